What follows belongs to an exercise in optimizing a design on an open flow for small area; a production flow would make more cautious choices. RTL that was checked went through simulation tests only; none was proved equivalent to the original. Runs are listed by start time; runs that overlapped did not see each other's results, and the first one shown may already differ from the original design. Some runs may be left out. An edit can pass the tests and still lose a function that they never use. Only the layout flow was run in run 5; the RTL was not checked for function there. No driver is modelled on the clock port, so clocking that relies on it looks cheaper here than on a real chip. Power and IR drop assume default switching activity.

$ cat flow/run.sh
#!/bin/bash
# synth_recipe.tcl (not shown) runs the flow's synth.tcl, then flattens the netlist and writes it again
# the make line also repeats each setting of config.mk as NAME=value (left out here)
make -C /OpenROAD-flow-scripts/flow DESIGN_CONFIG=/design/flow/config.mk WORK_HOME=/design/flow/orfs CLKGATE_MAP_FILE= SYNTH_SCRIPT=/design/flow/synth_recipe.tcl finish
$ cat flow/constraint.sdc
create_clock -name core_clock -period 10.0 [get_ports {clk}]
set_input_delay 2.0000 -clock core_clock [delete_from_list [all_inputs] [get_ports {clk}]]
set_output_delay 2.0000 -clock core_clock [all_outputs]
set_load 0.01 [all_outputs]
$ cat flow/config.mk
export PLATFORM = sky130hd
export DESIGN_NAME = IDCT_all
export DESIGN_NICKNAME = IDCT_all
export VERILOG_FILES = /design/flow/design.v
export SDC_FILE = /design/flow/constraint.sdc
export NUM_CORES = 8
export LEC_CHECK = 0
export CAP_MARGIN = 20
export CORE_MARGIN = 2
export CORE_UTILIZATION = 45
export SLEW_MARGIN = 20
$ cat flow/design.v
module ff25(data_in, data_out, clk, reset);
    input clk;
    input reset;
    input [24:0] data_in;
    output reg signed [24:0] data_out;
    always @ ( posedge clk ) begin
        if(reset) begin
        	data_out <= 0;
        end
        else begin
        	data_out <= data_in;
    	end
    end
endmodule
module delay2(data_in, data_out, clk, reset);
	input clk;
	input reset;
	input signed [24:0] data_in;
	output reg signed [24:0] data_out;
	reg signed [24:0] data_temp1;
	always @ ( posedge clk ) begin
		if(reset) data_temp1 <= 0;
		else data_temp1 <= data_in;
	end
	always @ ( posedge clk ) begin
		if(reset) data_out <= 0;
		else data_out <= data_temp1;
	end
endmodule
module delay3(data_in, data_out, clk, reset);
	input clk;
	input reset;
	input signed [24:0] data_in;
	output reg signed [24:0] data_out;
	reg signed [24:0] data_temp1;
	reg signed [24:0] data_temp2;
	always @ ( posedge clk ) begin
		if(reset) data_temp1 <= 0;
		else data_temp1 <= data_in;
	end
	always @ ( posedge clk ) begin
		if(reset) data_temp2 <= 0;
		else data_temp2 <= data_temp1;
	end
	always @ ( posedge clk ) begin
		if(reset) data_out <= 0;
		else data_out <= data_temp2;
	end
endmodule
module delay4(data_in, data_out, clk, reset);
	input clk;
	input reset;
	input signed [24:0] data_in;
	output reg signed [24:0] data_out;
	reg signed [24:0] data_temp1;
	reg signed [24:0] data_temp2;
	reg signed [24:0] data_temp3;
	always @ ( posedge clk ) begin
		if(reset) data_temp1 <= 0;
		else data_temp1 <= data_in;
	end
	always @ ( posedge clk ) begin
		if(reset) data_temp2 <= 0;
		else data_temp2 <= data_temp1;
	end
	always @ ( posedge clk ) begin
		if(reset) data_temp3 <= 0;
		else data_temp3 <= data_temp2;
	end
	always @ ( posedge clk ) begin
		if(reset) data_out <= 0;
		else data_out <= data_temp3;
	end
endmodule
module delay5(data_in, data_out, clk, reset);
	input clk;
	input reset;
	input signed [24:0] data_in;
	output reg signed [24:0] data_out;
	reg signed [24:0] data_temp1;
	reg signed [24:0] data_temp2;
	reg signed [24:0] data_temp3;
	reg signed [24:0] data_temp4;
	always @ ( posedge clk ) begin
		if(reset) data_temp1 <= 0;
		else data_temp1 <= data_in;
	end
	always @ ( posedge clk ) begin
		if(reset) data_temp2 <= 0;
		else data_temp2 <= data_temp1;
	end
	always @ ( posedge clk ) begin
		if(reset) data_temp3 <= 0;
		else data_temp3 <= data_temp2;
	end
	always @ ( posedge clk ) begin
		if(reset) data_temp4 <= 0;
		else data_temp4 <= data_temp3;
	end
	always @ ( posedge clk ) begin
		if(reset) data_out <= 0;
		else data_out <= data_temp4;
	end
endmodule
module delay6(data_in, data_out, clk, reset);
	input clk;
	input reset;
	input signed [24:0] data_in;
	output reg signed [24:0] data_out;
	reg signed [24:0] data_temp1;
	reg signed [24:0] data_temp2;
	reg signed [24:0] data_temp3;
	reg signed [24:0] data_temp4;
	reg signed [24:0] data_temp5;
	always @ ( posedge clk ) begin
		if(reset) data_temp1 <= 0;
		else data_temp1 <= data_in;
	end
	always @ ( posedge clk ) begin
		if(reset) data_temp2 <= 0;
		else data_temp2 <= data_temp1;
	end
	always @ ( posedge clk ) begin
		if(reset) data_temp3 <= 0;
		else data_temp3 <= data_temp2;
	end
	always @ ( posedge clk ) begin
		if(reset) data_temp4 <= 0;
		else data_temp4 <= data_temp3;
	end
	always @ ( posedge clk ) begin
		if(reset) data_temp5 <= 0;
		else data_temp5 <= data_temp4;
	end
	always @ ( posedge clk ) begin
		if(reset) data_out <= 0;
		else data_out <= data_temp5;
	end
endmodule
module delay7(data_in, data_out, clk, reset);
	input clk;
	input reset;
	input signed [24:0] data_in;
	output reg signed [24:0] data_out;
	reg signed [24:0] data_temp1;
	reg signed [24:0] data_temp2;
	reg signed [24:0] data_temp3;
	reg signed [24:0] data_temp4;
	reg signed [24:0] data_temp5;
	reg signed [24:0] data_temp6;
	always @ ( posedge clk ) begin
		if(reset) data_temp1 <= 0;
		else data_temp1 <= data_in;
	end
	always @ ( posedge clk ) begin
		if(reset) data_temp2 <= 0;
		else data_temp2 <= data_temp1;
	end
	always @ ( posedge clk ) begin
		if(reset) data_temp3 <= 0;
		else data_temp3 <= data_temp2;
	end
	always @ ( posedge clk ) begin
		if(reset) data_temp4 <= 0;
		else data_temp4 <= data_temp3;
	end
	always @ ( posedge clk ) begin
		if(reset) data_temp5 <= 0;
		else data_temp5 <= data_temp4;
	end
	always @ ( posedge clk ) begin
		if(reset) data_temp6 <= 0;
		else data_temp6 <= data_temp5;
	end
	always @ ( posedge clk ) begin
		if(reset) data_out <= 0;
		else data_out <= data_temp6;
	end
endmodule
module IDCT_test1 ( d_in_1, d_in_2, d_in_3, d_in_4,
                    reset, clk,
                    d_out, d_out_1, d_out_2, d_out_3, d_out_4);
      input reset;
      input clk;
      input signed [24:0] d_in_1;
      input signed [24:0] d_in_2;
      input signed [24:0] d_in_3;
      input signed [24:0] d_in_4;
      parameter unsigned shift = 7;
      parameter signed add = 64;
      output reg signed [24:0] d_out;
      wire signed [24:0] d_out_temp;
      output signed [24:0] d_out_1;
      output signed [24:0] d_out_2;
      output signed [24:0] d_out_3;
      output signed [24:0] d_out_4;
      wire signed [24:0] multi_out_1;
      wire signed [24:0] multi_out_2;
      wire signed [24:0] multi_out_3;
      wire signed [24:0] multi_out_4;
      wire signed [24:0] ff_out_1;
      wire signed [24:0] ff_out_2;
      wire signed [24:0] ff_out_3;
      wire signed [24:0] adder_out_1;
      wire signed [24:0] adder_out_2;
      ff25 ff4(d_in_1, d_out_1, clk,reset);
      ff25 ff6(d_in_2, d_out_2, clk, reset);
      ff25 ff9(d_in_3, d_out_3, clk, reset);
      ff25 ff13(d_in_4, d_out_4, clk, reset);
      assign multi_out_1 = d_in_1 * 64;
      assign multi_out_2 = d_in_2 * 83;
      assign multi_out_3 = d_in_3 * 64;
      assign multi_out_4 = d_in_4 * 36;
      ff25 ff1(multi_out_1, ff_out_1, clk, reset);
      ff25 ff2(adder_out_1, ff_out_2, clk, reset);
      ff25 ff3(adder_out_2, ff_out_3, clk, reset);
      assign adder_out_1 = multi_out_2 + ff_out_1; 
      assign adder_out_2 = multi_out_3 + ff_out_2; 
      assign d_out_temp = multi_out_4 + ff_out_3; 
      always @ ( posedge clk ) begin
          if(reset) d_out <= 25'd0;
          else begin
              d_out <= (d_out_temp + add ) >>> shift;
          end
      end
endmodule
module IDCT_test2 ( d_in_1, d_in_2, d_in_3, d_in_4,
                    reset, clk,
                    d_out, d_out_1, d_out_2, d_out_3, d_out_4);
      input reset;
      input clk;
      input signed [24:0] d_in_1;
      input signed [24:0] d_in_2;
      input signed [24:0] d_in_3;
      input signed [24:0] d_in_4;
      parameter unsigned shift = 7;
      parameter signed add = 64;
      output reg signed [24:0] d_out;
      output signed [24:0] d_out_1;
      output signed [24:0] d_out_2;
      output signed [24:0] d_out_3;
      output signed [24:0] d_out_4;
      wire signed [24:0] d_out_temp;
      wire signed [24:0] multi_out_1;
      wire signed [24:0] multi_out_2;
      wire signed [24:0] multi_out_3;
      wire signed [24:0] multi_out_4;
      wire signed [24:0] ff_out_1;
      wire signed [24:0] ff_out_2;
      wire signed [24:0] ff_out_3;
      wire signed [24:0] adder_out_1;
      wire signed [24:0] adder_out_2;
      ff25 ff4(d_in_1, d_out_1, clk,reset);
      ff25 ff6(d_in_2, d_out_2, clk, reset);
      ff25 ff9(d_in_3, d_out_3, clk, reset);
      ff25 ff13(d_in_4, d_out_4, clk, reset);
      assign multi_out_1 = d_in_1 * 64;
      assign multi_out_2 = d_in_2 * 36;
      assign multi_out_3 = d_in_3 * -64;
      assign multi_out_4 = d_in_4 * -83;
      ff25 ff1(multi_out_1, ff_out_1, clk, reset);
      ff25 ff2(adder_out_1, ff_out_2, clk, reset);
      ff25 ff3(adder_out_2, ff_out_3, clk, reset);
      assign adder_out_1 = multi_out_2 + ff_out_1; 
      assign adder_out_2 = multi_out_3 + ff_out_2; 
      assign d_out_temp = multi_out_4 + ff_out_3; 
      always @ ( posedge clk ) begin
          if(reset) d_out <= 25'd0;
          else d_out <= (d_out_temp + add ) >>> shift;
      end
endmodule
module IDCT_test3 ( d_in_1, d_in_2, d_in_3, d_in_4,
                    reset, clk,
                    d_out, d_out_1, d_out_2, d_out_3, d_out_4);
      input reset;
      input clk;
      input signed [24:0] d_in_1;
      input signed [24:0] d_in_2;
      input signed [24:0] d_in_3;
      input signed [24:0] d_in_4;
      parameter unsigned shift = 7;
      parameter signed add = 64;
      output reg signed [24:0] d_out;
      output signed [24:0] d_out_1;
      output signed [24:0] d_out_2;
      output signed [24:0] d_out_3;
      output signed [24:0] d_out_4;
      wire signed [24:0] d_out_temp;
      wire signed [24:0] multi_out_1;
      wire signed [24:0] multi_out_2;
      wire signed [24:0] multi_out_3;
      wire signed [24:0] multi_out_4;
      wire signed [24:0] ff_out_1;
      wire signed [24:0] ff_out_2;
      wire signed [24:0] ff_out_3;
      wire signed [24:0] adder_out_1;
      wire signed [24:0] adder_out_2;
     ff25 ff4(d_in_1, d_out_1, clk,reset);
      ff25 ff6(d_in_2, d_out_2, clk, reset);
      ff25 ff9(d_in_3, d_out_3, clk, reset);
      ff25 ff13(d_in_4, d_out_4, clk, reset);
      assign multi_out_1 = d_in_1 * 64;
      assign multi_out_2 = d_in_2 * -36;
      assign multi_out_3 = d_in_3 * -64;
      assign multi_out_4 = d_in_4 * 83;
      ff25 ff1(multi_out_1, ff_out_1, clk, reset);
      ff25 ff2(adder_out_1, ff_out_2, clk, reset);
      ff25 ff3(adder_out_2, ff_out_3, clk, reset);
      assign adder_out_1 = multi_out_2 + ff_out_1; 
      assign adder_out_2 = multi_out_3 + ff_out_2; 
      assign d_out_temp = multi_out_4 + ff_out_3; 
      always @ ( posedge clk ) begin
          if(reset) d_out <= 25'd0;
          else d_out <= (d_out_temp + add ) >>> shift;
      end
endmodule
module IDCT_test4 ( d_in_1, d_in_2, d_in_3, d_in_4,
                    reset, clk,
                    d_out);
      input reset;
      input clk;
      input signed [24:0] d_in_1;
      input signed [24:0] d_in_2;
      input signed [24:0] d_in_3;
      input signed [24:0] d_in_4;
      parameter unsigned shift = 7;
      parameter signed add = 64;
      output reg signed [24:0] d_out;
      wire signed [24:0] d_out_temp;
      wire signed [24:0] multi_out_1;
      wire signed [24:0] multi_out_2;
      wire signed [24:0] multi_out_3;
      wire signed [24:0] multi_out_4;
      wire signed [24:0] ff_out_1;
      wire signed [24:0] ff_out_2;
      wire signed [24:0] ff_out_3;
      wire signed [24:0] adder_out_1;
      wire signed [24:0] adder_out_2;
      assign multi_out_1 = d_in_1 * 64;
      assign multi_out_2 = d_in_2 * -83;
      assign multi_out_3 = d_in_3 * 64;
      assign multi_out_4 = d_in_4 * -36;
      ff25 ff1(multi_out_1, ff_out_1, clk, reset);
      ff25 ff2(adder_out_1, ff_out_2, clk, reset);
      ff25 ff3(adder_out_2, ff_out_3, clk, reset);
      assign adder_out_1 = multi_out_2 + ff_out_1; 
      assign adder_out_2 = multi_out_3 + ff_out_2; 
      assign d_out_temp = multi_out_4 + ff_out_3; 
      always @ ( posedge clk ) begin
          if(reset) d_out <= 25'd0;
          else d_out <= (d_out_temp + add ) >>> shift;
      end
endmodule
module IDCT_test5 ( d_in_1, d_in_2, d_in_3, d_in_4,
                    reset, clk,
                    d_out, d_out_1, d_out_2, d_out_3, d_out_4);
      input reset;
      input clk;
      input signed [24:0] d_in_1;
      input signed [24:0] d_in_2;
      input signed [24:0] d_in_3;
      input signed [24:0] d_in_4;
      parameter unsigned shift = 12;
      parameter signed add = 2048;
      output reg signed [24:0] d_out;
      wire signed [24:0] d_out_temp;
      output signed [24:0] d_out_1;
      output signed [24:0] d_out_2;
      output signed [24:0] d_out_3;
      output signed [24:0] d_out_4;
      wire signed [24:0] multi_out_1;
      wire signed [24:0] multi_out_2;
      wire signed [24:0] multi_out_3;
      wire signed [24:0] multi_out_4;
      wire signed [24:0] ff_out_1;
      wire signed [24:0] ff_out_2;
      wire signed [24:0] ff_out_3;
      wire signed [24:0] adder_out_1;
      wire signed [24:0] adder_out_2;
      ff25 ff4(d_in_1, d_out_1, clk,reset);
      ff25 ff6(d_in_2, d_out_2, clk, reset);
      ff25 ff9(d_in_3, d_out_3, clk, reset);
      ff25 ff13(d_in_4, d_out_4, clk, reset);
      assign multi_out_1 = d_in_1 * 64;
      assign multi_out_2 = d_in_2 * 83;
      assign multi_out_3 = d_in_3 * 64;
      assign multi_out_4 = d_in_4 * 36;
      ff25 ff1(multi_out_1, ff_out_1, clk, reset);
      ff25 ff2(adder_out_1, ff_out_2, clk, reset);
      ff25 ff3(adder_out_2, ff_out_3, clk, reset);
      assign adder_out_1 = multi_out_2 + ff_out_1; 
      assign adder_out_2 = multi_out_3 + ff_out_2; 
      assign d_out_temp = multi_out_4 + ff_out_3; 
      always @ ( posedge clk ) begin
          if(reset) d_out <= 25'd0;
          else begin
              d_out <= (d_out_temp + add ) >>> shift;
          end
      end
endmodule
module IDCT_test6 ( d_in_1, d_in_2, d_in_3, d_in_4,
                    reset, clk,
                    d_out, d_out_1, d_out_2, d_out_3, d_out_4);
      input reset;
      input clk;
      input signed [24:0] d_in_1;
      input signed [24:0] d_in_2;
      input signed [24:0] d_in_3;
      input signed [24:0] d_in_4;
      parameter unsigned shift = 12;
      parameter signed add = 2048;
      output reg signed [24:0] d_out;
      output signed [24:0] d_out_1;
      output signed [24:0] d_out_2;
      output signed [24:0] d_out_3;
      output signed [24:0] d_out_4;
      wire signed [24:0] d_out_temp;
      wire signed [24:0] multi_out_1;
      wire signed [24:0] multi_out_2;
      wire signed [24:0] multi_out_3;
      wire signed [24:0] multi_out_4;
      wire signed [24:0] ff_out_1;
      wire signed [24:0] ff_out_2;
      wire signed [24:0] ff_out_3;
      wire signed [24:0] adder_out_1;
      wire signed [24:0] adder_out_2;
      ff25 ff4(d_in_1, d_out_1, clk,reset);
      ff25 ff6(d_in_2, d_out_2, clk, reset);
      ff25 ff9(d_in_3, d_out_3, clk, reset);
      ff25 ff13(d_in_4, d_out_4, clk, reset);
      assign multi_out_1 = d_in_1 * 64;
      assign multi_out_2 = d_in_2 * 36;
      assign multi_out_3 = d_in_3 * -64;
      assign multi_out_4 = d_in_4 * -83;
      ff25 ff1(multi_out_1, ff_out_1, clk, reset);
      ff25 ff2(adder_out_1, ff_out_2, clk, reset);
      ff25 ff3(adder_out_2, ff_out_3, clk, reset);
      assign adder_out_1 = multi_out_2 + ff_out_1; 
      assign adder_out_2 = multi_out_3 + ff_out_2; 
      assign d_out_temp = multi_out_4 + ff_out_3; 
      always @ ( posedge clk ) begin
          if(reset) d_out <= 25'd0;
          else d_out <= (d_out_temp + add ) >>> shift;
      end
endmodule
module IDCT_test7 ( d_in_1, d_in_2, d_in_3, d_in_4,
                    reset, clk,
                    d_out, d_out_1, d_out_2, d_out_3, d_out_4);
      input reset;
      input clk;
      input signed [24:0] d_in_1;
      input signed [24:0] d_in_2;
      input signed [24:0] d_in_3;
      input signed [24:0] d_in_4;
      parameter unsigned shift = 12;
      parameter signed add = 2048;
      output reg signed [24:0] d_out;
      output signed [24:0] d_out_1;
      output signed [24:0] d_out_2;
      output signed [24:0] d_out_3;
      output signed [24:0] d_out_4;
      wire signed [24:0] d_out_temp;
      wire signed [24:0] multi_out_1;
      wire signed [24:0] multi_out_2;
      wire signed [24:0] multi_out_3;
      wire signed [24:0] multi_out_4;
      wire signed [24:0] ff_out_1;
      wire signed [24:0] ff_out_2;
      wire signed [24:0] ff_out_3;
      wire signed [24:0] adder_out_1;
      wire signed [24:0] adder_out_2;
     ff25 ff4(d_in_1, d_out_1, clk,reset);
      ff25 ff6(d_in_2, d_out_2, clk, reset);
      ff25 ff9(d_in_3, d_out_3, clk, reset);
      ff25 ff13(d_in_4, d_out_4, clk, reset);
      assign multi_out_1 = d_in_1 * 64;
      assign multi_out_2 = d_in_2 * -36;
      assign multi_out_3 = d_in_3 * -64;
      assign multi_out_4 = d_in_4 * 83;
      ff25 ff1(multi_out_1, ff_out_1, clk, reset);
      ff25 ff2(adder_out_1, ff_out_2, clk, reset);
      ff25 ff3(adder_out_2, ff_out_3, clk, reset);
      assign adder_out_1 = multi_out_2 + ff_out_1; 
      assign adder_out_2 = multi_out_3 + ff_out_2; 
      assign d_out_temp = multi_out_4 + ff_out_3; 
      always @ ( posedge clk ) begin
          if(reset) d_out <= 25'd0;
          else d_out <= (d_out_temp + add ) >>> shift;
      end
endmodule
module IDCT_test8 ( d_in_1, d_in_2, d_in_3, d_in_4,
                    reset, clk,
                    d_out);
      input reset;
      input clk;
      input signed [24:0] d_in_1;
      input signed [24:0] d_in_2;
      input signed [24:0] d_in_3;
      input signed [24:0] d_in_4;
      parameter unsigned shift = 12;
      parameter signed add = 2048;
      output reg signed [24:0] d_out;
      wire signed [24:0] d_out_temp;
      wire signed [24:0] multi_out_1;
      wire signed [24:0] multi_out_2;
      wire signed [24:0] multi_out_3;
      wire signed [24:0] multi_out_4;
      wire signed [24:0] ff_out_1;
      wire signed [24:0] ff_out_2;
      wire signed [24:0] ff_out_3;
      wire signed [24:0] adder_out_1;
      wire signed [24:0] adder_out_2;
      assign multi_out_1 = d_in_1 * 64;
      assign multi_out_2 = d_in_2 * -83;
      assign multi_out_3 = d_in_3 * 64;
      assign multi_out_4 = d_in_4 * -36;
      ff25 ff1(multi_out_1, ff_out_1, clk, reset);
      ff25 ff2(adder_out_1, ff_out_2, clk, reset);
      ff25 ff3(adder_out_2, ff_out_3, clk, reset);
      assign adder_out_1 = multi_out_2 + ff_out_1; 
      assign adder_out_2 = multi_out_3 + ff_out_2; 
      assign d_out_temp = multi_out_4 + ff_out_3; 
      always @ ( posedge clk ) begin
          if(reset) d_out <= 25'd0;
          else d_out <= (d_out_temp + add ) >>> shift;
      end
endmodule
module IDCT_whole ( d_in_1_ori, d_in_2_ori, d_in_3_ori, d_in_4_ori,
                    reset, clk,
                    d_out_5_fin, d_out_6_fin, d_out_7_fin, d_out_8_fin);
      input reset;
      input clk;
      input signed [24:0] d_in_1_ori;
      input signed [24:0] d_in_2_ori;
      input signed [24:0] d_in_3_ori;
      input signed [24:0] d_in_4_ori;
      output wire signed [24:0] d_out_5_fin;
      output wire signed [24:0] d_out_6_fin;
      output wire signed [24:0] d_out_7_fin;
      output wire signed [24:0] d_out_8_fin;
      wire signed [24:0] d_in_1;
      wire signed [24:0] d_in_2;
      wire signed [24:0] d_in_3;
      wire signed [24:0] d_in_4;
      wire signed [24:0] d_out_1;
      wire signed [24:0] d_out_2;
      wire signed [24:0] d_out_3;
      wire signed [24:0] d_out_4;
      wire signed [24:0] d_in_5;
      wire signed [24:0] d_in_6;
      wire signed [24:0] d_in_7;
      wire signed [24:0] d_in_8;
      wire signed [24:0] d_out_5;
      wire signed [24:0] d_out_6;
      wire signed [24:0] d_out_7;
      wire signed [24:0] d_out_8;
      wire signed [24:0] int1_2_1;
      wire signed [24:0] int1_2_2;
      wire signed [24:0] int1_2_3;
      wire signed [24:0] int1_2_4;
      wire signed [24:0] int2_3_1;
      wire signed [24:0] int2_3_2;
      wire signed [24:0] int2_3_3;
      wire signed [24:0] int2_3_4;
      wire signed [24:0] int3_4_1;
      wire signed [24:0] int3_4_2;
      wire signed [24:0] int3_4_3;
      wire signed [24:0] int3_4_4;
      wire signed [24:0] int5_6_1;
      wire signed [24:0] int5_6_2;
      wire signed [24:0] int5_6_3;
      wire signed [24:0] int5_6_4;
      wire signed [24:0] int6_7_1;
      wire signed [24:0] int6_7_2;
      wire signed [24:0] int6_7_3;
      wire signed [24:0] int6_7_4;
      wire signed [24:0] int7_8_1;
      wire signed [24:0] int7_8_2;
      wire signed [24:0] int7_8_3;
      wire signed [24:0] int7_8_4;
      reg unsigned [1:0] counter;
      assign d_in_1 = d_in_1_ori;
      ff25 module9(.data_in(d_in_2_ori), .data_out(d_in_2), .clk(clk), .reset(reset));
      delay2 module10(.data_in(d_in_3_ori), .data_out(d_in_3), .clk(clk), .reset(reset));
      delay3 module11(.data_in(d_in_4_ori), .data_out(d_in_4), .clk(clk), .reset(reset));
      assign d_out_8_fin = d_out_8;
      ff25 module12(.data_in(d_out_7), .data_out(d_out_7_fin), .clk(clk), .reset(reset));
      delay2 module13(.data_in(d_out_6), .data_out(d_out_6_fin), .clk(clk), .reset(reset));
      delay3 module14(.data_in(d_out_5), .data_out(d_out_5_fin), .clk(clk), .reset(reset));
      always @ ( posedge clk ) begin
          if(reset) counter <= 0;
          else if(counter == 4'd3) begin
              counter <= 4'd0;
          end
          else begin
              counter <= counter + 1;
          end
      end
      assign d_in_5 = (counter == 1) ? d_out_1:
                      (counter == 2) ? d_out_2:
                      (counter == 3) ? d_out_3:d_out_4;
      assign d_in_6 = (counter == 2) ? d_out_1:
                      (counter == 3) ? d_out_2:
                      (counter == 0) ? d_out_3:d_out_4;
      assign d_in_7 = (counter == 3) ? d_out_1:
                      (counter == 0) ? d_out_2:
                      (counter == 1) ? d_out_3:d_out_4;
      assign d_in_8 = (counter == 0) ? d_out_1:
                      (counter == 1) ? d_out_2:
                      (counter == 2) ? d_out_3:d_out_4;
      IDCT_test1 module1( .d_in_1(d_in_1), .d_in_2(d_in_2), .d_in_3(d_in_3), .d_in_4(d_in_4),
                    .reset(reset), .clk(clk),
                    .d_out(d_out_1), .d_out_1(int1_2_1), .d_out_2(int1_2_2), .d_out_3(int1_2_3), .d_out_4(int1_2_4));
      IDCT_test2 module2( .d_in_1(int1_2_1), .d_in_2(int1_2_2), .d_in_3(int1_2_3), .d_in_4(int1_2_4),
                    .reset(reset), .clk(clk),
                    .d_out(d_out_2), .d_out_1(int2_3_1), .d_out_2(int2_3_2), .d_out_3(int2_3_3), .d_out_4(int2_3_4));
      IDCT_test3 module3( .d_in_1(int2_3_1), .d_in_2(int2_3_2), .d_in_3(int2_3_3), .d_in_4(int2_3_4),
                    .reset(reset), .clk(clk),
                    .d_out(d_out_3), .d_out_1(int3_4_1), .d_out_2(int3_4_2), .d_out_3(int3_4_3), .d_out_4(int3_4_4));
      IDCT_test4 module4( .d_in_1(int3_4_1), .d_in_2(int3_4_2), .d_in_3(int3_4_3), .d_in_4(int3_4_4),
                    .reset(reset), .clk(clk),
                    .d_out(d_out_4));
      IDCT_test5 module5( .d_in_1(d_in_5), .d_in_2(d_in_6), .d_in_3(d_in_7), .d_in_4(d_in_8),
                    .reset(reset), .clk(clk),
                    .d_out(d_out_5), .d_out_1(int5_6_1), .d_out_2(int5_6_2), .d_out_3(int5_6_3), .d_out_4(int5_6_4));
      IDCT_test6 module6( .d_in_1(int5_6_1), .d_in_2(int5_6_2), .d_in_3(int5_6_3), .d_in_4(int5_6_4),
                    .reset(reset), .clk(clk),
                    .d_out(d_out_6), .d_out_1(int6_7_1), .d_out_2(int6_7_2), .d_out_3(int6_7_3), .d_out_4(int6_7_4));
      IDCT_test7 module7( .d_in_1(int6_7_1), .d_in_2(int6_7_2), .d_in_3(int6_7_3), .d_in_4(int6_7_4),
                    .reset(reset), .clk(clk),
                    .d_out(d_out_7), .d_out_1(int7_8_1), .d_out_2(int7_8_2), .d_out_3(int7_8_3), .d_out_4(int7_8_4));
      IDCT_test8 module8( .d_in_1(int7_8_1), .d_in_2(int7_8_2), .d_in_3(int7_8_3), .d_in_4(int7_8_4),
                    .reset(reset), .clk(clk),
                    .d_out(d_out_8));
endmodule
module IDCT_test8_1( d_in_1, d_in_2, d_in_3, d_in_4,
                     d_in_5, d_in_6, d_in_7, d_in_8,
                     reset, clk,
                     d_out,
                     d_prop_1, d_prop_2, d_prop_3, d_prop_4,
                     d_prop_5, d_prop_6, d_prop_7, d_prop_8,
                     shift, add);
    input reset;
    input clk;
    input signed [24:0] d_in_1;
    input signed [24:0] d_in_2;
    input signed [24:0] d_in_3;
    input signed [24:0] d_in_4;
    input signed [24:0] d_in_5;
    input signed [24:0] d_in_6;
    input signed [24:0] d_in_7;
    input signed [24:0] d_in_8;
    input signed [24:0] add;
    input signed [3:0] shift;
    output reg signed [24:0] d_out;
    output reg signed [24:0] d_prop_1;
    output reg signed [24:0] d_prop_2;
    output reg signed [24:0] d_prop_3;
    output reg signed [24:0] d_prop_4;
    output reg signed [24:0] d_prop_5;
    output reg signed [24:0] d_prop_6;
    output reg signed [24:0] d_prop_7;
    output reg signed [24:0] d_prop_8;
	reg signed [24:0] adder1_in;
	reg signed [24:0] adder2_in;
	reg signed [24:0] adder3_in;
	reg signed [24:0] adder4_in;
	reg signed [24:0] adder5_in;
	reg signed [24:0] adder6_in;
	reg signed [24:0] adder7_in;
    always @ ( posedge clk ) begin
        if(reset) adder1_in <= 0;
		else adder1_in <= d_in_1 * 64;
    end
	always @ ( posedge clk ) begin
		if(reset) adder2_in <= 0;
		else adder2_in <= adder1_in + d_in_2 * 89;
	end
	always @ ( posedge clk ) begin
		if(reset) adder3_in <= 0;
		else adder3_in <= adder2_in + d_in_3 * 83;
	end
	always @ ( posedge clk ) begin
		if(reset) adder4_in <= 0;
		else adder4_in <= adder3_in + d_in_4 * 75;
	end
	always @ ( posedge clk ) begin
		if(reset) adder5_in <= 0;
		else adder5_in <= adder4_in + d_in_5 * 64;
	end
	always @ ( posedge clk ) begin
		if(reset) adder6_in <= 0;
		else adder6_in <= adder5_in + d_in_6 * 50;
	end
	always @ ( posedge clk ) begin
		if(reset) adder7_in <= 0;
		else adder7_in <= adder6_in + d_in_7 * 36;
	end
	always @ ( posedge clk ) begin
		if(reset) d_out <= 0;
		else d_out <= (adder7_in + d_in_8 * 18 + add) >>> shift;
	end
	always @ ( posedge clk ) begin
		if(reset) d_prop_1 <= 0;
		else d_prop_1 <= d_in_1;
	end
	always @ ( posedge clk ) begin
		if(reset) d_prop_2 <= 0;
		else d_prop_2 <= d_in_2;
	end
	always @ ( posedge clk ) begin
		if(reset) d_prop_3 <= 0;
		else d_prop_3 <= d_in_3;
	end
	always @ ( posedge clk ) begin
		if(reset) d_prop_4 <= 0;
		else d_prop_4 <= d_in_4;
	end
	always @ ( posedge clk ) begin
		if(reset) d_prop_5 <= 0;
		else d_prop_5 <= d_in_5;
	end
	always @ ( posedge clk ) begin
		if(reset) d_prop_6 <= 0;
		else d_prop_6 <= d_in_6;
	end
	always @ ( posedge clk ) begin
		if(reset) d_prop_7 <= 0;
		else d_prop_7 <= d_in_7;
	end
	always @ ( posedge clk ) begin
		if(reset) d_prop_8 <= 0;
		else d_prop_8 <= d_in_8;
	end
endmodule
module IDCT_test8_2( d_in_1, d_in_2, d_in_3, d_in_4,
                     d_in_5, d_in_6, d_in_7, d_in_8,
                     reset, clk,
                     d_out,
                     d_prop_1, d_prop_2, d_prop_3, d_prop_4,
                     d_prop_5, d_prop_6, d_prop_7, d_prop_8,
                     shift, add);
    input reset;
    input clk;
    input signed [24:0] d_in_1;
    input signed [24:0] d_in_2;
    input signed [24:0] d_in_3;
    input signed [24:0] d_in_4;
    input signed [24:0] d_in_5;
    input signed [24:0] d_in_6;
    input signed [24:0] d_in_7;
    input signed [24:0] d_in_8;
    input signed [24:0] add;
    input signed [3:0] shift;
    output reg signed [24:0] d_out;
    output reg signed [24:0] d_prop_1;
    output reg signed [24:0] d_prop_2;
    output reg signed [24:0] d_prop_3;
    output reg signed [24:0] d_prop_4;
    output reg signed [24:0] d_prop_5;
    output reg signed [24:0] d_prop_6;
    output reg signed [24:0] d_prop_7;
    output reg signed [24:0] d_prop_8;
	reg signed [24:0] adder1_in;
	reg signed [24:0] adder2_in;
	reg signed [24:0] adder3_in;
	reg signed [24:0] adder4_in;
	reg signed [24:0] adder5_in;
	reg signed [24:0] adder6_in;
	reg signed [24:0] adder7_in;
    always @ ( posedge clk ) begin
        if(reset) adder1_in <= 0;
		else adder1_in <= d_in_1 * 64;
    end
	always @ ( posedge clk ) begin
		if(reset) adder2_in <= 0;
		else adder2_in <= adder1_in + d_in_2 * 75;
	end
	always @ ( posedge clk ) begin
		if(reset) adder3_in <= 0;
		else adder3_in <= adder2_in + d_in_3 * 36;
	end
	always @ ( posedge clk ) begin
		if(reset) adder4_in <= 0;
		else adder4_in <= adder3_in + d_in_4 * -18;
	end
	always @ ( posedge clk ) begin
		if(reset) adder5_in <= 0;
		else adder5_in <= adder4_in + d_in_5 * -64;
	end
	always @ ( posedge clk ) begin
		if(reset) adder6_in <= 0;
		else adder6_in <= adder5_in + d_in_6 * -89;
	end
	always @ ( posedge clk ) begin
		if(reset) adder7_in <= 0;
		else adder7_in <= adder6_in + d_in_7 * -83;
	end
	always @ ( posedge clk ) begin
		if(reset) d_out <= 0;
		else d_out <= (adder7_in + d_in_8 * -50 + add) >>> shift;
	end
	always @ ( posedge clk ) begin
		if(reset) d_prop_1 <= 0;
		else d_prop_1 <= d_in_1;
	end
	always @ ( posedge clk ) begin
		if(reset) d_prop_2 <= 0;
		else d_prop_2 <= d_in_2;
	end
	always @ ( posedge clk ) begin
		if(reset) d_prop_3 <= 0;
		else d_prop_3 <= d_in_3;
	end
	always @ ( posedge clk ) begin
		if(reset) d_prop_4 <= 0;
		else d_prop_4 <= d_in_4;
	end
	always @ ( posedge clk ) begin
		if(reset) d_prop_5 <= 0;
		else d_prop_5 <= d_in_5;
	end
	always @ ( posedge clk ) begin
		if(reset) d_prop_6 <= 0;
		else d_prop_6 <= d_in_6;
	end
	always @ ( posedge clk ) begin
		if(reset) d_prop_7 <= 0;
		else d_prop_7 <= d_in_7;
	end
	always @ ( posedge clk ) begin
		if(reset) d_prop_8 <= 0;
		else d_prop_8 <= d_in_8;
	end
endmodule
module IDCT_test8_3( d_in_1, d_in_2, d_in_3, d_in_4,
                     d_in_5, d_in_6, d_in_7, d_in_8,
                     reset, clk,
                     d_out,
                     d_prop_1, d_prop_2, d_prop_3, d_prop_4,
                     d_prop_5, d_prop_6, d_prop_7, d_prop_8,
                     shift, add);
    input reset;
    input clk;
    input signed [24:0] d_in_1;
    input signed [24:0] d_in_2;
    input signed [24:0] d_in_3;
    input signed [24:0] d_in_4;
    input signed [24:0] d_in_5;
    input signed [24:0] d_in_6;
    input signed [24:0] d_in_7;
    input signed [24:0] d_in_8;
    input signed [24:0] add;
    input signed [3:0] shift;
    output reg signed [24:0] d_out;
    output reg signed [24:0] d_prop_1;
    output reg signed [24:0] d_prop_2;
    output reg signed [24:0] d_prop_3;
    output reg signed [24:0] d_prop_4;
    output reg signed [24:0] d_prop_5;
    output reg signed [24:0] d_prop_6;
    output reg signed [24:0] d_prop_7;
    output reg signed [24:0] d_prop_8;
	reg signed [24:0] adder1_in;
	reg signed [24:0] adder2_in;
	reg signed [24:0] adder3_in;
	reg signed [24:0] adder4_in;
	reg signed [24:0] adder5_in;
	reg signed [24:0] adder6_in;
	reg signed [24:0] adder7_in;
    always @ ( posedge clk ) begin
        if(reset) adder1_in <= 0;
		else adder1_in <= d_in_1 * 64;
    end
	always @ ( posedge clk ) begin
		if(reset) adder2_in <= 0;
		else adder2_in <= adder1_in + d_in_2 * 50;
	end
	always @ ( posedge clk ) begin
		if(reset) adder3_in <= 0;
		else adder3_in <= adder2_in + d_in_3 * -36;
	end
	always @ ( posedge clk ) begin
		if(reset) adder4_in <= 0;
		else adder4_in <= adder3_in + d_in_4 * -89;
	end
	always @ ( posedge clk ) begin
		if(reset) adder5_in <= 0;
		else adder5_in <= adder4_in + d_in_5 * -64;
	end
	always @ ( posedge clk ) begin
		if(reset) adder6_in <= 0;
		else adder6_in <= adder5_in + d_in_6 * 18;
	end
	always @ ( posedge clk ) begin
		if(reset) adder7_in <= 0;
		else adder7_in <= adder6_in + d_in_7 * 83;
	end
	always @ ( posedge clk ) begin
		if(reset) d_out <= 0;
		else d_out <= (adder7_in + d_in_8 * 75 + add) >>> shift;
	end
	always @ ( posedge clk ) begin
		if(reset) d_prop_1 <= 0;
		else d_prop_1 <= d_in_1;
	end
	always @ ( posedge clk ) begin
		if(reset) d_prop_2 <= 0;
		else d_prop_2 <= d_in_2;
	end
	always @ ( posedge clk ) begin
		if(reset) d_prop_3 <= 0;
		else d_prop_3 <= d_in_3;
	end
	always @ ( posedge clk ) begin
		if(reset) d_prop_4 <= 0;
		else d_prop_4 <= d_in_4;
	end
	always @ ( posedge clk ) begin
		if(reset) d_prop_5 <= 0;
		else d_prop_5 <= d_in_5;
	end
	always @ ( posedge clk ) begin
		if(reset) d_prop_6 <= 0;
		else d_prop_6 <= d_in_6;
	end
	always @ ( posedge clk ) begin
		if(reset) d_prop_7 <= 0;
		else d_prop_7 <= d_in_7;
	end
	always @ ( posedge clk ) begin
		if(reset) d_prop_8 <= 0;
		else d_prop_8 <= d_in_8;
	end
endmodule
module IDCT_test8_4( d_in_1, d_in_2, d_in_3, d_in_4,
                     d_in_5, d_in_6, d_in_7, d_in_8,
                     reset, clk,
                     d_out,
                     d_prop_1, d_prop_2, d_prop_3, d_prop_4,
                     d_prop_5, d_prop_6, d_prop_7, d_prop_8,
                     shift, add);
    input reset;
    input clk;
    input signed [24:0] d_in_1;
    input signed [24:0] d_in_2;
    input signed [24:0] d_in_3;
    input signed [24:0] d_in_4;
    input signed [24:0] d_in_5;
    input signed [24:0] d_in_6;
    input signed [24:0] d_in_7;
    input signed [24:0] d_in_8;
    input signed [24:0] add;
    input signed [3:0] shift;
    output reg signed [24:0] d_out;
    output reg signed [24:0] d_prop_1;
    output reg signed [24:0] d_prop_2;
    output reg signed [24:0] d_prop_3;
    output reg signed [24:0] d_prop_4;
    output reg signed [24:0] d_prop_5;
    output reg signed [24:0] d_prop_6;
    output reg signed [24:0] d_prop_7;
    output reg signed [24:0] d_prop_8;
	reg signed [24:0] adder1_in;
	reg signed [24:0] adder2_in;
	reg signed [24:0] adder3_in;
	reg signed [24:0] adder4_in;
	reg signed [24:0] adder5_in;
	reg signed [24:0] adder6_in;
	reg signed [24:0] adder7_in;
    always @ ( posedge clk ) begin
        if(reset) adder1_in <= 0;
		else adder1_in <= d_in_1 * 64;
    end
	always @ ( posedge clk ) begin
		if(reset) adder2_in <= 0;
		else adder2_in <= adder1_in + d_in_2 * 18;
	end
	always @ ( posedge clk ) begin
		if(reset) adder3_in <= 0;
		else adder3_in <= adder2_in + d_in_3 * -83;
	end
	always @ ( posedge clk ) begin
		if(reset) adder4_in <= 0;
		else adder4_in <= adder3_in + d_in_4 * -50;
	end
	always @ ( posedge clk ) begin
		if(reset) adder5_in <= 0;
		else adder5_in <= adder4_in + d_in_5 * 64;
	end
	always @ ( posedge clk ) begin
		if(reset) adder6_in <= 0;
		else adder6_in <= adder5_in + d_in_6 * 75;
	end
	always @ ( posedge clk ) begin
		if(reset) adder7_in <= 0;
		else adder7_in <= adder6_in + d_in_7 * -36;
	end
	always @ ( posedge clk ) begin
		if(reset) d_out <= 0;
		else d_out <= (adder7_in + d_in_8 * -89 + add) >>> shift;
	end
	always @ ( posedge clk ) begin
		if(reset) d_prop_1 <= 0;
		else d_prop_1 <= d_in_1;
	end
	always @ ( posedge clk ) begin
		if(reset) d_prop_2 <= 0;
		else d_prop_2 <= d_in_2;
	end
	always @ ( posedge clk ) begin
		if(reset) d_prop_3 <= 0;
		else d_prop_3 <= d_in_3;
	end
	always @ ( posedge clk ) begin
		if(reset) d_prop_4 <= 0;
		else d_prop_4 <= d_in_4;
	end
	always @ ( posedge clk ) begin
		if(reset) d_prop_5 <= 0;
		else d_prop_5 <= d_in_5;
	end
	always @ ( posedge clk ) begin
		if(reset) d_prop_6 <= 0;
		else d_prop_6 <= d_in_6;
	end
	always @ ( posedge clk ) begin
		if(reset) d_prop_7 <= 0;
		else d_prop_7 <= d_in_7;
	end
	always @ ( posedge clk ) begin
		if(reset) d_prop_8 <= 0;
		else d_prop_8 <= d_in_8;
	end
endmodule
module IDCT_test8_5( d_in_1, d_in_2, d_in_3, d_in_4,
                     d_in_5, d_in_6, d_in_7, d_in_8,
                     reset, clk,
                     d_out,
                     d_prop_1, d_prop_2, d_prop_3, d_prop_4,
                     d_prop_5, d_prop_6, d_prop_7, d_prop_8,
                     shift, add);
    input reset;
    input clk;
    input signed [24:0] d_in_1;
    input signed [24:0] d_in_2;
    input signed [24:0] d_in_3;
    input signed [24:0] d_in_4;
    input signed [24:0] d_in_5;
    input signed [24:0] d_in_6;
    input signed [24:0] d_in_7;
    input signed [24:0] d_in_8;
    input signed [24:0] add;
    input signed [3:0] shift;
    output reg signed [24:0] d_out;
    output reg signed [24:0] d_prop_1;
    output reg signed [24:0] d_prop_2;
    output reg signed [24:0] d_prop_3;
    output reg signed [24:0] d_prop_4;
    output reg signed [24:0] d_prop_5;
    output reg signed [24:0] d_prop_6;
    output reg signed [24:0] d_prop_7;
    output reg signed [24:0] d_prop_8;
	reg signed [24:0] adder1_in;
	reg signed [24:0] adder2_in;
	reg signed [24:0] adder3_in;
	reg signed [24:0] adder4_in;
	reg signed [24:0] adder5_in;
	reg signed [24:0] adder6_in;
	reg signed [24:0] adder7_in;
    always @ ( posedge clk ) begin
        if(reset) adder1_in <= 0;
		else adder1_in <= d_in_1 * 64;
    end
	always @ ( posedge clk ) begin
		if(reset) adder2_in <= 0;
		else adder2_in <= adder1_in + d_in_2 * -18;
	end
	always @ ( posedge clk ) begin
		if(reset) adder3_in <= 0;
		else adder3_in <= adder2_in + d_in_3 * -83;
	end
	always @ ( posedge clk ) begin
		if(reset) adder4_in <= 0;
		else adder4_in <= adder3_in + d_in_4 * 50;
	end
	always @ ( posedge clk ) begin
		if(reset) adder5_in <= 0;
		else adder5_in <= adder4_in + d_in_5 * 64;
	end
	always @ ( posedge clk ) begin
		if(reset) adder6_in <= 0;
		else adder6_in <= adder5_in + d_in_6 * -75;
	end
	always @ ( posedge clk ) begin
		if(reset) adder7_in <= 0;
		else adder7_in <= adder6_in + d_in_7 * -36;
	end
	always @ ( posedge clk ) begin
		if(reset) d_out <= 0;
		else d_out <= (adder7_in + d_in_8 * 89 + add) >>> shift;
	end
	always @ ( posedge clk ) begin
		if(reset) d_prop_1 <= 0;
		else d_prop_1 <= d_in_1;
	end
	always @ ( posedge clk ) begin
		if(reset) d_prop_2 <= 0;
		else d_prop_2 <= d_in_2;
	end
	always @ ( posedge clk ) begin
		if(reset) d_prop_3 <= 0;
		else d_prop_3 <= d_in_3;
	end
	always @ ( posedge clk ) begin
		if(reset) d_prop_4 <= 0;
		else d_prop_4 <= d_in_4;
	end
	always @ ( posedge clk ) begin
		if(reset) d_prop_5 <= 0;
		else d_prop_5 <= d_in_5;
	end
	always @ ( posedge clk ) begin
		if(reset) d_prop_6 <= 0;
		else d_prop_6 <= d_in_6;
	end
	always @ ( posedge clk ) begin
		if(reset) d_prop_7 <= 0;
		else d_prop_7 <= d_in_7;
	end
	always @ ( posedge clk ) begin
		if(reset) d_prop_8 <= 0;
		else d_prop_8 <= d_in_8;
	end
endmodule
module IDCT_test8_6( d_in_1, d_in_2, d_in_3, d_in_4,
                     d_in_5, d_in_6, d_in_7, d_in_8,
                     reset, clk,
                     d_out,
                     d_prop_1, d_prop_2, d_prop_3, d_prop_4,
                     d_prop_5, d_prop_6, d_prop_7, d_prop_8,
                     shift, add);
    input reset;
    input clk;
    input signed [24:0] d_in_1;
    input signed [24:0] d_in_2;
    input signed [24:0] d_in_3;
    input signed [24:0] d_in_4;
    input signed [24:0] d_in_5;
    input signed [24:0] d_in_6;
    input signed [24:0] d_in_7;
    input signed [24:0] d_in_8;
    input signed [24:0] add;
    input signed [3:0] shift;
    output reg signed [24:0] d_out;
    output reg signed [24:0] d_prop_1;
    output reg signed [24:0] d_prop_2;
    output reg signed [24:0] d_prop_3;
    output reg signed [24:0] d_prop_4;
    output reg signed [24:0] d_prop_5;
    output reg signed [24:0] d_prop_6;
    output reg signed [24:0] d_prop_7;
    output reg signed [24:0] d_prop_8;
	reg signed [24:0] adder1_in;
	reg signed [24:0] adder2_in;
	reg signed [24:0] adder3_in;
	reg signed [24:0] adder4_in;
	reg signed [24:0] adder5_in;
	reg signed [24:0] adder6_in;
	reg signed [24:0] adder7_in;
    always @ ( posedge clk ) begin
        if(reset) adder1_in <= 0;
		else adder1_in <= d_in_1 * 64;
    end
	always @ ( posedge clk ) begin
		if(reset) adder2_in <= 0;
		else adder2_in <= adder1_in + d_in_2 * -50;
	end
	always @ ( posedge clk ) begin
		if(reset) adder3_in <= 0;
		else adder3_in <= adder2_in + d_in_3 * -36;
	end
	always @ ( posedge clk ) begin
		if(reset) adder4_in <= 0;
		else adder4_in <= adder3_in + d_in_4 * 89;
	end
	always @ ( posedge clk ) begin
		if(reset) adder5_in <= 0;
		else adder5_in <= adder4_in + d_in_5 * -64;
	end
	always @ ( posedge clk ) begin
		if(reset) adder6_in <= 0;
		else adder6_in <= adder5_in + d_in_6 * -18;
	end
	always @ ( posedge clk ) begin
		if(reset) adder7_in <= 0;
		else adder7_in <= adder6_in + d_in_7 * 83;
	end
	always @ ( posedge clk ) begin
		if(reset) d_out <= 0;
		else d_out <= (adder7_in + d_in_8 * -75 +add) >>> shift;
	end
	always @ ( posedge clk ) begin
		if(reset) d_prop_1 <= 0;
		else d_prop_1 <= d_in_1;
	end
	always @ ( posedge clk ) begin
		if(reset) d_prop_2 <= 0;
		else d_prop_2 <= d_in_2;
	end
	always @ ( posedge clk ) begin
		if(reset) d_prop_3 <= 0;
		else d_prop_3 <= d_in_3;
	end
	always @ ( posedge clk ) begin
		if(reset) d_prop_4 <= 0;
		else d_prop_4 <= d_in_4;
	end
	always @ ( posedge clk ) begin
		if(reset) d_prop_5 <= 0;
		else d_prop_5 <= d_in_5;
	end
	always @ ( posedge clk ) begin
		if(reset) d_prop_6 <= 0;
		else d_prop_6 <= d_in_6;
	end
	always @ ( posedge clk ) begin
		if(reset) d_prop_7 <= 0;
		else d_prop_7 <= d_in_7;
	end
	always @ ( posedge clk ) begin
		if(reset) d_prop_8 <= 0;
		else d_prop_8 <= d_in_8;
	end
endmodule
module IDCT_test8_7( d_in_1, d_in_2, d_in_3, d_in_4,
                     d_in_5, d_in_6, d_in_7, d_in_8,
                     reset, clk,
                     d_out,
                     d_prop_1, d_prop_2, d_prop_3, d_prop_4,
                     d_prop_5, d_prop_6, d_prop_7, d_prop_8,
                     shift, add);
    input reset;
    input clk;
    input signed [24:0] d_in_1;
    input signed [24:0] d_in_2;
    input signed [24:0] d_in_3;
    input signed [24:0] d_in_4;
    input signed [24:0] d_in_5;
    input signed [24:0] d_in_6;
    input signed [24:0] d_in_7;
    input signed [24:0] d_in_8;
    input signed [24:0] add;
    input signed [3:0] shift;
    output reg signed [24:0] d_out;
    output reg signed [24:0] d_prop_1;
    output reg signed [24:0] d_prop_2;
    output reg signed [24:0] d_prop_3;
    output reg signed [24:0] d_prop_4;
    output reg signed [24:0] d_prop_5;
    output reg signed [24:0] d_prop_6;
    output reg signed [24:0] d_prop_7;
    output reg signed [24:0] d_prop_8;
	reg signed [24:0] adder1_in;
	reg signed [24:0] adder2_in;
	reg signed [24:0] adder3_in;
	reg signed [24:0] adder4_in;
	reg signed [24:0] adder5_in;
	reg signed [24:0] adder6_in;
	reg signed [24:0] adder7_in;
    always @ ( posedge clk ) begin
        if(reset) adder1_in <= 0;
		else adder1_in <= d_in_1 * 64;
    end
	always @ ( posedge clk ) begin
		if(reset) adder2_in <= 0;
		else adder2_in <= adder1_in + d_in_2 * -75;
	end
	always @ ( posedge clk ) begin
		if(reset) adder3_in <= 0;
		else adder3_in <= adder2_in + d_in_3 * 36;
	end
	always @ ( posedge clk ) begin
		if(reset) adder4_in <= 0;
		else adder4_in <= adder3_in + d_in_4 * 18;
	end
	always @ ( posedge clk ) begin
		if(reset) adder5_in <= 0;
		else adder5_in <= adder4_in + d_in_5 * -64;
	end
	always @ ( posedge clk ) begin
		if(reset) adder6_in <= 0;
		else adder6_in <= adder5_in + d_in_6 * 89;
	end
	always @ ( posedge clk ) begin
		if(reset) adder7_in <= 0;
		else adder7_in <= adder6_in + d_in_7 * -83;
	end
	always @ ( posedge clk ) begin
		if(reset) d_out <= 0;
		else d_out <= (adder7_in + d_in_8 * 50 + add) >>> shift;
	end
	always @ ( posedge clk ) begin
		if(reset) d_prop_1 <= 0;
		else d_prop_1 <= d_in_1;
	end
	always @ ( posedge clk ) begin
		if(reset) d_prop_2 <= 0;
		else d_prop_2 <= d_in_2;
	end
	always @ ( posedge clk ) begin
		if(reset) d_prop_3 <= 0;
		else d_prop_3 <= d_in_3;
	end
	always @ ( posedge clk ) begin
		if(reset) d_prop_4 <= 0;
		else d_prop_4 <= d_in_4;
	end
	always @ ( posedge clk ) begin
		if(reset) d_prop_5 <= 0;
		else d_prop_5 <= d_in_5;
	end
	always @ ( posedge clk ) begin
		if(reset) d_prop_6 <= 0;
		else d_prop_6 <= d_in_6;
	end
	always @ ( posedge clk ) begin
		if(reset) d_prop_7 <= 0;
		else d_prop_7 <= d_in_7;
	end
	always @ ( posedge clk ) begin
		if(reset) d_prop_8 <= 0;
		else d_prop_8 <= d_in_8;
	end
endmodule
module IDCT_test8_8( d_in_1, d_in_2, d_in_3, d_in_4,
                     d_in_5, d_in_6, d_in_7, d_in_8,
                     reset, clk,
                     d_out,
                     shift, add);
    input reset;
    input clk;
    input signed [24:0] d_in_1;
    input signed [24:0] d_in_2;
    input signed [24:0] d_in_3;
    input signed [24:0] d_in_4;
    input signed [24:0] d_in_5;
    input signed [24:0] d_in_6;
    input signed [24:0] d_in_7;
    input signed [24:0] d_in_8;
    input signed [24:0] add;
    input signed [3:0] shift;
    output reg signed [24:0] d_out;
	reg signed [24:0] adder1_in;
	reg signed [24:0] adder2_in;
	reg signed [24:0] adder3_in;
	reg signed [24:0] adder4_in;
	reg signed [24:0] adder5_in;
	reg signed [24:0] adder6_in;
	reg signed [24:0] adder7_in;
    always @ ( posedge clk ) begin
        if(reset) adder1_in <= 0;
		else adder1_in <= d_in_1 * 64;
    end
	always @ ( posedge clk ) begin
		if(reset) adder2_in <= 0;
		else adder2_in <= adder1_in + d_in_2 * -89;
	end
	always @ ( posedge clk ) begin
		if(reset) adder3_in <= 0;
		else adder3_in <= adder2_in + d_in_3 * 83;
	end
	always @ ( posedge clk ) begin
		if(reset) adder4_in <= 0;
		else adder4_in <= adder3_in + d_in_4 * -75;
	end
	always @ ( posedge clk ) begin
		if(reset) adder5_in <= 0;
		else adder5_in <= adder4_in + d_in_5 * 64;
	end
	always @ ( posedge clk ) begin
		if(reset) adder6_in <= 0;
		else adder6_in <= adder5_in + d_in_6 * -50;
	end
	always @ ( posedge clk ) begin
		if(reset) adder7_in <= 0;
		else adder7_in <= adder6_in + d_in_7 * 36;
	end
	always @ ( posedge clk ) begin
		if(reset) d_out <= 0;
		else d_out <= (adder7_in + d_in_8 * -18 + add) >>> shift;
	end
endmodule
module IDCT8_whole( data_in_1_ori, data_in_2_ori, data_in_3_ori, data_in_4_ori,
                    data_in_5_ori, data_in_6_ori, data_in_7_ori, data_in_8_ori,
                    reset, clk,
                    data_out_1_fin, data_out_2_fin, data_out_3_fin, data_out_4_fin,
					          data_out_5_fin, data_out_6_fin, data_out_7_fin, data_out_8_fin);
        input reset;
        input clk;
        input signed [24:0] data_in_1_ori;
        input signed [24:0] data_in_2_ori;
        input signed [24:0] data_in_3_ori;
        input signed [24:0] data_in_4_ori;
        input signed [24:0] data_in_5_ori;
        input signed [24:0] data_in_6_ori;
        input signed [24:0] data_in_7_ori;
        input signed [24:0] data_in_8_ori;
        output wire signed [24:0] data_out_1_fin;
        output wire signed [24:0] data_out_2_fin;
        output wire signed [24:0] data_out_3_fin;
        output wire signed [24:0] data_out_4_fin;
        output wire signed [24:0] data_out_5_fin;
        output wire signed [24:0] data_out_6_fin;
        output wire signed [24:0] data_out_7_fin;
        output wire signed [24:0] data_out_8_fin;
        wire signed [24:0] data_in_1;
        wire signed [24:0] data_in_2;
        wire signed [24:0] data_in_3;
        wire signed [24:0] data_in_4;
        wire signed [24:0] data_in_5;
        wire signed [24:0] data_in_6;
        wire signed [24:0] data_in_7;
        wire signed [24:0] data_in_8;
       wire signed [24:0] data_out_1;
       wire signed [24:0] data_out_2;
       wire signed [24:0] data_out_3;
       wire signed [24:0] data_out_4;
       wire signed [24:0] data_out_5;
       wire signed [24:0] data_out_6;
       wire signed [24:0] data_out_7;
       wire signed [24:0] data_out_8;
    wire unsigned [3:0]  shift_col;
		wire signed   [24:0] add_col;
		wire unsigned [3:0]  shift_row;
		wire signed   [24:0] add_row;
        wire signed [24:0] prop_11_2 [8:1];
        wire signed [24:0] prop_12_3 [8:1];
        wire signed [24:0] prop_13_4 [8:1];
        wire signed [24:0] prop_14_5 [8:1];
        wire signed [24:0] prop_15_6 [8:1];
        wire signed [24:0] prop_16_7 [8:1];
        wire signed [24:0] prop_17_8 [8:1];
		wire signed [24:0] prop_21_2 [8:1];
        wire signed [24:0] prop_22_3 [8:1];
        wire signed [24:0] prop_23_4 [8:1];
        wire signed [24:0] prop_24_5 [8:1];
        wire signed [24:0] prop_25_6 [8:1];
        wire signed [24:0] prop_26_7 [8:1];
        wire signed [24:0] prop_27_8 [8:1];
        reg unsigned [4:0] counter;
		    wire signed [24:0] data_out_temp1;
        wire signed [24:0] data_out_temp2;
        wire signed [24:0] data_out_temp3;
        wire signed [24:0] data_out_temp4;
        wire signed [24:0] data_out_temp5;
        wire signed [24:0] data_out_temp6;
        wire signed [24:0] data_out_temp7;
        wire signed [24:0] data_out_temp8;
        wire signed [24:0] data_in_temp1;
        wire signed [24:0] data_in_temp2;
        wire signed [24:0] data_in_temp3;
        wire signed [24:0] data_in_temp4;
        wire signed [24:0] data_in_temp5;
        wire signed [24:0] data_in_temp6;
        wire signed [24:0] data_in_temp7;
        wire signed [24:0] data_in_temp8;
      assign data_in_1 = data_in_1_ori;
      ff25 module29(.data_in(data_in_2_ori), .data_out(data_in_2), .clk(clk), .reset(reset));
      delay2 module30(.data_in(data_in_3_ori), .data_out(data_in_3), .clk(clk), .reset(reset));
      delay3 module31(.data_in(data_in_4_ori), .data_out(data_in_4), .clk(clk), .reset(reset));
      delay4 module32(.data_in(data_in_5_ori), .data_out(data_in_5), .clk(clk), .reset(reset));
      delay5 module33(.data_in(data_in_6_ori), .data_out(data_in_6), .clk(clk), .reset(reset));
      delay6 module34(.data_in(data_in_7_ori), .data_out(data_in_7), .clk(clk), .reset(reset));
      delay7 module35(.data_in(data_in_8_ori), .data_out(data_in_8), .clk(clk), .reset(reset));
      assign data_out_8_fin = data_out_8;
      ff25 module36(.data_in(data_out_7), .data_out(data_out_7_fin), .clk(clk), .reset(reset));
      delay2 module37(.data_in(data_out_6), .data_out(data_out_6_fin), .clk(clk), .reset(reset));
      delay3 module38(.data_in(data_out_5), .data_out(data_out_5_fin), .clk(clk), .reset(reset));
      delay4 module39(.data_in(data_out_4), .data_out(data_out_4_fin), .clk(clk), .reset(reset));
      delay5 module40(.data_in(data_out_3), .data_out(data_out_3_fin), .clk(clk), .reset(reset));
      delay6 module41(.data_in(data_out_2), .data_out(data_out_2_fin), .clk(clk), .reset(reset));
      delay7 module42(.data_in(data_out_1), .data_out(data_out_1_fin), .clk(clk), .reset(reset));
		assign data_in_temp1 = (counter==1) ? data_out_temp1 :
							   (counter==2) ? data_out_temp2 :
							   (counter==3) ? data_out_temp3 : 
							   (counter==4) ? data_out_temp4 :
							   (counter==5) ? data_out_temp5 :
							   (counter==6) ? data_out_temp6 :
							   (counter==7) ? data_out_temp7 : data_out_temp8;
		assign data_in_temp2 = (counter==2) ? data_out_temp1 :
							   (counter==3) ? data_out_temp2 :
							   (counter==4) ? data_out_temp3 :
							   (counter==5) ? data_out_temp4 :
							   (counter==6) ? data_out_temp5 :
							   (counter==7) ? data_out_temp6 :
							   (counter==8) ? data_out_temp7 : data_out_temp8;
		assign data_in_temp3 = (counter==3) ? data_out_temp1 :
							   (counter==4) ? data_out_temp2 :
							   (counter==5) ? data_out_temp3 :
							   (counter==6) ? data_out_temp4 :
							   (counter==7) ? data_out_temp5 :
							   (counter==8) ? data_out_temp6 :
							   (counter==1) ? data_out_temp7 : data_out_temp8;
		assign data_in_temp4 = (counter==4) ? data_out_temp1 :
							   (counter==5) ? data_out_temp2 :
							   (counter==6) ? data_out_temp3 :
							   (counter==7) ? data_out_temp4 :
							   (counter==8) ? data_out_temp5 :
							   (counter==1) ? data_out_temp6 :
							   (counter==2) ? data_out_temp7 : data_out_temp8;					   
		assign data_in_temp5 = (counter==5) ? data_out_temp1 :
							   (counter==6) ? data_out_temp2 :
							   (counter==7) ? data_out_temp3 :
							   (counter==8) ? data_out_temp4 :
							   (counter==1) ? data_out_temp5 :
							   (counter==2) ? data_out_temp6 :
							   (counter==3) ? data_out_temp7 : data_out_temp8;
		assign data_in_temp6 = (counter==6) ? data_out_temp1 :
							   (counter==7) ? data_out_temp2 :
							   (counter==8) ? data_out_temp3 :
							   (counter==1) ? data_out_temp4 :
							   (counter==2) ? data_out_temp5 :
							   (counter==3) ? data_out_temp6 :
							   (counter==4) ? data_out_temp7 : data_out_temp8;
		assign data_in_temp7 = (counter==7) ? data_out_temp1 :
							   (counter==8) ? data_out_temp2 :
							   (counter==1) ? data_out_temp3 :
							   (counter==2) ? data_out_temp4 :
							   (counter==3) ? data_out_temp5 :
							   (counter==4) ? data_out_temp6 :
							   (counter==5) ? data_out_temp7 : data_out_temp8;
		assign data_in_temp8 = (counter==8) ? data_out_temp1 :
							   (counter==1) ? data_out_temp2 :
							   (counter==2) ? data_out_temp3 :
							   (counter==3) ? data_out_temp4 :
							   (counter==4) ? data_out_temp5 :
							   (counter==5) ? data_out_temp6 :
							   (counter==6) ? data_out_temp7 : data_out_temp8;
		assign shift_col = 4'd7;
		assign add_col = 25'd64;
		assign shift_row = 4'd12;
		assign add_row = 25'd2048;
        always @ ( posedge clk ) begin
            if(reset) counter <= 0;
            else if(counter == 8) counter <= 1;
            else begin
              counter <= counter + 1;
            end
        end
        IDCT_test8_1  module11( .d_in_1( data_in_1 ), .d_in_2( data_in_2 ), .d_in_3( data_in_3 ), .d_in_4( data_in_4 ),
							                 .d_in_5( data_in_5 ), .d_in_6( data_in_6 ), .d_in_7( data_in_7 ), .d_in_8( data_in_8 ),
							                 .reset(reset), .clk(clk),
							                 .d_out(data_out_temp1),
							                 .d_prop_1( prop_11_2[1] ), .d_prop_2( prop_11_2[2] ), .d_prop_3( prop_11_2[3] ), .d_prop_4( prop_11_2[4] ),
							                 .d_prop_5( prop_11_2[5] ), .d_prop_6( prop_11_2[6] ), .d_prop_7( prop_11_2[7] ), .d_prop_8( prop_11_2[8] ),
							                 .shift( shift_col ), .add( add_col )
							               );
        IDCT_test8_2  module12( .d_in_1( prop_11_2[1] ), .d_in_2( prop_11_2[2] ), .d_in_3( prop_11_2[3] ), .d_in_4( prop_11_2[4] ),
                     				   .d_in_5( prop_11_2[5] ), .d_in_6( prop_11_2[6] ), .d_in_7( prop_11_2[7] ), .d_in_8( prop_11_2[8] ),
                     					 .reset(reset), .clk(clk),
                     					 .d_out(data_out_temp2),
                     					 .d_prop_1( prop_12_3[1] ), .d_prop_2( prop_12_3[2] ), .d_prop_3( prop_12_3[3] ), .d_prop_4( prop_12_3[4] ),
                     					 .d_prop_5( prop_12_3[5] ), .d_prop_6( prop_12_3[6] ), .d_prop_7( prop_12_3[7] ), .d_prop_8( prop_12_3[8] ),
                     					 .shift( shift_col ), .add( add_col )
                     				 );
        IDCT_test8_3  module13( .d_in_1( prop_12_3[1] ), .d_in_2( prop_12_3[2] ), .d_in_3( prop_12_3[3] ), .d_in_4( prop_12_3[4] ),
                               .d_in_5( prop_12_3[5] ), .d_in_6( prop_12_3[6] ), .d_in_7( prop_12_3[7] ), .d_in_8( prop_12_3[8] ),
                               .reset(reset), .clk(clk),
                               .d_out(data_out_temp3),
                               .d_prop_1( prop_13_4[1] ), .d_prop_2( prop_13_4[2] ), .d_prop_3( prop_13_4[3] ), .d_prop_4( prop_13_4[4] ),
                               .d_prop_5( prop_13_4[5] ), .d_prop_6( prop_13_4[6] ), .d_prop_7( prop_13_4[7] ), .d_prop_8( prop_13_4[8] ),
                               .shift( shift_col ), .add( add_col )
                              );
        IDCT_test8_4  module14( .d_in_1( prop_13_4[1] ), .d_in_2( prop_13_4[2] ), .d_in_3( prop_13_4[3] ), .d_in_4( prop_13_4[4] ),
                               .d_in_5( prop_13_4[5] ), .d_in_6( prop_13_4[6] ), .d_in_7( prop_13_4[7] ), .d_in_8( prop_13_4[8] ),
                               .reset(reset), .clk(clk),
                               .d_out(data_out_temp4),
                               .d_prop_1( prop_14_5[1] ), .d_prop_2( prop_14_5[2] ), .d_prop_3( prop_14_5[3] ), .d_prop_4( prop_14_5[4] ),
                               .d_prop_5( prop_14_5[5] ), .d_prop_6( prop_14_5[6] ), .d_prop_7( prop_14_5[7] ), .d_prop_8( prop_14_5[8] ),
                               .shift( shift_col ), .add( add_col )
                            );
        IDCT_test8_5  module15( .d_in_1( prop_14_5[1] ), .d_in_2( prop_14_5[2] ), .d_in_3( prop_14_5[3] ), .d_in_4( prop_14_5[4] ),
  						                 .d_in_5( prop_14_5[5] ), .d_in_6( prop_14_5[6] ), .d_in_7( prop_14_5[7] ), .d_in_8( prop_14_5[8] ),
  						                 .reset(reset), .clk(clk),
  						                 .d_out(data_out_temp5),
  						                 .d_prop_1( prop_15_6[1] ), .d_prop_2( prop_15_6[2] ), .d_prop_3( prop_15_6[3] ), .d_prop_4( prop_15_6[4] ),
  						                 .d_prop_5( prop_15_6[5] ), .d_prop_6( prop_15_6[6] ), .d_prop_7( prop_15_6[7] ), .d_prop_8( prop_15_6[8] ),
  						                 .shift( shift_col ), .add( add_col )
  						               );
        IDCT_test8_6  module16( .d_in_1( prop_15_6[1] ), .d_in_2( prop_15_6[2] ), .d_in_3( prop_15_6[3] ), .d_in_4( prop_15_6[4] ),
                     				   .d_in_5( prop_15_6[5] ), .d_in_6( prop_15_6[6] ), .d_in_7( prop_15_6[7] ), .d_in_8( prop_15_6[8] ),
                     					 .reset(reset), .clk(clk),
                     					 .d_out(data_out_temp6),
                     					 .d_prop_1( prop_16_7[1] ), .d_prop_2( prop_16_7[2] ), .d_prop_3( prop_16_7[3] ), .d_prop_4( prop_16_7[4] ),
                     					 .d_prop_5( prop_16_7[5] ), .d_prop_6( prop_16_7[6] ), .d_prop_7( prop_16_7[7] ), .d_prop_8( prop_16_7[8] ),
                     					 .shift( shift_col ), .add( add_col )
                     				 );
        IDCT_test8_7  module17( .d_in_1( prop_16_7[1] ), .d_in_2( prop_16_7[2] ), .d_in_3( prop_16_7[3] ), .d_in_4( prop_16_7[4] ),
                               .d_in_5( prop_16_7[5] ), .d_in_6( prop_16_7[6] ), .d_in_7( prop_16_7[7] ), .d_in_8( prop_16_7[8] ),
                               .reset(reset), .clk(clk),
                               .d_out(data_out_temp7),
                               .d_prop_1( prop_17_8[1] ), .d_prop_2( prop_17_8[2] ), .d_prop_3( prop_17_8[3] ), .d_prop_4( prop_17_8[4] ),
                               .d_prop_5( prop_17_8[5] ), .d_prop_6( prop_17_8[6] ), .d_prop_7( prop_17_8[7] ), .d_prop_8( prop_17_8[8] ),
                               .shift( shift_col ), .add( add_col )
                              );
        IDCT_test8_8  module18( .d_in_1( prop_17_8[1] ), .d_in_2( prop_17_8[2] ), .d_in_3( prop_17_8[3] ), .d_in_4( prop_17_8[4] ),
                               .d_in_5( prop_17_8[5] ), .d_in_6( prop_17_8[6] ), .d_in_7( prop_17_8[7] ), .d_in_8( prop_17_8[8] ),
                               .reset(reset), .clk(clk),
                               .d_out(data_out_temp8),
                               .shift( shift_col ), .add( add_col )
                            );
        IDCT_test8_1  module21( .d_in_1( data_in_temp1 ), .d_in_2( data_in_temp2 ), .d_in_3( data_in_temp3 ), .d_in_4( data_in_temp4 ),
							                 .d_in_5( data_in_temp5 ), .d_in_6( data_in_temp6 ), .d_in_7( data_in_temp7 ), .d_in_8( data_in_temp8 ),
							                 .reset(reset), .clk(clk),
							                 .d_out(data_out_1),
							                 .d_prop_1( prop_21_2[1] ), .d_prop_2( prop_21_2[2] ), .d_prop_3( prop_21_2[3] ), .d_prop_4( prop_21_2[4] ),
							                 .d_prop_5( prop_21_2[5] ), .d_prop_6( prop_21_2[6] ), .d_prop_7( prop_21_2[7] ), .d_prop_8( prop_21_2[8] ),
							                 .shift( shift_row ), .add( add_row )
							               );
        IDCT_test8_2  module22( .d_in_1( prop_21_2[1] ), .d_in_2( prop_21_2[2] ), .d_in_3( prop_21_2[3] ), .d_in_4( prop_21_2[4] ),
                     				   .d_in_5( prop_21_2[5] ), .d_in_6( prop_21_2[6] ), .d_in_7( prop_21_2[7] ), .d_in_8( prop_21_2[8] ),
                     					 .reset(reset), .clk(clk),
                     					 .d_out(data_out_2),
                     					 .d_prop_1( prop_22_3[1] ), .d_prop_2( prop_22_3[2] ), .d_prop_3( prop_22_3[3] ), .d_prop_4( prop_22_3[4] ),
                     					 .d_prop_5( prop_22_3[5] ), .d_prop_6( prop_22_3[6] ), .d_prop_7( prop_22_3[7] ), .d_prop_8( prop_22_3[8] ),
                     					 .shift( shift_row ), .add( add_row )
                     				 );
        IDCT_test8_3  module23( .d_in_1( prop_22_3[1] ), .d_in_2( prop_22_3[2] ), .d_in_3( prop_22_3[3] ), .d_in_4( prop_22_3[4] ),
                               .d_in_5( prop_22_3[5] ), .d_in_6( prop_22_3[6] ), .d_in_7( prop_22_3[7] ), .d_in_8( prop_22_3[8] ),
                               .reset(reset), .clk(clk),
                               .d_out(data_out_3),
                               .d_prop_1( prop_23_4[1] ), .d_prop_2( prop_23_4[2] ), .d_prop_3( prop_23_4[3] ), .d_prop_4( prop_23_4[4] ),
                               .d_prop_5( prop_23_4[5] ), .d_prop_6( prop_23_4[6] ), .d_prop_7( prop_23_4[7] ), .d_prop_8( prop_23_4[8] ),
                               .shift( shift_row ), .add( add_row )
                              );
        IDCT_test8_4  module24( .d_in_1( prop_23_4[1] ), .d_in_2( prop_23_4[2] ), .d_in_3( prop_23_4[3] ), .d_in_4( prop_23_4[4] ),
                               .d_in_5( prop_23_4[5] ), .d_in_6( prop_23_4[6] ), .d_in_7( prop_23_4[7] ), .d_in_8( prop_23_4[8] ),
                               .reset(reset), .clk(clk),
                               .d_out(data_out_4),
                               .d_prop_1( prop_24_5[1] ), .d_prop_2( prop_24_5[2] ), .d_prop_3( prop_24_5[3] ), .d_prop_4( prop_24_5[4] ),
                               .d_prop_5( prop_24_5[5] ), .d_prop_6( prop_24_5[6] ), .d_prop_7( prop_24_5[7] ), .d_prop_8( prop_24_5[8] ),
                               .shift( shift_row ), .add( add_row )
                            );
        IDCT_test8_5  module25( .d_in_1( prop_24_5[1] ), .d_in_2( prop_24_5[2] ), .d_in_3( prop_24_5[3] ), .d_in_4( prop_24_5[4] ),
  						                 .d_in_5( prop_24_5[5] ), .d_in_6( prop_24_5[6] ), .d_in_7( prop_24_5[7] ), .d_in_8( prop_24_5[8] ),
  						                 .reset(reset), .clk(clk),
  						                 .d_out(data_out_5),
  						                 .d_prop_1( prop_25_6[1] ), .d_prop_2( prop_25_6[2] ), .d_prop_3( prop_25_6[3] ), .d_prop_4( prop_25_6[4] ),
  						                 .d_prop_5( prop_25_6[5] ), .d_prop_6( prop_25_6[6] ), .d_prop_7( prop_25_6[7] ), .d_prop_8( prop_25_6[8] ),
  						                 .shift( shift_row ), .add( add_row )
  						               );
        IDCT_test8_6  module26( .d_in_1( prop_25_6[1] ), .d_in_2( prop_25_6[2] ), .d_in_3( prop_25_6[3] ), .d_in_4( prop_25_6[4] ),
                     				   .d_in_5( prop_25_6[5] ), .d_in_6( prop_25_6[6] ), .d_in_7( prop_25_6[7] ), .d_in_8( prop_25_6[8] ),
                     					 .reset(reset), .clk(clk),
                     					 .d_out(data_out_6),
                     					 .d_prop_1( prop_26_7[1] ), .d_prop_2( prop_26_7[2] ), .d_prop_3( prop_26_7[3] ), .d_prop_4( prop_26_7[4] ),
                     					 .d_prop_5( prop_26_7[5] ), .d_prop_6( prop_26_7[6] ), .d_prop_7( prop_26_7[7] ), .d_prop_8( prop_26_7[8] ),
                     					 .shift( shift_row ), .add( add_row )
                     				 );
        IDCT_test8_7  module27( .d_in_1( prop_26_7[1] ), .d_in_2( prop_26_7[2] ), .d_in_3( prop_26_7[3] ), .d_in_4( prop_26_7[4] ),
                               .d_in_5( prop_26_7[5] ), .d_in_6( prop_26_7[6] ), .d_in_7( prop_26_7[7] ), .d_in_8( prop_26_7[8] ),
                               .reset(reset), .clk(clk),
                               .d_out(data_out_7),
                               .d_prop_1( prop_27_8[1] ), .d_prop_2( prop_27_8[2] ), .d_prop_3( prop_27_8[3] ), .d_prop_4( prop_27_8[4] ),
                               .d_prop_5( prop_27_8[5] ), .d_prop_6( prop_27_8[6] ), .d_prop_7( prop_27_8[7] ), .d_prop_8( prop_27_8[8] ),
                               .shift( shift_row ), .add( add_row )
                              );
        IDCT_test8_8  module28( .d_in_1( prop_27_8[1] ), .d_in_2( prop_27_8[2] ), .d_in_3( prop_27_8[3] ), .d_in_4( prop_27_8[4] ),
                               .d_in_5( prop_27_8[5] ), .d_in_6( prop_27_8[6] ), .d_in_7( prop_27_8[7] ), .d_in_8( prop_27_8[8] ),
                               .reset(reset), .clk(clk),
                               .d_out(data_out_8),
                               .shift( shift_row ), .add( add_row )
                            );
endmodule
module IDCT_all( seq_in, mode, clk, reset,
                    seq_out_4,seq_out_8);
input signed [24:0] seq_in;
input mode;
input clk;
input reset;
output signed  [24:0] seq_out_4;
output signed  [24:0] seq_out_8;
wire rst4;
wire rst8;
wire r4;
wire r8;
reg signed [24:0] buffer_in_8 [63:0];
reg signed [24:0] buffer_out_8 [63:0];
reg signed [24:0] buffer_in_4 [15:0];
reg signed [24:0] buffer_out_4 [15:0];
reg signed [24:0] out_tmp_4;
reg signed [24:0] out_tmp_8;
reg signed [9:0]  count_in_4_sql;
reg signed [9:0]  count_in_8_sql;
reg signed [9:0]  count_in_4_pal;
reg signed [9:0]  count_in_8_pal;
reg signed [1:0] count_in;
reg signed [9:0] count_out_4_sql;
reg signed [9:0] count_out_8_sql;
reg signed [9:0] count_out_8_pal;
reg signed [9:0] count_out_4_pal;
wire signed [24:0] out8[7:0];
wire signed [24:0] out4[3:0];
always @ ( posedge clk ) begin
	if(!reset) begin
		if( count_in_8_sql >= 0 && count_in_8_sql < 64 ) begin
			buffer_in_8[ count_in_8_sql ] <= seq_in;
		end
	end
end
always @ ( posedge clk ) begin
	if(!reset) begin
		if( count_in_4_sql >= 0 && count_in_4_sql < 16 ) begin
			buffer_in_4[ count_in_4_sql ] <= seq_in;
		end
	end
end
always @ ( posedge clk ) begin
	if(!reset) begin
		if(count_out_8_pal >= 0 && count_out_8_pal < 8) begin
			buffer_out_8[count_out_8_pal*8+0] <= out8[0];
			buffer_out_8[count_out_8_pal*8+1] <= out8[1];
			buffer_out_8[count_out_8_pal*8+2] <= out8[2];
			buffer_out_8[count_out_8_pal*8+3] <= out8[3];
			buffer_out_8[count_out_8_pal*8+4] <= out8[4];
			buffer_out_8[count_out_8_pal*8+5] <= out8[5];
			buffer_out_8[count_out_8_pal*8+6] <= out8[6];
			buffer_out_8[count_out_8_pal*8+7] <= out8[7];
		end
	end
end
always @ ( posedge clk ) begin
	if(!reset) begin
		if(count_out_4_pal >=0 && count_out_4_pal < 4) begin
			buffer_out_4[count_out_4_pal*4+0] <= out4[0];
			buffer_out_4[count_out_4_pal*4+1] <= out4[1];
			buffer_out_4[count_out_4_pal*4+2] <= out4[2];
			buffer_out_4[count_out_4_pal*4+3] <= out4[3];
		end
	end
end
always @ ( posedge clk ) begin
	if(reset) begin
        count_in_4_pal  <= -1;
	end
	else if(count_in_4_sql == 15) begin
		count_in_4_pal <= 0;
	end
	else if(count_in_4_pal == 3) begin
		count_in_4_pal <= -1;
	end
	else if(count_in_4_pal == -1) begin
		count_in_4_pal <= count_in_4_pal + 0;
	end
	else begin
		count_in_4_pal <= count_in_4_pal + 1;
	end
end
always @ ( posedge clk ) begin
	if(reset) begin
        count_in_8_pal  <= -1;
	end
	else if(count_in_8_sql == 63) begin
		count_in_8_pal <= 0;
	end
	else if(count_in_8_pal == 7) begin
		count_in_8_pal <= -1;
	end
	else if(count_in_8_pal == -1) begin 
		count_in_8_pal <= count_in_8_pal + 0;
	end
	else begin
		count_in_8_pal <= count_in_8_pal + 1;
	end
end
always @ ( posedge clk ) begin
	if(reset) begin
        count_in_8_sql  <= -1;
	end
	else if(count_in == 0 && mode == 1) begin
		count_in_8_sql <= 0;
	end
	else if(count_in_8_sql == 63) begin
		count_in_8_sql <= -1;
	end
	else if(count_in_8_sql == -1) begin 
		count_in_8_sql <= count_in_8_sql + 0;
	end
	else begin
		count_in_8_sql <= count_in_8_sql + 1;
	end
end
always @ ( posedge clk ) begin
	if(reset) begin
		count_in_4_sql  <= -1;
	end
	else if(count_in == 2'b00 && mode==0 ) begin
		count_in_4_sql <= 10'd0;
	end
	else if(count_in_4_sql == 15) begin
		count_in_4_sql <= -1;
	end
	else if(count_in_4_sql == -1) begin
		count_in_4_sql <= count_in_4_sql + 0;
	end
	else begin
		count_in_4_sql <= count_in_4_sql + 1;
	end
end
always @ ( posedge clk ) begin
	if(reset) begin
        count_out_8_sql <= -1;
	end
	else if(count_out_8_sql == 63) begin
		count_out_8_sql <= -1;
	end
	else if(count_out_8_pal == 0) begin
		count_out_8_sql <= 0;
	end
	else if(count_out_8_sql == -1) begin
		count_out_8_sql <= count_out_8_sql + 0;
	end
	else begin
		count_out_8_sql <= count_out_8_sql + 1;
	end
end
always @ ( posedge clk ) begin
	if(reset) begin
        count_out_4_sql <= -1;
	end
	else if(count_out_4_sql == 15) begin
		count_out_4_sql <= -1;
	end
	else if(count_out_4_pal == 0) begin
		count_out_4_sql <= 0;
	end
	else if(count_out_4_sql == -1) begin
		count_out_4_sql <= count_out_4_sql + 0;
	end	
	else begin
		count_out_4_sql <= count_out_4_sql + 1;
	end
end
always @ ( posedge clk ) begin
	if(reset) begin
        count_out_8_pal <= -24;
	end
	else if(count_out_8_pal == 7) begin
		count_out_8_pal <= -24;
	end
	else if(count_in_8_sql == 63) begin
		count_out_8_pal <= -23;
	end
	else if(count_out_8_pal == -24) begin
		count_out_8_pal <= count_out_8_pal + 0;
	end
	else begin
		count_out_8_pal <= count_out_8_pal + 1;
	end
end
always @ ( posedge clk ) begin
	if(reset) begin
        count_out_4_pal <= -12;
	end
	else if(count_out_4_pal == 3) begin
		count_out_4_pal <= -12;
	end
	else if(count_in_4_sql == 15) begin
		count_out_4_pal <= -11;
	end
	else if(count_out_4_pal == -12) begin
		count_out_4_pal <= count_out_4_pal + 0;
	end
	else begin
		count_out_4_pal <= count_out_4_pal + 1;
	end
end
always @ ( posedge clk ) begin
	if(reset) begin
        count_in <= 2'b00;
	end
	else if(count_in==2'b00) begin
		count_in <= 2'b01;
	end
	else if(count_in == 2'b11) begin
		count_in <= 2'b00;
	end
	else if(count_in_8_sql==62 || count_in_4_sql==14) begin
		count_in <= 2'b11;
	end
	else if(count_in == 2'b01) begin
		count_in <= count_in + 0;
	end
end
always @ ( posedge clk ) begin
	if(count_out_8_sql >= 0 && count_out_8_sql < 64) begin
		out_tmp_8 <= buffer_out_8[count_out_8_sql] ;
	end
end
always @ ( posedge clk ) begin
	if(count_out_4_sql >= 0 && count_out_4_sql < 16) begin
		out_tmp_4 <= buffer_out_4[count_out_4_sql] ;
	end
end
assign  r8 = (reset || (count_in_8_sql==62))?1:0;
assign rst8 = r8 | reset;
assign r4 = (reset || (count_in_4_sql==14))?1:0;
assign rst4 = r4 | reset;
assign seq_out_8 = out_tmp_8;
assign seq_out_4 = out_tmp_4;
	IDCT8_whole module1(.data_in_1_ori(buffer_in_8[count_in_8_pal*8+0]),
       .data_in_2_ori(buffer_in_8[count_in_8_pal*8+1]),
       .data_in_3_ori(buffer_in_8[count_in_8_pal*8+2]),
       .data_in_4_ori(buffer_in_8[count_in_8_pal*8+3]),
       .data_in_5_ori(buffer_in_8[count_in_8_pal*8+4]),
       .data_in_6_ori(buffer_in_8[count_in_8_pal*8+5]),
       .data_in_7_ori(buffer_in_8[count_in_8_pal*8+6]),
       .data_in_8_ori(buffer_in_8[count_in_8_pal*8+7]),
       .reset(rst8),
       .clk(clk),
       .data_out_1_fin(out8[0]),
       .data_out_2_fin(out8[1]),
       .data_out_3_fin(out8[2]),
       .data_out_4_fin(out8[3]),
       .data_out_5_fin(out8[4]),
       .data_out_6_fin(out8[5]),
       .data_out_7_fin(out8[6]),
       .data_out_8_fin(out8[7]));
	IDCT_whole module2(.d_in_1_ori(buffer_in_4[count_in_4_pal*4]),
       .d_in_2_ori(buffer_in_4[count_in_4_pal*4+1]),
       .d_in_3_ori(buffer_in_4[count_in_4_pal*4+2]),
       .d_in_4_ori(buffer_in_4[count_in_4_pal*4+3]),
       .reset(rst4),
       .clk(clk),
       .d_out_5_fin(out4[0]),
       .d_out_6_fin(out4[1]),
       .d_out_7_fin(out4[2]),
       .d_out_8_fin(out4[3]));
endmodule
==> summary.md, run 1 <==
| Metric | Value |
|---|---|
| Clk slew on worst S/H paths | approximately 70 ps |
| Hold EP | module1.module41.data_temp4[10] |
| Die W | 1271 um |
| CP Launch Type | register |
| Starting Density | between 40% and 50% |
| Core ar. | between 1.5 and 2 mm2 |
| DRT antenna net count | 0 |
| # IOs | slightly below 80 |
| R2r setup slk | between 1000 and 1500 ps |
| RSZ-0062 raised after global routing | false |
| Post-synth design cell area | roughly 0.72 mm2 |
| Clock Skew | ~140 ps |
| Post-CTS setup buffers | 0 |
| Outcome | complete, no violations |
| Cell mode on critical path | buf_4 |
| DRC viols | 0 |
| Initial antenna violation count | around 110 |
| Maximum vdd drop | 0.3210 mV |
| DR WL/cell | just over 20 um |
| Post-CTS sizing | 0 |
| Vias in the first global route | between 400k and 500k |
| Most frequent cells in the layout | 10180 x ha_1, 7877 x dfxtp_1, 7365 x inv_1 |
| Nets | between 80000 and 90000 |
| Largest fanout on the critical path | 72 |
| Minimum clock period | 8689 ps |
| Final Hold Fails | 0 |
| First-pass GRT wire length | between 2000000 and 3000000 um |
| Yosys reg bits | between 10000 and 15000 |
| CP max stage cell | and2_4 |
| Vias per cell | 5.150 |
| CP Capture Type | register |
| Die area | between 1.5 and 2 mm2 |
| WHS Path Cells | 1 |
| Number of core rows | approximately 470 |
| Depth of the worst register-to-register path | 29 |
| Root Buffer | clkbuf_16 |
| Latest clock arrival within the worst-skew pair | 1370 ps |
| Router iterations before antenna repair | 6 |
| Placed Cells | 86100 |
| Post-DP HPWL | approximately 1400000 um |
| Clock sink total | roughly 11000 |
| Via count | 456400 |
| Layout cell share with drive strength beyond 1 | approximately 6% |
| Unique masters post-synth | slightly above 100 |
| Final period utilization | 86.89% |
| Crit path kind | reg -> reg |
| Largest net degree at the start of global routing | 270 |
| Overall routing resource usage | approximately 22% |
| Syn Nets | between 80000 and 90000 |
| Max Slew Vio Count | 0 |
| Actual slew at the worst max-slew pin | roughly 1400 ps |
| Ys flop type | dfxtp_1 |
| Die Y | 1271 um |
| Pleak | around 0.37 uW |
| Peak Freq | ~120 MHz |
| Routability Congestion | 0.9245 |
| Post-Layout Cell Count | between 80000 and 90000 |
| Slew headroom | between 8 and 9% |
| Seq/Total Area, Yosys | a little over a third |
| Pwr per Cell Area | 226.2 mW/mm2 |
| Asr flop ratio synth | 0% |
| Post-synth EDFFs | ~3400 |
| Required @ worst endpoint | ~11000 ps |
| Drt initial violations | 25030 |
| CTS tree | yes |
| Post-Syn Area per Cell | between 10 and 15 um2 |
| CTS Buf Count | roughly 1300 |
| Post-synthesis cell count | approximately 66000 |
| Area growth from synthesis to layout | 9.699% |
| Worst R2R End | module1.module21.d_out[17] |
| Max-cap viol count | 0 |
| Final Setup Violations | 0 |
| RR Startpoint | module1.counter[2] |
| Htree depth | 7 |
| CTS Buffer Depth | 6 |
| Gr ovfl total | 0 |
| Hold_sp | module1.module41.data_temp3[10] |
| Synth Warn # | 26 |
| Setup tns final | 0 ps |
| Data arrival time of the critical path | around 9800 ps |
| Worst Hold Class | reg -> reg |
| IO buf count | 77 |
| Final wirelength | between 1500000 and 2000000 um |
| Crit-path max cell delay | around 800 ps |
| Hold Buf Count CTS | 0 |
| Most common cell after layout, fill and taps aside | ha_1 |
## per-stage QoR
stage                     util [%]  setup slack (ps)  cell area, um2  hold WS [ps]  power (uW)
after CTS                    49.41              1337          791500         307.5      181000
after floorplan                  -             27.20          722100         405.7      112600
final                        49.45              1311          792100         320.1      179200
after detailed placement     46.71              1430          748100         409.7      131600
after global placement       46.70              1240          748100         407.5      131300
after global routing         49.45             817.2          792000         334.2      192600
## critical path, delay by kind of cell (launching register included)
family,cells,cell delay [ps]
AO/OA/AOI/OAI,12,3370
XOR/XNOR,1,110
adder cells (fa/ha/maj),4,1010
buffers and inverters,5,1170
flip-flops,1,590
multiplexers,1,100
AND/OR/NAND/NOR,6,2090
## cells by family after synthesis
group                    count (synthesis)  synth area share, %
buffers and inverters                 9015                4.707
multiplexers                          1353                3.530
XOR/XNOR                              4178                5.072
AND/OR/NAND/NOR                      16670                11.35
flip-flops                           11290                35.99
adder cells (fa/ha/maj)              15450                32.25
AO/OA/AOI/OAI                         7993                7.097
## area by class of cell
cell class	instances	area, um2
repair buffers	551	5179
clock buffers	1719	36750
fillers	145000	809600
diodes	219	548.0
inverters	7365	27650
well taps	21250	26590
flip-flops and latches	11290	259900
clock inverters	579	6618
multi-input cells	45650	428900
## synth_stat cells (all sizes together) (819+ instances only)
cell type  instances  share of area, %
nor3            1356              0.94
and2            3890               3.4
mux4             954               3.0
ha             10190                18
nand2           2106               1.1
inv             7365               3.8
o21ai           1524               1.1
nand3           1033              0.72
xor2            1326               1.6
a21o             819              0.85
clkbuf          1411              0.74
edfxtp          3394                14
xnor2           2850               3.5
dfxtp           7891                22
nor2            5814               3.0
a21oi           2508               1.7
fa              5264                15
## metal layers
| layer | part of all wire, % | vias up | wire length, um | global-route usage (%) |
|---|---|---|---|---|
| li1 | - | 223800 | - | - |
| met1 | 43 | 222300 | 784900 | 28.36 |
| met2 | 49 | 7484 | 895500 | 38.99 |
| met3 | 3.4 | 2728 | 62480 | 2.171 |
| met4 | 4.4 | 26 | 79450 | 8.386 |
| met5 | 0.0094 | - | 172 | 0 |
## state kept, by name, summed over array words and instances, names as in the netlist, 224 cells and up
signal,count
buffer_out_8,1280
buffer_out_4,224
buffer_in_8,1504
buffer_in_4,352
## power breakdown
group          total [uW]  internal [uW]  switching, uW
combinational       74400          32800          41600
clock               48500          29000          19500
sequential          56300          51800           4410
## worst max-delay path by stage
| stage | slack, ps | from | endpoint | depth (start not counted) |
|---|---|---|---|---|
| after floorplan | 30 | reset | buffer_out_8[40][0] | 5 |
| after global placement | 1240 | module1.counter[2] | module1.module21.d_out[18] | 31 |
| after detailed placement | 1430 | module1.counter[2] | module1.module21.d_out[18] | 31 |
| after CTS | 1340 | module1.counter[2] | module1.module21.d_out[18] | 31 |
| after global routing | 820 | module1.counter[2] | module1.module21.adder2_in[23] | 29 |
| final | 1310 | module1.counter[2] | module1.module21.d_out[17] | 29 |
==> inputs of run 2 (changes only) <==
==> flow/design.v (replaced) <==
module IDCT_all(seq_in, mode, clk, reset, seq_out_4, seq_out_8);
input  signed [24:0] seq_in;
input                mode;
input                clk;
input                reset;
output signed [24:0] seq_out_4;
output signed [24:0] seq_out_8;
reg       act;         
reg       m8;          
reg [5:0] cnt;         
always @(posedge clk) begin
    if (reset)
        act <= 1'b0;
    else if (!act)
        act <= 1'b1;
    else if (cnt == (m8 ? 6'd63 : 6'd15))
        act <= 1'b0;
    if (!act) begin
        m8  <= mode;
        cnt <= 6'd0;
    end else
        cnt <= cnt + 6'd1;
end
reg signed [15:0] xr;
reg               xv;
reg               xm;
reg [5:0]         xi;
always @(posedge clk) begin
    xr <= seq_in[15:0];
    xi <= cnt;
    xm <= m8;
    xv <= act & ~reset;
end
wire [2:0] c1     = xm ? xi[2:0] : {xi[1:0], 1'b0};
wire       first1 = xm ? (xi[2:0] == 3'd0) : (xi[1:0] == 2'd0);
wire [8*23-1:0] acc1;
idct_mac #(.AW(23), .N(8), .RND(64)) pass1 (
    .clk(clk), .x(xr), .c(c1), .first(first1), .acc(acc1));
wire [15:0] y0 = acc1[0*23+7 +: 16];
wire [15:0] y1 = acc1[1*23+7 +: 16];
wire [15:0] y2 = acc1[2*23+7 +: 16];
wire [15:0] y3 = acc1[3*23+7 +: 16];
wire [15:0] y4 = acc1[4*23+7 +: 16];
wire [15:0] y5 = acc1[5*23+7 +: 16];
wire [15:0] y6 = acc1[6*23+7 +: 16];
wire [15:0] y7 = acc1[7*23+7 +: 16];
reg rd;      
reg rdm;     
always @(posedge clk) begin
    rd  <= xv & (xm ? (xi[2:0] == 3'd7) : (xi[1:0] == 2'd3));
    rdm <= xm;
end
reg [15:0] ys1, ys2, ys3, ys4, ys5, ys6, ys7;
wire ld8 = rd &  rdm;
wire ld4 = rd & ~rdm;
always @(posedge clk) begin
    ys1 <= ld8 ? y1 : ys2;
    ys2 <= ld8 ? y2 : ys3;
    ys3 <= ld8 ? y3 : ld4 ? y0 : ys4;
    ys4 <= ld8 ? y4 : ld4 ? y1 : ys5;
    ys5 <= ld8 ? y5 : ld4 ? y2 : ys6;
    ys6 <= ld8 ? y6 : ld4 ? y3 : ys7;
    ys7 <= y7;
end
wire [15:0] ystr = ld8 ? y0 : ys1;
reg       s8v;
reg [5:0] s8p;
reg       s4v;
reg [3:0] s4p;
always @(posedge clk) begin
    if (reset)
        s8v <= 1'b0;
    else if (xv & xm & (xi == 6'd7))
        s8v <= 1'b1;
    else if (s8p == 6'd63)
        s8v <= 1'b0;
    if (xv & xm & (xi == 6'd7))
        s8p <= 6'd0;
    else
        s8p <= s8p + 6'd1;
    if (reset)
        s4v <= 1'b0;
    else if (xv & ~xm & (xi == 6'd6))
        s4v <= 1'b1;
    else if (s4p == 4'd15)
        s4v <= 1'b0;
    if (xv & ~xm & (xi == 6'd6))
        s4p <= 4'd0;
    else
        s4p <= s4p + 4'd1;
end
wire [15:0] ta, tb, tc;
wire        pav, pbv, pcv;
wire [5:0]  pa, pb, pc;
idct_swap #(.W(16), .PW(6), .D(7),  .I(0), .J(3)) sw8a (
    .clk(clk), .reset(reset), .din(ystr), .piv(s8v), .pin(s8p), .dout(ta), .pov(pav), .pout(pa));
idct_swap #(.W(16), .PW(6), .D(14), .I(1), .J(4)) sw8b (
    .clk(clk), .reset(reset), .din(ta), .piv(pav), .pin(pa), .dout(tb), .pov(pbv), .pout(pb));
idct_swap #(.W(16), .PW(6), .D(28), .I(2), .J(5)) sw8c (
    .clk(clk), .reset(reset), .din(tb), .piv(pbv), .pin(pb), .dout(tc), .pov(pcv), .pout(pc));
wire [8*25-1:0] acc2;
idct_mac #(.AW(25), .N(8), .RND(2048)) pass2 (
    .clk(clk), .x(tc), .c(pc[2:0]), .first(pc[2:0] == 3'd0), .acc(acc2));
reg cd8;
always @(posedge clk) cd8 <= pcv & (pc[2:0] == 3'd7);
reg [12:0] z8 [0:29];
integer n8;
always @(posedge clk) begin
    for (n8 = 0; n8 < 22; n8 = n8 + 1)
        z8[n8] <= z8[n8+1];
    for (n8 = 22; n8 < 29; n8 = n8 + 1)
        z8[n8] <= cd8 ? acc2[(n8-22)*25+12 +: 13] : z8[n8+1];
    z8[29] <= acc2[7*25+12 +: 13];
end
assign seq_out_8 = {{12{z8[0][12]}}, z8[0]};
wire [15:0] ua, ub;
wire        qav, qbv;
wire [3:0]  qa, qb;
idct_swap #(.W(16), .PW(4), .D(3), .I(0), .J(2)) sw4a (
    .clk(clk), .reset(reset), .din(ys1), .piv(s4v), .pin(s4p), .dout(ua), .pov(qav), .pout(qa));
idct_swap #(.W(16), .PW(4), .D(6), .I(1), .J(3)) sw4b (
    .clk(clk), .reset(reset), .din(ua), .piv(qav), .pin(qa), .dout(ub), .pov(qbv), .pout(qb));
wire [4*24-1:0] acc4;
idct_mac #(.AW(24), .N(4), .RND(2048)) pass4 (
    .clk(clk), .x(ub), .c({qb[1:0], 1'b0}), .first(qb[1:0] == 2'd0), .acc(acc4));
reg cd4;
always @(posedge clk) cd4 <= qbv & (qb[1:0] == 2'd3);
reg [11:0] z4 [0:10];
integer n4;
always @(posedge clk) begin
    for (n4 = 0; n4 < 7; n4 = n4 + 1)
        z4[n4] <= z4[n4+1];
    for (n4 = 7; n4 < 10; n4 = n4 + 1)
        z4[n4] <= cd4 ? acc4[(n4-7)*24+12 +: 12] : z4[n4+1];
    z4[10] <= acc4[3*24+12 +: 12];
end
assign seq_out_4 = {{13{z4[0][11]}}, z4[0]};
endmodule
module idct_mac #(parameter AW = 23, parameter N = 8, parameter RND = 64) (
    input                  clk,
    input  signed [15:0]   x,
    input         [2:0]    c,
    input                  first,
    output     [N*AW-1:0]  acc);
wire signed [AW-1:0] X   = x;
wire signed [AW-1:0] m64 = X <<< 6;
wire signed [AW-1:0] m9  = (X <<< 3) + X;
wire signed [AW-1:0] m5  = (X <<< 2) + X;
wire signed [AW-1:0] m89 = (m5 <<< 4) + m9;
wire signed [AW-1:0] m75 = (m5 <<< 4) - m5;
wire signed [AW-1:0] m25 = (X <<< 4) + m9;
wire signed [AW-1:0] m50 = m25 <<< 1;
wire signed [AW-1:0] m83 = m75 + (X <<< 3);
wire signed [AW-1:0] m36 = m9 <<< 2;
wire signed [AW-1:0] m18 = m9 <<< 1;
reg  [AW-1:0] mag [0:3];
reg  [3:0]    neg;
always @* begin
    case (c)
    3'd0: begin mag[0] = m64; mag[1] = m64; mag[2] = m64; mag[3] = m64; neg = 4'b0000; end
    3'd1: begin mag[0] = m89; mag[1] = m75; mag[2] = m50; mag[3] = m18; neg = 4'b0000; end
    3'd2: begin mag[0] = m83; mag[1] = m36; mag[2] = m36; mag[3] = m83; neg = 4'b1100; end
    3'd3: begin mag[0] = m75; mag[1] = m18; mag[2] = m89; mag[3] = m50; neg = 4'b1110; end
    3'd4: begin mag[0] = m64; mag[1] = m64; mag[2] = m64; mag[3] = m64; neg = 4'b0110; end
    3'd5: begin mag[0] = m50; mag[1] = m89; mag[2] = m18; mag[3] = m75; neg = 4'b0010; end
    3'd6: begin mag[0] = m36; mag[1] = m83; mag[2] = m83; mag[3] = m36; neg = 4'b1010; end
    default: begin mag[0] = m18; mag[1] = m50; mag[2] = m75; mag[3] = m89; neg = 4'b1010; end
    endcase
end
reg [AW-1:0] a [0:N-1];
genvar k;
generate
    for (k = 0; k < 4; k = k + 1) begin : lo
        wire [AW-1:0] base = first ? RND[AW-1:0] : a[k];
        always @(posedge clk)
            a[k] <= base + (mag[k] ^ {AW{neg[k]}}) + {{(AW-1){1'b0}}, neg[k]};
        assign acc[k*AW +: AW] = a[k];
    end
    if (N == 8) begin : hi
        for (k = 0; k < 4; k = k + 1) begin : h
            wire          ng   = neg[k] ^ c[0];
            wire [AW-1:0] base = first ? RND[AW-1:0] : a[7-k];
            always @(posedge clk)
                a[7-k] <= base + (mag[k] ^ {AW{ng}}) + {{(AW-1){1'b0}}, ng};
            assign acc[(7-k)*AW +: AW] = a[7-k];
        end
    end
endgenerate
endmodule
module idct_swap #(parameter W = 16, parameter PW = 6, parameter D = 7,
                   parameter I = 0, parameter J = 3) (
    input               clk,
    input               reset,
    input  [W-1:0]      din,
    input               piv,
    input  [PW-1:0]     pin,
    output [W-1:0]      dout,
    output reg          pov,
    output reg [PW-1:0] pout);
reg  [W-1:0] line [0:D-1];
wire         sel = piv & ~pin[I] & pin[J];
integer n;
always @(posedge clk) begin
    line[0] <= sel ? line[D-1] : din;
    for (n = 1; n < D; n = n + 1)
        line[n] <= line[n-1];
end
assign dout = sel ? din : line[D-1];
always @(posedge clk) begin
    if (reset)
        pov <= 1'b0;
    else if (piv & (pin == D - 1))
        pov <= 1'b1;
    else if (pout == {PW{1'b1}})
        pov <= 1'b0;
    if (piv & (pin == D - 1))
        pout <= {PW{1'b0}};
    else
        pout <= pout + 1'b1;
end
endmodule
==> run 2 against run 1 <==
  * Still clean on timing, DRC and antenna
  * Sequential cell count shrank 9164
  * Routed wire length decreased by 86%
  * Die area is 86% lower
  * Largest cell class unchanged
  * Highest routed layer is now met4
==> summary.md, run 2 <==
| Metric | Value |
|---|---|
| Final Setup Violations | 0 |
| Synth Warn # | 22 |
| Placed Cells | 12930 |
| Area growth from synthesis to layout | 13.28% |
| Asr flop ratio synth | 0% |
| Critical path buffers and inverters | 3 |
| Post-synth design cell area | between 0.09 and 0.1 mm2 |
| DR WL/cell | ~18 um |
| Post-Layout Cell Count | roughly 13000 |
| Htree depth | 4 |
| Minimum clock period | around 9500 ps |
| Gr ovfl total | 0 |
| Peak Freq | approximately 110 MHz |
| Initial antenna violation count | 4 |
| Largest Register | sw8c.line |
| CTS Buf Count | 211 |
| IO buf count | 68 |
| Hold EP | sw8c.line[27][1] |
| Vias in the first global route | approximately 70000 |
| # IOs | around 80 |
| Router iterations before antenna repair | 6 |
| Crit path kind | reg -> reg |
| Nets | roughly 11000 |
| Layout cell share with drive strength beyond 1 | 9.951% |
| Slew headroom | between 20% and 30% |
| Outcome | complete, no violations |
| Unique masters post-synth | ~120 |
| Clk slew on worst S/H paths | 70 ps |
| Number of core rows | 170 |
| Hold WS | between 200 and 300 ps |
| Final period utilization | between 90% and 100% |
| DRC viols | 0 |
| Cell mode on critical path | ha_1 |
| CTS tree | yes |
| Die W | roughly 470 um |
| Number of flip-flops in the largest register | 448 |
| Biggest regs | sw8c.line x448, z8 x390, sw8b.line x224 |
| CTS Buffer Depth | 3 |
| Drt initial violations | 5429 |
| Crit. path cell count | 39 |
| Ys flop type | dfxtp_1 |
| Largest fanout on the critical path | 12 |
| Post-DP HPWL | 184400 um |
| Vias per cell | 5.417 |
| Required @ worst endpoint | approximately 11000 ps |
| Top cell type's share of synthesized area | about 44% |
| CP Capture Type | register |
| Final Hold Fails | 0 |
| CP top delay family | compound AO/OA/AOI/OAI gates |
| Root Buffer | clkbuf_16 |
| Top-count cell post-synth | dfxtp_1 |
| Top cells by count, synth | 2120 x dfxtp_1, 817 x xnor2_1, 783 x nor2_1 |
| R2r setup slk | ~500 ps |
| Post-Syn Area per Cell | ~9.6 um2 |
| Clock Skew | about 80 ps |
| Most common cell after layout, fill and taps aside | dfxtp_1 |
| Largest net degree at the start of global routing | just over 90 |
| Max-cap viol count | 0 |
| Leading area contributor after synthesis | dfxtp_1 |
| CP max stage cell | a21oi_1 |
| CP Launch Type | register |
| Most frequent cells in the layout | 2112 x dfxtp_1, 811 x xnor2_1, 776 x nor2_1 |
| Latest clock arrival within the worst-skew pair | 880 ps |
| Worst Hold Class | reg -> reg |
| Post-synthesis cell count | between 10000 and 15000 |
| First-pass GRT wire length | approximately 390000 um |
| Data arrival time of the critical path | slightly above 10000 ps |
| Crit-path max cell delay | a little under 600 ps |
| Routability Congestion | approximately 0.93 |
| Hold Buf Count CTS | 0 |
| Max Slew Vio Count | 0 |
| Yosys reg bits | between 2000 and 2500 |
| Clock sink total | approximately 2100 |
| Post-synth EDFFs | 1 |
| Actual slew at the worst max-slew pin | 1149 ps |
| Hold_sp | sw8c.line[26][1] |
| Die area | between 0.2 and 0.25 mm2 |
| DRT antenna net count | 0 |
| Overall routing resource usage | between 20 and 25% |
| Seq/Total Area, Yosys | between 40% and 50% |
| Worst R2R End | pass2.a[0][24] |
| WHS Path Cells | 0 |
| Final wirelength | roughly 250000 um |
| Via count | around 72000 |
| Syn Nets | between 10000 and 15000 |
| Die Y | 468.7 um |
| Core ar. | between 0.2 and 0.25 mm2 |
| Dominant cells by area after synthesis | dfxtp_1 44%, ha_1 9.7%, xnor2_1 7.4%, a21oi_1 3.9%, nor2_1 3.0% |
| Starting Density | a little under half |
| Depth of the worst register-to-register path | 39 |
| RR Startpoint | s8p[3] |
==> run 2: logic make-up (layout without fill, tap and decap cells) <==
group,after synthesis,after routing,synth area share [%]
compound gates,2438,2438,16.45
xor+xnor,1094,1094,9.890
fa+ha+maj,789,789,10.39
buf+inv,715,1091,2.920
flops,2121,2121,43.70
mux,298,298,3.328
other cells,0,2,0
simple gates,2670,2670,13.32
==> run 2: routing by layer <==
| layer | vias to the layer above | part of all wire (%) | global-route usage [%] |
|---|---|---|---|
| met5 | - | 0 | 0 |
| met4 | 0 | 2.5 | 6.143 |
| met3 | 353 | 5.6 | 3.340 |
| met2 | 1866 | 43 | 34.34 |
| met1 | 34230 | 49 | 31.50 |
| li1 | 35820 | - | - |
==> run 2: worst max path at each step <==
stage	startpoint	end	slack, ps
6_report	s8p[3]	pass2.a[0][24]	510
5_1_grt	s8p[3]	pass2.a[6][24]	-80
4_1_cts	sw8a.pout[4]	pass2.a[3][24]	130
3_5_place_dp	rdm	pass2.a[3][24]	110
3_3_place_gp	rdm	pass2.a[3][24]	100
2_1_floorplan	sw8b.pout[2]	pass2.a[3][24]	630
==> run 2: final cells by class <==
class                   instances  area, um2
multi-input cells            7289      52210
well taps                    2838       3551
fillers                     19210     104500
inverters                     342       1286
clock buffers                 286       6033
repair buffers                353       2848
flip-flops and latches       2121      42490
clock inverters               110       1654
diodes                          2      5.005
==> run 2: repair_timing <==
action                     in CTS  in global routing
gates resized for setup         0                 41
setup buffers                   0                 11
setup endpoints to repair       0                 38
==> run 2: metrics by stage <==
| step | area, um2 | setup WS (ps) | TNS (ps) | utilization [%] |
|---|---|---|---|---|
| final | 110100 | 507.8 | 0 | 51.29 |
| after global routing | 110100 | -80.78 | -197.8 | 51.29 |
| after CTS | 109800 | 135.0 | 0 | 51.15 |
| after detailed placement | 102100 | 110.3 | 0 | 47.56 |
| after global placement | 102100 | 98.59 | 0 | 47.56 |
| after floorplan | 97180 | 626.9 | 0 | - |
==> run 2: worst reg2reg max path, delay by kind of cell, from the launching register on <==
kind | cells | cell delay (ps)
AND/OR/NAND/NOR | 5 | 790
AO/OA/AOI/OAI | 22 | 5200
adder cells (fa/ha/maj) | 6 | 2030
flip-flops | 1 | 410
XOR/XNOR | 3 | 530
buffers and inverters | 3 | 430
Power of run 2 is left out: the tool's default activity adds up to more than one toggle a clock period on the data nets, which glitch-free logic cannot reach.
==> run 3: too many edits to list; what changed since run 2 <==
flow/design.v: 221 -> 2847 lines; modules unchanged: 1
  idct_mac1: new, 1020 lines, not shown
  idct_mac2: new, 1052 lines, shown in part
  idct_mac4: new, 564 lines, not shown
  IDCT_all: edited, 138 -> 179 lines
  removed: idct_mac
==> module idct_mac2 as of run 3, first 47 of 1052 lines <==
module idct_mac2 (
    input              clk,
    input       [15:0] x,
    input       [2:0] c,
    input              first,
    output      [103:0] acca,
    output      [95:0] accb);
reg [15:7] xd;
reg [2:0] cd;
reg firstd;
always @(posedge clk) begin
    xd <= x[15:7];
    cd <= c;
    firstd <= first;
end
wire [12:0] m3_1;
wire [13:0] m3_c1;
assign m3_c1[0] = 1'b0;
assign m3_1[0] = 1'b0 ^ x[0] ^ m3_c1[0];
assign m3_c1[1] = (1'b0 & x[0]) | (m3_c1[0] & (1'b0 ^ x[0]));
assign m3_1[1] = x[0] ^ x[1] ^ m3_c1[1];
assign m3_c1[2] = (x[0] & x[1]) | (m3_c1[1] & (x[0] ^ x[1]));
assign m3_1[2] = x[1] ^ x[2] ^ m3_c1[2];
assign m3_c1[3] = (x[1] & x[2]) | (m3_c1[2] & (x[1] ^ x[2]));
assign m3_1[3] = x[2] ^ x[3] ^ m3_c1[3];
assign m3_c1[4] = (x[2] & x[3]) | (m3_c1[3] & (x[2] ^ x[3]));
assign m3_1[4] = x[3] ^ x[4] ^ m3_c1[4];
assign m3_c1[5] = (x[3] & x[4]) | (m3_c1[4] & (x[3] ^ x[4]));
assign m3_1[5] = x[4] ^ x[5] ^ m3_c1[5];
assign m3_c1[6] = (x[4] & x[5]) | (m3_c1[5] & (x[4] ^ x[5]));
assign m3_1[6] = x[5] ^ x[6] ^ m3_c1[6];
assign m3_c1[7] = (x[5] & x[6]) | (m3_c1[6] & (x[5] ^ x[6]));
assign m3_1[7] = x[6] ^ x[7] ^ m3_c1[7];
assign m3_c1[8] = (x[6] & x[7]) | (m3_c1[7] & (x[6] ^ x[7]));
assign m3_1[8] = x[7] ^ x[8] ^ m3_c1[8];
assign m3_c1[9] = (x[7] & x[8]) | (m3_c1[8] & (x[7] ^ x[8]));
assign m3_1[9] = x[8] ^ x[9] ^ m3_c1[9];
assign m3_c1[10] = (x[8] & x[9]) | (m3_c1[9] & (x[8] ^ x[9]));
assign m3_1[10] = x[9] ^ x[10] ^ m3_c1[10];
assign m3_c1[11] = (x[9] & x[10]) | (m3_c1[10] & (x[9] ^ x[10]));
assign m3_1[11] = x[10] ^ x[11] ^ m3_c1[11];
assign m3_c1[12] = (x[10] & x[11]) | (m3_c1[11] & (x[10] ^ x[11]));
assign m3_1[12] = x[11] ^ x[12] ^ m3_c1[12];
assign m3_c1[13] = (x[11] & x[12]) | (m3_c1[12] & (x[11] ^ x[12]));
wire [17:13] m3_2;
wire [18:13] m3_c2;
reg m3_cr;
==> module IDCT_all as of run 3 <==
module IDCT_all(seq_in, mode, clk, reset, seq_out_4, seq_out_8);
input  signed [24:0] seq_in;
input                mode;
input                clk;
input                reset;
output signed [24:0] seq_out_4;
output signed [24:0] seq_out_8;
reg       act;         
reg       m8;          
reg [5:0] cnt;         
always @(posedge clk) begin
    if (reset)
        act <= 1'b0;
    else if (!act)
        act <= 1'b1;
    else if (cnt == (m8 ? 6'd63 : 6'd15))
        act <= 1'b0;
    if (!act) begin
        m8  <= mode;
        cnt <= 6'd0;
    end else
        cnt <= cnt + 6'd1;
end
reg [15:0] xr;
reg        xv;
reg        xm;
reg [5:0]  xi;
always @(posedge clk) begin
    xr <= seq_in[15:0];
    xi <= cnt;
    xm <= m8;
    xv <= act & ~reset;
end
wire [2:0]  c1     = xm ? xi[2:0] : {xi[1:0], 1'b0};
wire        first1 = xm ? (xi[2:0] == 3'd0) : (xi[1:0] == 2'd0);
localparam S1 = 13;              
localparam YA = S1 - 7;          
localparam YB = 23 - S1;         
wire [8*S1-1:0] a1;              
wire [8*YB-1:0] b1;              
idct_mac1 pass1 (.clk(clk), .x(xr), .c(c1), .first(first1), .acca(a1), .accb(b1));
reg rd, rdm;         
reg rd2, rdm2;       
always @(posedge clk) begin
    rd   <= xv & (xm ? (xi[2:0] == 3'd7) : (xi[1:0] == 2'd3));
    rdm  <= xm;
    rd2  <= rd;
    rdm2 <= rdm;
end
wire [YA-1:0] ya0 = a1[0*S1+7 +: YA];
wire [YA-1:0] ya1 = a1[1*S1+7 +: YA];
wire [YA-1:0] ya2 = a1[2*S1+7 +: YA];
wire [YA-1:0] ya3 = a1[3*S1+7 +: YA];
wire [YA-1:0] ya4 = a1[4*S1+7 +: YA];
wire [YA-1:0] ya5 = a1[5*S1+7 +: YA];
wire [YA-1:0] ya6 = a1[6*S1+7 +: YA];
wire [YA-1:0] ya7 = a1[7*S1+7 +: YA];
wire [YB-1:0] yb0 = b1[0*YB +: YB];
wire [YB-1:0] yb1 = b1[1*YB +: YB];
wire [YB-1:0] yb2 = b1[2*YB +: YB];
wire [YB-1:0] yb3 = b1[3*YB +: YB];
wire [YB-1:0] yb4 = b1[4*YB +: YB];
wire [YB-1:0] yb5 = b1[5*YB +: YB];
wire [YB-1:0] yb6 = b1[6*YB +: YB];
wire [YB-1:0] yb7 = b1[7*YB +: YB];
reg [YA-1:0] sa1, sa2, sa3, sa4, sa5, sa6, sa7, sa8;
reg [YB-1:0] sb1, sb2, sb3, sb4, sb5, sb6, sb7;
wire ld8a = rd  &  rdm;
wire ld4a = rd  & ~rdm;
wire ld8b = rd2 &  rdm2;
wire ld4b = rd2 & ~rdm2;
always @(posedge clk) begin
    sa1 <= ld8a ? ya0 : sa2;
    sa2 <= ld8a ? ya1 : sa3;
    sa3 <= ld8a ? ya2 : sa4;
    sa4 <= ld8a ? ya3 : ld4a ? ya0 : sa5;
    sa5 <= ld8a ? ya4 : ld4a ? ya1 : sa6;
    sa6 <= ld8a ? ya5 : ld4a ? ya2 : sa7;
    sa7 <= ld8a ? ya6 : ld4a ? ya3 : sa8;
    sa8 <= ya7;
    sb1 <= ld8b ? yb1 : sb2;
    sb2 <= ld8b ? yb2 : sb3;
    sb3 <= ld8b ? yb3 : ld4b ? yb0 : sb4;
    sb4 <= ld8b ? yb4 : ld4b ? yb1 : sb5;
    sb5 <= ld8b ? yb5 : ld4b ? yb2 : sb6;
    sb6 <= ld8b ? yb6 : ld4b ? yb3 : sb7;
    sb7 <= yb7;
end
wire [15:0] ystr = {ld8b ? yb0 : sb1, sa1};    
wire [15:0] ys1  = {sb1, sa1};                 
reg       s8v;
reg [5:0] s8p;
reg       s4v;
reg [3:0] s4p;
always @(posedge clk) begin
    if (reset)
        s8v <= 1'b0;
    else if (xv & xm & (xi == 6'd8))
        s8v <= 1'b1;
    else if (s8p == 6'd63)
        s8v <= 1'b0;
    if (xv & xm & (xi == 6'd8))
        s8p <= 6'd0;
    else
        s8p <= s8p + 6'd1;
    if (reset)
        s4v <= 1'b0;
    else if (xv & ~xm & (xi == 6'd7))
        s4v <= 1'b1;
    else if (s4p == 4'd15)
        s4v <= 1'b0;
    if (xv & ~xm & (xi == 6'd7))
        s4p <= 4'd0;
    else
        s4p <= s4p + 4'd1;
end
wire [15:0] ta, tb, tc;
wire        pav, pbv, pcv;
wire [5:0]  pa, pb, pc;
idct_swap #(.W(16), .PW(6), .D(7),  .I(0), .J(3)) sw8a (
    .clk(clk), .reset(reset), .din(ystr), .piv(s8v), .pin(s8p), .dout(ta), .pov(pav), .pout(pa));
idct_swap #(.W(16), .PW(6), .D(14), .I(1), .J(4)) sw8b (
    .clk(clk), .reset(reset), .din(ta), .piv(pav), .pin(pa), .dout(tb), .pov(pbv), .pout(pb));
idct_swap #(.W(16), .PW(6), .D(28), .I(2), .J(5)) sw8c (
    .clk(clk), .reset(reset), .din(tb), .piv(pbv), .pin(pb), .dout(tc), .pov(pcv), .pout(pc));
localparam S2 = 13;              
localparam ZA = S2 - 12;         
localparam ZB = 25 - S2;         
wire [8*S2-1:0] a2;
wire [8*ZB-1:0] b2;
idct_mac2 pass2 (.clk(clk), .x(tc), .c(pc[2:0]), .first(pc[2:0] == 3'd0), .acca(a2), .accb(b2));
reg cd8a, cd8;       
always @(posedge clk) begin
    cd8a <= pcv & (pc[2:0] == 3'd7);
    cd8  <= cd8a;
end
reg [ZB-1:0] z8b [0:27];
reg [ZA-1:0] z8a [0:28];
integer n8;
always @(posedge clk) begin
    for (n8 = 0; n8 < 20; n8 = n8 + 1)
        z8b[n8] <= z8b[n8+1];
    for (n8 = 20; n8 < 27; n8 = n8 + 1)
        z8b[n8] <= cd8 ? b2[(n8-20)*ZB +: ZB] : z8b[n8+1];
    z8b[27] <= b2[7*ZB +: ZB];
    for (n8 = 0; n8 < 21; n8 = n8 + 1)
        z8a[n8] <= z8a[n8+1];
    for (n8 = 21; n8 < 28; n8 = n8 + 1)
        z8a[n8] <= cd8a ? a2[(n8-21)*S2+12 +: ZA] : z8a[n8+1];
    z8a[28] <= a2[7*S2+12 +: ZA];
end
wire [12:0] z8o = {z8b[0], z8a[0]};
assign seq_out_8 = {{12{z8o[12]}}, z8o};
wire [15:0] ua, ub;
wire        qav, qbv;
wire [3:0]  qa, qb;
idct_swap #(.W(16), .PW(4), .D(3), .I(0), .J(2)) sw4a (
    .clk(clk), .reset(reset), .din(ys1), .piv(s4v), .pin(s4p), .dout(ua), .pov(qav), .pout(qa));
idct_swap #(.W(16), .PW(4), .D(6), .I(1), .J(3)) sw4b (
    .clk(clk), .reset(reset), .din(ua), .piv(qav), .pin(qa), .dout(ub), .pov(qbv), .pout(qb));
wire [47:0] a4;      
wire [47:0] b4;      
idct_mac4 pass4 (.clk(clk), .x(ub), .c(qb[1:0]), .first(qb[1:0] == 2'd0), .acca(a4), .accb(b4));
reg cd4a, cd4;
always @(posedge clk) begin
    cd4a <= qbv & (qb[1:0] == 2'd3);
    cd4  <= cd4a;
end
reg [11:0] z4 [0:8];
integer n4;
always @(posedge clk) begin
    for (n4 = 0; n4 < 5; n4 = n4 + 1)
        z4[n4] <= z4[n4+1];
    for (n4 = 5; n4 < 8; n4 = n4 + 1)
        z4[n4] <= cd4 ? b4[(n4-5)*12 +: 12] : z4[n4+1];
    z4[8] <= b4[3*12 +: 12];
end
assign seq_out_4 = {{13{z4[0][11]}}, z4[0]};
endmodule
==> run 3 against run 2 <==
  * Non-clock buffer count down 196
  * Worst hold slack better by 15 ps
  * Maximum frequency up 7.4%
  * Clock skew down 22 ps
  * Highest routed layer unchanged
  * Register-to-register slack better by 650 ps
==> summary.md, run 3 <==
| Metric | Value |
|---|---|
| Outcome | complete, no violations |
| Router iterations before antenna repair | 6 |
| Minimum clock period | between 8000 and 9000 ps |
| Largest fanout on the critical path | 12 |
| Die area | around 0.19 mm2 |
| Drt initial violations | about 3400 |
| Largest net degree at the start of global routing | 97 |
| DRT antenna net count | 0 |
| CTS Buffer Depth | 3 |
| Data arrival time of the critical path | roughly 9600 ps |
| Latest clock arrival within the worst-skew pair | 840 ps |
| DR WL/cell | ~16 um |
| Biggest regs | sw8c.line x448, z8b x336, sw8b.line x224 |
| Yosys reg bits | 2179 |
| Pwr per Cell Area | between 300 and 400 mW/mm2 |
| Leading area contributor after synthesis | dfxtp_1 |
| Top cells by count, synth | 2178 x dfxtp_1, 713 x fa_1, 710 x inv_1 |
| Clk slew on worst S/H paths | 60 ps |
| Crit path kind | reg -> reg |
| CP Launch Type | register |
| Core ar. | about 0.19 mm2 |
| Nets | about 8200 |
| First-pass GRT wire length | roughly 270000 um |
| DRC viols | 0 |
| CTS Buf Count | between 200 and 250 |
| Vias per cell | 4.869 |
| CP max stage cell | fa_1 |
| Post-CTS sizing | 0 |
| Starting Density | between 40% and 50% |
| Final Setup Violations | 0 |
| Utilization after layout | about 51% |
| Required @ worst endpoint | between 10000 and 15000 ps |
| Gr ovfl total | 0 |
| CP top delay family | adder cells |
| Layout cell share with drive strength beyond 1 | 9.849% |
| Max-cap viol count | 0 |
| Overall routing resource usage | 17.21% |
| Final period utilization | between 80% and 90% |
| Top cell type's share of synthesized area | between 50 and 60% |
| Asr flop ratio synth | 0% |
| Worst Hold Class | reg -> reg |
| Maximum vdd drop | about 0.33 mV |
| Peak Freq | about 110 MHz |
| Cell mode on critical path | fa_1 |
| Die W | roughly 440 um |
| Vias in the first global route | approximately 49000 |
| Top-count cell post-synth | dfxtp_1 |
| Via count | 48860 |
| Synth Warn # | 17 |
| Area growth from synthesis to layout | 12.44% |
| Multi-input logic area | 0.03617 mm2 |
| Htree depth | 4 |
| Most frequent cells in the layout | 2164 x dfxtp_1, 713 x fa_1, 710 x inv_1 |
| Clock sink total | between 2000 and 2500 |
| Total Power | between 20000 and 30000 uW |
| Fill count | around 16000 |
| Dominant cells by area after synthesis | dfxtp_1 52%, fa_1 17%, inv_1 3.2%, mux2_2 2.8%, xnor2_1 2.5% |
| Reg area | 0.04366 mm2 |
| Max Slew Vio Count | 0 |
| Crit-path max cell delay | approximately 540 ps |
| Final wirelength | ~160000 um |
| Post-CTS setup buffers | 0 |
| Post-synth EDFFs | 1 |
| Largest Register | sw8c.line |
| Ys flop type | dfxtp_1 |
| Final Hold Fails | 0 |
| Setup tns final | 0 ps |
| Actual slew at the worst max-slew pin | roughly 1100 ps |
| Post-synth design cell area | ~0.084 mm2 |
| Post-synthesis cell count | ~7400 |
| Critical path buffers and inverters | 1 |
| CTS tree | yes |
| Root Buffer | clkbuf_16 |
| Pleak | around 0.04 uW |
| Post-Syn Area per Cell | between 10 and 15 um2 |
| Routability Congestion | ~0.86 |
| Syn Nets | 8163 |
| Cell area after layout | about 0.095 mm2 |
| Hold Buf Count CTS | 0 |
| CP Capture Type | register |
| Most common cell after layout, fill and taps aside | dfxtp_1 |
| Post-DP HPWL | between 100000 and 150000 um |
| Unique masters post-synth | between 90 and 100 |
| Number of flip-flops in the largest register | about 450 |
| Clock Skew | 57.34 ps |
| Initial antenna violation count | 2 |
| Slew headroom | approximately a quarter |
| RSZ-0062 raised after global routing | false |
| Die Y | around 440 um |
| IO buf count | a little under 70 |
| Number of core rows | around 160 |
| Seq/Total Area, Yosys | roughly half |
| Placement Cell Area | 0.08698 mm2 |
| # IOs | 78 |
[run 3: cell count changes after synthesis, sizes merged, moves of 122 or more]
cell    before  now
xor2       275  109
and2       386   38
nor2       785  367
inv        335  714
nor3       183   26
a21oi      750  344
a21o       156   31
xnor2      818  244
o21ai      507  313
ha         752   46
o21bai     132   10
nand2b      93  252
fa          31  713
[run 3: cell type report]
| type | instances | area share (%) |
|---|---|---|
| clock inverters | 110 | 1.674 |
| repair buffers | 157 | 1.425 |
| inverters | 721 | 2.864 |
| diodes | 1 | 0.002646 |
| flip-flops and latches | 2179 | 46.16 |
| multi-input cells | 4102 | 38.24 |
| well taps | 2480 | 3.281 |
| clock buffers | 285 | 6.345 |
[run 3: final timing paths]
check / slack, ps / cells after the start / end / from
setup / recovery: 1160 / 25 / pass2.a1[12] / s8p[0]
hold / removal: 280 / 0 / sw8b.line[4][14] / sw8b.line[3][14]
setup reg to reg: 1160 / 25 / pass2.a1[12] / s8p[0]
hold reg to reg: 280 / 0 / sw8b.line[4][14] / sw8b.line[3][14]
[run 3: routing by layer]
metal / global-route usage [%] / vias up / share of wire, %
li1: - / 23650 / -
met4: 4.950 / 0 / 2.4
met2: 26.30 / 1216 / 44
met1: 25.04 / 23700 / 48
met5: 0 / - / 0
met3: 2.959 / 297 / 5.1
[run 3: logic make-up after synthesis]
group / share of synthesized area, %
compound gates: 8.502
xor+xnor: 3.676
fa+ha+maj: 17.66
buf+inv: 5.167
flops: 51.88
mux: 4.976
simple gates: 8.148
[run 3: power breakdown]
| group | switching (uW) | internal (uW) | total, uW |
|---|---|---|---|
| combinational | 4230 | 3430 | 7650 |
| clock | 3420 | 4960 | 8380 |
| sequential | 1000 | 11700 | 12700 |
[run 3: metrics by stage]
stage               setup slack [ps]  instances  hold WS, ps
floorplan                       1907       7376        309.6
global placement                1259       9638        309.8
detailed placement              1128       9639        312.1
CTS                             1136      10030        268.4
global route                   728.2      10040        284.3
finish                          1159      10040        279.4
==> inputs of run 4 (changes only) <==
--- a/flow/config.mk
+++ b/flow/config.mk
@@ -8,4 +8,5 @@
 export CAP_MARGIN = 20
 export CORE_MARGIN = 2
 export CORE_UTILIZATION = 45
+export CTS_BUF_LIST = sky130_fd_sc_hd__clkbuf_2 sky130_fd_sc_hd__clkbuf_4 sky130_fd_sc_hd__clkbuf_8
 export SLEW_MARGIN = 20
==> run 4 against run 3 <==
  * Worst hold slack lost 10 ps
  * Synthesized cell count is the same
  * Sequential cell count is the same
  * Critical path depth is the same
  * Power shrank 1.4%
  * Core utilization is essentially flat
  * Critical path type unchanged
  * Critical endpoint unchanged
  * Largest power group unchanged
==> summary.md, run 4 <==
| Metric | Value |
|---|---|
| Worst R2R End | pass2.a1[12] |
| Gr ovfl total | 0 |
| Final Hold Fails | 0 |
| Hold EP | sw8c.line[17][3] |
| WHS Path Cells | 0 |
| CP Launch Type | register |
| CP max stage cell | fa_1 |
| IO buf count | ~70 |
| Dominant cells by area after synthesis | dfxtp_1 52%, fa_1 17%, inv_1 3.2%, mux2_2 2.8%, xnor2_1 2.5% |
| R2r setup slk | 1180 ps |
| DRC viols | 0 |
| Top-count cell post-synth | dfxtp_1 |
| Critical path buffers and inverters | 1 |
| Reg area | 0.04366 mm2 |
| Top cells by count, synth | 2178 x dfxtp_1, 713 x fa_1, 710 x inv_1 |
| Maximum vdd drop | roughly 0.33 mV |
| Routability Congestion | around 0.86 |
| Cell area after layout | 0.09456 mm2 |
| First-pass GRT wire length | between 200000 and 300000 um |
| Slew headroom | between 20% and 30% |
| Unique masters post-synth | 91 |
| Number of core rows | 158 |
| Multi-input logic area | about 0.036 mm2 |
| Largest net degree at the start of global routing | 97 |
| Drt initial violations | between 3000 and 4000 |
| DRT antenna net count | 0 |
| Asr flop ratio synth | 0% |
| Hold Buf Count CTS | 0 |
| Router iterations before antenna repair | 8 |
| Pleak | ~0.040 uW |
| Biggest regs | sw8c.line x448, z8b x336, sw8b.line x224 |
| Final Setup Violations | 0 |
| Data arrival time of the critical path | 9700 ps |
| Most frequent cells in the layout | 2164 x dfxtp_1, 713 x fa_1, 710 x inv_1 |
| Area growth from synthesis to layout | 12.43% |
| Required @ worst endpoint | roughly 11000 ps |
| Via count | between 40000 and 50000 |
| Post-DP HPWL | approximately 110000 um |
| Vias per cell | 4.837 |
| Die Y | roughly 440 um |
| Starting Density | 45.31% |
| Post-CTS setup buffers | 0 |
| Most common cell after layout, fill and taps aside | dfxtp_1 |
| Hold_sp | sw8c.line[16][3] |
| CTS tree | yes |
| Ys flop type | dfxtp_1 |
| Actual slew at the worst max-slew pin | ~1100 ps |
| Die area | between 0.15 and 0.2 mm2 |
| Clock Skew | 80.20 ps |
| Synth Warn # | 17 |
| Internal Power | between 15000 and 20000 uW |
| Post-CTS sizing | 0 |
| Pwr per Cell Area | between 200 and 300 mW/mm2 |
| Depth of the worst register-to-register path | 25 |
| Cell mode on critical path | fa_1 |
| Vias in the first global route | 50390 |
| CTS Buf Count | roughly 350 |
| Worst Hold Class | reg -> reg |
| Max Slew Vio Count | 0 |
| Setup tns final | 0 ps |
| RSZ-0062 raised after global routing | false |
| Final period utilization | 88.22% |
| CP top delay family | adder cells |
| Syn Nets | between 8000 and 9000 |
| Post-Syn Area per Cell | between 10 and 15 um2 |
| Combinational power share | 27.0% |
| Final wirelength | ~160000 um |
| Htree depth | 5 |
| CTS Buffer Depth | 4 |
| Leading area contributor after synthesis | dfxtp_1 |
| Number of flip-flops in the largest register | between 400 and 500 |
| Top cell type's share of synthesized area | roughly half |
| Minimum clock period | 8822 ps |
| # IOs | 78 |
| Outcome | complete, no violations |
| Crit path kind | reg -> reg |
| Total Power | about 28000 uW |
| Max-cap viol count | 0 |
| Initial antenna violation count | 3 |
| RR Startpoint | s8p[0] |
| P_sw | 8571 uW |
| Clk slew on worst S/H paths | 60 ps |
| Crit-path max cell delay | approximately 540 ps |
| Die W | 436.3 um |
| Clock sink total | 2179 |
| DR WL/cell | about 16 um |
| Seq/Total Area, Yosys | between 50% and 60% |
| Yosys reg bits | between 2000 and 2500 |
| Overall routing resource usage | ~17% |
| Clk network pwr share | around 28% |
| Post-synth design cell area | 0.08411 mm2 |
| CP Capture Type | register |
| Placement Cell Area | 0.08698 mm2 |
| Utilization after layout | between 50% and 60% |
| Largest Register | sw8c.line |
| Nets | between 8000 and 9000 |
| Root Buffer | clkbuf_8 |
| Layout cell share with drive strength beyond 1 | between 10% and 20% |
| Fill count | between 15000 and 20000 |
| Core ar. | between 0.15 and 0.2 mm2 |
| Sw Ratio | a little under a third |
| Latest clock arrival within the worst-skew pair | between 1000 and 1500 ps |
| Largest fanout on the critical path | 12 |
| Post-synth EDFFs | 1 |
| Sequential share of power | between 40% and 50% |
| Post-synthesis cell count | 7376 |
| Peak Freq | approximately 110 MHz |
==> run 4: cell counts after synthesis <==
No cell type changed its count.
==> run 4: final cells by class <==
class | instances | area share (%)
Tap cell | 2480 | 3.282
Antenna cell | 7 | 0.01852
Timing Repair Buffer | 157 | 1.425
Multi-Input combinational cell | 4102 | 38.25
Clock buffer | 540 | 7.264
Inverter | 721 | 2.865
Sequential cell | 2179 | 46.17
Clock inverter | 71 | 0.7238
==> run 4: worst max path at each step <==
stage | from | slack (ps) | to | depth (start not counted)
2_1_floorplan | s8p[0] | 1910 | pass2.a6[12] | 26
3_3_place_gp | s8p[0] | 1260 | pass2.a1[12] | 25
3_5_place_dp | s8p[0] | 1130 | pass2.a1[12] | 25
4_1_cts | s8p[0] | 1170 | pass2.a1[12] | 25
5_1_grt | s8p[0] | 780 | pass2.a1[12] | 25
6_report | s8p[0] | 1180 | pass2.a1[12] | 25
==> run 4: power by group through the flow <==
stage	registers [uW]	logic, uW	clock network (uW)
2_1_floorplan	12500	5840	0
3_3_place_gp	12800	7360	0
3_5_place_dp	12900	7680	0
4_1_cts	12700	7730	8270
5_1_grt	13000	8940	8680
6_report	12700	7650	7980
==> run 4: per-stage QoR <==
stage,instances,setup WS (ps),hold slack [ps]
floorplan,7376,1907,309.6
finish,10260,1178,269.2
global placement,9638,1259,309.8
global route,10260,777.2,272.7
CTS,10250,1170,256.9
detailed placement,9639,1128,312.1
==> run 4: cells by family after synthesis <==
| group | share of synthesized area (%) |
|---|---|
| muxes | 4.976 |
| DFF | 51.88 |
| AOI/OAI and AO/OA | 8.502 |
| adders and majority gates | 17.66 |
| buffers and inverters | 5.167 |
| xor gates and xnor gates | 3.676 |
| and+or+nand+nor | 8.148 |
==> run 4: per-layer routing <==
metal | routed length (um) | share of wire, % | GRT usage [%]
met5 | 0 | 0 | 0
met4 | 4261 | 2.6 | 6.033
met3 | 8318 | 5.1 | 3.256
met2 | 72820 | 45 | 26.43
met1 | 78150 | 48 | 24.89
--- run 5: outline of the changes from run 4 ---
flow/design.v: 2847 -> 2693 lines; modules unchanged: 1
  idct_mac1: edited, 1020 -> 928 lines, shown in part
  idct_mac2: edited, 1052 -> 960 lines, not shown
  idct_mac4: edited, 564 -> 578 lines, not shown
  IDCT_all: edited, 179 -> 195 lines
==> module idct_mac1, changes in run 5, first 40 of 404 lines <==
@@ -13,98 +13,6 @@
     cd <= c;
     firstd <= first;
 end
-wire [12:0] m3_1;
-wire [13:0] m3_c1;
-assign m3_c1[0] = 1'b0;
-assign m3_1[0] = 1'b0 ^ x[0] ^ m3_c1[0];
-assign m3_c1[1] = (1'b0 & x[0]) | (m3_c1[0] & (1'b0 ^ x[0]));
-assign m3_1[1] = x[0] ^ x[1] ^ m3_c1[1];
-assign m3_c1[2] = (x[0] & x[1]) | (m3_c1[1] & (x[0] ^ x[1]));
-assign m3_1[2] = x[1] ^ x[2] ^ m3_c1[2];
-assign m3_c1[3] = (x[1] & x[2]) | (m3_c1[2] & (x[1] ^ x[2]));
-assign m3_1[3] = x[2] ^ x[3] ^ m3_c1[3];
-assign m3_c1[4] = (x[2] & x[3]) | (m3_c1[3] & (x[2] ^ x[3]));
-assign m3_1[4] = x[3] ^ x[4] ^ m3_c1[4];
-assign m3_c1[5] = (x[3] & x[4]) | (m3_c1[4] & (x[3] ^ x[4]));
-assign m3_1[5] = x[4] ^ x[5] ^ m3_c1[5];
-assign m3_c1[6] = (x[4] & x[5]) | (m3_c1[5] & (x[4] ^ x[5]));
-assign m3_1[6] = x[5] ^ x[6] ^ m3_c1[6];
-assign m3_c1[7] = (x[5] & x[6]) | (m3_c1[6] & (x[5] ^ x[6]));
-assign m3_1[7] = x[6] ^ x[7] ^ m3_c1[7];
-assign m3_c1[8] = (x[6] & x[7]) | (m3_c1[7] & (x[6] ^ x[7]));
-assign m3_1[8] = x[7] ^ x[8] ^ m3_c1[8];
-assign m3_c1[9] = (x[7] & x[8]) | (m3_c1[8] & (x[7] ^ x[8]));
-assign m3_1[9] = x[8] ^ x[9] ^ m3_c1[9];
-assign m3_c1[10] = (x[8] & x[9]) | (m3_c1[9] & (x[8] ^ x[9]));
-assign m3_1[10] = x[9] ^ x[10] ^ m3_c1[10];
-assign m3_c1[11] = (x[9] & x[10]) | (m3_c1[10] & (x[9] ^ x[10]));
-assign m3_1[11] = x[10] ^ x[11] ^ m3_c1[11];
-assign m3_c1[12] = (x[10] & x[11]) | (m3_c1[11] & (x[10] ^ x[11]));
-assign m3_1[12] = x[11] ^ x[12] ^ m3_c1[12];
-assign m3_c1[13] = (x[11] & x[12]) | (m3_c1[12] & (x[11] ^ x[12]));
-wire [17:13] m3_2;
-wire [18:13] m3_c2;
-reg m3_cr;
-always @(posedge clk) m3_cr <= m3_c1[13];
-assign m3_c2[13] = m3_cr;
-assign m3_2[13] = xd[12] ^ xd[13] ^ m3_c2[13];
-assign m3_c2[14] = (xd[12] & xd[13]) | (m3_c2[13] & (xd[12] ^ xd[13]));
==> module IDCT_all, changes in run 5 <==
@@ -128,26 +128,34 @@
 localparam ZB = 25 - S2;         
 wire [8*S2-1:0] a2;
 wire [8*ZB-1:0] b2;
-idct_mac2 pass2 (.clk(clk), .x(tc), .c(pc[2:0]), .first(pc[2:0] == 3'd0), .acca(a2), .accb(b2));
+reg [15:0] tr;
+reg [2:0]  pr;
+reg        prv;
+always @(posedge clk) begin
+    tr  <= tc;
+    pr  <= pc[2:0];
+    prv <= pcv;
+end
+idct_mac2 pass2 (.clk(clk), .x(tr), .c(pr), .first(pr == 3'd0), .acca(a2), .accb(b2));
 reg cd8a, cd8;       
 always @(posedge clk) begin
-    cd8a <= pcv & (pc[2:0] == 3'd7);
+    cd8a <= prv & (pr == 3'd7);
     cd8  <= cd8a;
 end
-reg [ZB-1:0] z8b [0:27];
-reg [ZA-1:0] z8a [0:28];
+reg [ZB-1:0] z8b [0:26];
+reg [ZA-1:0] z8a [0:27];
 integer n8;
 always @(posedge clk) begin
+    for (n8 = 0; n8 < 19; n8 = n8 + 1)
+        z8b[n8] <= z8b[n8+1];
+    for (n8 = 19; n8 < 26; n8 = n8 + 1)
+        z8b[n8] <= cd8 ? b2[(n8-19)*ZB +: ZB] : z8b[n8+1];
+    z8b[26] <= b2[7*ZB +: ZB];
     for (n8 = 0; n8 < 20; n8 = n8 + 1)
-        z8b[n8] <= z8b[n8+1];
+        z8a[n8] <= z8a[n8+1];
     for (n8 = 20; n8 < 27; n8 = n8 + 1)
-        z8b[n8] <= cd8 ? b2[(n8-20)*ZB +: ZB] : z8b[n8+1];
-    z8b[27] <= b2[7*ZB +: ZB];
-    for (n8 = 0; n8 < 21; n8 = n8 + 1)
-        z8a[n8] <= z8a[n8+1];
-    for (n8 = 21; n8 < 28; n8 = n8 + 1)
-        z8a[n8] <= cd8a ? a2[(n8-21)*S2+12 +: ZA] : z8a[n8+1];
-    z8a[28] <= a2[7*S2+12 +: ZA];
+        z8a[n8] <= cd8a ? a2[(n8-20)*S2+12 +: ZA] : z8a[n8+1];
+    z8a[27] <= a2[7*S2+12 +: ZA];
 end
 wire [12:0] z8o = {z8b[0], z8a[0]};
 assign seq_out_8 = {{12{z8o[12]}}, z8o};
@@ -158,22 +166,30 @@
     .clk(clk), .reset(reset), .din(ys1), .piv(s4v), .pin(s4p), .dout(ua), .pov(qav), .pout(qa));
 idct_swap #(.W(16), .PW(4), .D(6), .I(1), .J(3)) sw4b (
     .clk(clk), .reset(reset), .din(ua), .piv(qav), .pin(qa), .dout(ub), .pov(qbv), .pout(qb));
+reg [15:0] ur;
+reg [1:0]  qr;
+reg        qrv;
+always @(posedge clk) begin
+    ur  <= ub;
+    qr  <= qb[1:0];
+    qrv <= qbv;
+end
 wire [47:0] a4;      
 wire [47:0] b4;      
-idct_mac4 pass4 (.clk(clk), .x(ub), .c(qb[1:0]), .first(qb[1:0] == 2'd0), .acca(a4), .accb(b4));
+idct_mac4 pass4 (.clk(clk), .x(ur), .c(qr), .first(qr == 2'd0), .acca(a4), .accb(b4));
 reg cd4a, cd4;
 always @(posedge clk) begin
-    cd4a <= qbv & (qb[1:0] == 2'd3);
+    cd4a <= qrv & (qr == 2'd3);
     cd4  <= cd4a;
 end
-reg [11:0] z4 [0:8];
+reg [11:0] z4 [0:7];
 integer n4;
 always @(posedge clk) begin
-    for (n4 = 0; n4 < 5; n4 = n4 + 1)
+    for (n4 = 0; n4 < 4; n4 = n4 + 1)
         z4[n4] <= z4[n4+1];
-    for (n4 = 5; n4 < 8; n4 = n4 + 1)
-        z4[n4] <= cd4 ? b4[(n4-5)*12 +: 12] : z4[n4+1];
-    z4[8] <= b4[3*12 +: 12];
+    for (n4 = 4; n4 < 7; n4 = n4 + 1)
+        z4[n4] <= cd4 ? b4[(n4-4)*12 +: 12] : z4[n4+1];
+    z4[7] <= b4[3*12 +: 12];
 end
 assign seq_out_4 = {{13{z4[0][11]}}, z4[0]};
 endmodule
removed: flow/run.sh
==> flow/flow/run.sh (new file) <==
#!/bin/bash
set -uo pipefail

RES=orfs/results/${FLOW_PLATFORM}/IDCT_all/base
LOGS=orfs/logs/${FLOW_PLATFORM}/IDCT_all/base

flops() {
    grep -oE 'sky130_fd_sc_hd__[a-z0-9_]+ +[^ (]+ *\(' "$1" \
        | grep -E 'sky130_fd_sc_hd__(s?e?df|dl)' | sed 's/ *($//' | sort
}

# 1. reference: the standard synthesis
bash standard.sh synth > synth_standard.log 2>&1 || exit 1
cp "$RES/1_2_yosys.v" synth_standard.v
cp "$LOGS/1_2_yosys.log" synth_standard_yosys.log 2>/dev/null

# 2. synthesis without the generic abc pass
rm -f "$RES/1_2_yosys.v" "$RES/1_2_yosys.sdc" "$RES/1_synth.odb" "$RES/1_synth.sdc"
if SYNTH_OPERATIONS_ARGS=-noabc bash standard.sh synth > synth_noabc.log 2>&1 \
    && [[ -s "$RES/1_2_yosys.v" ]] \
    && flops synth_standard.v > flops_standard.txt \
    && flops "$RES/1_2_yosys.v" > flops_noabc.txt \
    && [[ -s flops_standard.txt ]] \
    && cmp -s flops_standard.txt flops_noabc.txt; then
    echo "using the -noabc synthesis" > synth_choice.txt
else
    echo "registers differ or synthesis failed: using the standard synthesis" > synth_choice.txt
    rm -f "$RES/1_2_yosys.v" "$RES/1_2_yosys.sdc" "$RES/1_synth.odb" "$RES/1_synth.sdc"
    cp synth_standard.v "$RES/1_2_yosys.v"
    cp "$FLOW_SDC" "$RES/1_2_yosys.sdc"
    bash standard.sh synth > synth_restore.log 2>&1 || exit 1
fi

# 3. the rest of the standard flow, with the clock tree settings
CTS_ARGS="-sink_clustering_enable -repair_clock_nets -dont_use_dummy_load -sink_clustering_size 16 -sink_clustering_max_diameter 60 -buf_list sky130_fd_sc_hd__clkbuf_8" \
    bash standard.sh finish > finish.log 2>&1 || exit 1

[[ -s out/final.def ]]
==> flow/standard.sh (new file) <==
#!/bin/bash
# synth_recipe.tcl (not shown) runs the flow's synth.tcl, then flattens the netlist and writes it again
# the make line also repeats each setting of config.mk as NAME=value (left out here)
make -C /OpenROAD-flow-scripts/flow DESIGN_CONFIG=/design/flow/config.mk WORK_HOME=/design/flow/orfs CLKGATE_MAP_FILE= SYNTH_SCRIPT=/design/flow/synth_recipe.tcl "${@:-finish}"
--- a/flow/config.mk
+++ b/flow/config.mk
@@ -8,5 +8,4 @@
 export CAP_MARGIN = 20
 export CORE_MARGIN = 2
 export CORE_UTILIZATION = 45
-export CTS_BUF_LIST = sky130_fd_sc_hd__clkbuf_2 sky130_fd_sc_hd__clkbuf_4 sky130_fd_sc_hd__clkbuf_8
 export SLEW_MARGIN = 20
==> run 5 against run 4 <==
  * Register-to-register slack got worse by 720 ps
  * First-iteration DRC count fell by 4.7%
  * Worst hold slack got worse by 20 ps
  * Critical path type unchanged
  * Routed wire length fell by 6.1%
  * Sequential cell count fell by 1
  * Clock-buffer cell count fell by 366
  * Synthesized cell count fell by 9.7%
  * Clock skew rose by 13 ps
==> summary.md, run 5 <==
| Metric | Value |
|---|---|
| Die Y | about 430 um |
| Top-count cell post-synth | dfxtp_1 |
| Vias in the first global route | about 46000 |
| Die area | ~0.19 mm2 |
| Crit path kind | reg -> reg |
| Max-cap viol count | 0 |
| Hold Buf Count CTS | 0 |
| Nets | approximately 7400 |
| Post-synthesis cell count | 6661 |
| Syn Nets | ~7400 |
| Core ar. | about 0.18 mm2 |
| Gr ovfl total | 0 |
| Peak Freq | about 100 MHz |
| RSZ-0062 raised after global routing | false |
| Initial antenna violation count | 4 |
| Critical path buffers and inverters | 0 |
| Top cells by count, synth | 2177 x dfxtp_1, 680 x fa_1, 505 x nor2b_1 |
| Biggest regs | sw8c.line x448, z8b x324, sw8b.line x224 |
| Post-synth EDFFs | 1 |
| Minimum clock period | 9545 ps |
| Final period utilization | between 90% and 100% |
| # IOs | 78 |
| Router iterations before antenna repair | 5 |
| Htree depth | 4 |
| Final Setup Violations | 0 |
| Latest clock arrival within the worst-skew pair | between 900 and 1000 ps |
| Number of core rows | between 150 and 200 |
| Asr flop ratio synth | 0% |
| CP Launch Type | register |
| CTS tree | yes |
| Clock Skew | between 90 and 100 ps |
| Clock sink total | between 2000 and 2500 |
| Via count | 45050 |
| Die W | around 430 um |
| CP Capture Type | register |
| Starting Density | between 40% and 50% |
| Setup tns final | 0 ps |
| Leading area contributor after synthesis | dfxtp_1 |
| Number of flip-flops in the largest register | between 400 and 500 |
| Synth Warn # | 17 |
| R2r setup slk | 460 ps |
| CTS Buf Count | 174 |
| Unique masters post-synth | a little over 100 |
| Ys flop type | dfxtp_1 |
| Slew headroom | approximately a quarter |
| DR WL/cell | about 17 um |
| IO buf count | 68 |
| Top cell type's share of synthesized area | 53.11% |
| Largest fanout on the critical path | 6 |
| Area growth from synthesis to layout | 6.223% |
| Root Buffer | clkbuf_8 |
| Max Slew Vio Count | 0 |
| DRC viols | 0 |
| Data arrival time of the critical path | 10310 ps |
| Most frequent cells in the layout | 2158 x dfxtp_1, 679 x fa_1, 504 x nor2b_1 |
| Largest net degree at the start of global routing | 88 |
| First-pass GRT wire length | ~250000 um |
| Required @ worst endpoint | 10770 ps |
| Vias per cell | 5.010 |
| Final wirelength | 153500 um |
| Largest Register | sw8c.line |
| Post-Syn Area per Cell | 12.32 um2 |
| Seq/Total Area, Yosys | a little over half |
| CP top delay family | adder cells |
| Outcome | complete, no violations |
| CTS Buffer Depth | 3 |
| Layout cell share with drive strength beyond 1 | a little under a tenth |
| Yosys reg bits | between 2000 and 2500 |
| Routability Congestion | slightly below 0.9 |
| CP max stage cell | fa_1 |
| Post-DP HPWL | around 110000 um |
| Drt initial violations | 3269 |
| Final Hold Fails | 0 |
| Clk slew on worst S/H paths | approximately 100 ps |
| Actual slew at the worst max-slew pin | roughly 1100 ps |
| Crit-path max cell delay | ~660 ps |
| Cell mode on critical path | fa_1 |
| Worst-path cell chain | fa_2 > fa_1 > fa_1 > fa_1 > o211a_1 > a211o_1 > a311oi_4 > o21ai_0 > and3_1 > fa_1 > fa_1 > fa_1 > fa_1 > fa_1 > fa_1 > fa_1 > fa_1 > fa_1 > fa_1 > fa_1 > xnor2_1 > xnor2_1 |
| DRT antenna net count | 0 |
| Post-synth design cell area | around 0.08 mm2 |
| Most common cell after layout, fill and taps aside | dfxtp_1 |
| Worst Hold Class | reg -> reg |
| Overall routing resource usage | approximately 17% |
| Dominant cells by area after synthesis | dfxtp_1 53%, fa_1 17%, nor2b_1 3.9%, mux2i_1 3.0%, mux2_2 3.0% |
==> run 5: changes by cell type in the layout (fill, tap and decap cells not counted), sizes merged, moves of 68 or more <==
cell and change:
o2bb2ai +69, mux2i +68, nand2 -229, nor2b +402
inv -665, nand2b -200, clkbuf -366
==> run 5: layer usage <==
layer	part of all wire [%]	track usage, %
met5	0	0
met4	2.3	4.768
met3	4.7	2.847
met2	43	25.23
met1	49	24.90
==> run 5: final timing paths <==
| check | startpoint | end | cells past startpoint |
|---|---|---|---|
| hold / removal | sw8c.line[11][8] | sw8c.line[12][8] | 0 |
| setup / recovery | pass2.xd[10] | pass2.b6[11] | 22 |
| hold reg to reg | sw8c.line[11][8] | sw8c.line[12][8] | 0 |
| setup reg to reg | pass2.xd[10] | pass2.b6[11] | 22 |
==> run 5: layout make-up <==
class	instances	area [um2]
multi-input cells	4038	36460
well taps	2370	2965
inverters	60	225.2
clock buffers	174	2395
repair buffers	168	1456
diodes	5	12.51
flip-flops and latches	2178	43650
fillers	15940	93780
==> run 5: repair_timing <==
action                                  4_1_cts  5_1_grt
endpoints found under the setup margin        0        3
setup buffers                                 0        0
gates resized for setup                       0        3
==> run 5: cells by family after synthesis <==
logic type / count (synthesis) / synth area share (%)
muxes: 476 / 6.191
xor gates and xnor gates: 298 / 3.181
DFF: 2178 / 53.15
AOI/OAI and AO/OA: 1025 / 8.095
buffers and inverters: 445 / 2.508
adders and majority gates: 738 / 17.47
and+or+nand+nor: 1501 / 9.402
==> run 5: per-stage QoR <==
stage                     worst slack [ps]  instances  utilization, %  hold slack [ps]  instance area, um2
after floorplan                      721.3       6661               -            309.6               82060
after global routing                 43.85       8992           48.17            243.6               87160
after detailed placement             220.3       8814           46.83            312.1               84730
final                                455.2       8993           48.17            249.6               87160
after global placement               309.6       8814           46.82            309.8               84720
after CTS                            179.0       8988           48.15            241.1               87120
Power of run 5 is left out: the tool's default activity adds up to more than one toggle a clock period on the data nets, which glitch-free logic cannot reach.
--- run 6: outline of the changes from run 5 ---
flow/design.v: 2693 -> 2505 lines; modules unchanged: 1
  idct_mac1: edited, 928 -> 860 lines
  idct_mac2: edited, 960 -> 892 lines, shown in part
  idct_mac4: edited, 578 -> 526 lines, not shown
  IDCT_all: edited, 195 -> 195 lines
==> module idct_mac1, changes in run 6 <==
@@ -277,110 +277,42 @@
 assign m83_c2[22] = (m75_2[21] & xd[15]) | (m83_c2[21] & (m75_2[21] ^ xd[15]));
 assign m83_2[22] = m75_2[22] ^ xd[15] ^ m83_c2[22];
 assign m83_c2[23] = (m75_2[22] & xd[15]) | (m83_c2[22] & (m75_2[22] ^ xd[15]));
-reg [12:0] p1_0;
-always @* begin
-    case (c)
-    3'd0: p1_0 = {x[6], x[5], x[4], x[3], x[2], x[1], x[0], 1'b0, 1'b0, 1'b0, 1'b0, 1'b0, 1'b0};
-    3'd1: p1_0 = {m89_1[12], m89_1[11], m89_1[10], m89_1[9], m89_1[8], m89_1[7], m89_1[6], m89_1[5], m89_1[4], m89_1[3], m89_1[2], m89_1[1], m89_1[0]};
-    3'd2: p1_0 = {m83_1[12], m83_1[11], m83_1[10], m83_1[9], m83_1[8], m83_1[7], m83_1[6], m83_1[5], m83_1[4], m83_1[3], m83_1[2], m83_1[1], m83_1[0]};
-    3'd3: p1_0 = {m75_1[12], m75_1[11], m75_1[10], m75_1[9], m75_1[8], m75_1[7], m75_1[6], m75_1[5], m75_1[4], m75_1[3], m75_1[2], m75_1[1], m75_1[0]};
-    3'd4: p1_0 = {x[6], x[5], x[4], x[3], x[2], x[1], x[0], 1'b0, 1'b0, 1'b0, 1'b0, 1'b0, 1'b0};
-    3'd5: p1_0 = {m25_1[11], m25_1[10], m25_1[9], m25_1[8], m25_1[7], m25_1[6], m25_1[5], m25_1[4], m25_1[3], m25_1[2], m25_1[1], m25_1[0], 1'b0};
-    3'd6: p1_0 = {m9_1[10], m9_1[9], m9_1[8], m9_1[7], m9_1[6], m9_1[5], m9_1[4], m9_1[3], m9_1[2], m9_1[1], m9_1[0], 1'b0, 1'b0};
-    default: p1_0 = {m9_1[11], m9_1[10], m9_1[9], m9_1[8], m9_1[7], m9_1[6], m9_1[5], m9_1[4], m9_1[3], m9_1[2], m9_1[1], m9_1[0], 1'b0};
-    endcase
-end
-reg [12:0] p1_1;
-always @* begin
-    case (c)
-    3'd0: p1_1 = {x[6], x[5], x[4], x[3], x[2], x[1], x[0], 1'b0, 1'b0, 1'b0, 1'b0, 1'b0, 1'b0};
-    3'd1: p1_1 = {m75_1[12], m75_1[11], m75_1[10], m75_1[9], m75_1[8], m75_1[7], m75_1[6], m75_1[5], m75_1[4], m75_1[3], m75_1[2], m75_1[1], m75_1[0]};
-    3'd2: p1_1 = {m9_1[10], m9_1[9], m9_1[8], m9_1[7], m9_1[6], m9_1[5], m9_1[4], m9_1[3], m9_1[2], m9_1[1], m9_1[0], 1'b0, 1'b0};
-    3'd3: p1_1 = {m9_1[11], m9_1[10], m9_1[9], m9_1[8], m9_1[7], m9_1[6], m9_1[5], m9_1[4], m9_1[3], m9_1[2], m9_1[1], m9_1[0], 1'b0};
-    3'd4: p1_1 = {x[6], x[5], x[4], x[3], x[2], x[1], x[0], 1'b0, 1'b0, 1'b0, 1'b0, 1'b0, 1'b0};
-    3'd5: p1_1 = {m89_1[12], m89_1[11], m89_1[10], m89_1[9], m89_1[8], m89_1[7], m89_1[6], m89_1[5], m89_1[4], m89_1[3], m89_1[2], m89_1[1], m89_1[0]};
-    3'd6: p1_1 = {m83_1[12], m83_1[11], m83_1[10], m83_1[9], m83_1[8], m83_1[7], m83_1[6], m83_1[5], m83_1[4], m83_1[3], m83_1[2], m83_1[1], m83_1[0]};
-    default: p1_1 = {m25_1[11], m25_1[10], m25_1[9], m25_1[8], m25_1[7], m25_1[6], m25_1[5], m25_1[4], m25_1[3], m25_1[2], m25_1[1], m25_1[0], 1'b0};
-    endcase
-end
-reg [12:0] p1_2;
-always @* begin
-    case (c)
-    3'd0: p1_2 = {x[6], x[5], x[4], x[3], x[2], x[1], x[0], 1'b0, 1'b0, 1'b0, 1'b0, 1'b0, 1'b0};
-    3'd1: p1_2 = {m25_1[11], m25_1[10], m25_1[9], m25_1[8], m25_1[7], m25_1[6], m25_1[5], m25_1[4], m25_1[3], m25_1[2], m25_1[1], m25_1[0], 1'b0};
-    3'd2: p1_2 = {m9_1[10], m9_1[9], m9_1[8], m9_1[7], m9_1[6], m9_1[5], m9_1[4], m9_1[3], m9_1[2], m9_1[1], m9_1[0], 1'b0, 1'b0};
-    3'd3: p1_2 = {m89_1[12], m89_1[11], m89_1[10], m89_1[9], m89_1[8], m89_1[7], m89_1[6], m89_1[5], m89_1[4], m89_1[3], m89_1[2], m89_1[1], m89_1[0]};
-    3'd4: p1_2 = {x[6], x[5], x[4], x[3], x[2], x[1], x[0], 1'b0, 1'b0, 1'b0, 1'b0, 1'b0, 1'b0};
-    3'd5: p1_2 = {m9_1[11], m9_1[10], m9_1[9], m9_1[8], m9_1[7], m9_1[6], m9_1[5], m9_1[4], m9_1[3], m9_1[2], m9_1[1], m9_1[0], 1'b0};
-    3'd6: p1_2 = {m83_1[12], m83_1[11], m83_1[10], m83_1[9], m83_1[8], m83_1[7], m83_1[6], m83_1[5], m83_1[4], m83_1[3], m83_1[2], m83_1[1], m83_1[0]};
-    default: p1_2 = {m75_1[12], m75_1[11], m75_1[10], m75_1[9], m75_1[8], m75_1[7], m75_1[6], m75_1[5], m75_1[4], m75_1[3], m75_1[2], m75_1[1], m75_1[0]};
-    endcase
-end
-reg [12:0] p1_3;
-always @* begin
-    case (c)
-    3'd0: p1_3 = {x[6], x[5], x[4], x[3], x[2], x[1], x[0], 1'b0, 1'b0, 1'b0, 1'b0, 1'b0, 1'b0};
-    3'd1: p1_3 = {m9_1[11], m9_1[10], m9_1[9], m9_1[8], m9_1[7], m9_1[6], m9_1[5], m9_1[4], m9_1[3], m9_1[2], m9_1[1], m9_1[0], 1'b0};
-    3'd2: p1_3 = {m83_1[12], m83_1[11], m83_1[10], m83_1[9], m83_1[8], m83_1[7], m83_1[6], m83_1[5], m83_1[4], m83_1[3], m83_1[2], m83_1[1], m83_1[0]};
-    3'd3: p1_3 = {m25_1[11], m25_1[10], m25_1[9], m25_1[8], m25_1[7], m25_1[6], m25_1[5], m25_1[4], m25_1[3], m25_1[2], m25_1[1], m25_1[0], 1'b0};
-    3'd4: p1_3 = {x[6], x[5], x[4], x[3], x[2], x[1], x[0], 1'b0, 1'b0, 1'b0, 1'b0, 1'b0, 1'b0};
-    3'd5: p1_3 = {m75_1[12], m75_1[11], m75_1[10], m75_1[9], m75_1[8], m75_1[7], m75_1[6], m75_1[5], m75_1[4], m75_1[3], m75_1[2], m75_1[1], m75_1[0]};
-    3'd6: p1_3 = {m9_1[10], m9_1[9], m9_1[8], m9_1[7], m9_1[6], m9_1[5], m9_1[4], m9_1[3], m9_1[2], m9_1[1], m9_1[0], 1'b0, 1'b0};
-    default: p1_3 = {m89_1[12], m89_1[11], m89_1[10], m89_1[9], m89_1[8], m89_1[7], m89_1[6], m89_1[5], m89_1[4], m89_1[3], m89_1[2], m89_1[1], m89_1[0]};
-    endcase
-end
-reg [22:13] p2_0;
-always @* begin
-    case (cd)
-    3'd0: p2_0 = {xd[15], xd[15], xd[14], xd[13], xd[12], xd[11], xd[10], xd[9], xd[8], xd[7]};
-    3'd1: p2_0 = {m89_2[22], m89_2[21], m89_2[20], m89_2[19], m89_2[18], m89_2[17], m89_2[16], m89_2[15], m89_2[14], m89_2[13]};
-    3'd2: p2_0 = {m83_2[22], m83_2[21], m83_2[20], m83_2[19], m83_2[18], m83_2[17], m83_2[16], m83_2[15], m83_2[14], m83_2[13]};
-    3'd3: p2_0 = {m75_2[22], m75_2[21], m75_2[20], m75_2[19], m75_2[18], m75_2[17], m75_2[16], m75_2[15], m75_2[14], m75_2[13]};
-    3'd4: p2_0 = {xd[15], xd[15], xd[14], xd[13], xd[12], xd[11], xd[10], xd[9], xd[8], xd[7]};
-    3'd5: p2_0 = {m25_2[20], m25_2[20], m25_2[19], m25_2[18], m25_2[17], m25_2[16], m25_2[15], m25_2[14], m25_2[13], m25_r[12]};
-    3'd6: p2_0 = {m9_2[19], m9_2[19], m9_2[18], m9_2[17], m9_2[16], m9_2[15], m9_2[14], m9_2[13], m9_r[12], m9_r[11]};
-    default: p2_0 = {m9_2[19], m9_2[19], m9_2[19], m9_2[18], m9_2[17], m9_2[16], m9_2[15], m9_2[14], m9_2[13], m9_r[12]};
-    endcase
-end
-reg [22:13] p2_1;
-always @* begin
-    case (cd)
-    3'd0: p2_1 = {xd[15], xd[15], xd[14], xd[13], xd[12], xd[11], xd[10], xd[9], xd[8], xd[7]};
-    3'd1: p2_1 = {m75_2[22], m75_2[21], m75_2[20], m75_2[19], m75_2[18], m75_2[17], m75_2[16], m75_2[15], m75_2[14], m75_2[13]};
-    3'd2: p2_1 = {m9_2[19], m9_2[19], m9_2[18], m9_2[17], m9_2[16], m9_2[15], m9_2[14], m9_2[13], m9_r[12], m9_r[11]};
-    3'd3: p2_1 = {m9_2[19], m9_2[19], m9_2[19], m9_2[18], m9_2[17], m9_2[16], m9_2[15], m9_2[14], m9_2[13], m9_r[12]};
-    3'd4: p2_1 = {xd[15], xd[15], xd[14], xd[13], xd[12], xd[11], xd[10], xd[9], xd[8], xd[7]};
-    3'd5: p2_1 = {m89_2[22], m89_2[21], m89_2[20], m89_2[19], m89_2[18], m89_2[17], m89_2[16], m89_2[15], m89_2[14], m89_2[13]};
-    3'd6: p2_1 = {m83_2[22], m83_2[21], m83_2[20], m83_2[19], m83_2[18], m83_2[17], m83_2[16], m83_2[15], m83_2[14], m83_2[13]};
-    default: p2_1 = {m25_2[20], m25_2[20], m25_2[19], m25_2[18], m25_2[17], m25_2[16], m25_2[15], m25_2[14], m25_2[13], m25_r[12]};
-    endcase
-end
-reg [22:13] p2_2;
-always @* begin
-    case (cd)
-    3'd0: p2_2 = {xd[15], xd[15], xd[14], xd[13], xd[12], xd[11], xd[10], xd[9], xd[8], xd[7]};
-    3'd1: p2_2 = {m25_2[20], m25_2[20], m25_2[19], m25_2[18], m25_2[17], m25_2[16], m25_2[15], m25_2[14], m25_2[13], m25_r[12]};
-    3'd2: p2_2 = {m9_2[19], m9_2[19], m9_2[18], m9_2[17], m9_2[16], m9_2[15], m9_2[14], m9_2[13], m9_r[12], m9_r[11]};
-    3'd3: p2_2 = {m89_2[22], m89_2[21], m89_2[20], m89_2[19], m89_2[18], m89_2[17], m89_2[16], m89_2[15], m89_2[14], m89_2[13]};
-    3'd4: p2_2 = {xd[15], xd[15], xd[14], xd[13], xd[12], xd[11], xd[10], xd[9], xd[8], xd[7]};
-    3'd5: p2_2 = {m9_2[19], m9_2[19], m9_2[19], m9_2[18], m9_2[17], m9_2[16], m9_2[15], m9_2[14], m9_2[13], m9_r[12]};
-    3'd6: p2_2 = {m83_2[22], m83_2[21], m83_2[20], m83_2[19], m83_2[18], m83_2[17], m83_2[16], m83_2[15], m83_2[14], m83_2[13]};
-    default: p2_2 = {m75_2[22], m75_2[21], m75_2[20], m75_2[19], m75_2[18], m75_2[17], m75_2[16], m75_2[15], m75_2[14], m75_2[13]};
-    endcase
-end
-reg [22:13] p2_3;
-always @* begin
-    case (cd)
-    3'd0: p2_3 = {xd[15], xd[15], xd[14], xd[13], xd[12], xd[11], xd[10], xd[9], xd[8], xd[7]};
-    3'd1: p2_3 = {m9_2[19], m9_2[19], m9_2[19], m9_2[18], m9_2[17], m9_2[16], m9_2[15], m9_2[14], m9_2[13], m9_r[12]};
-    3'd2: p2_3 = {m83_2[22], m83_2[21], m83_2[20], m83_2[19], m83_2[18], m83_2[17], m83_2[16], m83_2[15], m83_2[14], m83_2[13]};
-    3'd3: p2_3 = {m25_2[20], m25_2[20], m25_2[19], m25_2[18], m25_2[17], m25_2[16], m25_2[15], m25_2[14], m25_2[13], m25_r[12]};
-    3'd4: p2_3 = {xd[15], xd[15], xd[14], xd[13], xd[12], xd[11], xd[10], xd[9], xd[8], xd[7]};
-    3'd5: p2_3 = {m75_2[22], m75_2[21], m75_2[20], m75_2[19], m75_2[18], m75_2[17], m75_2[16], m75_2[15], m75_2[14], m75_2[13]};
-    3'd6: p2_3 = {m9_2[19], m9_2[19], m9_2[18], m9_2[17], m9_2[16], m9_2[15], m9_2[14], m9_2[13], m9_r[12], m9_r[11]};
-    default: p2_3 = {m89_2[22], m89_2[21], m89_2[20], m89_2[19], m89_2[18], m89_2[17], m89_2[16], m89_2[15], m89_2[14], m89_2[13]};
-    endcase
-end
+wire [12:0] w1_0 = {m89_1[12], m89_1[11], m89_1[10], m89_1[9], m89_1[8], m89_1[7], m89_1[6], m89_1[5], m89_1[4], m89_1[3], m89_1[2], m89_1[1], m89_1[0]};
+wire [12:0] w1_1 = {m75_1[12], m75_1[11], m75_1[10], m75_1[9], m75_1[8], m75_1[7], m75_1[6], m75_1[5], m75_1[4], m75_1[3], m75_1[2], m75_1[1], m75_1[0]};
+wire [12:0] w1_2 = {m9_1[11], m9_1[10], m9_1[9], m9_1[8], m9_1[7], m9_1[6], m9_1[5], m9_1[4], m9_1[3], m9_1[2], m9_1[1], m9_1[0], 1'b0};
+wire [12:0] w1_3 = {m25_1[11], m25_1[10], m25_1[9], m25_1[8], m25_1[7], m25_1[6], m25_1[5], m25_1[4], m25_1[3], m25_1[2], m25_1[1], m25_1[0], 1'b0};
+wire [12:0] t1_0 = c[2] ? w1_2 : w1_0;
+wire [12:0] t1_1 = c[2] ? w1_3 : w1_1;
+wire [12:0] t1_2 = c[2] ? w1_0 : w1_2;
+wire [12:0] t1_3 = c[2] ? w1_1 : w1_3;
+wire [12:0] r1_0 = (c[2] ^ c[1]) ? t1_1 : t1_0;
+wire [12:0] r1_1 = (c[2] ^ c[1]) ? t1_2 : t1_1;
+wire [12:0] r1_2 = (c[2] ^ c[1]) ? t1_3 : t1_2;
+wire [12:0] r1_3 = (c[2] ^ c[1]) ? t1_0 : t1_3;
+wire [12:0] ea1 = c[1] ? (c[2] ? {m9_1[10], m9_1[9], m9_1[8], m9_1[7], m9_1[6], m9_1[5], m9_1[4], m9_1[3], m9_1[2], m9_1[1], m9_1[0], 1'b0, 1'b0} : {m83_1[12], m83_1[11], m83_1[10], m83_1[9], m83_1[8], m83_1[7], m83_1[6], m83_1[5], m83_1[4], m83_1[3], m83_1[2], m83_1[1], m83_1[0]}) : {x[6], x[5], x[4], x[3], x[2], x[1], x[0], 1'b0, 1'b0, 1'b0, 1'b0, 1'b0, 1'b0};
+wire [12:0] eb1 = c[1] ? (c[2] ? {m83_1[12], m83_1[11], m83_1[10], m83_1[9], m83_1[8], m83_1[7], m83_1[6], m83_1[5], m83_1[4], m83_1[3], m83_1[2], m83_1[1], m83_1[0]} : {m9_1[10], m9_1[9], m9_1[8], m9_1[7], m9_1[6], m9_1[5], m9_1[4], m9_1[3], m9_1[2], m9_1[1], m9_1[0], 1'b0, 1'b0}) : {x[6], x[5], x[4], x[3], x[2], x[1], x[0], 1'b0, 1'b0, 1'b0, 1'b0, 1'b0, 1'b0};
+wire [12:0] p1_0 = c[0] ? r1_0 : ea1;
+wire [12:0] p1_1 = c[0] ? r1_1 : eb1;
+wire [12:0] p1_2 = c[0] ? r1_3 : eb1;
+wire [12:0] p1_3 = c[0] ? r1_2 : ea1;
+wire [22:13] w2_0 = {m89_2[22], m89_2[21], m89_2[20], m89_2[19], m89_2[18], m89_2[17], m89_2[16], m89_2[15], m89_2[14], m89_2[13]};
+wire [22:13] w2_1 = {m75_2[22], m75_2[21], m75_2[20], m75_2[19], m75_2[18], m75_2[17], m75_2[16], m75_2[15], m75_2[14], m75_2[13]};
+wire [22:13] w2_2 = {m9_2[19], m9_2[19], m9_2[19], m9_2[18], m9_2[17], m9_2[16], m9_2[15], m9_2[14], m9_2[13], m9_r[12]};
+wire [22:13] w2_3 = {m25_2[20], m25_2[20], m25_2[19], m25_2[18], m25_2[17], m25_2[16], m25_2[15], m25_2[14], m25_2[13], m25_r[12]};
+wire [22:13] t2_0 = cd[2] ? w2_2 : w2_0;
+wire [22:13] t2_1 = cd[2] ? w2_3 : w2_1;
+wire [22:13] t2_2 = cd[2] ? w2_0 : w2_2;
+wire [22:13] t2_3 = cd[2] ? w2_1 : w2_3;
+wire [22:13] r2_0 = (cd[2] ^ cd[1]) ? t2_1 : t2_0;
+wire [22:13] r2_1 = (cd[2] ^ cd[1]) ? t2_2 : t2_1;
+wire [22:13] r2_2 = (cd[2] ^ cd[1]) ? t2_3 : t2_2;
+wire [22:13] r2_3 = (cd[2] ^ cd[1]) ? t2_0 : t2_3;
+wire [22:13] ea2 = cd[1] ? (cd[2] ? {m9_2[19], m9_2[19], m9_2[18], m9_2[17], m9_2[16], m9_2[15], m9_2[14], m9_2[13], m9_r[12], m9_r[11]} : {m83_2[22], m83_2[21], m83_2[20], m83_2[19], m83_2[18], m83_2[17], m83_2[16], m83_2[15], m83_2[14], m83_2[13]}) : {xd[15], xd[15], xd[14], xd[13], xd[12], xd[11], xd[10], xd[9], xd[8], xd[7]};
+wire [22:13] eb2 = cd[1] ? (cd[2] ? {m83_2[22], m83_2[21], m83_2[20], m83_2[19], m83_2[18], m83_2[17], m83_2[16], m83_2[15], m83_2[14], m83_2[13]} : {m9_2[19], m9_2[19], m9_2[18], m9_2[17], m9_2[16], m9_2[15], m9_2[14], m9_2[13], m9_r[12], m9_r[11]}) : {xd[15], xd[15], xd[14], xd[13], xd[12], xd[11], xd[10], xd[9], xd[8], xd[7]};
+wire [22:13] p2_0 = cd[0] ? r2_0 : ea2;
+wire [22:13] p2_1 = cd[0] ? r2_1 : eb2;
+wire [22:13] p2_2 = cd[0] ? r2_3 : eb2;
+wire [22:13] p2_3 = cd[0] ? r2_2 : ea2;
 wire n1_0 = 1'b0;
 wire n2_0 = 1'b0;
 reg [12:0] a0;
==> module idct_mac2, changes in run 6, first 53 of 734 lines <==
@@ -3,18 +3,18 @@
     input       [15:0] x,
     input       [2:0] c,
     input              first,
-    output      [103:0] acca,
-    output      [95:0] accb);
-reg [15:7] xd;
+    output      [111:0] acca,
+    output      [87:0] accb);
+reg [15:8] xd;
 reg [2:0] cd;
 reg firstd;
 always @(posedge clk) begin
-    xd <= x[15:7];
+    xd <= x[15:8];
     cd <= c;
     firstd <= first;
 end
-wire [12:0] m9_1;
-wire [13:0] m9_c1;
+wire [13:0] m9_1;
+wire [14:0] m9_c1;
 assign m9_c1[0] = 1'b0;
 assign m9_1[0] = 1'b0 ^ x[0] ^ m9_c1[0];
 assign m9_c1[1] = (1'b0 & x[0]) | (m9_c1[0] & (1'b0 ^ x[0]));
@@ -42,15 +42,15 @@
 assign m9_c1[12] = (x[8] & x[11]) | (m9_c1[11] & (x[8] ^ x[11]));
 assign m9_1[12] = x[9] ^ x[12] ^ m9_c1[12];
 assign m9_c1[13] = (x[9] & x[12]) | (m9_c1[12] & (x[9] ^ x[12]));
-reg [12:11] m9_r;
-always @(posedge clk) m9_r <= m9_1[12:11];
-wire [19:13] m9_2;
-wire [20:13] m9_c2;
+assign m9_1[13] = x[10] ^ x[13] ^ m9_c1[13];
+assign m9_c1[14] = (x[10] & x[13]) | (m9_c1[13] & (x[10] ^ x[13]));
+reg [13:12] m9_r;
+always @(posedge clk) m9_r <= m9_1[13:12];
+wire [19:14] m9_2;
+wire [20:14] m9_c2;
 reg m9_cr;
-always @(posedge clk) m9_cr <= m9_c1[13];
-assign m9_c2[13] = m9_cr;
-assign m9_2[13] = xd[10] ^ xd[13] ^ m9_c2[13];
-assign m9_c2[14] = (xd[10] & xd[13]) | (m9_c2[13] & (xd[10] ^ xd[13]));
+always @(posedge clk) m9_cr <= m9_c1[14];
+assign m9_c2[14] = m9_cr;
 assign m9_2[14] = xd[11] ^ xd[14] ^ m9_c2[14];
 assign m9_c2[15] = (xd[11] & xd[14]) | (m9_c2[14] & (xd[11] ^ xd[14]));
 assign m9_2[15] = xd[12] ^ xd[15] ^ m9_c2[15];
@@ -63,8 +63,8 @@
 assign m9_c2[19] = (xd[15] & xd[15]) | (m9_c2[18] & (xd[15] ^ xd[15]));
 assign m9_2[19] = xd[15] ^ xd[15] ^ m9_c2[19];
 assign m9_c2[20] = (xd[15] & xd[15]) | (m9_c2[19] & (xd[15] ^ xd[15]));
==> module IDCT_all, changes in run 6 <==
@@ -123,7 +123,7 @@
     .clk(clk), .reset(reset), .din(ta), .piv(pav), .pin(pa), .dout(tb), .pov(pbv), .pout(pb));
 idct_swap #(.W(16), .PW(6), .D(28), .I(2), .J(5)) sw8c (
     .clk(clk), .reset(reset), .din(tb), .piv(pbv), .pin(pb), .dout(tc), .pov(pcv), .pout(pc));
-localparam S2 = 13;              
+localparam S2 = 14;              
 localparam ZA = S2 - 12;         
 localparam ZB = 25 - S2;         
 wire [8*S2-1:0] a2;
==> run 6 against run 5 <==
  * Still clean
  * Setup slack better by 480 ps
  * Routed wire length is 12% lower
  * Via count is 9.3% lower
  * Sequential share of layout area is 1.1 points higher
  * Clock skew increased by 16 ps
  * Area after synthesis decreased by 2.2%
  * Die area shrank 2.2%
  * Register-to-register slack better by 480 ps
==> summary.md, run 6 <==
| Metric | Value |
|---|---|
| Outcome | complete, no violations |
| Post-synthesis cell count | 6129 |
| Actual slew at the worst max-slew pin | a little over 1000 ps |
| Root Buffer | clkbuf_8 |
| Clock Skew | roughly 110 ps |
| Via count | 40860 |
| RR Startpoint | xr[3] |
| Crit-path max cell delay | between 800 and 900 ps |
| CP max stage cell | fa_1 |
| Multi-input logic area | approximately 0.035 mm2 |
| Die Y | about 430 um |
| Post-synth EDFFs | 1 |
| Dominant cells by area after synthesis | dfxtp_1 54%, fa_1 17%, nor2b_1 3.8%, xnor2_1 3.0%, mux2_2 2.8% |
| DR WL/cell | around 16 um |
| Final Hold Fails | 0 |
| Post-CTS setup buffers | 0 |
| Largest Register | sw8c.line |
| Number of flip-flops in the largest register | about 450 |
| CTS Buffer Depth | 3 |
| Peak Freq | approximately 110 MHz |
| Biggest regs | sw8c.line x448, z8b x297, sw8b.line x224 |
| Yosys reg bits | 2177 |
| Number of core rows | 155 |
| Max Slew Vio Count | 0 |
| Asr flop ratio synth | 0% |
| Cell mode on critical path | fa_1 |
| IO buf count | 68 |
| Most common cell after layout, fill and taps aside | dfxtp_1 |
| Latest clock arrival within the worst-skew pair | 930 ps |
| Hold_sp | sw8c.line[26][14] |
| Clk slew on worst S/H paths | about 90 ps |
| Drt initial violations | about 2300 |
| Reg area | about 0.044 mm2 |
| Top cell type's share of synthesized area | ~54% |
| Post-synth design cell area | 0.08026 mm2 |
| Die W | approximately 430 um |
| RSZ-0062 raised after global routing | false |
| CP startpoint | xr[3] |
| Worst Hold Class | reg -> reg |
| Hold Buf Count CTS | 0 |
| CP Capture Type | register |
| Core ar. | 0.1778 mm2 |
| Starting Density | 45.13% |
| Largest net degree at the start of global routing | 101 |
| Vias per cell | 4.833 |
| Unique masters post-synth | between 80 and 90 |
| Setup tns final | 0 ps |
| Post-Syn Area per Cell | 13.10 um2 |
| Nets | around 7000 |
| Ys flop type | dfxtp_1 |
| Data arrival time of the critical path | slightly below 10000 ps |
| Router iterations before antenna repair | 5 |
| Worst-path cell chain | ha_1 > fa_1 > fa_1 > fa_1 > fa_1 > fa_1 > fa_1 > fa_1 > fa_1 > fa_1 > fa_1 > fa_1 > fa_1 > mux2i_1 > nor2_1 > a211oi_1 > o21ai_2 > xnor2_1 > fa_1 |
| DRT antenna net count | 0 |
| Post-CTS sizing | 0 |
| Post-DP HPWL | 93830 um |
| Htree depth | 4 |
| CTS tree | yes |
| Top cells by count, synth | 2176 x dfxtp_1, 667 x fa_1, 482 x nor2b_1 |
| Required @ worst endpoint | around 11000 ps |
| # IOs | 78 |
| Final Setup Violations | 0 |
| Top-count cell post-synth | dfxtp_1 |
| Synth Warn # | 17 |
| Most frequent cells in the layout | 2161 x dfxtp_1, 667 x fa_1, 482 x nor2b_1 |
| Final period utilization | slightly above 90% |
| Overall routing resource usage | between 10% and 20% |
| DRC viols | 0 |
| Clock sink total | 2177 |
| Routability Congestion | approximately 0.83 |
| Vias in the first global route | just over 40000 |
| Layout cell share with drive strength beyond 1 | a little over a tenth |
| Final wirelength | ~140000 um |
| Largest fanout on the critical path | 11 |
| Fill count | 15560 |
| First-pass GRT wire length | around 230000 um |
| Gr ovfl total | 0 |
| CTS Buf Count | ~180 |
| CP Launch Type | register |
| Seq/Total Area, Yosys | approximately 54% |
| Leading area contributor after synthesis | dfxtp_1 |
| Max-cap viol count | 0 |
| Slew headroom | a little under a third |
| Initial antenna violation count | 4 |
| Area growth from synthesis to layout | 6.228% |
| Crit path kind | reg -> reg |
| Minimum clock period | 9064 ps |
| Syn Nets | just under 7000 |
| Die area | approximately 0.18 mm2 |
-- run 6: cell count changes after synthesis, sizes merged, moves of 22 or more --
cell / previous run / this run
mux4: 2 / 96
a22oi: 48 / 5
mux2i: 251 / 213
nand2: 312 / 211
nor2: 398 / 242
a221oi: 34 / 5
nor2b: 505 / 482
clkbuf: 194 / 168
a21o: 10 / 54
xnor2: 242 / 281
o21ai: 295 / 244
o2bb2ai: 73 / 2
mux2: 223 / 201
-- run 6: worst max-delay path: cells and delay by family, from the launching register on --
| family | cells | cell delay (ps) |
|---|---|---|
| XOR/XNOR | 1 | 240 |
| multiplexers | 1 | 150 |
| AND/OR/NAND/NOR | 1 | 50 |
| adder cells (fa/ha/maj) | 14 | 7220 |
| AO/OA/AOI/OAI | 2 | 810 |
| flip-flops | 1 | 460 |
-- run 6: layout make-up --
| type | instances | area share (%) |
|---|---|---|
| clock buffer | 175 | 2.825 |
| inverter | 50 | 0.2201 |
| tap | 2355 | 3.456 |
| timing repair buffer | 139 | 1.438 |
| antenna | 2 | 0.005870 |
| sequential | 2177 | 51.17 |
| multi-input combinational | 3556 | 40.88 |
-- run 6: cell families (layout without fill, tap and decap cells) --
family	Yosys count	after routing	share of synthesized area (%)
other cells	0	2	0
mux	510	510	8.195
buf+inv	396	364	2.307
fa+ha+maj	725	725	17.54
xor+xnor	335	335	3.738
flops	2177	2177	54.31
simple gates	1140	1140	7.480
compound gates	846	846	6.424
-- run 6: per-layer routing --
metal / part of all wire [%] / global-route usage (%) / routed length [um]
met3: 4.1 / 2.945 / 5610
met5: 0 / 0 / 0
met4: 2.2 / 4.305 / 3051
met2: 44 / 22.96 / 59700
met1: 50 / 22.70 / 67310
-- run 6: per-stage QoR --
| stage | instances | utilization, % | instance area [um2] | setup WS (ps) | hold slack (ps) |
|---|---|---|---|---|---|
| 5_1_grt | 8454 | 47.94 | 85260 | 558.1 | 277.9 |
| 2_1_floorplan | 6129 | - | 80260 | 1850 | 309.6 |
| 3_3_place_gp | 8277 | 46.58 | 82830 | 999.4 | 309.9 |
| 6_report | 8454 | 47.94 | 85260 | 936.3 | 283.8 |
| 3_5_place_dp | 8277 | 46.58 | 82840 | 981.8 | 312.1 |
| 4_1_cts | 8452 | 47.94 | 85250 | 941.4 | 267.3 |
-- run 6: path summary, 6_finish.rpt --
check             cells past startpoint  slack [ps]                end
hold reg to reg                       0         280  sw8c.line[27][14]
setup reg to reg                     19         940       pass1.a3[12]
hold / removal                        0         280  sw8c.line[27][14]
setup / recovery                     19         940       pass1.a3[12]
Power of run 6 is not shown: the default activity estimate is doubtful for this run.
==> inputs of run 7 (changes only) <==
--- a/flow/config.mk
+++ b/flow/config.mk
@@ -7,5 +7,5 @@
 export LEC_CHECK = 0
 export CAP_MARGIN = 20
 export CORE_MARGIN = 2
-export CORE_UTILIZATION = 45
+export CORE_UTILIZATION = 65
 export SLEW_MARGIN = 20
==> run 7 against run 6 <==
  * Via count rose by 0.40%
  * Routed wire length shrank 2.0%
  * Critical path type unchanged
  * Cell count down 8.8%
  * Area after synthesis did not move
  * Sequential cell count unchanged
  * Synthesized cell count stayed put
  * Non-clock buffer count fell by 2
  * Setup slack improved by 170 ps
  * Global-route usage increased by 6.6 points
  * Clock skew is 11 ps higher
==> summary.md, run 7 <==
| Metric | Value |
|---|---|
| Slew headroom | about 33% |
| Asr flop ratio synth | 0% |
| Layout cell share with drive strength beyond 1 | about a tenth |
| Die Y | between 300 and 400 um |
| Most common cell after layout, fill and taps aside | dfxtp_1 |
| Most frequent cells in the layout | 2161 x dfxtp_1, 667 x fa_1, 482 x nor2b_1 |
| Post-CTS sizing | 0 |
| Synth Area in Compound Gates | between 6 and 7% |
| First-pass GRT wire length | between 200000 and 250000 um |
| Actual slew at the worst max-slew pin | 1011 ps |
| Number of flip-flops in the largest register | between 400 and 500 |
| Final period utilization | 88.94% |
| Final Hold Fails | 0 |
| Largest net degree at the start of global routing | between 80 and 90 |
| Setup tns final | 0 ps |
| Largest family of logic cells by synthesized area | adder cells |
| CP startpoint | xr[3] |
| Outcome | complete, no violations |
| Latest clock arrival within the worst-skew pair | roughly 910 ps |
| CP Launch Type | register |
| Required @ worst endpoint | around 11000 ps |
| Adder-Cell Fraction of Synth Area | ~18% |
| Overall routing resource usage | a little over a fifth |
| Final Setup Violations | 0 |
| DR WL/cell | 17.24 um |
| Unique masters post-synth | 87 |
| Data arrival time of the critical path | ~9600 ps |
| Yosys reg bits | around 2200 |
| Post-Synth Simple-Gate Area | about 7.5% |
| Post-synthesis cell count | about 6000 |
| Htree depth | 4 |
| Post-Syn Area per Cell | 13.10 um2 |
| DRC viols | 0 |
| Synth Warn # | 17 |
| Critical path buffers and inverters | 0 |
| Clock Skew | about 120 ps |
| Max Slew Vio Count | 0 |
| Crit-path max cell delay | approximately 850 ps |
| Final wirelength | approximately 130000 um |
| CP top delay family | adder cells |
| Gr ovfl total | 0 |
| Crit path kind | reg -> reg |
| Initial antenna violation count | 5 |
| Ys flop type | dfxtp_1 |
| Hold Buf Count CTS | 0 |
| Worst-path cell chain | ha_1 > fa_1 > fa_1 > fa_1 > fa_1 > fa_1 > fa_1 > fa_1 > fa_1 > fa_1 > fa_1 > fa_1 > fa_1 > a222oi_1 > o21ai_2 > xnor2_1 > fa_1 |
| CTS Buffer Depth | 3 |
| Post-CTS setup buffers | 0 |
| Biggest regs | sw8c.line x448, z8b x297, sw8b.line x224 |
| Starting Density | between 60 and 70% |
| # IOs | 78 |
| Seq/Total Area, Yosys | between 50% and 60% |
| Post-synth design cell area | 0.08026 mm2 |
| Clk slew on worst S/H paths | about 90 ps |
| Post-DP HPWL | about 94000 um |
| Leading area contributor after synthesis | dfxtp_1 |
| Cell mode on critical path | fa_1 |
| Die area | ~0.13 mm2 |
| Root Buffer | clkbuf_8 |
| Peak Freq | around 110 MHz |
| Top cells by count, synth | 2176 x dfxtp_1, 667 x fa_1, 482 x nor2b_1 |
| DRT antenna net count | 0 |
| Syn Nets | a little under 7000 |
| CTS Buf Count | ~170 |
| IO buf count | 68 |
| Vias in the first global route | between 40000 and 50000 |
| Minimum clock period | roughly 8900 ps |
| Worst Hold Class | reg -> reg |
| Synth Area in XOR/XNOR | 3.738% |
| CTS tree | yes |
| Core ar. | ~0.12 mm2 |
| Largest Register | sw8c.line |
| RSZ-0062 raised after global routing | false |
| Max-cap viol count | 0 |
| R2r setup slk | 1110 ps |
| Top-count cell post-synth | dfxtp_1 |
| RR Startpoint | xr[3] |
| CP Capture Type | register |
| Area growth from synthesis to layout | 4.937% |
| Number of core rows | between 100 and 150 |
| Post-synthesis mux area share | roughly 8% |
| Drt initial violations | 2780 |
| Vias per cell | 5.318 |
| Clock sink total | ~2200 |
| Router iterations before antenna repair | 6 |
| Post-synth EDFFs | 1 |
| CP max stage cell | fa_1 |
| Top cell type's share of synthesized area | between 50% and 60% |
| Largest fanout on the critical path | 11 |
| Via count | between 40000 and 50000 |
| Dominant cells by area after synthesis | dfxtp_1 54%, fa_1 17%, nor2b_1 3.8%, xnor2_1 3.0%, mux2_2 2.8% |
| Die W | 355.4 um |
| Hold_sp | sw8c.line[25][11] |
| Routability Congestion | around 0.85 |
| Nets | 6843 |
[run 7: cell counts after synthesis]
Identical to the previous run, type by type.
[run 7: worst register-to-register path: stages (launching register included)]
cell,delay [ps]
dfxtp_1,430
ha_1,260
fa_1,410
fa_1,430
fa_1,470
fa_1,480
fa_1,460
fa_1,470
fa_1,850
fa_1,620
fa_1,460
fa_1,470
fa_1,730
fa_1,560
a222oi_1,750
o21ai_2,220
xnor2_1,270
fa_1,440
[run 7: final timing paths]
| kind | endpoint | cells after the start |
|---|---|---|
| setup / recovery | pass1.a2[12] | 17 |
| hold / removal | sw8c.line[26][11] | 0 |
| setup reg to reg | pass1.a2[12] | 17 |
| hold reg to reg | sw8c.line[26][11] | 0 |
[run 7: routing by layer]
layer,vias to the layer above,GRT usage (%),part of all wire (%)
met5,-,0,0
met1,20010,32.83,49
li1,20040,-,-
met3,223,3.646,4.4
met4,0,6.271,2.3
met2,755,33.21,45
[run 7: logic make-up after synthesis]
kind of cell             after synthesis
flip-flops                          2177
AO/OA/AOI/OAI                        846
adder cells (fa/ha/maj)              725
AND/OR/NAND/NOR                     1140
XOR/XNOR                             335
multiplexers                         510
buffers and inverters                396
[run 7: layout make-up]
cell class | instances | area (um2)
clock buffers | 168 | 2312
flip-flops and latches | 2177 | 43630
repair buffers | 137 | 1199
multi-input cells | 3556 | 34860
diodes | 1 | 2.502
fillers | 8749 | 37980
well taps | 1625 | 2033
inverters | 50 | 187.7
[run 7: through the flow]
| step | hold WS [ps] | area (um2) | utilization [%] | worst slack [ps] | cells |
|---|---|---|---|---|---|
| after floorplan | 309.6 | 80260 | - | 1850 | 6129 |
| after global placement | 309.6 | 81890 | 67.02 | 1208 | 7545 |
| after detailed placement | 312.1 | 81900 | 67.02 | 1057 | 7545 |
| after CTS | 247.4 | 84210 | 68.91 | 1076 | 7713 |
| after global routing | 258.6 | 84220 | 68.92 | 687.1 | 7714 |
| final | 251.6 | 84220 | 68.92 | 1106 | 7714 |
Power of run 7 is not shown: the default activity estimate is doubtful for this run.
==> inputs of run 8 (changes only) <==
--- a/flow/design.v
+++ b/flow/design.v
@@ -895,18 +895,18 @@
     input       [15:0] x,
     input       [2:0] c,
     input              first,
-    output      [111:0] acca,
-    output      [87:0] accb);
-reg [15:8] xd;
+    output      [103:0] acca,
+    output      [95:0] accb);
+reg [15:7] xd;
 reg [2:0] cd;
 reg firstd;
 always @(posedge clk) begin
-    xd <= x[15:8];
+    xd <= x[15:7];
     cd <= c;
     firstd <= first;
 end
-wire [13:0] m9_1;
-wire [14:0] m9_c1;
+wire [12:0] m9_1;
+wire [13:0] m9_c1;
 assign m9_c1[0] = 1'b0;
 assign m9_1[0] = 1'b0 ^ x[0] ^ m9_c1[0];
 assign m9_c1[1] = (1'b0 & x[0]) | (m9_c1[0] & (1'b0 ^ x[0]));
@@ -934,15 +934,15 @@
 assign m9_c1[12] = (x[8] & x[11]) | (m9_c1[11] & (x[8] ^ x[11]));
 assign m9_1[12] = x[9] ^ x[12] ^ m9_c1[12];
 assign m9_c1[13] = (x[9] & x[12]) | (m9_c1[12] & (x[9] ^ x[12]));
-assign m9_1[13] = x[10] ^ x[13] ^ m9_c1[13];
-assign m9_c1[14] = (x[10] & x[13]) | (m9_c1[13] & (x[10] ^ x[13]));
-reg [13:12] m9_r;
-always @(posedge clk) m9_r <= m9_1[13:12];
-wire [19:14] m9_2;
-wire [20:14] m9_c2;
+reg [12:11] m9_r;
+always @(posedge clk) m9_r <= m9_1[12:11];
+wire [19:13] m9_2;
+wire [20:13] m9_c2;
 reg m9_cr;
-always @(posedge clk) m9_cr <= m9_c1[14];
-assign m9_c2[14] = m9_cr;
+always @(posedge clk) m9_cr <= m9_c1[13];
+assign m9_c2[13] = m9_cr;
+assign m9_2[13] = xd[10] ^ xd[13] ^ m9_c2[13];
+assign m9_c2[14] = (xd[10] & xd[13]) | (m9_c2[13] & (xd[10] ^ xd[13]));
 assign m9_2[14] = xd[11] ^ xd[14] ^ m9_c2[14];
 assign m9_c2[15] = (xd[11] & xd[14]) | (m9_c2[14] & (xd[11] ^ xd[14]));
 assign m9_2[15] = xd[12] ^ xd[15] ^ m9_c2[15];
@@ -955,8 +955,8 @@
 assign m9_c2[19] = (xd[15] & xd[15]) | (m9_c2[18] & (xd[15] ^ xd[15]));
 assign m9_2[19] = xd[15] ^ xd[15] ^ m9_c2[19];
 assign m9_c2[20] = (xd[15] & xd[15]) | (m9_c2[19] & (xd[15] ^ xd[15]));
-wire [13:0] m25_1;
-wire [14:0] m25_c1;
+wire [12:0] m25_1;
+wire [13:0] m25_c1;
 assign m25_c1[0] = 1'b0;
 assign m25_1[0] = 1'b0 ^ m9_1[0] ^ m25_c1[0];
 assign m25_c1[1] = (1'b0 & m9_1[0]) | (m25_c1[0] & (1'b0 ^ m9_1[0]));
@@ -984,15 +984,15 @@
 assign m25_c1[12] = (x[7] & m9_1[11]) | (m25_c1[11] & (x[7] ^ m9_1[11]));
 assign m25_1[12] = x[8] ^ m9_1[12] ^ m25_c1[12];
 assign m25_c1[13] = (x[8] & m9_1[12]) | (m25_c1[12] & (x[8] ^ m9_1[12]));
-assign m25_1[13] = x[9] ^ m9_1[13] ^ m25_c1[13];
-assign m25_c1[14] = (x[9] & m9_1[13]) | (m25_c1[13] & (x[9] ^ m9_1[13]));
-reg [13:13] m25_r;
-always @(posedge clk) m25_r <= m25_1[13:13];
-wire [20:14] m25_2;
-wire [21:14] m25_c2;
+reg [12:12] m25_r;
+always @(posedge clk) m25_r <= m25_1[12:12];
+wire [20:13] m25_2;
+wire [21:13] m25_c2;
 reg m25_cr;
-always @(posedge clk) m25_cr <= m25_c1[14];
-assign m25_c2[14] = m25_cr;
+always @(posedge clk) m25_cr <= m25_c1[13];
+assign m25_c2[13] = m25_cr;
+assign m25_2[13] = xd[9] ^ m9_2[13] ^ m25_c2[13];
+assign m25_c2[14] = (xd[9] & m9_2[13]) | (m25_c2[13] & (xd[9] ^ m9_2[13]));
 assign m25_2[14] = xd[10] ^ m9_2[14] ^ m25_c2[14];
 assign m25_c2[15] = (xd[10] & m9_2[14]) | (m25_c2[14] & (xd[10] ^ m9_2[14]));
 assign m25_2[15] = xd[11] ^ m9_2[15] ^ m25_c2[15];
@@ -1007,8 +1007,8 @@
 assign m25_c2[20] = (xd[15] & m9_2[19]) | (m25_c2[19] & (xd[15] ^ m9_2[19]));
 assign m25_2[20] = xd[15] ^ m9_2[19] ^ m25_c2[20];
 assign m25_c2[21] = (xd[15] & m9_2[19]) | (m25_c2[20] & (xd[15] ^ m9_2[19]));
-wire [13:0] m89_1;
-wire [14:0] m89_c1;
+wire [12:0] m89_1;
+wire [13:0] m89_c1;
 assign m89_c1[0] = 1'b0;
 assign m89_1[0] = 1'b0 ^ m25_1[0] ^ m89_c1[0];
 assign m89_c1[1] = (1'b0 & m25_1[0]) | (m89_c1[0] & (1'b0 ^ m25_1[0]));
@@ -1036,13 +1036,13 @@
 assign m89_c1[12] = (x[5] & m25_1[11]) | (m89_c1[11] & (x[5] ^ m25_1[11]));
 assign m89_1[12] = x[6] ^ m25_1[12] ^ m89_c1[12];
 assign m89_c1[13] = (x[6] & m25_1[12]) | (m89_c1[12] & (x[6] ^ m25_1[12]));
-assign m89_1[13] = x[7] ^ m25_1[13] ^ m89_c1[13];
-assign m89_c1[14] = (x[7] & m25_1[13]) | (m89_c1[13] & (x[7] ^ m25_1[13]));
-wire [22:14] m89_2;
-wire [23:14] m89_c2;
+wire [22:13] m89_2;
+wire [23:13] m89_c2;
 reg m89_cr;
-always @(posedge clk) m89_cr <= m89_c1[14];
-assign m89_c2[14] = m89_cr;
+always @(posedge clk) m89_cr <= m89_c1[13];
+assign m89_c2[13] = m89_cr;
+assign m89_2[13] = xd[7] ^ m25_2[13] ^ m89_c2[13];
+assign m89_c2[14] = (xd[7] & m25_2[13]) | (m89_c2[13] & (xd[7] ^ m25_2[13]));
 assign m89_2[14] = xd[8] ^ m25_2[14] ^ m89_c2[14];
 assign m89_c2[15] = (xd[8] & m25_2[14]) | (m89_c2[14] & (xd[8] ^ m25_2[14]));
 assign m89_2[15] = xd[9] ^ m25_2[15] ^ m89_c2[15];
@@ -1061,8 +1061,8 @@
 assign m89_c2[22] = (xd[15] & m25_2[20]) | (m89_c2[21] & (xd[15] ^ m25_2[20]));
 assign m89_2[22] = xd[15] ^ m25_2[20] ^ m89_c2[22];
 assign m89_c2[23] = (xd[15] & m25_2[20]) | (m89_c2[22] & (xd[15] ^ m25_2[20]));
-wire [13:0] m75_1;
-wire [14:0] m75_c1;
+wire [12:0] m75_1;
+wire [13:0] m75_c1;
 assign m75_c1[0] = 1'b0;
 assign m75_1[0] = 1'b0 ^ m25_1[0] ^ m75_c1[0];
 assign m75_c1[1] = (1'b0 & m25_1[0]) | (m75_c1[0] & (1'b0 ^ m25_1[0]));
@@ -1090,15 +1090,15 @@
 assign m75_c1[12] = (m25_1[10] & m25_1[11]) | (m75_c1[11] & (m25_1[10] ^ m25_1[11]));
 assign m75_1[12] = m25_1[11] ^ m25_1[12] ^ m75_c1[12];
 assign m75_c1[13] = (m25_1[11] & m25_1[12]) | (m75_c1[12] & (m25_1[11] ^ m25_1[12]));
-assign m75_1[13] = m25_1[12] ^ m25_1[13] ^ m75_c1[13];
-assign m75_c1[14] = (m25_1[12] & m25_1[13]) | (m75_c1[13] & (m25_1[12] ^ m25_1[13]));
-wire [22:14] m75_2;
-wire [23:14] m75_c2;
+wire [22:13] m75_2;
+wire [23:13] m75_c2;
 reg m75_cr;
-always @(posedge clk) m75_cr <= m75_c1[14];
-assign m75_c2[14] = m75_cr;
-assign m75_2[14] = m25_r[13] ^ m25_2[14] ^ m75_c2[14];
-assign m75_c2[15] = (m25_r[13] & m25_2[14]) | (m75_c2[14] & (m25_r[13] ^ m25_2[14]));
+always @(posedge clk) m75_cr <= m75_c1[13];
+assign m75_c2[13] = m75_cr;
+assign m75_2[13] = m25_r[12] ^ m25_2[13] ^ m75_c2[13];
+assign m75_c2[14] = (m25_r[12] & m25_2[13]) | (m75_c2[13] & (m25_r[12] ^ m25_2[13]));
+assign m75_2[14] = m25_2[13] ^ m25_2[14] ^ m75_c2[14];
+assign m75_c2[15] = (m25_2[13] & m25_2[14]) | (m75_c2[14] & (m25_2[13] ^ m25_2[14]));
 assign m75_2[15] = m25_2[14] ^ m25_2[15] ^ m75_c2[15];
 assign m75_c2[16] = (m25_2[14] & m25_2[15]) | (m75_c2[15] & (m25_2[14] ^ m25_2[15]));
 assign m75_2[16] = m25_2[15] ^ m25_2[16] ^ m75_c2[16];
@@ -1115,8 +1115,8 @@
 assign m75_c2[22] = (m25_2[20] & m25_2[20]) | (m75_c2[21] & (m25_2[20] ^ m25_2[20]));
 assign m75_2[22] = m25_2[20] ^ m25_2[20] ^ m75_c2[22];
 assign m75_c2[23] = (m25_2[20] & m25_2[20]) | (m75_c2[22] & (m25_2[20] ^ m25_2[20]));
-wire [13:0] m83_1;
-wire [14:0] m83_c1;
+wire [12:0] m83_1;
+wire [13:0] m83_c1;
 assign m83_c1[0] = 1'b0;
 assign m83_1[0] = m75_1[0] ^ 1'b0 ^ m83_c1[0];
 assign m83_c1[1] = (m75_1[0] & 1'b0) | (m83_c1[0] & (m75_1[0] ^ 1'b0));
@@ -1144,13 +1144,13 @@
 assign m83_c1[12] = (m75_1[11] & x[8]) | (m83_c1[11] & (m75_1[11] ^ x[8]));
 assign m83_1[12] = m75_1[12] ^ x[9] ^ m83_c1[12];
 assign m83_c1[13] = (m75_1[12] & x[9]) | (m83_c1[12] & (m75_1[12] ^ x[9]));
-assign m83_1[13] = m75_1[13] ^ x[10] ^ m83_c1[13];
-assign m83_c1[14] = (m75_1[13] & x[10]) | (m83_c1[13] & (m75_1[13] ^ x[10]));
-wire [22:14] m83_2;
-wire [23:14] m83_c2;
+wire [22:13] m83_2;
+wire [23:13] m83_c2;
 reg m83_cr;
-always @(posedge clk) m83_cr <= m83_c1[14];
-assign m83_c2[14] = m83_cr;
+always @(posedge clk) m83_cr <= m83_c1[13];
+assign m83_c2[13] = m83_cr;
+assign m83_2[13] = m75_2[13] ^ xd[10] ^ m83_c2[13];
+assign m83_c2[14] = (m75_2[13] & xd[10]) | (m83_c2[13] & (m75_2[13] ^ xd[10]));
 assign m83_2[14] = m75_2[14] ^ xd[11] ^ m83_c2[14];
 assign m83_c2[15] = (m75_2[14] & xd[11]) | (m83_c2[14] & (m75_2[14] ^ xd[11]));
 assign m83_2[15] = m75_2[15] ^ xd[12] ^ m83_c2[15];
@@ -1169,50 +1169,50 @@
 assign m83_c2[22] = (m75_2[21] & xd[15]) | (m83_c2[21] & (m75_2[21] ^ xd[15]));
 assign m83_2[22] = m75_2[22] ^ xd[15] ^ m83_c2[22];
 assign m83_c2[23] = (m75_2[22] & xd[15]) | (m83_c2[22] & (m75_2[22] ^ xd[15]));
-wire [13:0] w1_0 = {m89_1[13], m89_1[12], m89_1[11], m89_1[10], m89_1[9], m89_1[8], m89_1[7], m89_1[6], m89_1[5], m89_1[4], m89_1[3], m89_1[2], m89_1[1], m89_1[0]};
-wire [13:0] w1_1 = {m75_1[13], m75_1[12], m75_1[11], m75_1[10], m75_1[9], m75_1[8], m75_1[7], m75_1[6], m75_1[5], m75_1[4], m75_1[3], m75_1[2], m75_1[1], m75_1[0]};
-wire [13:0] w1_2 = {m9_1[12], m9_1[11], m9_1[10], m9_1[9], m9_1[8], m9_1[7], m9_1[6], m9_1[5], m9_1[4], m9_1[3], m9_1[2], m9_1[1], m9_1[0], 1'b0};
-wire [13:0] w1_3 = {m25_1[12], m25_1[11], m25_1[10], m25_1[9], m25_1[8], m25_1[7], m25_1[6], m25_1[5], m25_1[4], m25_1[3], m25_1[2], m25_1[1], m25_1[0], 1'b0};
-wire [13:0] t1_0 = c[2] ? w1_2 : w1_0;
-wire [13:0] t1_1 = c[2] ? w1_3 : w1_1;
-wire [13:0] t1_2 = c[2] ? w1_0 : w1_2;
-wire [13:0] t1_3 = c[2] ? w1_1 : w1_3;
-wire [13:0] r1_0 = (c[2] ^ c[1]) ? t1_1 : t1_0;
-wire [13:0] r1_1 = (c[2] ^ c[1]) ? t1_2 : t1_1;
-wire [13:0] r1_2 = (c[2] ^ c[1]) ? t1_3 : t1_2;
-wire [13:0] r1_3 = (c[2] ^ c[1]) ? t1_0 : t1_3;
-wire [13:0] ea1 = c[1] ? (c[2] ? {m9_1[11], m9_1[10], m9_1[9], m9_1[8], m9_1[7], m9_1[6], m9_1[5], m9_1[4], m9_1[3], m9_1[2], m9_1[1], m9_1[0], 1'b0, 1'b0} : {m83_1[13], m83_1[12], m83_1[11], m83_1[10], m83_1[9], m83_1[8], m83_1[7], m83_1[6], m83_1[5], m83_1[4], m83_1[3], m83_1[2], m83_1[1], m83_1[0]}) : {x[7], x[6], x[5], x[4], x[3], x[2], x[1], x[0], 1'b0, 1'b0, 1'b0, 1'b0, 1'b0, 1'b0};
-wire [13:0] eb1 = c[1] ? (c[2] ? {m83_1[13], m83_1[12], m83_1[11], m83_1[10], m83_1[9], m83_1[8], m83_1[7], m83_1[6], m83_1[5], m83_1[4], m83_1[3], m83_1[2], m83_1[1], m83_1[0]} : {m9_1[11], m9_1[10], m9_1[9], m9_1[8], m9_1[7], m9_1[6], m9_1[5], m9_1[4], m9_1[3], m9_1[2], m9_1[1], m9_1[0], 1'b0, 1'b0}) : {x[7], x[6], x[5], x[4], x[3], x[2], x[1], x[0], 1'b0, 1'b0, 1'b0, 1'b0, 1'b0, 1'b0};
-wire [13:0] p1_0 = c[0] ? r1_0 : ea1;
-wire [13:0] p1_1 = c[0] ? r1_1 : eb1;
-wire [13:0] p1_2 = c[0] ? r1_3 : eb1;
-wire [13:0] p1_3 = c[0] ? r1_2 : ea1;
-wire [24:14] w2_0 = {m89_2[22], m89_2[22], m89_2[22], m89_2[21], m89_2[20], m89_2[19], m89_2[18], m89_2[17], m89_2[16], m89_2[15], m89_2[14]};
-wire [24:14] w2_1 = {m75_2[22], m75_2[22], m75_2[22], m75_2[21], m75_2[20], m75_2[19], m75_2[18], m75_2[17], m75_2[16], m75_2[15], m75_2[14]};
-wire [24:14] w2_2 = {m9_2[19], m9_2[19], m9_2[19], m9_2[19], m9_2[19], m9_2[18], m9_2[17], m9_2[16], m9_2[15], m9_2[14], m9_r[13]};
-wire [24:14] w2_3 = {m25_2[20], m25_2[20], m25_2[20], m25_2[20], m25_2[19], m25_2[18], m25_2[17], m25_2[16], m25_2[15], m25_2[14], m25_r[13]};
-wire [24:14] t2_0 = cd[2] ? w2_2 : w2_0;
-wire [24:14] t2_1 = cd[2] ? w2_3 : w2_1;
-wire [24:14] t2_2 = cd[2] ? w2_0 : w2_2;
-wire [24:14] t2_3 = cd[2] ? w2_1 : w2_3;
-wire [24:14] r2_0 = (cd[2] ^ cd[1]) ? t2_1 : t2_0;
-wire [24:14] r2_1 = (cd[2] ^ cd[1]) ? t2_2 : t2_1;
-wire [24:14] r2_2 = (cd[2] ^ cd[1]) ? t2_3 : t2_2;
-wire [24:14] r2_3 = (cd[2] ^ cd[1]) ? t2_0 : t2_3;
-wire [24:14] ea2 = cd[1] ? (cd[2] ? {m9_2[19], m9_2[19], m9_2[19], m9_2[19], m9_2[18], m9_2[17], m9_2[16], m9_2[15], m9_2[14], m9_r[13], m9_r[12]} : {m83_2[22], m83_2[22], m83_2[22], m83_2[21], m83_2[20], m83_2[19], m83_2[18], m83_2[17], m83_2[16], m83_2[15], m83_2[14]}) : {xd[15], xd[15], xd[15], xd[15], xd[14], xd[13], xd[12], xd[11], xd[10], xd[9], xd[8]};
-wire [24:14] eb2 = cd[1] ? (cd[2] ? {m83_2[22], m83_2[22], m83_2[22], m83_2[21], m83_2[20], m83_2[19], m83_2[18], m83_2[17], m83_2[16], m83_2[15], m83_2[14]} : {m9_2[19], m9_2[19], m9_2[19], m9_2[19], m9_2[18], m9_2[17], m9_2[16], m9_2[15], m9_2[14], m9_r[13], m9_r[12]}) : {xd[15], xd[15], xd[15], xd[15], xd[14], xd[13], xd[12], xd[11], xd[10], xd[9], xd[8]};
-wire [24:14] p2_0 = cd[0] ? r2_0 : ea2;
-wire [24:14] p2_1 = cd[0] ? r2_1 : eb2;
-wire [24:14] p2_2 = cd[0] ? r2_3 : eb2;
-wire [24:14] p2_3 = cd[0] ? r2_2 : ea2;
+wire [12:0] w1_0 = {m89_1[12], m89_1[11], m89_1[10], m89_1[9], m89_1[8], m89_1[7], m89_1[6], m89_1[5], m89_1[4], m89_1[3], m89_1[2], m89_1[1], m89_1[0]};
+wire [12:0] w1_1 = {m75_1[12], m75_1[11], m75_1[10], m75_1[9], m75_1[8], m75_1[7], m75_1[6], m75_1[5], m75_1[4], m75_1[3], m75_1[2], m75_1[1], m75_1[0]};
+wire [12:0] w1_2 = {m9_1[11], m9_1[10], m9_1[9], m9_1[8], m9_1[7], m9_1[6], m9_1[5], m9_1[4], m9_1[3], m9_1[2], m9_1[1], m9_1[0], 1'b0};
+wire [12:0] w1_3 = {m25_1[11], m25_1[10], m25_1[9], m25_1[8], m25_1[7], m25_1[6], m25_1[5], m25_1[4], m25_1[3], m25_1[2], m25_1[1], m25_1[0], 1'b0};
+wire [12:0] t1_0 = c[2] ? w1_2 : w1_0;
+wire [12:0] t1_1 = c[2] ? w1_3 : w1_1;
+wire [12:0] t1_2 = c[2] ? w1_0 : w1_2;
+wire [12:0] t1_3 = c[2] ? w1_1 : w1_3;
+wire [12:0] r1_0 = (c[2] ^ c[1]) ? t1_1 : t1_0;
+wire [12:0] r1_1 = (c[2] ^ c[1]) ? t1_2 : t1_1;
+wire [12:0] r1_2 = (c[2] ^ c[1]) ? t1_3 : t1_2;
+wire [12:0] r1_3 = (c[2] ^ c[1]) ? t1_0 : t1_3;
+wire [12:0] ea1 = c[1] ? (c[2] ? {m9_1[10], m9_1[9], m9_1[8], m9_1[7], m9_1[6], m9_1[5], m9_1[4], m9_1[3], m9_1[2], m9_1[1], m9_1[0], 1'b0, 1'b0} : {m83_1[12], m83_1[11], m83_1[10], m83_1[9], m83_1[8], m83_1[7], m83_1[6], m83_1[5], m83_1[4], m83_1[3], m83_1[2], m83_1[1], m83_1[0]}) : {x[6], x[5], x[4], x[3], x[2], x[1], x[0], 1'b0, 1'b0, 1'b0, 1'b0, 1'b0, 1'b0};
+wire [12:0] eb1 = c[1] ? (c[2] ? {m83_1[12], m83_1[11], m83_1[10], m83_1[9], m83_1[8], m83_1[7], m83_1[6], m83_1[5], m83_1[4], m83_1[3], m83_1[2], m83_1[1], m83_1[0]} : {m9_1[10], m9_1[9], m9_1[8], m9_1[7], m9_1[6], m9_1[5], m9_1[4], m9_1[3], m9_1[2], m9_1[1], m9_1[0], 1'b0, 1'b0}) : {x[6], x[5], x[4], x[3], x[2], x[1], x[0], 1'b0, 1'b0, 1'b0, 1'b0, 1'b0, 1'b0};
+wire [12:0] p1_0 = c[0] ? r1_0 : ea1;
+wire [12:0] p1_1 = c[0] ? r1_1 : eb1;
+wire [12:0] p1_2 = c[0] ? r1_3 : eb1;
+wire [12:0] p1_3 = c[0] ? r1_2 : ea1;
+wire [24:13] w2_0 = {m89_2[22], m89_2[22], m89_2[22], m89_2[21], m89_2[20], m89_2[19], m89_2[18], m89_2[17], m89_2[16], m89_2[15], m89_2[14], m89_2[13]};
+wire [24:13] w2_1 = {m75_2[22], m75_2[22], m75_2[22], m75_2[21], m75_2[20], m75_2[19], m75_2[18], m75_2[17], m75_2[16], m75_2[15], m75_2[14], m75_2[13]};
+wire [24:13] w2_2 = {m9_2[19], m9_2[19], m9_2[19], m9_2[19], m9_2[19], m9_2[18], m9_2[17], m9_2[16], m9_2[15], m9_2[14], m9_2[13], m9_r[12]};
+wire [24:13] w2_3 = {m25_2[20], m25_2[20], m25_2[20], m25_2[20], m25_2[19], m25_2[18], m25_2[17], m25_2[16], m25_2[15], m25_2[14], m25_2[13], m25_r[12]};
+wire [24:13] t2_0 = cd[2] ? w2_2 : w2_0;
+wire [24:13] t2_1 = cd[2] ? w2_3 : w2_1;
+wire [24:13] t2_2 = cd[2] ? w2_0 : w2_2;
+wire [24:13] t2_3 = cd[2] ? w2_1 : w2_3;
+wire [24:13] r2_0 = (cd[2] ^ cd[1]) ? t2_1 : t2_0;
+wire [24:13] r2_1 = (cd[2] ^ cd[1]) ? t2_2 : t2_1;
+wire [24:13] r2_2 = (cd[2] ^ cd[1]) ? t2_3 : t2_2;
+wire [24:13] r2_3 = (cd[2] ^ cd[1]) ? t2_0 : t2_3;
+wire [24:13] ea2 = cd[1] ? (cd[2] ? {m9_2[19], m9_2[19], m9_2[19], m9_2[19], m9_2[18], m9_2[17], m9_2[16], m9_2[15], m9_2[14], m9_2[13], m9_r[12], m9_r[11]} : {m83_2[22], m83_2[22], m83_2[22], m83_2[21], m83_2[20], m83_2[19], m83_2[18], m83_2[17], m83_2[16], m83_2[15], m83_2[14], m83_2[13]}) : {xd[15], xd[15], xd[15], xd[15], xd[14], xd[13], xd[12], xd[11], xd[10], xd[9], xd[8], xd[7]};
+wire [24:13] eb2 = cd[1] ? (cd[2] ? {m83_2[22], m83_2[22], m83_2[22], m83_2[21], m83_2[20], m83_2[19], m83_2[18], m83_2[17], m83_2[16], m83_2[15], m83_2[14], m83_2[13]} : {m9_2[19], m9_2[19], m9_2[19], m9_2[19], m9_2[18], m9_2[17], m9_2[16], m9_2[15], m9_2[14], m9_2[13], m9_r[12], m9_r[11]}) : {xd[15], xd[15], xd[15], xd[15], xd[14], xd[13], xd[12], xd[11], xd[10], xd[9], xd[8], xd[7]};
+wire [24:13] p2_0 = cd[0] ? r2_0 : ea2;
+wire [24:13] p2_1 = cd[0] ? r2_1 : eb2;
+wire [24:13] p2_2 = cd[0] ? r2_3 : eb2;
+wire [24:13] p2_3 = cd[0] ? r2_2 : ea2;
 wire n1_0 = 1'b0;
 wire n2_0 = 1'b0;
-reg [13:0] a0;
+reg [12:0] a0;
 reg ca0;
-wire [13:0] a0_b = first ? 14'd2048 : a0;
-wire [13:0] a0_p = p1_0 ^ {14{n1_0}};
-wire [13:0] a0_s;
-wire [14:0] a0_c;
+wire [12:0] a0_b = first ? 13'd2048 : a0;
+wire [12:0] a0_p = p1_0 ^ {13{n1_0}};
+wire [12:0] a0_s;
+wire [13:0] a0_c;
 assign a0_c[0] = n1_0;
 assign a0_s[0] = a0_b[0] ^ a0_p[0] ^ a0_c[0];
 assign a0_c[1] = (a0_b[0] & a0_p[0]) | (a0_c[0] & (a0_b[0] ^ a0_p[0]));
@@ -1240,17 +1240,15 @@
 assign a0_c[12] = (a0_b[11] & a0_p[11]) | (a0_c[11] & (a0_b[11] ^ a0_p[11]));
 assign a0_s[12] = a0_b[12] ^ a0_p[12] ^ a0_c[12];
 assign a0_c[13] = (a0_b[12] & a0_p[12]) | (a0_c[12] & (a0_b[12] ^ a0_p[12]));
-assign a0_s[13] = a0_b[13] ^ a0_p[13] ^ a0_c[13];
-assign a0_c[14] = (a0_b[13] & a0_p[13]) | (a0_c[13] & (a0_b[13] ^ a0_p[13]));
 always @(posedge clk) begin
     a0 <= a0_s;
-    ca0 <= a0_c[14];
+    ca0 <= a0_c[13];
 end
-reg [10:0] b0;
-wire [10:0] b0_b = firstd ? 11'd0 : b0;
-wire [10:0] b0_p = p2_0 ^ {11{n2_0}};
-wire [10:0] b0_s;
-wire [11:0] b0_c;
+reg [11:0] b0;
+wire [11:0] b0_b = firstd ? 12'd0 : b0;
+wire [11:0] b0_p = p2_0 ^ {12{n2_0}};
+wire [11:0] b0_s;
+wire [12:0] b0_c;
 assign b0_c[0] = ca0;
 assign b0_s[0] = b0_b[0] ^ b0_p[0] ^ b0_c[0];
 assign b0_c[1] = (b0_b[0] & b0_p[0]) | (b0_c[0] & (b0_b[0] ^ b0_p[0]));
@@ -1274,17 +1272,19 @@
 assign b0_c[10] = (b0_b[9] & b0_p[9]) | (b0_c[9] & (b0_b[9] ^ b0_p[9]));
 assign b0_s[10] = b0_b[10] ^ b0_p[10] ^ b0_c[10];
 assign b0_c[11] = (b0_b[10] & b0_p[10]) | (b0_c[10] & (b0_b[10] ^ b0_p[10]));
+assign b0_s[11] = b0_b[11] ^ b0_p[11] ^ b0_c[11];
+assign b0_c[12] = (b0_b[11] & b0_p[11]) | (b0_c[11] & (b0_b[11] ^ b0_p[11]));
 always @(posedge clk) b0 <= b0_s;
-assign acca[0 +: 14] = a0;
-assign accb[0 +: 11] = b0;
+assign acca[0 +: 13] = a0;
+assign accb[0 +: 12] = b0;
 wire n1_1 = (c == 3'd3) | (c == 3'd4) | (c == 3'd5) | (c == 3'd6) | (c == 3'd7);
 wire n2_1 = (cd == 3'd3) | (cd == 3'd4) | (cd == 3'd5) | (cd == 3'd6) | (cd == 3'd7);
-reg [13:0] a1;
+reg [12:0] a1;
 reg ca1;
-wire [13:0] a1_b = first ? 14'd2048 : a1;
-wire [13:0] a1_p = p1_1 ^ {14{n1_1}};
-wire [13:0] a1_s;
-wire [14:0] a1_c;
+wire [12:0] a1_b = first ? 13'd2048 : a1;
+wire [12:0] a1_p = p1_1 ^ {13{n1_1}};
+wire [12:0] a1_s;
+wire [13:0] a1_c;
 assign a1_c[0] = n1_1;
 assign a1_s[0] = a1_b[0] ^ a1_p[0] ^ a1_c[0];
 assign a1_c[1] = (a1_b[0] & a1_p[0]) | (a1_c[0] & (a1_b[0] ^ a1_p[0]));
@@ -1312,17 +1312,15 @@
 assign a1_c[12] = (a1_b[11] & a1_p[11]) | (a1_c[11] & (a1_b[11] ^ a1_p[11]));
 assign a1_s[12] = a1_b[12] ^ a1_p[12] ^ a1_c[12];
 assign a1_c[13] = (a1_b[12] & a1_p[12]) | (a1_c[12] & (a1_b[12] ^ a1_p[12]));
-assign a1_s[13] = a1_b[13] ^ a1_p[13] ^ a1_c[13];
-assign a1_c[14] = (a1_b[13] & a1_p[13]) | (a1_c[13] & (a1_b[13] ^ a1_p[13]));
 always @(posedge clk) begin
     a1 <= a1_s;
-    ca1 <= a1_c[14];
+    ca1 <= a1_c[13];
 end
-reg [10:0] b1;
-wire [10:0] b1_b = firstd ? 11'd0 : b1;
-wire [10:0] b1_p = p2_1 ^ {11{n2_1}};
-wire [10:0] b1_s;
-wire [11:0] b1_c;
+reg [11:0] b1;
+wire [11:0] b1_b = firstd ? 12'd0 : b1;
+wire [11:0] b1_p = p2_1 ^ {12{n2_1}};
+wire [11:0] b1_s;
+wire [12:0] b1_c;
 assign b1_c[0] = ca1;
 assign b1_s[0] = b1_b[0] ^ b1_p[0] ^ b1_c[0];
 assign b1_c[1] = (b1_b[0] & b1_p[0]) | (b1_c[0] & (b1_b[0] ^ b1_p[0]));
@@ -1346,17 +1344,19 @@
 assign b1_c[10] = (b1_b[9] & b1_p[9]) | (b1_c[9] & (b1_b[9] ^ b1_p[9]));
 assign b1_s[10] = b1_b[10] ^ b1_p[10] ^ b1_c[10];
 assign b1_c[11] = (b1_b[10] & b1_p[10]) | (b1_c[10] & (b1_b[10] ^ b1_p[10]));
+assign b1_s[11] = b1_b[11] ^ b1_p[11] ^ b1_c[11];
+assign b1_c[12] = (b1_b[11] & b1_p[11]) | (b1_c[11] & (b1_b[11] ^ b1_p[11]));
 always @(posedge clk) b1 <= b1_s;
-assign acca[14 +: 14] = a1;
-assign accb[11 +: 11] = b1;
+assign acca[13 +: 13] = a1;
+assign accb[12 +: 12] = b1;
 wire n1_2 = (c == 3'd2) | (c == 3'd3) | (c == 3'd4);
 wire n2_2 = (cd == 3'd2) | (cd == 3'd3) | (cd == 3'd4);
-reg [13:0] a2;
+reg [12:0] a2;
 reg ca2;
-wire [13:0] a2_b = first ? 14'd2048 : a2;
-wire [13:0] a2_p = p1_2 ^ {14{n1_2}};
-wire [13:0] a2_s;
-wire [14:0] a2_c;
+wire [12:0] a2_b = first ? 13'd2048 : a2;
+wire [12:0] a2_p = p1_2 ^ {13{n1_2}};
+wire [12:0] a2_s;
+wire [13:0] a2_c;
 assign a2_c[0] = n1_2;
 assign a2_s[0] = a2_b[0] ^ a2_p[0] ^ a2_c[0];
 assign a2_c[1] = (a2_b[0] & a2_p[0]) | (a2_c[0] & (a2_b[0] ^ a2_p[0]));
@@ -1384,17 +1384,15 @@
 assign a2_c[12] = (a2_b[11] & a2_p[11]) | (a2_c[11] & (a2_b[11] ^ a2_p[11]));
 assign a2_s[12] = a2_b[12] ^ a2_p[12] ^ a2_c[12];
 assign a2_c[13] = (a2_b[12] & a2_p[12]) | (a2_c[12] & (a2_b[12] ^ a2_p[12]));
-assign a2_s[13] = a2_b[13] ^ a2_p[13] ^ a2_c[13];
-assign a2_c[14] = (a2_b[13] & a2_p[13]) | (a2_c[13] & (a2_b[13] ^ a2_p[13]));
 always @(posedge clk) begin
     a2 <= a2_s;
-    ca2 <= a2_c[14];
+    ca2 <= a2_c[13];
 end
-reg [10:0] b2;
-wire [10:0] b2_b = firstd ? 11'd0 : b2;
-wire [10:0] b2_p = p2_2 ^ {11{n2_2}};
-wire [10:0] b2_s;
-wire [11:0] b2_c;
+reg [11:0] b2;
+wire [11:0] b2_b = firstd ? 12'd0 : b2;
+wire [11:0] b2_p = p2_2 ^ {12{n2_2}};
+wire [11:0] b2_s;
+wire [12:0] b2_c;
 assign b2_c[0] = ca2;
 assign b2_s[0] = b2_b[0] ^ b2_p[0] ^ b2_c[0];
 assign b2_c[1] = (b2_b[0] & b2_p[0]) | (b2_c[0] & (b2_b[0] ^ b2_p[0]));
@@ -1418,17 +1416,19 @@
 assign b2_c[10] = (b2_b[9] & b2_p[9]) | (b2_c[9] & (b2_b[9] ^ b2_p[9]));
 assign b2_s[10] = b2_b[10] ^ b2_p[10] ^ b2_c[10];
 assign b2_c[11] = (b2_b[10] & b2_p[10]) | (b2_c[10] & (b2_b[10] ^ b2_p[10]));
+assign b2_s[11] = b2_b[11] ^ b2_p[11] ^ b2_c[11];
+assign b2_c[12] = (b2_b[11] & b2_p[11]) | (b2_c[11] & (b2_b[11] ^ b2_p[11]));
 always @(posedge clk) b2 <= b2_s;
-assign acca[28 +: 14] = a2;
-assign accb[22 +: 11] = b2;
+assign acca[26 +: 13] = a2;
+assign accb[24 +: 12] = b2;
 wire n1_3 = (c == 3'd2) | (c == 3'd3) | (c == 3'd6) | (c == 3'd7);
 wire n2_3 = (cd == 3'd2) | (cd == 3'd3) | (cd == 3'd6) | (cd == 3'd7);
-reg [13:0] a3;
+reg [12:0] a3;
 reg ca3;
-wire [13:0] a3_b = first ? 14'd2048 : a3;
-wire [13:0] a3_p = p1_3 ^ {14{n1_3}};
-wire [13:0] a3_s;
-wire [14:0] a3_c;
+wire [12:0] a3_b = first ? 13'd2048 : a3;
+wire [12:0] a3_p = p1_3 ^ {13{n1_3}};
+wire [12:0] a3_s;
+wire [13:0] a3_c;
 assign a3_c[0] = n1_3;
 assign a3_s[0] = a3_b[0] ^ a3_p[0] ^ a3_c[0];
 assign a3_c[1] = (a3_b[0] & a3_p[0]) | (a3_c[0] & (a3_b[0] ^ a3_p[0]));
@@ -1456,17 +1456,15 @@
 assign a3_c[12] = (a3_b[11] & a3_p[11]) | (a3_c[11] & (a3_b[11] ^ a3_p[11]));
 assign a3_s[12] = a3_b[12] ^ a3_p[12] ^ a3_c[12];
 assign a3_c[13] = (a3_b[12] & a3_p[12]) | (a3_c[12] & (a3_b[12] ^ a3_p[12]));
-assign a3_s[13] = a3_b[13] ^ a3_p[13] ^ a3_c[13];
-assign a3_c[14] = (a3_b[13] & a3_p[13]) | (a3_c[13] & (a3_b[13] ^ a3_p[13]));
 always @(posedge clk) begin
     a3 <= a3_s;
-    ca3 <= a3_c[14];
+    ca3 <= a3_c[13];
 end
-reg [10:0] b3;
-wire [10:0] b3_b = firstd ? 11'd0 : b3;
-wire [10:0] b3_p = p2_3 ^ {11{n2_3}};
-wire [10:0] b3_s;
-wire [11:0] b3_c;
+reg [11:0] b3;
+wire [11:0] b3_b = firstd ? 12'd0 : b3;
+wire [11:0] b3_p = p2_3 ^ {12{n2_3}};
+wire [11:0] b3_s;
+wire [12:0] b3_c;
 assign b3_c[0] = ca3;
 assign b3_s[0] = b3_b[0] ^ b3_p[0] ^ b3_c[0];
 assign b3_c[1] = (b3_b[0] & b3_p[0]) | (b3_c[0] & (b3_b[0] ^ b3_p[0]));
@@ -1490,17 +1488,19 @@
 assign b3_c[10] = (b3_b[9] & b3_p[9]) | (b3_c[9] & (b3_b[9] ^ b3_p[9]));
 assign b3_s[10] = b3_b[10] ^ b3_p[10] ^ b3_c[10];
 assign b3_c[11] = (b3_b[10] & b3_p[10]) | (b3_c[10] & (b3_b[10] ^ b3_p[10]));
+assign b3_s[11] = b3_b[11] ^ b3_p[11] ^ b3_c[11];
+assign b3_c[12] = (b3_b[11] & b3_p[11]) | (b3_c[11] & (b3_b[11] ^ b3_p[11]));
 always @(posedge clk) b3 <= b3_s;
-assign acca[42 +: 14] = a3;
-assign accb[33 +: 11] = b3;
+assign acca[39 +: 13] = a3;
+assign accb[36 +: 12] = b3;
 wire n1_4 = (c == 3'd1) | (c == 3'd2) | (c == 3'd5) | (c == 3'd6);
 wire n2_4 = (cd == 3'd1) | (cd == 3'd2) | (cd == 3'd5) | (cd == 3'd6);
-reg [13:0] a4;
+reg [12:0] a4;
 reg ca4;
-wire [13:0] a4_b = first ? 14'd2048 : a4;
-wire [13:0] a4_p = p1_3 ^ {14{n1_4}};
-wire [13:0] a4_s;
-wire [14:0] a4_c;
+wire [12:0] a4_b = first ? 13'd2048 : a4;
+wire [12:0] a4_p = p1_3 ^ {13{n1_4}};
+wire [12:0] a4_s;
+wire [13:0] a4_c;
 assign a4_c[0] = n1_4;
 assign a4_s[0] = a4_b[0] ^ a4_p[0] ^ a4_c[0];
 assign a4_c[1] = (a4_b[0] & a4_p[0]) | (a4_c[0] & (a4_b[0] ^ a4_p[0]));
@@ -1528,17 +1528,15 @@
 assign a4_c[12] = (a4_b[11] & a4_p[11]) | (a4_c[11] & (a4_b[11] ^ a4_p[11]));
 assign a4_s[12] = a4_b[12] ^ a4_p[12] ^ a4_c[12];
 assign a4_c[13] = (a4_b[12] & a4_p[12]) | (a4_c[12] & (a4_b[12] ^ a4_p[12]));
-assign a4_s[13] = a4_b[13] ^ a4_p[13] ^ a4_c[13];
-assign a4_c[14] = (a4_b[13] & a4_p[13]) | (a4_c[13] & (a4_b[13] ^ a4_p[13]));
 always @(posedge clk) begin
     a4 <= a4_s;
-    ca4 <= a4_c[14];
+    ca4 <= a4_c[13];
 end
-reg [10:0] b4;
-wire [10:0] b4_b = firstd ? 11'd0 : b4;
-wire [10:0] b4_p = p2_3 ^ {11{n2_4}};
-wire [10:0] b4_s;
-wire [11:0] b4_c;
+reg [11:0] b4;
+wire [11:0] b4_b = firstd ? 12'd0 : b4;
+wire [11:0] b4_p = p2_3 ^ {12{n2_4}};
+wire [11:0] b4_s;
+wire [12:0] b4_c;
 assign b4_c[0] = ca4;
 assign b4_s[0] = b4_b[0] ^ b4_p[0] ^ b4_c[0];
 assign b4_c[1] = (b4_b[0] & b4_p[0]) | (b4_c[0] & (b4_b[0] ^ b4_p[0]));
@@ -1562,17 +1560,19 @@
 assign b4_c[10] = (b4_b[9] & b4_p[9]) | (b4_c[9] & (b4_b[9] ^ b4_p[9]));
 assign b4_s[10] = b4_b[10] ^ b4_p[10] ^ b4_c[10];
 assign b4_c[11] = (b4_b[10] & b4_p[10]) | (b4_c[10] & (b4_b[10] ^ b4_p[10]));
+assign b4_s[11] = b4_b[11] ^ b4_p[11] ^ b4_c[11];
+assign b4_c[12] = (b4_b[11] & b4_p[11]) | (b4_c[11] & (b4_b[11] ^ b4_p[11]));
 always @(posedge clk) b4 <= b4_s;
-assign acca[56 +: 14] = a4;
-assign accb[44 +: 11] = b4;
+assign acca[52 +: 13] = a4;
+assign accb[48 +: 12] = b4;
 wire n1_5 = (c == 3'd1) | (c == 3'd2) | (c == 3'd4) | (c == 3'd5) | (c == 3'd7);
 wire n2_5 = (cd == 3'd1) | (cd == 3'd2) | (cd == 3'd4) | (cd == 3'd5) | (cd == 3'd7);
-reg [13:0] a5;
+reg [12:0] a5;
 reg ca5;
-wire [13:0] a5_b = first ? 14'd2048 : a5;
-wire [13:0] a5_p = p1_2 ^ {14{n1_5}};
-wire [13:0] a5_s;
-wire [14:0] a5_c;
+wire [12:0] a5_b = first ? 13'd2048 : a5;
+wire [12:0] a5_p = p1_2 ^ {13{n1_5}};
+wire [12:0] a5_s;
+wire [13:0] a5_c;
 assign a5_c[0] = n1_5;
 assign a5_s[0] = a5_b[0] ^ a5_p[0] ^ a5_c[0];
 assign a5_c[1] = (a5_b[0] & a5_p[0]) | (a5_c[0] & (a5_b[0] ^ a5_p[0]));
@@ -1600,17 +1600,15 @@
 assign a5_c[12] = (a5_b[11] & a5_p[11]) | (a5_c[11] & (a5_b[11] ^ a5_p[11]));
 assign a5_s[12] = a5_b[12] ^ a5_p[12] ^ a5_c[12];
 assign a5_c[13] = (a5_b[12] & a5_p[12]) | (a5_c[12] & (a5_b[12] ^ a5_p[12]));
-assign a5_s[13] = a5_b[13] ^ a5_p[13] ^ a5_c[13];
-assign a5_c[14] = (a5_b[13] & a5_p[13]) | (a5_c[13] & (a5_b[13] ^ a5_p[13]));
 always @(posedge clk) begin
     a5 <= a5_s;
-    ca5 <= a5_c[14];
+    ca5 <= a5_c[13];
 end
-reg [10:0] b5;
-wire [10:0] b5_b = firstd ? 11'd0 : b5;
-wire [10:0] b5_p = p2_2 ^ {11{n2_5}};
-wire [10:0] b5_s;
-wire [11:0] b5_c;
+reg [11:0] b5;
+wire [11:0] b5_b = firstd ? 12'd0 : b5;
+wire [11:0] b5_p = p2_2 ^ {12{n2_5}};
+wire [11:0] b5_s;
+wire [12:0] b5_c;
 assign b5_c[0] = ca5;
 assign b5_s[0] = b5_b[0] ^ b5_p[0] ^ b5_c[0];
 assign b5_c[1] = (b5_b[0] & b5_p[0]) | (b5_c[0] & (b5_b[0] ^ b5_p[0]));
@@ -1634,17 +1632,19 @@
 assign b5_c[10] = (b5_b[9] & b5_p[9]) | (b5_c[9] & (b5_b[9] ^ b5_p[9]));
 assign b5_s[10] = b5_b[10] ^ b5_p[10] ^ b5_c[10];
 assign b5_c[11] = (b5_b[10] & b5_p[10]) | (b5_c[10] & (b5_b[10] ^ b5_p[10]));
+assign b5_s[11] = b5_b[11] ^ b5_p[11] ^ b5_c[11];
+assign b5_c[12] = (b5_b[11] & b5_p[11]) | (b5_c[11] & (b5_b[11] ^ b5_p[11]));
 always @(posedge clk) b5 <= b5_s;
-assign acca[70 +: 14] = a5;
-assign accb[55 +: 11] = b5;
+assign acca[65 +: 13] = a5;
+assign accb[60 +: 12] = b5;
 wire n1_6 = (c == 3'd1) | (c == 3'd4) | (c == 3'd6);
 wire n2_6 = (cd == 3'd1) | (cd == 3'd4) | (cd == 3'd6);
-reg [13:0] a6;
+reg [12:0] a6;
 reg ca6;
-wire [13:0] a6_b = first ? 14'd2048 : a6;
-wire [13:0] a6_p = p1_1 ^ {14{n1_6}};
-wire [13:0] a6_s;
-wire [14:0] a6_c;
+wire [12:0] a6_b = first ? 13'd2048 : a6;
+wire [12:0] a6_p = p1_1 ^ {13{n1_6}};
+wire [12:0] a6_s;
+wire [13:0] a6_c;
 assign a6_c[0] = n1_6;
 assign a6_s[0] = a6_b[0] ^ a6_p[0] ^ a6_c[0];
 assign a6_c[1] = (a6_b[0] & a6_p[0]) | (a6_c[0] & (a6_b[0] ^ a6_p[0]));
@@ -1672,17 +1672,15 @@
 assign a6_c[12] = (a6_b[11] & a6_p[11]) | (a6_c[11] & (a6_b[11] ^ a6_p[11]));
 assign a6_s[12] = a6_b[12] ^ a6_p[12] ^ a6_c[12];
 assign a6_c[13] = (a6_b[12] & a6_p[12]) | (a6_c[12] & (a6_b[12] ^ a6_p[12]));
-assign a6_s[13] = a6_b[13] ^ a6_p[13] ^ a6_c[13];
-assign a6_c[14] = (a6_b[13] & a6_p[13]) | (a6_c[13] & (a6_b[13] ^ a6_p[13]));
 always @(posedge clk) begin
     a6 <= a6_s;
-    ca6 <= a6_c[14];
+    ca6 <= a6_c[13];
 end
-reg [10:0] b6;
-wire [10:0] b6_b = firstd ? 11'd0 : b6;
-wire [10:0] b6_p = p2_1 ^ {11{n2_6}};
-wire [10:0] b6_s;
-wire [11:0] b6_c;
+reg [11:0] b6;
+wire [11:0] b6_b = firstd ? 12'd0 : b6;
+wire [11:0] b6_p = p2_1 ^ {12{n2_6}};
+wire [11:0] b6_s;
+wire [12:0] b6_c;
 assign b6_c[0] = ca6;
 assign b6_s[0] = b6_b[0] ^ b6_p[0] ^ b6_c[0];
 assign b6_c[1] = (b6_b[0] & b6_p[0]) | (b6_c[0] & (b6_b[0] ^ b6_p[0]));
@@ -1706,17 +1704,19 @@
 assign b6_c[10] = (b6_b[9] & b6_p[9]) | (b6_c[9] & (b6_b[9] ^ b6_p[9]));
 assign b6_s[10] = b6_b[10] ^ b6_p[10] ^ b6_c[10];
 assign b6_c[11] = (b6_b[10] & b6_p[10]) | (b6_c[10] & (b6_b[10] ^ b6_p[10]));
+assign b6_s[11] = b6_b[11] ^ b6_p[11] ^ b6_c[11];
+assign b6_c[12] = (b6_b[11] & b6_p[11]) | (b6_c[11] & (b6_b[11] ^ b6_p[11]));
 always @(posedge clk) b6 <= b6_s;
-assign acca[84 +: 14] = a6;
-assign accb[66 +: 11] = b6;
+assign acca[78 +: 13] = a6;
+assign accb[72 +: 12] = b6;
 wire n1_7 = (c == 3'd1) | (c == 3'd3) | (c == 3'd5) | (c == 3'd7);
 wire n2_7 = (cd == 3'd1) | (cd == 3'd3) | (cd == 3'd5) | (cd == 3'd7);
-reg [13:0] a7;
+reg [12:0] a7;
 reg ca7;
-wire [13:0] a7_b = first ? 14'd2048 : a7;
-wire [13:0] a7_p = p1_0 ^ {14{n1_7}};
-wire [13:0] a7_s;
-wire [14:0] a7_c;
+wire [12:0] a7_b = first ? 13'd2048 : a7;
+wire [12:0] a7_p = p1_0 ^ {13{n1_7}};
+wire [12:0] a7_s;
+wire [13:0] a7_c;
 assign a7_c[0] = n1_7;
 assign a7_s[0] = a7_b[0] ^ a7_p[0] ^ a7_c[0];
 assign a7_c[1] = (a7_b[0] & a7_p[0]) | (a7_c[0] & (a7_b[0] ^ a7_p[0]));
@@ -1744,17 +1744,15 @@
 assign a7_c[12] = (a7_b[11] & a7_p[11]) | (a7_c[11] & (a7_b[11] ^ a7_p[11]));
 assign a7_s[12] = a7_b[12] ^ a7_p[12] ^ a7_c[12];
 assign a7_c[13] = (a7_b[12] & a7_p[12]) | (a7_c[12] & (a7_b[12] ^ a7_p[12]));
-assign a7_s[13] = a7_b[13] ^ a7_p[13] ^ a7_c[13];
-assign a7_c[14] = (a7_b[13] & a7_p[13]) | (a7_c[13] & (a7_b[13] ^ a7_p[13]));
 always @(posedge clk) begin
     a7 <= a7_s;
-    ca7 <= a7_c[14];
+    ca7 <= a7_c[13];
 end
-reg [10:0] b7;
-wire [10:0] b7_b = firstd ? 11'd0 : b7;
-wire [10:0] b7_p = p2_0 ^ {11{n2_7}};
-wire [10:0] b7_s;
-wire [11:0] b7_c;
+reg [11:0] b7;
+wire [11:0] b7_b = firstd ? 12'd0 : b7;
+wire [11:0] b7_p = p2_0 ^ {12{n2_7}};
+wire [11:0] b7_s;
+wire [12:0] b7_c;
 assign b7_c[0] = ca7;
 assign b7_s[0] = b7_b[0] ^ b7_p[0] ^ b7_c[0];
 assign b7_c[1] = (b7_b[0] & b7_p[0]) | (b7_c[0] & (b7_b[0] ^ b7_p[0]));
@@ -1778,9 +1776,11 @@
 assign b7_c[10] = (b7_b[9] & b7_p[9]) | (b7_c[9] & (b7_b[9] ^ b7_p[9]));
 assign b7_s[10] = b7_b[10] ^ b7_p[10] ^ b7_c[10];
 assign b7_c[11] = (b7_b[10] & b7_p[10]) | (b7_c[10] & (b7_b[10] ^ b7_p[10]));
+assign b7_s[11] = b7_b[11] ^ b7_p[11] ^ b7_c[11];
+assign b7_c[12] = (b7_b[11] & b7_p[11]) | (b7_c[11] & (b7_b[11] ^ b7_p[11]));
 always @(posedge clk) b7 <= b7_s;
-assign acca[98 +: 14] = a7;
-assign accb[77 +: 11] = b7;
+assign acca[91 +: 13] = a7;
+assign accb[84 +: 12] = b7;
 endmodule
 module idct_mac4 (
     input              clk,
@@ -2433,39 +2433,31 @@
     .clk(clk), .reset(reset), .din(ta), .piv(pav), .pin(pa), .dout(tb), .pov(pbv), .pout(pb));
 idct_swap #(.W(16), .PW(6), .D(28), .I(2), .J(5)) sw8c (
     .clk(clk), .reset(reset), .din(tb), .piv(pbv), .pin(pb), .dout(tc), .pov(pcv), .pout(pc));
-localparam S2 = 14;              
+localparam S2 = 13;              
 localparam ZA = S2 - 12;         
 localparam ZB = 25 - S2;         
 wire [8*S2-1:0] a2;
 wire [8*ZB-1:0] b2;
-reg [15:0] tr;
-reg [2:0]  pr;
-reg        prv;
-always @(posedge clk) begin
-    tr  <= tc;
-    pr  <= pc[2:0];
-    prv <= pcv;
-end
-idct_mac2 pass2 (.clk(clk), .x(tr), .c(pr), .first(pr == 3'd0), .acca(a2), .accb(b2));
+idct_mac2 pass2 (.clk(clk), .x(tc), .c(pc[2:0]), .first(pc[2:0] == 3'd0), .acca(a2), .accb(b2));
 reg cd8a, cd8;       
 always @(posedge clk) begin
-    cd8a <= prv & (pr == 3'd7);
+    cd8a <= pcv & (pc[2:0] == 3'd7);
     cd8  <= cd8a;
 end
-reg [ZB-1:0] z8b [0:26];
-reg [ZA-1:0] z8a [0:27];
+reg [ZB-1:0] z8b [0:27];
+reg [ZA-1:0] z8a [0:28];
 integer n8;
 always @(posedge clk) begin
-    for (n8 = 0; n8 < 19; n8 = n8 + 1)
-        z8b[n8] <= z8b[n8+1];
-    for (n8 = 19; n8 < 26; n8 = n8 + 1)
-        z8b[n8] <= cd8 ? b2[(n8-19)*ZB +: ZB] : z8b[n8+1];
-    z8b[26] <= b2[7*ZB +: ZB];
     for (n8 = 0; n8 < 20; n8 = n8 + 1)
-        z8a[n8] <= z8a[n8+1];
+        z8b[n8] <= z8b[n8+1];
     for (n8 = 20; n8 < 27; n8 = n8 + 1)
-        z8a[n8] <= cd8a ? a2[(n8-20)*S2+12 +: ZA] : z8a[n8+1];
-    z8a[27] <= a2[7*S2+12 +: ZA];
+        z8b[n8] <= cd8 ? b2[(n8-20)*ZB +: ZB] : z8b[n8+1];
+    z8b[27] <= b2[7*ZB +: ZB];
+    for (n8 = 0; n8 < 21; n8 = n8 + 1)
+        z8a[n8] <= z8a[n8+1];
+    for (n8 = 21; n8 < 28; n8 = n8 + 1)
+        z8a[n8] <= cd8a ? a2[(n8-21)*S2+12 +: ZA] : z8a[n8+1];
+    z8a[28] <= a2[7*S2+12 +: ZA];
 end
 wire [12:0] z8o = {z8b[0], z8a[0]};
 assign seq_out_8 = {{12{z8o[12]}}, z8o};
@@ -2476,30 +2468,22 @@
     .clk(clk), .reset(reset), .din(ys1), .piv(s4v), .pin(s4p), .dout(ua), .pov(qav), .pout(qa));
 idct_swap #(.W(16), .PW(4), .D(6), .I(1), .J(3)) sw4b (
     .clk(clk), .reset(reset), .din(ua), .piv(qav), .pin(qa), .dout(ub), .pov(qbv), .pout(qb));
-reg [15:0] ur;
-reg [1:0]  qr;
-reg        qrv;
-always @(posedge clk) begin
-    ur  <= ub;
-    qr  <= qb[1:0];
-    qrv <= qbv;
-end
 wire [47:0] a4;      
 wire [47:0] b4;      
-idct_mac4 pass4 (.clk(clk), .x(ur), .c(qr), .first(qr == 2'd0), .acca(a4), .accb(b4));
+idct_mac4 pass4 (.clk(clk), .x(ub), .c(qb[1:0]), .first(qb[1:0] == 2'd0), .acca(a4), .accb(b4));
 reg cd4a, cd4;
 always @(posedge clk) begin
-    cd4a <= qrv & (qr == 2'd3);
+    cd4a <= qbv & (qb[1:0] == 2'd3);
     cd4  <= cd4a;
 end
-reg [11:0] z4 [0:7];
+reg [11:0] z4 [0:8];
 integer n4;
 always @(posedge clk) begin
-    for (n4 = 0; n4 < 4; n4 = n4 + 1)
+    for (n4 = 0; n4 < 5; n4 = n4 + 1)
         z4[n4] <= z4[n4+1];
-    for (n4 = 4; n4 < 7; n4 = n4 + 1)
-        z4[n4] <= cd4 ? b4[(n4-4)*12 +: 12] : z4[n4+1];
-    z4[7] <= b4[3*12 +: 12];
+    for (n4 = 5; n4 < 8; n4 = n4 + 1)
+        z4[n4] <= cd4 ? b4[(n4-5)*12 +: 12] : z4[n4+1];
+    z4[8] <= b4[3*12 +: 12];
 end
 assign seq_out_4 = {{13{z4[0][11]}}, z4[0]};
 endmodule
--- a/flow/config.mk
+++ b/flow/config.mk
@@ -7,5 +7,5 @@
 export LEC_CHECK = 0
 export CAP_MARGIN = 20
 export CORE_MARGIN = 2
-export CORE_UTILIZATION = 65
+export CORE_UTILIZATION = 45
 export SLEW_MARGIN = 20
==> run 8 against run 7 <==
  * Still clean on timing, DRC and antenna
  * Critical path depth rose by 6
  * Setup slack worse by 530 ps
  * Worst hold slack better by 22 ps
  * Global-route usage down 6.7 points
  * Critical endpoint is now pass2.a5[12]
  * Largest cell class unchanged
==> summary.md, run 8 <==
| Metric | Value |
|---|---|
| Outcome | complete, no violations |
| Vias in the first global route | ~41000 |
| Unique masters post-synth | between 90 and 100 |
| CTS Buf Count | between 150 and 200 |
| Hold Buf Count CTS | 0 |
| Most common cell after layout, fill and taps aside | dfxtp_1 |
| Hold EP | sw8c.line[9][14] |
| Final period utilization | a little over nine tenths |
| Asr flop ratio synth | 0% |
| CTS tree | yes |
| DRC viols | 0 |
| Required @ worst endpoint | 10770 ps |
| Routability Congestion | between 0.7 and 0.8 |
| Leading area contributor after synthesis | dfxtp_1 |
| Max Slew Vio Count | 0 |
| Layout cell share with drive strength beyond 1 | between 10% and 20% |
| Root Buffer | clkbuf_8 |
| # IOs | 78 |
| Actual slew at the worst max-slew pin | roughly 1000 ps |
| Ys flop type | dfxtp_1 |
| Seq/Total Area, Yosys | between 50 and 60% |
| Worst R2R End | pass2.a5[12] |
| Worst Hold Class | reg -> reg |
| Number of flip-flops in the largest register | about 450 |
| Die W | 423.7 um |
| Final wirelength | about 130000 um |
| Peak Freq | ~110 MHz |
| First-pass GRT wire length | approximately 220000 um |
| Dominant cells by area after synthesis | dfxtp_1 55%, fa_1 17%, nor2b_1 3.9%, mux4_2 3.6%, xnor2_1 3.2% |
| DR WL/cell | ~16 um |
| Top cell type's share of synthesized area | a little over half |
| Area growth from synthesis to layout | 6.703% |
| Clk slew on worst S/H paths | roughly 90 ps |
| Nets | ~6700 |
| CP Capture Type | register |
| Hold WS | ~270 ps |
| Syn Nets | 6680 |
| Setup tns final | 0 ps |
| Most frequent cells in the layout | 2150 x dfxtp_1, 666 x fa_1, 487 x nor2b_1 |
| Via count | slightly below 40000 |
| Die Y | between 400 and 500 um |
| Final Setup Violations | 0 |
| Post-synth EDFFs | 1 |
| RR Startpoint | s8p[3] |
| Clock Skew | a little over 100 ps |
| Starting Density | 45.15% |
| Latest clock arrival within the worst-skew pair | around 940 ps |
| Htree depth | 4 |
| IO buf count | between 60 and 70 |
| Drt initial violations | about 2000 |
| Number of core rows | 154 |
| Synth Warn # | 17 |
| Gr ovfl total | 0 |
| Post-synthesis cell count | 5925 |
| Initial antenna violation count | 3 |
| Max-cap viol count | 0 |
| Slew headroom | 30.54% |
| Clock sink total | 2163 |
| Post-synth design cell area | just under 0.08 mm2 |
| Final Hold Fails | 0 |
| Data arrival time of the critical path | between 10000 and 15000 ps |
| Router iterations before antenna repair | 5 |
| Minimum clock period | between 9000 and 10000 ps |
| Top cells by count, synth | 2162 x dfxtp_1, 667 x fa_1, 488 x nor2b_1 |
| Post-CTS setup buffers | 0 |
| Vias per cell | ~4.8 |
| Largest Register | sw8c.line |
| WHS Path Cells | 0 |
| Post-CTS sizing | 0 |
| Largest net degree at the start of global routing | between 80 and 90 |
| Die area | ~0.18 mm2 |
| Utilization after layout | 48.18% |
| Top-count cell post-synth | dfxtp_1 |
| DRT antenna net count | 0 |
| Post-Syn Area per Cell | 13.38 um2 |
| Overall routing resource usage | between 10% and 20% |
| Biggest regs | sw8c.line x448, z8b x336, sw8b.line x224 |
| Largest fanout on the critical path | 12 |
| CTS Buffer Depth | 3 |
| Core ar. | around 0.18 mm2 |
| R2r setup slk | slightly below 600 ps |
| Hold_sp | sw8c.line[8][14] |
| CP Launch Type | register |
| RSZ-0062 raised after global routing | false |
| Post-DP HPWL | 92130 um |
| Depth of the worst register-to-register path | 23 |
| Crit path kind | reg -> reg |
| Yosys reg bits | around 2200 |
run 8: layout make-up:
type | instances | area [um2]
inverters | 41 | 158.9
multi-input cells | 3406 | 34330
clock buffers | 173 | 2381
diodes | 1 | 2.502
repair buffers | 167 | 1431
fillers | 15350 | 90970
flip-flops and latches | 2163 | 43340
well taps | 2340 | 2928
run 8: per-stage QoR:
stage / std cells / instance area [um2] / worst slack [ps]
2_1_floorplan: 5925 / 79250 / 1313
3_3_place_gp: 8116 / 82150 / 527.0
3_5_place_dp: 8117 / 82180 / 480.2
4_1_cts: 8290 / 84560 / 444.1
5_1_grt: 8291 / 84570 / 5.999
6_report: 8291 / 84570 / 578.1
run 8: kinds of logic (layout without fill, tap and decap cells):
kind of cell	count (synthesis)	in the layout	synth area share [%]
buffers and inverters	356	381	2.071
adder cells (fa/ha/maj)	727	727	17.80
XOR/XNOR	363	363	4.030
AND/OR/NAND/NOR	1143	1143	7.576
flip-flops	2163	2163	54.65
multiplexers	499	499	8.628
AO/OA/AOI/OAI	674	674	5.249
other	0	1	0
run 8: worst max-delay path by stage:
| stage | from | end | slack [ps] | cells after the start |
|---|---|---|---|---|
| 2_1_floorplan | sw8a.pout[1] | pass2.a7[12] | 1310 | 23 |
| 3_3_place_gp | s8p[3] | pass2.a5[12] | 530 | 22 |
| 3_5_place_dp | s8p[3] | pass2.a5[12] | 480 | 21 |
| 4_1_cts | s8p[3] | pass2.a5[12] | 440 | 21 |
| 5_1_grt | s8p[3] | pass2.a5[12] | 6 | 23 |
| 6_report | s8p[3] | pass2.a5[12] | 580 | 23 |
run 8: critical path: stages, from the launching register on:
cell	delay, ps
dfxtp_1	540
nand3b_1	330
a211oi_1	310
buf_4	190
o31a_2	250
inv_2	50
ha_1	210
fa_1	410
fa_1	440
fa_1	460
fa_1	460
fa_1	470
fa_1	630
fa_1	460
fa_1	470
fa_1	730
fa_1	560
fa_1	590
mux2i_1	90
a21oi_1	180
o21ai_0	270
xnor2_1	240
fa_1	470
fa_1	480
run 8: per-layer routing:
layer	vias up	share of wire [%]	track usage [%]
li1	19360	-	-
met1	19300	50	22.72
met2	545	44	22.86
met3	194	3.6	2.376
met4	0	2.1	4.300
met5	-	0	0
Power of run 8 is not shown: the default activity estimate is doubtful for this run.
==> inputs of run 9 (changes only) <==
--- a/flow/config.mk
+++ b/flow/config.mk
@@ -8,4 +8,5 @@
 export CAP_MARGIN = 20
 export CORE_MARGIN = 2
 export CORE_UTILIZATION = 45
+export GPL_TIMING_DRIVEN = 0
 export SLEW_MARGIN = 20
==> run 9 against run 8 <==
  * Core utilization increased by 0.42 points
  * Setup slack got worse by 320 ps
  * Register-to-register slack got worse by 320 ps
  * Area after synthesis unchanged
  * Non-clock buffer count grew 218
  * Via count increased by 4.8%
==> summary.md, run 9 <==
| Metric | Value |
|---|---|
| Post-synth design cell area | between 0.07 and 0.08 mm2 |
| Max Slew Vio Count | 0 |
| Most frequent cells in the layout | 2161 x dfxtp_1, 663 x fa_1, 488 x nor2b_1 |
| Largest Register | sw8c.line |
| Number of core rows | about 150 |
| Syn Nets | about 6700 |
| Initial antenna violation count | 3 |
| Crit path kind | reg -> reg |
| CP max stage cell | fa_1 |
| Outcome | complete, no violations |
| # IOs | approximately 80 |
| Max-cap viol count | 0 |
| Via count | a little over 40000 |
| RSZ-0062 raised after global routing | false |
| Core ar. | 0.1755 mm2 |
| CTS Buf Count | approximately 170 |
| DRC viols | 0 |
| Seq/Total Area, Yosys | between 50% and 60% |
| Placed Cells | between 8000 and 9000 |
| CTS tree | yes |
| Post-Layout Cell Count | between 8000 and 9000 |
| Placement Cell Area | a little over 0.08 mm2 |
| Actual slew at the worst max-slew pin | roughly 1100 ps |
| Data arrival time of the critical path | 10490 ps |
| Unique masters post-synth | 92 |
| Ys flop type | dfxtp_1 |
| Final Setup Violations | 0 |
| Vias per cell | 4.855 |
| CP Launch Type | register |
| Post-synthesis cell count | slightly below 6000 |
| DR WL/cell | ~18 um |
| First-pass GRT wire length | 244800 um |
| Top cell type's share of synthesized area | 54.61% |
| Router iterations before antenna repair | 5 |
| Leading area contributor after synthesis | dfxtp_1 |
| Crit-path max cell delay | 750 ps |
| Overall routing resource usage | between 10% and 20% |
| Cell area after layout | 0.08531 mm2 |
| Worst Hold Class | reg -> reg |
| Layout cell share with drive strength beyond 1 | 11.50% |
| Worst-path cell chain | buf_4 > nand3b_1 > buf_4 > a211oi_2 > o31ai_4 > ha_1 > fa_1 > fa_1 > fa_1 > fa_1 > fa_1 > fa_1 > fa_1 > fa_1 > fa_1 > fa_1 > fa_1 > mux2i_1 > a21oi_1 > o21ai_0 > xnor2_1 > fa_1 > fa_1 |
| CP Capture Type | register |
| Post-synth EDFFs | 1 |
| Starting Density | roughly 45% |
| Top cells by count, synth | 2162 x dfxtp_1, 667 x fa_1, 488 x nor2b_1 |
| Vias in the first global route | 43260 |
| Die area | between 0.15 and 0.2 mm2 |
| Area growth from synthesis to layout | 7.640% |
| Largest net degree at the start of global routing | 17 |
| Synth Warn # | 17 |
| Clock Skew | approximately 110 ps |
| Minimum clock period | around 9700 ps |
| Critical path buffers and inverters | 2 |
| Biggest regs | sw8c.line x448, z8b x336, sw8b.line x224 |
| CTS Buffer Depth | 3 |
| Root Buffer | clkbuf_8 |
| Hold Buf Count CTS | 0 |
| IO buf count | 67 |
| Latest clock arrival within the worst-skew pair | roughly 920 ps |
| Routability Congestion | ~0.86 |
| Final Hold Fails | 0 |
| Required @ worst endpoint | 10750 ps |
| Gr ovfl total | 0 |
| Top-count cell post-synth | dfxtp_1 |
| Asr flop ratio synth | 0% |
| Final period utilization | between 90 and 100% |
| Htree depth | 4 |
| Cell mode on critical path | fa_1 |
| Die Y | 423.7 um |
| Most common cell after layout, fill and taps aside | dfxtp_1 |
| Nets | ~6900 |
| Final wirelength | ~150000 um |
| Number of flip-flops in the largest register | between 400 and 500 |
| Post-Syn Area per Cell | 13.38 um2 |
| Peak Freq | 102.6 MHz |
| Clk slew on worst S/H paths | approximately 100 ps |
| Die W | approximately 420 um |
| Dominant cells by area after synthesis | dfxtp_1 55%, fa_1 17%, nor2b_1 3.9%, mux4_2 3.6%, xnor2_1 3.2% |
| DRT antenna net count | 0 |
| Drt initial violations | 2381 |
| Post-DP HPWL | approximately 110000 um |
| Clock sink total | approximately 2200 |
| Largest fanout on the critical path | 10 |
| Slew headroom | 29.80% |
| CP top delay family | adder cells |
| Yosys reg bits | 2163 |
-- run 9: worst reg2reg max path: stages (launching register included) --
cell      delay (ps)
dfxtp_1          340
buf_4            160
nand3b_1         150
buf_4            230
a211oi_2         490
o31ai_4          240
ha_1             270
fa_1             420
fa_1             430
fa_1             750
fa_1             610
fa_1             450
fa_1             610
fa_1             460
fa_1             460
fa_1             480
fa_1             470
fa_1             600
mux2i_1           90
a21oi_1          180
o21ai_0          360
xnor2_1          280
fa_1             550
fa_1             510
-- run 9: area by class of cell --
class | instances | area, um2
sequential | 2163 | 43310
antenna | 2 | 5.005
buffer | 315 | 1486
clock buffer | 172 | 2367
multi-input combinational | 3406 | 34360
timing repair buffer | 70 | 690.7
fill | 15410 | 90230
inverter | 41 | 158.9
tap | 2340 | 2928
-- run 9: what timing repair did --
action / in CTS / in global routing
buffers inserted: 0 / 2
pin swaps: 0 / 1
resized for setup: 2 / 17
endpoints found under the setup margin: 7 / 14
-- run 9: logic make-up after synthesis --
| kind of cell | Yosys count | synth area share [%] |
|---|---|---|
| simple gates | 1143 | 7.576 |
| compound gates | 674 | 5.249 |
| fa+ha+maj | 727 | 17.80 |
| buf+inv | 356 | 2.071 |
| xor+xnor | 363 | 4.030 |
| flops | 2163 | 54.65 |
| mux | 499 | 8.628 |
-- run 9: per-stage QoR --
| step | TNS (ps) | setup slack, ps | hold slack (ps) | utilization, % |
|---|---|---|---|---|
| 4_1_cts | 0 | 36.00 | 257.8 | 48.56 |
| 2_1_floorplan | 0 | 1313 | 309.6 | - |
| 3_3_place_gp | -1390 | -270.6 | 309.6 | 47.20 |
| 3_5_place_dp | -791.7 | -206.8 | 312.1 | 47.21 |
| 6_report | 0 | 254.8 | 255.5 | 48.60 |
| 5_1_grt | 0 | 3.570 | 268.9 | 48.60 |
-- run 9: worst paths after layout --
| check | start | endpoint | slack (ps) | depth (start not counted) |
|---|---|---|---|---|
| hold / removal | sw8c.line[8][7] | sw8c.line[9][7] | 260 | 0 |
| setup / recovery | s8p[3] | pass2.a6[12] | 250 | 23 |
| hold reg to reg | sw8c.line[8][7] | sw8c.line[9][7] | 260 | 0 |
| setup reg to reg | s8p[3] | pass2.a6[12] | 250 | 23 |
-- run 9: per-layer routing --
| layer | global-route usage [%] | vias to the layer above | wire (um) | part of all wire (%) |
|---|---|---|---|---|
| met4 | 4.834 | 0 | 3342 | 2.2 |
| li1 | - | 19780 | - | - |
| met5 | 0 | - | 0 | 0 |
| met3 | 2.731 | 214 | 6105 | 4.0 |
| met2 | 26.64 | 792 | 67530 | 45 |
| met1 | 25.14 | 20530 | 74440 | 49 |
Power of run 9 is not shown: the default activity estimate is doubtful for this run.
==> inputs of run 10 (changes only) <==
--- a/flow/flow/run.sh
+++ b/flow/flow/run.sh
@@ -32,7 +32,7 @@
 fi
 
 # 3. the rest of the standard flow, with the clock tree settings
-CTS_ARGS="-sink_clustering_enable -repair_clock_nets -dont_use_dummy_load -sink_clustering_size 16 -sink_clustering_max_diameter 60 -buf_list sky130_fd_sc_hd__clkbuf_8" \
+BUFFER_PORTS_ARGS="-buffer_cell sky130_fd_sc_hd__buf_1" CTS_ARGS="-sink_clustering_enable -repair_clock_nets -dont_use_dummy_load -sink_clustering_size 16 -sink_clustering_max_diameter 60 -buf_list sky130_fd_sc_hd__clkbuf_8" \
     bash standard.sh finish > finish.log 2>&1 || exit 1
 
 [[ -s out/final.def ]]
--- a/flow/config.mk
+++ b/flow/config.mk
@@ -8,5 +8,4 @@
 export CAP_MARGIN = 20
 export CORE_MARGIN = 2
 export CORE_UTILIZATION = 45
-export GPL_TIMING_DRIVEN = 0
 export SLEW_MARGIN = 20
==> run 10 against run 9 <==
  * Global-route usage is 2.1 points lower
  * Design area down 1.4%
  * Clock-buffer cell count is the same
  * Still clean
  * Die area unchanged
  * Core utilization fell by 0.68 points
==> summary.md, run 10 <==
| Metric | Value |
|---|---|
| Clock Skew | 106.1 ps |
| Crit path to | pass2.a4[12] |
| CTS Buffer Depth | 3 |
| Clk slew on worst S/H paths | 90 ps |
| Largest Register | sw8c.line |
| Leading area contributor after synthesis | dfxtp_1 |
| Post-synth EDFFs | 1 |
| Clock sink total | 2163 |
| Largest fanout on the critical path | 12 |
| Gr ovfl total | 0 |
| CTS tree | yes |
| Ys flop type | dfxtp_1 |
| Depth of the worst register-to-register path | 22 |
| Top cell type's share of synthesized area | a little over half |
| Vias per cell | between 4 and 5 |
| Post-CTS setup buffers | 0 |
| Multi-input logic area | approximately 0.034 mm2 |
| IO buf count | 68 |
| Final period utilization | ~94% |
| CP Capture Type | register |
| Biggest regs | sw8c.line x448, z8b x336, sw8b.line x224 |
| Minimum clock period | 9436 ps |
| Nets | roughly 6700 |
| Peak Freq | 106.0 MHz |
| Asr flop ratio synth | 0% |
| Yosys reg bits | between 2000 and 2500 |
| Final Hold Fails | 0 |
| Vias in the first global route | 40830 |
| DRC viols | 0 |
| Syn Nets | between 6000 and 7000 |
| Fill count | approximately 15000 |
| Overall routing resource usage | about 15% |
| Htree depth | 4 |
| First-pass GRT wire length | between 200000 and 250000 um |
| CP startpoint | s8p[3] |
| Post-CTS sizing | 0 |
| Die W | 423.7 um |
| Post-synth design cell area | slightly below 0.08 mm2 |
| Area growth from synthesis to layout | 6.144% |
| Router iterations before antenna repair | 5 |
| Die Y | around 420 um |
| Seq/Total Area, Yosys | a little over half |
| Latest clock arrival within the worst-skew pair | 910 ps |
| Starting Density | 45.15% |
| Slew headroom | between 20% and 30% |
| Crit path kind | reg -> reg |
| Most common cell after layout, fill and taps aside | dfxtp_1 |
| Largest net degree at the start of global routing | 97 |
| Root Buffer | clkbuf_8 |
| WHS Path Cells | 0 |
| Number of flip-flops in the largest register | ~450 |
| Setup tns final | 0 ps |
| Via count | roughly 39000 |
| Required @ worst endpoint | between 10000 and 15000 ps |
| Worst R2R End | pass2.a4[12] |
| DR WL/cell | around 16 um |
| Post-synthesis cell count | 5925 |
| # IOs | about 80 |
| RSZ-0062 raised after global routing | false |
| Dominant cells by area after synthesis | dfxtp_1 55%, fa_1 17%, nor2b_1 3.9%, mux4_2 3.6%, xnor2_1 3.2% |
| Actual slew at the worst max-slew pin | about 1100 ps |
| Core ar. | about 0.18 mm2 |
| Synth Warn # | 17 |
| Unique masters post-synth | 92 |
| Worst Hold Class | reg -> reg |
| Die area | 0.1795 mm2 |
| Routability Congestion | between 0.7 and 0.8 |
| Top-count cell post-synth | dfxtp_1 |
| Drt initial violations | approximately 2000 |
| RR Startpoint | s8p[3] |
| Final wirelength | approximately 130000 um |
| Max Slew Vio Count | 0 |
| Data arrival time of the critical path | just over 10000 ps |
| Outcome | complete, no violations |
| Number of core rows | between 150 and 200 |
| Layout cell share with drive strength beyond 1 | between 10% and 20% |
| R2r setup slk | ~560 ps |
| Top cells by count, synth | 2162 x dfxtp_1, 667 x fa_1, 488 x nor2b_1 |
| Final Setup Violations | 0 |
| Initial antenna violation count | 3 |
| Post-Syn Area per Cell | about 13 um2 |
| CTS Buf Count | around 170 |
| CP Launch Type | register |
| Reg area | 0.04334 mm2 |
| Post-DP HPWL | approximately 90000 um |
| Most frequent cells in the layout | 2150 x dfxtp_1, 667 x fa_1, 487 x nor2b_1 |
| Max-cap viol count | 0 |
| Hold Buf Count CTS | 0 |
| PnR worst setup slack | about 560 ps |
| DRT antenna net count | 0 |
| Worst slack, placed | 574.2 ps |
## run 10: worst min path at each step
stage                           startpoint           endpoint  slack (ps)
final                      sw8a.line[1][5]    sw8a.line[2][5]         260
after global routing      sw8b.line[2][13]   sw8b.line[3][13]         260
after CTS                 sw8b.line[2][13]   sw8b.line[3][13]         250
after detailed placement  sw8c.line[9][10]  sw8c.line[10][10]         310
after global placement           z8b[6][1]          z8b[5][1]         310
after floorplan                       cd4a                cd4         310
## run 10: per-stage QoR
| stage | hold slack, ps | util, % | instances | instance area (um2) |
|---|---|---|---|---|
| 2_1_floorplan | 309.6 | - | 5925 | 79250 |
| 3_3_place_gp | 309.7 | 46.56 | 8115 | 81720 |
| 3_5_place_dp | 312.1 | 46.56 | 8115 | 81720 |
| 4_1_cts | 246.9 | 47.90 | 8287 | 84090 |
| 5_1_grt | 259.7 | 47.92 | 8291 | 84120 |
| 6_report | 262.4 | 47.92 | 8291 | 84120 |
## run 10: area by class of cell
type / instances / area share [%]
antenna: 3 / 0.008924
timing repair buffer: 166 / 1.202
sequential: 2163 / 51.52
clock buffer: 172 / 2.814
multi-input combinational: 3406 / 40.79
inverter: 41 / 0.1889
tap: 2340 / 3.480
## run 10: cells by family after synthesis
logic type | count (synthesis) | share of synthesized area [%]
AND/OR/NAND/NOR | 1143 | 7.576
buffers and inverters | 356 | 2.071
AO/OA/AOI/OAI | 674 | 5.249
adder cells (fa/ha/maj) | 727 | 17.80
multiplexers | 499 | 8.628
flip-flops | 2163 | 54.65
XOR/XNOR | 363 | 4.030
## run 10: metal layers
| layer | global-route usage, % | up-vias | routed length (um) |
|---|---|---|---|
| met4 | 4.009 | 0 | 2988 |
| li1 | - | 19350 | - |
| met3 | 2.656 | 198 | 4560 |
| met1 | 22.38 | 19210 | 66550 |
| met2 | 22.84 | 440 | 57100 |
| met5 | 0 | - | 0 |
## run 10: worst max-delay path, cell delays in order, from the launching register on
cell	delay [ps]
dfxtp_1	550
nand3b_1	210
buf_4	220
a211oi_2	390
o31ai_2	190
ha_1	230
fa_1	420
fa_1	600
fa_1	780
fa_1	580
fa_1	470
fa_1	480
fa_1	480
fa_1	470
fa_1	470
fa_1	460
fa_1	570
mux2i_1	70
a21oi_1	210
o21ai_0	270
xnor2_1	240
fa_1	450
fa_1	490
Power of run 10 is not shown: the default activity estimate is doubtful for this run.
==> inputs of run 11 (changes only) <==
--- a/flow/flow/run.sh
+++ b/flow/flow/run.sh
@@ -31,7 +31,7 @@
     bash standard.sh synth > synth_restore.log 2>&1 || exit 1
 fi
 
-# 3. the rest of the standard flow, with the clock tree settings
+# 3. the rest of the standard flow, with the clock tree and port buffer settings
 BUFFER_PORTS_ARGS="-buffer_cell sky130_fd_sc_hd__buf_1" CTS_ARGS="-sink_clustering_enable -repair_clock_nets -dont_use_dummy_load -sink_clustering_size 16 -sink_clustering_max_diameter 60 -buf_list sky130_fd_sc_hd__clkbuf_8" \
     bash standard.sh finish > finish.log 2>&1 || exit 1
 
==> run 11 against run 10 <==
  * Routed wire length unchanged
  * Area after synthesis is the same
  * Worst hold slack stayed put
  * Synthesized cell count unchanged
  * Sequential cell count is the same
  * Sequential share of layout area is the same
==> summary.md, run 11 <==
| Metric | Value |
|---|---|
| Final wirelength | 131200 um |
| Latest clock arrival within the worst-skew pair | 910 ps |
| Nets | about 6700 |
| First-pass GRT wire length | 219900 um |
| CP max stage cell | fa_1 |
| Router iterations before antenna repair | 5 |
| Dominant cells by area after synthesis | dfxtp_1 55%, fa_1 17%, nor2b_1 3.9%, mux4_2 3.6%, xnor2_1 3.2% |
| Cell area after layout | around 0.084 mm2 |
| Worst R2R End | pass2.a4[12] |
| Overall routing resource usage | between 15 and 20% |
| Initial antenna violation count | 3 |
| Die area | ~0.18 mm2 |
| Max-cap viol count | 0 |
| Top-count cell post-synth | dfxtp_1 |
| Post-CTS sizing | 0 |
| Die Y | between 400 and 500 um |
| RSZ-0062 raised after global routing | false |
| Die W | between 400 and 500 um |
| Number of core rows | about 150 |
| Utilization after layout | 47.92% |
| Fill count | 15380 |
| Asr flop ratio synth | 0% |
| CP Capture Type | register |
| CTS Buffer Depth | 3 |
| Vias in the first global route | between 40000 and 50000 |
| PnR worst setup slack | ~560 ps |
| Htree depth | 4 |
| CTS tree | yes |
| RR Startpoint | s8p[3] |
| Slew headroom | roughly 28% |
| Worst-path cell chain | nand3b_1 > buf_4 > a211oi_2 > o31ai_2 > ha_1 > fa_1 > fa_1 > fa_1 > fa_1 > fa_1 > fa_1 > fa_1 > fa_1 > fa_1 > fa_1 > fa_1 > mux2i_1 > a21oi_1 > o21ai_0 > xnor2_1 > fa_1 > fa_1 |
| Leading area contributor after synthesis | dfxtp_1 |
| DRC viols | 0 |
| Post-synth design cell area | between 0.07 and 0.08 mm2 |
| Hold Buf Count CTS | 0 |
| Layout cell share with drive strength beyond 1 | between 10% and 20% |
| DR WL/cell | between 15 and 20 um |
| Post-DP HPWL | a little over 90000 um |
| # IOs | a little under 80 |
| Syn Nets | 6680 |
| CP startpoint | s8p[3] |
| Worst slack, placed | roughly 570 ps |
| Depth of the worst register-to-register path | 22 |
| Post-Syn Area per Cell | around 13 um2 |
| Placement Cell Area | ~0.082 mm2 |
| Final period utilization | between 90% and 100% |
| Top cells by count, synth | 2162 x dfxtp_1, 667 x fa_1, 488 x nor2b_1 |
| Peak Freq | between 100 and 150 MHz |
| Worst Hold Class | reg -> reg |
| Yosys reg bits | 2163 |
| Largest Register | sw8c.line |
| Critical path buffers and inverters | 1 |
| Starting Density | a little under half |
| Most common cell after layout, fill and taps aside | dfxtp_1 |
| Gr ovfl total | 0 |
| Root Buffer | clkbuf_8 |
| Most frequent cells in the layout | 2150 x dfxtp_1, 667 x fa_1, 487 x nor2b_1 |
| Core ar. | around 0.18 mm2 |
| Final Hold Fails | 0 |
| CP Launch Type | register |
| Data arrival time of the critical path | slightly above 10000 ps |
| Cell mode on critical path | fa_1 |
| Top cell type's share of synthesized area | a little over half |
| Unique masters post-synth | 92 |
| Crit path to | pass2.a4[12] |
| Largest net degree at the start of global routing | just under 100 |
| Area growth from synthesis to layout | 6.144% |
| CP top delay family | adder cells |
| Clock Skew | ~110 ps |
| Clock sink total | between 2000 and 2500 |
| Drt initial violations | roughly 2100 |
| Minimum clock period | about 9400 ps |
| Ys flop type | dfxtp_1 |
| Via count | 39200 |
| Largest fanout on the critical path | 12 |
| Post-synthesis cell count | 5925 |
| Biggest regs | sw8c.line x448, z8b x336, sw8b.line x224 |
| Setup tns final | 0 ps |
| Routability Congestion | ~0.78 |
| Crit-path max cell delay | slightly below 800 ps |
| DRT antenna net count | 0 |
| Number of flip-flops in the largest register | around 450 |
| Crit path kind | reg -> reg |
| Synth Warn # | 17 |
| Post-synth EDFFs | 1 |
| Final Setup Violations | 0 |
| Outcome | complete, no violations |
| CTS Buf Count | between 150 and 200 |
| Max Slew Vio Count | 0 |
| Post-CTS setup buffers | 0 |
| Required @ worst endpoint | about 11000 ps |
| R2r setup slk | about 560 ps |
| Crit. path cell count | 22 |
| Actual slew at the worst max-slew pin | roughly 1100 ps |
| Vias per cell | ~4.7 |
| Seq/Total Area, Yosys | 54.65% |
| Clk slew on worst S/H paths | about 90 ps |
| IO buf count | 68 |
==> run 11: cell counts after synthesis <==
Identical to the previous run, type by type.
==> run 11: cells by family (layout without fill, tap and decap cells) <==
kind of cell	Yosys count	in the layout	share of synthesized area, %
and+or+nand+nor	1143	1143	7.576
buffers and inverters	356	379	2.071
other	0	3	0
muxes	499	499	8.628
xor gates and xnor gates	363	363	4.030
AOI/OAI and AO/OA	674	674	5.249
adders and majority gates	727	727	17.80
DFF	2163	2163	54.65
==> run 11: worst min-delay path by stage <==
stage	startpoint	end	slack [ps]	depth (start not counted)
final	sw8a.line[1][5]	sw8a.line[2][5]	260	0
after global routing	sw8b.line[2][13]	sw8b.line[3][13]	260	0
after CTS	sw8b.line[2][13]	sw8b.line[3][13]	250	0
after detailed placement	sw8c.line[9][10]	sw8c.line[10][10]	310	0
after global placement	z8b[6][1]	z8b[5][1]	310	0
after floorplan	cd4a	cd4	310	0
==> run 11: metrics by stage <==
stage | instances | hold slack [ps]
2_1_floorplan | 5925 | 309.6
3_3_place_gp | 8115 | 309.7
3_5_place_dp | 8115 | 312.1
4_1_cts | 8287 | 246.9
5_1_grt | 8291 | 259.7
6_report | 8291 | 262.4
==> run 11: worst register-to-register path: cells and delay by family (launching register included) <==
family | cells | cell delay, ps
simple gates | 1 | 210
mux | 1 | 70
buf+inv | 1 | 220
fa+ha+maj | 14 | 6950
xor+xnor | 1 | 240
compound gates | 4 | 1070
flops | 1 | 550
==> run 11: final cells by class <==
type                            instances  area (um2)  share of cell area, %
Timing Repair Buffer                  166        1011                  1.202
Multi-Input combinational cell       3406       34310                  40.79
Antenna cell                            3       7.507               0.008924
Inverter                               41       158.9                 0.1889
Tap cell                             2340        2928                  3.480
Sequential cell                      2163       43340                  51.52
Clock buffer                          172        2367                  2.814
==> run 11: routing by layer <==
metal | up-vias | GRT usage [%] | share of wire (%)
li1 | 19350 | - | -
met1 | 19210 | 22.38 | 51
met2 | 440 | 22.84 | 44
met3 | 198 | 2.656 | 3.5
met4 | 0 | 4.009 | 2.3
met5 | - | 0 | 0
Power of run 11 is not shown: the default activity estimate is doubtful for this run.
==> inputs of run 12 (changes only) <==
==> flow/flow/run.sh (replaced) <==
#!/bin/bash
# Layout flow: the standard flow (standard.sh) with these changes.
#
#  1. Synthesis runs with SYNTH_OPERATIONS_ARGS=-noabc: Yosys's generic
#     "abc -fast" pass is skipped before full-adder extraction, so the
#     ripple-carry adders of the RTL map straight onto full-adder cells
#     instead of full adders wrapped in inverters.
#  2. The combinational logic of that netlist (all but registers, full/half
#     adders and tie cells) is mapped again by ABC with a shorter script
#     (flow/reopt.ys, flow/reopt.abc), and checked equivalent to it
#     (flow/equiv.ys).
#     After each of steps 1 and 2 the registers are compared with the
#     standard synthesis (same instance names and cell types); if a step
#     fails or changes them, the flow goes back to the previous netlist.
#  3. Clock tree synthesis without dummy loads and with larger sink clusters
#     driven by clkbuf_8 leaf buffers (CTS_ARGS).
#  4. Every input and output port still gets its own buffer, but a buf_1
#     instead of the default clkdlybuf4s50_1 (BUFFER_PORTS_ARGS).
#
# Everything else (floorplan, power grid, placement, routing, finishing) is
# standard.sh unchanged. Each step's output goes to its own log file here.
set -uo pipefail

RES=orfs/results/${FLOW_PLATFORM}/IDCT_all/base
LOGS=orfs/logs/${FLOW_PLATFORM}/IDCT_all/base
YOSYS=$(command -v yosys || echo "$FLOW_HOME/../tools/install/yosys/bin/yosys")

flops() {
    grep -oE 'sky130_fd_sc_hd__[a-z0-9_]+ +[^ (]+ *\(' "$1" \
        | grep -E 'sky130_fd_sc_hd__(s?e?df|dl)' | sed 's/ *($//' | sort
}

same_flops() {   # $1: netlist; compared with the standard synthesis
    flops "$1" > flops_check.txt && [[ -s flops_standard.txt ]] \
        && cmp -s flops_standard.txt flops_check.txt
}

use_netlist() {  # $1: netlist to lay out; rebuilds 1_synth.odb from it
    rm -f "$RES/1_2_yosys.v" "$RES/1_synth.odb" "$RES/1_synth.sdc"
    cp "$1" "$RES/1_2_yosys.v"
    [[ -f "$RES/1_2_yosys.sdc" ]] || cp "$FLOW_SDC" "$RES/1_2_yosys.sdc"
    bash standard.sh synth > "synth_odb_$(basename "$1" .v).log" 2>&1
}

# 1. reference: the standard synthesis
bash standard.sh synth > synth_standard.log 2>&1 || exit 1
cp "$RES/1_2_yosys.v" synth_standard.v
cp "$LOGS/1_2_yosys.log" synth_standard_yosys.log 2>/dev/null
flops synth_standard.v > flops_standard.txt
chosen=synth_standard.v

# 1'. synthesis without the generic abc pass
rm -f "$RES/1_2_yosys.v" "$RES/1_2_yosys.sdc" "$RES/1_synth.odb" "$RES/1_synth.sdc"
if SYNTH_OPERATIONS_ARGS=-noabc bash standard.sh synth > synth_noabc.log 2>&1 \
    && [[ -s "$RES/1_2_yosys.v" ]] && same_flops "$RES/1_2_yosys.v"; then
    cp "$RES/1_2_yosys.v" synth_noabc.v
    chosen=synth_noabc.v
    echo "noabc synthesis: used" > synth_choice.txt
else
    echo "noabc synthesis: failed or registers differ, not used" > synth_choice.txt
fi

# 2. re-map the combinational logic
LIB=$(make -s -C "$FLOW_HOME" DESIGN_CONFIG="$PWD/config.mk" WORK_HOME="$PWD/orfs" print-LIB_FILES 2>/dev/null | sed 's/^LIB_FILES: *//' | awk '{print $1}')
DONTUSE=$(make -s -C "$FLOW_HOME" DESIGN_CONFIG="$PWD/config.mk" WORK_HOME="$PWD/orfs" print-DONT_USE_CELLS 2>/dev/null | sed 's/^DONT_USE_CELLS: *//' | awk '{for (i = 1; i <= NF; i++) printf "-dont_use %s ", $i}')
PERIOD_PS=$(awk -v p="$FLOW_PERIOD_NS" 'BEGIN {printf "%d", p * 1000}')
printf 'set_driving_cell sky130_fd_sc_hd__buf_1\nset_load 5\n' > reopt.constr
sed -e "s#@LIB@#$LIB#g" -e "s#@IN@#$chosen#" -e "s#@OUT@#reopt.v#" -e "s#@TOP@#$FLOW_TOP#" \
    -e "s#@DONTUSE@#$DONTUSE#" -e "s#@CONSTR@#-constr reopt.constr#" -e "s#@PERIOD_PS@#$PERIOD_PS#" \
    -e "s#@ABC@#flow/reopt.abc#" flow/reopt.ys > reopt.ys
sed -e "s#@LIB@#$LIB#g" -e "s#@GOLD@#$chosen#" -e "s#@GATE@#reopt.v#" -e "s#@TOP@#$FLOW_TOP#g" \
    flow/equiv.ys > equiv.ys
if [[ -n "$LIB" ]] && timeout 1800 "$YOSYS" -s reopt.ys > reopt_yosys.log 2>&1 \
    && [[ -s reopt.v ]] && same_flops reopt.v \
    && timeout 1800 "$YOSYS" -s equiv.ys > reopt_equiv.log 2>&1; then
    chosen=reopt.v
    echo "re-mapped netlist: used" >> synth_choice.txt
else
    echo "re-mapped netlist: failed, not equivalent or registers differ, not used" >> synth_choice.txt
fi
use_netlist "$chosen" || { use_netlist synth_standard.v || exit 1; }

# 3. the rest of the standard flow, with the clock tree and port buffer settings
BUFFER_PORTS_ARGS="-buffer_cell sky130_fd_sc_hd__buf_1" \
CTS_ARGS="-sink_clustering_enable -repair_clock_nets -dont_use_dummy_load -sink_clustering_size 16 -sink_clustering_max_diameter 60 -buf_list sky130_fd_sc_hd__clkbuf_8" \
    bash standard.sh finish > finish.log 2>&1 || exit 1

[[ -s out/final.def ]]
==> flow/flow/equiv.ys (new file) <==
# The re-mapped netlist must do what the synthesized one does, register for
# register (registers are black boxes with the same names in both).
read_liberty -ignore_miss_func @LIB@
read_verilog @GOLD@
rename @TOP@ gold
read_verilog @GATE@
rename @TOP@ gate
blackbox sky130_fd_sc_hd__*df* sky130_fd_sc_hd__*dl* sky130_fd_sc_hd__fa_* sky130_fd_sc_hd__ha_* sky130_fd_sc_hd__conb_*
flatten
equiv_make gold gate eq
hierarchy -top eq
equiv_simple
equiv_status -assert
==> flow/flow/reopt.abc (new file) <==
&get -n
&st
&dch
&nf
&put
buffer -c
topo
stime -c
upsize -c
dnsize -c
==> flow/flow/reopt.ys (new file) <==
# Re-map the combinational logic of the synthesized netlist with a shorter
# ABC script. Registers, full/half adders and tie cells are kept as they are
# (black boxes); everything else is flattened into logic and mapped again.
read_liberty -ignore_miss_func @LIB@
read_verilog @IN@
hierarchy -top @TOP@
blackbox sky130_fd_sc_hd__*df* sky130_fd_sc_hd__*dl* sky130_fd_sc_hd__fa_* sky130_fd_sc_hd__ha_* sky130_fd_sc_hd__conb_*
flatten
opt_clean -purge
abc -liberty @LIB@ @DONTUSE@ @CONSTR@ -D @PERIOD_PS@ -script @ABC@
opt_clean -purge
setundef -zero
hilomap -singleton -hicell sky130_fd_sc_hd__conb_1 HI -locell sky130_fd_sc_hd__conb_1 LO
splitnets
opt_clean -purge
insbuf -buf sky130_fd_sc_hd__buf_4 A X
stat -liberty @LIB@
write_verilog -noattr -nohex -nodec @OUT@
==> run 12 against run 11 <==
  * Still clean on timing, DRC and antenna
  * Via count rose by 3.6%
  * Core utilization grew 0.25 points
  * First-iteration DRC count rose by 19%
  * Global-route usage is 0.58 points higher
  * Maximum frequency shrank 0.51%
  * Critical path depth rose by 1
  * Clock skew rose by 4.1 ps
  * Sequential cell count is the same
  * Routed wire length up 3.4%
  * Worst hold slack got worse by 21 ps
  * Critical path type unchanged
  * Largest cell class unchanged
==> summary.md, run 12 <==
| Metric | Value |
|---|---|
| Post-synth design cell area | about 0.08 mm2 |
| Post-synthesis cell count | about 6100 |
| Syn Nets | approximately 7000 |
| Largest Register | sw8c.line |
| Clk slew on worst S/H paths | 100 ps |
| Initial antenna violation count | 2 |
| Routability Congestion | ~0.86 |
| Vias per cell | around 4.8 |
| R2r setup slk | slightly above 500 ps |
| Vias in the first global route | 42100 |
| Data arrival time of the critical path | 10200 ps |
| Crit path kind | reg -> reg |
| Worst Hold Class | reg -> reg |
| CTS Buf Count | between 150 and 200 |
| Biggest regs | sw8c.line x448, z8b x336, sw8b.line x224 |
| Gr ovfl total | 0 |
| Nets | 6883 |
| Final period utilization | between 90 and 100% |
| Layout cell share with drive strength beyond 1 | around a tenth |
| Actual slew at the worst max-slew pin | roughly 1100 ps |
| Max Slew Vio Count | 0 |
| Clock sink total | ~2200 |
| Area growth from synthesis to layout | 6.426% |
| Number of flip-flops in the largest register | 448 |
| Most common cell after layout, fill and taps aside | dfxtp_1 |
| Clock Skew | roughly 110 ps |
| CTS Buffer Depth | 3 |
| Die W | 422.1 um |
| Number of core rows | approximately 150 |
| Slew headroom | roughly 27% |
| Latest clock arrival within the worst-skew pair | 940 ps |
| Via count | about 41000 |
| Largest net degree at the start of global routing | 97 |
| Drt initial violations | around 2400 |
| Peak Freq | between 100 and 150 MHz |
| Final Setup Violations | 0 |
| Final Hold Fails | 0 |
| IO buf count | 68 |
| DRT antenna net count | 0 |
| Post-DP HPWL | 95000 um |
| Outcome | complete, no violations |
| Overall routing resource usage | 15.70% |
| Core ar. | 0.1738 mm2 |
| First-pass GRT wire length | between 200000 and 250000 um |
| CTS tree | yes |
| Hold Buf Count CTS | 0 |
| RSZ-0062 raised after global routing | false |
| CP Launch Type | register |
| Final wirelength | 135700 um |
| Die area | between 0.15 and 0.2 mm2 |
| Htree depth | 4 |
| CP Capture Type | register |
| Die Y | 422.1 um |
| DR WL/cell | 16.05 um |
| Starting Density | around 45% |
| Max-cap viol count | 0 |
| Most frequent cells in the layout | 2151 x dfxtp_1, 667 x fa_1, 480 x nor2b_1 |
| # IOs | just under 80 |
| Router iterations before antenna repair | 6 |
| Minimum clock period | 9485 ps |
| Setup tns final | 0 ps |
| Required @ worst endpoint | ~11000 ps |
| Hold WS | roughly 240 ps |
| Root Buffer | clkbuf_8 |
| Post-Syn Area per Cell | around 13 um2 |
| DRC viols | 0 |
| Synth Warn # | 17 |
| Largest fanout on the critical path | 12 |
[run 12: final cells by class]
| class | instances | area [um2] |
|---|---|---|
| multi-input combinational | 3569 | 33820 |
| sequential | 2163 | 43330 |
| antenna | 3 | 7.507 |
| fill | 15430 | 90090 |
| timing repair buffer | 177 | 1090 |
| clock buffer | 176 | 2422 |
| tap | 2325 | 2909 |
| inverter | 41 | 156.4 |
[run 12: through the flow]
| step | instances | setup slack [ps] | cell area (um2) | util, % |
|---|---|---|---|---|
| final | 8454 | 515.2 | 83730 | 48.17 |
| after global routing | 8453 | 17.17 | 83730 | 48.17 |
| after CTS | 8449 | 203.0 | 83690 | 48.15 |
| after detailed placement | 8273 | 236.0 | 81270 | 46.75 |
| after global placement | 8273 | 331.1 | 81270 | 46.75 |
| after floorplan | 6097 | 1046 | 78680 | - |
[run 12: per-layer routing]
metal / share of wire [%] / vias to the layer above / track usage (%)
met1: 50 / 19740 / 23.30
li1: - / 19910 / -
met3: 4.3 / 232 / 2.808
met4: 2.5 / 0 / 4.726
met5: 0 / - / 0
met2: 43 / 729 / 23.36
[run 12: critical path, stage by stage, from the launching register on]
cell and delay, ps:
dfxtp_1 530, and4b_1 260, a211oi_2 380, a2bb2oi_2 290, inv_1 90, ha_1 210, fa_1 420, fa_1 440
fa_1 590, fa_1 430, fa_1 780, fa_1 570, fa_1 470, fa_1 510, nand2_1 80, a31o_2 140
a21oi_1 50, a311oi_2 500, xnor2_1 170, fa_1 440, fa_1 510, fa_1 470, fa_1 460, fa_1 470
[run 12: what timing repair did]
item	4_1_cts	5_1_grt
endpoints found under the setup margin	0	15
gates resized for setup	0	7
buffers inserted	0	2
[run 12: final timing paths]
check	start	end	depth (start not counted)
min	sw8c.line[25][14]	sw8c.line[26][14]	0
max	s8p[0]	pass2.a4[12]	23
max reg2reg	s8p[0]	pass2.a4[12]	23
min reg2reg	sw8c.line[25][14]	sw8c.line[26][14]	0
Power of run 12 is not shown: the default activity estimate is doubtful for this run.
==> inputs of run 13 (changes only) <==
--- a/flow/flow/run.sh
+++ b/flow/flow/run.sh
@@ -66,7 +66,7 @@
 PERIOD_PS=$(awk -v p="$FLOW_PERIOD_NS" 'BEGIN {printf "%d", p * 1000}')
 printf 'set_driving_cell sky130_fd_sc_hd__buf_1\nset_load 5\n' > reopt.constr
 sed -e "s#@LIB@#$LIB#g" -e "s#@IN@#$chosen#" -e "s#@OUT@#reopt.v#" -e "s#@TOP@#$FLOW_TOP#" \
-    -e "s#@DONTUSE@#$DONTUSE#" -e "s#@CONSTR@#-constr reopt.constr#" -e "s#@PERIOD_PS@#$PERIOD_PS#" \
+    -e "s#@DONTUSE@#$DONTUSE#" -e "s#@CONSTR@##" -e "s#@PERIOD_PS@#$PERIOD_PS#" \
     -e "s#@ABC@#flow/reopt.abc#" flow/reopt.ys > reopt.ys
 sed -e "s#@LIB@#$LIB#g" -e "s#@GOLD@#$chosen#" -e "s#@GATE@#reopt.v#" -e "s#@TOP@#$FLOW_TOP#g" \
     flow/equiv.ys > equiv.ys
==> run 13 against run 12 <==
  * Design area is 0.10% higher
  * Global-route usage is 0.25 points higher
  * Critical endpoint is now pass2.b3[11]
  * Area after synthesis is 0.66% lower
  * Non-clock buffer count is 1 higher
  * Core utilization is 0.53 points higher
  * Sequential share of layout area is 0.052 points lower
  * Worst hold slack better by 21 ps
  * Largest cell class unchanged
  * Critical path depth is 2 lower
  * Clock-buffer cell count is 1 lower
  * Still clean
  * Synthesized cell count is 2.6% lower
  * First-iteration DRC count is 10% higher
==> summary.md, run 13 <==
| Metric | Value |
|---|---|
| Hold EP | sw8c.line[13][12] |
| Area growth from synthesis to layout | 7.241% |
| Routability Congestion | 0.8756 |
| CP top delay family | adder cells |
| Final period utilization | between 90% and 100% |
| Critical path buffers and inverters | 0 |
| First-pass GRT wire length | about 230000 um |
| Hold WS | 262.1 ps |
| Number of core rows | between 150 and 200 |
| Die W | 420.8 um |
| Die Y | 420.8 um |
| Crit. path cell count | 21 |
| Drt initial violations | approximately 2700 |
| Clock Skew | approximately 90 ps |
| Post-Syn Area per Cell | between 10 and 15 um2 |
| Hold_sp | sw8c.line[12][12] |
| Setup tns final | 0 ps |
| Layout cell share with drive strength beyond 1 | 10.61% |
| IO buf count | between 60 and 70 |
| Max-cap viol count | 0 |
| Largest net degree at the start of global routing | 96 |
| Max Slew Vio Count | 0 |
| Root Buffer | clkbuf_8 |
| Slew headroom | about 32% |
| Starting Density | a little under half |
| Final Hold Fails | 0 |
| Required @ worst endpoint | about 11000 ps |
| Final wirelength | around 140000 um |
| Syn Nets | around 6700 |
| Largest Register | sw8c.line |
| Gr ovfl total | 0 |
| Cell mode on critical path | fa_1 |
| CTS Buf Count | ~180 |
| Placement Cell Area | about 0.081 mm2 |
| Most frequent cells in the layout | 2151 x dfxtp_1, 667 x fa_1, 468 x nor2b_1 |
| Data arrival time of the critical path | about 10000 ps |
| # IOs | 78 |
| Worst-path cell chain | fa_1 > fa_1 > fa_1 > fa_1 > fa_1 > mux2i_1 > a21o_1 > a21boi_0 > xnor2_1 > fa_1 > fa_1 > fa_1 > fa_1 > fa_1 > fa_1 > fa_1 > fa_1 > fa_1 > fa_1 > xnor2_1 > xnor2_1 |
| Crit-path max cell delay | 750 ps |
| DRT antenna net count | 0 |
| DRC viols | 0 |
| Actual slew at the worst max-slew pin | 1008 ps |
| Biggest regs | sw8c.line x448, z8b x336, sw8b.line x224 |
| Minimum clock period | about 9500 ps |
| Initial antenna violation count | 1 |
| Most common cell after layout, fill and taps aside | dfxtp_1 |
| Final Setup Violations | 0 |
| Worst slack, placed | 507.0 ps |
| CP max stage cell | fa_1 |
| Clk slew on worst S/H paths | roughly 90 ps |
| CP Launch Type | register |
| Latest clock arrival within the worst-skew pair | between 900 and 1000 ps |
| Peak Freq | 105.6 MHz |
| Router iterations before antenna repair | 5 |
| Outcome | complete, no violations |
| WHS Path Cells | 0 |
| CTS tree | yes |
| Worst R2R End | pass2.b3[11] |
| Number of flip-flops in the largest register | approximately 450 |
| DR WL/cell | between 15 and 20 um |
| Post-synthesis cell count | roughly 6000 |
| Die area | approximately 0.18 mm2 |
| Fill count | approximately 15000 |
| Post-DP HPWL | approximately 96000 um |
| Vias in the first global route | approximately 42000 |
| Depth of the worst register-to-register path | 21 |
| Multi-input logic area | about 0.034 mm2 |
| Synth Warn # | 17 |
| PnR worst setup slack | between 500 and 600 ps |
| RSZ-0062 raised after global routing | false |
| Clock sink total | ~2200 |
| RR Startpoint | pass2.xd[10] |
| Via count | between 40000 and 50000 |
| CP Capture Type | register |
| Post-synth design cell area | between 0.07 and 0.08 mm2 |
| Crit path kind | reg -> reg |
| Overall routing resource usage | roughly 16% |
| Largest fanout on the critical path | 7 |
| Nets | around 6900 |
| Core ar. | approximately 0.17 mm2 |
| Worst Hold Class | reg -> reg |
| R2r setup slk | about 530 ps |
| CTS Buffer Depth | 3 |
| Htree depth | 4 |
| Vias per cell | about 4.8 |
| Cell area after layout | between 0.08 and 0.09 mm2 |
| Reg area | roughly 0.043 mm2 |
==> run 13: worst max path at each step <==
stage | slack [ps] | end | from
3_3_place_gp | 600 | pass2.a7[12] | s8p[3]
6_report | 530 | pass2.b3[11] | pass2.xd[10]
2_1_floorplan | 590 | pass2.a2[12] | sw8c.pout[0]
3_5_place_dp | 510 | pass2.b3[11] | pass2.xd[10]
5_1_grt | 50 | pass2.b3[11] | pass2.xd[10]
4_1_cts | 450 | pass2.b3[11] | pass2.xd[10]
==> run 13: cell type report <==
type / count / area share [%]
well taps: 2310 / 3.448
diodes: 1 / 0.002986
clock buffers: 175 / 2.874
multi-input cells: 3569 / 40.46
flip-flops and latches: 2163 / 51.70
inverters: 41 / 0.1836
repair buffers: 178 / 1.338
==> run 13: per-stage QoR <==
stage	util, %	cells
final	48.70	8437
after global routing	48.70	8437
after CTS	48.66	8433
after detailed placement	47.26	8258
after global placement	47.26	8258
after floorplan	-	5938
==> run 13: layer usage <==
metal  vias up  share of wire [%]  track usage [%]
met5         -                  0                0
met3       239                4.2            2.925
met4         0                2.5            4.799
met1     19820                 50            23.70
li1      19910                  -                -
met2       716                 43            23.64
==> run 13: worst register-to-register path: stages (launching register included) <==
cell and delay (ps):
dfxtp_1 520, fa_1 600, fa_1 470, fa_1 750, fa_1 560, fa_1 520, mux2i_1 140, a21o_1 160
a21boi_0 430, xnor2_1 160, fa_1 460, fa_1 470, fa_1 480, fa_1 470, fa_1 480, fa_1 480
fa_1 470, fa_1 470, fa_1 480, fa_1 450, xnor2_1 190, xnor2_1 90
==> run 13: what timing repair did <==
action,in CTS,in global routing
endpoints found under the setup margin,0,1
endpoints found under the hold margin,0,0
hold buffers,0,0
gates resized for setup,0,1
setup buffers,0,0
Power of run 13 is not shown: the default activity estimate is doubtful for this run.
==> inputs of run 14 (changes only) <==
--- a/flow/flow/run.sh
+++ b/flow/flow/run.sh
@@ -66,7 +66,7 @@
 PERIOD_PS=$(awk -v p="$FLOW_PERIOD_NS" 'BEGIN {printf "%d", p * 1000}')
 printf 'set_driving_cell sky130_fd_sc_hd__buf_1\nset_load 5\n' > reopt.constr
 sed -e "s#@LIB@#$LIB#g" -e "s#@IN@#$chosen#" -e "s#@OUT@#reopt.v#" -e "s#@TOP@#$FLOW_TOP#" \
-    -e "s#@DONTUSE@#$DONTUSE#" -e "s#@CONSTR@##" -e "s#@PERIOD_PS@#$PERIOD_PS#" \
+    -e "s#@DONTUSE@#$DONTUSE#" -e "s#@CONSTR@#-constr reopt.constr#" -e "s#@PERIOD_PS@#$PERIOD_PS#" \
     -e "s#@ABC@#flow/reopt.abc#" flow/reopt.ys > reopt.ys
 sed -e "s#@LIB@#$LIB#g" -e "s#@GOLD@#$chosen#" -e "s#@GATE@#reopt.v#" -e "s#@TOP@#$FLOW_TOP#g" \
     flow/equiv.ys > equiv.ys
==> flow/flow/reopt.abc (replaced) <==
&get -n
&st
&dch
&nf -R 1000
&put
buffer -c
topo
stime -c
upsize -c
dnsize -c
==> run 14 against run 13 <==
  * Global-route usage shrank 0.52 points
  * First-iteration DRC count up 2.8%
  * Sequential share of layout area rose by 0.30 points
  * Maximum frequency down 0.62%
  * Worst hold slack gained 19 ps
  * Sequential cell count unchanged
  * Largest cell class unchanged
  * Highest routed layer unchanged
==> summary.md, run 14 <==
| Metric | Value |
|---|---|
| Largest Register | sw8c.line |
| CTS Buf Count | about 170 |
| Crit path kind | reg -> reg |
| Clock Skew | between 90 and 100 ps |
| Post-CTS setup buffers | 0 |
| Max Slew Vio Count | 0 |
| Setup tns final | 0 ps |
| Post-DP HPWL | roughly 94000 um |
| Required @ worst endpoint | about 11000 ps |
| Max-cap viol count | 0 |
| Gr ovfl total | 0 |
| Latest clock arrival within the worst-skew pair | approximately 880 ps |
| CP Capture Type | register |
| CP Launch Type | register |
| Nets | 6880 |
| DR WL/cell | about 16 um |
| Vias in the first global route | 41420 |
| RSZ-0062 raised after global routing | false |
| R2r setup slk | about 470 ps |
| Actual slew at the worst max-slew pin | about 1100 ps |
| Slew headroom | 26.39% |
| DRT antenna net count | 0 |
| Routed length on met3 | 5917 um |
| Final Setup Violations | 0 |
| Initial antenna violation count | 1 |
| Clock sink total | approximately 2200 |
| Post-synth design cell area | 0.07830 mm2 |
| Number of core rows | between 150 and 200 |
| Clk slew on worst S/H paths | 90 ps |
| Final period utilization | 95.29% |
| Most common cell after layout, fill and taps aside | dfxtp_1 |
| Multi-input logic area | 0.03350 mm2 |
| Worst-path cell chain | inv_2 > and3_4 > and2_2 > a211oi_1 > o31ai_2 > ha_1 > fa_1 > fa_1 > fa_1 > fa_1 > fa_1 > fa_1 > fa_1 > fa_1 > fa_1 > fa_1 > mux2_2 > o21ai_1 > a211oi_1 > buf_4 > xor2_1 > fa_1 > fa_1 > fa_1 |
| Area growth from synthesis to layout | 6.435% |
| Final Hold Fails | 0 |
| Die Y | around 420 um |
| Overall routing resource usage | about 15% |
| Post-Layout Cell Count | between 8000 and 9000 |
| Synth Warn # | 17 |
| CP max stage cell | fa_1 |
| Drt initial violations | between 2000 and 3000 |
| Worst Hold Class | reg -> reg |
| Biggest regs | sw8c.line x448, z8b x336, sw8b.line x224 |
| Root Buffer | clkbuf_8 |
| First-pass GRT wire length | approximately 220000 um |
| Number of flip-flops in the largest register | about 450 |
| Syn Nets | just under 7000 |
| Fill count | between 15000 and 20000 |
| Placed Cells | between 8000 and 9000 |
| Crit. path cell count | 24 |
| Final wirelength | ~130000 um |
| Routability Congestion | around 0.88 |
| Largest net degree at the start of global routing | between 80 and 90 |
| Most frequent cells in the layout | 2151 x dfxtp_1, 667 x fa_1, 478 x nor2b_1 |
| Routed met2 length | between 50000 and 60000 um |
| WHS Path Cells | 0 |
| Via count | 40490 |
| DRC viols | 0 |
| Crit-path max cell delay | 750 ps |
| CTS Buffer Depth | 3 |
| Htree depth | 4 |
| Data arrival time of the critical path | around 10000 ps |
| Starting Density | about 45% |
| Minimum clock period | approximately 9500 ps |
| Router iterations before antenna repair | 6 |
| Critical path buffers and inverters | 2 |
| Die W | 421.1 um |
| IO buf count | a little under 70 |
| Reg area | between 0.04 and 0.05 mm2 |
| Peak Freq | 104.9 MHz |
| Outcome | complete, no violations |
| Layout cell share with drive strength beyond 1 | around 10% |
| Post-synthesis cell count | 6087 |
| # IOs | between 70 and 80 |
| Core ar. | between 0.15 and 0.2 mm2 |
| Highest Signal Layer | met4 |
| CTS tree | yes |
| Cell mode on critical path | fa_1 |
| Post-Syn Area per Cell | between 10 and 15 um2 |
| Vias per cell | between 4 and 5 |
| Largest fanout on the critical path | 11 |
| WL met1 | between 60000 and 70000 um |
| CP top delay family | adder cells |
| Die area | 0.1774 mm2 |
| Depth of the worst register-to-register path | 24 |
## run 14: cell types whose count changed in the layout (fill, tap and decap cells not counted), sizes merged, moves of 6 or more
cell / previous run / this run
o21ai: 198 / 209
nor2b: 470 / 479
nand2: 334 / 373
nor2: 268 / 281
a211oi: 23 / 12
a31oi: 25 / 33
o211ai: 15 / 7
a21boi: 17 / 25
a21oi: 300 / 306
and2: 33 / 19
and2b: 12 / 1
o21a: 14 / 3
## run 14: final timing paths
check,startpoint,endpoint
worst max-delay path,s8p[0],pass2.a5[12]
worst min-delay path,sw8c.line[24][13],sw8c.line[25][13]
worst max register to register,s8p[0],pass2.a5[12]
worst min register to register,sw8c.line[24][13],sw8c.line[25][13]
## run 14: final cells by class
cell class	instances	share of cell area, %
Antenna cell	1	0.003003
Tap cell	2325	3.491
Timing Repair Buffer	179	1.306
Clock buffer	171	2.824
Inverter	41	0.1847
Multi-Input combinational cell	3569	40.20
Sequential cell	2163	51.99
## run 14: worst register-to-register path: cells and delay by family, from the launching register on
family	cells	cell delay, ps
buffers and inverters	2	240
AO/OA/AOI/OAI	4	990
AND/OR/NAND/NOR	2	440
multiplexers	1	280
flip-flops	1	400
adder cells (fa/ha/maj)	14	6850
XOR/XNOR	1	150
## run 14: repair_timing
action / in CTS / in global routing
setup endpoints to repair: 0 / 9
hold buffers: 0 / 0
gates resized for setup: 0 / 2
## run 14: layer usage
| layer | GRT usage [%] | vias up |
|---|---|---|
| li1 | - | 19840 |
| met3 | 2.893 | 249 |
| met5 | 0 | - |
| met2 | 22.88 | 798 |
| met1 | 22.87 | 19610 |
| met4 | 4.642 | 0 |
## run 14: per-stage QoR
stage / setup slack, ps / hold WS [ps] / cell area, um2 / utilization (%)
2_1_floorplan: 1258 / 309.6 / 78300 / -
3_3_place_gp: 523.8 / 309.5 / 80970 / 46.68
3_5_place_dp: 391.2 / 312.1 / 80970 / 46.69
4_1_cts: 329.2 / 270.4 / 83320 / 48.04
5_1_grt: 41.77 / 269.4 / 83340 / 48.05
6_report: 471.0 / 280.7 / 83340 / 48.05
Power of run 14 is not shown: the default activity estimate is doubtful for this run.
==> inputs of run 15 (changes only) <==
==> flow/flow/reopt.abc (replaced) <==
strash
dc2
dch
amap
topo
stime -c
buffer -c
upsize -c
dnsize -c
==> run 15 against run 14 <==
  * Sequential cell count stayed put
  * Routed wire length is 12% higher
  * Synthesized cell count is 12% higher
  * Clock-buffer cell count is 2 higher
  * Critical path depth is 3 higher
  * Largest cell class unchanged
==> summary.md, run 15 <==
| Metric | Value |
|---|---|
| Outcome | complete, no violations |
| Peak Freq | roughly 100 MHz |
| Post-Syn Area per Cell | roughly 11 um2 |
| Largest Register | sw8c.line |
| DRC viols | 0 |
| CP top delay family | adder cells |
| DRT antenna net count | 0 |
| PnR worst setup slack | 447.6 ps |
| Post-synthesis cell count | approximately 6800 |
| Clock Skew | between 100 and 150 ps |
| CTS tree | yes |
| CP Launch Type | register |
| IO buf count | 68 |
| Critical path buffers and inverters | 4 |
| Met2 Use GR | between 20% and 30% |
| Final Hold Fails | 0 |
| Latest clock arrival within the worst-skew pair | between 900 and 1000 ps |
| Gr ovfl total | 0 |
| Most common cell after layout, fill and taps aside | dfxtp_1 |
| Largest fanout on the critical path | 8 |
| Die W | between 400 and 500 um |
| Overall routing resource usage | ~17% |
| Biggest regs | sw8c.line x448, z8b x336, sw8b.line x224 |
| CP Capture Type | register |
| Syn Nets | roughly 7600 |
| First-pass GRT wire length | ~250000 um |
| Area growth from synthesis to layout | 6.544% |
| Grt met1 use | about a quarter |
| Nets | roughly 7600 |
| Required @ worst endpoint | roughly 11000 ps |
| Die Y | about 420 um |
| Setup tns final | 0 ps |
| Largest net degree at the start of global routing | ~110 |
| Core ar. | about 0.17 mm2 |
| # IOs | 78 |
| Root Buffer | clkbuf_8 |
| Cell area after layout | between 0.08 and 0.09 mm2 |
| Clk slew on worst S/H paths | roughly 100 ps |
| CP max stage cell | fa_1 |
| RSZ-0062 raised after global routing | true |
| Routability Congestion | 0.8878 |
| Met3 Track Usage GR | under 10% |
| GR peak layer | met1 |
| Actual slew at the worst max-slew pin | ~1100 ps |
| Final period utilization | between 90% and 100% |
| Final Setup Violations | 0 |
| Most frequent cells in the layout | 2155 x dfxtp_1, 814 x nor2_1, 662 x fa_1 |
| Placement Cell Area | 0.08038 mm2 |
| Final wirelength | around 150000 um |
| Drt initial violations | around 3400 |
| Slew headroom | around a quarter |
| Htree depth | 4 |
| Starting Density | a little under half |
| Worst slack, placed | 206.6 ps |
| Fill count | 15430 |
| Synth Warn # | 17 |
| Data arrival time of the critical path | 10280 ps |
| Post-synth design cell area | about 0.078 mm2 |
| CTS Buffer Depth | 3 |
| Cell mode on critical path | fa_1 |
| Post-DP HPWL | between 100000 and 150000 um |
| Max-cap viol count | 0 |
| Number of flip-flops in the largest register | between 400 and 500 |
| Vias in the first global route | roughly 46000 |
| Hold Buf Count CTS | 0 |
| Max Slew Vio Count | 0 |
| Number of core rows | approximately 150 |
| CTS Buf Count | approximately 170 |
| Worst Hold Class | reg -> reg |
| Crit path kind | reg -> reg |
| Initial antenna violation count | 1 |
| Vias per cell | between 5 and 6 |
| Layout cell share with drive strength beyond 1 | under 10% |
| Crit-path max cell delay | 590 ps |
| DR WL/cell | around 16 um |
| Die area | roughly 0.18 mm2 |
| Via count | roughly 46000 |
| Router iterations before antenna repair | 5 |
| Clock sink total | 2163 |
| Minimum clock period | 9552 ps |
[run 15: timing repair]
action                                  in CTS  in global routing
hold endpoints to repair                     0                  0
setup buffers                                0                  4
resized for setup                            0                  8
endpoints found under the setup margin       0                 16
[run 15: metrics by stage]
stage               hold slack [ps]  util, %  cells
global placement              309.5    46.81   8949
detailed placement            312.1    46.81   8949
floorplan                     309.6        -   6796
global route                  239.5    48.26   9129
CTS                           248.6    48.19   9122
finish                        251.8    48.26   9130
[run 15: final cells by class]
type                    count  area [um2]  share of cell area [%]
well taps                2310        2890                   3.487
multi-input cells        3773       31160                   37.59
clock buffers             173        2381                   2.873
repair buffers            182        1149                   1.386
inverters                 527        1981                   2.390
flip-flops and latches   2163       43320                   52.27
diodes                      2       5.005                0.006038
[run 15: routing by layer]
metal | vias up | routed length [um]
met4 | 0 | 3545
met1 | 21990 | 74180
met5 | - | 0
li1 | 22370 | -
met2 | 1151 | 63660
met3 | 258 | 7704
[run 15: path summary, 6_finish.rpt]
kind                                        from               end  slack [ps]  cells past startpoint
worst max-delay path                      s8p[3]      pass2.a2[12]         450                     27
worst min-delay path            sw8b.line[11][0]  sw8b.line[12][0]         250                      0
worst max register to register            s8p[3]      pass2.a2[12]         450                     27
worst min register to register  sw8b.line[11][0]  sw8b.line[12][0]         250                      0
[run 15: worst register-to-register path, stage by stage, from the launching register on]
cell and delay [ps]:
dfxtp_1 420, inv_2 80, nor3_4 370, inv_2 160
o22ai_2 210, nor2_1 90, a21oi_2 280, o22ai_4 120
buf_4 220, ha_1 230, fa_1 450, fa_1 470
fa_1 480, fa_1 470, fa_1 480, fa_1 460
fa_1 470, fa_1 590, fa_1 470, fa_1 590
nor2_1 50, a211oi_1 280, o311ai_1 300, inv_1 160
o22ai_1 110, fa_1 460, fa_1 460, fa_1 480
Power of run 15 is not shown: the default activity estimate is doubtful for this run.
==> inputs of run 16 (changes only) <==
==> flow/flow/reopt.abc (replaced) <==
strash
dch
amap
topo
stime -c
buffer -c
upsize -c
dnsize -c
==> run 16 against run 15 <==
  * Clock-buffer cell count fell by 2
  * Critical path depth fell by 4
  * Via count rose by 1.3%
  * Core utilization fell by 0.13 points
  * Register-to-register slack improved by 20 ps
  * Highest routed layer unchanged
==> summary.md, run 16 <==
| Metric | Value |
|---|---|
| CP max stage cell | fa_1 |
| Layout cell share with drive strength beyond 1 | 5.474% |
| Final wirelength | 149100 um |
| Depth of the worst register-to-register path | 23 |
| Post-Syn Area per Cell | roughly 11 um2 |
| Die W | between 400 and 500 um |
| Largest fanout on the critical path | 35 |
| Critical path buffers and inverters | 2 |
| RSZ-0062 raised after global routing | false |
| First-pass GRT wire length | 246800 um |
| Htree depth | 4 |
| Largest Register | sw8c.line |
| Most frequent cells in the layout | 2155 x dfxtp_1, 924 x nor2_1, 666 x fa_1 |
| Routability Congestion | ~0.90 |
| Final period utilization | between 90% and 100% |
| Number of core rows | 152 |
| CP top delay family | adder cells |
| RR Startpoint | s8p[0] |
| Die area | between 0.15 and 0.2 mm2 |
| # IOs | 78 |
| Hold_sp | z8b[16][8] |
| Overall routing resource usage | 17.36% |
| Actual slew at the worst max-slew pin | approximately 1000 ps |
| Vias per cell | around 5 |
| Vias in the first global route | around 46000 |
| Post-CTS sizing | 0 |
| Data arrival time of the critical path | ~10000 ps |
| Max-cap viol count | 0 |
| Final Hold Fails | 0 |
| Max Slew Vio Count | 0 |
| Post-CTS setup buffers | 0 |
| Worst-path cell chain | inv_1 > nand3_2 > buf_4 > o22ai_1 > o22ai_1 > o22ai_1 > fa_1 > fa_1 > fa_1 > fa_1 > fa_1 > fa_1 > a211oi_1 > or3_1 > o21ai_0 > o21ai_0 > fa_1 > fa_1 > fa_1 > fa_1 > fa_1 > fa_1 > fa_1 |
| DRC viols | 0 |
| R2r setup slk | around 470 ps |
| Hold EP | z8b[15][8] |
| Initial antenna violation count | 2 |
| Number of flip-flops in the largest register | approximately 450 |
| DR WL/cell | 16.08 um |
| Syn Nets | approximately 7700 |
| Post-synth design cell area | approximately 0.08 mm2 |
| Latest clock arrival within the worst-skew pair | 920 ps |
| CTS tree | yes |
| Clock Skew | a little over 80 ps |
| Drt initial violations | between 3000 and 4000 |
| Cell mode on critical path | fa_1 |
| Setup tns final | 0 ps |
| Area growth from synthesis to layout | 6.217% |
| Clk slew on worst S/H paths | ~90 ps |
| Core ar. | 0.1717 mm2 |
| CP Capture Type | register |
| Minimum clock period | between 9000 and 10000 ps |
| Crit path kind | reg -> reg |
| WHS Path Cells | 0 |
| Outcome | complete, no violations |
| Starting Density | between 40% and 50% |
| Synth Warn # | 17 |
| DRT antenna net count | 0 |
| Largest net degree at the start of global routing | between 80 and 90 |
| CP Launch Type | register |
| CTS Buf Count | around 170 |
| Hold Buf Count CTS | 0 |
| Clock sink total | approximately 2200 |
| Biggest regs | sw8c.line x448, z8b x336, sw8b.line x224 |
| Router iterations before antenna repair | 6 |
| Final Setup Violations | 0 |
| Post-synthesis cell count | between 6000 and 7000 |
| Via count | roughly 46000 |
| Die Y | between 400 and 500 um |
| Gr ovfl total | 0 |
| Worst Hold Class | reg -> reg |
| Peak Freq | between 100 and 150 MHz |
| Crit-path max cell delay | between 700 and 800 ps |
| Worst R2R End | pass2.a7[12] |
| IO buf count | 68 |
| Slew headroom | about a third |
| Most common cell after layout, fill and taps aside | dfxtp_1 |
| Nets | approximately 7700 |
| Post-DP HPWL | 105500 um |
| CTS Buffer Depth | 3 |
| Root Buffer | clkbuf_8 |
| Required @ worst endpoint | between 10000 and 15000 ps |
==> run 16: worst reg2reg max path, stage by stage, from the launching register on <==
cell      delay (ps)
dfxtp_1          390
inv_1             90
nand3_2          150
buf_4            360
o22ai_1          220
o22ai_1          370
o22ai_1          230
fa_1             440
fa_1             570
fa_1             430
fa_1             740
fa_1             520
fa_1             570
a211oi_1          80
or3_1            440
o21ai_0          210
o21ai_0          190
fa_1             440
fa_1             470
fa_1             470
fa_1             540
fa_1             510
fa_1             460
fa_1             480
==> run 16: layout make-up <==
cell class                 instances  area, um2
inverter                         675       2536
antenna                            1      2.502
fill                           15460      89070
sequential                      2163      43330
tap                             2310       2890
multi-input combinational       3782      30540
timing repair buffer             169       1013
clock buffer                     171       2354
==> run 16: worst max path at each step <==
| stage | end | startpoint | depth (start not counted) | slack, ps |
|---|---|---|---|---|
| after floorplan | pass2.b2[11] | pass2.xd[13] | 24 | 1250 |
| after global placement | pass2.a7[12] | s8p[0] | 25 | 500 |
| after detailed placement | pass2.a7[12] | s8p[0] | 25 | 350 |
| after CTS | pass2.a7[12] | s8p[0] | 25 | 310 |
| after global routing | pass2.a7[12] | s8p[3] | 25 | 40 |
| final | pass2.a7[12] | s8p[0] | 23 | 470 |
==> run 16: stage by stage <==
stage	utilization [%]	instance area (um2)	std cells	setup slack (ps)	hold slack [ps]
after floorplan	-	77820	6965	1254	309.6
after global placement	46.75	80290	9099	500.3	309.5
after detailed placement	46.75	80290	9099	352.1	312.0
after CTS	48.12	82650	9270	310.7	280.3
after global routing	48.13	82660	9271	40.11	291.6
final	48.13	82660	9271	472.3	285.3
==> run 16: layer usage <==
metal	share of wire, %	track usage, %	vias to the layer above
met2	44	26.12	1063
met5	0	0	-
met1	49	25.46	22360
met4	2.6	5.713	0
met3	4.8	2.791	246
li1	-	-	22710
Power of run 16 is not shown: the default activity estimate is doubtful for this run.
==> inputs of run 17 (changes only) <==
--- a/flow/flow/run.sh
+++ b/flow/flow/run.sh
@@ -7,7 +7,7 @@
 #     instead of full adders wrapped in inverters.
 #  2. The combinational logic of that netlist (all but registers, full/half
 #     adders and tie cells) is mapped again by ABC with a shorter script
-#     (flow/reopt.ys, flow/reopt.abc), and checked equivalent to it
+#     (flow/reopt.ys, flow/reopt.abc: an area-oriented amap), and checked equivalent to it
 #     (flow/equiv.ys).
 #     After each of steps 1 and 2 the registers are compared with the
 #     standard synthesis (same instance names and cell types); if a step
==> run 17 against run 16 <==
  * Sequential cell count is the same
  * Maximum frequency is the same
  * Still clean
  * Critical path depth is the same
  * Largest cell class unchanged
  * Area after synthesis is the same
  * Clock skew is the same
  * Non-clock buffer count is the same
  * First-iteration DRC count is the same
  * Sequential share of layout area is the same
  * Die area is the same
  * Worst hold slack is the same
  * Global-route usage is the same
  * Core utilization is the same
==> summary.md, run 17 <==
| Metric | Value |
|---|---|
| Outcome | complete, no violations |
| Largest net degree at the start of global routing | slightly below 90 |
| Most frequent cells in the layout | 2155 x dfxtp_1, 924 x nor2_1, 666 x fa_1 |
| Slew headroom | about a third |
| Final Setup Violations | 0 |
| Post-DP HPWL | roughly 110000 um |
| Initial antenna violation count | 2 |
| Multi-input logic area | between 0.03 and 0.04 mm2 |
| Die W | ~420 um |
| Vias per cell | around 5.0 |
| Core ar. | 0.1717 mm2 |
| RSZ-0062 raised after global routing | false |
| Clk slew on worst S/H paths | 90 ps |
| Final Hold Fails | 0 |
| Clock sink total | around 2200 |
| Area growth from synthesis to layout | 6.217% |
| Gr ovfl total | 0 |
| Required @ worst endpoint | between 10000 and 15000 ps |
| Die Y | 419.9 um |
| Crit path kind | reg -> reg |
| Fill count | between 15000 and 20000 |
| CTS tree | yes |
| Most common cell after layout, fill and taps aside | dfxtp_1 |
| DR WL/cell | roughly 16 um |
| Largest fanout on the critical path | 35 |
| Minimum clock period | 9528 ps |
| CP Capture Type | register |
| IO buf count | between 60 and 70 |
| Reg area | 0.04333 mm2 |
| Layout cell share with drive strength beyond 1 | about 5.5% |
| Largest Register | sw8c.line |
| Vias in the first global route | 46420 |
| PnR worst setup slack | roughly 470 ps |
| Drt initial violations | ~3300 |
| # IOs | a little under 80 |
| CP Launch Type | register |
| Worst slack, placed | about 350 ps |
| Post-Syn Area per Cell | ~11 um2 |
| Max-cap viol count | 0 |
| Die area | roughly 0.18 mm2 |
| Hold Buf Count CTS | 0 |
| DRT antenna net count | 0 |
| Final period utilization | a little over nine tenths |
| First-pass GRT wire length | approximately 250000 um |
| Cell area after layout | ~0.083 mm2 |
| Peak Freq | 105.0 MHz |
| Overall routing resource usage | 17.36% |
| Max Slew Vio Count | 0 |
| Htree depth | 4 |
| Post-synth design cell area | between 0.07 and 0.08 mm2 |
| CTS Buf Count | between 150 and 200 |
| Biggest regs | sw8c.line x448, z8b x336, sw8b.line x224 |
| Starting Density | 45.32% |
| Router iterations before antenna repair | 6 |
| Root Buffer | clkbuf_8 |
| CTS Buffer Depth | 3 |
| Latest clock arrival within the worst-skew pair | approximately 900 ps |
| Actual slew at the worst max-slew pin | roughly 1000 ps |
| Worst Hold Class | reg -> reg |
| Via count | roughly 46000 |
| Synth Warn # | 17 |
| Setup tns final | 0 ps |
| Routability Congestion | roughly 0.90 |
| Post-synthesis cell count | 6965 |
| Nets | a little under 8000 |
| Data arrival time of the critical path | just over 10000 ps |
| Syn Nets | 7720 |
| Final wirelength | roughly 150000 um |
| Number of core rows | about 150 |
| Clock Skew | a little over 80 ps |
| Placement Cell Area | approximately 0.08 mm2 |
| DRC viols | 0 |
| Number of flip-flops in the largest register | ~450 |
-- run 17: cell counts in the layout (fill, tap and decap cells not counted) --
Identical to the previous run, type by type.
-- run 17: per-layer routing --
layer | global-route usage, % | part of all wire [%] | up-vias
met5 | 0 | 0 | -
met4 | 5.713 | 2.6 | 0
met3 | 2.791 | 4.8 | 246
met2 | 26.12 | 44 | 1063
met1 | 25.46 | 49 | 22360
li1 | - | - | 22710
-- run 17: stage by stage --
step,hold slack [ps],utilization [%],std cells
floorplan,309.6,-,6965
global placement,309.5,46.75,9099
detailed placement,312.0,46.75,9099
CTS,280.3,48.12,9270
global route,291.6,48.13,9271
finish,285.3,48.13,9271
-- run 17: final cells by class --
| class | instances | share of cell area, % |
|---|---|---|
| sequential | 2163 | 52.41 |
| inverter | 675 | 3.068 |
| multi-input combinational | 3782 | 36.95 |
| timing repair buffer | 169 | 1.226 |
| antenna | 1 | 0.003027 |
| tap | 2310 | 3.496 |
| clock buffer | 171 | 2.847 |
-- run 17: worst max-delay path: stages (launching register included) --
cell      delay [ps]
dfxtp_1          390
inv_1             90
nand3_2          150
buf_4            360
o22ai_1          210
o22ai_1          370
o22ai_1          230
fa_1             440
fa_1             570
fa_1             430
fa_1             740
fa_1             520
fa_1             570
a211oi_1          80
or3_1            440
o21ai_0          210
o21ai_0          190
fa_1             440
fa_1             470
fa_1             470
fa_1             540
fa_1             500
fa_1             460
fa_1             480
-- run 17: timing repair --
action,4_1_cts,5_1_grt
setup buffers,0,0
setup endpoints to repair,0,7
gates resized for setup,0,5
-- run 17: path summary, 6_finish.rpt --
check / from / endpoint / slack (ps) / cells past startpoint
setup / recovery: s8p[0] / pass2.a7[12] / 470 / 23
setup reg to reg: s8p[0] / pass2.a7[12] / 470 / 23
hold reg to reg: z8b[16][8] / z8b[15][8] / 290 / 0
hold / removal: z8b[16][8] / z8b[15][8] / 290 / 0
Power of run 17 is not shown: the default activity estimate is doubtful for this run.
==> inputs of run 18 (changes only) <==
==> flow/flow/reopt.abc (replaced) <==
strash
dch
amap -F 3 -A 8
strash
dch
amap -F 3 -A 8
strash
dch
amap -F 3 -A 8
topo
stime -c
buffer -c
upsize -c
dnsize -c
==> run 18 against run 17 <==
  * Clock skew increased by 34 ps
  * Clock-buffer cell count unchanged
  * Synthesized cell count decreased by 3.0%
  * Design area decreased by 0.61%
  * Still clean
  * Worst hold slack got worse by 42 ps
  * Core utilization decreased by 0.13 points
  * Sequential share of layout area increased by 0.32 points
  * Maximum frequency about the same
  * Die area decreased by 0.65%
  * Area after synthesis decreased by 0.66%
==> summary.md, run 18 <==
| Metric | Value |
|---|---|
| Area growth from synthesis to layout | 6.271% |
| Vias per cell | 5.087 |
| Initial antenna violation count | 2 |
| Latest clock arrival within the worst-skew pair | between 900 and 1000 ps |
| Post-CTS setup buffers | 0 |
| Die Y | roughly 420 um |
| First-pass GRT wire length | around 240000 um |
| Via count | 45750 |
| Core ar. | 0.1712 mm2 |
| Nets | 7515 |
| Largest Register | sw8c.line |
| Synth Warn # | 17 |
| DRT antenna net count | 0 |
| Overall routing resource usage | roughly 17% |
| Root Buffer | clkbuf_8 |
| Largest net degree at the start of global routing | 94 |
| Most common cell after layout, fill and taps aside | dfxtp_1 |
| Slew headroom | 31.51% |
| DRC viols | 0 |
| Post-CTS sizing | 0 |
| Layout cell share with drive strength beyond 1 | under 10% |
| CTS Buffer Depth | 3 |
| CTS tree | yes |
| Peak Freq | about 100 MHz |
| Routability Congestion | 0.8835 |
| Hold WS | 242.9 ps |
| Starting Density | roughly 45% |
| CP Capture Type | register |
| Syn Nets | ~7500 |
| Router iterations before antenna repair | 8 |
| Required @ worst endpoint | 10660 ps |
| Clock Skew | 116.2 ps |
| CP Launch Type | register |
| Data arrival time of the critical path | 10190 ps |
| Gr ovfl total | 0 |
| IO buf count | 68 |
| Final wirelength | approximately 150000 um |
| Number of core rows | about 150 |
| Hold Buf Count CTS | 0 |
| RSZ-0062 raised after global routing | false |
| Post-synth design cell area | 0.07731 mm2 |
| Max Slew Vio Count | 0 |
| DR WL/cell | 16.31 um |
| Post-DP HPWL | between 100000 and 150000 um |
| Drt initial violations | approximately 3400 |
| Die area | ~0.18 mm2 |
| Worst Hold Class | reg -> reg |
| Actual slew at the worst max-slew pin | 1017 ps |
| Htree depth | 4 |
| Largest fanout on the critical path | 6 |
| CTS Buf Count | 171 |
| Post-Syn Area per Cell | between 10 and 15 um2 |
| Minimum clock period | around 9500 ps |
| Vias in the first global route | between 40000 and 50000 |
| Setup tns final | 0 ps |
| Biggest regs | sw8c.line x448, z8b x336, sw8b.line x224 |
| Crit path kind | reg -> reg |
| Final period utilization | between 90% and 100% |
| Max-cap viol count | 0 |
| Outcome | complete, no violations |
| Clk slew on worst S/H paths | 90 ps |
| Die W | between 400 and 500 um |
| Most frequent cells in the layout | 2156 x dfxtp_1, 667 x nor2_1, 661 x fa_1 |
| Number of flip-flops in the largest register | around 450 |
| Final Setup Violations | 0 |
| Final Hold Fails | 0 |
| # IOs | between 70 and 80 |
| Clock sink total | approximately 2200 |
| Post-synthesis cell count | around 6800 |
==> run 18: layout make-up <==
type                       count  area (um2)
fill                       15460       89010
sequential                  2163       43320
multi-input combinational   3616       30220
tap                         2233        2794
inverter                     631        2371
clock buffer                 171        2354
timing repair buffer         177        1091
antenna                        2       5.005
==> run 18: per-layer routing <==
layer  track usage [%]  vias up  routed length (um)
met5                 0        -                   0
li1                  -    22340                   -
met3             2.686      216                7303
met4             4.840        0                3123
met2             25.88     1142               64650
met1             25.27    22050               71620
==> run 18: through the flow <==
step / area [um2] / worst slack, ps / util [%] / cells
floorplan: 77310 / 1171 / - / 6755
global placement: 79770 / 478.2 / 46.61 / 8820
detailed placement: 79770 / 377.8 / 46.61 / 8820
CTS: 82130 / 235.0 / 47.98 / 8991
global route: 82160 / 15.45 / 48.00 / 8993
finish: 82160 / 470.5 / 48.00 / 8993
==> run 18: worst max-delay path, cell delays in order (launching register included) <==
cell      delay, ps
dfxtp_2         380
fa_1            620
fa_2            550
fa_1            690
fa_1            480
o22a_1          200
o21ai_0         340
o221ai_2        220
inv_1           120
o22ai_1         100
fa_1            480
fa_1            470
fa_1            470
fa_1            470
fa_1            480
fa_1            480
fa_1            470
fa_1            470
fa_1            490
fa_1            480
fa_1            450
a21oi_1         130
a31oi_1          70
nor2_1          110
a21oi_1          50
==> run 18: final timing paths <==
kind           startpoint           end  slack, ps  cells after the start
max reg2reg  pass2.xd[10]  pass2.b4[11]        470                     24
min reg2reg   z8b[17][10]   z8b[16][10]        240                      0
max          pass2.xd[10]  pass2.b4[11]        470                     24
min           z8b[17][10]   z8b[16][10]        240                      0
Power of run 18 is not shown: the default activity estimate is doubtful for this run.
--- run 19: outline of the changes from run 18 ---
flow/design.v: 2489 -> 2475 lines; modules unchanged: 2
  idct_mac1: edited, 860 -> 853 lines, not shown
  idct_mac2: edited, 892 -> 885 lines, shown in part
  IDCT_all: edited, 179 -> 179 lines
==> module idct_mac2, changes in run 19, first 33 of 1206 lines <==
@@ -3,15 +3,18 @@
     input       [15:0] x,
     input       [2:0] c,
     input              first,
+    input       [1:0]  rot,
     output      [103:0] acca,
     output      [95:0] accb);
 reg [15:7] xd;
 reg [2:0] cd;
 reg firstd;
+reg [1:0] rotd;
 always @(posedge clk) begin
     xd <= x[15:7];
     cd <= c;
     firstd <= first;
+    rotd <= rot;
 end
 wire [12:0] m9_1;
 wire [13:0] m9_c1;
@@ -281,612 +284,602 @@
 wire [12:0] w1_1 = {m75_1[12], m75_1[11], m75_1[10], m75_1[9], m75_1[8], m75_1[7], m75_1[6], m75_1[5], m75_1[4], m75_1[3], m75_1[2], m75_1[1], m75_1[0]};
 wire [12:0] w1_2 = {m9_1[11], m9_1[10], m9_1[9], m9_1[8], m9_1[7], m9_1[6], m9_1[5], m9_1[4], m9_1[3], m9_1[2], m9_1[1], m9_1[0], 1'b0};
 wire [12:0] w1_3 = {m25_1[11], m25_1[10], m25_1[9], m25_1[8], m25_1[7], m25_1[6], m25_1[5], m25_1[4], m25_1[3], m25_1[2], m25_1[1], m25_1[0], 1'b0};
-wire [12:0] t1_0 = c[2] ? w1_2 : w1_0;
-wire [12:0] t1_1 = c[2] ? w1_3 : w1_1;
-wire [12:0] t1_2 = c[2] ? w1_0 : w1_2;
-wire [12:0] t1_3 = c[2] ? w1_1 : w1_3;
-wire [12:0] r1_0 = (c[2] ^ c[1]) ? t1_1 : t1_0;
-wire [12:0] r1_1 = (c[2] ^ c[1]) ? t1_2 : t1_1;
-wire [12:0] r1_2 = (c[2] ^ c[1]) ? t1_3 : t1_2;
-wire [12:0] r1_3 = (c[2] ^ c[1]) ? t1_0 : t1_3;
+wire os1 = ~(c[2] ^ c[1]);
 wire [12:0] ea1 = c[1] ? (c[2] ? {m9_1[10], m9_1[9], m9_1[8], m9_1[7], m9_1[6], m9_1[5], m9_1[4], m9_1[3], m9_1[2], m9_1[1], m9_1[0], 1'b0, 1'b0} : {m83_1[12], m83_1[11], m83_1[10], m83_1[9], m83_1[8], m83_1[7], m83_1[6], m83_1[5], m83_1[4], m83_1[3], m83_1[2], m83_1[1], m83_1[0]}) : {x[6], x[5], x[4], x[3], x[2], x[1], x[0], 1'b0, 1'b0, 1'b0, 1'b0, 1'b0, 1'b0};
==> module IDCT_all, changes in run 19 <==
@@ -38,7 +38,7 @@
 localparam YB = 23 - S1;         
 wire [8*S1-1:0] a1;              
 wire [8*YB-1:0] b1;              
-idct_mac1 pass1 (.clk(clk), .x(xr), .c(c1), .first(first1), .acca(a1), .accb(b1));
+idct_mac1 pass1 (.clk(clk), .x(xr), .c(c1), .first(first1), .rot(xi[1:0]), .acca(a1), .accb(b1));
 reg rd, rdm;         
 reg rd2, rdm2;       
 always @(posedge clk) begin
@@ -128,7 +128,7 @@
 localparam ZB = 25 - S2;         
 wire [8*S2-1:0] a2;
 wire [8*ZB-1:0] b2;
-idct_mac2 pass2 (.clk(clk), .x(tc), .c(pc[2:0]), .first(pc[2:0] == 3'd0), .acca(a2), .accb(b2));
+idct_mac2 pass2 (.clk(clk), .x(tc), .c(pc[2:0]), .first(pc[2:0] == 3'd0), .rot(pc[1:0]), .acca(a2), .accb(b2));
 reg cd8a, cd8;       
 always @(posedge clk) begin
     cd8a <= pcv & (pc[2:0] == 3'd7);
--- a/flow/config.mk
+++ b/flow/config.mk
@@ -7,5 +7,6 @@
 export LEC_CHECK = 0
 export CAP_MARGIN = 20
 export CORE_MARGIN = 2
-export CORE_UTILIZATION = 45
+export CORE_UTILIZATION = 60
+export PLACE_DENSITY = 0.75
 export SLEW_MARGIN = 20
==> run 19 against run 18 <==
  * Worst hold slack improved by 15 ps
  * Cell count shrank 9.8%
  * Routed wire length is 0.69% higher
  * Critical path type unchanged
==> summary.md, run 19 <==
| Metric | Value |
|---|---|
| Max Slew Vio Count | 0 |
| Final wirelength | between 100000 and 150000 um |
| Number of flip-flops in the largest register | 448 |
| CTS Buffer Depth | 3 |
| Fill count | around 9400 |
| Router iterations before antenna repair | 8 |
| Placement Cell Area | ~0.078 mm2 |
| Largest net degree at the start of global routing | 90 |
| CTS Buf Count | about 170 |
| Crit path kind | reg -> reg |
| Syn Nets | 7148 |
| Die W | ~360 um |
| Die area | about 0.13 mm2 |
| Final Setup Violations | 0 |
| Vias in the first global route | ~45000 |
| DRC viols | 0 |
| Critical path buffers and inverters | 1 |
| Most common cell after layout, fill and taps aside | dfxtp_1 |
| Routability Congestion | about 0.9 |
| Clk slew on worst S/H paths | 90 ps |
| Post-Syn Area per Cell | 11.96 um2 |
| Starting Density | between 60% and 70% |
| Core ar. | around 0.13 mm2 |
| Peak Freq | between 100 and 150 MHz |
| Data arrival time of the critical path | 10370 ps |
| Setup tns final | 0 ps |
| Overall routing resource usage | between 20% and 30% |
| Max-cap viol count | 0 |
| Latest clock arrival within the worst-skew pair | roughly 940 ps |
| Cell area after layout | between 0.08 and 0.09 mm2 |
| Number of core rows | between 100 and 150 |
| Htree depth | 4 |
| Largest fanout on the critical path | 5 |
| Worst Hold Class | reg -> reg |
| Minimum clock period | between 9000 and 10000 ps |
| Final period utilization | between 90% and 100% |
| Slew headroom | around a third |
| DRT antenna net count | 0 |
| Post-synthesis cell count | between 6000 and 7000 |
| Largest Register | sw8c.line |
| Clock sink total | about 2200 |
| Nets | 7215 |
| CP startpoint | pass2.xd[10] |
| CTS tree | yes |
| Final Hold Fails | 0 |
| CP Launch Type | register |
| Die Y | approximately 360 um |
| Outcome | complete, no violations |
| IO buf count | 68 |
| RR Startpoint | pass2.xd[10] |
| Utilization after layout | ~64% |
| First-pass GRT wire length | ~240000 um |
| RSZ-0062 raised after global routing | false |
| Hold_sp | sw8c.line[16][14] |
| Cell mode on critical path | fa_1 |
| CP Capture Type | register |
| Required @ worst endpoint | 10820 ps |
| Clock Skew | 122.0 ps |
| Gr ovfl total | 0 |
| Actual slew at the worst max-slew pin | roughly 1000 ps |
| Crit-path max cell delay | 670 ps |
| Initial antenna violation count | 3 |
| Drt initial violations | 3896 |
| Most frequent cells in the layout | 2161 x dfxtp_1, 669 x fa_1, 531 x o22ai_1 |
| Post-synth design cell area | 0.07646 mm2 |
| Root Buffer | clkbuf_8 |
| DR WL/cell | 18.20 um |
| Layout cell share with drive strength beyond 1 | about 6.7% |
| Post-DP HPWL | roughly 110000 um |
| Vias per cell | between 5 and 6 |
| Area growth from synthesis to layout | 5.787% |
| Via count | 45110 |
| # IOs | 78 |
| CP top delay family | adder cells |
| Hold Buf Count CTS | 0 |
| Synth Warn # | 17 |
| CP max stage cell | fa_1 |
| Biggest regs | sw8c.line x448, z8b x336, sw8b.line x224 |
run 19: worst register-to-register path, cell delays in order (launching register included):
cell     delay (ps)
dfxtp_1         340
fa_1            460
fa_1            670
fa_1            480
fa_1            570
fa_1            480
fa_1            500
fa_1            490
fa_1            490
fa_1            480
inv_1            80
o21ai_0          70
o21ai_0         480
nand2_1         200
nor2_1          130
a21oi_1          60
o221a_2         300
fa_1            440
fa_1            460
fa_1            480
fa_1            470
fa_1            460
fa_1            450
a31oi_1         190
nor2_1           60
a21oi_1         190
run 19: cell type report:
cell class                      count  area [um2]  share of cell area, %
Sequential cell                  2165       43360                  53.61
Multi-Input combinational cell   3352       29690                  36.71
Clock buffer                      168        2312                  2.859
Inverter                          571        2158                  2.669
Tap cell                         1650        2064                  2.552
Timing Repair Buffer              202        1281                  1.584
Antenna cell                        6       15.01                0.01856
run 19: path summary, 6_finish.rpt:
check                                         end  slack, ps  depth (start not counted)
worst min register to register  sw8c.line[17][14]        260                          0
worst max register to register      pass2.b0p[11]        450                         25
worst min-delay path            sw8c.line[17][14]        260                          0
worst max-delay path                pass2.b0p[11]        450                         25
run 19: per-stage QoR:
step | setup WS, ps | instances | hold WS, ps
after floorplan | 789.5 | 6393 | 309.6
after global placement | 536.9 | 7937 | 309.5
after detailed placement | 447.6 | 7937 | 312.1
after CTS | 454.5 | 8105 | 251.8
after global routing | 8.949 | 8113 | 252.4
final | 447.3 | 8114 | 258.3
run 19: per-layer routing:
layer / up-vias / GRT usage, % / wire length, um
li1: 21470 / - / -
met1: 21920 / 34.40 / 68760
met2: 1462 / 35.09 / 65920
met3: 265 / 3.759 / 9234
met4: 0 / 6.891 / 3785
met5: - / 0 / 0
run 19: what timing repair did:
action	4_1_cts	5_1_grt
gates resized for setup	0	1
setup endpoints to repair	0	4
setup buffers	0	2
hold endpoints to repair	0	0
Power of run 19 is not shown: the default activity estimate is doubtful for this run.
==> inputs of run 20 (changes only) <==
--- a/flow/config.mk
+++ b/flow/config.mk
@@ -8,5 +8,4 @@
 export CAP_MARGIN = 20
 export CORE_MARGIN = 2
 export CORE_UTILIZATION = 60
-export PLACE_DENSITY = 0.75
 export SLEW_MARGIN = 20
==> run 20 against run 19 <==
  * Critical endpoint is now pass2.b1s[11]
  * Clock skew down 35 ps
  * Critical path type unchanged
  * Via count down 0.92%
  * Synthesized cell count unchanged
  * Non-clock buffer count down 4
  * Worst hold slack better by 21 ps
  * Sequential share of layout area about the same
  * Core utilization about the same
  * Die area unchanged
==> summary.md, run 20 <==
| Metric | Value |
|---|---|
| Syn Nets | between 7000 and 8000 |
| Root Buffer | clkbuf_8 |
| Setup tns final | 0 ps |
| CTS tree | yes |
| CP Launch Type | register |
| Biggest regs | sw8c.line x448, z8b x336, sw8b.line x224 |
| Final wirelength | ~150000 um |
| Minimum clock period | between 9000 and 10000 ps |
| Vias in the first global route | 44890 |
| Clock Skew | 86.98 ps |
| Number of core rows | 130 |
| Core ar. | 0.1261 mm2 |
| Drt initial violations | approximately 3300 |
| Final Setup Violations | 0 |
| Overall routing resource usage | a little under a quarter |
| Die Y | approximately 360 um |
| Most frequent cells in the layout | 2161 x dfxtp_1, 669 x fa_1, 529 x o22ai_1 |
| Depth of the worst register-to-register path | 26 |
| DR WL/cell | around 19 um |
| Clock sink total | between 2000 and 2500 |
| Largest Register | sw8c.line |
| Htree depth | 4 |
| Final period utilization | 94.21% |
| Initial antenna violation count | 4 |
| Cell area after layout | ~0.081 mm2 |
| Slew headroom | approximately a third |
| Max-cap viol count | 0 |
| Router iterations before antenna repair | 5 |
| CTS Buf Count | 167 |
| Nets | between 7000 and 8000 |
| Final Hold Fails | 0 |
| Largest net degree at the start of global routing | 90 |
| Post-Syn Area per Cell | between 10 and 15 um2 |
| R2r setup slk | 580 ps |
| Hold EP | sw4a.line[2][11] |
| DRT antenna net count | 0 |
| Post-CTS setup buffers | 0 |
| Actual slew at the worst max-slew pin | around 1000 ps |
| # IOs | slightly below 80 |
| CP max stage cell | fa_1 |
| Cell mode on critical path | fa_1 |
| WHS Path Cells | 0 |
| Worst Hold Class | reg -> reg |
| Data arrival time of the critical path | just over 10000 ps |
| Clk slew on worst S/H paths | around 90 ps |
| Largest fanout on the critical path | 4 |
| Post-synthesis cell count | about 6400 |
| RSZ-0062 raised after global routing | false |
| Gr ovfl total | 0 |
| First-pass GRT wire length | around 250000 um |
| Placement Cell Area | around 0.078 mm2 |
| Number of flip-flops in the largest register | between 400 and 500 |
| Routability Congestion | 0.9008 |
| Starting Density | a little over 60% |
| Hold_sp | sw4a.line[1][11] |
| Area growth from synthesis to layout | 5.788% |
| Layout cell share with drive strength beyond 1 | under 10% |
| Synth Warn # | 17 |
| Crit-path max cell delay | 670 ps |
| Peak Freq | around 110 MHz |
| Post-synth design cell area | roughly 0.076 mm2 |
| Die area | roughly 0.13 mm2 |
| Crit path kind | reg -> reg |
| DRC viols | 0 |
| Placed Cells | 7935 |
| IO buf count | slightly below 70 |
| Most common cell after layout, fill and taps aside | dfxtp_1 |
| Post-Layout Cell Count | approximately 8100 |
| Post-CTS sizing | 0 |
| Vias per cell | about 5.5 |
| Latest clock arrival within the worst-skew pair | ~930 ps |
| Critical path buffers and inverters | 1 |
| Post-DP HPWL | roughly 110000 um |
| Worst R2R End | pass2.b1s[11] |
| CP top delay family | adder cells |
| Die W | around 360 um |
| CP Capture Type | register |
| Max Slew Vio Count | 0 |
| Hold WS | 279.7 ps |
| Required @ worst endpoint | 10740 ps |
| Hold Buf Count CTS | 0 |
| Outcome | complete, no violations |
| RR Startpoint | pass2.m9_cr |
| CTS Buffer Depth | 3 |
| Via count | roughly 45000 |
## run 20: cell type report
cell class | instances | area, um2
multi-input cells | 3352 | 29730
inverters | 571 | 2160
flip-flops and latches | 2165 | 43360
well taps | 1650 | 2064
clock buffers | 167 | 2298
fillers | 9940 | 45180
diodes | 5 | 12.51
repair buffers | 198 | 1261
## run 20: worst register-to-register path: stages, from the launching register on
cell and delay, ps:
dfxtp_1 330, fa_1 470, fa_1 670, fa_1 490
fa_1 490, fa_1 510, inv_1 50, a221oi_1 520
a21oi_1 80, o221ai_1 200, o21ai_0 180, nand2_1 110
o21ai_0 110, fa_1 440, fa_1 480, fa_1 480
fa_1 480, fa_1 480, fa_1 490, fa_1 500
fa_1 470, fa_1 460, fa_1 450, a21oi_1 120
a31oi_1 70, nor2_1 110, a21oi_1 50
## run 20: metrics by stage
stage / setup WS [ps] / utilization, %
2_1_floorplan: 789.5 / -
3_3_place_gp: 557.4 / 62.26
3_5_place_dp: 348.3 / 62.27
4_1_cts: 274.8 / 64.09
5_1_grt: 41.66 / 64.16
6_report: 578.7 / 64.16
## run 20: per-layer routing
metal / GRT usage [%] / up-vias / routed length, um
li1: - / 21420 / -
met3: 3.690 / 242 / 8599
met2: 35.79 / 1222 / 66150
met1: 35.95 / 21810 / 73310
met5: 0 / - / 0
met4: 6.547 / 0 / 3453
## run 20: worst max-delay path by stage
stage                    endpoint          from  cells after the start
CTS                 pass2.a0p[12]        s8p[3]                     22
global route        pass2.b1s[11]   pass2.m9_cr                     26
floorplan           pass2.b1s[11]  pass2.xd[13]                     26
global placement    pass2.b1s[11]   pass2.m9_cr                     26
finish              pass2.b1s[11]   pass2.m9_cr                     26
detailed placement  pass2.a0p[12]        s8p[0]                     23
Power of run 20 is not shown: the default activity estimate is doubtful for this run.
==> inputs of run 21 (changes only) <==
--- a/flow/config.mk
+++ b/flow/config.mk
@@ -8,4 +8,5 @@
 export CAP_MARGIN = 20
 export CORE_MARGIN = 2
 export CORE_UTILIZATION = 60
+export GPL_TIMING_DRIVEN = 0
 export SLEW_MARGIN = 20
==> run 21 against run 20 <==
  * Still clean on timing, DRC and antenna
  * Routed wire length rose by 15%
  * First-iteration DRC count rose by 23%
  * Design area rose by 0.54%
  * Register-to-register slack got worse by 150 ps
  * Core utilization rose by 0.34 points
  * Maximum frequency fell by 1.6%
  * Setup slack got worse by 150 ps
  * Worst hold slack got worse by 20 ps
  * Non-clock buffer count rose by 182
  * Cell count rose by 2.2%
  * Synthesized cell count did not move
  * Clock-buffer cell count fell by 1
  * Largest cell class unchanged
==> summary.md, run 21 <==
| Metric | Value |
|---|---|
| Outcome | complete, no violations |
| Final Hold Fails | 0 |
| Largest net degree at the start of global routing | 18 |
| Post-DP HPWL | about 130000 um |
| Htree depth | 4 |
| Final wirelength | around 170000 um |
| RSZ-0062 raised after global routing | false |
| Max Slew Vio Count | 0 |
| Hold EP | sw8c.line[19][10] |
| Post-synthesis cell count | between 6000 and 7000 |
| # IOs | just under 80 |
| Die W | about 360 um |
| Fill count | 9982 |
| Required @ worst endpoint | 10760 ps |
| Post-Syn Area per Cell | 11.96 um2 |
| Syn Nets | 7148 |
| Most common cell after layout, fill and taps aside | dfxtp_1 |
| DRT antenna net count | 0 |
| Largest Register | sw8c.line |
| Post-Layout Cell Count | ~8300 |
| Nets | roughly 7400 |
| Crit-path max cell delay | around 630 ps |
| Peak Freq | around 100 MHz |
| Starting Density | around three fifths |
| Clock sink total | 2165 |
| Final period utilization | about 96% |
| Area growth from synthesis to layout | 6.356% |
| CTS tree | yes |
| Number of core rows | 130 |
| CTS Buffer Depth | 3 |
| Cell mode on critical path | fa_1 |
| Router iterations before antenna repair | 5 |
| RR Startpoint | pass2.xd[13] |
| Hold_sp | sw8c.line[18][10] |
| CP Launch Type | register |
| Worst-path cell chain | fa_2 > fa_2 > fa_2 > fa_1 > fa_1 > fa_1 > fa_1 > fa_1 > fa_1 > fa_1 > fa_1 > inv_1 > a221oi_4 > inv_1 > a222oi_1 > o22ai_1 > fa_1 > fa_1 > fa_1 > fa_1 > a21oi_1 > a31oi_1 > nor2_1 > a21oi_1 |
| Clock Skew | ~84 ps |
| IO buf count | 67 |
| CP Capture Type | register |
| CTS Buf Count | 166 |
| Number of flip-flops in the largest register | 448 |
| Core ar. | ~0.13 mm2 |
| CP max stage cell | fa_2 |
| Vias per cell | approximately 5.6 |
| Vias in the first global route | 47000 |
| Actual slew at the worst max-slew pin | around 1100 ps |
| Routability Congestion | ~0.96 |
| Initial antenna violation count | 3 |
| Via count | ~47000 |
| Worst R2R End | pass2.b1s[11] |
| Die area | about 0.13 mm2 |
| Latest clock arrival within the worst-skew pair | around 900 ps |
| Most frequent cells in the layout | 2161 x dfxtp_1, 655 x fa_1, 527 x o22ai_1 |
| Max-cap viol count | 0 |
| Drt initial violations | ~4100 |
| Hold Buf Count CTS | 0 |
| Layout cell share with drive strength beyond 1 | 5.788% |
| Depth of the worst register-to-register path | 24 |
| Post-synth design cell area | ~0.076 mm2 |
| Worst Hold Class | reg -> reg |
| R2r setup slk | ~430 ps |
| Biggest regs | sw8c.line x448, z8b x336, sw8b.line x224 |
| Hold WS | 259.9 ps |
| Die Y | between 300 and 400 um |
| Synth Warn # | 17 |
| DRC viols | 0 |
| DR WL/cell | approximately 21 um |
| First-pass GRT wire length | roughly 270000 um |
| Crit path kind | reg -> reg |
| Clk slew on worst S/H paths | ~90 ps |
| Slew headroom | roughly a quarter |
| Final Setup Violations | 0 |
| Placed Cells | 8112 |
| Largest fanout on the critical path | 7 |
| Gr ovfl total | 0 |
| Overall routing resource usage | a little over a quarter |
| Minimum clock period | about 9600 ps |
| Root Buffer | clkbuf_8 |
| WHS Path Cells | 0 |
| Data arrival time of the critical path | just over 10000 ps |
-- run 21: routing by layer --
metal / global-route usage [%] / routed length, um / vias up
li1: - / - / 21790
met1: 40.98 / 83180 / 23070
met2: 39.23 / 73880 / 1614
met3: 5.473 / 12880 / 286
met4: 7.408 / 4333 / 0
met5: 0 / 0 / -
-- run 21: critical path: cells and delay by family, from the launching register on --
family                   cells  cell delay [ps]
AO/OA/AOI/OAI                6             1220
adder cells (fa/ha/maj)     15             7440
buffers and inverters        2              180
flip-flops                   1              470
AND/OR/NAND/NOR              1              120
-- run 21: area by class of cell --
class | count | area, um2 | share of cell area, %
flip-flops and latches | 2165 | 43360 | 53.32
multi-input cells | 3352 | 29820 | 36.67
clock buffers | 166 | 2285 | 2.810
inverters | 571 | 2156 | 2.651
well taps | 1650 | 2064 | 2.539
plain buffers | 305 | 1313 | 1.614
repair buffers | 75 | 315.3 | 0.3877
diodes | 2 | 5.005 | 0.006155
-- run 21: how the worst max path moves through the flow --
stage	from	endpoint	slack [ps]
6_report	pass2.xd[13]	pass2.b1s[11]	430
5_1_grt	pass2.xd[13]	pass2.b1s[11]	20
4_1_cts	pass2.xd[13]	pass2.b1s[11]	7
3_5_place_dp	pass2.xd[13]	pass2.b1s[11]	-590
3_3_place_gp	pass2.xd[13]	pass2.b1s[11]	-500
2_1_floorplan	pass2.xd[13]	pass2.b1s[11]	790
-- run 21: timing repair --
| action | CTS | global route |
|---|---|---|
| pin swaps | 0 | 6 |
| setup buffers | 0 | 6 |
| endpoints found under the hold margin | 0 | 0 |
| gates resized for setup | 10 | 36 |
| endpoints found under the setup margin | 13 | 27 |
-- run 21: stage by stage --
stage	instance area, um2	setup TNS, ps	utilization, %	setup slack (ps)
2_1_floorplan	76460	0	-	789.5
3_3_place_gp	78770	-2459	62.49	-503.6
3_5_place_dp	78820	-2672	62.52	-589.9
4_1_cts	81130	0	64.36	7.349
5_1_grt	81310	0	64.51	16.72
6_report	81320	0	64.51	427.7
Power of run 21 is not shown: the default activity estimate is doubtful for this run.
==> inputs of run 22 (changes only) <==
==> flow/flow/reopt.abc (replaced) <==
strash
dch
amap -F 3 -A 8
strash
dch
amap -F 3 -A 8
strash
dch
amap -F 3 -A 8
topo
stime -c
upsize -c
dnsize -c
==> run 22 against run 21 <==
  * Still clean on timing, DRC and antenna
  * Die area fell by 1.5%
  * Non-clock buffer count fell by 242
  * Design area fell by 0.51%
  * Critical endpoint is now pass1.a1s[12]
==> summary.md, run 22 <==
| Metric | Value |
|---|---|
| Post-Syn Area per Cell | approximately 12 um2 |
| Die Y | about 360 um |
| Synth Warn # | 17 |
| Final Setup Violations | 0 |
| First-pass GRT wire length | ~240000 um |
| Setup tns final | 0 ps |
| Data arrival time of the critical path | about 10000 ps |
| Biggest regs | sw8c.line x448, z8b x336, sw8b.line x224 |
| Fill count | slightly below 10000 |
| DRT antenna net count | 0 |
| Clk slew on worst S/H paths | 90 ps |
| Worst Hold Class | reg -> reg |
| Area growth from synthesis to layout | 7.485% |
| Minimum clock period | 9709 ps |
| Syn Nets | ~6900 |
| Max-cap viol count | 0 |
| CTS Buf Count | ~170 |
| Actual slew at the worst max-slew pin | 1105 ps |
| CP Launch Type | register |
| # IOs | 78 |
| IO buf count | 68 |
| CTS Buffer Depth | 3 |
| Crit path kind | reg -> reg |
| Clock Skew | about 92 ps |
| Number of core rows | ~130 |
| CP startpoint | xi[0] |
| Layout cell share with drive strength beyond 1 | around 6.2% |
| Peak Freq | just over 100 MHz |
| Outcome | complete, no violations |
| Router iterations before antenna repair | 8 |
| Final Hold Fails | 0 |
| R2r setup slk | ~290 ps |
| Drt initial violations | roughly 3400 |
| Via count | about 45000 |
| Required @ worst endpoint | ~11000 ps |
| Most common cell after layout, fill and taps aside | dfxtp_1 |
| Latest clock arrival within the worst-skew pair | ~900 ps |
| Post-DP HPWL | 107300 um |
| Starting Density | 60.64% |
| Largest Register | sw8c.line |
| Hold Buf Count CTS | 0 |
| Die W | about 360 um |
| Final wirelength | approximately 150000 um |
| RR Startpoint | xi[0] |
| Post-synth design cell area | ~0.075 mm2 |
| Worst slack, placed | -662.3 ps |
| Routability Congestion | between 0.9 and 1 |
| DR WL/cell | about 19 um |
| Worst R2R End | pass1.a1s[12] |
| Gr ovfl total | 0 |
| Max Slew Vio Count | 0 |
| Largest fanout on the critical path | 37 |
| Utilization after layout | between 60% and 70% |
| PnR worst setup slack | roughly 290 ps |
| Most frequent cells in the layout | 2147 x dfxtp_1, 654 x fa_1, 521 x o22ai_1 |
| Initial antenna violation count | 2 |
| Root Buffer | clkbuf_8 |
| Post-synthesis cell count | around 6000 |
| Hold WS | 269.6 ps |
| Crit path to | pass1.a1s[12] |
| Vias in the first global route | 44370 |
| CTS tree | yes |
| Final period utilization | between 90% and 100% |
| Nets | slightly above 7000 |
| Largest net degree at the start of global routing | 72 |
| Htree depth | 4 |
| Vias per cell | 5.561 |
| Number of flip-flops in the largest register | 448 |
| Depth of the worst register-to-register path | 18 |
| Clock sink total | between 2000 and 2500 |
| DRC viols | 0 |
| Overall routing resource usage | 24.10% |
| Slew headroom | between 20% and 30% |
| Core ar. | around 0.12 mm2 |
| Die area | around 0.13 mm2 |
| CP Capture Type | register |
[run 22: what timing repair did]
action                                  CTS  global route
endpoints found under the setup margin   37            33
gates resized for setup                  15            44
gates cloned                              1             1
pin swaps                                 2             8
buffers inserted                          1            10
[run 22: critical path, cell delays in order (launching register included)]
cell and delay, ps:
dfxtp_1 800, inv_4 280, nor2_2 650, inv_2 480
o21ai_4 590, clkinv_2 450, fa_1 530, fa_1 500
fa_1 490, fa_1 510, fa_1 480, fa_1 470
fa_1 480, fa_1 480, fa_1 460, fa_1 470
fa_1 480, fa_1 470, fa_1 490
[run 22: metrics by stage]
step / instance area (um2) / cells
2_1_floorplan: 75270 / 6117
3_3_place_gp: 77570 / 7822
3_5_place_dp: 78320 / 7852
4_1_cts: 80660 / 8019
5_1_grt: 80900 / 8031
6_report: 80900 / 8032
[run 22: layer usage]
layer / part of all wire [%] / global-route usage, % / vias up / routed length, um
li1: - / - / 21410 / -
met1: 48 / 36.44 / 21750 / 72940
met2: 44 / 35.84 / 1232 / 66020
met3: 5.6 / 4.157 / 275 / 8520
met4: 2.6 / 6.862 / 0 / 3904
met5: 0 / 0 / - / 0
[run 22: worst min-delay path by stage]
stage                               start              end  slack [ps]  cells past startpoint
after floorplan                      cd4a              cd4         310                      0
after global placement          z8b[8][4]        z8b[7][4]         310                      0
after detailed placement             cd4a              cd4         310                      0
after CTS                 sw4a.line[1][7]  sw4a.line[2][7]         250                      0
after global routing      sw4a.line[1][8]  sw4a.line[2][8]         280                      0
final                     sw4a.line[1][8]  sw4a.line[2][8]         270                      0
[run 22: cell type report]
cell class | count | area, um2 | share of cell area [%]
timing repair buffer | 109 | 927.1 | 1.146
sequential | 2165 | 43390 | 53.63
buffer | 29 | 214.0 | 0.2645
inverter | 571 | 2290 | 2.830
clock buffer | 165 | 2271 | 2.807
tap | 1637 | 2048 | 2.532
multi-input combinational | 3354 | 29760 | 36.79
antenna | 2 | 5.005 | 0.006186
Power of run 22 is not shown: the default activity estimate is doubtful for this run.
==> inputs of run 23 (changes only) <==
--- a/flow/flow/run.sh
+++ b/flow/flow/run.sh
@@ -82,7 +82,7 @@
 
 # 3. the rest of the standard flow, with the clock tree and port buffer settings
 BUFFER_PORTS_ARGS="-buffer_cell sky130_fd_sc_hd__buf_1" \
-CTS_ARGS="-sink_clustering_enable -repair_clock_nets -dont_use_dummy_load -sink_clustering_size 16 -sink_clustering_max_diameter 60 -buf_list sky130_fd_sc_hd__clkbuf_8" \
+CTS_ARGS="-sink_clustering_enable -repair_clock_nets -dont_use_dummy_load -sink_clustering_size 18 -sink_clustering_max_diameter 60 -buf_list sky130_fd_sc_hd__clkbuf_8" \
     bash standard.sh finish > finish.log 2>&1 || exit 1
 
 [[ -s out/final.def ]]
==> flow/flow/reopt.abc (replaced) <==
strash
dch
amap -F 3 -A 8
strash
dch
amap -F 3 -A 8
strash
dch
amap -F 3 -A 8
strash
dch
amap -F 3 -A 8
strash
dch
amap -F 3 -A 8
topo
stime -c
buffer -c
upsize -c
dnsize -c
--- a/flow/config.mk
+++ b/flow/config.mk
@@ -8,5 +8,4 @@
 export CAP_MARGIN = 20
 export CORE_MARGIN = 2
 export CORE_UTILIZATION = 60
-export GPL_TIMING_DRIVEN = 0
 export SLEW_MARGIN = 20
==> run 23 against run 22 <==
  * Non-clock buffer count grew 79
  * Cell count up 0.20%
  * Maximum frequency is 2.3% higher
  * Routed wire length down 0.63%
  * Global-route usage down 0.35 points
  * Via count down 1.3%
  * Sequential share of layout area is 0.35 points higher
  * Sequential cell count unchanged
  * Clock skew shrank 6.7 ps
  * Area after synthesis up 1.0%
  * Design area is 0.72% lower
  * Critical endpoint is now pass2.a3p[12]
  * Largest cell class unchanged
==> summary.md, run 23 <==
| Metric | Value |
|---|---|
| Clock sink total | about 2200 |
| Slew headroom | between 30% and 40% |
| RR Startpoint | s8p[3] |
| Number of flip-flops in the largest register | about 450 |
| CTS Buf Count | 149 |
| Depth of the worst register-to-register path | 25 |
| DR WL/cell | around 19 um |
| Outcome | complete, no violations |
| Clk slew on worst S/H paths | between 100 and 150 ps |
| Crit path to | pass2.a3p[12] |
| Root Buffer | clkbuf_8 |
| Hold WS | ~280 ps |
| Most frequent cells in the layout | 2161 x dfxtp_1, 668 x fa_1, 537 x o22ai_1 |
| IO buf count | 68 |
| Gr ovfl total | 0 |
| Area growth from synthesis to layout | 5.631% |
| Crit path kind | reg -> reg |
| Largest net degree at the start of global routing | 90 |
| Number of core rows | between 100 and 150 |
| CP startpoint | s8p[3] |
| Worst R2R End | pass2.a3p[12] |
| Router iterations before antenna repair | 6 |
| Biggest regs | sw8c.line x448, z8b x336, sw8b.line x224 |
| DRT antenna net count | 0 |
| Die Y | approximately 360 um |
| Most common cell after layout, fill and taps aside | dfxtp_1 |
| Nets | ~7000 |
| Minimum clock period | ~9500 ps |
| Final Hold Fails | 0 |
| Htree depth | 4 |
| CP Launch Type | register |
| Routability Congestion | between 0.9 and 1 |
| Peak Freq | approximately 110 MHz |
| Largest fanout on the critical path | 14 |
| Initial antenna violation count | 2 |
| Vias in the first global route | approximately 44000 |
| Final wirelength | between 150000 and 200000 um |
| Worst Hold Class | reg -> reg |
| Worst slack, placed | around 380 ps |
| Max-cap viol count | 0 |
| PnR worst setup slack | 511.6 ps |
| Data arrival time of the critical path | ~10000 ps |
| Starting Density | around 60% |
| Synth Warn # | 17 |
| Setup tns final | 0 ps |
| R2r setup slk | roughly 510 ps |
| Core ar. | approximately 0.13 mm2 |
| Layout cell share with drive strength beyond 1 | between 6 and 7% |
| Post-synth design cell area | between 0.07 and 0.08 mm2 |
| Clock Skew | around 86 ps |
| Final period utilization | 94.88% |
| Largest Register | sw8c.line |
| Via count | approximately 44000 |
| Overall routing resource usage | 23.75% |
| Die area | ~0.13 mm2 |
| Drt initial violations | roughly 3400 |
| Vias per cell | approximately 5.5 |
| DRC viols | 0 |
| Latest clock arrival within the worst-skew pair | between 800 and 900 ps |
| Max Slew Vio Count | 0 |
| Hold Buf Count CTS | 0 |
| First-pass GRT wire length | 243200 um |
| Syn Nets | 7087 |
| Required @ worst endpoint | approximately 11000 ps |
| Post-DP HPWL | between 100000 and 150000 um |
| CTS tree | yes |
| RSZ-0062 raised after global routing | false |
| # IOs | ~80 |
| Post-Syn Area per Cell | between 10 and 15 um2 |
| WHS Path Cells | 0 |
| Actual slew at the worst max-slew pin | 1047 ps |
| Final Setup Violations | 0 |
| Post-synthesis cell count | 6332 |
| CP Capture Type | register |
| Die W | 360.0 um |
| CTS Buffer Depth | 3 |
-- run 23: timing repair --
item,CTS,global route
resized for setup,0,4
endpoints found under the setup margin,0,13
buffers inserted,0,1
-- run 23: stage by stage --
stage	cell area (um2)	cells	utilization, %
floorplan	76040	6332	-
global placement	78230	7896	62.22
detailed placement	78230	7896	62.22
CTS	80280	8045	63.85
global route	80320	8048	63.88
finish	80320	8048	63.88
-- run 23: per-layer routing --
| metal | share of wire [%] | global-route usage [%] | routed length (um) | vias up |
|---|---|---|---|---|
| li1 | - | - | - | 21230 |
| met1 | 49 | 36.59 | 74000 | 21520 |
| met2 | 43 | 35.01 | 64900 | 1119 |
| met3 | 5.5 | 3.654 | 8252 | 224 |
| met4 | 2.2 | 6.377 | 3286 | 0 |
| met5 | 0 | 0 | 0 | - |
-- run 23: final cells by class --
class	count	area, um2
sequential	2165	43360
multi-input combinational	3300	29330
fill	9901	45410
inverter	566	2131
timing repair buffer	217	1381
clock buffer	149	2051
tap	1650	2064
antenna	1	2.502
-- run 23: worst min-delay path by stage --
stage	start	endpoint	slack, ps
after global routing	sw4a.line[0][11]	sw4a.line[1][11]	290
after floorplan	cd4a	cd4	310
after detailed placement	sw4a.line[0][11]	sw4a.line[1][11]	310
after CTS	sw8a.line[1][0]	sw8a.line[2][0]	280
final	sw4a.line[0][11]	sw4a.line[1][11]	280
after global placement	sw8c.line[0][3]	sw8c.line[1][3]	310
-- run 23: critical path: stages (launching register included) --
cell        delay (ps)
dfxtp_1            470
nand3_4            220
clkinvlp_4         230
o22ai_1            160
o22ai_1            280
o22ai_1            180
buf_4              240
ha_1               200
fa_1               420
fa_1               600
fa_1               690
fa_1               530
fa_1               450
fa_1               460
fa_1               570
o22ai_1             90
o21ai_0            240
o221ai_1           240
inv_1              150
o22ai_1            100
fa_1               440
fa_1               470
fa_1               470
fa_1               470
fa_1               480
fa_1               490
Power of run 23 is not shown: the default activity estimate is doubtful for this run.
==> inputs of run 24 (changes only) <==
--- a/flow/config.mk
+++ b/flow/config.mk
@@ -5,7 +5,7 @@
 export SDC_FILE = /design/flow/constraint.sdc
 export NUM_CORES = 8
 export LEC_CHECK = 0
-export CAP_MARGIN = 20
+export CAP_MARGIN = 5
 export CORE_MARGIN = 2
 export CORE_UTILIZATION = 60
-export SLEW_MARGIN = 20
+export SLEW_MARGIN = 5
==> run 24 against run 23 <==
  * Setup slack got worse by 12 ps
  * Design area is essentially flat
  * Cell count hardly changed
  * First-iteration DRC count up 7.6%
  * Maximum frequency down 0.13%
  * Critical path type unchanged
==> summary.md, run 24 <==
| Metric | Value |
|---|---|
| Outcome | complete, no violations |
| Worst Hold Class | reg -> reg |
| Initial antenna violation count | 4 |
| Gr ovfl total | 0 |
| Post-CTS setup buffers | 0 |
| Clock sink total | between 2000 and 2500 |
| Actual slew at the worst max-slew pin | between 1000 and 1500 ps |
| Largest Register | sw8c.line |
| Largest fanout on the critical path | 4 |
| DRC viols | 0 |
| Minimum clock period | between 9000 and 10000 ps |
| Starting Density | roughly 60% |
| Number of flip-flops in the largest register | roughly 450 |
| Crit path kind | reg -> reg |
| Post-synth design cell area | 0.07604 mm2 |
| Final Hold Fails | 0 |
| Required @ worst endpoint | between 10000 and 15000 ps |
| Most frequent cells in the layout | 2161 x dfxtp_1, 667 x fa_1, 537 x o22ai_1 |
| Max-cap viol count | 0 |
| Die area | between 0.1 and 0.15 mm2 |
| Biggest regs | sw8c.line x448, z8b x336, sw8b.line x224 |
| Synth Warn # | 17 |
| Routability Congestion | approximately 0.91 |
| Router iterations before antenna repair | 6 |
| Setup tns final | 0 ps |
| Fill count | 9897 |
| Overall routing resource usage | between 20% and 30% |
| CTS Buffer Depth | 3 |
| CTS tree | yes |
| Peak Freq | between 100 and 150 MHz |
| CP Launch Type | register |
| Max Slew Vio Count | 0 |
| Root Buffer | clkbuf_8 |
| Data arrival time of the critical path | around 10000 ps |
| Latest clock arrival within the worst-skew pair | between 800 and 900 ps |
| Post-Syn Area per Cell | approximately 12 um2 |
| Most common cell after layout, fill and taps aside | dfxtp_1 |
| Vias per cell | roughly 5.5 |
| First-pass GRT wire length | between 200000 and 250000 um |
| Multi-input logic area | around 0.029 mm2 |
| Clock Skew | approximately 97 ps |
| Number of core rows | between 100 and 150 |
| Final wirelength | about 150000 um |
| Core ar. | roughly 0.13 mm2 |
| Post-DP HPWL | about 110000 um |
| Slew headroom | a little under a third |
| DR WL/cell | between 15 and 20 um |
| # IOs | approximately 80 |
| Nets | around 7200 |
| Htree depth | 4 |
| Vias in the first global route | 44370 |
| CP Capture Type | register |
| Die Y | ~360 um |
| CTS Buf Count | 151 |
| DRT antenna net count | 0 |
| Area growth from synthesis to layout | 5.642% |
| Layout cell share with drive strength beyond 1 | 6.549% |
| Reg area | approximately 0.043 mm2 |
| Via count | about 44000 |
| Clk slew on worst S/H paths | ~110 ps |
| Hold WS | 296.4 ps |
| Final period utilization | ~95% |
| IO buf count | 68 |
| RSZ-0062 raised after global routing | false |
| Drt initial violations | 3635 |
| Die W | between 300 and 400 um |
| Final Setup Violations | 0 |
| Post-synthesis cell count | 6332 |
| Largest net degree at the start of global routing | 90 |
| Syn Nets | 7087 |
## run 24: worst paths after layout
path                                  startpoint               end  slack [ps]  cells after the start
worst max-delay path                 pass2.m9_cr     pass2.b1s[11]         500                     24
worst min-delay path            sw4a.line[0][11]  sw4a.line[1][11]         300                      0
worst max register to register       pass2.m9_cr     pass2.b1s[11]         500                     24
worst min register to register  sw4a.line[0][11]  sw4a.line[1][11]         300                      0
## run 24: layer usage
layer	share of wire [%]	wire length [um]	track usage [%]
met5	0	0	0
met4	2.0	2936	6.171
met3	5.3	7951	3.644
met2	43	65110	34.97
met1	49	74380	36.61
## run 24: cell type report
class	instances	area share, %
diodes	2	0.006230
clock buffers	151	2.587
inverters	566	2.653
multi-input cells	3300	36.51
flip-flops and latches	2165	53.97
well taps	1650	2.570
repair buffers	216	1.698
## run 24: timing repair
item | in CTS | in global routing
hold buffers | 0 | 0
gates resized for setup | 0 | 5
endpoints found under the setup margin | 0 | 14
## run 24: critical path, stage by stage, from the launching register on
cell and delay, ps:
dfxtp_1 320, fa_1 480, fa_1 680, fa_1 500, fa_1 430, fa_1 500
fa_1 480, fa_1 470, fa_1 480, fa_1 590, fa_1 460, fa_1 550
inv_1 50, a222oi_1 430, nand2_1 160, a222oi_1 400, o22ai_1 160, fa_1 480
fa_1 480, fa_1 460, fa_1 460, a21oi_1 150, a31oi_1 80, nor2_1 110
a21oi_1 40
## run 24: stage by stage
step	setup WS [ps]	utilization [%]	area, um2	instances
2_1_floorplan	940.8	-	76040	6332
3_3_place_gp	494.7	62.22	78230	7896
3_5_place_dp	379.1	62.22	78230	7896
4_1_cts	343.4	63.87	80300	8047
5_1_grt	7.521	63.89	80330	8049
6_report	499.3	63.89	80330	8050
Power of run 24 is not shown: the default activity estimate is doubtful for this run.
==> inputs of run 25 (changes only) <==
--- a/flow/config.mk
+++ b/flow/config.mk
@@ -5,7 +5,7 @@
 export SDC_FILE = /design/flow/constraint.sdc
 export NUM_CORES = 8
 export LEC_CHECK = 0
-export CAP_MARGIN = 5
+export CAP_MARGIN = 10
 export CORE_MARGIN = 2
 export CORE_UTILIZATION = 60
-export SLEW_MARGIN = 5
+export SLEW_MARGIN = 10
==> run 25 against run 24 <==
  * Still clean on timing, DRC and antenna
  * Critical path depth stayed put
  * Register-to-register slack hardly changed
  * Synthesized cell count stayed put
  * Core utilization hardly changed
  * Via count hardly changed
==> summary.md, run 25 <==
| Metric | Value |
|---|---|
| Outcome | complete, no violations |
| Max Slew Vio Count | 0 |
| Number of core rows | 130 |
| RR Startpoint | pass2.m9_cr |
| Syn Nets | around 7100 |
| Post-Syn Area per Cell | 12.01 um2 |
| Most frequent cells in the layout | 2161 x dfxtp_1, 667 x fa_1, 537 x o22ai_1 |
| Post-synthesis cell count | 6332 |
| CTS Buf Count | ~150 |
| Final period utilization | a little over nine tenths |
| Largest net degree at the start of global routing | 90 |
| Layout cell share with drive strength beyond 1 | 6.550% |
| DR WL/cell | 18.68 um |
| Largest fanout on the critical path | 4 |
| Fill count | about 9900 |
| Htree depth | 4 |
| Clock sink total | between 2000 and 2500 |
| Largest Register | sw8c.line |
| Die Y | between 300 and 400 um |
| Routability Congestion | 0.9086 |
| Post-synth design cell area | 0.07604 mm2 |
| # IOs | between 70 and 80 |
| Slew headroom | around 28% |
| DRT antenna net count | 0 |
| Most common cell after layout, fill and taps aside | dfxtp_1 |
| Final Setup Violations | 0 |
| Final wirelength | between 150000 and 200000 um |
| Minimum clock period | 9490 ps |
| Hold Buf Count CTS | 0 |
| Die W | 360.0 um |
| Starting Density | between 60% and 70% |
| Post-CTS setup buffers | 0 |
| Via count | 44000 |
| CP Capture Type | register |
| Setup tns final | 0 ps |
| Root Buffer | clkbuf_8 |
| Data arrival time of the critical path | just over 10000 ps |
| Number of flip-flops in the largest register | between 400 and 500 |
| CTS Buffer Depth | 3 |
| Overall routing resource usage | a little under a quarter |
| Crit path kind | reg -> reg |
| Required @ worst endpoint | around 11000 ps |
| Core ar. | 0.1257 mm2 |
| Depth of the worst register-to-register path | 24 |
| Die area | approximately 0.13 mm2 |
| DRC viols | 0 |
| R2r setup slk | 510 ps |
| Biggest regs | sw8c.line x448, z8b x336, sw8b.line x224 |
| Area growth from synthesis to layout | 5.644% |
| Vias in the first global route | 44370 |
| Max-cap viol count | 0 |
| Nets | 7154 |
| Peak Freq | roughly 110 MHz |
| Latest clock arrival within the worst-skew pair | between 800 and 900 ps |
| Gr ovfl total | 0 |
| Initial antenna violation count | 4 |
| IO buf count | 68 |
| Worst slack, placed | ~380 ps |
| CP startpoint | pass2.m9_cr |
| Worst Hold Class | reg -> reg |
| CP Launch Type | register |
| Actual slew at the worst max-slew pin | roughly 1100 ps |
| PnR worst setup slack | just over 500 ps |
| Vias per cell | around 5.5 |
| Synth Warn # | 17 |
| Crit path to | pass2.b1s[11] |
| Clk slew on worst S/H paths | ~100 ps |
| RSZ-0062 raised after global routing | false |
| Final Hold Fails | 0 |
| Drt initial violations | 3423 |
| Worst R2R End | pass2.b1s[11] |
| Post-DP HPWL | around 110000 um |
| Clock Skew | around 97 ps |
| First-pass GRT wire length | approximately 240000 um |
| CTS tree | yes |
| Router iterations before antenna repair | 5 |
[run 25: metal layers]
layer / routed length [um] / track usage [%] / vias to the layer above / part of all wire, %
li1: - / - / 21210 / -
met1: 74020 / 36.61 / 21410 / 49
met2: 65000 / 34.97 / 1162 / 43
met3: 8379 / 3.644 / 212 / 5.6
met4: 2927 / 6.171 / 0 / 1.9
met5: 0 / 0 / - / 0
[run 25: cell type report]
type	instances	area (um2)	area share, %
Antenna cell	2	5.005	0.006230
Tap cell	1650	2064	2.570
Sequential cell	2165	43360	53.97
Timing Repair Buffer	215	1359	1.692
Multi-Input combinational cell	3300	29340	36.52
Inverter	566	2131	2.653
Clock buffer	151	2078	2.587
[run 25: worst min-delay path by stage]
stage	to	depth (start not counted)	from
6_report	z8b[16][4]	0	z8b[17][4]
5_1_grt	sb7[2]	0	pass1.b0s[2]
4_1_cts	z8b[4][8]	0	z8b[5][8]
3_5_place_dp	sw4a.line[1][11]	0	sw4a.line[0][11]
3_3_place_gp	sw8c.line[1][3]	0	sw8c.line[0][3]
2_1_floorplan	cd4	0	cd4a
[run 25: critical path, stage by stage (launching register included)]
cell	delay, ps
dfxtp_1	320
fa_1	480
fa_1	680
fa_1	500
fa_1	430
fa_1	500
fa_1	480
fa_1	470
fa_1	480
fa_1	600
fa_1	460
fa_1	540
inv_1	60
a222oi_1	400
nand2_1	160
a222oi_1	400
o22ai_1	160
fa_1	470
fa_1	470
fa_1	460
fa_1	460
a21oi_1	150
a31oi_1	80
nor2_1	110
a21oi_1	40
[run 25: metrics by stage]
| stage | hold slack (ps) | util (%) | cells | cell area [um2] |
|---|---|---|---|---|
| 3_3_place_gp | 309.5 | 62.22 | 7896 | 78230 |
| 5_1_grt | 300.4 | 63.89 | 8048 | 80330 |
| 3_5_place_dp | 312.1 | 62.22 | 7896 | 78230 |
| 4_1_cts | 281.7 | 63.87 | 8047 | 80300 |
| 2_1_floorplan | 309.6 | - | 6332 | 76040 |
| 6_report | 290.2 | 63.89 | 8049 | 80330 |
[run 25: timing repair]
action	CTS	global route
gates resized for setup	0	5
endpoints found under the setup margin	0	14
endpoints found under the hold margin	0	0
Power of run 25 is not shown: the default activity estimate is doubtful for this run.
==> inputs of run 26 (changes only) <==
--- a/flow/flow/run.sh
+++ b/flow/flow/run.sh
@@ -81,7 +81,7 @@
 use_netlist "$chosen" || { use_netlist synth_standard.v || exit 1; }
 
 # 3. the rest of the standard flow, with the clock tree and port buffer settings
-BUFFER_PORTS_ARGS="-buffer_cell sky130_fd_sc_hd__buf_1" \
+DONT_USE_CELLS="sky130_fd_sc_hd__buf_4 sky130_fd_sc_hd__buf_6" BUFFER_PORTS_ARGS="-buffer_cell sky130_fd_sc_hd__buf_1" \
 CTS_ARGS="-sink_clustering_enable -repair_clock_nets -dont_use_dummy_load -sink_clustering_size 18 -sink_clustering_max_diameter 60 -buf_list sky130_fd_sc_hd__clkbuf_8" \
     bash standard.sh finish > finish.log 2>&1 || exit 1
 
--- a/flow/flow/reopt.abc
+++ b/flow/flow/reopt.abc
@@ -16,5 +16,4 @@
 topo
 stime -c
 buffer -c
-upsize -c
 dnsize -c
--- a/flow/config.mk
+++ b/flow/config.mk
@@ -5,7 +5,7 @@
 export SDC_FILE = /design/flow/constraint.sdc
 export NUM_CORES = 8
 export LEC_CHECK = 0
-export CAP_MARGIN = 10
+export CAP_MARGIN = 20
 export CORE_MARGIN = 2
 export CORE_UTILIZATION = 60
-export SLEW_MARGIN = 10
+export SLEW_MARGIN = 20
==> run 26 against run 25 <==
  * Still clean on timing, DRC and antenna
  * Synthesized cell count stayed put
  * Sequential share of layout area is 0.094 points higher
  * Clock skew is 15 ps lower
  * Global-route usage hardly changed
  * Setup slack better by 90 ps
  * Routed wire length is 0.73% lower
  * First-iteration DRC count is 0.53% higher
  * Via count is 0.75% higher
  * Design area is 0.17% lower
  * Register-to-register slack better by 90 ps
  * Maximum frequency is 0.96% higher
==> summary.md, run 26 <==
| Metric | Value |
|---|---|
| Outcome | complete, no violations |
| CP Capture Type | register |
| CTS tree | yes |
| Final period utilization | ~94% |
| Most frequent cells in the layout | 2161 x dfxtp_1, 669 x fa_1, 544 x o22ai_1 |
| Latest clock arrival within the worst-skew pair | ~900 ps |
| Number of flip-flops in the largest register | 448 |
| Setup tns final | 0 ps |
| Post-synth design cell area | ~0.076 mm2 |
| DRT antenna net count | 0 |
| RSZ-0062 raised after global routing | false |
| Largest fanout on the critical path | 7 |
| Post-synthesis cell count | about 6300 |
| Hold Buf Count CTS | 0 |
| Final wirelength | between 100000 and 150000 um |
| Largest Register | sw8c.line |
| Clock Skew | about 80 ps |
| Via count | around 44000 |
| Data arrival time of the critical path | just over 10000 ps |
| Clock sink total | ~2200 |
| Minimum clock period | about 9400 ps |
| Post-CTS setup buffers | 0 |
| Area growth from synthesis to layout | 5.902% |
| Most common cell after layout, fill and taps aside | dfxtp_1 |
| WHS Path Cells | 0 |
| Cell area after layout | around 0.080 mm2 |
| Core ar. | about 0.13 mm2 |
| Required @ worst endpoint | ~11000 ps |
| DR WL/cell | roughly 19 um |
| Peak Freq | 106.4 MHz |
| CP Launch Type | register |
| First-pass GRT wire length | roughly 240000 um |
| IO buf count | just under 70 |
| CTS Buf Count | between 150 and 200 |
| Htree depth | 4 |
| Vias per cell | roughly 5.5 |
| Die Y | 359.3 um |
| Number of core rows | 130 |
| Layout cell share with drive strength beyond 1 | between 5 and 6% |
| Nets | 7167 |
| Post-Syn Area per Cell | 11.96 um2 |
| Vias in the first global route | roughly 44000 |
| Depth of the worst register-to-register path | 24 |
| Synth Warn # | 17 |
| Max-cap viol count | 0 |
| Starting Density | approximately 60% |
| Slew headroom | 21.22% |
| Post-CTS sizing | 0 |
| CTS Buffer Depth | 3 |
| Biggest regs | sw8c.line x448, z8b x336, sw8b.line x224 |
| Largest net degree at the start of global routing | 90 |
| Overall routing resource usage | 23.72% |
| Router iterations before antenna repair | 6 |
| Utilization after layout | between 60% and 70% |
| Post-DP HPWL | between 100000 and 150000 um |
| Drt initial violations | 3441 |
| # IOs | 78 |
| Syn Nets | around 7100 |
| Actual slew at the worst max-slew pin | 1172 ps |
| Final Setup Violations | 0 |
| Gr ovfl total | 0 |
| Max Slew Vio Count | 0 |
| DRC viols | 0 |
| Die W | 359.3 um |
| Fill count | slightly below 10000 |
| Root Buffer | clkbuf_8 |
| Placement Cell Area | 0.07805 mm2 |
| Crit path kind | reg -> reg |
| Initial antenna violation count | 2 |
| Clk slew on worst S/H paths | ~100 ps |
| Final Hold Fails | 0 |
| Routability Congestion | 0.8972 |
| Die area | roughly 0.13 mm2 |
| Worst Hold Class | reg -> reg |
[run 26: stage by stage]
step	cells	hold WS (ps)	setup WS (ps)
final	8064	277.3	599.5
after global routing	8061	280.6	13.88
after CTS	8059	275.4	555.3
after detailed placement	7906	312.1	524.2
after global placement	7906	309.6	507.7
after floorplan	6332	309.6	854.8
[run 26: path summary, 6_finish.rpt]
check               endpoint       startpoint  slack, ps
max reg2reg    pass2.b1s[11]      pass2.m9_cr        600
min reg2reg  sw8c.line[9][7]  sw8c.line[8][7]        280
max            pass2.b1s[11]      pass2.m9_cr        600
min          sw8c.line[9][7]  sw8c.line[8][7]        280
[run 26: worst max-delay path, cell delays in order (launching register included)]
cell      delay (ps)
dfxtp_1          320
fa_1             470
fa_1             470
fa_1             720
fa_1             510
fa_1             430
fa_1             480
fa_1             480
fa_1             490
fa_1             470
fa_1             580
fa_1             530
inv_1             50
a222oi_1         370
nand2_1          150
a222oi_1         410
o22ai_1          160
fa_1             480
fa_1             480
fa_1             460
fa_1             450
a21oi_1          120
a31oi_1           70
nor2_1           120
a21oi_1           50
[run 26: area by class of cell]
type | instances | area, um2 | share of cell area, %
Tap cell | 1650 | 2064 | 2.574
Clock buffer | 153 | 2106 | 2.626
Inverter | 566 | 2125 | 2.649
Sequential cell | 2165 | 43360 | 54.07
Timing Repair Buffer | 226 | 1461 | 1.822
Antenna cell | 4 | 10.01 | 0.01248
Multi-Input combinational cell | 3300 | 29070 | 36.25
[run 26: metal layers]
layer / wire length (um) / vias up / track usage (%)
met5: 0 / - / 0
met4: 2990 / 0 / 5.982
met2: 64910 / 1083 / 35.41
li1: - / 21270 / -
met1: 73140 / 21750 / 36.35
met3: 8181 / 224 / 3.684
Power of run 26 is not shown: the default activity estimate is doubtful for this run.
==> inputs of run 27 (changes only) <==
--- a/flow/flow/run.sh
+++ b/flow/flow/run.sh
@@ -81,7 +81,7 @@
 use_netlist "$chosen" || { use_netlist synth_standard.v || exit 1; }
 
 # 3. the rest of the standard flow, with the clock tree and port buffer settings
-DONT_USE_CELLS="sky130_fd_sc_hd__buf_4 sky130_fd_sc_hd__buf_6" BUFFER_PORTS_ARGS="-buffer_cell sky130_fd_sc_hd__buf_1" \
+BUFFER_PORTS_ARGS="-buffer_cell sky130_fd_sc_hd__buf_1" \
 CTS_ARGS="-sink_clustering_enable -repair_clock_nets -dont_use_dummy_load -sink_clustering_size 18 -sink_clustering_max_diameter 60 -buf_list sky130_fd_sc_hd__clkbuf_8" \
     bash standard.sh finish > finish.log 2>&1 || exit 1
 
==> run 27 against run 26 <==
  * Still clean
  * First-iteration DRC count unchanged
  * Die area unchanged
  * Design area unchanged
  * Setup slack unchanged
  * Critical path depth unchanged
  * Sequential share of layout area unchanged
  * Non-clock buffer count unchanged
  * Maximum frequency unchanged
  * Area after synthesis unchanged
  * Critical path type unchanged
  * Critical endpoint unchanged
==> summary.md, run 27 <==
| Metric | Value |
|---|---|
| Hold_sp | sw8c.line[8][7] |
| Actual slew at the worst max-slew pin | between 1000 and 1500 ps |
| WHS Path Cells | 0 |
| Number of flip-flops in the largest register | between 400 and 500 |
| Vias per cell | ~5.5 |
| CTS Buffer Depth | 3 |
| CP Launch Type | register |
| Root Buffer | clkbuf_8 |
| Peak Freq | 106.4 MHz |
| Minimum clock period | 9401 ps |
| Multi-input logic area | a little under 0.03 mm2 |
| Setup tns final | 0 ps |
| Final Hold Fails | 0 |
| Final Setup Violations | 0 |
| CP max stage cell | fa_1 |
| Largest Register | sw8c.line |
| Post-DP HPWL | around 110000 um |
| Biggest regs | sw8c.line x448, z8b x336, sw8b.line x224 |
| Worst-path cell chain | fa_1 > fa_1 > fa_1 > fa_1 > fa_1 > fa_1 > fa_1 > fa_1 > fa_1 > fa_1 > fa_1 > inv_1 > a222oi_1 > nand2_1 > a222oi_1 > o22ai_1 > fa_1 > fa_1 > fa_1 > fa_1 > a21oi_1 > a31oi_1 > nor2_1 > a21oi_1 |
| Fill count | roughly 10000 |
| DRC viols | 0 |
| Synth Warn # | 17 |
| CTS tree | yes |
| Critical path buffers and inverters | 1 |
| Die W | 359.3 um |
| Data arrival time of the critical path | 10140 ps |
| Final wirelength | roughly 150000 um |
| CP Capture Type | register |
| Utilization after layout | a little under two thirds |
| Worst R2R End | pass2.b1s[11] |
| Syn Nets | just over 7000 |
| First-pass GRT wire length | roughly 240000 um |
| Post-CTS sizing | 0 |
| Slew headroom | a little over a fifth |
| Post-CTS setup buffers | 0 |
| Crit-path max cell delay | between 700 and 800 ps |
| IO buf count | between 60 and 70 |
| Post-Layout Cell Count | between 8000 and 9000 |
| Worst Hold Class | reg -> reg |
| Most common cell after layout, fill and taps aside | dfxtp_1 |
| Htree depth | 4 |
| DR WL/cell | 18.50 um |
| Largest fanout on the critical path | 7 |
| Initial antenna violation count | 2 |
| Required @ worst endpoint | ~11000 ps |
| Clock Skew | 82.26 ps |
| Core ar. | around 0.13 mm2 |
| Hold Buf Count CTS | 0 |
| RR Startpoint | pass2.m9_cr |
| Layout cell share with drive strength beyond 1 | roughly 5.7% |
| Clk slew on worst S/H paths | 100 ps |
| Gr ovfl total | 0 |
| DRT antenna net count | 0 |
| Vias in the first global route | 44210 |
| Routability Congestion | roughly 0.90 |
| RSZ-0062 raised after global routing | false |
| Via count | ~44000 |
| Max Slew Vio Count | 0 |
| Clock sink total | around 2200 |
| Depth of the worst register-to-register path | 24 |
| Outcome | complete, no violations |
| Post-Syn Area per Cell | about 12 um2 |
| Overall routing resource usage | a little under a quarter |
| Largest net degree at the start of global routing | 90 |
| Starting Density | between 60% and 70% |
| Router iterations before antenna repair | 6 |
| Crit path kind | reg -> reg |
| Crit. path cell count | 24 |
| Post-synthesis cell count | ~6300 |
| Max-cap viol count | 0 |
| Hold EP | sw8c.line[9][7] |
| Placed Cells | a little under 8000 |
| Drt initial violations | between 3000 and 4000 |
| Die area | 0.1291 mm2 |
| CTS Buf Count | around 150 |
| Reg area | 0.04336 mm2 |
| Nets | 7167 |
| Area growth from synthesis to layout | 5.902% |
| Most frequent cells in the layout | 2161 x dfxtp_1, 669 x fa_1, 544 x o22ai_1 |
| Post-synth design cell area | around 0.076 mm2 |
| R2r setup slk | approximately 600 ps |
| Cell mode on critical path | fa_1 |
| Final period utilization | roughly 94% |
| Die Y | 359.3 um |
| Number of core rows | 130 |
| Latest clock arrival within the worst-skew pair | about 900 ps |
| CP top delay family | adder cells |
| # IOs | 78 |
-- run 27: cell type report --
type                            instances  area share (%)
Sequential cell                      2165           54.07
Multi-Input combinational cell       3300           36.25
Inverter                              566           2.649
Clock buffer                          153           2.626
Tap cell                             1650           2.574
Timing Repair Buffer                  226           1.822
Antenna cell                            4         0.01248
-- run 27: worst max-delay path by stage --
stage / to / start / slack [ps]
2_1_floorplan: pass2.b1s[11] / pass2.xd[13] / 850
3_3_place_gp: pass2.b1s[11] / pass2.m9_cr / 510
3_5_place_dp: pass2.b1s[11] / pass2.m9_cr / 520
4_1_cts: pass2.b1s[11] / pass2.m9_cr / 560
5_1_grt: pass2.b1s[11] / pass2.m9_cr / 10
6_report: pass2.b1s[11] / pass2.m9_cr / 600
-- run 27: worst reg2reg max path, cell delays in order (launching register included) --
cell and delay, ps:
dfxtp_1 320, fa_1 470, fa_1 470, fa_1 720
fa_1 510, fa_1 430, fa_1 480, fa_1 480
fa_1 490, fa_1 470, fa_1 580, fa_1 530
inv_1 50, a222oi_1 370, nand2_1 150, a222oi_1 410
o22ai_1 160, fa_1 480, fa_1 480, fa_1 460
fa_1 450, a21oi_1 120, a31oi_1 70, nor2_1 120
a21oi_1 50
-- run 27: through the flow --
step	instance area (um2)	hold WS [ps]	setup slack, ps
finish	80200	277.3	599.5
global route	80190	280.6	13.88
CTS	80150	275.4	555.3
detailed placement	78050	312.1	524.2
global placement	78050	309.6	507.7
floorplan	75730	309.6	854.8
-- run 27: routing by layer --
metal  track usage [%]  up-vias  part of all wire (%)
met5                 0        -                     0
met4             5.982        0                   2.0
met3             3.684      224                   5.5
met2             35.41     1083                    44
met1             36.35    21750                    49
li1                  -    21270                     -
Power of run 27 is not shown: the default activity estimate is doubtful for this run.
==> inputs of run 28 (changes only) <==
--- a/flow/flow/run.sh
+++ b/flow/flow/run.sh
@@ -81,7 +81,7 @@
 use_netlist "$chosen" || { use_netlist synth_standard.v || exit 1; }
 
 # 3. the rest of the standard flow, with the clock tree and port buffer settings
-BUFFER_PORTS_ARGS="-buffer_cell sky130_fd_sc_hd__buf_1" \
+PRE_GLOBAL_PLACE_TCL="$PWD/flow/small_buffers.tcl" PRE_RESIZE_TCL="$PWD/flow/small_buffers.tcl" PRE_CTS_TCL="$PWD/flow/small_buffers.tcl" PRE_GLOBAL_ROUTE_TCL="$PWD/flow/small_buffers.tcl" BUFFER_PORTS_ARGS="-buffer_cell sky130_fd_sc_hd__buf_1" \
 CTS_ARGS="-sink_clustering_enable -repair_clock_nets -dont_use_dummy_load -sink_clustering_size 18 -sink_clustering_max_diameter 60 -buf_list sky130_fd_sc_hd__clkbuf_8" \
     bash standard.sh finish > finish.log 2>&1 || exit 1
 
==> flow/flow/small_buffers.tcl (new file) <==
# Repair buffering with buf_1/buf_2/buf_8 and up: buf_4 and buf_6 are not used.
set_dont_use [get_lib_cells {sky130_fd_sc_hd__buf_4 sky130_fd_sc_hd__buf_6}]
==> run 28 against run 27 <==
  * Still clean
  * Synthesized cell count unchanged
  * Critical path depth up 1
  * Design area down 0.42%
  * Maximum frequency about the same
  * Global-route usage down 0.17 points
  * Register-to-register slack about the same
  * Clock skew up 14 ps
  * Worst hold slack worse by 4.7 ps
  * Die area unchanged
  * Cell count up 0.19%
  * Via count down 0.24%
  * Critical endpoint is now pass2.b1p[11]
==> summary.md, run 28 <==
| Metric | Value |
|---|---|
| Outcome | complete, no violations |
| CP Capture Type | register |
| Multi-input logic area | roughly 0.029 mm2 |
| CP max stage cell | fa_1 |
| Slew headroom | approximately 29% |
| Cell mode on critical path | fa_1 |
| Clk slew on worst S/H paths | 100 ps |
| Final Hold Fails | 0 |
| Required @ worst endpoint | approximately 11000 ps |
| Crit-path max cell delay | ~700 ps |
| Initial antenna violation count | 3 |
| Overall routing resource usage | a little under a quarter |
| Peak Freq | around 110 MHz |
| Most frequent cells in the layout | 2161 x dfxtp_1, 669 x fa_1, 542 x o22ai_1 |
| Actual slew at the worst max-slew pin | 1062 ps |
| Core ar. | around 0.13 mm2 |
| Synth Warn # | 17 |
| Starting Density | about three fifths |
| Number of flip-flops in the largest register | 448 |
| Biggest regs | sw8c.line x448, z8b x336, sw8b.line x224 |
| Drt initial violations | 3327 |
| Clock sink total | between 2000 and 2500 |
| Latest clock arrival within the worst-skew pair | 910 ps |
| Final wirelength | between 100000 and 150000 um |
| Post-synthesis cell count | 6332 |
| Minimum clock period | 9404 ps |
| CTS tree | yes |
| Worst Hold Class | reg -> reg |
| Final period utilization | roughly 94% |
| Post-DP HPWL | 108800 um |
| Max Slew Vio Count | 0 |
| CTS Buf Count | approximately 150 |
| Fill count | 9984 |
| Router iterations before antenna repair | 6 |
| # IOs | ~80 |
| Post-synth design cell area | roughly 0.076 mm2 |
| Number of core rows | between 100 and 150 |
| DRC viols | 0 |
| DR WL/cell | between 15 and 20 um |
| Via count | about 44000 |
| Routability Congestion | 0.9015 |
| Vias in the first global route | 44190 |
| DRT antenna net count | 0 |
| Clock Skew | between 90 and 100 ps |
| Nets | ~7200 |
| Largest fanout on the critical path | 7 |
| Largest Register | sw8c.line |
| Layout cell share with drive strength beyond 1 | approximately 5.9% |
| Data arrival time of the critical path | approximately 10000 ps |
| RSZ-0062 raised after global routing | false |
| Most common cell after layout, fill and taps aside | dfxtp_1 |
| Post-Syn Area per Cell | 11.96 um2 |
| Final Setup Violations | 0 |
| First-pass GRT wire length | about 240000 um |
| Setup tns final | 0 ps |
| Max-cap viol count | 0 |
| Reg area | ~0.043 mm2 |
| Die Y | between 300 and 400 um |
| Syn Nets | 7087 |
| Utilization after layout | 63.68% |
| Vias per cell | about 5.5 |
| IO buf count | 68 |
| Gr ovfl total | 0 |
| Die W | between 300 and 400 um |
| Area growth from synthesis to layout | 5.459% |
| Hold Buf Count CTS | 0 |
| Crit path kind | reg -> reg |
| Die area | between 0.1 and 0.15 mm2 |
| CP Launch Type | register |
| Largest net degree at the start of global routing | 80 |
run 28: path summary, 6_finish.rpt:
| kind | start | to | slack [ps] | depth (start not counted) |
|---|---|---|---|---|
| setup / recovery | pass2.m9_cr | pass2.b1p[11] | 600 | 25 |
| hold / removal | sw8c.line[17][11] | sw8c.line[18][11] | 270 | 0 |
| setup reg to reg | pass2.m9_cr | pass2.b1p[11] | 600 | 25 |
| hold reg to reg | sw8c.line[17][11] | sw8c.line[18][11] | 270 | 0 |
run 28: critical path, delay by kind of cell (launching register included):
family	cells	cell delay, ps
adders and majority gates	15	7430
AOI/OAI and AO/OA	4	870
buffers and inverters	3	320
and+or+nand+nor	3	350
DFF	1	340
run 28: routing by layer:
metal	GRT usage [%]	wire length [um]	up-vias
met4	6.205	3141	0
li1	-	-	21290
met2	34.96	64340	1132
met5	0	0	-
met1	36.15	73750	21570
met3	3.699	8250	225
run 28: timing repair:
action | CTS | global route
resized for setup | 0 | 3
setup endpoints to repair | 0 | 12
buffers inserted | 0 | 0
run 28: final cells by class:
cell class              count  share of cell area (%)
diodes                      7                 0.02193
clock buffers             153                   2.637
inverters                 566                   2.660
multi-input cells        3300                   36.41
flip-flops and latches   2165                   54.30
well taps                1650                   2.585
repair buffers            238                   1.394
run 28: stage by stage:
stage,cell area [um2],hold slack [ps],cells,worst slack (ps)
after floorplan,75730,309.6,6332,854.8
after global placement,77720,309.6,7919,582.0
after detailed placement,77720,312.1,7919,523.1
after CTS,79820,273.5,8072,474.4
after global routing,79850,263.0,8074,11.30
final,79860,272.6,8079,595.6
Power of run 28 is not shown: the default activity estimate is doubtful for this run.
==> inputs of run 29 (changes only) <==
==> flow/flow/small_buffers.tcl (replaced) <==
# Repair buffering with the smallest buffers: buf_2, buf_4 and buf_6 are not used.
set_dont_use [get_lib_cells {sky130_fd_sc_hd__buf_2 sky130_fd_sc_hd__buf_4 sky130_fd_sc_hd__buf_6 sky130_fd_sc_hd__clkbuf_2 sky130_fd_sc_hd__clkbuf_4}]
==> run 29 against run 28 <==
  * Still clean on timing, DRC and antenna
  * Non-clock buffer count up 10
  * First-iteration DRC count down 1.2%
  * Via count up 0.28%
  * Clock skew down 5.7 ps
  * Largest cell class unchanged
==> summary.md, run 29 <==
| Metric | Value |
|---|---|
| Outcome | complete, no violations |
| CP startpoint | s8p[3] |
| # IOs | just under 80 |
| Post-synth design cell area | between 0.07 and 0.08 mm2 |
| Final wirelength | approximately 150000 um |
| Clk slew on worst S/H paths | about 100 ps |
| Routability Congestion | roughly 0.91 |
| Max-cap viol count | 0 |
| Overall routing resource usage | roughly a quarter |
| R2r setup slk | roughly 570 ps |
| Post-synthesis cell count | ~6300 |
| Hold WS | around 280 ps |
| Drt initial violations | between 3000 and 4000 |
| Reg area | 0.04336 mm2 |
| Fill count | slightly below 10000 |
| DR WL/cell | about 19 um |
| Nets | 7188 |
| Largest fanout on the critical path | 12 |
| First-pass GRT wire length | roughly 240000 um |
| Number of core rows | between 100 and 150 |
| Setup tns final | 0 ps |
| WL met1 | about 75000 um |
| Hold Buf Count CTS | 0 |
| Vias in the first global route | around 44000 |
| Largest net degree at the start of global routing | between 80 and 90 |
| Synth Warn # | 17 |
| Core ar. | approximately 0.13 mm2 |
| Slew headroom | roughly 27% |
| Required @ worst endpoint | between 10000 and 15000 ps |
| Worst Hold Class | reg -> reg |
| Depth of the worst register-to-register path | 24 |
| Vias per cell | around 5.5 |
| Worst slack, placed | about 490 ps |
| Syn Nets | about 7100 |
| Max Slew Vio Count | 0 |
| Placement Cell Area | around 0.08 mm2 |
| DRC viols | 0 |
| Latest clock arrival within the worst-skew pair | 910 ps |
| Clock sink total | approximately 2200 |
| Critical path buffers and inverters | 2 |
| Via count | 44340 |
| Initial antenna violation count | 2 |
| CTS tree | yes |
| Die W | between 300 and 400 um |
| CP Capture Type | register |
| Final period utilization | between 90 and 100% |
| Routed length on met3 | roughly 8000 um |
| Die area | roughly 0.13 mm2 |
| Routed met2 length | 65110 um |
| Post-DP HPWL | 110200 um |
| Clock Skew | 90.64 ps |
| Router iterations before antenna repair | 8 |
| Cell area after layout | between 0.08 and 0.09 mm2 |
| Data arrival time of the critical path | 10270 ps |
| PnR worst setup slack | around 570 ps |
| Largest Register | sw8c.line |
| CP Launch Type | register |
| Minimum clock period | 9432 ps |
| Layout cell share with drive strength beyond 1 | roughly 3.9% |
| Post-Syn Area per Cell | ~12 um2 |
| Area growth from synthesis to layout | 6.685% |
| Worst-path cell chain | nand3_2 > clkinv_1 > o22ai_1 > o22ai_1 > o22ai_1 > ha_1 > fa_1 > fa_1 > fa_1 > fa_1 > fa_1 > fa_1 > fa_1 > fa_1 > o22ai_1 > o21ai_0 > o221ai_1 > inv_1 > o22ai_1 > fa_1 > fa_1 > fa_1 > fa_1 > fa_1 |
| Crit path kind | reg -> reg |
| Highest Signal Layer | met4 |
| DRT antenna net count | 0 |
| Crit. path cell count | 24 |
| RSZ-0062 raised after global routing | false |
| Worst R2R End | pass2.a1p[12] |
| CP top delay family | adder cells |
| Number of flip-flops in the largest register | between 400 and 500 |
| Final Setup Violations | 0 |
| RR Startpoint | s8p[3] |
| Crit-path max cell delay | between 700 and 800 ps |
| Peak Freq | between 100 and 150 MHz |
| CP max stage cell | fa_1 |
| Most common cell after layout, fill and taps aside | dfxtp_1 |
| Final Hold Fails | 0 |
| Die Y | ~360 um |
| Cell mode on critical path | fa_1 |
| Biggest regs | sw8c.line x448, z8b x336, sw8b.line x224 |
| Starting Density | 60.38% |
| IO buf count | between 60 and 70 |
| Gr ovfl total | 0 |
| Most frequent cells in the layout | 2161 x dfxtp_1, 669 x fa_1, 540 x o22ai_1 |
| CTS Buf Count | approximately 150 |
| Multi-input logic area | between 0.02 and 0.03 mm2 |
| Crit path to | pass2.a1p[12] |
| Actual slew at the worst max-slew pin | roughly 1100 ps |
run 29: per-layer routing:
metal	up-vias	track usage (%)
met4	0	6.619
met5	-	0
li1	21330	-
met3	241	3.624
met2	1112	35.42
met1	21670	36.96
run 29: worst min-delay path by stage:
| stage | start | to | slack (ps) | depth (start not counted) |
|---|---|---|---|---|
| after floorplan | cd4a | cd4 | 310 | 0 |
| after global placement | sw8c.line[4][6] | sw8c.line[5][6] | 310 | 0 |
| after detailed placement | sw8b.line[10][1] | sw8b.line[11][1] | 310 | 0 |
| after CTS | sw8c.line[16][8] | sw8c.line[17][8] | 280 | 0 |
| after global routing | sw8c.line[16][8] | sw8c.line[17][8] | 280 | 0 |
| final | sw8c.line[16][8] | sw8c.line[17][8] | 280 | 0 |
run 29: what timing repair did:
| item | in CTS | in global routing |
|---|---|---|
| gates resized for setup | 0 | 6 |
| setup buffers | 0 | 3 |
| endpoints found under the setup margin | 0 | 11 |
run 29: layout make-up:
class | instances | share of cell area (%)
Antenna cell | 3 | 0.009292
Clock buffer | 152 | 2.589
Inverter | 566 | 2.634
Multi-Input combinational cell | 3300 | 36.04
Sequential cell | 2165 | 53.67
Tap cell | 1650 | 2.555
Timing Repair Buffer | 248 | 2.500
run 29: worst register-to-register path: cells and delay by family, from the launching register on:
kind	cells	cell delay [ps]
adder cells (fa/ha/maj)	14	6820
AO/OA/AOI/OAI	7	1480
flip-flops	1	450
buffers and inverters	2	380
AND/OR/NAND/NOR	1	240
run 29: stage by stage:
| step | utilization (%) | cells |
|---|---|---|
| final | 64.42 | 8084 |
| after global routing | 64.42 | 8083 |
| after CTS | 64.34 | 8077 |
| after detailed placement | 62.67 | 7925 |
| after global placement | 62.66 | 7925 |
| after floorplan | - | 6332 |
Power of run 29 is not shown: the default activity estimate is doubtful for this run.
==> inputs of run 30 (changes only) <==
--- a/flow/flow/run.sh
+++ b/flow/flow/run.sh
@@ -7,7 +7,8 @@
 #     instead of full adders wrapped in inverters.
 #  2. The combinational logic of that netlist (all but registers, full/half
 #     adders and tie cells) is mapped again by ABC with a shorter script
-#     (flow/reopt.ys, flow/reopt.abc: an area-oriented amap), and checked equivalent to it
+#     (flow/reopt.ys, flow/reopt.abc: area-oriented amap passes, then
+#     buffering and down-sizing for timing), and checked equivalent to it
 #     (flow/equiv.ys).
 #     After each of steps 1 and 2 the registers are compared with the
 #     standard synthesis (same instance names and cell types); if a step
@@ -16,6 +17,10 @@
 #     driven by clkbuf_8 leaf buffers (CTS_ARGS).
 #  4. Every input and output port still gets its own buffer, but a buf_1
 #     instead of the default clkdlybuf4s50_1 (BUFFER_PORTS_ARGS).
+#  5. The placement, resizing, clock tree and global routing steps repair
+#     slew, capacitance and timing without buf_4 and buf_6, so they buffer
+#     with the smaller buf_2 (flow/small_buffers.tcl, through the PRE_*_TCL
+#     hooks of those steps).
 #
 # Everything else (floorplan, power grid, placement, routing, finishing) is
 # standard.sh unchanged. Each step's output goes to its own log file here.
@@ -80,7 +85,8 @@
 fi
 use_netlist "$chosen" || { use_netlist synth_standard.v || exit 1; }
 
-# 3. the rest of the standard flow, with the clock tree and port buffer settings
+# 3. the rest of the standard flow, with the clock tree, port buffer and
+#    repair buffer settings
 PRE_GLOBAL_PLACE_TCL="$PWD/flow/small_buffers.tcl" PRE_RESIZE_TCL="$PWD/flow/small_buffers.tcl" PRE_CTS_TCL="$PWD/flow/small_buffers.tcl" PRE_GLOBAL_ROUTE_TCL="$PWD/flow/small_buffers.tcl" BUFFER_PORTS_ARGS="-buffer_cell sky130_fd_sc_hd__buf_1" \
 CTS_ARGS="-sink_clustering_enable -repair_clock_nets -dont_use_dummy_load -sink_clustering_size 18 -sink_clustering_max_diameter 60 -buf_list sky130_fd_sc_hd__clkbuf_8" \
     bash standard.sh finish > finish.log 2>&1 || exit 1
==> flow/flow/small_buffers.tcl (replaced) <==
# Repair buffering with buf_1/buf_2/buf_8 and up: buf_4 and buf_6 are not used.
set_dont_use [get_lib_cells {sky130_fd_sc_hd__buf_4 sky130_fd_sc_hd__buf_6}]
==> run 30 against run 29 <==
  * Via count is 0.28% lower
  * Worst hold slack worse by 4.0 ps
  * Non-clock buffer count decreased by 10
  * Critical path type unchanged
  * Sequential cell count unchanged
  * Clock-buffer cell count grew 1
  * Sequential share of layout area is 0.62 points higher
  * Cell count hardly changed
  * Register-to-register slack better by 30 ps
  * Core utilization down 0.74 points
==> summary.md, run 30 <==
| Metric | Value |
|---|---|
| CTS tree | yes |
| Die Y | 359.3 um |
| Nets | 7179 |
| Actual slew at the worst max-slew pin | roughly 1100 ps |
| Worst slack, placed | between 500 and 600 ps |
| Vias in the first global route | about 44000 |
| CP Capture Type | register |
| CP max stage cell | fa_1 |
| Slew headroom | 28.62% |
| Router iterations before antenna repair | 6 |
| Post-CTS setup buffers | 0 |
| Synth Warn # | 17 |
| PnR worst setup slack | 595.6 ps |
| Post-synth design cell area | 0.07573 mm2 |
| Utilization after layout | 63.68% |
| RSZ-0062 raised after global routing | false |
| Cell mode on critical path | fa_1 |
| RR Startpoint | pass2.m9_cr |
| DRT antenna net count | 0 |
| CP Launch Type | register |
| Final Setup Violations | 0 |
| Die area | approximately 0.13 mm2 |
| Minimum clock period | approximately 9400 ps |
| Area growth from synthesis to layout | 5.459% |
| Final wirelength | 149500 um |
| Vias per cell | between 5 and 6 |
| Required @ worst endpoint | 10790 ps |
| Most frequent cells in the layout | 2161 x dfxtp_1, 669 x fa_1, 542 x o22ai_1 |
| Number of flip-flops in the largest register | 448 |
| Post-synthesis cell count | between 6000 and 7000 |
| Layout cell share with drive strength beyond 1 | under 10% |
| Starting Density | 60.38% |
| Routability Congestion | about 0.9 |
| Crit path to | pass2.b1p[11] |
| Crit path kind | reg -> reg |
| Syn Nets | roughly 7100 |
| Clock sink total | about 2200 |
| Data arrival time of the critical path | a little over 10000 ps |
| Post-Syn Area per Cell | roughly 12 um2 |
| Biggest regs | sw8c.line x448, z8b x336, sw8b.line x224 |
| Critical path buffers and inverters | 3 |
| Final period utilization | 94.04% |
| Crit-path max cell delay | about 720 ps |
| Depth of the worst register-to-register path | 25 |
| CP startpoint | pass2.m9_cr |
| # IOs | between 70 and 80 |
| Die W | between 300 and 400 um |
| CP top delay family | adder cells |
| Overall routing resource usage | 23.55% |
| Clk slew on worst S/H paths | ~100 ps |
| Post-CTS sizing | 0 |
| First-pass GRT wire length | 241300 um |
| Worst R2R End | pass2.b1p[11] |
| DRC viols | 0 |
| Setup tns final | 0 ps |
| Initial antenna violation count | 3 |
| Clock Skew | roughly 96 ps |
| Largest net degree at the start of global routing | 80 |
| Worst Hold Class | reg -> reg |
| Max-cap viol count | 0 |
| Hold Buf Count CTS | 0 |
| Most common cell after layout, fill and taps aside | dfxtp_1 |
| Peak Freq | approximately 110 MHz |
| Latest clock arrival within the worst-skew pair | between 900 and 1000 ps |
| Drt initial violations | 3327 |
| Via count | 44220 |
| DR WL/cell | around 19 um |
| Number of core rows | 130 |
| Post-DP HPWL | about 110000 um |
| Outcome | complete, no violations |
| Gr ovfl total | 0 |
| Largest fanout on the critical path | 7 |
| Core ar. | around 0.13 mm2 |
| Largest Register | sw8c.line |
| Final Hold Fails | 0 |
| Crit. path cell count | 25 |
| CTS Buf Count | between 150 and 200 |
| IO buf count | 68 |
| R2r setup slk | between 500 and 600 ps |
| Max Slew Vio Count | 0 |
## run 30: cell count changes in the layout (fill, tap and decap cells not counted), sizes merged, moves of 4 or more
cell | previous run | this run
buf | 71 | 235
dlygate4sd1 | 141 | 0
clkdlybuf4s15 | 16 | 0
bufbuf | 11 | 0
clkdlybuf4s25 | 9 | 0
clkbuf | 152 | 156
diode | 3 | 7
## run 30: routing by layer
metal	GRT usage, %	share of wire (%)	vias to the layer above
met3	3.699	5.5	225
li1	-	-	21290
met5	0	0	-
met4	6.205	2.1	0
met2	34.96	43	1132
met1	36.15	49	21570
## run 30: how the worst min path moves through the flow
stage                           start  cells after the start                end  slack (ps)
global route        sw8c.line[17][12]                      0  sw8c.line[18][12]         260
CTS                 sw8c.line[17][11]                      0  sw8c.line[18][11]         270
detailed placement  sw8c.line[21][15]                      0  sw8c.line[22][15]         310
floorplan                        cd4a                      0                cd4         310
global placement     sw8c.line[15][8]                      0   sw8c.line[16][8]         310
finish              sw8c.line[17][11]                      0  sw8c.line[18][11]         270
## run 30: stage by stage
step,hold slack (ps),cell area (um2),cells
after global placement,309.6,77720,7919
after CTS,273.5,79820,8072
after detailed placement,312.1,77720,7919
final,272.6,79860,8079
after global routing,263.0,79850,8074
after floorplan,309.6,75730,6332
## run 30: area by class of cell
cell class,instances,area [um2]
Sequential cell,2165,43360
Timing Repair Buffer,238,1114
Fill cell,9984,45550
Antenna cell,7,17.52
Clock buffer,153,2106
Tap cell,1650,2064
Inverter,566,2125
Multi-Input combinational cell,3300,29070
## run 30: worst register-to-register path, delay by kind of cell (launching register included)
kind	cells	cell delay, ps
AO/OA/AOI/OAI	4	870
adder cells (fa/ha/maj)	15	7430
buffers and inverters	3	320
flip-flops	1	340
AND/OR/NAND/NOR	3	350
Power of run 30 is not shown: the default activity estimate is doubtful for this run.

[afterwards: timing with drivers on the ports]
The flow's constraints put no driver on any port. The routed layouts listed below were extracted and timed again, unchanged, in two steps.
Step 1 sets driving cells, clkbuf_16 on the clock port and buf_2 on the other inputs (assumed; they add their load-dependent delay and slew).
Step 2 moves the port delays by t, midway between the first and last clock arrival at a register: inputs arrive t later, outputs are due t later. That takes back most of the time a late clock gives input paths.
a / b / c = no drivers / after step 1 / after step 2; a / b = the first two.
| run | shift t [ns] | setup slack, ns | worst register clock-pin slew, ns |
|---|---|---|---|
| run 1 | 1.482 | 1.311 / 1.311 / 1.311 | 0.07 / 0.07 |
| run 2 | 0.924 | 0.508 / 0.508 / 0.508 | 0.08 / 0.08 |
| run 3 | 0.892 | 1.159 / 1.159 / 1.159 | 0.07 / 0.07 |
| run 4 | 1.051 | 1.178 / 1.178 / 1.178 | 0.07 / 0.07 |
| run 5 | 0.964 | 0.455 / 0.455 / 0.455 | 0.11 / 0.11 |
| run 6 | 0.945 | 0.936 / 0.936 / 0.936 | 0.11 / 0.11 |
| run 7 | 0.923 | 1.106 / 1.106 / 1.106 | 0.10 / 0.10 |
| run 8 | 0.944 | 0.578 / 0.578 / 0.578 | 0.11 / 0.11 |
| run 9 | 0.944 | 0.255 / 0.255 / 0.255 | 0.10 / 0.10 |
| run 10 | 0.930 | 0.564 / 0.564 / 0.564 | 0.10 / 0.10 |
| run 11 | 0.930 | 0.564 / 0.564 / 0.564 | 0.10 / 0.10 |
| run 12 | 0.952 | 0.515 / 0.515 / 0.515 | 0.10 / 0.10 |
| run 13 | 0.951 | 0.530 / 0.530 / 0.530 | 0.10 / 0.10 |
| run 14 | 0.914 | 0.471 / 0.471 / 0.471 | 0.10 / 0.10 |
| run 15 | 0.929 | 0.448 / 0.448 / 0.448 | 0.10 / 0.10 |
| run 16 | 0.956 | 0.472 / 0.472 / 0.472 | 0.10 / 0.10 |
| run 17 | 0.956 | 0.472 / 0.472 / 0.472 | 0.10 / 0.10 |
| run 18 | 0.934 | 0.470 / 0.470 / 0.470 | 0.11 / 0.11 |
| run 19 | 0.949 | 0.447 / 0.447 / 0.447 | 0.10 / 0.10 |
| run 20 | 0.941 | 0.579 / 0.579 / 0.579 | 0.10 / 0.10 |
| run 21 | 0.941 | 0.428 / 0.428 / 0.428 | 0.11 / 0.11 |
| run 22 | 0.932 | 0.291 / 0.291 / 0.291 | 0.10 / 0.10 |
| run 23 | 0.928 | 0.512 / 0.512 / 0.512 | 0.11 / 0.11 |
| run 24 | 0.911 | 0.499 / 0.499 / 0.499 | 0.11 / 0.11 |
| run 25 | 0.909 | 0.510 / 0.510 / 0.510 | 0.11 / 0.11 |
| run 26 | 0.914 | 0.599 / 0.599 / 0.599 | 0.11 / 0.11 |
| run 27 | 0.914 | 0.599 / 0.599 / 0.599 | 0.11 / 0.11 |
| run 28 | 0.926 | 0.596 / 0.596 / 0.596 | 0.11 / 0.11 |
| run 29 | 0.942 | 0.568 / 0.568 / 0.568 | 0.11 / 0.11 |
| run 30 | 0.926 | 0.596 / 0.596 / 0.596 | 0.11 / 0.11 |
After both steps every run listed still meets setup and hold.
